Background: an optimization exercise with open tools, aiming at small area, a short achievable clock period and few clock cycles per item. Do not read the settings as production practice. RTL that was checked went through simulation tests only; none was proved equivalent to the original. The runs stand in the order in which they began. Some may have run side by side, so a run need not build on the results above it, and the first need not be the original design. Some runs may be left out. An edit can pass the tests and still lose a function that they never use. Only the layout flow was run in runs 1, 2, 4, 5, 9 to 11, 13 and 16 to 20; the RTL was not checked for function there.

$ cat design/flow/run.sh
#!/bin/bash
# synth_recipe.tcl (not shown) runs the flow's synth.tcl, then flattens the netlist and writes it again
# the make line also repeats each setting of config.mk as NAME=value (left out here)
make -C /OpenROAD-flow-scripts/flow DESIGN_CONFIG=/design/flow/config.mk WORK_HOME=/design/flow/orfs CLKGATE_MAP_FILE= SYNTH_SCRIPT=/design/flow/synth_recipe.tcl finish
$ cat design/flow/config.mk
export PLATFORM = sky130hd
export DESIGN_NAME = geofence
export DESIGN_NICKNAME = geofence
export VERILOG_FILES = /design/flow/design.v
export SDC_FILE = /design/flow/constraint.sdc
export NUM_CORES = 4
export LEC_CHECK = 0
export CAP_MARGIN = 20
export CORE_MARGIN = 2
export CORE_UTILIZATION = 40
export SLEW_MARGIN = 20
$ cat design/flow/constraint.sdc
create_clock -name core_clock -period 12.0 [get_ports {clk}]
set_input_delay 2.4000 -clock core_clock [delete_from_list [all_inputs] [get_ports {clk}]]
set_output_delay 2.4000 -clock core_clock [all_outputs]
set_load 0.01 [all_outputs]
$ cat design/flow/design.v
module geofence ( clk,reset,X,Y,valid,is_inside);
  input clk;
  input reset;
  input [9:0] X;
  input [9:0] Y;
  output reg valid;
  output reg is_inside;
  parameter RST    = 3'b000,
            GET    = 3'b001,
            SORT   = 3'b010,
            DETECT = 3'b011,
            VALID  = 3'b100;
  reg [9:0] DUT_X;
  reg [9:0] DUT_Y;
  reg [9:0] receiver_x [0:5];
  reg [9:0] receiver_y [0:5];
  reg [2:0] counter;
  reg [2:0] state;
  reg [2:0] n_state;
  reg [2:0] index1;
  reg [2:0] index2;
  wire signed [10:0] x0;
  wire signed [10:0] y0;
  wire signed [10:0] x1;
  wire signed [10:0] y1;
  wire signed [10:0] x2;
  wire signed [10:0] y2;
  wire signed [10:0] Ax;
  wire signed [10:0] Ay;
  wire signed [10:0] Bx;
  wire signed [10:0] By;
  wire signed [20:0] mul_Ax_By;
  wire signed [20:0] mul_Ay_Bx;
  assign x0 = (state==SORT)?{1'b0, receiver_x[0]}:{1'b0, DUT_X};
  assign y0 = (state==SORT)?{1'b0, receiver_y[0]}:{1'b0, DUT_Y};
  assign x1 = {1'b0, receiver_x[index1]};
  assign y1 = {1'b0, receiver_y[index1]};
  assign x2 = {1'b0, receiver_x[index2]};
  assign y2 = {1'b0, receiver_y[index2]};
  assign Ax = x1 - x0;
  assign Ay = y1 - y0;
  assign Bx = x2 - x0;
  assign By = y2 - y0;
  assign mul_Ax_By = Ax * By;
  assign mul_Ay_Bx = Ay * Bx;
  always@(posedge clk or posedge reset)begin
    if(reset)begin
      state <= RST;
    end else begin
      state <= n_state;
    end
  end
  always@(posedge clk)begin
    if(state==RST)begin
      counter <= 3'd0;
    end else if(state!=n_state)begin
      counter <= 3'd0;
    end else begin
      counter <= counter + 3'd1;
    end
  end
  always@(posedge clk)begin
    if(state==RST)begin
      DUT_X <= X;
      DUT_Y <= Y;
    end
  end
  always@(posedge clk)begin
    if(state==GET)begin
      receiver_x[counter] <= X;
      receiver_y[counter] <= Y;
    end else if(state==SORT && mul_Ax_By>mul_Ay_Bx)begin
      receiver_x[index1] <= x2[9:0];
      receiver_y[index1] <= y2[9:0];
      receiver_x[index2] <= x1[9:0];
      receiver_y[index2] <= y1[9:0];
    end
  end
  always@(posedge clk)begin
    if(state==GET)begin
      index1 <= 3'd1;
    end else if(state==SORT && n_state==DETECT)begin
      index1 <= 3'd0;
    end else if(state==DETECT || index2==3'd5)begin
      index1 <= index1 + 3'd1;
    end else begin
      index1 <= index1;
    end
  end
  always@(posedge clk)begin
    if(state==GET)begin
      index2 <= 3'd2;
    end else if(state==SORT && n_state==DETECT)begin
      index2 <= 3'd1;
    end else if(state==DETECT)begin
      index2 <= (index2==3'd5)?3'd0:index2 + 3'd1;
    end else if(index2==3'd5)begin
      index2 <= index1 + 3'd2;
    end else begin
      index2 <= index2 + 3'd1;
    end
  end
  always@(posedge clk)begin
    if(mul_Ax_By<mul_Ay_Bx && index1==3'd5)begin
      is_inside <= 1'b1;
    end else begin
      is_inside <= 1'b0;
    end
  end
  always@(*)begin
    case(state)
      RST:begin
        valid = 1'b0;
        n_state = GET;
      end
      GET:begin
        valid = 1'b0;
        n_state = (counter==3'd5)?SORT:GET;
      end
      SORT:begin
        valid = 1'b0;
        n_state = (index1==3'd4 && index2==3'd5)?DETECT:SORT;
      end
      DETECT:begin
        valid = 1'b0;
        n_state = (mul_Ax_By>mul_Ay_Bx || index1==3'd5)?VALID:DETECT;
      end
      VALID:begin
        valid = 1'b1;
        n_state = RST;
      end
      default:begin
        valid = 1'b0;
        n_state = RST;
      end
    endcase
  end
endmodule
==> results of run 1 <==
[placed cells by master (no fill, tap or decap), types with 4 or more instances in the layout]
master	netlist	final
a21boi_0	4	4
a21o_1	11	11
a21oi_1	118	118
a31oi_1	8	8
and2_1	5	5
and3_1	9	9
buf_12	0	6
buf_4	3	84
clkbuf_16	0	17
clkdlybuf4s50_1	0	23
clkinv_4	0	5
dfxtp_1	10	5
edfxtp_1	140	140
fa_1	230	230
ha_1	157	157
inv_1	359	359
mux2_2	5	5
mux2i_1	143	142
mux4_2	40	40
nand2_1	139	139
nand2b_1	26	26
nand3_1	18	18
nand4_1	7	7
nor2_1	238	238
nor2b_1	18	18
nor3_1	25	24
o211ai_1	5	5
o21a_1	19	19
o21ai_0	43	36
o21ai_1	4	5
o21ai_2	1	7
o21bai_1	5	5
o31ai_1	4	4
or2_2	13	13
or3_1	10	10
xnor2_1	59	59
xor2_1	33	32
[cell type report]
| class | instances | share of cell area |
|---|---|---|
| inverter | 360 | 0.0613 |
| sequential | 153 | 0.204 |
| timing repair buffer | 114 | 0.0450 |
| clock buffer | 18 | 0.0195 |
| clock inverter | 13 | 0.00670 |
| tap | 664 | 0.0377 |
| multi-input combinational | 1454 | 0.626 |
[metal layers]
metal / vias to the layer above / routed length, µm / track usage / share of wire
met5: - / 0 / 0 / 0
met4: 0 / 1890 / 0.0840 / 0.035
met3: 87 / 2970 / 0.0209 / 0.055
met2: 442 / 26500 / 0.377 / 0.49
met1: 7272 / 22500 / 0.283 / 0.42
li1: 6852 / - / - / -
[cells by family (layout without fill, tap and decap cells)]
kind of cell,Yosys count,after routing,synth area share
and+or+nand+nor,526,526,0.118
muxes,190,190,0.122
adders and majority gates,388,388,0.331
AOI/OAI and AO/OA,258,258,0.0801
DFF,153,153,0.226
buffers and inverters,433,505,0.0833
xor gates and xnor gates,92,92,0.0406
[critical path: cells and delay by family, from the launching register on]
kind,cells,cell delay [ns]
multiplexers,1,0.23
AO/OA/AOI/OAI,14,3.00
adder cells (fa/ha/maj),8,3.39
buffers and inverters,8,1.33
AND/OR/NAND/NOR,9,1.38
XOR/XNOR,3,0.79
flip-flops,1,0.86
[sequential cells by signal (all words and copies together), names as in the netlist]
| signal | count |
|---|---|
| DUT_X | 10 |
| state | 3 |
| index2 | 3 |
| receiver_x | 60 |
| index1 | 3 |
| receiver_y | 60 |
| is_inside | 1 |
| counter | 3 |
| DUT_Y | 10 |
[worst paths after layout]
check | startpoint | end | slack [ns]
max in group asynchronous | reset | state[1] | 9.72
worst min register to register | state[2] | state[1] | 0.60
worst max-delay path | index2[0] | receiver_x[4][8] | 0.72
min in group asynchronous | reset | state[2] | 2.14
worst max register to register | index2[0] | receiver_x[4][8] | 0.72
worst min-delay path | state[2] | state[1] | 0.60
[through the flow]
stage / setup slack [ns] / std cells / area, µm²
global route: 0.00279 / 2776 / 22000
finish: 0.725 / 2776 / 22000
global placement: 0.754 / 2745 / 21400
floorplan: -0.235 / 2040 / 19900
detailed placement: 0.438 / 2745 / 21400
CTS: 0.402 / 2776 / 22000
==> summary.txt, run 1 <==
Run status
  • Status: timing/DRC/antenna clean

Drt
  • DR vias: 14653
  • WL per Instance: 19.4 µm
  • Vias per inst: 5.28
  • Residual DRC count: 0
  • Total routed wirelength: 53800 µm
  • Initial DRT Pass Iterations: 5
  • Initial DRC Count: 1063
  • DRT antenna net count: 0

Clock network
  • H-tree depth: 4
  • CTS resizes: 0
  • Setup Buffers After CTS: 0
  • CTS tree: yes
  • Clk buf depth: 2
  • Clock Latency Late Sink: 0.43 ns
  • Clock Sinks: 153
  • Hold_buf cts: 0
  • Root buffer cell: clkbuf_16
  • CTS clock-pin slew for the worst setup and hold paths: 0.06 ns
  • CTS Buf Count: 17

Timing
  • Fin. max-slew vios: 0
  • Final worst-path cycle share: 0.940
  • Max Fclk: 88.7 MHz
  • RSZ-0062 raised after global routing: false
  • # setup viols final: 0
  • Clock Skews: 0.0115 ns
  • Final hold vios: 0
  • Min cycle time layout: 11.28 ns
  • Hold Worst Slack: 0.604 ns
  • Final TNS setup: 0 ns
  • Slew Limit Headroom: 0.314
  • Slew @ Worst Pin: 1.02 ns

Logic synthesis
  • Most area-hungry cell type in the Yosys netlist: fa_1
  • Yosys top cell area share: 0.232
  • Leading post-synthesis cells by cell area: fa_1, edfxtp_1, ha_1
  • Avg Synthesized Cell Area: 9.74 µm²
  • Post-Synthesis Cells: 2040
  • Syn. warnings: 1
  • Number of flops mapped to enable cells by yosys: 140
  • Synth top cells by count: inv_1, nor2_1, fa_1, ha_1, mux2i_1
  • Post-synth ARST share: 0.0196
  • Dominant synthesized flop cell: edfxtp_1
  • Cell area after synthesis: 19900 µm²
  • Count of different cell masters after synthesis: 80
  • Seq/Total Area, Yosys: 0.226
  • Seq cells post-synth: 153
  • Cell with the most instances after synthesis: inv_1

Critical path
  • CP Max Fanout: 25
  • Slowest stage cell, crit path: dfxtp_2
  • CP endpoint kind: flop
  • Max stage delay on crit path: 0.86 ns
  • CP Class: flop to flop
  • Crit path launch type: flop
  • Critical path arrival: 11.41 ns
  • Register-to-Register Path Depth: 43
  • Most frequent CP cell: a21oi_1
  • Worst EP required: 12.13 ns

Floorplanning
  • Die area: 51500 µm²
  • Initial Utilization: 0.406
  • Die height: 227 µm
  • Ports: 24
  • # rows: 81
  • CORE AREA: 49000 µm²
  • Die X: 227 µm

Run
  • Max cap viols: 0

Min path
  • Cell count of the worst hold path: 1
  • Hold crit path type: flop to flop

Global route
  • Pin count of the biggest net entering global routing: 40
  • Total GRT Usage: 0.218
  • Vias in the first global route: 15393
  • Total grt overflow: 0
  • Initial antenna violation count: 0
  • First-pass GRT wire length: 85400 µm

Final layout
  • Area growth, synth to finish: 10.9%
  • FILL cells: 4624
  • N_diodes: 0
  • Footprint of the multi-input gates: 13800 µm²
  • Final Util: 0.450
  • Post-layout net count: 2509
  • Layout cell share with drive strength beyond 1: 0.0999
  • FF+latch area: 4490 µm²

Placement
  • PortBufs: 23
  • Post-DP HPWL: 44300 µm
  • RD Place Congestion: 0.911
Power of run 1 is left out: the tool's default activity adds up to more than one toggle a clock period on the data nets, which glitch-free logic cannot reach.
==> run 2, diff against run 1 <==
==> design/flow/design.v (replaced) <==
module geofence ( clk,reset,X,Y,valid,is_inside);
  input clk;
  input reset;
  input [9:0] X;
  input [9:0] Y;
  output reg valid;
  output reg is_inside;
  reg  [3:0]  cnt;      
  reg  [9:0]  px, py;   
  reg  signed [10:0] v0x, v0y;    
  reg  signed [10:0] vsx, vsy;    
  reg  signed [10:0] vcx, vcy;    
  reg         gc;                 
  reg  signed [10:0] ax, ay, bx, by;    
  reg         has_l, has_r, hit;
  wire signed [10:0] dx = $signed({1'b0, X}) - $signed({1'b0, px});
  wire signed [10:0] dy = $signed({1'b0, Y}) - $signed({1'b0, py});
  wire last = (cnt == 4'd8);
  wire signed [10:0] s_px = last ? bx : vsx;
  wire signed [10:0] s_py = last ? by : vsy;
  wire signed [10:0] s_qx = last ? ax : v0x;
  wire signed [10:0] s_qy = last ? ay : v0y;
  wire signed [21:0] s_d = s_px * s_qy - s_py * s_qx;
  wire s_neg = s_d[21];
  wire use_b = gc ^ last;
  wire signed [10:0] c_px = use_b ? bx : ax;
  wire signed [10:0] c_py = use_b ? by : ay;
  wire signed [21:0] c_d = c_px * vcy - c_py * vcx;
  wire c_neg = c_d[21];
  wire c_pos = ~c_d[21] & (|c_d);
  wire c_act = (cnt >= 4'd4) && (cnt <= 4'd7);
  wire upd_a = c_act & ~gc & (~has_l | c_neg);
  wire upd_b = c_act &  gc & (~has_r | c_pos);
  wire ok_ab = has_l & has_r & ~s_neg;
  wire ok_5  = gc ? (has_l & ~c_pos) : (has_r & ~c_neg);
  wire fin_l = has_l | ~gc;
  wire fin_r = has_r | gc;
  wire res = fin_l & fin_r & (hit | ok_ab | ok_5);
  always @(posedge clk or posedge reset) begin
    if (reset) begin
      cnt <= 4'd0;
    end else begin
      cnt <= (cnt == 4'd9) ? 4'd0 : cnt + 4'd1;
    end
  end
  always @(posedge clk) begin
    valid <= last;
    is_inside <= res;
    vsx <= dx; vsy <= dy;
    vcx <= vsx; vcy <= vsy;
    gc <= s_neg;
    if (cnt == 4'd0) begin px <= X; py <= Y; end
    if (cnt == 4'd1) begin v0x <= dx; v0y <= dy; end
    if (cnt == 4'd1) hit <= 1'b0;
    else if (cnt >= 4'd2 && cnt <= 4'd6 && dx == 0 && dy == 0) hit <= 1'b1;
    if (cnt == 4'd3) begin has_l <= 1'b0; has_r <= 1'b0; end
    else begin
      if (upd_a) begin ax <= vcx; ay <= vcy; has_l <= 1'b1; end
      if (upd_b) begin bx <= vcx; by <= vcy; has_r <= 1'b1; end
    end
  end
endmodule
==> run 2 against run 1 <==
  * Sequential cell count fell by 13
  * Area after synthesis rose by 23%
  * First-iteration DRC count fell by 17%
  * Non-clock buffer count fell by 75
  * Register-to-register slack improved by 1.2 ns
  * Via count rose by 7.8%
  * Clock-buffer cell count rose by 2
  * Cell area rose by 18%
  * Synthesized cell count rose by 18%
  * Still clean
  * Cell count rose by 15%
  * Critical path type unchanged
==> summary.txt, run 2 <==
Placement
  • PortBufs: 23 (unchanged)
  • DP Area: 25500 µm² (+19%)
  • Place WS: 1.79 ns (+1.35 ns)
  • Post-DP HPWL: 49500 µm (+12%)
  • RD Place Congestion: 0.930 (+2.1%)

Final layout
  • Footprint of the multi-input gates: 18200 µm² (+32%)
  • Area growth, synth to finish: 6.81%
  • FILL cells: 5793 (+25%)
  • Layout cell share with drive strength beyond 1: 0.0504 (-0.0496)
  • FF+latch area: 3680 µm² (-18%)
  • Commonest non-fill, non-tap cell in the layout: inv_1
  • Cell area after layout: 26100 µm² (+18%)
  • Post-layout net count: 3123 (+24%)
  • Most frequent cells in the layout: inv_1, fa_1, nand2_1

Drt
  • DR vias: 15799 (+7.8%)
  • Initial DRT Pass Iterations: 6 (+1)
  • Vias per inst: 4.96 (-6.1%)
  • Initial DRC Count: 882 (-17%)
  • DRT antenna net count: 0 (unchanged)
  • WL per Instance: 18.1 µm (-6.7%)
  • Residual DRC count: 0 (unchanged)
  • Total routed wirelength: 57600 µm (+7.1%)

Timing
  • Final worst-path cycle share: 0.842 (-0.0979)
  • Min cycle time layout: 10.10 ns (-1.17 ns)
  • Final TNS setup: 0 ns (unchanged)
  • RSZ-0062 raised after global routing: false
  • Slew @ Worst Pin: 1.02 ns (+0.00226 ns)
  • Slew Limit Headroom: 0.298 (-0.0161)
  • Fin. max-slew vios: 0 (unchanged)
  • Final hold vios: 0 (unchanged)
  • Worst setup margin: 1.90 ns (+1.17 ns)
  • Clock Skews: 0.0105 ns (-0.000977 ns)
  • Max Fclk: 99.0 MHz (+12%)
  • # setup viols final: 0 (unchanged)

Logic synthesis
  • Seq cells post-synth: 140 (-8.5%)
  • Count of different cell masters after synthesis: 65 (-19%)
  • Number of flops mapped to enable cells by yosys: 86 (-39%)
  • Post-Synthesis Cells: 2408 (+18%)
  • Avg Synthesized Cell Area: 10.1 µm² (+4.1%)
  • Cell area after synthesis: 24400 µm² (+23%)
  • Syn. warnings: 1 (unchanged)
  • Synth top cells by count: inv_1, fa_1, nand2_1, ha_1, nor2_1
  • Leading post-synthesis cells by cell area: fa_1, edfxtp_1, ha_1
  • Cell with the most instances after synthesis: inv_1
  • Post-synth ARST share: 0.0286 (+0.00896)
  • Yosys top cell area share: 0.436 (+0.204)
  • Most area-hungry cell type in the Yosys netlist: fa_1
  • Dominant synthesized flop cell: edfxtp_1
  • Seq/Total Area, Yosys: 0.151 (-0.0746)

Critical path
  • R2r endpoint: by[3]
  • Number of cells on the critical path: 27 (-37%)
  • Crit path launch type: flop
  • CP endpoint kind: flop
  • Critical path arrival: 10.14 ns (-1.27 ns)
  • Critical Path Sink: by[3]
  • Crit-path leading delay family: adder cells
  • R2R Setup Slk: 1.90 ns (+1.17 ns)
  • Register-to-Register Path Depth: 27 (-37%)
  • Critical path startpoint: cnt[3]
  • CP Class: flop to flop
  • Most frequent CP cell: fa_1
  • WP buf/inv: 6 (-2)
  • Worst EP required: 12.04 ns (-0.09 ns)
  • R2r startpoint: cnt[3]
  • Max stage delay on crit path: 0.88 ns (+0.02 ns)
  • CP Max Fanout: 29 (+16%)
  • Slowest stage cell, crit path: mux2i_1

Floorplanning
  • Die height: 251 µm (+11%)
  • Die X: 251 µm (+11%)
  • Die area: 63000 µm² (+22%)
  • # rows: 90 (+11%)
  • Ports: 24 (unchanged)
  • Initial Utilization: 0.404 (-0.00131)
  • CORE AREA: 60400 µm² (+23%)

Clock network
  • Root buffer cell: clkbuf_16
  • Hold_buf cts: 0 (unchanged)
  • CTS resizes: 0 (unchanged)
  • CTS Buf Count: 17 (unchanged)
  • Clock Sinks: 140 (-8.5%)
  • Clk buf depth: 2 (unchanged)
  • CTS clock-pin slew for the worst setup and hold paths: 0.06 ns (about the same)
  • Setup Buffers After CTS: 0 (unchanged)
  • Clock Latency Late Sink: 0.42 ns (about the same)
  • CTS tree: yes
  • H-tree depth: 4 (unchanged)

Global route
  • Vias in the first global route: 17814 (+16%)
  • Pin count of the biggest net entering global routing: 47 (+18%)
  • Initial antenna violation count: 0 (unchanged)
  • First-pass GRT wire length: 95400 µm (+12%)
  • Total grt overflow: 0 (unchanged)
  • Total GRT Usage: 0.195 (-0.0236)

Run
  • Max cap viols: 0 (unchanged)

Min path
  • Hold crit path type: flop to flop

Run status
  • Status: timing/DRC/antenna clean
## run 2: changes by cell type in the layout (fill, tap and decap cells not counted), sizes merged, moves of 42 or more
cell | before | now
nor2 | 238 | 169
inv | 361 | 599
mux2i | 143 | 52
nand2 | 139 | 192
fa | 230 | 532
nor2b | 18 | 60
edfxtp | 140 | 86
a21oi | 119 | 22
and2 | 6 | 107
buf | 91 | 16
## run 2: final cells by class
cell class,instances,area share
diodes,1,0.0000960
inverters,596,0.0858
repair buffers,39,0.0137
multi-input cells,1596,0.700
well taps,782,0.0375
clock buffers,20,0.0167
flip-flops and latches,140,0.141
clock inverters,12,0.00528
## run 2: through the flow
stage / cells / hold slack [ns] / util
4_1_cts: 3185 / 0.352 / 0.432
3_5_place_dp: 3153 / 0.339 / 0.422
6_report: 3186 / 0.351 / 0.432
5_1_grt: 3185 / 0.359 / 0.432
2_1_floorplan: 2408 / 0.327 / -
3_3_place_gp: 3152 / 0.341 / 0.422
## run 2: logic make-up (layout without fill, tap and decap cells)
| group | after synthesis | in the layout | share of synthesized area |
|---|---|---|---|
| adders and majority gates | 711 | 711 | 0.528 |
| and+or+nand+nor | 608 | 608 | 0.121 |
| muxes | 99 | 99 | 0.0430 |
| DFF | 140 | 140 | 0.151 |
| other | 0 | 1 | 0 |
| xor gates and xnor gates | 63 | 63 | 0.0232 |
| buffers and inverters | 672 | 667 | 0.104 |
| AOI/OAI and AO/OA | 115 | 115 | 0.0304 |
## run 2: how the worst min path moves through the flow
stage,end,slack [ns],cells past startpoint,startpoint
2_1_floorplan,vcx[2],0.33,0,vsx[2]
3_3_place_gp,vcy[2],0.34,0,vsy[2]
3_5_place_dp,vcy[2],0.34,0,vsy[2]
4_1_cts,vcy[2],0.35,0,vsy[2]
5_1_grt,vcy[3],0.36,0,vsy[3]
6_report,vcy[9],0.35,0,vsy[9]
## run 2: layer usage
metal  GRT usage  part of all wire
met1       0.259              0.43
met2       0.338              0.50
met3      0.0218             0.049
met4      0.0544             0.028
met5           0                 0
## run 2: worst register-to-register path: stages, from the launching register on
cell	delay, ns
dfrtp_1	0.57
nor4b_4	0.26
buf_4	0.44
xnor2_2	0.16
buf_4	0.36
mux2i_1	0.89
nor2b_1	0.17
fa_1	0.55
inv_1	0.05
fa_1	0.47
fa_1	0.52
fa_1	0.51
inv_1	0.05
fa_1	0.50
fa_1	0.49
inv_1	0.05
fa_1	0.47
inv_1	0.04
ha_1	0.35
a2111oi_0	0.40
o21ai_1	0.16
nand4_1	0.17
a31o_1	0.23
o21a_1	0.19
o21ai_0	0.17
xnor2_2	0.39
o41a_1	0.36
o211a_1	0.76
Power of run 2 is left out for the same reason.
==> run 3, diff against run 2 <==
==> design/flow/design.v (replaced) <==
module geofence ( clk,reset,X,Y,valid,is_inside);
  input clk;
  input reset;
  input [9:0] X;
  input [9:0] Y;
  output reg valid;
  output reg is_inside;
  reg  [3:0]  cnt;      
  reg  [9:0]  px, py;   
  reg  signed [10:0] v0x, v0y;    
  reg  signed [10:0] vsx, vsy;    
  reg  signed [10:0] vcx, vcy;    
  reg         gc;                 
  reg  signed [10:0] ax, ay, bx, by;    
  reg         has_l, has_r, hit;
  wire signed [10:0] dx = {1'b0, X} - {1'b0, px};
  wire signed [10:0] dy = {1'b0, Y} - {1'b0, py};
  reg last, c_act, use_b;    
  wire signed [10:0] s_px = last ? bx : vsx;
  wire signed [10:0] s_py = last ? by : vsy;
  wire signed [10:0] s_qx = last ? ax : v0x;
  wire signed [10:0] s_qy = last ? ay : v0y;
  wire s_neg, s_zero;
  xsign u_s (.ax(s_px), .ay(s_py), .bx(s_qx), .by(s_qy), .neg(s_neg), .zero(s_zero));
  wire signed [10:0] c_px = use_b ? bx : ax;
  wire signed [10:0] c_py = use_b ? by : ay;
  wire c_neg, c_zero;
  xsign u_c (.ax(c_px), .ay(c_py), .bx(vcx), .by(vcy), .neg(c_neg), .zero(c_zero));
  wire c_pos = ~c_neg & ~c_zero;
  wire upd_a = c_act & ~gc & (~has_l | c_neg);
  wire upd_b = c_act &  gc & (~has_r | c_pos);
  wire ok_ab = has_l & has_r & ~s_neg;
  wire ok_5  = gc ? (has_l & ~c_pos) : (has_r & ~c_neg);
  wire fin_l = has_l | ~gc;
  wire fin_r = has_r | gc;
  wire res = fin_l & fin_r & (hit | ok_ab | ok_5);
  always @(posedge clk or posedge reset) begin
    if (reset) begin
      cnt <= 4'd0;
    end else begin
      cnt <= (cnt == 4'd9) ? 4'd0 : cnt + 4'd1;
    end
  end
  always @(posedge clk) begin
    valid <= last;
    last <= (cnt == 4'd7);
    c_act <= (cnt >= 4'd3) && (cnt <= 4'd6);
    use_b <= s_neg ^ (cnt == 4'd7);
    is_inside <= res;
    vsx <= dx; vsy <= dy;
    vcx <= vsx; vcy <= vsy;
    gc <= s_neg;
    if (cnt == 4'd0) begin px <= X; py <= Y; end
    if (cnt == 4'd1) begin v0x <= dx; v0y <= dy; end
    if (cnt == 4'd1) hit <= 1'b0;
    else if (cnt >= 4'd2 && cnt <= 4'd6 && dx == 0 && dy == 0) hit <= 1'b1;
    if (cnt == 4'd3) begin has_l <= 1'b0; has_r <= 1'b0; end
    else begin
      if (upd_a) begin ax <= vcx; ay <= vcy; has_l <= 1'b1; end
      if (upd_b) begin bx <= vcx; by <= vcy; has_r <= 1'b1; end
    end
  end
endmodule
module xsign (input [10:0] ax, input [10:0] ay, input [10:0] bx, input [10:0] by, output neg, output zero);
  wire p1 = ax[0] & by[0];
  wire p2 = ax[0] & by[1];
  wire p3 = ax[0] & by[2];
  wire p4 = ax[0] & by[3];
  wire p5 = ax[0] & by[4];
  wire p6 = ax[0] & by[5];
  wire p7 = ax[0] & by[6];
  wire p8 = ax[0] & by[7];
  wire p9 = ax[0] & by[8];
  wire p10 = ax[0] & by[9];
  wire p11 = ~(ax[0] & by[10]);
  wire p12 = ax[1] & by[0];
  wire p13 = ax[1] & by[1];
  wire p14 = ax[1] & by[2];
  wire p15 = ax[1] & by[3];
  wire p16 = ax[1] & by[4];
  wire p17 = ax[1] & by[5];
  wire p18 = ax[1] & by[6];
  wire p19 = ax[1] & by[7];
  wire p20 = ax[1] & by[8];
  wire p21 = ax[1] & by[9];
  wire p22 = ~(ax[1] & by[10]);
  wire p23 = ax[2] & by[0];
  wire p24 = ax[2] & by[1];
  wire p25 = ax[2] & by[2];
  wire p26 = ax[2] & by[3];
  wire p27 = ax[2] & by[4];
  wire p28 = ax[2] & by[5];
  wire p29 = ax[2] & by[6];
  wire p30 = ax[2] & by[7];
  wire p31 = ax[2] & by[8];
  wire p32 = ax[2] & by[9];
  wire p33 = ~(ax[2] & by[10]);
  wire p34 = ax[3] & by[0];
  wire p35 = ax[3] & by[1];
  wire p36 = ax[3] & by[2];
  wire p37 = ax[3] & by[3];
  wire p38 = ax[3] & by[4];
  wire p39 = ax[3] & by[5];
  wire p40 = ax[3] & by[6];
  wire p41 = ax[3] & by[7];
  wire p42 = ax[3] & by[8];
  wire p43 = ax[3] & by[9];
  wire p44 = ~(ax[3] & by[10]);
  wire p45 = ax[4] & by[0];
  wire p46 = ax[4] & by[1];
  wire p47 = ax[4] & by[2];
  wire p48 = ax[4] & by[3];
  wire p49 = ax[4] & by[4];
  wire p50 = ax[4] & by[5];
  wire p51 = ax[4] & by[6];
  wire p52 = ax[4] & by[7];
  wire p53 = ax[4] & by[8];
  wire p54 = ax[4] & by[9];
  wire p55 = ~(ax[4] & by[10]);
  wire p56 = ax[5] & by[0];
  wire p57 = ax[5] & by[1];
  wire p58 = ax[5] & by[2];
  wire p59 = ax[5] & by[3];
  wire p60 = ax[5] & by[4];
  wire p61 = ax[5] & by[5];
  wire p62 = ax[5] & by[6];
  wire p63 = ax[5] & by[7];
  wire p64 = ax[5] & by[8];
  wire p65 = ax[5] & by[9];
  wire p66 = ~(ax[5] & by[10]);
  wire p67 = ax[6] & by[0];
  wire p68 = ax[6] & by[1];
  wire p69 = ax[6] & by[2];
  wire p70 = ax[6] & by[3];
  wire p71 = ax[6] & by[4];
  wire p72 = ax[6] & by[5];
  wire p73 = ax[6] & by[6];
  wire p74 = ax[6] & by[7];
  wire p75 = ax[6] & by[8];
  wire p76 = ax[6] & by[9];
  wire p77 = ~(ax[6] & by[10]);
  wire p78 = ax[7] & by[0];
  wire p79 = ax[7] & by[1];
  wire p80 = ax[7] & by[2];
  wire p81 = ax[7] & by[3];
  wire p82 = ax[7] & by[4];
  wire p83 = ax[7] & by[5];
  wire p84 = ax[7] & by[6];
  wire p85 = ax[7] & by[7];
  wire p86 = ax[7] & by[8];
  wire p87 = ax[7] & by[9];
  wire p88 = ~(ax[7] & by[10]);
  wire p89 = ax[8] & by[0];
  wire p90 = ax[8] & by[1];
  wire p91 = ax[8] & by[2];
  wire p92 = ax[8] & by[3];
  wire p93 = ax[8] & by[4];
  wire p94 = ax[8] & by[5];
  wire p95 = ax[8] & by[6];
  wire p96 = ax[8] & by[7];
  wire p97 = ax[8] & by[8];
  wire p98 = ax[8] & by[9];
  wire p99 = ~(ax[8] & by[10]);
  wire p100 = ax[9] & by[0];
  wire p101 = ax[9] & by[1];
  wire p102 = ax[9] & by[2];
  wire p103 = ax[9] & by[3];
  wire p104 = ax[9] & by[4];
  wire p105 = ax[9] & by[5];
  wire p106 = ax[9] & by[6];
  wire p107 = ax[9] & by[7];
  wire p108 = ax[9] & by[8];
  wire p109 = ax[9] & by[9];
  wire p110 = ~(ax[9] & by[10]);
  wire p111 = ~(ax[10] & by[0]);
  wire p112 = ~(ax[10] & by[1]);
  wire p113 = ~(ax[10] & by[2]);
  wire p114 = ~(ax[10] & by[3]);
  wire p115 = ~(ax[10] & by[4]);
  wire p116 = ~(ax[10] & by[5]);
  wire p117 = ~(ax[10] & by[6]);
  wire p118 = ~(ax[10] & by[7]);
  wire p119 = ~(ax[10] & by[8]);
  wire p120 = ~(ax[10] & by[9]);
  wire p121 = ax[10] & by[10];
  wire [10:0] nbx = ~bx;
  wire p122 = ay[0] & nbx[0];
  wire p123 = ay[0] & nbx[1];
  wire p124 = ay[0] & nbx[2];
  wire p125 = ay[0] & nbx[3];
  wire p126 = ay[0] & nbx[4];
  wire p127 = ay[0] & nbx[5];
  wire p128 = ay[0] & nbx[6];
  wire p129 = ay[0] & nbx[7];
  wire p130 = ay[0] & nbx[8];
  wire p131 = ay[0] & nbx[9];
  wire p132 = ~(ay[0] & nbx[10]);
  wire p133 = ay[1] & nbx[0];
  wire p134 = ay[1] & nbx[1];
  wire p135 = ay[1] & nbx[2];
  wire p136 = ay[1] & nbx[3];
  wire p137 = ay[1] & nbx[4];
  wire p138 = ay[1] & nbx[5];
  wire p139 = ay[1] & nbx[6];
  wire p140 = ay[1] & nbx[7];
  wire p141 = ay[1] & nbx[8];
  wire p142 = ay[1] & nbx[9];
  wire p143 = ~(ay[1] & nbx[10]);
  wire p144 = ay[2] & nbx[0];
  wire p145 = ay[2] & nbx[1];
  wire p146 = ay[2] & nbx[2];
  wire p147 = ay[2] & nbx[3];
  wire p148 = ay[2] & nbx[4];
  wire p149 = ay[2] & nbx[5];
  wire p150 = ay[2] & nbx[6];
  wire p151 = ay[2] & nbx[7];
  wire p152 = ay[2] & nbx[8];
  wire p153 = ay[2] & nbx[9];
  wire p154 = ~(ay[2] & nbx[10]);
  wire p155 = ay[3] & nbx[0];
  wire p156 = ay[3] & nbx[1];
  wire p157 = ay[3] & nbx[2];
  wire p158 = ay[3] & nbx[3];
  wire p159 = ay[3] & nbx[4];
  wire p160 = ay[3] & nbx[5];
  wire p161 = ay[3] & nbx[6];
  wire p162 = ay[3] & nbx[7];
  wire p163 = ay[3] & nbx[8];
  wire p164 = ay[3] & nbx[9];
  wire p165 = ~(ay[3] & nbx[10]);
  wire p166 = ay[4] & nbx[0];
  wire p167 = ay[4] & nbx[1];
  wire p168 = ay[4] & nbx[2];
  wire p169 = ay[4] & nbx[3];
  wire p170 = ay[4] & nbx[4];
  wire p171 = ay[4] & nbx[5];
  wire p172 = ay[4] & nbx[6];
  wire p173 = ay[4] & nbx[7];
  wire p174 = ay[4] & nbx[8];
  wire p175 = ay[4] & nbx[9];
  wire p176 = ~(ay[4] & nbx[10]);
  wire p177 = ay[5] & nbx[0];
  wire p178 = ay[5] & nbx[1];
  wire p179 = ay[5] & nbx[2];
  wire p180 = ay[5] & nbx[3];
  wire p181 = ay[5] & nbx[4];
  wire p182 = ay[5] & nbx[5];
  wire p183 = ay[5] & nbx[6];
  wire p184 = ay[5] & nbx[7];
  wire p185 = ay[5] & nbx[8];
  wire p186 = ay[5] & nbx[9];
  wire p187 = ~(ay[5] & nbx[10]);
  wire p188 = ay[6] & nbx[0];
  wire p189 = ay[6] & nbx[1];
  wire p190 = ay[6] & nbx[2];
  wire p191 = ay[6] & nbx[3];
  wire p192 = ay[6] & nbx[4];
  wire p193 = ay[6] & nbx[5];
  wire p194 = ay[6] & nbx[6];
  wire p195 = ay[6] & nbx[7];
  wire p196 = ay[6] & nbx[8];
  wire p197 = ay[6] & nbx[9];
  wire p198 = ~(ay[6] & nbx[10]);
  wire p199 = ay[7] & nbx[0];
  wire p200 = ay[7] & nbx[1];
  wire p201 = ay[7] & nbx[2];
  wire p202 = ay[7] & nbx[3];
  wire p203 = ay[7] & nbx[4];
  wire p204 = ay[7] & nbx[5];
  wire p205 = ay[7] & nbx[6];
  wire p206 = ay[7] & nbx[7];
  wire p207 = ay[7] & nbx[8];
  wire p208 = ay[7] & nbx[9];
  wire p209 = ~(ay[7] & nbx[10]);
  wire p210 = ay[8] & nbx[0];
  wire p211 = ay[8] & nbx[1];
  wire p212 = ay[8] & nbx[2];
  wire p213 = ay[8] & nbx[3];
  wire p214 = ay[8] & nbx[4];
  wire p215 = ay[8] & nbx[5];
  wire p216 = ay[8] & nbx[6];
  wire p217 = ay[8] & nbx[7];
  wire p218 = ay[8] & nbx[8];
  wire p219 = ay[8] & nbx[9];
  wire p220 = ~(ay[8] & nbx[10]);
  wire p221 = ay[9] & nbx[0];
  wire p222 = ay[9] & nbx[1];
  wire p223 = ay[9] & nbx[2];
  wire p224 = ay[9] & nbx[3];
  wire p225 = ay[9] & nbx[4];
  wire p226 = ay[9] & nbx[5];
  wire p227 = ay[9] & nbx[6];
  wire p228 = ay[9] & nbx[7];
  wire p229 = ay[9] & nbx[8];
  wire p230 = ay[9] & nbx[9];
  wire p231 = ~(ay[9] & nbx[10]);
  wire p232 = ~(ay[10] & nbx[0]);
  wire p233 = ~(ay[10] & nbx[1]);
  wire p234 = ~(ay[10] & nbx[2]);
  wire p235 = ~(ay[10] & nbx[3]);
  wire p236 = ~(ay[10] & nbx[4]);
  wire p237 = ~(ay[10] & nbx[5]);
  wire p238 = ~(ay[10] & nbx[6]);
  wire p239 = ~(ay[10] & nbx[7]);
  wire p240 = ~(ay[10] & nbx[8]);
  wire p241 = ~(ay[10] & nbx[9]);
  wire p242 = ay[10] & nbx[10];
  wire p243 = ~ay[10];
  wire s244 = p10 ^ p20 ^ p30;
  wire c245 = (p10 & p20) | (p10 & p30) | (p20 & p30);
  wire s246 = p11 ^ p21 ^ p31;
  wire c247 = (p11 & p21) | (p11 & p31) | (p21 & p31);
  wire s248 = p41 ^ p51 ^ p61;
  wire c249 = (p41 & p51) | (p41 & p61) | (p51 & p61);
  wire s250 = p71 ^ p81 ^ p91;
  wire c251 = (p71 & p81) | (p71 & p91) | (p81 & p91);
  wire s252 = p22 ^ p32 ^ p42;
  wire c253 = (p22 & p32) | (p22 & p42) | (p32 & p42);
  wire s254 = p52 ^ p62 ^ p72;
  wire c255 = (p52 & p62) | (p52 & p72) | (p62 & p72);
  wire s256 = p82 ^ p92;
  wire c257 = p82 & p92;
  wire s258 = p33 ^ p43 ^ p53;
  wire c259 = (p33 & p43) | (p33 & p53) | (p43 & p53);
  wire s260 = p7 ^ p17 ^ p27;
  wire c261 = (p7 & p17) | (p7 & p27) | (p17 & p27);
  wire s262 = p8 ^ p18 ^ p28;
  wire c263 = (p8 & p18) | (p8 & p28) | (p18 & p28);
  wire s264 = p38 ^ p48 ^ p58;
  wire c265 = (p38 & p48) | (p38 & p58) | (p48 & p58);
  wire s266 = p68 ^ p78;
  wire c267 = p68 & p78;
  wire s268 = p9 ^ p19 ^ p29;
  wire c269 = (p9 & p19) | (p9 & p29) | (p19 & p29);
  wire s270 = p39 ^ p49 ^ p59;
  wire c271 = (p39 & p49) | (p39 & p59) | (p49 & p59);
  wire s272 = p69 ^ p79 ^ p89;
  wire c273 = (p69 & p79) | (p69 & p89) | (p79 & p89);
  wire s274 = p130 ^ p140 ^ p150;
  wire c275 = (p130 & p140) | (p130 & p150) | (p140 & p150);
  wire s276 = p160 ^ p170;
  wire c277 = p160 & p170;
  wire s278 = p40 ^ p50 ^ p60;
  wire c279 = (p40 & p50) | (p40 & p60) | (p50 & p60);
  wire s280 = p70 ^ p80 ^ p90;
  wire c281 = (p70 & p80) | (p70 & p90) | (p80 & p90);
  wire s282 = p100 ^ p131 ^ p141;
  wire c283 = (p100 & p131) | (p100 & p141) | (p131 & p141);
  wire s284 = p151 ^ p161 ^ p171;
  wire c285 = (p151 & p161) | (p151 & p171) | (p161 & p171);
  wire s286 = p181 ^ p191 ^ p201;
  wire c287 = (p181 & p191) | (p181 & p201) | (p191 & p201);
  wire s288 = p211 ^ p221;
  wire c289 = p211 & p221;
  wire s290 = p101 ^ p111 ^ p132;
  wire c291 = (p101 & p111) | (p101 & p132) | (p111 & p132);
  wire s292 = p142 ^ p152 ^ p162;
  wire c293 = (p142 & p152) | (p142 & p162) | (p152 & p162);
  wire s294 = p172 ^ p182 ^ p192;
  wire c295 = (p172 & p182) | (p172 & p192) | (p182 & p192);
  wire s296 = p202 ^ p212 ^ p222;
  wire c297 = (p202 & p212) | (p202 & p222) | (p212 & p222);
  wire s298 = p232 ^ p243 ^ 1'b1;
  wire c299 = (p232 & p243) | (p232 & 1'b1) | (p243 & 1'b1);
  wire s300 = c245 ^ s246 ^ s248;
  wire c301 = (c245 & s246) | (c245 & s248) | (s246 & s248);
  wire s302 = p102 ^ p112 ^ p143;
  wire c303 = (p102 & p112) | (p102 & p143) | (p112 & p143);
  wire s304 = p153 ^ p163 ^ p173;
  wire c305 = (p153 & p163) | (p153 & p173) | (p163 & p173);
  wire s306 = p183 ^ p193 ^ p203;
  wire c307 = (p183 & p193) | (p183 & p203) | (p193 & p203);
  wire s308 = p213 ^ p223 ^ p233;
  wire c309 = (p213 & p223) | (p213 & p233) | (p223 & p233);
  wire s310 = 1'b1 ^ c247 ^ c249;
  wire c311 = (1'b1 & c247) | (1'b1 & c249) | (c247 & c249);
  wire s312 = c251 ^ s252 ^ s254;
  wire c313 = (c251 & s252) | (c251 & s254) | (s252 & s254);
  wire s314 = p63 ^ p73 ^ p83;
  wire c315 = (p63 & p73) | (p63 & p83) | (p73 & p83);
  wire s316 = p93 ^ p103 ^ p113;
  wire c317 = (p93 & p103) | (p93 & p113) | (p103 & p113);
  wire s318 = p154 ^ p164 ^ p174;
  wire c319 = (p154 & p164) | (p154 & p174) | (p164 & p174);
  wire s320 = p184 ^ p194 ^ p204;
  wire c321 = (p184 & p194) | (p184 & p204) | (p194 & p204);
  wire s322 = p214 ^ p224 ^ p234;
  wire c323 = (p214 & p224) | (p214 & p234) | (p224 & p234);
  wire s324 = c253 ^ c255 ^ c257;
  wire c325 = (c253 & c255) | (c253 & c257) | (c255 & c257);
  wire s326 = p44 ^ p54 ^ p64;
  wire c327 = (p44 & p54) | (p44 & p64) | (p54 & p64);
  wire s328 = p74 ^ p84 ^ p94;
  wire c329 = (p74 & p84) | (p74 & p94) | (p84 & p94);
  wire s330 = p104 ^ p114 ^ p165;
  wire c331 = (p104 & p114) | (p104 & p165) | (p114 & p165);
  wire s332 = p175 ^ p185 ^ p195;
  wire c333 = (p175 & p185) | (p175 & p195) | (p185 & p195);
  wire s334 = p205 ^ p215 ^ p225;
  wire c335 = (p205 & p215) | (p205 & p225) | (p215 & p225);
  wire s336 = p55 ^ p65 ^ p75;
  wire c337 = (p55 & p65) | (p55 & p75) | (p65 & p75);
  wire s338 = p85 ^ p95 ^ p105;
  wire c339 = (p85 & p95) | (p85 & p105) | (p95 & p105);
  wire s340 = p115 ^ p176 ^ p186;
  wire c341 = (p115 & p176) | (p115 & p186) | (p176 & p186);
  wire s342 = p66 ^ p76 ^ p86;
  wire c343 = (p66 & p76) | (p66 & p86) | (p76 & p86);
  wire s344 = p5 ^ p15 ^ p25;
  wire c345 = (p5 & p15) | (p5 & p25) | (p15 & p25);
  wire s346 = p6 ^ p16 ^ p26;
  wire c347 = (p6 & p16) | (p6 & p26) | (p16 & p26);
  wire s348 = p36 ^ p46 ^ p56;
  wire c349 = (p36 & p46) | (p36 & p56) | (p46 & p56);
  wire s350 = p127 ^ p137;
  wire c351 = p127 & p137;
  wire s352 = p37 ^ p47 ^ p57;
  wire c353 = (p37 & p47) | (p37 & p57) | (p47 & p57);
  wire s354 = p67 ^ p128 ^ p138;
  wire c355 = (p67 & p128) | (p67 & p138) | (p128 & p138);
  wire s356 = p148 ^ p158 ^ p168;
  wire c357 = (p148 & p158) | (p148 & p168) | (p158 & p168);
  wire s358 = p178 ^ p188;
  wire c359 = p178 & p188;
  wire s360 = p129 ^ p139 ^ p149;
  wire c361 = (p129 & p139) | (p129 & p149) | (p139 & p149);
  wire s362 = p159 ^ p169 ^ p179;
  wire c363 = (p159 & p169) | (p159 & p179) | (p169 & p179);
  wire s364 = p189 ^ p199 ^ ay[7];
  wire c365 = (p189 & p199) | (p189 & ay[7]) | (p199 & ay[7]);
  wire s366 = c261 ^ s262 ^ s264;
  wire c367 = (c261 & s262) | (c261 & s264) | (s262 & s264);
  wire s368 = p180 ^ p190 ^ p200;
  wire c369 = (p180 & p190) | (p180 & p200) | (p190 & p200);
  wire s370 = p210 ^ ay[8] ^ c263;
  wire c371 = (p210 & ay[8]) | (p210 & c263) | (ay[8] & c263);
  wire s372 = c265 ^ c267 ^ s268;
  wire c373 = (c265 & c267) | (c265 & s268) | (c267 & s268);
  wire s374 = s270 ^ s272 ^ s274;
  wire c375 = (s270 & s272) | (s270 & s274) | (s272 & s274);
  wire s376 = ay[9] ^ c269 ^ c271;
  wire c377 = (ay[9] & c269) | (ay[9] & c271) | (c269 & c271);
  wire s378 = c273 ^ c275 ^ c277;
  wire c379 = (c273 & c275) | (c273 & c277) | (c275 & c277);
  wire s380 = s278 ^ s280 ^ s282;
  wire c381 = (s278 & s280) | (s278 & s282) | (s280 & s282);
  wire s382 = s284 ^ s286 ^ s288;
  wire c383 = (s284 & s286) | (s284 & s288) | (s286 & s288);
  wire s384 = c279 ^ c281 ^ c283;
  wire c385 = (c279 & c281) | (c279 & c283) | (c281 & c283);
  wire s386 = c285 ^ c287 ^ c289;
  wire c387 = (c285 & c287) | (c285 & c289) | (c287 & c289);
  wire s388 = s290 ^ s292 ^ s294;
  wire c389 = (s290 & s292) | (s290 & s294) | (s292 & s294);
  wire s390 = s296 ^ s298 ^ s250;
  wire c391 = (s296 & s298) | (s296 & s250) | (s298 & s250);
  wire s392 = c291 ^ c293 ^ c295;
  wire c393 = (c291 & c293) | (c291 & c295) | (c293 & c295);
  wire s394 = c297 ^ c299 ^ s302;
  wire c395 = (c297 & c299) | (c297 & s302) | (c299 & s302);
  wire s396 = s304 ^ s306 ^ s308;
  wire c397 = (s304 & s306) | (s304 & s308) | (s306 & s308);
  wire s398 = s256 ^ c301 ^ s310;
  wire c399 = (s256 & c301) | (s256 & s310) | (c301 & s310);
  wire s400 = c303 ^ c305 ^ c307;
  wire c401 = (c303 & c305) | (c303 & c307) | (c305 & c307);
  wire s402 = c309 ^ s314 ^ s316;
  wire c403 = (c309 & s314) | (c309 & s316) | (s314 & s316);
  wire s404 = s318 ^ s320 ^ s322;
  wire c405 = (s318 & s320) | (s318 & s322) | (s320 & s322);
  wire s406 = s258 ^ c311 ^ c313;
  wire c407 = (s258 & c311) | (s258 & c313) | (c311 & c313);
  wire s408 = p235 ^ c315 ^ c317;
  wire c409 = (p235 & c315) | (p235 & c317) | (c315 & c317);
  wire s410 = c319 ^ c321 ^ c323;
  wire c411 = (c319 & c321) | (c319 & c323) | (c321 & c323);
  wire s412 = s326 ^ s328 ^ s330;
  wire c413 = (s326 & s328) | (s326 & s330) | (s328 & s330);
  wire s414 = s332 ^ s334 ^ c259;
  wire c415 = (s332 & s334) | (s332 & c259) | (s334 & c259);
  wire s416 = p196 ^ p206 ^ p216;
  wire c417 = (p196 & p206) | (p196 & p216) | (p206 & p216);
  wire s418 = p226 ^ p236 ^ c327;
  wire c419 = (p226 & p236) | (p226 & c327) | (p236 & c327);
  wire s420 = c329 ^ c331 ^ c333;
  wire c421 = (c329 & c331) | (c329 & c333) | (c331 & c333);
  wire s422 = c335 ^ s336 ^ s338;
  wire c423 = (c335 & s336) | (c335 & s338) | (s336 & s338);
  wire s424 = p96 ^ p106 ^ p116;
  wire c425 = (p96 & p106) | (p96 & p116) | (p106 & p116);
  wire s426 = p187 ^ p197 ^ p207;
  wire c427 = (p187 & p197) | (p187 & p207) | (p197 & p207);
  wire s428 = p217 ^ p227 ^ p237;
  wire c429 = (p217 & p227) | (p217 & p237) | (p227 & p237);
  wire s430 = c337 ^ c339 ^ c341;
  wire c431 = (c337 & c339) | (c337 & c341) | (c339 & c341);
  wire s432 = p77 ^ p87 ^ p97;
  wire c433 = (p77 & p87) | (p77 & p97) | (p87 & p97);
  wire s434 = p107 ^ p117 ^ p198;
  wire c435 = (p107 & p117) | (p107 & p198) | (p117 & p198);
  wire s436 = p208 ^ p218 ^ p228;
  wire c437 = (p208 & p218) | (p208 & p228) | (p218 & p228);
  wire s438 = p88 ^ p98 ^ p108;
  wire c439 = (p88 & p98) | (p88 & p108) | (p98 & p108);
  wire s440 = p3 ^ p13;
  wire c441 = p3 & p13;
  wire s442 = p4 ^ p14 ^ p24;
  wire c443 = (p4 & p14) | (p4 & p24) | (p14 & p24);
  wire s444 = p34 ^ p125 ^ p135;
  wire c445 = (p34 & p125) | (p34 & p135) | (p125 & p135);
  wire s446 = p35 ^ p45 ^ p126;
  wire c447 = (p35 & p45) | (p35 & p126) | (p45 & p126);
  wire s448 = p136 ^ p146 ^ p156;
  wire c449 = (p136 & p146) | (p136 & p156) | (p146 & p156);
  wire s450 = p166 ^ ay[4];
  wire c451 = p166 & ay[4];
  wire s452 = p147 ^ p157 ^ p167;
  wire c453 = (p147 & p157) | (p147 & p167) | (p157 & p167);
  wire s454 = p177 ^ ay[5] ^ c345;
  wire c455 = (p177 & ay[5]) | (p177 & c345) | (ay[5] & c345);
  wire s456 = s346 ^ s348 ^ s350;
  wire c457 = (s346 & s348) | (s346 & s350) | (s348 & s350);
  wire s458 = ay[6] ^ c347 ^ c349;
  wire c459 = (ay[6] & c347) | (ay[6] & c349) | (c347 & c349);
  wire s460 = c351 ^ s352 ^ s354;
  wire c461 = (c351 & s352) | (c351 & s354) | (s352 & s354);
  wire s462 = s356 ^ s358 ^ s260;
  wire c463 = (s356 & s358) | (s356 & s260) | (s358 & s260);
  wire s464 = c353 ^ c355 ^ c357;
  wire c465 = (c353 & c355) | (c353 & c357) | (c355 & c357);
  wire s466 = c359 ^ s360 ^ s362;
  wire c467 = (c359 & s360) | (c359 & s362) | (s360 & s362);
  wire s468 = s364 ^ s266 ^ s366;
  wire c469 = (s364 & s266) | (s364 & s366) | (s266 & s366);
  wire s470 = c361 ^ c363 ^ c365;
  wire c471 = (c361 & c363) | (c361 & c365) | (c363 & c365);
  wire s472 = s368 ^ s276 ^ c367;
  wire c473 = (s368 & s276) | (s368 & c367) | (s276 & c367);
  wire s474 = s370 ^ s372 ^ s374;
  wire c475 = (s370 & s372) | (s370 & s374) | (s372 & s374);
  wire s476 = c369 ^ s244 ^ c371;
  wire c477 = (c369 & s244) | (c369 & c371) | (s244 & c371);
  wire s478 = c373 ^ c375 ^ s376;
  wire c479 = (c373 & c375) | (c373 & s376) | (c375 & s376);
  wire s480 = s378 ^ s380 ^ s382;
  wire c481 = (s378 & s380) | (s378 & s382) | (s380 & s382);
  wire s482 = c377 ^ c379 ^ c381;
  wire c483 = (c377 & c379) | (c377 & c381) | (c379 & c381);
  wire s484 = c383 ^ s384 ^ s386;
  wire c485 = (c383 & s384) | (c383 & s386) | (s384 & s386);
  wire s486 = s388 ^ s390 ^ s300;
  wire c487 = (s388 & s390) | (s388 & s300) | (s390 & s300);
  wire s488 = c385 ^ c387 ^ c389;
  wire c489 = (c385 & c387) | (c385 & c389) | (c387 & c389);
  wire s490 = c391 ^ s392 ^ s394;
  wire c491 = (c391 & s392) | (c391 & s394) | (s392 & s394);
  wire s492 = s396 ^ s312 ^ s398;
  wire c493 = (s396 & s312) | (s396 & s398) | (s312 & s398);
  wire s494 = c393 ^ c395 ^ c397;
  wire c495 = (c393 & c395) | (c393 & c397) | (c395 & c397);
  wire s496 = s400 ^ s402 ^ s404;
  wire c497 = (s400 & s402) | (s400 & s404) | (s402 & s404);
  wire s498 = s324 ^ c399 ^ s406;
  wire c499 = (s324 & c399) | (s324 & s406) | (c399 & s406);
  wire s500 = c401 ^ c403 ^ c405;
  wire c501 = (c401 & c403) | (c401 & c405) | (c403 & c405);
  wire s502 = s408 ^ s410 ^ s412;
  wire c503 = (s408 & s410) | (s408 & s412) | (s410 & s412);
  wire s504 = s414 ^ c325 ^ c407;
  wire c505 = (s414 & c325) | (s414 & c407) | (c325 & c407);
  wire s506 = s416 ^ s340 ^ c409;
  wire c507 = (s416 & s340) | (s416 & c409) | (s340 & c409);
  wire s508 = c411 ^ c413 ^ c415;
  wire c509 = (c411 & c413) | (c411 & c415) | (c413 & c415);
  wire s510 = s418 ^ s420 ^ s422;
  wire c511 = (s418 & s420) | (s418 & s422) | (s420 & s422);
  wire s512 = c417 ^ s424 ^ s426;
  wire c513 = (c417 & s424) | (c417 & s426) | (s424 & s426);
  wire s514 = s428 ^ s342 ^ c419;
  wire c515 = (s428 & s342) | (s428 & c419) | (s342 & c419);
  wire s516 = c421 ^ c423 ^ s430;
  wire c517 = (c421 & c423) | (c421 & s430) | (c423 & s430);
  wire s518 = p238 ^ c425 ^ c427;
  wire c519 = (p238 & c425) | (p238 & c427) | (c425 & c427);
  wire s520 = c429 ^ s432 ^ s434;
  wire c521 = (c429 & s432) | (c429 & s434) | (s432 & s434);
  wire s522 = s436 ^ c343 ^ c431;
  wire c523 = (s436 & c343) | (s436 & c431) | (c343 & c431);
  wire s524 = p118 ^ p209 ^ p219;
  wire c525 = (p118 & p209) | (p118 & p219) | (p209 & p219);
  wire s526 = p229 ^ p239 ^ c433;
  wire c527 = (p229 & p239) | (p229 & c433) | (p239 & c433);
  wire s528 = c435 ^ c437 ^ s438;
  wire c529 = (c435 & c437) | (c435 & s438) | (c437 & s438);
  wire s530 = p99 ^ p109 ^ p119;
  wire c531 = (p99 & p109) | (p99 & p119) | (p109 & p119);
  wire s532 = p220 ^ p230 ^ p240;
  wire c533 = (p220 & p230) | (p220 & p240) | (p230 & p240);
  wire s534 = p2 ^ p12;
  wire c535 = p2 & p12;
  wire s536 = p23 ^ p124 ^ p134;
  wire c537 = (p23 & p124) | (p23 & p134) | (p124 & p134);
  wire s538 = p144 ^ ay[2];
  wire c539 = p144 & ay[2];
  wire s540 = p145 ^ p155 ^ ay[3];
  wire c541 = (p145 & p155) | (p145 & ay[3]) | (p155 & ay[3]);
  wire s542 = c441 ^ s442 ^ s444;
  wire c543 = (c441 & s442) | (c441 & s444) | (s442 & s444);
  wire s544 = c443 ^ c445 ^ s446;
  wire c545 = (c443 & c445) | (c443 & s446) | (c445 & s446);
  wire s546 = s448 ^ s450 ^ s344;
  wire c547 = (s448 & s450) | (s448 & s344) | (s450 & s344);
  wire s548 = c447 ^ c449 ^ c451;
  wire c549 = (c447 & c449) | (c447 & c451) | (c449 & c451);
  wire s550 = s452 ^ s454 ^ s456;
  wire c551 = (s452 & s454) | (s452 & s456) | (s454 & s456);
  wire s552 = c453 ^ c455 ^ c457;
  wire c553 = (c453 & c455) | (c453 & c457) | (c455 & c457);
  wire s554 = s458 ^ s460 ^ s462;
  wire c555 = (s458 & s460) | (s458 & s462) | (s460 & s462);
  wire s556 = c459 ^ c461 ^ c463;
  wire c557 = (c459 & c461) | (c459 & c463) | (c461 & c463);
  wire s558 = s464 ^ s466 ^ s468;
  wire c559 = (s464 & s466) | (s464 & s468) | (s466 & s468);
  wire s560 = c465 ^ c467 ^ s470;
  wire c561 = (c465 & c467) | (c465 & s470) | (c467 & s470);
  wire s562 = c469 ^ s472 ^ s474;
  wire c563 = (c469 & s472) | (c469 & s474) | (s472 & s474);
  wire s564 = c471 ^ c473 ^ c475;
  wire c565 = (c471 & c473) | (c471 & c475) | (c473 & c475);
  wire s566 = s476 ^ s478 ^ s480;
  wire c567 = (s476 & s478) | (s476 & s480) | (s478 & s480);
  wire s568 = c477 ^ c479 ^ c481;
  wire c569 = (c477 & c479) | (c477 & c481) | (c479 & c481);
  wire s570 = s482 ^ s484 ^ s486;
  wire c571 = (s482 & s484) | (s482 & s486) | (s484 & s486);
  wire s572 = c483 ^ c485 ^ c487;
  wire c573 = (c483 & c485) | (c483 & c487) | (c485 & c487);
  wire s574 = s488 ^ s490 ^ s492;
  wire c575 = (s488 & s490) | (s488 & s492) | (s490 & s492);
  wire s576 = c489 ^ c491 ^ s494;
  wire c577 = (c489 & c491) | (c489 & s494) | (c491 & s494);
  wire s578 = s496 ^ c493 ^ s498;
  wire c579 = (s496 & c493) | (s496 & s498) | (c493 & s498);
  wire s580 = c495 ^ c497 ^ s500;
  wire c581 = (c495 & c497) | (c495 & s500) | (c497 & s500);
  wire s582 = s502 ^ c499 ^ s504;
  wire c583 = (s502 & c499) | (s502 & s504) | (c499 & s504);
  wire s584 = c501 ^ c503 ^ s506;
  wire c585 = (c501 & c503) | (c501 & s506) | (c503 & s506);
  wire s586 = s508 ^ s510 ^ c505;
  wire c587 = (s508 & s510) | (s508 & c505) | (s510 & c505);
  wire s588 = s512 ^ c507 ^ c509;
  wire c589 = (s512 & c507) | (s512 & c509) | (c507 & c509);
  wire s590 = c511 ^ s514 ^ s516;
  wire c591 = (c511 & s514) | (c511 & s516) | (s514 & s516);
  wire s592 = c513 ^ s518 ^ s520;
  wire c593 = (c513 & s518) | (c513 & s520) | (s518 & s520);
  wire s594 = c515 ^ c517 ^ s522;
  wire c595 = (c515 & c517) | (c515 & s522) | (c517 & s522);
  wire s596 = s524 ^ c519 ^ c521;
  wire c597 = (s524 & c519) | (s524 & c521) | (c519 & c521);
  wire s598 = s526 ^ s528 ^ c523;
  wire c599 = (s526 & s528) | (s526 & c523) | (s528 & c523);
  wire s600 = c525 ^ s530 ^ s532;
  wire c601 = (c525 & s530) | (c525 & s532) | (s530 & s532);
  wire s602 = c439 ^ c527 ^ c529;
  wire c603 = (c439 & c527) | (c439 & c529) | (c527 & c529);
  wire s604 = p110 ^ p120 ^ p231;
  wire c605 = (p110 & p120) | (p110 & p231) | (p120 & p231);
  wire s606 = p241 ^ c531 ^ c533;
  wire c607 = (p241 & c531) | (p241 & c533) | (c531 & c533);
  wire s608 = p123 ^ p133;
  wire c609 = p123 & p133;
  wire s610 = c535 ^ s536 ^ s538;
  wire c611 = (c535 & s536) | (c535 & s538) | (s536 & s538);
  wire s612 = c537 ^ c539 ^ s540;
  wire c613 = (c537 & c539) | (c537 & s540) | (c539 & s540);
  wire s614 = c541 ^ c543 ^ s544;
  wire c615 = (c541 & c543) | (c541 & s544) | (c543 & s544);
  wire s616 = c545 ^ c547 ^ s548;
  wire c617 = (c545 & c547) | (c545 & s548) | (c547 & s548);
  wire s618 = c549 ^ c551 ^ s552;
  wire c619 = (c549 & c551) | (c549 & s552) | (c551 & s552);
  wire s620 = c553 ^ c555 ^ s556;
  wire c621 = (c553 & c555) | (c553 & s556) | (c555 & s556);
  wire s622 = c557 ^ s560 ^ c559;
  wire c623 = (c557 & s560) | (c557 & c559) | (s560 & c559);
  wire s624 = c561 ^ c563 ^ s564;
  wire c625 = (c561 & c563) | (c561 & s564) | (c563 & s564);
  wire s626 = c565 ^ c567 ^ s568;
  wire c627 = (c565 & c567) | (c565 & s568) | (c567 & s568);
  wire s628 = c569 ^ c571 ^ s572;
  wire c629 = (c569 & c571) | (c569 & s572) | (c571 & s572);
  wire s630 = c573 ^ s576 ^ c575;
  wire c631 = (c573 & s576) | (c573 & c575) | (s576 & c575);
  wire s632 = c577 ^ s580 ^ c579;
  wire c633 = (c577 & s580) | (c577 & c579) | (s580 & c579);
  wire s634 = c581 ^ s584 ^ c583;
  wire c635 = (c581 & s584) | (c581 & c583) | (s584 & c583);
  wire s636 = c585 ^ s588 ^ s590;
  wire c637 = (c585 & s588) | (c585 & s590) | (s588 & s590);
  wire s638 = s592 ^ c589 ^ c591;
  wire c639 = (s592 & c589) | (s592 & c591) | (c589 & c591);
  wire s640 = c593 ^ s596 ^ c595;
  wire c641 = (c593 & s596) | (c593 & c595) | (s596 & c595);
  wire s642 = s600 ^ c597 ^ s602;
  wire c643 = (s600 & c597) | (s600 & s602) | (c597 & s602);
  wire s644 = s604 ^ c601 ^ s606;
  wire c645 = (s604 & c601) | (s604 & s606) | (c601 & s606);
  wire s646 = p121 ^ p242 ^ c605;
  wire c647 = (p121 & p242) | (p121 & c605) | (p242 & c605);
  wire s648 = p1 ^ p122;
  wire c649 = p1 & p122;
  wire s650 = ay[1] ^ s608 ^ s534;
  wire c651 = (ay[1] & s608) | (ay[1] & s534) | (s608 & s534);
  wire s652 = c609 ^ s440 ^ s610;
  wire c653 = (c609 & s440) | (c609 & s610) | (s440 & s610);
  wire s654 = c611 ^ s612 ^ s542;
  wire c655 = (c611 & s612) | (c611 & s542) | (s612 & s542);
  wire s656 = c613 ^ s546 ^ s614;
  wire c657 = (c613 & s546) | (c613 & s614) | (s546 & s614);
  wire s658 = c615 ^ s616 ^ s550;
  wire c659 = (c615 & s616) | (c615 & s550) | (s616 & s550);
  wire s660 = c617 ^ s554 ^ s618;
  wire c661 = (c617 & s554) | (c617 & s618) | (s554 & s618);
  wire s662 = c619 ^ s620 ^ s558;
  wire c663 = (c619 & s620) | (c619 & s558) | (s620 & s558);
  wire s664 = c621 ^ s562 ^ s622;
  wire c665 = (c621 & s562) | (c621 & s622) | (s562 & s622);
  wire s666 = s566 ^ c623 ^ s624;
  wire c667 = (s566 & c623) | (s566 & s624) | (c623 & s624);
  wire s668 = s570 ^ c625 ^ s626;
  wire c669 = (s570 & c625) | (s570 & s626) | (c625 & s626);
  wire s670 = c627 ^ s628 ^ s574;
  wire c671 = (c627 & s628) | (c627 & s574) | (s628 & s574);
  wire s672 = c629 ^ s578 ^ s630;
  wire c673 = (c629 & s578) | (c629 & s630) | (s578 & s630);
  wire s674 = s582 ^ c631 ^ s632;
  wire c675 = (s582 & c631) | (s582 & s632) | (c631 & s632);
  wire s676 = s586 ^ c633 ^ s634;
  wire c677 = (s586 & c633) | (s586 & s634) | (c633 & s634);
  wire s678 = s636 ^ c587 ^ c635;
  wire c679 = (s636 & c587) | (s636 & c635) | (c587 & c635);
  wire s680 = s594 ^ c637 ^ s638;
  wire c681 = (s594 & c637) | (s594 & s638) | (c637 & s638);
  wire s682 = s598 ^ c639 ^ s640;
  wire c683 = (s598 & c639) | (s598 & s640) | (c639 & s640);
  wire s684 = s642 ^ c599 ^ c641;
  wire c685 = (s642 & c599) | (s642 & c641) | (c599 & c641);
  wire s686 = s644 ^ c603 ^ c643;
  wire c687 = (s644 & c603) | (s644 & c643) | (c603 & c643);
  wire s688 = s646 ^ c607 ^ c645;
  wire c689 = (s646 & c607) | (s646 & c645) | (c607 & c645);
  wire [21:0] r0 = {c689, c687, c685, c683, c681, c679, c677, c675, c673, c671, c669, c667, c665, c663, c661, c659, c657, c655, c653, c651, c649, s648};
  wire [21:0] r1 = {c647, s688, s686, s684, s682, s680, s678, s676, s674, s672, s670, s668, s666, s664, s662, s660, s658, s656, s654, s652, s650, ay[0]};
  wire [21:0] sum = r0 + r1;
  assign neg = sum[21];
  wire [21:0] zc = {r0[20:0] | r1[20:0], 1'b0};
  assign zero = &(~(r0 ^ r1 ^ zc));
endmodule
==> run 3 against run 2 <==
  * First-iteration DRC count increased by 5.9%
  * Sequential share of layout area increased by 3.0 points
  * Worst setup slack improved by 2.2 ns
  * Clock skew increased by 0.0050 ns
  * Critical endpoint is now by[4]
  * Largest cell class unchanged
==> summary.txt, run 3 <==
Drt
  • Total routed wirelength: 53800 µm (-6.6%)
  • Vias per inst: 4.98 (+0.44%)
  • Residual DRC count: 0 (unchanged)
  • DRT antenna net count: 0 (unchanged)
  • Initial DRC Count: 934 (+5.9%)
  • DR vias: 13543 (-14%)
  • Initial DRT Pass Iterations: 6 (unchanged)
  • WL per Instance: 19.8 µm (+9.5%)

Timing
  • Min cycle time layout: 7.88 ns (-2.22 ns)
  • # setup viols final: 0 (unchanged)
  • Fin. max-slew vios: 0 (unchanged)
  • Slew Limit Headroom: 0.264 (-0.0338)
  • RSZ-0062 raised after global routing: false
  • Clock Skews: 0.0155 ns (+0.00496 ns)
  • Final TNS setup: 0 ns (unchanged)
  • Max Fclk: 127 MHz (+28%)
  • Slew @ Worst Pin: 1.07 ns (+0.0492 ns)
  • Final worst-path cycle share: 0.657 (-0.185)
  • Final hold vios: 0 (unchanged)

Final layout
  • FF+latch area: 3750 µm² (+1.7%)
  • Commonest non-fill, non-tap cell in the layout: inv_1
  • FILL cells: 4825 (-17%)
  • Area growth, synth to finish: 8.47%
  • Most frequent cells in the layout: inv_1, fa_1, nor2_1
  • Footprint of the multi-input gates: 14500 µm² (-21%)
  • N_diodes: 0 (-1)
  • Post-layout net count: 2576 (-18%)
  • Layout cell share with drive strength beyond 1: 0.0860 (+0.0356)

Floorplanning
  • CORE AREA: 50000 µm² (-17%)
  • Die X: 229 µm (-8.9%)
  • Die area: 52300 µm² (-17%)
  • Initial Utilization: 0.404 (about the same)
  • Ports: 24 (unchanged)
  • Die height: 229 µm (-8.9%)
  • # rows: 82 (-8.9%)

Clock network
  • CTS clock-pin slew for the worst setup and hold paths: 0.06 ns (about the same)
  • Hold_buf cts: 0 (unchanged)
  • Clk buf depth: 2 (unchanged)
  • CTS Buf Count: 17 (unchanged)
  • Root buffer cell: clkbuf_16
  • H-tree depth: 4 (unchanged)
  • CTS tree: yes
  • Setup Buffers After CTS: 0 (unchanged)
  • CTS resizes: 0 (unchanged)
  • Clock Latency Late Sink: 0.43 ns (about the same)
  • Clock Sinks: 143 (+2.1%)

Critical path
  • Max stage delay on crit path: 0.91 ns (+0.03 ns)
  • Most frequent CP cell: fa_1
  • CP endpoint kind: flop
  • Crit path launch type: flop
  • Critical path startpoint: use_b
  • R2R Setup Slk: 4.12 ns (+2.22 ns)
  • Crit-path cells: buf_4 > mux2i_2 > nor2_1 > fa_1 > inv_1 > fa_1 > inv_1 > fa_1 > inv_1 > fa_1 > fa_1 > inv_1 > fa_1 > ha_1 > a21oi_1 > o21ai_0 > a211oi_1 > o31ai_1 > mux2i_1 > nor2_1 > nor3_2 > buf_4
  • Slowest stage cell, crit path: mux2i_2
  • R2r startpoint: use_b
  • CP Max Fanout: 22 (-24%)
  • CP Class: flop to flop
  • Critical path arrival: 7.96 ns (-2.18 ns)
  • Worst EP required: 12.08 ns (+0.04 ns)

Global route
  • Initial antenna violation count: 0 (unchanged)
  • Total grt overflow: 0 (unchanged)
  • First-pass GRT wire length: 85900 µm (-9.9%)
  • Total GRT Usage: 0.217 (+0.0219)
  • Pin count of the biggest net entering global routing: 60 (+28%)
  • Vias in the first global route: 15139 (-15%)

Logic synthesis
  • Count of different cell masters after synthesis: 58 (-11%)
  • Seq/Total Area, Yosys: 0.185 (+0.0344)
  • Yosys top cell area share: 0.408 (-0.0280)
  • Cell with the most instances after synthesis: inv_1
  • Number of flops mapped to enable cells by yosys: 86 (unchanged)
  • Syn. warnings: 1 (unchanged)
  • Leading post-synthesis cells by cell area: fa_1, edfxtp_1, inv_1
  • Post-synth ARST share: 0.0280 (-0.000599)
  • Most area-hungry cell type in the Yosys netlist: fa_1
  • Avg Synthesized Cell Area: 9.96 µm² (-1.8%)
  • Cell area after synthesis: 20200 µm² (-17%)
  • Seq cells post-synth: 143 (+2.1%)
  • Dominant synthesized flop cell: edfxtp_1
  • Synth top cells by count: inv_1, fa_1, nor2_1, nand2_1, ha_1
  • Post-Synthesis Cells: 2029 (-16%)

Placement
  • Post-DP HPWL: 44700 µm (-9.7%)
  • RD Place Congestion: 0.959 (+3.1%)
  • PortBufs: 23 (unchanged)

Min path
  • Hold crit path type: flop to flop
  • Hold Startpoint: vsy[1]

Run
  • Max cap viols: 0 (unchanged)

Run status
  • Status: timing/DRC/antenna clean
-- run 3: cell types whose count changed in the layout (fill, tap and decap cells not counted), sizes merged, moves of 44 or more --
cell | before | now
fa | 532 | 412
nor2 | 169 | 213
nor2b | 60 | 8
inv | 599 | 481
ha | 179 | 108
-- run 3: stage by stage --
stage               utilization  area [µm²]  worst slack (ns)  hold slack, ns  cells
finish                    0.439       21900              4.12           0.352   2719
global route              0.439       21900              3.85           0.358   2719
CTS                       0.439       21900              4.18           0.351   2719
detailed placement        0.426       21300              4.23           0.339   2687
global placement          0.425       21200              3.87           0.340   2685
floorplan                     -       20200              4.10           0.327   2029
-- run 3: cells by family (layout without fill, tap and decap cells) --
logic type,Yosys count,count (layout),share of synthesized area
XOR/XNOR,48,48,0.0212
adder cells (fa/ha/maj),520,520,0.475
AO/OA/AOI/OAI,92,92,0.0296
AND/OR/NAND/NOR,582,582,0.132
multiplexers,107,107,0.0562
flip-flops,143,143,0.185
buffers and inverters,537,555,0.100
-- run 3: path summary, 6_finish.rpt --
kind                            endpoint  cells after the start
worst max-delay path               by[4]                     22
worst min-delay path              vcy[1]                      0
worst max register to register     by[4]                     22
worst min register to register    vcy[1]                      0
max in group asynchronous         cnt[2]                      2
min in group asynchronous         cnt[0]                      2
-- run 3: final cells by class --
type,instances,share of cell area
Multi-Input combinational cell,1349,0.661
Clock inverter,13,0.00902
Sequential cell,143,0.171
Clock buffer,19,0.0202
Tap cell,672,0.0384
Inverter,475,0.0814
Timing Repair Buffer,48,0.0191
-- run 3: worst max-delay path: cells and delay by family, from the launching register on --
kind            cells  cell delay, ns
fa+ha+maj           7            3.30
mux                 2            1.34
compound gates      4            1.15
buf+inv             6            0.91
simple gates        3            0.44
flops               1            0.37
-- run 3: routing by layer --
metal  track usage  part of all wire  vias to the layer above
met5             0                 0                        -
met4        0.0629             0.028                        0
met3        0.0236             0.051                       77
met2         0.375              0.50                      397
met1         0.287              0.42                     6985
li1              -                 -                     6084
Testbench counts for the RTL of run 3, summed over its fixed seeds: cycles 9,592, items 960.
Power of run 3 is left out for the same reason.
==> run 4, diff against run 3 <==
==> design/flow/design.v (replaced) <==
module geofence ( clk,reset,X,Y,valid,is_inside);
  input clk;
  input reset;
  input [9:0] X;
  input [9:0] Y;
  output reg valid;
  output reg is_inside;
  reg  [3:0]  cnt;
  reg  [9:0]  px, py;                   
  reg  [10:0] spx, spy, sqx, sqy;       
  reg  [10:0] cpx, cpy;                 
  reg  [10:0] vcx, vcy;                 
  reg         gc;                       
  reg  [10:0] ax, ay, bx, by;           
  reg         has_l, has_r, hit;
  reg         last, c_act;              
  wire [10:0] dx = {1'b0, X} - {1'b0, px};
  wire [10:0] dy = {1'b0, Y} - {1'b0, py};
  wire s_neg, s_zero;
  xsign u_s (.ax(spx), .ay(spy), .bx(sqx), .by(sqy), .neg(s_neg), .zero(s_zero));
  wire c_neg, c_zero;
  xsign u_c (.ax(cpx), .ay(cpy), .bx(vcx), .by(vcy), .neg(c_neg), .zero(c_zero));
  wire c_pos = ~c_neg & ~c_zero;
  wire upd_a = c_act & ~gc & (~has_l | c_neg);
  wire upd_b = c_act &  gc & (~has_r | c_pos);
  wire [10:0] ax_n = upd_a ? vcx : ax;
  wire [10:0] ay_n = upd_a ? vcy : ay;
  wire [10:0] bx_n = upd_b ? vcx : bx;
  wire [10:0] by_n = upd_b ? vcy : by;
  wire pre_last = (cnt == 4'd7);
  wire use_b_n = s_neg ^ pre_last;      
  wire ok_ab = has_l & has_r & ~s_neg;
  wire ok_5  = gc ? (has_l & ~c_pos) : (has_r & ~c_neg);
  wire fin_l = has_l | ~gc;
  wire fin_r = has_r | gc;
  wire res = fin_l & fin_r & (hit | ok_ab | ok_5);
  always @(posedge clk or posedge reset) begin
    if (reset) begin
      cnt <= 4'd0;
    end else begin
      cnt <= (cnt == 4'd9) ? 4'd0 : cnt + 4'd1;
    end
  end
  always @(posedge clk) begin
    valid <= last;
    is_inside <= res;
    last <= pre_last;
    c_act <= (cnt >= 4'd3) && (cnt <= 4'd6);
    if (cnt == 4'd0) begin px <= X; py <= Y; end
    if (pre_last) begin spx <= bx_n; spy <= by_n; end
    else begin spx <= dx; spy <= dy; end
    if (cnt == 4'd1) begin sqx <= dx; sqy <= dy; end
    else if (pre_last) begin sqx <= ax_n; sqy <= ay_n; end
    vcx <= spx; vcy <= spy;
    gc <= s_neg;
    if (use_b_n) begin cpx <= bx_n; cpy <= by_n; end
    else begin cpx <= ax_n; cpy <= ay_n; end
    ax <= ax_n; ay <= ay_n; bx <= bx_n; by <= by_n;
    if (cnt == 4'd1) hit <= 1'b0;
    else if (cnt >= 4'd2 && cnt <= 4'd6 && dx == 11'd0 && dy == 11'd0) hit <= 1'b1;
    if (cnt == 4'd3) begin has_l <= 1'b0; has_r <= 1'b0; end
    else begin
      if (upd_a) has_l <= 1'b1;
      if (upd_b) has_r <= 1'b1;
    end
  end
endmodule
module xsign (input [10:0] ax, input [10:0] ay, input [10:0] bx, input [10:0] by, output neg, output zero);
  wire p1 = ax[0] & by[0];
  wire p2 = ax[0] & by[1];
  wire p3 = ax[0] & by[2];
  wire p4 = ax[0] & by[3];
  wire p5 = ax[0] & by[4];
  wire p6 = ax[0] & by[5];
  wire p7 = ax[0] & by[6];
  wire p8 = ax[0] & by[7];
  wire p9 = ax[0] & by[8];
  wire p10 = ax[0] & by[9];
  wire p11 = ~(ax[0] & by[10]);
  wire p12 = ax[1] & by[0];
  wire p13 = ax[1] & by[1];
  wire p14 = ax[1] & by[2];
  wire p15 = ax[1] & by[3];
  wire p16 = ax[1] & by[4];
  wire p17 = ax[1] & by[5];
  wire p18 = ax[1] & by[6];
  wire p19 = ax[1] & by[7];
  wire p20 = ax[1] & by[8];
  wire p21 = ax[1] & by[9];
  wire p22 = ~(ax[1] & by[10]);
  wire p23 = ax[2] & by[0];
  wire p24 = ax[2] & by[1];
  wire p25 = ax[2] & by[2];
  wire p26 = ax[2] & by[3];
  wire p27 = ax[2] & by[4];
  wire p28 = ax[2] & by[5];
  wire p29 = ax[2] & by[6];
  wire p30 = ax[2] & by[7];
  wire p31 = ax[2] & by[8];
  wire p32 = ax[2] & by[9];
  wire p33 = ~(ax[2] & by[10]);
  wire p34 = ax[3] & by[0];
  wire p35 = ax[3] & by[1];
  wire p36 = ax[3] & by[2];
  wire p37 = ax[3] & by[3];
  wire p38 = ax[3] & by[4];
  wire p39 = ax[3] & by[5];
  wire p40 = ax[3] & by[6];
  wire p41 = ax[3] & by[7];
  wire p42 = ax[3] & by[8];
  wire p43 = ax[3] & by[9];
  wire p44 = ~(ax[3] & by[10]);
  wire p45 = ax[4] & by[0];
  wire p46 = ax[4] & by[1];
  wire p47 = ax[4] & by[2];
  wire p48 = ax[4] & by[3];
  wire p49 = ax[4] & by[4];
  wire p50 = ax[4] & by[5];
  wire p51 = ax[4] & by[6];
  wire p52 = ax[4] & by[7];
  wire p53 = ax[4] & by[8];
  wire p54 = ax[4] & by[9];
  wire p55 = ~(ax[4] & by[10]);
  wire p56 = ax[5] & by[0];
  wire p57 = ax[5] & by[1];
  wire p58 = ax[5] & by[2];
  wire p59 = ax[5] & by[3];
  wire p60 = ax[5] & by[4];
  wire p61 = ax[5] & by[5];
  wire p62 = ax[5] & by[6];
  wire p63 = ax[5] & by[7];
  wire p64 = ax[5] & by[8];
  wire p65 = ax[5] & by[9];
  wire p66 = ~(ax[5] & by[10]);
  wire p67 = ax[6] & by[0];
  wire p68 = ax[6] & by[1];
  wire p69 = ax[6] & by[2];
  wire p70 = ax[6] & by[3];
  wire p71 = ax[6] & by[4];
  wire p72 = ax[6] & by[5];
  wire p73 = ax[6] & by[6];
  wire p74 = ax[6] & by[7];
  wire p75 = ax[6] & by[8];
  wire p76 = ax[6] & by[9];
  wire p77 = ~(ax[6] & by[10]);
  wire p78 = ax[7] & by[0];
  wire p79 = ax[7] & by[1];
  wire p80 = ax[7] & by[2];
  wire p81 = ax[7] & by[3];
  wire p82 = ax[7] & by[4];
  wire p83 = ax[7] & by[5];
  wire p84 = ax[7] & by[6];
  wire p85 = ax[7] & by[7];
  wire p86 = ax[7] & by[8];
  wire p87 = ax[7] & by[9];
  wire p88 = ~(ax[7] & by[10]);
  wire p89 = ax[8] & by[0];
  wire p90 = ax[8] & by[1];
  wire p91 = ax[8] & by[2];
  wire p92 = ax[8] & by[3];
  wire p93 = ax[8] & by[4];
  wire p94 = ax[8] & by[5];
  wire p95 = ax[8] & by[6];
  wire p96 = ax[8] & by[7];
  wire p97 = ax[8] & by[8];
  wire p98 = ax[8] & by[9];
  wire p99 = ~(ax[8] & by[10]);
  wire p100 = ax[9] & by[0];
  wire p101 = ax[9] & by[1];
  wire p102 = ax[9] & by[2];
  wire p103 = ax[9] & by[3];
  wire p104 = ax[9] & by[4];
  wire p105 = ax[9] & by[5];
  wire p106 = ax[9] & by[6];
  wire p107 = ax[9] & by[7];
  wire p108 = ax[9] & by[8];
  wire p109 = ax[9] & by[9];
  wire p110 = ~(ax[9] & by[10]);
  wire p111 = ~(ax[10] & by[0]);
  wire p112 = ~(ax[10] & by[1]);
  wire p113 = ~(ax[10] & by[2]);
  wire p114 = ~(ax[10] & by[3]);
  wire p115 = ~(ax[10] & by[4]);
  wire p116 = ~(ax[10] & by[5]);
  wire p117 = ~(ax[10] & by[6]);
  wire p118 = ~(ax[10] & by[7]);
  wire p119 = ~(ax[10] & by[8]);
  wire p120 = ~(ax[10] & by[9]);
  wire p121 = ax[10] & by[10];
  wire [10:0] nbx = ~bx;
  wire p122 = ay[0] & nbx[0];
  wire p123 = ay[0] & nbx[1];
  wire p124 = ay[0] & nbx[2];
  wire p125 = ay[0] & nbx[3];
  wire p126 = ay[0] & nbx[4];
  wire p127 = ay[0] & nbx[5];
  wire p128 = ay[0] & nbx[6];
  wire p129 = ay[0] & nbx[7];
  wire p130 = ay[0] & nbx[8];
  wire p131 = ay[0] & nbx[9];
  wire p132 = ~(ay[0] & nbx[10]);
  wire p133 = ay[1] & nbx[0];
  wire p134 = ay[1] & nbx[1];
  wire p135 = ay[1] & nbx[2];
  wire p136 = ay[1] & nbx[3];
  wire p137 = ay[1] & nbx[4];
  wire p138 = ay[1] & nbx[5];
  wire p139 = ay[1] & nbx[6];
  wire p140 = ay[1] & nbx[7];
  wire p141 = ay[1] & nbx[8];
  wire p142 = ay[1] & nbx[9];
  wire p143 = ~(ay[1] & nbx[10]);
  wire p144 = ay[2] & nbx[0];
  wire p145 = ay[2] & nbx[1];
  wire p146 = ay[2] & nbx[2];
  wire p147 = ay[2] & nbx[3];
  wire p148 = ay[2] & nbx[4];
  wire p149 = ay[2] & nbx[5];
  wire p150 = ay[2] & nbx[6];
  wire p151 = ay[2] & nbx[7];
  wire p152 = ay[2] & nbx[8];
  wire p153 = ay[2] & nbx[9];
  wire p154 = ~(ay[2] & nbx[10]);
  wire p155 = ay[3] & nbx[0];
  wire p156 = ay[3] & nbx[1];
  wire p157 = ay[3] & nbx[2];
  wire p158 = ay[3] & nbx[3];
  wire p159 = ay[3] & nbx[4];
  wire p160 = ay[3] & nbx[5];
  wire p161 = ay[3] & nbx[6];
  wire p162 = ay[3] & nbx[7];
  wire p163 = ay[3] & nbx[8];
  wire p164 = ay[3] & nbx[9];
  wire p165 = ~(ay[3] & nbx[10]);
  wire p166 = ay[4] & nbx[0];
  wire p167 = ay[4] & nbx[1];
  wire p168 = ay[4] & nbx[2];
  wire p169 = ay[4] & nbx[3];
  wire p170 = ay[4] & nbx[4];
  wire p171 = ay[4] & nbx[5];
  wire p172 = ay[4] & nbx[6];
  wire p173 = ay[4] & nbx[7];
  wire p174 = ay[4] & nbx[8];
  wire p175 = ay[4] & nbx[9];
  wire p176 = ~(ay[4] & nbx[10]);
  wire p177 = ay[5] & nbx[0];
  wire p178 = ay[5] & nbx[1];
  wire p179 = ay[5] & nbx[2];
  wire p180 = ay[5] & nbx[3];
  wire p181 = ay[5] & nbx[4];
  wire p182 = ay[5] & nbx[5];
  wire p183 = ay[5] & nbx[6];
  wire p184 = ay[5] & nbx[7];
  wire p185 = ay[5] & nbx[8];
  wire p186 = ay[5] & nbx[9];
  wire p187 = ~(ay[5] & nbx[10]);
  wire p188 = ay[6] & nbx[0];
  wire p189 = ay[6] & nbx[1];
  wire p190 = ay[6] & nbx[2];
  wire p191 = ay[6] & nbx[3];
  wire p192 = ay[6] & nbx[4];
  wire p193 = ay[6] & nbx[5];
  wire p194 = ay[6] & nbx[6];
  wire p195 = ay[6] & nbx[7];
  wire p196 = ay[6] & nbx[8];
  wire p197 = ay[6] & nbx[9];
  wire p198 = ~(ay[6] & nbx[10]);
  wire p199 = ay[7] & nbx[0];
  wire p200 = ay[7] & nbx[1];
  wire p201 = ay[7] & nbx[2];
  wire p202 = ay[7] & nbx[3];
  wire p203 = ay[7] & nbx[4];
  wire p204 = ay[7] & nbx[5];
  wire p205 = ay[7] & nbx[6];
  wire p206 = ay[7] & nbx[7];
  wire p207 = ay[7] & nbx[8];
  wire p208 = ay[7] & nbx[9];
  wire p209 = ~(ay[7] & nbx[10]);
  wire p210 = ay[8] & nbx[0];
  wire p211 = ay[8] & nbx[1];
  wire p212 = ay[8] & nbx[2];
  wire p213 = ay[8] & nbx[3];
  wire p214 = ay[8] & nbx[4];
  wire p215 = ay[8] & nbx[5];
  wire p216 = ay[8] & nbx[6];
  wire p217 = ay[8] & nbx[7];
  wire p218 = ay[8] & nbx[8];
  wire p219 = ay[8] & nbx[9];
  wire p220 = ~(ay[8] & nbx[10]);
  wire p221 = ay[9] & nbx[0];
  wire p222 = ay[9] & nbx[1];
  wire p223 = ay[9] & nbx[2];
  wire p224 = ay[9] & nbx[3];
  wire p225 = ay[9] & nbx[4];
  wire p226 = ay[9] & nbx[5];
  wire p227 = ay[9] & nbx[6];
  wire p228 = ay[9] & nbx[7];
  wire p229 = ay[9] & nbx[8];
  wire p230 = ay[9] & nbx[9];
  wire p231 = ~(ay[9] & nbx[10]);
  wire p232 = ~(ay[10] & nbx[0]);
  wire p233 = ~(ay[10] & nbx[1]);
  wire p234 = ~(ay[10] & nbx[2]);
  wire p235 = ~(ay[10] & nbx[3]);
  wire p236 = ~(ay[10] & nbx[4]);
  wire p237 = ~(ay[10] & nbx[5]);
  wire p238 = ~(ay[10] & nbx[6]);
  wire p239 = ~(ay[10] & nbx[7]);
  wire p240 = ~(ay[10] & nbx[8]);
  wire p241 = ~(ay[10] & nbx[9]);
  wire p242 = ay[10] & nbx[10];
  wire p243 = ~ay[10];
  wire s244, c245;
  assign {c245, s244} = p10 + p20 + p30;
  wire s246, c247;
  assign {c247, s246} = p11 + p21 + p31;
  wire s248, c249;
  assign {c249, s248} = p41 + p51 + p61;
  wire s250, c251;
  assign {c251, s250} = p71 + p81 + p91;
  wire s252, c253;
  assign {c253, s252} = p22 + p32 + p42;
  wire s254, c255;
  assign {c255, s254} = p52 + p62 + p72;
  wire s256 = p82 ^ p92;
  wire c257 = p82 & p92;
  wire s258, c259;
  assign {c259, s258} = p33 + p43 + p53;
  wire s260, c261;
  assign {c261, s260} = p7 + p17 + p27;
  wire s262, c263;
  assign {c263, s262} = p8 + p18 + p28;
  wire s264, c265;
  assign {c265, s264} = p38 + p48 + p58;
  wire s266 = p68 ^ p78;
  wire c267 = p68 & p78;
  wire s268, c269;
  assign {c269, s268} = p9 + p19 + p29;
  wire s270, c271;
  assign {c271, s270} = p39 + p49 + p59;
  wire s272, c273;
  assign {c273, s272} = p69 + p79 + p89;
  wire s274, c275;
  assign {c275, s274} = p130 + p140 + p150;
  wire s276 = p160 ^ p170;
  wire c277 = p160 & p170;
  wire s278, c279;
  assign {c279, s278} = p40 + p50 + p60;
  wire s280, c281;
  assign {c281, s280} = p70 + p80 + p90;
  wire s282, c283;
  assign {c283, s282} = p100 + p131 + p141;
  wire s284, c285;
  assign {c285, s284} = p151 + p161 + p171;
  wire s286, c287;
  assign {c287, s286} = p181 + p191 + p201;
  wire s288 = p211 ^ p221;
  wire c289 = p211 & p221;
  wire s290, c291;
  assign {c291, s290} = p101 + p111 + p132;
  wire s292, c293;
  assign {c293, s292} = p142 + p152 + p162;
  wire s294, c295;
  assign {c295, s294} = p172 + p182 + p192;
  wire s296, c297;
  assign {c297, s296} = p202 + p212 + p222;
  wire s298, c299;
  assign {c299, s298} = p232 + p243 + 1'b1;
  wire s300, c301;
  assign {c301, s300} = c245 + s246 + s248;
  wire s302, c303;
  assign {c303, s302} = p102 + p112 + p143;
  wire s304, c305;
  assign {c305, s304} = p153 + p163 + p173;
  wire s306, c307;
  assign {c307, s306} = p183 + p193 + p203;
  wire s308, c309;
  assign {c309, s308} = p213 + p223 + p233;
  wire s310, c311;
  assign {c311, s310} = 1'b1 + c247 + c249;
  wire s312, c313;
  assign {c313, s312} = c251 + s252 + s254;
  wire s314, c315;
  assign {c315, s314} = p63 + p73 + p83;
  wire s316, c317;
  assign {c317, s316} = p93 + p103 + p113;
  wire s318, c319;
  assign {c319, s318} = p154 + p164 + p174;
  wire s320, c321;
  assign {c321, s320} = p184 + p194 + p204;
  wire s322, c323;
  assign {c323, s322} = p214 + p224 + p234;
  wire s324, c325;
  assign {c325, s324} = c253 + c255 + c257;
  wire s326, c327;
  assign {c327, s326} = p44 + p54 + p64;
  wire s328, c329;
  assign {c329, s328} = p74 + p84 + p94;
  wire s330, c331;
  assign {c331, s330} = p104 + p114 + p165;
  wire s332, c333;
  assign {c333, s332} = p175 + p185 + p195;
  wire s334, c335;
  assign {c335, s334} = p205 + p215 + p225;
  wire s336, c337;
  assign {c337, s336} = p55 + p65 + p75;
  wire s338, c339;
  assign {c339, s338} = p85 + p95 + p105;
  wire s340, c341;
  assign {c341, s340} = p115 + p176 + p186;
  wire s342, c343;
  assign {c343, s342} = p66 + p76 + p86;
  wire s344, c345;
  assign {c345, s344} = p5 + p15 + p25;
  wire s346, c347;
  assign {c347, s346} = p6 + p16 + p26;
  wire s348, c349;
  assign {c349, s348} = p36 + p46 + p56;
  wire s350 = p127 ^ p137;
  wire c351 = p127 & p137;
  wire s352, c353;
  assign {c353, s352} = p37 + p47 + p57;
  wire s354, c355;
  assign {c355, s354} = p67 + p128 + p138;
  wire s356, c357;
  assign {c357, s356} = p148 + p158 + p168;
  wire s358 = p178 ^ p188;
  wire c359 = p178 & p188;
  wire s360, c361;
  assign {c361, s360} = p129 + p139 + p149;
  wire s362, c363;
  assign {c363, s362} = p159 + p169 + p179;
  wire s364, c365;
  assign {c365, s364} = p189 + p199 + ay[7];
  wire s366, c367;
  assign {c367, s366} = c261 + s262 + s264;
  wire s368, c369;
  assign {c369, s368} = p180 + p190 + p200;
  wire s370, c371;
  assign {c371, s370} = p210 + ay[8] + c263;
  wire s372, c373;
  assign {c373, s372} = c265 + c267 + s268;
  wire s374, c375;
  assign {c375, s374} = s270 + s272 + s274;
  wire s376, c377;
  assign {c377, s376} = ay[9] + c269 + c271;
  wire s378, c379;
  assign {c379, s378} = c273 + c275 + c277;
  wire s380, c381;
  assign {c381, s380} = s278 + s280 + s282;
  wire s382, c383;
  assign {c383, s382} = s284 + s286 + s288;
  wire s384, c385;
  assign {c385, s384} = c279 + c281 + c283;
  wire s386, c387;
  assign {c387, s386} = c285 + c287 + c289;
  wire s388, c389;
  assign {c389, s388} = s290 + s292 + s294;
  wire s390, c391;
  assign {c391, s390} = s296 + s298 + s250;
  wire s392, c393;
  assign {c393, s392} = c291 + c293 + c295;
  wire s394, c395;
  assign {c395, s394} = c297 + c299 + s302;
  wire s396, c397;
  assign {c397, s396} = s304 + s306 + s308;
  wire s398, c399;
  assign {c399, s398} = s256 + c301 + s310;
  wire s400, c401;
  assign {c401, s400} = c303 + c305 + c307;
  wire s402, c403;
  assign {c403, s402} = c309 + s314 + s316;
  wire s404, c405;
  assign {c405, s404} = s318 + s320 + s322;
  wire s406, c407;
  assign {c407, s406} = s258 + c311 + c313;
  wire s408, c409;
  assign {c409, s408} = p235 + c315 + c317;
  wire s410, c411;
  assign {c411, s410} = c319 + c321 + c323;
  wire s412, c413;
  assign {c413, s412} = s326 + s328 + s330;
  wire s414, c415;
  assign {c415, s414} = s332 + s334 + c259;
  wire s416, c417;
  assign {c417, s416} = p196 + p206 + p216;
  wire s418, c419;
  assign {c419, s418} = p226 + p236 + c327;
  wire s420, c421;
  assign {c421, s420} = c329 + c331 + c333;
  wire s422, c423;
  assign {c423, s422} = c335 + s336 + s338;
  wire s424, c425;
  assign {c425, s424} = p96 + p106 + p116;
  wire s426, c427;
  assign {c427, s426} = p187 + p197 + p207;
  wire s428, c429;
  assign {c429, s428} = p217 + p227 + p237;
  wire s430, c431;
  assign {c431, s430} = c337 + c339 + c341;
  wire s432, c433;
  assign {c433, s432} = p77 + p87 + p97;
  wire s434, c435;
  assign {c435, s434} = p107 + p117 + p198;
  wire s436, c437;
  assign {c437, s436} = p208 + p218 + p228;
  wire s438, c439;
  assign {c439, s438} = p88 + p98 + p108;
  wire s440 = p3 ^ p13;
  wire c441 = p3 & p13;
  wire s442, c443;
  assign {c443, s442} = p4 + p14 + p24;
  wire s444, c445;
  assign {c445, s444} = p34 + p125 + p135;
  wire s446, c447;
  assign {c447, s446} = p35 + p45 + p126;
  wire s448, c449;
  assign {c449, s448} = p136 + p146 + p156;
  wire s450 = p166 ^ ay[4];
  wire c451 = p166 & ay[4];
  wire s452, c453;
  assign {c453, s452} = p147 + p157 + p167;
  wire s454, c455;
  assign {c455, s454} = p177 + ay[5] + c345;
  wire s456, c457;
  assign {c457, s456} = s346 + s348 + s350;
  wire s458, c459;
  assign {c459, s458} = ay[6] + c347 + c349;
  wire s460, c461;
  assign {c461, s460} = c351 + s352 + s354;
  wire s462, c463;
  assign {c463, s462} = s356 + s358 + s260;
  wire s464, c465;
  assign {c465, s464} = c353 + c355 + c357;
  wire s466, c467;
  assign {c467, s466} = c359 + s360 + s362;
  wire s468, c469;
  assign {c469, s468} = s364 + s266 + s366;
  wire s470, c471;
  assign {c471, s470} = c361 + c363 + c365;
  wire s472, c473;
  assign {c473, s472} = s368 + s276 + c367;
  wire s474, c475;
  assign {c475, s474} = s370 + s372 + s374;
  wire s476, c477;
  assign {c477, s476} = c369 + s244 + c371;
  wire s478, c479;
  assign {c479, s478} = c373 + c375 + s376;
  wire s480, c481;
  assign {c481, s480} = s378 + s380 + s382;
  wire s482, c483;
  assign {c483, s482} = c377 + c379 + c381;
  wire s484, c485;
  assign {c485, s484} = c383 + s384 + s386;
  wire s486, c487;
  assign {c487, s486} = s388 + s390 + s300;
  wire s488, c489;
  assign {c489, s488} = c385 + c387 + c389;
  wire s490, c491;
  assign {c491, s490} = c391 + s392 + s394;
  wire s492, c493;
  assign {c493, s492} = s396 + s312 + s398;
  wire s494, c495;
  assign {c495, s494} = c393 + c395 + c397;
  wire s496, c497;
  assign {c497, s496} = s400 + s402 + s404;
  wire s498, c499;
  assign {c499, s498} = s324 + c399 + s406;
  wire s500, c501;
  assign {c501, s500} = c401 + c403 + c405;
  wire s502, c503;
  assign {c503, s502} = s408 + s410 + s412;
  wire s504, c505;
  assign {c505, s504} = s414 + c325 + c407;
  wire s506, c507;
  assign {c507, s506} = s416 + s340 + c409;
  wire s508, c509;
  assign {c509, s508} = c411 + c413 + c415;
  wire s510, c511;
  assign {c511, s510} = s418 + s420 + s422;
  wire s512, c513;
  assign {c513, s512} = c417 + s424 + s426;
  wire s514, c515;
  assign {c515, s514} = s428 + s342 + c419;
  wire s516, c517;
  assign {c517, s516} = c421 + c423 + s430;
  wire s518, c519;
  assign {c519, s518} = p238 + c425 + c427;
  wire s520, c521;
  assign {c521, s520} = c429 + s432 + s434;
  wire s522, c523;
  assign {c523, s522} = s436 + c343 + c431;
  wire s524, c525;
  assign {c525, s524} = p118 + p209 + p219;
  wire s526, c527;
  assign {c527, s526} = p229 + p239 + c433;
  wire s528, c529;
  assign {c529, s528} = c435 + c437 + s438;
  wire s530, c531;
  assign {c531, s530} = p99 + p109 + p119;
  wire s532, c533;
  assign {c533, s532} = p220 + p230 + p240;
  wire s534 = p2 ^ p12;
  wire c535 = p2 & p12;
  wire s536, c537;
  assign {c537, s536} = p23 + p124 + p134;
  wire s538 = p144 ^ ay[2];
  wire c539 = p144 & ay[2];
  wire s540, c541;
  assign {c541, s540} = p145 + p155 + ay[3];
  wire s542, c543;
  assign {c543, s542} = c441 + s442 + s444;
  wire s544, c545;
  assign {c545, s544} = c443 + c445 + s446;
  wire s546, c547;
  assign {c547, s546} = s448 + s450 + s344;
  wire s548, c549;
  assign {c549, s548} = c447 + c449 + c451;
  wire s550, c551;
  assign {c551, s550} = s452 + s454 + s456;
  wire s552, c553;
  assign {c553, s552} = c453 + c455 + c457;
  wire s554, c555;
  assign {c555, s554} = s458 + s460 + s462;
  wire s556, c557;
  assign {c557, s556} = c459 + c461 + c463;
  wire s558, c559;
  assign {c559, s558} = s464 + s466 + s468;
  wire s560, c561;
  assign {c561, s560} = c465 + c467 + s470;
  wire s562, c563;
  assign {c563, s562} = c469 + s472 + s474;
  wire s564, c565;
  assign {c565, s564} = c471 + c473 + c475;
  wire s566, c567;
  assign {c567, s566} = s476 + s478 + s480;
  wire s568, c569;
  assign {c569, s568} = c477 + c479 + c481;
  wire s570, c571;
  assign {c571, s570} = s482 + s484 + s486;
  wire s572, c573;
  assign {c573, s572} = c483 + c485 + c487;
  wire s574, c575;
  assign {c575, s574} = s488 + s490 + s492;
  wire s576, c577;
  assign {c577, s576} = c489 + c491 + s494;
  wire s578, c579;
  assign {c579, s578} = s496 + c493 + s498;
  wire s580, c581;
  assign {c581, s580} = c495 + c497 + s500;
  wire s582, c583;
  assign {c583, s582} = s502 + c499 + s504;
  wire s584, c585;
  assign {c585, s584} = c501 + c503 + s506;
  wire s586, c587;
  assign {c587, s586} = s508 + s510 + c505;
  wire s588, c589;
  assign {c589, s588} = s512 + c507 + c509;
  wire s590, c591;
  assign {c591, s590} = c511 + s514 + s516;
  wire s592, c593;
  assign {c593, s592} = c513 + s518 + s520;
  wire s594, c595;
  assign {c595, s594} = c515 + c517 + s522;
  wire s596, c597;
  assign {c597, s596} = s524 + c519 + c521;
  wire s598, c599;
  assign {c599, s598} = s526 + s528 + c523;
  wire s600, c601;
  assign {c601, s600} = c525 + s530 + s532;
  wire s602, c603;
  assign {c603, s602} = c439 + c527 + c529;
  wire s604, c605;
  assign {c605, s604} = p110 + p120 + p231;
  wire s606, c607;
  assign {c607, s606} = p241 + c531 + c533;
  wire s608 = p123 ^ p133;
  wire c609 = p123 & p133;
  wire s610, c611;
  assign {c611, s610} = c535 + s536 + s538;
  wire s612, c613;
  assign {c613, s612} = c537 + c539 + s540;
  wire s614, c615;
  assign {c615, s614} = c541 + c543 + s544;
  wire s616, c617;
  assign {c617, s616} = c545 + c547 + s548;
  wire s618, c619;
  assign {c619, s618} = c549 + c551 + s552;
  wire s620, c621;
  assign {c621, s620} = c553 + c555 + s556;
  wire s622, c623;
  assign {c623, s622} = c557 + s560 + c559;
  wire s624, c625;
  assign {c625, s624} = c561 + c563 + s564;
  wire s626, c627;
  assign {c627, s626} = c565 + c567 + s568;
  wire s628, c629;
  assign {c629, s628} = c569 + c571 + s572;
  wire s630, c631;
  assign {c631, s630} = c573 + s576 + c575;
  wire s632, c633;
  assign {c633, s632} = c577 + s580 + c579;
  wire s634, c635;
  assign {c635, s634} = c581 + s584 + c583;
  wire s636, c637;
  assign {c637, s636} = c585 + s588 + s590;
  wire s638, c639;
  assign {c639, s638} = s592 + c589 + c591;
  wire s640, c641;
  assign {c641, s640} = c593 + s596 + c595;
  wire s642, c643;
  assign {c643, s642} = s600 + c597 + s602;
  wire s644, c645;
  assign {c645, s644} = s604 + c601 + s606;
  wire s646, c647;
  assign {c647, s646} = p121 + p242 + c605;
  wire s648 = p1 ^ p122;
  wire c649 = p1 & p122;
  wire s650, c651;
  assign {c651, s650} = ay[1] + s608 + s534;
  wire s652, c653;
  assign {c653, s652} = c609 + s440 + s610;
  wire s654, c655;
  assign {c655, s654} = c611 + s612 + s542;
  wire s656, c657;
  assign {c657, s656} = c613 + s546 + s614;
  wire s658, c659;
  assign {c659, s658} = c615 + s616 + s550;
  wire s660, c661;
  assign {c661, s660} = c617 + s554 + s618;
  wire s662, c663;
  assign {c663, s662} = c619 + s620 + s558;
  wire s664, c665;
  assign {c665, s664} = c621 + s562 + s622;
  wire s666, c667;
  assign {c667, s666} = s566 + c623 + s624;
  wire s668, c669;
  assign {c669, s668} = s570 + c625 + s626;
  wire s670, c671;
  assign {c671, s670} = c627 + s628 + s574;
  wire s672, c673;
  assign {c673, s672} = c629 + s578 + s630;
  wire s674, c675;
  assign {c675, s674} = s582 + c631 + s632;
  wire s676, c677;
  assign {c677, s676} = s586 + c633 + s634;
  wire s678, c679;
  assign {c679, s678} = s636 + c587 + c635;
  wire s680, c681;
  assign {c681, s680} = s594 + c637 + s638;
  wire s682, c683;
  assign {c683, s682} = s598 + c639 + s640;
  wire s684, c685;
  assign {c685, s684} = s642 + c599 + c641;
  wire s686, c687;
  assign {c687, s686} = s644 + c603 + c643;
  wire s688, c689;
  assign {c689, s688} = s646 + c607 + c645;
  wire [21:0] r0 = {c689, c687, c685, c683, c681, c679, c677, c675, c673, c671, c669, c667, c665, c663, c661, c659, c657, c655, c653, c651, c649, s648};
  wire [21:0] r1 = {c647, s688, s686, s684, s682, s680, s678, s676, s674, s672, s670, s668, s666, s664, s662, s660, s658, s656, s654, s652, s650, ay[0]};
  wire [21:0] sum = r0 + r1;
  assign neg = sum[21];
  wire [21:0] zc = {r0[20:0] | r1[20:0], 1'b0};
  assign zero = &(~(r0 ^ r1 ^ zc));
endmodule
--- a/design/flow/config.mk
+++ b/design/flow/config.mk
@@ -5,7 +5,9 @@
 export SDC_FILE = /design/flow/constraint.sdc
 export NUM_CORES = 4
 export LEC_CHECK = 0
+export ABC_CLOCK_PERIOD_IN_PS = 5000
 export CAP_MARGIN = 20
 export CORE_MARGIN = 2
 export CORE_UTILIZATION = 40
+export SETUP_SLACK_MARGIN = 5
 export SLEW_MARGIN = 20
==> run 4 against run 3 <==
  * Still clean on timing, DRC and antenna
  * First-iteration DRC count down 29%
  * Global-route usage shrank 0.89 points
  * Die area rose by 1.1%
  * Utilization is 0.87 points higher
  * Area after synthesis is 1.1% higher
  * Sequential share of layout area is 0.15 points lower
  * Maximum frequency is 16% higher
  * Sequential cell count rose by 21
  * Wire length fell by 1.9%
  * Worst setup slack improved by 1.1 ns
  * Critical path type unchanged
  * Highest routed layer is now met5
==> summary.txt, run 4 <==
Logic synthesis
  • Yosys top cell area share: 0.412 (+0.00336)
  • Avg Synthesized Cell Area: 10.2 µm² (+2.6%)
  • Most area-hungry cell type in the Yosys netlist: fa_1
  • Seq cells post-synth: 164 (+15%)
  • Cell area after synthesis: 20400 µm² (+1.1%)
  • Synth top cells by count: fa_1, inv_1, nor2b_1, and2_1, nand2_1
  • Post-synth ARST share: 0.0244 (-0.00358)
  • Syn. warnings: 1 (unchanged)
  • Post-Synthesis Cells: 2000 (-1.4%)
  • Cell with the most instances after synthesis: fa_1
  • Seq/Total Area, Yosys: 0.182 (-0.00301)
  • Count of different cell masters after synthesis: 60 (+3.4%)
  • Dominant synthesized flop cell: dfxtp_1
  • Leading post-synthesis cells by cell area: fa_1, dfxtp_1, inv_1
  • Number of flops mapped to enable cells by yosys: 42 (-51%)

Placement
  • RD Place Congestion: 0.856 (-11%)
  • DP Area: 21200 µm² (-0.34%)
  • PortBufs: 23 (unchanged)
  • Post-DP HPWL: 41200 µm (-7.9%)

Drt
  • Top layer in use: met5
  • DRT antenna net count: 0 (unchanged)
  • DR vias: 13389 (-1.1%)
  • Vias per inst: 5.00 (+0.34%)
  • Residual DRC count: 0 (unchanged)
  • M1 WL: 21900 µm (-4.2%)
  • Met3 routed WL: 2650 µm (-3.4%)
  • Initial DRC Count: 667 (-29%)
  • WL per Instance: 19.7 µm (-0.45%)
  • Total routed wirelength: 52800 µm (-1.9%)
  • Initial DRT Pass Iterations: 5 (-1)
  • WL met2: 26800 µm (+0.29%)

Clock network
  • Clock Sinks: 164 (+15%)
  • Root buffer cell: clkbuf_16
  • CTS tree: yes
  • Clk buf depth: 2 (unchanged)
  • CTS Buf Count: 17 (unchanged)
  • H-tree depth: 4 (unchanged)
  • CTS clock-pin slew for the worst setup and hold paths: 0.07 ns (about the same)
  • Hold_buf cts: 0 (unchanged)
  • Clock Latency Late Sink: 0.43 ns (about the same)

Timing
  • Slew @ Worst Pin: 0.865 ns (-0.208 ns)
  • # setup viols final: 0 (unchanged)
  • Clock Skews: 0.0129 ns (-0.00254 ns)
  • Final worst-path cycle share: 0.568 (-0.0887)
  • Final hold vios: 0 (unchanged)
  • Fin. max-slew vios: 0 (unchanged)
  • RSZ-0062 raised after global routing: false
  • Slew Limit Headroom: 0.419 (+0.155)
  • Final TNS setup: 0 ns (unchanged)
  • Min cycle time layout: 6.81 ns (-1.06 ns)
  • Max Fclk: 147 MHz (+16%)

Run
  • Max cap viols: 0 (unchanged)

Final layout
  • Post-layout net count: 2540 (-1.4%)
  • Most frequent cells in the layout: fa_1, inv_1, nor2b_1
  • Layout cell share with drive strength beyond 1: 0.0872 (+0.00122)
  • Area growth, synth to finish: 10.1%
  • FILL cells: 4769 (-1.2%)
  • N_diodes: 0 (unchanged)
  • Cell area after layout: 22500 µm² (+2.6%)
  • Commonest non-fill, non-tap cell in the layout: fa_1

Floorplanning
  • CORE AREA: 50300 µm² (+0.62%)
  • Initial Utilization: 0.406 (+0.00198)
  • Die area: 52900 µm² (+1.1%)
  • Die X: 230 µm (+0.54%)
  • # rows: 82 (unchanged)
  • Die height: 230 µm (+0.54%)
  • Ports: 24 (unchanged)

Critical path
  • CP Class: flop to flop
  • Crit path launch type: flop
  • R2r endpoint: sqy[5]
  • Worst EP required: 12.14 ns (+0.06 ns)
  • R2r startpoint: vcy[1]
  • Critical path arrival: 6.96 ns (-1.00 ns)
  • R2R Setup Slk: 5.19 ns (+1.06 ns)
  • Register-to-Register Path Depth: 20 (-9.1%)
  • CP Max Fanout: 13 (-41%)
  • CP endpoint kind: flop

Global route
  • First-pass GRT wire length: 83700 µm (-2.6%)
  • Vias in the first global route: 14803 (-2.2%)
  • Initial antenna violation count: 1 (+1)
  • Total grt overflow: 0 (unchanged)
  • Total GRT Usage: 0.208 (-0.00888)
  • Pin count of the biggest net entering global routing: 40 (-33%)

Run status
  • Status: timing/DRC/antenna clean

Min path
  • Hold Startpoint: last
  • Cell count of the worst hold path: 0 (unchanged)
  • WHS Endpoint: valid
  • Hold crit path type: flop to flop
[run 4: cell types whose count changed after synthesis, moves of 23 or more]
cell and delta:
nand2_1 -52, inv_1 -109, edfxtp_1 -44, nand2b_1 +51, or2_2 -50, clkbuf_1 +41, mux2i_1 +23, nor2_1 -141
nor2b_1 +146, and2_1 +80, dfxtp_1 +65, mux2_2 -47
[run 4: area by class of cell]
class	count	area [µm²]	area share
Inverter	369	1400	0.0620
Clock buffer	19	464	0.0206
Tap cell	672	841	0.0374
Clock inverter	13	111	0.00495
Timing Repair Buffer	76	716	0.0318
Multi-Input combinational cell	1366	15100	0.674
Sequential cell	164	3810	0.169
[run 4: per-layer routing]
layer / track usage / vias to the layer above
met1: 0.267 / 6970
met5: 0 / -
met3: 0.0306 / 86
met4: 0.0556 / 2
met2: 0.365 / 347
li1: - / 5984
[run 4: cells by family after synthesis]
family,synth area share
AND/OR/NAND/NOR,0.163
adder cells (fa/ha/maj),0.475
buffers and inverters,0.0880
flip-flops,0.182
AO/OA/AOI/OAI,0.0329
multiplexers,0.0415
XOR/XNOR,0.0174
[run 4: worst max-delay path, stage by stage, from the launching register on]
cell,delay [ns]
dfxtp_1,0.71
nand2_1,0.14
fa_1,0.54
fa_1,0.45
fa_1,0.47
fa_1,0.51
fa_1,0.53
fa_1,0.61
inv_1,0.06
ha_1,0.31
nand4_1,0.24
nor3_4,0.29
o211ai_1,0.15
buf_4,0.19
and4_2,0.27
o31ai_4,0.22
buf_12,0.15
buf_12,0.15
mux2_2,0.37
nand2_1,0.07
o21ai_1,0.09
[run 4: per-stage QoR]
stage	setup slack, ns	hold slack, ns	std cells	util
after detailed placement	4.39	0.321	2607	0.422
after global placement	4.43	0.313	2607	0.422
after global routing	4.98	0.356	2679	0.447
after floorplan	5.42	0.310	2000	-
after CTS	4.98	0.337	2644	0.437
final	5.19	0.336	2679	0.447
[run 4: worst max-delay path by stage]
stage,from,endpoint,slack [ns],cells after the start
after floorplan,vcy[5],sqx[0],5.42,21
after global placement,vcy[5],sqy[5],4.43,20
after detailed placement,vcy[5],sqy[5],4.39,20
after CTS,vcy[8],sqx[0],4.98,22
after global routing,sqy[7],cpx[1],4.98,19
final,vcy[1],sqy[5],5.19,20
[run 4: what timing repair did]
| action | 4_1_cts | 5_1_grt |
|---|---|---|
| hold endpoints to repair | 0 | 0 |
| resized for setup | 51 | 61 |
| setup buffers | 4 | 34 |
| pin swaps | 6 | 11 |
| cloned | 1 | 1 |
| endpoints found under the setup margin | 110 | 107 |
Power of run 4 is left out for the same reason.
==> run 5, diff against run 4 <==
==> design/flow/config.mk (replaced) <==
export PLATFORM = sky130hd
export DESIGN_NAME = geofence
export DESIGN_NICKNAME = geofence
export VERILOG_FILES = /design/flow/design.v
export SDC_FILE = /design/flow/constraint.sdc
export NUM_CORES = 4
export LEC_CHECK = 0
export CAP_MARGIN = 20
export CORE_MARGIN = 2
export CORE_UTILIZATION = 40
export SLEW_MARGIN = 20
==> run 5 against run 4 <==
  * Still clean on timing, DRC and antenna
  * Non-clock buffer count down 40
  * Hold slack is essentially flat
  * Sequential cell count unchanged
  * Clock skew barely moved
  * Maximum frequency is 11% lower
  * Sequential share of layout area grew 0.15 points
  * Clock-buffer cell count unchanged
  * Critical endpoint unchanged
  * Highest routed layer unchanged
==> summary.txt, run 5 <==
Placement
  • PortBufs: 23 (unchanged)
  • Post-DP HPWL: 41200 µm (unchanged)
  • Placed instance count: 2607 (unchanged)
  • RD Place Congestion: 0.856 (unchanged)
  • DP Area: 21200 µm² (unchanged)

Timing
  • Slew Limit Headroom: 0.421 (+0.00165)
  • Final worst-path cycle share: 0.638 (+0.0705)
  • Min cycle time layout: 7.66 ns (+0.847 ns)
  • Fin. max-slew vios: 0 (unchanged)
  • # setup viols final: 0 (unchanged)
  • Final hold vios: 0 (unchanged)
  • Clock Skews: 0.0129 ns (-0.0000512 ns)
  • Slew @ Worst Pin: 0.868 ns (+0.00255 ns)
  • Max Fclk: 131 MHz (-11%)
  • Final TNS setup: 0 ns (unchanged)
  • RSZ-0062 raised after global routing: false

Drt
  • Initial DRC Count: 838 (+26%)
  • Vias per inst: 5.00 (about the same)
  • WL per Instance: 19.6 µm (-0.45%)
  • Initial DRT Pass Iterations: 5 (unchanged)
  • Residual DRC count: 0 (unchanged)
  • DRT antenna net count: 0 (unchanged)
  • DR vias: 13199 (-1.4%)
  • Total routed wirelength: 51800 µm (-1.9%)

Critical path
  • Crit-path leading delay family: adder cells
  • CP endpoint kind: flop
  • Critical path arrival: 7.79 ns (+0.83 ns)
  • Crit-path cells: nand2_1 > fa_1 > fa_1 > fa_1 > fa_1 > fa_1 > fa_1 > inv_1 > fa_1 > inv_1 > ha_1 > nand4_1 > nor3_2 > o211ai_1 > and4_1 > o31ai_4 > buf_4 > mux2_2 > nand2_1 > o21ai_0
  • CP Max Fanout: 22 (+9)
  • CP Class: flop to flop
  • WP buf/inv: 3 (-1)
  • Most frequent CP cell: fa_1
  • Max stage delay on crit path: 0.69 ns (-0.02 ns)
  • Crit path launch type: flop
  • Slowest stage cell, crit path: dfxtp_1
  • Worst EP required: 12.13 ns (about the same)

Global route
  • Met3 Use GR: 0.0306 (unchanged)
  • GRT busiest layer: met2
  • GR Util met2: 0.363 (-0.00169)
  • Total grt overflow: 0 (unchanged)
  • First-pass GRT wire length: 83100 µm (-0.78%)
  • Total GRT Usage: 0.206 (-0.00191)
  • Initial antenna violation count: 1 (unchanged)
  • Pin count of the biggest net entering global routing: 40 (unchanged)
  • Vias in the first global route: 14737 (-0.45%)
  • GR Util met1: 0.264 (-0.00316)

Final layout
  • FILL cells: 4832 (+1.3%)
  • Final cell count without fillers: 2640 (-1.5%)
  • Most frequent cells in the layout: fa_1, inv_1, nor2b_1
  • Layout cell share with drive strength beyond 1: 0.0300 (-0.0572)
  • Final Util: 0.433 (-0.0141)
  • Post-layout net count: 2500 (-1.6%)
  • Commonest non-fill, non-tap cell in the layout: fa_1
  • Cell area after layout: 21800 µm² (-3.1%)
  • Area growth, synth to finish: 6.62%

Clock network
  • CTS resizes: 0 (-100%)
  • Hold_buf cts: 0 (unchanged)
  • Clock Latency Late Sink: 0.43 ns (about the same)
  • H-tree depth: 4 (unchanged)
  • CTS Buf Count: 17 (unchanged)
  • CTS tree: yes
  • Setup Buffers After CTS: 0 (-4)
  • Clock Sinks: 164 (unchanged)
  • CTS clock-pin slew for the worst setup and hold paths: 0.07 ns (about the same)
  • Root buffer cell: clkbuf_16
  • Clk buf depth: 2 (unchanged)

Logic synthesis
  • Seq cells post-synth: 164 (unchanged)
  • Share of synthesized area spent on multiplexers: 0.0415 (unchanged)
  • Seq/Total Area, Yosys: 0.182 (unchanged)
  • Syn. warnings: 1 (unchanged)
  • Yosys top cell area share: 0.412 (unchanged)
  • Synth Area in Adders: 0.475 (unchanged)
  • Post-Synthesis Cells: 2000 (unchanged)
  • Largest family of logic cells by synthesized area: adder cells
  • Simple-gate share of the synthesized area: 0.163 (unchanged)
  • Dominant synthesized flop cell: dfxtp_1
  • Leading post-synthesis cells by cell area: fa_1, dfxtp_1, inv_1
  • Cell with the most instances after synthesis: fa_1
  • Avg Synthesized Cell Area: 10.2 µm² (unchanged)
  • Count of different cell masters after synthesis: 60 (unchanged)
  • Area share of xor/xnor cells in the synthesized design: 0.0174 (unchanged)
  • Complex-gate fraction of the synthesized area: 0.0329 (unchanged)
  • Post-synth ARST share: 0.0244 (unchanged)
  • Number of flops mapped to enable cells by yosys: 42 (unchanged)
  • Most area-hungry cell type in the Yosys netlist: fa_1
  • Cell area after synthesis: 20400 µm² (unchanged)
  • Synth top cells by count: fa_1, inv_1, nor2b_1, and2_1, nand2_1

Run
  • Max cap viols: 0 (unchanged)

Floorplanning
  • Ports: 24 (unchanged)
  • Die area: 52900 µm² (unchanged)
  • Die X: 230 µm (unchanged)
  • Initial Utilization: 0.406 (unchanged)
  • # rows: 82 (unchanged)
  • Die height: 230 µm (unchanged)
  • CORE AREA: 50300 µm² (unchanged)

Min path
  • Hold crit path type: flop to flop

Run status
  • Status: timing/DRC/antenna clean
[run 5: cell count changes in the layout (fill, tap and decap cells not counted), moves of 7 or more]
cell     previous run  this run
dfxtp_2            28         0
dfxtp_1            76       118
mux2i_4             7         0
dfxtp_4            14         0
mux2i_1            65        79
buf_4              45        13
mux2i_2             7         0
[run 5: kinds of logic (layout without fill, tap and decap cells)]
group / count (synthesis) / count (layout)
and+or+nand+nor: 614 / 614
adders and majority gates: 524 / 524
buffers and inverters: 470 / 437
DFF: 164 / 164
AOI/OAI and AO/OA: 105 / 105
muxes: 84 / 84
xor gates and xnor gates: 39 / 39
other: 0 / 1
[run 5: worst register-to-register path, cell delays in order (launching register included)]
cell	delay (ns)
dfxtp_1	0.69
nand2_1	0.16
fa_1	0.53
fa_1	0.48
fa_1	0.52
fa_1	0.54
fa_1	0.46
fa_1	0.54
inv_1	0.05
fa_1	0.56
inv_1	0.05
ha_1	0.30
nand4_1	0.17
nor3_2	0.34
o211ai_1	0.35
and4_1	0.38
o31ai_4	0.17
buf_4	0.42
mux2_2	0.45
nand2_1	0.07
o21ai_0	0.13
[run 5: routing by layer]
| layer | vias up | routed length (µm) |
|---|---|---|
| li1 | 5901 | - |
| met2 | 349 | 26600 |
| met5 | - | 10 |
| met4 | 2 | 1230 |
| met1 | 6871 | 21400 |
| met3 | 76 | 2500 |
[run 5: worst paths after layout]
check | slack (ns) | from | to | cells past startpoint
max | 4.34 | vcy[5] | sqy[5] | 20
min | 0.34 | last | valid | 0
max reg2reg | 4.34 | vcy[5] | sqy[5] | 20
min reg2reg | 0.34 | last | valid | 0
max in group asynchronous | 9.72 | reset | cnt[1] | 2
min in group asynchronous | 2.14 | reset | cnt[2] | 2
[run 5: layout make-up]
cell class | count | area, µm² | area share
diodes | 1 | 2.50 | 0.000115
flip-flops and latches | 164 | 3720 | 0.171
clock inverters | 13 | 111 | 0.00511
multi-input cells | 1366 | 14900 | 0.685
inverters | 369 | 1390 | 0.0636
well taps | 672 | 841 | 0.0386
clock buffers | 19 | 464 | 0.0213
repair buffers | 36 | 328 | 0.0151
[run 5: stage by stage]
| stage | hold WS (ns) | setup WS (ns) |
|---|---|---|
| floorplan | 0.310 | 5.42 |
| global placement | 0.313 | 4.43 |
| detailed placement | 0.321 | 4.39 |
| CTS | 0.337 | 4.37 |
| global route | 0.356 | 4.05 |
| finish | 0.336 | 4.34 |
Power of run 5 is left out for the same reason.
==> run 6, diff against run 5 <==
==> design/flow/design.v (replaced) <==
module geofence ( clk,reset,X,Y,valid,is_inside);
  input clk;
  input reset;
  input [9:0] X;
  input [9:0] Y;
  output reg valid;
  output reg is_inside;
  reg  [3:0]  cnt;
  reg  [9:0]  px, py;                   
  reg  [10:0] spx, spy, sqx, sqy;       
  reg  [10:0] cpx, cpy;                 
  reg  [10:0] vcx, vcy;                 
  reg         gc;                       
  reg  [10:0] ax, ay, bx, by;           
  reg         has_l, has_r, hit;
  reg         last, c_act;              
  wire [10:0] dx1 = {1'b0, X} - {1'b0, px};
  wire [10:0] dy1 = {1'b0, Y} - {1'b0, py};
  wire [9:0]  dx2 = px - X;
  wire [9:0]  dy2 = py - Y;
  wire [10:0] dx = {dx1[10], dx1[10] ? dx2 : dx1[9:0]};
  wire [10:0] dy = {dy1[10], dy1[10] ? dy2 : dy1[9:0]};
  wire s_neg, s_zero;
  xsm u_s (.ax(spx), .ay(spy), .bx(sqx), .by(sqy), .neg(s_neg), .zero(s_zero));
  wire c_neg, c_zero;
  xsm u_c (.ax(cpx), .ay(cpy), .bx(vcx), .by(vcy), .neg(c_neg), .zero(c_zero));
  wire c_pos = ~c_neg & ~c_zero;
  wire upd_a = c_act & ~gc & (~has_l | c_neg);
  wire upd_b = c_act &  gc & (~has_r | c_pos);
  wire [10:0] ax_n = upd_a ? vcx : ax;
  wire [10:0] ay_n = upd_a ? vcy : ay;
  wire [10:0] bx_n = upd_b ? vcx : bx;
  wire [10:0] by_n = upd_b ? vcy : by;
  wire pre_last = (cnt == 4'd7);
  wire use_b_n = s_neg ^ pre_last;      
  wire ok_ab = has_l & has_r & ~s_neg;
  wire ok_5  = gc ? (has_l & ~c_pos) : (has_r & ~c_neg);
  wire fin_l = has_l | ~gc;
  wire fin_r = has_r | gc;
  wire res = fin_l & fin_r & (hit | ok_ab | ok_5);
  always @(posedge clk or posedge reset) begin
    if (reset) begin
      cnt <= 4'd0;
    end else begin
      cnt <= (cnt == 4'd9) ? 4'd0 : cnt + 4'd1;
    end
  end
  always @(posedge clk) begin
    valid <= last;
    is_inside <= res;
    last <= pre_last;
    c_act <= (cnt >= 4'd3) && (cnt <= 4'd6);
    if (cnt == 4'd0) begin px <= X; py <= Y; end
    if (pre_last) begin spx <= bx_n; spy <= by_n; end
    else begin spx <= dx; spy <= dy; end
    if (cnt == 4'd1) begin sqx <= dx; sqy <= dy; end
    else if (pre_last) begin sqx <= ax_n; sqy <= ay_n; end
    vcx <= spx; vcy <= spy;
    gc <= s_neg;
    if (use_b_n) begin cpx <= bx_n; cpy <= by_n; end
    else begin cpx <= ax_n; cpy <= ay_n; end
    ax <= ax_n; ay <= ay_n; bx <= bx_n; by <= by_n;
    if (cnt == 4'd1) hit <= 1'b0;
    else if (cnt >= 4'd2 && cnt <= 4'd6 && X == px && Y == py) hit <= 1'b1;
    if (cnt == 4'd3) begin has_l <= 1'b0; has_r <= 1'b0; end
    else begin
      if (upd_a) has_l <= 1'b1;
      if (upd_b) has_r <= 1'b1;
    end
  end
endmodule
module xsm (input [10:0] ax, input [10:0] ay, input [10:0] bx, input [10:0] by, output neg, output zero);
  wire p1 = ax[0] & by[0];
  wire p2 = ax[0] & by[1];
  wire p3 = ax[0] & by[2];
  wire p4 = ax[0] & by[3];
  wire p5 = ax[0] & by[4];
  wire p6 = ax[0] & by[5];
  wire p7 = ax[0] & by[6];
  wire p8 = ax[0] & by[7];
  wire p9 = ax[0] & by[8];
  wire p10 = ax[0] & by[9];
  wire p11 = ax[1] & by[0];
  wire p12 = ax[1] & by[1];
  wire p13 = ax[1] & by[2];
  wire p14 = ax[1] & by[3];
  wire p15 = ax[1] & by[4];
  wire p16 = ax[1] & by[5];
  wire p17 = ax[1] & by[6];
  wire p18 = ax[1] & by[7];
  wire p19 = ax[1] & by[8];
  wire p20 = ax[1] & by[9];
  wire p21 = ax[2] & by[0];
  wire p22 = ax[2] & by[1];
  wire p23 = ax[2] & by[2];
  wire p24 = ax[2] & by[3];
  wire p25 = ax[2] & by[4];
  wire p26 = ax[2] & by[5];
  wire p27 = ax[2] & by[6];
  wire p28 = ax[2] & by[7];
  wire p29 = ax[2] & by[8];
  wire p30 = ax[2] & by[9];
  wire p31 = ax[3] & by[0];
  wire p32 = ax[3] & by[1];
  wire p33 = ax[3] & by[2];
  wire p34 = ax[3] & by[3];
  wire p35 = ax[3] & by[4];
  wire p36 = ax[3] & by[5];
  wire p37 = ax[3] & by[6];
  wire p38 = ax[3] & by[7];
  wire p39 = ax[3] & by[8];
  wire p40 = ax[3] & by[9];
  wire p41 = ax[4] & by[0];
  wire p42 = ax[4] & by[1];
  wire p43 = ax[4] & by[2];
  wire p44 = ax[4] & by[3];
  wire p45 = ax[4] & by[4];
  wire p46 = ax[4] & by[5];
  wire p47 = ax[4] & by[6];
  wire p48 = ax[4] & by[7];
  wire p49 = ax[4] & by[8];
  wire p50 = ax[4] & by[9];
  wire p51 = ax[5] & by[0];
  wire p52 = ax[5] & by[1];
  wire p53 = ax[5] & by[2];
  wire p54 = ax[5] & by[3];
  wire p55 = ax[5] & by[4];
  wire p56 = ax[5] & by[5];
  wire p57 = ax[5] & by[6];
  wire p58 = ax[5] & by[7];
  wire p59 = ax[5] & by[8];
  wire p60 = ax[5] & by[9];
  wire p61 = ax[6] & by[0];
  wire p62 = ax[6] & by[1];
  wire p63 = ax[6] & by[2];
  wire p64 = ax[6] & by[3];
  wire p65 = ax[6] & by[4];
  wire p66 = ax[6] & by[5];
  wire p67 = ax[6] & by[6];
  wire p68 = ax[6] & by[7];
  wire p69 = ax[6] & by[8];
  wire p70 = ax[6] & by[9];
  wire p71 = ax[7] & by[0];
  wire p72 = ax[7] & by[1];
  wire p73 = ax[7] & by[2];
  wire p74 = ax[7] & by[3];
  wire p75 = ax[7] & by[4];
  wire p76 = ax[7] & by[5];
  wire p77 = ax[7] & by[6];
  wire p78 = ax[7] & by[7];
  wire p79 = ax[7] & by[8];
  wire p80 = ax[7] & by[9];
  wire p81 = ax[8] & by[0];
  wire p82 = ax[8] & by[1];
  wire p83 = ax[8] & by[2];
  wire p84 = ax[8] & by[3];
  wire p85 = ax[8] & by[4];
  wire p86 = ax[8] & by[5];
  wire p87 = ax[8] & by[6];
  wire p88 = ax[8] & by[7];
  wire p89 = ax[8] & by[8];
  wire p90 = ax[8] & by[9];
  wire p91 = ax[9] & by[0];
  wire p92 = ax[9] & by[1];
  wire p93 = ax[9] & by[2];
  wire p94 = ax[9] & by[3];
  wire p95 = ax[9] & by[4];
  wire p96 = ax[9] & by[5];
  wire p97 = ax[9] & by[6];
  wire p98 = ax[9] & by[7];
  wire p99 = ax[9] & by[8];
  wire p100 = ax[9] & by[9];
  wire p101 = ~(ay[0] & bx[0]);
  wire p102 = ~(ay[0] & bx[1]);
  wire p103 = ~(ay[0] & bx[2]);
  wire p104 = ~(ay[0] & bx[3]);
  wire p105 = ~(ay[0] & bx[4]);
  wire p106 = ~(ay[0] & bx[5]);
  wire p107 = ~(ay[0] & bx[6]);
  wire p108 = ~(ay[0] & bx[7]);
  wire p109 = ~(ay[0] & bx[8]);
  wire p110 = ~(ay[0] & bx[9]);
  wire p111 = ~(ay[1] & bx[0]);
  wire p112 = ~(ay[1] & bx[1]);
  wire p113 = ~(ay[1] & bx[2]);
  wire p114 = ~(ay[1] & bx[3]);
  wire p115 = ~(ay[1] & bx[4]);
  wire p116 = ~(ay[1] & bx[5]);
  wire p117 = ~(ay[1] & bx[6]);
  wire p118 = ~(ay[1] & bx[7]);
  wire p119 = ~(ay[1] & bx[8]);
  wire p120 = ~(ay[1] & bx[9]);
  wire p121 = ~(ay[2] & bx[0]);
  wire p122 = ~(ay[2] & bx[1]);
  wire p123 = ~(ay[2] & bx[2]);
  wire p124 = ~(ay[2] & bx[3]);
  wire p125 = ~(ay[2] & bx[4]);
  wire p126 = ~(ay[2] & bx[5]);
  wire p127 = ~(ay[2] & bx[6]);
  wire p128 = ~(ay[2] & bx[7]);
  wire p129 = ~(ay[2] & bx[8]);
  wire p130 = ~(ay[2] & bx[9]);
  wire p131 = ~(ay[3] & bx[0]);
  wire p132 = ~(ay[3] & bx[1]);
  wire p133 = ~(ay[3] & bx[2]);
  wire p134 = ~(ay[3] & bx[3]);
  wire p135 = ~(ay[3] & bx[4]);
  wire p136 = ~(ay[3] & bx[5]);
  wire p137 = ~(ay[3] & bx[6]);
  wire p138 = ~(ay[3] & bx[7]);
  wire p139 = ~(ay[3] & bx[8]);
  wire p140 = ~(ay[3] & bx[9]);
  wire p141 = ~(ay[4] & bx[0]);
  wire p142 = ~(ay[4] & bx[1]);
  wire p143 = ~(ay[4] & bx[2]);
  wire p144 = ~(ay[4] & bx[3]);
  wire p145 = ~(ay[4] & bx[4]);
  wire p146 = ~(ay[4] & bx[5]);
  wire p147 = ~(ay[4] & bx[6]);
  wire p148 = ~(ay[4] & bx[7]);
  wire p149 = ~(ay[4] & bx[8]);
  wire p150 = ~(ay[4] & bx[9]);
  wire p151 = ~(ay[5] & bx[0]);
  wire p152 = ~(ay[5] & bx[1]);
  wire p153 = ~(ay[5] & bx[2]);
  wire p154 = ~(ay[5] & bx[3]);
  wire p155 = ~(ay[5] & bx[4]);
  wire p156 = ~(ay[5] & bx[5]);
  wire p157 = ~(ay[5] & bx[6]);
  wire p158 = ~(ay[5] & bx[7]);
  wire p159 = ~(ay[5] & bx[8]);
  wire p160 = ~(ay[5] & bx[9]);
  wire p161 = ~(ay[6] & bx[0]);
  wire p162 = ~(ay[6] & bx[1]);
  wire p163 = ~(ay[6] & bx[2]);
  wire p164 = ~(ay[6] & bx[3]);
  wire p165 = ~(ay[6] & bx[4]);
  wire p166 = ~(ay[6] & bx[5]);
  wire p167 = ~(ay[6] & bx[6]);
  wire p168 = ~(ay[6] & bx[7]);
  wire p169 = ~(ay[6] & bx[8]);
  wire p170 = ~(ay[6] & bx[9]);
  wire p171 = ~(ay[7] & bx[0]);
  wire p172 = ~(ay[7] & bx[1]);
  wire p173 = ~(ay[7] & bx[2]);
  wire p174 = ~(ay[7] & bx[3]);
  wire p175 = ~(ay[7] & bx[4]);
  wire p176 = ~(ay[7] & bx[5]);
  wire p177 = ~(ay[7] & bx[6]);
  wire p178 = ~(ay[7] & bx[7]);
  wire p179 = ~(ay[7] & bx[8]);
  wire p180 = ~(ay[7] & bx[9]);
  wire p181 = ~(ay[8] & bx[0]);
  wire p182 = ~(ay[8] & bx[1]);
  wire p183 = ~(ay[8] & bx[2]);
  wire p184 = ~(ay[8] & bx[3]);
  wire p185 = ~(ay[8] & bx[4]);
  wire p186 = ~(ay[8] & bx[5]);
  wire p187 = ~(ay[8] & bx[6]);
  wire p188 = ~(ay[8] & bx[7]);
  wire p189 = ~(ay[8] & bx[8]);
  wire p190 = ~(ay[8] & bx[9]);
  wire p191 = ~(ay[9] & bx[0]);
  wire p192 = ~(ay[9] & bx[1]);
  wire p193 = ~(ay[9] & bx[2]);
  wire p194 = ~(ay[9] & bx[3]);
  wire p195 = ~(ay[9] & bx[4]);
  wire p196 = ~(ay[9] & bx[5]);
  wire p197 = ~(ay[9] & bx[6]);
  wire p198 = ~(ay[9] & bx[7]);
  wire p199 = ~(ay[9] & bx[8]);
  wire p200 = ~(ay[9] & bx[9]);
  wire s201, c202;
  assign {c202, s201} = p10 + p19 + p28;
  wire s203 = p20 ^ p29;
  wire c204 = p20 & p29;
  wire s205, c206;
  assign {c206, s205} = p7 + p16 + p25;
  wire s207, c208;
  assign {c208, s207} = p8 + p17 + p26;
  wire s209, c210;
  assign {c210, s209} = p35 + p44 + p53;
  wire s211 = p62 ^ p71;
  wire c212 = p62 & p71;
  wire s213, c214;
  assign {c214, s213} = p9 + p18 + p27;
  wire s215, c216;
  assign {c216, s215} = p36 + p45 + p54;
  wire s217, c218;
  assign {c218, s217} = p63 + p72 + p81;
  wire s219, c220;
  assign {c220, s219} = p109 + p118 + p127;
  wire s221 = p136 ^ p145;
  wire c222 = p136 & p145;
  wire s223, c224;
  assign {c224, s223} = p37 + p46 + p55;
  wire s225, c226;
  assign {c226, s225} = p64 + p73 + p82;
  wire s227, c228;
  assign {c228, s227} = p91 + p110 + p119;
  wire s229, c230;
  assign {c230, s229} = p128 + p137 + p146;
  wire s231, c232;
  assign {c232, s231} = p155 + p164 + p173;
  wire s233 = p182 ^ p191;
  wire c234 = p182 & p191;
  wire s235, c236;
  assign {c236, s235} = p38 + p47 + p56;
  wire s237, c238;
  assign {c238, s237} = p65 + p74 + p83;
  wire s239, c240;
  assign {c240, s239} = p92 + p120 + p129;
  wire s241, c242;
  assign {c242, s241} = p138 + p147 + p156;
  wire s243, c244;
  assign {c244, s243} = p165 + p174 + p183;
  wire s245, c246;
  assign {c246, s245} = p192 + 1'b1 + c202;
  wire s247, c248;
  assign {c248, s247} = p30 + p39 + p48;
  wire s249, c250;
  assign {c250, s249} = p57 + p66 + p75;
  wire s251, c252;
  assign {c252, s251} = p84 + p93 + p130;
  wire s253, c254;
  assign {c254, s253} = p139 + p148 + p157;
  wire s255, c256;
  assign {c256, s255} = p166 + p175 + p184;
  wire s257, c258;
  assign {c258, s257} = p40 + p49 + p58;
  wire s259, c260;
  assign {c260, s259} = p67 + p76 + p85;
  wire s261, c262;
  assign {c262, s261} = p94 + p140 + p149;
  wire s263, c264;
  assign {c264, s263} = p50 + p59 + p68;
  wire s265, c266;
  assign {c266, s265} = p5 + p14 + p23;
  wire s267, c268;
  assign {c268, s267} = p6 + p15 + p24;
  wire s269, c270;
  assign {c270, s269} = p33 + p42 + p51;
  wire s271 = p106 ^ p115;
  wire c272 = p106 & p115;
  wire s273, c274;
  assign {c274, s273} = p34 + p43 + p52;
  wire s275, c276;
  assign {c276, s275} = p61 + p107 + p116;
  wire s277, c278;
  assign {c278, s277} = p125 + p134 + p143;
  wire s279 = p152 ^ p161;
  wire c280 = p152 & p161;
  wire s281, c282;
  assign {c282, s281} = p108 + p117 + p126;
  wire s283, c284;
  assign {c284, s283} = p135 + p144 + p153;
  wire s285, c286;
  assign {c286, s285} = p162 + p171 + 1'b1;
  wire s287, c288;
  assign {c288, s287} = c206 + s207 + s209;
  wire s289, c290;
  assign {c290, s289} = p154 + p163 + p172;
  wire s291, c292;
  assign {c292, s291} = p181 + 1'b1 + c208;
  wire s293, c294;
  assign {c294, s293} = c210 + c212 + s213;
  wire s295, c296;
  assign {c296, s295} = s215 + s217 + s219;
  wire s297, c298;
  assign {c298, s297} = 1'b1 + c214 + c216;
  wire s299, c300;
  assign {c300, s299} = c218 + c220 + c222;
  wire s301, c302;
  assign {c302, s301} = s223 + s225 + s227;
  wire s303, c304;
  assign {c304, s303} = s229 + s231 + s233;
  wire s305, c306;
  assign {c306, s305} = c224 + c226 + c228;
  wire s307, c308;
  assign {c308, s307} = c230 + c232 + c234;
  wire s309, c310;
  assign {c310, s309} = s235 + s237 + s239;
  wire s311, c312;
  assign {c312, s311} = s241 + s243 + s203;
  wire s313, c314;
  assign {c314, s313} = p193 + c236 + c238;
  wire s315, c316;
  assign {c316, s315} = c240 + c242 + c244;
  wire s317, c318;
  assign {c318, s317} = s247 + s249 + s251;
  wire s319, c320;
  assign {c320, s319} = s253 + s255 + c204;
  wire s321, c322;
  assign {c322, s321} = p158 + p167 + p176;
  wire s323, c324;
  assign {c324, s323} = p185 + p194 + c248;
  wire s325, c326;
  assign {c326, s325} = c250 + c252 + c254;
  wire s327, c328;
  assign {c328, s327} = c256 + s257 + s259;
  wire s329, c330;
  assign {c330, s329} = p77 + p86 + p95;
  wire s331, c332;
  assign {c332, s331} = p150 + p159 + p168;
  wire s333, c334;
  assign {c334, s333} = p177 + p186 + p195;
  wire s335, c336;
  assign {c336, s335} = c258 + c260 + c262;
  wire s337, c338;
  assign {c338, s337} = p60 + p69 + p78;
  wire s339, c340;
  assign {c340, s339} = p87 + p96 + p160;
  wire s341, c342;
  assign {c342, s341} = p169 + p178 + p187;
  wire s343, c344;
  assign {c344, s343} = p70 + p79 + p88;
  wire s345 = p3 ^ p12;
  wire c346 = p3 & p12;
  wire s347, c348;
  assign {c348, s347} = p4 + p13 + p22;
  wire s349, c350;
  assign {c350, s349} = p31 + p104 + p113;
  wire s351, c352;
  assign {c352, s351} = p32 + p41 + p105;
  wire s353, c354;
  assign {c354, s353} = p114 + p123 + p132;
  wire s355 = p141 ^ 1'b1;
  wire c356 = p141 & 1'b1;
  wire s357, c358;
  assign {c358, s357} = p124 + p133 + p142;
  wire s359, c360;
  assign {c360, s359} = p151 + 1'b1 + c266;
  wire s361, c362;
  assign {c362, s361} = s267 + s269 + s271;
  wire s363, c364;
  assign {c364, s363} = 1'b1 + c268 + c270;
  wire s365, c366;
  assign {c366, s365} = c272 + s273 + s275;
  wire s367, c368;
  assign {c368, s367} = s277 + s279 + s205;
  wire s369, c370;
  assign {c370, s369} = c274 + c276 + c278;
  wire s371, c372;
  assign {c372, s371} = c280 + s281 + s283;
  wire s373, c374;
  assign {c374, s373} = s285 + s211 + s287;
  wire s375, c376;
  assign {c376, s375} = c282 + c284 + c286;
  wire s377, c378;
  assign {c378, s377} = s289 + s221 + c288;
  wire s379, c380;
  assign {c380, s379} = s291 + s293 + s295;
  wire s381, c382;
  assign {c382, s381} = c290 + s201 + c292;
  wire s383, c384;
  assign {c384, s383} = c294 + c296 + s297;
  wire s385, c386;
  assign {c386, s385} = s299 + s301 + s303;
  wire s387, c388;
  assign {c388, s387} = c298 + c300 + c302;
  wire s389, c390;
  assign {c390, s389} = c304 + s305 + s307;
  wire s391, c392;
  assign {c392, s391} = s309 + s311 + s245;
  wire s393, c394;
  assign {c394, s393} = c306 + c308 + c310;
  wire s395, c396;
  assign {c396, s395} = c312 + s313 + s315;
  wire s397, c398;
  assign {c398, s397} = s317 + s319 + c246;
  wire s399, c400;
  assign {c400, s399} = s321 + s261 + c314;
  wire s401, c402;
  assign {c402, s401} = c316 + c318 + c320;
  wire s403, c404;
  assign {c404, s403} = s323 + s325 + s327;
  wire s405, c406;
  assign {c406, s405} = c322 + s329 + s331;
  wire s407, c408;
  assign {c408, s407} = s333 + s263 + c324;
  wire s409, c410;
  assign {c410, s409} = c326 + c328 + s335;
  wire s411, c412;
  assign {c412, s411} = p196 + c330 + c332;
  wire s413, c414;
  assign {c414, s413} = c334 + s337 + s339;
  wire s415, c416;
  assign {c416, s415} = s341 + c264 + c336;
  wire s417, c418;
  assign {c418, s417} = p97 + p170 + p179;
  wire s419, c420;
  assign {c420, s419} = p188 + p197 + c338;
  wire s421, c422;
  assign {c422, s421} = c340 + c342 + s343;
  wire s423, c424;
  assign {c424, s423} = p80 + p89 + p98;
  wire s425, c426;
  assign {c426, s425} = p180 + p189 + p198;
  wire s427 = p2 ^ p11;
  wire c428 = p2 & p11;
  wire s429, c430;
  assign {c430, s429} = p21 + p103 + p112;
  wire s431 = p121 ^ 1'b1;
  wire c432 = p121 & 1'b1;
  wire s433, c434;
  assign {c434, s433} = p122 + p131 + 1'b1;
  wire s435, c436;
  assign {c436, s435} = c346 + s347 + s349;
  wire s437, c438;
  assign {c438, s437} = c348 + c350 + s351;
  wire s439, c440;
  assign {c440, s439} = s353 + s355 + s265;
  wire s441, c442;
  assign {c442, s441} = c352 + c354 + c356;
  wire s443, c444;
  assign {c444, s443} = s357 + s359 + s361;
  wire s445, c446;
  assign {c446, s445} = c358 + c360 + c362;
  wire s447, c448;
  assign {c448, s447} = s363 + s365 + s367;
  wire s449, c450;
  assign {c450, s449} = c364 + c366 + c368;
  wire s451, c452;
  assign {c452, s451} = s369 + s371 + s373;
  wire s453, c454;
  assign {c454, s453} = c370 + c372 + s375;
  wire s455, c456;
  assign {c456, s455} = c374 + s377 + s379;
  wire s457, c458;
  assign {c458, s457} = c376 + c378 + c380;
  wire s459, c460;
  assign {c460, s459} = s381 + s383 + s385;
  wire s461, c462;
  assign {c462, s461} = c382 + c384 + c386;
  wire s463, c464;
  assign {c464, s463} = s387 + s389 + s391;
  wire s465, c466;
  assign {c466, s465} = c388 + c390 + c392;
  wire s467, c468;
  assign {c468, s467} = s393 + s395 + s397;
  wire s469, c470;
  assign {c470, s469} = c394 + c396 + c398;
  wire s471, c472;
  assign {c472, s471} = s399 + s401 + s403;
  wire s473, c474;
  assign {c474, s473} = s405 + c400 + c402;
  wire s475, c476;
  assign {c476, s475} = c404 + s407 + s409;
  wire s477, c478;
  assign {c478, s477} = c406 + s411 + s413;
  wire s479, c480;
  assign {c480, s479} = c408 + c410 + s415;
  wire s481, c482;
  assign {c482, s481} = s417 + c412 + c414;
  wire s483, c484;
  assign {c484, s483} = s419 + s421 + c416;
  wire s485, c486;
  assign {c486, s485} = c418 + s423 + s425;
  wire s487, c488;
  assign {c488, s487} = c344 + c420 + c422;
  wire s489, c490;
  assign {c490, s489} = p90 + p99 + p190;
  wire s491, c492;
  assign {c492, s491} = p199 + c424 + c426;
  wire s493 = p102 ^ p111;
  wire c494 = p102 & p111;
  wire s495, c496;
  assign {c496, s495} = c428 + s429 + s431;
  wire s497, c498;
  assign {c498, s497} = c430 + c432 + s433;
  wire s499, c500;
  assign {c500, s499} = c434 + c436 + s437;
  wire s501, c502;
  assign {c502, s501} = c438 + c440 + s441;
  wire s503, c504;
  assign {c504, s503} = c442 + c444 + s445;
  wire s505, c506;
  assign {c506, s505} = c446 + c448 + s449;
  wire s507, c508;
  assign {c508, s507} = c450 + s453 + c452;
  wire s509, c510;
  assign {c510, s509} = c454 + c456 + s457;
  wire s511, c512;
  assign {c512, s511} = c458 + c460 + s461;
  wire s513, c514;
  assign {c514, s513} = c462 + c464 + s465;
  wire s515, c516;
  assign {c516, s515} = c466 + c468 + s469;
  wire s517, c518;
  assign {c518, s517} = c470 + c472 + s473;
  wire s519, c520;
  assign {c520, s519} = s477 + c474 + c476;
  wire s521, c522;
  assign {c522, s521} = c478 + s481 + c480;
  wire s523, c524;
  assign {c524, s523} = s485 + c482 + s487;
  wire s525, c526;
  assign {c526, s525} = s489 + c486 + s491;
  wire s527, c528;
  assign {c528, s527} = p100 + p200 + c490;
  wire s529 = p1 ^ p101;
  wire c530 = p1 & p101;
  wire s531, c532;
  assign {c532, s531} = 1'b1 + s493 + s427;
  wire s533, c534;
  assign {c534, s533} = c494 + s345 + s495;
  wire s535, c536;
  assign {c536, s535} = c496 + s497 + s435;
  wire s537, c538;
  assign {c538, s537} = c498 + s439 + s499;
  wire s539, c540;
  assign {c540, s539} = c500 + s501 + s443;
  wire s541, c542;
  assign {c542, s541} = c502 + s447 + s503;
  wire s543, c544;
  assign {c544, s543} = c504 + s505 + s451;
  wire s545, c546;
  assign {c546, s545} = c506 + s455 + s507;
  wire s547, c548;
  assign {c548, s547} = s459 + c508 + s509;
  wire s549, c550;
  assign {c550, s549} = s463 + c510 + s511;
  wire s551, c552;
  assign {c552, s551} = s467 + c512 + s513;
  wire s553, c554;
  assign {c554, s553} = s471 + c514 + s515;
  wire s555, c556;
  assign {c556, s555} = s475 + c516 + s517;
  wire s557, c558;
  assign {c558, s557} = s479 + c518 + s519;
  wire s559, c560;
  assign {c560, s559} = s483 + c520 + s521;
  wire s561, c562;
  assign {c562, s561} = s523 + c484 + c522;
  wire s563, c564;
  assign {c564, s563} = s525 + c488 + c524;
  wire s565, c566;
  assign {c566, s565} = s527 + c492 + c526;
  wire [20:0] r0 = {1'b1, c566, c564, c562, c560, c558, c556, c554, c552, c550, c548, c546, c544, c542, c540, c538, c536, c534, c532, c530, s529};
  wire [20:0] r1 = {1'b0, c528, s565, s563, s561, s559, s557, s555, s553, s551, s549, s547, s545, s543, s541, s539, s537, s535, s533, s531, 1'b1};
  wire [20:0] e = r0 + r1;
  wire e_neg = e[20];
  wire [20:0] zc = {r0[19:0] | r1[19:0], 1'b0};
  wire e_zero = &(~(r0 ^ r1 ^ zc));
  wire s1 = ax[10] ^ by[10];
  wire s2 = ~(ay[10] ^ bx[10]);
  wire z1 = ~(|ax[9:0]) | ~(|by[9:0]);
  wire z2 = ~(|ay[9:0]) | ~(|bx[9:0]);
  assign zero = (s1 == s2) ? (z1 & z2) : e_zero;
  assign neg = (s1 == s2) ? (s1 & ~(z1 & z2)) : (s1 ? (~e_neg & ~e_zero) : e_neg);
endmodule
--- a/design/flow/config.mk
+++ b/design/flow/config.mk
@@ -5,7 +5,9 @@
 export SDC_FILE = /design/flow/constraint.sdc
 export NUM_CORES = 4
 export LEC_CHECK = 0
+export ABC_CLOCK_PERIOD_IN_PS = 5000
 export CAP_MARGIN = 20
 export CORE_MARGIN = 2
 export CORE_UTILIZATION = 40
+export SETUP_SLACK_MARGIN = 5
 export SLEW_MARGIN = 20
==> run 6 against run 5 <==
  * Critical path type unchanged
  * Clock-buffer cell count up 2
  * Area after synthesis is 3.6% lower
  * Cell area fell by 2.4%
  * Sequential share of layout area is 0.72 points higher
  * Still clean
  * Critical endpoint is now cpx[3]
  * Non-clock buffer count up 3
==> summary.txt, run 6 <==
Clock network
  • Clock Latency Late Sink: 0.44 ns (about the same)
  • Clk buf depth: 2 (unchanged)
  • Clock Sinks: 164 (unchanged)
  • Root buffer cell: clkbuf_16
  • CTS Buf Count: 17 (unchanged)
  • CTS tree: yes
  • H-tree depth: 4 (unchanged)
  • CTS clock-pin slew for the worst setup and hold paths: 0.07 ns (about the same)

Logic synthesis
  • Cell with the most instances after synthesis: inv_1
  • Dominant synthesized flop cell: dfxtp_1
  • Count of different cell masters after synthesis: 66 (+10%)
  • Post-Synthesis Cells: 1991 (-0.45%)
  • Synth top cells by count: inv_1, fa_1, and2_1, nand2_1, ha_1
  • Seq/Total Area, Yosys: 0.189 (+0.00681)
  • Avg Synthesized Cell Area: 9.89 µm² (-3.2%)
  • Leading post-synthesis cells by cell area: fa_1, dfxtp_1, ha_1
  • Post-synth ARST share: 0.0244 (unchanged)
  • Yosys top cell area share: 0.336 (-0.0761)
  • Number of flops mapped to enable cells by yosys: 42 (unchanged)
  • Cell area after synthesis: 19700 µm² (-3.6%)
  • Most area-hungry cell type in the Yosys netlist: fa_1
  • Syn. warnings: 1 (unchanged)
  • Seq cells post-synth: 164 (unchanged)

Floorplanning
  • Die area: 51000 µm² (-3.5%)
  • CORE AREA: 48700 µm² (-3.0%)
  • Initial Utilization: 0.404 (-0.00238)
  • Ports: 24 (unchanged)
  • # rows: 81 (-1.2%)
  • Die height: 226 µm (-1.8%)
  • Die X: 226 µm (-1.8%)

Critical path
  • R2r startpoint: sqx[2]
  • Worst EP required: 12.28 ns (+0.15 ns)
  • Critical path startpoint: sqx[2]
  • CP Max Fanout: 11 (-50%)
  • Crit-path cells: and2_1 > fa_1 > fa_1 > fa_1 > fa_1 > fa_1 > fa_1 > inv_1 > ha_1 > and4_1 > o311a_1 > a221oi_2 > o21a_1 > o211ai_1 > buf_4 > xnor2_2 > buf_4 > mux2i_4 > a222oi_1
  • Most frequent CP cell: fa_1
  • Crit path launch type: flop
  • CP Class: flop to flop
  • CP endpoint kind: flop
  • Slowest stage cell, crit path: edfxtp_1
  • R2r endpoint: cpx[3]
  • Register-to-Register Path Depth: 19 (-5.0%)
  • Max stage delay on crit path: 0.63 ns (-0.06 ns)
  • R2R Setup Slk: 5.24 ns (+0.90 ns)
  • Critical path arrival: 7.04 ns (-0.75 ns)
  • Critical Path Sink: cpx[3]

Drt
  • DRT antenna net count: 0 (unchanged)
  • Initial DRT Pass Iterations: 8 (+3)
  • Residual DRC count: 0 (unchanged)
  • Total routed wirelength: 52600 µm (+1.6%)
  • Initial DRC Count: 881 (+5.1%)
  • DR vias: 13718 (+3.9%)
  • Vias per inst: 5.22 (+4.4%)
  • WL per Instance: 20.0 µm (+2.1%)

Global route
  • Initial antenna violation count: 0 (-1)
  • Pin count of the biggest net entering global routing: 32 (-20%)
  • First-pass GRT wire length: 84400 µm (+1.5%)
  • Total GRT Usage: 0.217 (+0.0114)
  • Vias in the first global route: 14985 (+1.7%)
  • Total grt overflow: 0 (unchanged)

Timing
  • # setup viols final: 0 (unchanged)
  • Slew Limit Headroom: 0.306 (-0.114)
  • Min cycle time layout: 6.76 ns (-0.902 ns)
  • Fin. max-slew vios: 0 (unchanged)
  • RSZ-0062 raised after global routing: true
  • Final TNS setup: 0 ns (unchanged)
  • Final hold vios: 0 (unchanged)
  • Final worst-path cycle share: 0.563 (-0.0751)
  • Clock Skews: 0.0138 ns (+0.000929 ns)
  • Slew @ Worst Pin: 1.04 ns (+0.173 ns)
  • Max Fclk: 148 MHz (+13%)

Placement
  • PortBufs: 23 (unchanged)
  • Post-DP HPWL: 40200 µm (-2.4%)
  • RD Place Congestion: 0.831 (-2.9%)

Final layout
  • Most frequent cells in the layout: inv_1, fa_1, and2_1
  • Area growth, synth to finish: 7.93%
  • FILL cells: 4671 (-3.3%)
  • N_diodes: 0 (-1)
  • Post-layout net count: 2452 (-1.9%)
  • Layout cell share with drive strength beyond 1: 0.0632 (+0.0332)
  • Commonest non-fill, non-tap cell in the layout: inv_1
  • FF+latch area: 3790 µm² (+1.7%)
  • Footprint of the multi-input gates: 14300 µm² (-4.4%)

Run status
  • Status: timing/DRC/antenna clean

Run
  • Max cap viols: 0 (unchanged)

Min path
  • Hold crit path type: flop to flop
==> run 6: cell types whose count changed after synthesis, moves of 13 or more <==
cell,delta
nand2b_1,-57
nor4_1,+14
xor2_1,+33
fa_1,-90
mux2_2,+14
nand2_1,+33
ha_1,+46
o21ai_0,+15
o21ai_1,-17
nor2b_1,-143
a222oi_1,+22
and2_1,+140
o21a_1,+13
nor2_1,-49
==> run 6: how the worst min path moves through the flow <==
| stage | cells past startpoint | slack [ns] | endpoint | from |
|---|---|---|---|---|
| floorplan | 0 | 0.31 | valid | last |
| global placement | 0 | 0.32 | valid | last |
| detailed placement | 0 | 0.32 | valid | last |
| CTS | 0 | 0.34 | valid | last |
| global route | 0 | 0.34 | valid | last |
| finish | 0 | 0.33 | valid | last |
==> run 6: final cells by class <==
class / count / area share
multi-input combinational: 1357 / 0.672
sequential: 164 / 0.178
inverter: 371 / 0.0655
tap: 664 / 0.0391
clock buffer: 21 / 0.0232
timing repair buffer: 39 / 0.0178
clock inverter: 11 / 0.00459
==> run 6: routing by layer <==
metal / wire [µm] / global-route usage
met1: 21400 / 0.274
met4: 1610 / 0.0681
met5: 0 / 0
met2: 26800 / 0.389
met3: 2740 / 0.0235
==> run 6: metrics by stage <==
stage                      util  instance area (µm²)  setup WS, ns  hold WS, ns  std cells
after floorplan               -                19700          5.83        0.310       1991
after global placement    0.418                20400          3.90        0.320       2583
after detailed placement  0.418                20400          3.83        0.319       2583
after CTS                 0.434                21100          5.00        0.340       2621
after global routing      0.436                21300          4.91        0.343       2627
final                     0.436                21300          5.24        0.332       2627
==> run 6: logic make-up (layout without fill, tap and decap cells) <==
kind of cell    Yosys count  in the layout  synth area share
compound gates          155            155            0.0580
xor+xnor                 59             59            0.0262
fa+ha+maj               480            480             0.431
buf+inv                 473            442            0.0926
flops                   164            164             0.189
mux                      87             89            0.0456
simple gates            573            574             0.158
==> run 6: timing repair <==
action                                  4_1_cts  5_1_grt
pin swaps                                     2        2
setup buffers                                 5        4
hold buffers                                  0        0
gates resized for setup                      49       20
endpoints found under the setup margin      111       62
gates cloned                                  1        2
==> run 6: critical path: cells and delay by family (launching register included) <==
family / cells / cell delay [ns]
compound gates: 5 / 0.94
xor+xnor: 1 / 0.15
fa+ha+maj: 7 / 3.40
buf+inv: 3 / 0.47
flops: 1 / 0.63
mux: 1 / 0.49
simple gates: 2 / 0.52
Testbench counts for the RTL of run 6, summed over its fixed seeds: cycles 9,592, items 960.
Power of run 6 is left out for the same reason.
==> run 7, diff against run 6 <==
--- a/design/flow/config.mk
+++ b/design/flow/config.mk
@@ -5,7 +5,6 @@
 export SDC_FILE = /design/flow/constraint.sdc
 export NUM_CORES = 4
 export LEC_CHECK = 0
-export ABC_CLOCK_PERIOD_IN_PS = 5000
 export CAP_MARGIN = 20
 export CORE_MARGIN = 2
 export CORE_UTILIZATION = 40
==> run 7 against run 6 <==
  * Clock-buffer cell count unchanged
  * Hold slack stayed put
  * Non-clock buffer count unchanged
  * Area after synthesis is the same
  * First-iteration DRC count stayed put
  * Sequential cell count unchanged
  * Die area unchanged
  * Wire length did not move
  * Global-route usage is the same
  * Cell count is the same
  * Synthesized cell count stayed put
  * Critical endpoint unchanged
  * Register-to-register slack barely moved
==> summary.txt, run 7 <==
Drt
  • Total routed wirelength: 52600 µm (unchanged)
  • Initial DRC Count: 881 (unchanged)
  • WL per Instance: 20.0 µm (unchanged)
  • Vias per inst: 5.22 (unchanged)
  • Residual DRC count: 0 (unchanged)
  • DRT antenna net count: 0 (unchanged)
  • Initial DRT Pass Iterations: 8 (unchanged)
  • DR vias: 13718 (unchanged)

Timing
  • Clock Skews: 0.0138 ns (unchanged)
  • Slew Limit Headroom: 0.306 (unchanged)
  • Final hold vios: 0 (unchanged)
  • RSZ-0062 raised after global routing: true
  • Fin. max-slew vios: 0 (unchanged)
  • Max Fclk: 148 MHz (unchanged)
  • Final worst-path cycle share: 0.563 (unchanged)
  • Final TNS setup: 0 ns (unchanged)
  • # setup viols final: 0 (unchanged)
  • Min cycle time layout: 6.76 ns (unchanged)
  • Slew @ Worst Pin: 1.04 ns (unchanged)

Logic synthesis
  • Seq/Total Area, Yosys: 0.189 (unchanged)
  • Count of different cell masters after synthesis: 66 (unchanged)
  • Dominant synthesized flop cell: dfxtp_1
  • Number of flops mapped to enable cells by yosys: 42 (unchanged)
  • Most area-hungry cell type in the Yosys netlist: fa_1
  • Syn. warnings: 1 (unchanged)
  • Leading post-synthesis cells by cell area: fa_1, dfxtp_1, ha_1
  • Cell area after synthesis: 19700 µm² (unchanged)
  • Synth top cells by count: inv_1, fa_1, and2_1, nand2_1, ha_1
  • Post-Synthesis Cells: 1991 (unchanged)
  • Avg Synthesized Cell Area: 9.89 µm² (unchanged)
  • Post-synth ARST share: 0.0244 (unchanged)
  • Yosys top cell area share: 0.336 (unchanged)
  • Cell with the most instances after synthesis: inv_1
  • Seq cells post-synth: 164 (unchanged)

Final layout
  • Layout cell share with drive strength beyond 1: 0.0632 (unchanged)
  • N_diodes: 0 (unchanged)
  • Post-layout net count: 2452 (unchanged)
  • Most frequent cells in the layout: inv_1, fa_1, and2_1
  • Final cell count without fillers: 2627 (unchanged)
  • Area growth, synth to finish: 7.93% (unchanged)
  • Commonest non-fill, non-tap cell in the layout: inv_1

Critical path
  • CP endpoint kind: flop
  • Crit path launch type: flop
  • Critical path arrival: 7.04 ns (about the same)
  • CP Class: flop to flop
  • Register-to-Register Path Depth: 19 (unchanged)
  • CP Max Fanout: 11 (unchanged)
  • Worst EP required: 12.28 ns (about the same)

Global route
  • Total grt overflow: 0 (unchanged)
  • Total GRT Usage: 0.217 (unchanged)
  • Pin count of the biggest net entering global routing: 32 (unchanged)
  • Vias in the first global route: 14985 (unchanged)
  • First-pass GRT wire length: 84400 µm (unchanged)
  • Initial antenna violation count: 0 (unchanged)

Floorplanning
  • Initial Utilization: 0.404 (unchanged)
  • Die area: 51000 µm² (unchanged)
  • # rows: 81 (unchanged)
  • CORE AREA: 48700 µm² (unchanged)
  • Ports: 24 (unchanged)
  • Die height: 226 µm (unchanged)
  • Die X: 226 µm (unchanged)

Placement
  • Post-DP HPWL: 40200 µm (unchanged)
  • PortBufs: 23 (unchanged)
  • Placed instance count: 2583 (unchanged)
  • RD Place Congestion: 0.831 (unchanged)

Clock network
  • Clk buf depth: 2 (unchanged)
  • CTS clock-pin slew for the worst setup and hold paths: 0.07 ns (about the same)
  • Clock Sinks: 164 (unchanged)
  • Clock Latency Late Sink: 0.44 ns (about the same)
  • Root buffer cell: clkbuf_16
  • H-tree depth: 4 (unchanged)
  • CTS Buf Count: 17 (unchanged)
  • CTS tree: yes

Run
  • Max cap viols: 0 (unchanged)

Run status
  • Status: timing/DRC/antenna clean

Min path
  • Hold crit path type: flop to flop
  • Cell count of the worst hold path: 0 (unchanged)
run 7: routing by layer:
layer	global-route usage	wire length [µm]	vias to the layer above
li1	-	-	6109
met1	0.274	21400	7049
met2	0.389	26800	458
met3	0.0235	2740	102
met4	0.0681	1610	0
met5	0	0	-
run 7: logic make-up after synthesis:
family | share of synthesized area
AND/OR/NAND/NOR | 0.158
adder cells (fa/ha/maj) | 0.431
buffers and inverters | 0.0926
multiplexers | 0.0456
flip-flops | 0.189
AO/OA/AOI/OAI | 0.0580
XOR/XNOR | 0.0262
run 7: layout make-up:
class,count,area (µm²)
clock inverter,11,97.6
multi-input combinational,1357,14300
fill,4671,27500
clock buffer,21,493
tap,664,831
inverter,371,1390
timing repair buffer,39,379
sequential,164,3790
run 7: repair_timing:
item | 4_1_cts | 5_1_grt
hold buffers | 0 | 0
endpoints found under the setup margin | 111 | 62
cloned | 1 | 2
pin swaps | 2 | 2
gates resized for setup | 49 | 20
setup buffers | 5 | 4
run 7: critical path, cell delays in order (launching register included):
cell and delay (ns):
edfxtp_1 0.63, and2_1 0.29, fa_1 0.56, fa_1 0.44, fa_1 0.46, fa_1 0.51
fa_1 0.52, fa_1 0.57, inv_1 0.06, ha_1 0.34, and4_1 0.23, o311a_1 0.15
a221oi_2 0.39, o21a_1 0.18, o211ai_1 0.09, buf_4 0.18, xnor2_2 0.15, buf_4 0.23
mux2i_4 0.49, a222oi_1 0.13
run 7: worst paths after layout:
path,start,end,slack [ns]
worst max-delay path,sqx[2],cpx[3],5.24
worst min-delay path,last,valid,0.33
worst max register to register,sqx[2],cpx[3],5.24
worst min register to register,last,valid,0.33
max in group asynchronous,reset,cnt[3],9.70
min in group asynchronous,reset,cnt[1],2.15
run 7: through the flow:
step                hold slack [ns]  utilization  worst slack, ns  cell area (µm²)
floorplan                     0.310            -             5.83            19700
global placement              0.320        0.418             3.90            20400
detailed placement            0.319        0.418             3.83            20400
CTS                           0.340        0.434             5.00            21100
global route                  0.343        0.436             4.91            21300
finish                        0.332        0.436             5.24            21300
Power of run 7 is left out for the same reason.
==> run 8, diff against run 7 <==
--- a/design/flow/design.v
+++ b/design/flow/design.v
@@ -271,371 +271,371 @@
   wire p199 = ~(ay[9] & bx[8]);
   wire p200 = ~(ay[9] & bx[9]);
   wire s201, c202;
-  assign {c202, s201} = p10 + p19 + p28;
+  fa1 us201 (.a(p10), .b(p19), .ci(p28), .s(s201), .co(c202));
   wire s203 = p20 ^ p29;
   wire c204 = p20 & p29;
   wire s205, c206;
-  assign {c206, s205} = p7 + p16 + p25;
+  fa1 us205 (.a(p7), .b(p16), .ci(p25), .s(s205), .co(c206));
   wire s207, c208;
-  assign {c208, s207} = p8 + p17 + p26;
+  fa1 us207 (.a(p8), .b(p17), .ci(p26), .s(s207), .co(c208));
   wire s209, c210;
-  assign {c210, s209} = p35 + p44 + p53;
+  fa1 us209 (.a(p35), .b(p44), .ci(p53), .s(s209), .co(c210));
   wire s211 = p62 ^ p71;
   wire c212 = p62 & p71;
   wire s213, c214;
-  assign {c214, s213} = p9 + p18 + p27;
+  fa1 us213 (.a(p9), .b(p18), .ci(p27), .s(s213), .co(c214));
   wire s215, c216;
-  assign {c216, s215} = p36 + p45 + p54;
+  fa1 us215 (.a(p36), .b(p45), .ci(p54), .s(s215), .co(c216));
   wire s217, c218;
-  assign {c218, s217} = p63 + p72 + p81;
+  fa1 us217 (.a(p63), .b(p72), .ci(p81), .s(s217), .co(c218));
   wire s219, c220;
-  assign {c220, s219} = p109 + p118 + p127;
+  fa1 us219 (.a(p109), .b(p118), .ci(p127), .s(s219), .co(c220));
   wire s221 = p136 ^ p145;
   wire c222 = p136 & p145;
   wire s223, c224;
-  assign {c224, s223} = p37 + p46 + p55;
+  fa1 us223 (.a(p37), .b(p46), .ci(p55), .s(s223), .co(c224));
   wire s225, c226;
-  assign {c226, s225} = p64 + p73 + p82;
+  fa1 us225 (.a(p64), .b(p73), .ci(p82), .s(s225), .co(c226));
   wire s227, c228;
-  assign {c228, s227} = p91 + p110 + p119;
+  fa1 us227 (.a(p91), .b(p110), .ci(p119), .s(s227), .co(c228));
   wire s229, c230;
-  assign {c230, s229} = p128 + p137 + p146;
+  fa1 us229 (.a(p128), .b(p137), .ci(p146), .s(s229), .co(c230));
   wire s231, c232;
-  assign {c232, s231} = p155 + p164 + p173;
+  fa1 us231 (.a(p155), .b(p164), .ci(p173), .s(s231), .co(c232));
   wire s233 = p182 ^ p191;
   wire c234 = p182 & p191;
   wire s235, c236;
-  assign {c236, s235} = p38 + p47 + p56;
+  fa1 us235 (.a(p38), .b(p47), .ci(p56), .s(s235), .co(c236));
   wire s237, c238;
-  assign {c238, s237} = p65 + p74 + p83;
+  fa1 us237 (.a(p65), .b(p74), .ci(p83), .s(s237), .co(c238));
   wire s239, c240;
-  assign {c240, s239} = p92 + p120 + p129;
+  fa1 us239 (.a(p92), .b(p120), .ci(p129), .s(s239), .co(c240));
   wire s241, c242;
-  assign {c242, s241} = p138 + p147 + p156;
+  fa1 us241 (.a(p138), .b(p147), .ci(p156), .s(s241), .co(c242));
   wire s243, c244;
-  assign {c244, s243} = p165 + p174 + p183;
+  fa1 us243 (.a(p165), .b(p174), .ci(p183), .s(s243), .co(c244));
   wire s245, c246;
-  assign {c246, s245} = p192 + 1'b1 + c202;
+  fa1 us245 (.a(p192), .b(1'b1), .ci(c202), .s(s245), .co(c246));
   wire s247, c248;
-  assign {c248, s247} = p30 + p39 + p48;
+  fa1 us247 (.a(p30), .b(p39), .ci(p48), .s(s247), .co(c248));
   wire s249, c250;
-  assign {c250, s249} = p57 + p66 + p75;
+  fa1 us249 (.a(p57), .b(p66), .ci(p75), .s(s249), .co(c250));
   wire s251, c252;
-  assign {c252, s251} = p84 + p93 + p130;
+  fa1 us251 (.a(p84), .b(p93), .ci(p130), .s(s251), .co(c252));
   wire s253, c254;
-  assign {c254, s253} = p139 + p148 + p157;
+  fa1 us253 (.a(p139), .b(p148), .ci(p157), .s(s253), .co(c254));
   wire s255, c256;
-  assign {c256, s255} = p166 + p175 + p184;
+  fa1 us255 (.a(p166), .b(p175), .ci(p184), .s(s255), .co(c256));
   wire s257, c258;
-  assign {c258, s257} = p40 + p49 + p58;
+  fa1 us257 (.a(p40), .b(p49), .ci(p58), .s(s257), .co(c258));
   wire s259, c260;
-  assign {c260, s259} = p67 + p76 + p85;
+  fa1 us259 (.a(p67), .b(p76), .ci(p85), .s(s259), .co(c260));
   wire s261, c262;
-  assign {c262, s261} = p94 + p140 + p149;
+  fa1 us261 (.a(p94), .b(p140), .ci(p149), .s(s261), .co(c262));
   wire s263, c264;
-  assign {c264, s263} = p50 + p59 + p68;
+  fa1 us263 (.a(p50), .b(p59), .ci(p68), .s(s263), .co(c264));
   wire s265, c266;
-  assign {c266, s265} = p5 + p14 + p23;
+  fa1 us265 (.a(p5), .b(p14), .ci(p23), .s(s265), .co(c266));
   wire s267, c268;
-  assign {c268, s267} = p6 + p15 + p24;
+  fa1 us267 (.a(p6), .b(p15), .ci(p24), .s(s267), .co(c268));
   wire s269, c270;
-  assign {c270, s269} = p33 + p42 + p51;
+  fa1 us269 (.a(p33), .b(p42), .ci(p51), .s(s269), .co(c270));
   wire s271 = p106 ^ p115;
   wire c272 = p106 & p115;
   wire s273, c274;
-  assign {c274, s273} = p34 + p43 + p52;
+  fa1 us273 (.a(p34), .b(p43), .ci(p52), .s(s273), .co(c274));
   wire s275, c276;
-  assign {c276, s275} = p61 + p107 + p116;
+  fa1 us275 (.a(p61), .b(p107), .ci(p116), .s(s275), .co(c276));
   wire s277, c278;
-  assign {c278, s277} = p125 + p134 + p143;
+  fa1 us277 (.a(p125), .b(p134), .ci(p143), .s(s277), .co(c278));
   wire s279 = p152 ^ p161;
   wire c280 = p152 & p161;
   wire s281, c282;
-  assign {c282, s281} = p108 + p117 + p126;
+  fa1 us281 (.a(p108), .b(p117), .ci(p126), .s(s281), .co(c282));
   wire s283, c284;
-  assign {c284, s283} = p135 + p144 + p153;
+  fa1 us283 (.a(p135), .b(p144), .ci(p153), .s(s283), .co(c284));
   wire s285, c286;
-  assign {c286, s285} = p162 + p171 + 1'b1;
+  fa1 us285 (.a(p162), .b(p171), .ci(1'b1), .s(s285), .co(c286));
   wire s287, c288;
-  assign {c288, s287} = c206 + s207 + s209;
+  fa1 us287 (.a(c206), .b(s207), .ci(s209), .s(s287), .co(c288));
   wire s289, c290;
-  assign {c290, s289} = p154 + p163 + p172;
+  fa1 us289 (.a(p154), .b(p163), .ci(p172), .s(s289), .co(c290));
   wire s291, c292;
-  assign {c292, s291} = p181 + 1'b1 + c208;
+  fa1 us291 (.a(p181), .b(1'b1), .ci(c208), .s(s291), .co(c292));
   wire s293, c294;
-  assign {c294, s293} = c210 + c212 + s213;
+  fa1 us293 (.a(c210), .b(c212), .ci(s213), .s(s293), .co(c294));
   wire s295, c296;
-  assign {c296, s295} = s215 + s217 + s219;
+  fa1 us295 (.a(s215), .b(s217), .ci(s219), .s(s295), .co(c296));
   wire s297, c298;
-  assign {c298, s297} = 1'b1 + c214 + c216;
+  fa1 us297 (.a(1'b1), .b(c214), .ci(c216), .s(s297), .co(c298));
   wire s299, c300;
-  assign {c300, s299} = c218 + c220 + c222;
+  fa1 us299 (.a(c218), .b(c220), .ci(c222), .s(s299), .co(c300));
   wire s301, c302;
-  assign {c302, s301} = s223 + s225 + s227;
+  fa1 us301 (.a(s223), .b(s225), .ci(s227), .s(s301), .co(c302));
   wire s303, c304;
-  assign {c304, s303} = s229 + s231 + s233;
+  fa1 us303 (.a(s229), .b(s231), .ci(s233), .s(s303), .co(c304));
   wire s305, c306;
-  assign {c306, s305} = c224 + c226 + c228;
+  fa1 us305 (.a(c224), .b(c226), .ci(c228), .s(s305), .co(c306));
   wire s307, c308;
-  assign {c308, s307} = c230 + c232 + c234;
+  fa1 us307 (.a(c230), .b(c232), .ci(c234), .s(s307), .co(c308));
   wire s309, c310;
-  assign {c310, s309} = s235 + s237 + s239;
+  fa1 us309 (.a(s235), .b(s237), .ci(s239), .s(s309), .co(c310));
   wire s311, c312;
-  assign {c312, s311} = s241 + s243 + s203;
+  fa1 us311 (.a(s241), .b(s243), .ci(s203), .s(s311), .co(c312));
   wire s313, c314;
-  assign {c314, s313} = p193 + c236 + c238;
+  fa1 us313 (.a(p193), .b(c236), .ci(c238), .s(s313), .co(c314));
   wire s315, c316;
-  assign {c316, s315} = c240 + c242 + c244;
+  fa1 us315 (.a(c240), .b(c242), .ci(c244), .s(s315), .co(c316));
   wire s317, c318;
-  assign {c318, s317} = s247 + s249 + s251;
+  fa1 us317 (.a(s247), .b(s249), .ci(s251), .s(s317), .co(c318));
   wire s319, c320;
-  assign {c320, s319} = s253 + s255 + c204;
+  fa1 us319 (.a(s253), .b(s255), .ci(c204), .s(s319), .co(c320));
   wire s321, c322;
-  assign {c322, s321} = p158 + p167 + p176;
+  fa1 us321 (.a(p158), .b(p167), .ci(p176), .s(s321), .co(c322));
   wire s323, c324;
-  assign {c324, s323} = p185 + p194 + c248;
+  fa1 us323 (.a(p185), .b(p194), .ci(c248), .s(s323), .co(c324));
   wire s325, c326;
-  assign {c326, s325} = c250 + c252 + c254;
+  fa1 us325 (.a(c250), .b(c252), .ci(c254), .s(s325), .co(c326));
   wire s327, c328;
-  assign {c328, s327} = c256 + s257 + s259;
+  fa1 us327 (.a(c256), .b(s257), .ci(s259), .s(s327), .co(c328));
   wire s329, c330;
-  assign {c330, s329} = p77 + p86 + p95;
+  fa1 us329 (.a(p77), .b(p86), .ci(p95), .s(s329), .co(c330));
   wire s331, c332;
-  assign {c332, s331} = p150 + p159 + p168;
+  fa1 us331 (.a(p150), .b(p159), .ci(p168), .s(s331), .co(c332));
   wire s333, c334;
-  assign {c334, s333} = p177 + p186 + p195;
+  fa1 us333 (.a(p177), .b(p186), .ci(p195), .s(s333), .co(c334));
   wire s335, c336;
-  assign {c336, s335} = c258 + c260 + c262;
+  fa1 us335 (.a(c258), .b(c260), .ci(c262), .s(s335), .co(c336));
   wire s337, c338;
-  assign {c338, s337} = p60 + p69 + p78;
+  fa1 us337 (.a(p60), .b(p69), .ci(p78), .s(s337), .co(c338));
   wire s339, c340;
-  assign {c340, s339} = p87 + p96 + p160;
+  fa1 us339 (.a(p87), .b(p96), .ci(p160), .s(s339), .co(c340));
   wire s341, c342;
-  assign {c342, s341} = p169 + p178 + p187;
+  fa1 us341 (.a(p169), .b(p178), .ci(p187), .s(s341), .co(c342));
   wire s343, c344;
-  assign {c344, s343} = p70 + p79 + p88;
+  fa1 us343 (.a(p70), .b(p79), .ci(p88), .s(s343), .co(c344));
   wire s345 = p3 ^ p12;
   wire c346 = p3 & p12;
   wire s347, c348;
-  assign {c348, s347} = p4 + p13 + p22;
+  fa1 us347 (.a(p4), .b(p13), .ci(p22), .s(s347), .co(c348));
   wire s349, c350;
-  assign {c350, s349} = p31 + p104 + p113;
+  fa1 us349 (.a(p31), .b(p104), .ci(p113), .s(s349), .co(c350));
   wire s351, c352;
-  assign {c352, s351} = p32 + p41 + p105;
+  fa1 us351 (.a(p32), .b(p41), .ci(p105), .s(s351), .co(c352));
   wire s353, c354;
-  assign {c354, s353} = p114 + p123 + p132;
+  fa1 us353 (.a(p114), .b(p123), .ci(p132), .s(s353), .co(c354));
   wire s355 = p141 ^ 1'b1;
   wire c356 = p141 & 1'b1;
   wire s357, c358;
-  assign {c358, s357} = p124 + p133 + p142;
+  fa1 us357 (.a(p124), .b(p133), .ci(p142), .s(s357), .co(c358));
   wire s359, c360;
-  assign {c360, s359} = p151 + 1'b1 + c266;
+  fa1 us359 (.a(p151), .b(1'b1), .ci(c266), .s(s359), .co(c360));
   wire s361, c362;
-  assign {c362, s361} = s267 + s269 + s271;
+  fa1 us361 (.a(s267), .b(s269), .ci(s271), .s(s361), .co(c362));
   wire s363, c364;
-  assign {c364, s363} = 1'b1 + c268 + c270;
+  fa1 us363 (.a(1'b1), .b(c268), .ci(c270), .s(s363), .co(c364));
   wire s365, c366;
-  assign {c366, s365} = c272 + s273 + s275;
+  fa1 us365 (.a(c272), .b(s273), .ci(s275), .s(s365), .co(c366));
   wire s367, c368;
-  assign {c368, s367} = s277 + s279 + s205;
+  fa1 us367 (.a(s277), .b(s279), .ci(s205), .s(s367), .co(c368));
   wire s369, c370;
-  assign {c370, s369} = c274 + c276 + c278;
+  fa1 us369 (.a(c274), .b(c276), .ci(c278), .s(s369), .co(c370));
   wire s371, c372;
-  assign {c372, s371} = c280 + s281 + s283;
+  fa1 us371 (.a(c280), .b(s281), .ci(s283), .s(s371), .co(c372));
   wire s373, c374;
-  assign {c374, s373} = s285 + s211 + s287;
+  fa1 us373 (.a(s285), .b(s211), .ci(s287), .s(s373), .co(c374));
   wire s375, c376;
-  assign {c376, s375} = c282 + c284 + c286;
+  fa1 us375 (.a(c282), .b(c284), .ci(c286), .s(s375), .co(c376));
   wire s377, c378;
-  assign {c378, s377} = s289 + s221 + c288;
+  fa1 us377 (.a(s289), .b(s221), .ci(c288), .s(s377), .co(c378));
   wire s379, c380;
-  assign {c380, s379} = s291 + s293 + s295;
+  fa1 us379 (.a(s291), .b(s293), .ci(s295), .s(s379), .co(c380));
   wire s381, c382;
-  assign {c382, s381} = c290 + s201 + c292;
+  fa1 us381 (.a(c290), .b(s201), .ci(c292), .s(s381), .co(c382));
   wire s383, c384;
-  assign {c384, s383} = c294 + c296 + s297;
+  fa1 us383 (.a(c294), .b(c296), .ci(s297), .s(s383), .co(c384));
   wire s385, c386;
-  assign {c386, s385} = s299 + s301 + s303;
+  fa1 us385 (.a(s299), .b(s301), .ci(s303), .s(s385), .co(c386));
   wire s387, c388;
-  assign {c388, s387} = c298 + c300 + c302;
+  fa1 us387 (.a(c298), .b(c300), .ci(c302), .s(s387), .co(c388));
   wire s389, c390;
-  assign {c390, s389} = c304 + s305 + s307;
+  fa1 us389 (.a(c304), .b(s305), .ci(s307), .s(s389), .co(c390));
   wire s391, c392;
-  assign {c392, s391} = s309 + s311 + s245;
+  fa1 us391 (.a(s309), .b(s311), .ci(s245), .s(s391), .co(c392));
   wire s393, c394;
-  assign {c394, s393} = c306 + c308 + c310;
+  fa1 us393 (.a(c306), .b(c308), .ci(c310), .s(s393), .co(c394));
   wire s395, c396;
-  assign {c396, s395} = c312 + s313 + s315;
+  fa1 us395 (.a(c312), .b(s313), .ci(s315), .s(s395), .co(c396));
   wire s397, c398;
-  assign {c398, s397} = s317 + s319 + c246;
+  fa1 us397 (.a(s317), .b(s319), .ci(c246), .s(s397), .co(c398));
   wire s399, c400;
-  assign {c400, s399} = s321 + s261 + c314;
+  fa1 us399 (.a(s321), .b(s261), .ci(c314), .s(s399), .co(c400));
   wire s401, c402;
-  assign {c402, s401} = c316 + c318 + c320;
+  fa1 us401 (.a(c316), .b(c318), .ci(c320), .s(s401), .co(c402));
   wire s403, c404;
-  assign {c404, s403} = s323 + s325 + s327;
+  fa1 us403 (.a(s323), .b(s325), .ci(s327), .s(s403), .co(c404));
   wire s405, c406;
-  assign {c406, s405} = c322 + s329 + s331;
+  fa1 us405 (.a(c322), .b(s329), .ci(s331), .s(s405), .co(c406));
   wire s407, c408;
-  assign {c408, s407} = s333 + s263 + c324;
+  fa1 us407 (.a(s333), .b(s263), .ci(c324), .s(s407), .co(c408));
   wire s409, c410;
-  assign {c410, s409} = c326 + c328 + s335;
+  fa1 us409 (.a(c326), .b(c328), .ci(s335), .s(s409), .co(c410));
   wire s411, c412;
-  assign {c412, s411} = p196 + c330 + c332;
+  fa1 us411 (.a(p196), .b(c330), .ci(c332), .s(s411), .co(c412));
   wire s413, c414;
-  assign {c414, s413} = c334 + s337 + s339;
+  fa1 us413 (.a(c334), .b(s337), .ci(s339), .s(s413), .co(c414));
   wire s415, c416;
-  assign {c416, s415} = s341 + c264 + c336;
+  fa1 us415 (.a(s341), .b(c264), .ci(c336), .s(s415), .co(c416));
   wire s417, c418;
-  assign {c418, s417} = p97 + p170 + p179;
+  fa1 us417 (.a(p97), .b(p170), .ci(p179), .s(s417), .co(c418));
   wire s419, c420;
-  assign {c420, s419} = p188 + p197 + c338;
+  fa1 us419 (.a(p188), .b(p197), .ci(c338), .s(s419), .co(c420));
   wire s421, c422;
-  assign {c422, s421} = c340 + c342 + s343;
+  fa1 us421 (.a(c340), .b(c342), .ci(s343), .s(s421), .co(c422));
   wire s423, c424;
-  assign {c424, s423} = p80 + p89 + p98;
+  fa1 us423 (.a(p80), .b(p89), .ci(p98), .s(s423), .co(c424));
   wire s425, c426;
-  assign {c426, s425} = p180 + p189 + p198;
+  fa1 us425 (.a(p180), .b(p189), .ci(p198), .s(s425), .co(c426));
   wire s427 = p2 ^ p11;
   wire c428 = p2 & p11;
   wire s429, c430;
-  assign {c430, s429} = p21 + p103 + p112;
+  fa1 us429 (.a(p21), .b(p103), .ci(p112), .s(s429), .co(c430));
   wire s431 = p121 ^ 1'b1;
   wire c432 = p121 & 1'b1;
   wire s433, c434;
-  assign {c434, s433} = p122 + p131 + 1'b1;
+  fa1 us433 (.a(p122), .b(p131), .ci(1'b1), .s(s433), .co(c434));
   wire s435, c436;
-  assign {c436, s435} = c346 + s347 + s349;
+  fa1 us435 (.a(c346), .b(s347), .ci(s349), .s(s435), .co(c436));
   wire s437, c438;
-  assign {c438, s437} = c348 + c350 + s351;
+  fa1 us437 (.a(c348), .b(c350), .ci(s351), .s(s437), .co(c438));
   wire s439, c440;
-  assign {c440, s439} = s353 + s355 + s265;
+  fa1 us439 (.a(s353), .b(s355), .ci(s265), .s(s439), .co(c440));
   wire s441, c442;
-  assign {c442, s441} = c352 + c354 + c356;
+  fa1 us441 (.a(c352), .b(c354), .ci(c356), .s(s441), .co(c442));
   wire s443, c444;
-  assign {c444, s443} = s357 + s359 + s361;
+  fa1 us443 (.a(s357), .b(s359), .ci(s361), .s(s443), .co(c444));
   wire s445, c446;
-  assign {c446, s445} = c358 + c360 + c362;
+  fa1 us445 (.a(c358), .b(c360), .ci(c362), .s(s445), .co(c446));
   wire s447, c448;
-  assign {c448, s447} = s363 + s365 + s367;
+  fa1 us447 (.a(s363), .b(s365), .ci(s367), .s(s447), .co(c448));
   wire s449, c450;
-  assign {c450, s449} = c364 + c366 + c368;
+  fa1 us449 (.a(c364), .b(c366), .ci(c368), .s(s449), .co(c450));
   wire s451, c452;
-  assign {c452, s451} = s369 + s371 + s373;
+  fa1 us451 (.a(s369), .b(s371), .ci(s373), .s(s451), .co(c452));
   wire s453, c454;
-  assign {c454, s453} = c370 + c372 + s375;
+  fa1 us453 (.a(c370), .b(c372), .ci(s375), .s(s453), .co(c454));
   wire s455, c456;
-  assign {c456, s455} = c374 + s377 + s379;
+  fa1 us455 (.a(c374), .b(s377), .ci(s379), .s(s455), .co(c456));
   wire s457, c458;
-  assign {c458, s457} = c376 + c378 + c380;
+  fa1 us457 (.a(c376), .b(c378), .ci(c380), .s(s457), .co(c458));
   wire s459, c460;
-  assign {c460, s459} = s381 + s383 + s385;
+  fa1 us459 (.a(s381), .b(s383), .ci(s385), .s(s459), .co(c460));
   wire s461, c462;
-  assign {c462, s461} = c382 + c384 + c386;
+  fa1 us461 (.a(c382), .b(c384), .ci(c386), .s(s461), .co(c462));
   wire s463, c464;
-  assign {c464, s463} = s387 + s389 + s391;
+  fa1 us463 (.a(s387), .b(s389), .ci(s391), .s(s463), .co(c464));
   wire s465, c466;
-  assign {c466, s465} = c388 + c390 + c392;
+  fa1 us465 (.a(c388), .b(c390), .ci(c392), .s(s465), .co(c466));
   wire s467, c468;
-  assign {c468, s467} = s393 + s395 + s397;
+  fa1 us467 (.a(s393), .b(s395), .ci(s397), .s(s467), .co(c468));
   wire s469, c470;
-  assign {c470, s469} = c394 + c396 + c398;
+  fa1 us469 (.a(c394), .b(c396), .ci(c398), .s(s469), .co(c470));
   wire s471, c472;
-  assign {c472, s471} = s399 + s401 + s403;
+  fa1 us471 (.a(s399), .b(s401), .ci(s403), .s(s471), .co(c472));
   wire s473, c474;
-  assign {c474, s473} = s405 + c400 + c402;
+  fa1 us473 (.a(s405), .b(c400), .ci(c402), .s(s473), .co(c474));
   wire s475, c476;
-  assign {c476, s475} = c404 + s407 + s409;
+  fa1 us475 (.a(c404), .b(s407), .ci(s409), .s(s475), .co(c476));
   wire s477, c478;
-  assign {c478, s477} = c406 + s411 + s413;
+  fa1 us477 (.a(c406), .b(s411), .ci(s413), .s(s477), .co(c478));
   wire s479, c480;
-  assign {c480, s479} = c408 + c410 + s415;
+  fa1 us479 (.a(c408), .b(c410), .ci(s415), .s(s479), .co(c480));
   wire s481, c482;
-  assign {c482, s481} = s417 + c412 + c414;
+  fa1 us481 (.a(s417), .b(c412), .ci(c414), .s(s481), .co(c482));
   wire s483, c484;
-  assign {c484, s483} = s419 + s421 + c416;
+  fa1 us483 (.a(s419), .b(s421), .ci(c416), .s(s483), .co(c484));
   wire s485, c486;
-  assign {c486, s485} = c418 + s423 + s425;
+  fa1 us485 (.a(c418), .b(s423), .ci(s425), .s(s485), .co(c486));
   wire s487, c488;
-  assign {c488, s487} = c344 + c420 + c422;
+  fa1 us487 (.a(c344), .b(c420), .ci(c422), .s(s487), .co(c488));
   wire s489, c490;
-  assign {c490, s489} = p90 + p99 + p190;
+  fa1 us489 (.a(p90), .b(p99), .ci(p190), .s(s489), .co(c490));
   wire s491, c492;
-  assign {c492, s491} = p199 + c424 + c426;
+  fa1 us491 (.a(p199), .b(c424), .ci(c426), .s(s491), .co(c492));
   wire s493 = p102 ^ p111;
   wire c494 = p102 & p111;
   wire s495, c496;
-  assign {c496, s495} = c428 + s429 + s431;
+  fa1 us495 (.a(c428), .b(s429), .ci(s431), .s(s495), .co(c496));
   wire s497, c498;
-  assign {c498, s497} = c430 + c432 + s433;
+  fa1 us497 (.a(c430), .b(c432), .ci(s433), .s(s497), .co(c498));
   wire s499, c500;
-  assign {c500, s499} = c434 + c436 + s437;
+  fa1 us499 (.a(c434), .b(c436), .ci(s437), .s(s499), .co(c500));
   wire s501, c502;
-  assign {c502, s501} = c438 + c440 + s441;
+  fa1 us501 (.a(c438), .b(c440), .ci(s441), .s(s501), .co(c502));
   wire s503, c504;
-  assign {c504, s503} = c442 + c444 + s445;
+  fa1 us503 (.a(c442), .b(c444), .ci(s445), .s(s503), .co(c504));
   wire s505, c506;
-  assign {c506, s505} = c446 + c448 + s449;
+  fa1 us505 (.a(c446), .b(c448), .ci(s449), .s(s505), .co(c506));
   wire s507, c508;
-  assign {c508, s507} = c450 + s453 + c452;
+  fa1 us507 (.a(c450), .b(s453), .ci(c452), .s(s507), .co(c508));
   wire s509, c510;
-  assign {c510, s509} = c454 + c456 + s457;
+  fa1 us509 (.a(c454), .b(c456), .ci(s457), .s(s509), .co(c510));
   wire s511, c512;
-  assign {c512, s511} = c458 + c460 + s461;
+  fa1 us511 (.a(c458), .b(c460), .ci(s461), .s(s511), .co(c512));
   wire s513, c514;
-  assign {c514, s513} = c462 + c464 + s465;
+  fa1 us513 (.a(c462), .b(c464), .ci(s465), .s(s513), .co(c514));
   wire s515, c516;
-  assign {c516, s515} = c466 + c468 + s469;
+  fa1 us515 (.a(c466), .b(c468), .ci(s469), .s(s515), .co(c516));
   wire s517, c518;
-  assign {c518, s517} = c470 + c472 + s473;
+  fa1 us517 (.a(c470), .b(c472), .ci(s473), .s(s517), .co(c518));
   wire s519, c520;
-  assign {c520, s519} = s477 + c474 + c476;
+  fa1 us519 (.a(s477), .b(c474), .ci(c476), .s(s519), .co(c520));
   wire s521, c522;
-  assign {c522, s521} = c478 + s481 + c480;
+  fa1 us521 (.a(c478), .b(s481), .ci(c480), .s(s521), .co(c522));
   wire s523, c524;
-  assign {c524, s523} = s485 + c482 + s487;
+  fa1 us523 (.a(s485), .b(c482), .ci(s487), .s(s523), .co(c524));
   wire s525, c526;
-  assign {c526, s525} = s489 + c486 + s491;
+  fa1 us525 (.a(s489), .b(c486), .ci(s491), .s(s525), .co(c526));
   wire s527, c528;
-  assign {c528, s527} = p100 + p200 + c490;
+  fa1 us527 (.a(p100), .b(p200), .ci(c490), .s(s527), .co(c528));
   wire s529 = p1 ^ p101;
   wire c530 = p1 & p101;
   wire s531, c532;
-  assign {c532, s531} = 1'b1 + s493 + s427;
+  fa1 us531 (.a(1'b1), .b(s493), .ci(s427), .s(s531), .co(c532));
   wire s533, c534;
-  assign {c534, s533} = c494 + s345 + s495;
+  fa1 us533 (.a(c494), .b(s345), .ci(s495), .s(s533), .co(c534));
   wire s535, c536;
-  assign {c536, s535} = c496 + s497 + s435;
+  fa1 us535 (.a(c496), .b(s497), .ci(s435), .s(s535), .co(c536));
   wire s537, c538;
-  assign {c538, s537} = c498 + s439 + s499;
+  fa1 us537 (.a(c498), .b(s439), .ci(s499), .s(s537), .co(c538));
   wire s539, c540;
-  assign {c540, s539} = c500 + s501 + s443;
+  fa1 us539 (.a(c500), .b(s501), .ci(s443), .s(s539), .co(c540));
   wire s541, c542;
-  assign {c542, s541} = c502 + s447 + s503;
+  fa1 us541 (.a(c502), .b(s447), .ci(s503), .s(s541), .co(c542));
   wire s543, c544;
-  assign {c544, s543} = c504 + s505 + s451;
+  fa1 us543 (.a(c504), .b(s505), .ci(s451), .s(s543), .co(c544));
   wire s545, c546;
-  assign {c546, s545} = c506 + s455 + s507;
+  fa1 us545 (.a(c506), .b(s455), .ci(s507), .s(s545), .co(c546));
   wire s547, c548;
-  assign {c548, s547} = s459 + c508 + s509;
+  fa1 us547 (.a(s459), .b(c508), .ci(s509), .s(s547), .co(c548));
   wire s549, c550;
-  assign {c550, s549} = s463 + c510 + s511;
+  fa1 us549 (.a(s463), .b(c510), .ci(s511), .s(s549), .co(c550));
   wire s551, c552;
-  assign {c552, s551} = s467 + c512 + s513;
+  fa1 us551 (.a(s467), .b(c512), .ci(s513), .s(s551), .co(c552));
   wire s553, c554;
-  assign {c554, s553} = s471 + c514 + s515;
+  fa1 us553 (.a(s471), .b(c514), .ci(s515), .s(s553), .co(c554));
   wire s555, c556;
-  assign {c556, s555} = s475 + c516 + s517;
+  fa1 us555 (.a(s475), .b(c516), .ci(s517), .s(s555), .co(c556));
   wire s557, c558;
-  assign {c558, s557} = s479 + c518 + s519;
+  fa1 us557 (.a(s479), .b(c518), .ci(s519), .s(s557), .co(c558));
   wire s559, c560;
-  assign {c560, s559} = s483 + c520 + s521;
+  fa1 us559 (.a(s483), .b(c520), .ci(s521), .s(s559), .co(c560));
   wire s561, c562;
-  assign {c562, s561} = s523 + c484 + c522;
+  fa1 us561 (.a(s523), .b(c484), .ci(c522), .s(s561), .co(c562));
   wire s563, c564;
-  assign {c564, s563} = s525 + c488 + c524;
+  fa1 us563 (.a(s525), .b(c488), .ci(c524), .s(s563), .co(c564));
   wire s565, c566;
-  assign {c566, s565} = s527 + c492 + c526;
+  fa1 us565 (.a(s527), .b(c492), .ci(c526), .s(s565), .co(c566));
   wire [20:0] r0 = {1'b1, c566, c564, c562, c560, c558, c556, c554, c552, c550, c548, c546, c544, c542, c540, c538, c536, c534, c532, c530, s529};
   wire [20:0] r1 = {1'b0, c528, s565, s563, s561, s559, s557, s555, s553, s551, s549, s547, s545, s543, s541, s539, s537, s535, s533, s531, 1'b1};
   wire [20:0] e = r0 + r1;
@@ -649,3 +649,6 @@
   assign zero = (s1 == s2) ? (z1 & z2) : e_zero;
   assign neg = (s1 == s2) ? (s1 & ~(z1 & z2)) : (s1 ? (~e_neg & ~e_zero) : e_neg);
 endmodule
+module fa1 (input a, input b, input ci, output s, output co);
+  assign {co, s} = a + b + ci;
+endmodule
--- a/design/flow/config.mk
+++ b/design/flow/config.mk
@@ -10,3 +10,5 @@
 export CORE_UTILIZATION = 40
 export SETUP_SLACK_MARGIN = 5
 export SLEW_MARGIN = 20
+export SYNTH_HIERARCHICAL = 1
+export SYNTH_MINIMUM_KEEP_SIZE = 0
==> run 8 against run 7 <==
  * Still clean on timing, DRC and antenna
  * Synthesized cell count fell by 11%
  * Cell count fell by 11%
  * Non-clock buffer count fell by 8
  * Sequential cell count did not move
  * Cell area fell by 5.9%
  * Register-to-register slack barely moved
  * Largest cell class unchanged
  * Highest routed layer unchanged
==> summary.txt, run 8 <==
Run status
  • Status: timing/DRC/antenna clean

Critical path
  • CP Class: flop to flop
  • CP endpoint kind: flop
  • Critical path arrival: 7.09 ns (+0.05 ns)
  • CP Max Fanout: 22 (+11)
  • Worst EP required: 12.32 ns (+0.04 ns)
  • R2R Setup Slk: 5.24 ns (about the same)
  • Crit path launch type: flop
  • Register-to-Register Path Depth: 19 (unchanged)
  • R2r startpoint: sqy[9]
  • R2r endpoint: cpx[1]

Final layout
  • FF+latch area: 3780 µm² (about the same)
  • Layout cell share with drive strength beyond 1: 0.0564 (-0.00675)
  • Area growth, synth to finish: 7.39%
  • FILL cells: 4385 (-6.1%)
  • Commonest non-fill, non-tap cell in the layout: fa_1
  • Footprint of the multi-input gates: 13900 µm² (-2.8%)
  • Most frequent cells in the layout: fa_1, nand2_1, and2_1
  • N_diodes: 0 (unchanged)
  • Final Util: 0.432 (-0.00359)
  • Post-layout net count: 2226 (-9.2%)

Min path
  • Hold crit path type: flop to flop
  • Hold Startpoint: last
  • WHS Endpoint: valid
  • Cell count of the worst hold path: 0 (unchanged)

Floorplanning
  • Die height: 220 µm (-2.7%)
  • Die area: 48300 µm² (-5.3%)
  • # rows: 79 (-2.5%)
  • Die X: 220 µm (-2.7%)
  • Initial Utilization: 0.403 (-0.00131)
  • Ports: 24 (unchanged)
  • CORE AREA: 46300 µm² (-5.1%)

Global route
  • Initial antenna violation count: 0 (unchanged)
  • Total grt overflow: 0 (unchanged)
  • Total GRT Usage: 0.208 (-0.00945)
  • Vias in the first global route: 13436 (-10%)
  • Pin count of the biggest net entering global routing: 30 (-6.3%)
  • First-pass GRT wire length: 75900 µm (-10%)

Drt
  • Total routed wirelength: 47200 µm (-10%)
  • Top layer in use: met4
  • Vias per inst: 5.19 (-0.52%)
  • DR vias: 12176 (-11%)
  • DRT antenna net count: 0 (unchanged)
  • Initial DRT Pass Iterations: 5 (-3)
  • M1 WL: 19900 µm (-7.0%)
  • Met3 routed WL: 2350 µm (-14%)
  • WL per Instance: 20.1 µm (+0.54%)
  • Initial DRC Count: 721 (-18%)
  • Residual DRC count: 0 (unchanged)
  • WL met2: 23600 µm (-12%)

Timing
  • Clock Skews: 0.0135 ns (-0.000260 ns)
  • Fin. max-slew vios: 0 (unchanged)
  • Hold Worst Slack: 0.328 ns (-0.00432 ns)
  • Final hold vios: 0 (unchanged)
  • Final TNS setup: 0 ns (unchanged)
  • RSZ-0062 raised after global routing: true
  • Final worst-path cycle share: 0.564 (about the same)
  • Max Fclk: 148 MHz (about the same)
  • Slew @ Worst Pin: 0.799 ns (-0.241 ns)
  • Min cycle time layout: 6.76 ns (+0.00401 ns)
  • Slew Limit Headroom: 0.466 (+0.159)
  • # setup viols final: 0 (unchanged)

Clock network
  • CTS Buf Count: 17 (unchanged)
  • Root buffer cell: clkbuf_16
  • Clk buf depth: 2 (unchanged)
  • CTS tree: yes
  • H-tree depth: 4 (unchanged)
  • CTS clock-pin slew for the worst setup and hold paths: 0.07 ns (about the same)
  • Hold_buf cts: 0 (unchanged)
  • Clock Latency Late Sink: 0.43 ns (about the same)
  • Clock Sinks: 164 (unchanged)

Placement
  • PortBufs: 23 (unchanged)
  • RD Place Congestion: 0.906 (+9.1%)
  • Post-DP HPWL: 36700 µm (-8.5%)

Logic synthesis
  • Post-Synthesis Cells: 1766 (-11%)
  • Cell area after synthesis: 18600 µm² (-5.4%)
  • Avg Synthesized Cell Area: 10.5 µm² (+6.6%)
  • Syn. warnings: 7 (+6)

Run
  • Max cap viols: 0 (unchanged)
[run 8: per-layer routing]
metal  GRT usage  vias to the layer above
met3      0.0304                       84
met2       0.359                      335
li1            -                     5478
met1       0.269                     6279
met4      0.0633                        0
met5           0                        -
[run 8: worst max-delay path: stages, from the launching register on]
cell,delay (ns)
edfxtp_1,0.59
and2_1,0.28
fa_1,0.51
fa_1,0.59
fa_1,0.53
fa_1,0.41
fa_1,0.43
fa_1,0.54
inv_1,0.05
ha_1,0.32
a21oi_1,0.18
o21ai_0,0.15
a221oi_1,0.48
o31ai_1,0.28
nand3_1,0.15
o211ai_1,0.10
buf_4,0.18
xor2_2,0.14
buf_4,0.40
mux2i_1,0.32
[run 8: what timing repair did]
item / in CTS / in global routing
endpoints found under the setup margin: 23 / 76
resized for setup: 14 / 36
pin swaps: 0 / 2
setup buffers: 0 / 2
[run 8: layout make-up]
type                       count  area share
clock buffer                  17      0.0213
clock inverter                15     0.00907
inverter                     181      0.0340
multi-input combinational   1329       0.693
sequential                   164       0.189
tap                          607      0.0380
timing repair buffer          31      0.0151
[run 8: worst max-delay path by stage]
stage               startpoint      to  slack [ns]  depth (start not counted)
global placement        vcx[7]  sqx[9]        4.83                         20
finish                  sqy[9]  cpx[1]        5.24                         19
detailed placement      vcx[7]  sqx[9]        4.81                         20
floorplan               vcx[8]  sqx[2]        5.89                         21
global route            vcy[6]  sqx[6]        4.98                         21
CTS                     vcy[8]  sqx[9]        5.00                         19
[run 8: per-stage QoR]
stage	instance area [µm²]	setup slack, ns	cells
floorplan	18700	5.89	1780
detailed placement	19300	4.81	2310
global placement	19300	4.83	2309
global route	20000	4.98	2344
finish	20000	5.24	2344
CTS	19900	5.00	2342
Testbench counts for the RTL of run 8, summed over its fixed seeds: cycles 9,592, items 960.
Power of run 8 is left out for the same reason.
==> run 9, diff against run 8 <==
--- a/design/flow/design.v
+++ b/design/flow/design.v
@@ -8,11 +8,10 @@
   reg  [3:0]  cnt;
   reg  [9:0]  px, py;                   
   reg  [10:0] spx, spy, sqx, sqy;       
-  reg  [10:0] cpx, cpy;                 
   reg  [10:0] vcx, vcy;                 
   reg         gc;                       
-  reg  [10:0] ax, ay, bx, by;           
-  reg         has_l, has_r, hit;
+  reg  [10:0] curx, cury, othx, othy;   
+  reg         has_cur, has_oth, hit;
   reg         last, c_act;              
   wire [10:0] dx1 = {1'b0, X} - {1'b0, px};
   wire [10:0] dy1 = {1'b0, Y} - {1'b0, py};
@@ -23,21 +22,24 @@
   wire s_neg, s_zero;
   xsm u_s (.ax(spx), .ay(spy), .bx(sqx), .by(sqy), .neg(s_neg), .zero(s_zero));
   wire c_neg, c_zero;
-  xsm u_c (.ax(cpx), .ay(cpy), .bx(vcx), .by(vcy), .neg(c_neg), .zero(c_zero));
+  xsm u_c (.ax(curx), .ay(cury), .bx(vcx), .by(vcy), .neg(c_neg), .zero(c_zero));
   wire c_pos = ~c_neg & ~c_zero;
-  wire upd_a = c_act & ~gc & (~has_l | c_neg);
-  wire upd_b = c_act &  gc & (~has_r | c_pos);
-  wire [10:0] ax_n = upd_a ? vcx : ax;
-  wire [10:0] ay_n = upd_a ? vcy : ay;
-  wire [10:0] bx_n = upd_b ? vcx : bx;
-  wire [10:0] by_n = upd_b ? vcy : by;
+  wire upd = c_act & (~has_cur | (gc ? c_pos : c_neg));
+  wire [10:0] nx = upd ? vcx : curx;    
+  wire [10:0] ny = upd ? vcy : cury;
+  wire n_has = has_cur | c_act;
   wire pre_last = (cnt == 4'd7);
-  wire use_b_n = s_neg ^ pre_last;      
-  wire ok_ab = has_l & has_r & ~s_neg;
-  wire ok_5  = gc ? (has_l & ~c_pos) : (has_r & ~c_neg);
-  wire fin_l = has_l | ~gc;
-  wire fin_r = has_r | gc;
-  wire res = fin_l & fin_r & (hit | ok_ab | ok_5);
+  wire g_next = s_neg ^ pre_last;
+  wire keep = (g_next == gc);
+  wire [10:0] curx_n = keep ? nx : othx;
+  wire [10:0] cury_n = keep ? ny : othy;
+  wire [10:0] othx_n = keep ? othx : nx;
+  wire [10:0] othy_n = keep ? othy : ny;
+  wire has_cur_n = keep ? n_has : has_oth;
+  wire has_oth_n = keep ? has_oth : n_has;
+  wire ok_ab = has_cur & has_oth & ~s_neg;
+  wire ok_5  = gc ? ~c_pos : ~c_neg;
+  wire res = has_cur & (hit | ok_ab | ok_5);
   always @(posedge clk or posedge reset) begin
     if (reset) begin
       cnt <= 4'd0;
@@ -51,22 +53,20 @@
     last <= pre_last;
     c_act <= (cnt >= 4'd3) && (cnt <= 4'd6);
     if (cnt == 4'd0) begin px <= X; py <= Y; end
-    if (pre_last) begin spx <= bx_n; spy <= by_n; end
-    else begin spx <= dx; spy <= dy; end
-    if (cnt == 4'd1) begin sqx <= dx; sqy <= dy; end
-    else if (pre_last) begin sqx <= ax_n; sqy <= ay_n; end
+    if (pre_last) begin
+      spx <= s_neg ? othx_n : curx_n; spy <= s_neg ? othy_n : cury_n;
+      sqx <= s_neg ? curx_n : othx_n; sqy <= s_neg ? cury_n : othy_n;
+    end else begin
+      spx <= dx; spy <= dy;
+      if (cnt == 4'd1) begin sqx <= dx; sqy <= dy; end
+    end
     vcx <= spx; vcy <= spy;
     gc <= s_neg;
-    if (use_b_n) begin cpx <= bx_n; cpy <= by_n; end
-    else begin cpx <= ax_n; cpy <= ay_n; end
-    ax <= ax_n; ay <= ay_n; bx <= bx_n; by <= by_n;
+    curx <= curx_n; cury <= cury_n; othx <= othx_n; othy <= othy_n;
+    if (cnt == 4'd3) begin has_cur <= 1'b0; has_oth <= 1'b0; end
+    else begin has_cur <= has_cur_n; has_oth <= has_oth_n; end
     if (cnt == 4'd1) hit <= 1'b0;
     else if (cnt >= 4'd2 && cnt <= 4'd6 && X == px && Y == py) hit <= 1'b1;
-    if (cnt == 4'd3) begin has_l <= 1'b0; has_r <= 1'b0; end
-    else begin
-      if (upd_a) has_l <= 1'b1;
-      if (upd_b) has_r <= 1'b1;
-    end
   end
 endmodule
 module xsm (input [10:0] ax, input [10:0] ay, input [10:0] bx, input [10:0] by, output neg, output zero);
==> run 9 against run 8 <==
  * Still clean
  * Sequential share of layout area down 2.0 points
  * Wire length increased by 4.0%
  * Hold slack better by 0.0094 ns
  * Via count increased by 7.4%
  * Non-clock buffer count up 30
  * Area after synthesis is 1.3% lower
  * Die area fell by 1.3%
  * Clock skew about the same
  * Cell count is 4.6% higher
  * Synthesized cell count rose by 5.3%
  * Maximum frequency decreased by 0.47%
  * Largest cell class unchanged
==> summary.txt, run 9 <==
Run status
  • Status: timing/DRC/antenna clean

Critical path
  • CP Max Fanout: 12 (-45%)
  • Slowest stage cell, crit path: fa_2
  • Crit path launch type: flop
  • CP endpoint kind: flop
  • Max stage delay on crit path: 0.62 ns (+0.03 ns)
  • Worst EP required: 12.17 ns (-0.15 ns)
  • R2r startpoint: vcy[1]
  • R2r endpoint: sqy[5]
  • Crit-path cells: and2_1 > fa_1 > fa_2 > fa_1 > fa_1 > fa_1 > fa_1 > inv_1 > ha_1 > a21oi_2 > o21ai_2 > a221oi_4 > o31ai_4 > o211ai_1 > nor2_1 > mux2_4 > o21ai_4 > clkbuf_16 > mux2i_4 > nand2_1 > o211a_1 > o21bai_2
  • R2R Setup Slk: 5.21 ns (-0.03 ns)
  • Most frequent CP cell: fa_1
  • Critical path arrival: 6.96 ns (-0.13 ns)
  • Register-to-Register Path Depth: 22 (+3)
  • CP Class: flop to flop

Drt
  • DR vias: 13075 (+7.4%)
  • Initial DRT Pass Iterations: 5 (unchanged)
  • Initial DRC Count: 975 (+35%)
  • Total routed wirelength: 49100 µm (+4.0%)
  • DRT antenna net count: 0 (unchanged)
  • Residual DRC count: 0 (unchanged)
  • WL per Instance: 20.0 µm (-0.50%)
  • Vias per inst: 5.33 (+2.7%)

Timing
  • Fin. max-slew vios: 0 (unchanged)
  • Final worst-path cycle share: 0.566 (+0.00268)
  • Max Fclk: 147 MHz (-0.47%)
  • Min cycle time layout: 6.79 ns (+0.0322 ns)
  • Slew Limit Headroom: 0.280 (-0.186)
  • RSZ-0062 raised after global routing: false
  • # setup viols final: 0 (unchanged)
  • Final TNS setup: 0 ns (unchanged)
  • Clock Skews: 0.0133 ns (-0.000207 ns)
  • Final hold vios: 0 (unchanged)
  • Slew @ Worst Pin: 1.08 ns (+0.280 ns)

Clock network
  • Clock Latency Late Sink: 0.43 ns (about the same)
  • Clock Sinks: 142 (-13%)
  • CTS clock-pin slew for the worst setup and hold paths: 0.06 ns (about the same)
  • Clk buf depth: 2 (unchanged)
  • CTS Buf Count: 17 (unchanged)
  • Root buffer cell: clkbuf_16
  • Hold_buf cts: 0 (unchanged)
  • H-tree depth: 4 (unchanged)
  • CTS tree: yes

Floorplanning
  • CORE AREA: 45400 µm² (-1.9%)
  • Die area: 47700 µm² (-1.3%)
  • Initial Utilization: 0.405 (+0.00242)
  • Die height: 218 µm (-0.65%)
  • Ports: 24 (unchanged)
  • Die X: 218 µm (-0.65%)
  • # rows: 78 (-1.3%)

Min path
  • Cell count of the worst hold path: 0 (unchanged)
  • WHS Endpoint: valid
  • Hold Startpoint: last
  • Hold crit path type: flop to flop

Placement
  • Post-DP HPWL: 37100 µm (+0.92%)
  • RD Place Congestion: 0.844 (-6.9%)
  • PortBufs: 23 (unchanged)

Logic synthesis
  • Cell area after synthesis: 18400 µm² (-1.3%)
  • Avg Synthesized Cell Area: 9.89 µm² (-6.2%)
  • Post-Synthesis Cells: 1859 (+5.3%)
  • Syn. warnings: 7 (unchanged)

Final layout
  • Layout cell share with drive strength beyond 1: 0.0800 (+0.0235)
  • FILL cells: 4310 (-1.7%)
  • Final Util: 0.445 (+0.0130)
  • Footprint of the multi-input gates: 14400 µm² (+3.6%)
  • N_diodes: 0 (unchanged)
  • Post-layout net count: 2340 (+5.1%)
  • Area growth, synth to finish: 9.97%
  • Commonest non-fill, non-tap cell in the layout: fa_1
  • FF+latch area: 3420 µm² (-9.8%)
  • Most frequent cells in the layout: fa_1, nand2_1, and2_1

Run
  • Max cap viols: 0 (unchanged)

Global route
  • Initial antenna violation count: 0 (unchanged)
  • First-pass GRT wire length: 78400 µm (+3.2%)
  • Total grt overflow: 0 (unchanged)
  • Total GRT Usage: 0.215 (+0.00718)
  • Pin count of the biggest net entering global routing: 93 (+210%)
  • Vias in the first global route: 14286 (+6.3%)
-- run 9: worst max-delay path: cells and delay by family (launching register included) --
family,cells,cell delay [ns]
simple gates,3,0.35
flops,1,0.42
compound gates,8,1.64
fa+ha+maj,7,3.26
buf+inv,2,0.27
mux,2,0.57
-- run 9: layout make-up --
cell class / count / area share
Multi-Input combinational cell: 1480 / 0.711
Tap cell: 600 / 0.0371
Sequential cell: 142 / 0.169
Clock inverter: 12 / 0.00545
Clock buffer: 20 / 0.0237
Timing Repair Buffer: 61 / 0.0286
Inverter: 136 / 0.0253
-- run 9: layer usage --
metal / vias to the layer above / routed length, µm / global-route usage
met3: 91 / 2920 / 0.0347
met4: 0 / 1560 / 0.0755
met1: 6636 / 19600 / 0.272
li1: 5904 / - / -
met5: - / 0 / 0
met2: 444 / 25000 / 0.372
-- run 9: metrics by stage --
stage / setup slack, ns / std cells / hold WS [ns] / instance area (µm²)
final: 5.21 / 2451 / 0.337 / 20200
after global routing: 4.97 / 2451 / 0.348 / 20200
after CTS: 5.00 / 2426 / 0.342 / 19800
after detailed placement: 3.97 / 2389 / 0.327 / 19000
after global placement: 3.86 / 2388 / 0.333 / 19000
after floorplan: 5.72 / 1873 / 0.310 / 18400
-- run 9: how the worst max path moves through the flow --
stage | start | end | slack (ns)
after floorplan | vcx[8] | sqx[5] | 5.72
final | vcy[1] | sqy[5] | 5.21
after CTS | vcx[8] | sqx[2] | 5.00
after detailed placement | vcx[7] | sqx[8] | 3.97
after global routing | curx[5] | sqy[5] | 4.97
after global placement | vcy[8] | sqx[8] | 3.86
-- run 9: repair_timing --
action,4_1_cts,5_1_grt
pin swaps,3,5
gates cloned,1,1
buffers inserted,4,24
setup endpoints to repair,90,90
gates resized for setup,49,63
Power of run 9 is left out for the same reason.
==> run 10, diff against run 9 <==
--- a/design/flow/design.v
+++ b/design/flow/design.v
@@ -5,71 +5,148 @@
   input [9:0] Y;
   output reg valid;
   output reg is_inside;
-  reg  [3:0]  cnt;
+  reg  [4:0]  cnt;
   reg  [9:0]  px, py;                   
-  reg  [10:0] spx, spy, sqx, sqy;       
+  reg  [9:0]  rx, ry;                   
+  reg  [10:0] v0x, v0y;                 
+  reg  [10:0] max_, may, mbx, mby, mcx, mcy;   
+  reg  [10:0] uax, uay, ubx, uby;       
   reg  [10:0] vcx, vcy;                 
-  reg         gc;                       
-  reg  [10:0] curx, cury, othx, othy;   
-  reg         has_cur, has_oth, hit;
-  reg         last, c_act;              
-  wire [10:0] dx1 = {1'b0, X} - {1'b0, px};
-  wire [10:0] dy1 = {1'b0, Y} - {1'b0, py};
-  wire [9:0]  dx2 = px - X;
-  wire [9:0]  dy2 = py - Y;
-  wire [10:0] dx = {dx1[10], dx1[10] ? dx2 : dx1[9:0]};
-  wire [10:0] dy = {dy1[10], dy1[10] ? dy2 : dy1[9:0]};
-  wire s_neg, s_zero;
-  xsm u_s (.ax(spx), .ay(spy), .bx(sqx), .by(sqy), .neg(s_neg), .zero(s_zero));
-  wire c_neg, c_zero;
-  xsm u_c (.ax(curx), .ay(cury), .bx(vcx), .by(vcy), .neg(c_neg), .zero(c_zero));
-  wire c_pos = ~c_neg & ~c_zero;
-  wire upd = c_act & (~has_cur | (gc ? c_pos : c_neg));
-  wire [10:0] nx = upd ? vcx : curx;    
-  wire [10:0] ny = upd ? vcy : cury;
-  wire n_has = has_cur | c_act;
-  wire pre_last = (cnt == 4'd7);
-  wire g_next = s_neg ^ pre_last;
-  wire keep = (g_next == gc);
-  wire [10:0] curx_n = keep ? nx : othx;
-  wire [10:0] cury_n = keep ? ny : othy;
-  wire [10:0] othx_n = keep ? othx : nx;
-  wire [10:0] othy_n = keep ? othy : ny;
-  wire has_cur_n = keep ? n_has : has_oth;
-  wire has_oth_n = keep ? has_oth : n_has;
-  wire ok_ab = has_cur & has_oth & ~s_neg;
-  wire ok_5  = gc ? ~c_pos : ~c_neg;
-  wire res = has_cur & (hit | ok_ab | ok_5);
+  reg  [10:0] ax, ay, bx, by;           
+  reg         has_a, has_b, hit;
+  reg         g3, g4, g5, gop;          
+  reg         ok_ab;
+  wire [10:0] dx1 = {1'b0, rx} - {1'b0, px};
+  wire [10:0] dy1 = {1'b0, ry} - {1'b0, py};
+  wire [9:0]  dx2 = px - rx;
+  wire [9:0]  dy2 = py - ry;
+  wire [10:0] vx = {dx1[10], dx1[10] ? dx2 : dx1[9:0]};
+  wire [10:0] vy = {dy1[10], dy1[10] ? dy2 : dy1[9:0]};
+  wire neg, zero;
+  xsm u (.clk(clk), .ax(uax), .ay(uay), .bx(ubx), .by(uby), .neg(neg), .zero(zero));
+  wire pos = ~neg & ~zero;
+  wire r_init = (cnt == 5'd5);          
+  wire r_grp  = (cnt == 5'd6) | (cnt == 5'd7) | (cnt == 5'd9) | (cnt == 5'd11);
+  wire r_cmp  = (cnt == 5'd8) | (cnt == 5'd10) | (cnt == 5'd12);
+  wire upd = r_cmp & (gop ? (~has_b | pos) : (~has_a | neg));
+  wire set_a = (r_init & ~pos) | (upd & ~gop);
+  wire set_b = (r_init & pos) | (upd & gop);
+  wire [10:0] ax_n = set_a ? vcx : ax;
+  wire [10:0] ay_n = set_a ? vcy : ay;
+  wire [10:0] bx_n = set_b ? vcx : bx;
+  wire [10:0] by_n = set_b ? vcy : by;
+  reg  [10:0] uax_n, uay_n, ubx_n, uby_n;
+  reg         gop_n;
+  always @(*) begin
+    uax_n = v0x; uay_n = v0y; ubx_n = vx; uby_n = vy; gop_n = gop;
+    case (cnt)
+      5'd6:  begin gop_n = pos;                                    
+                   uax_n = pos ? bx_n : ax_n; uay_n = pos ? by_n : ay_n;
+                   ubx_n = max_; uby_n = may; end
+      5'd7:  begin ubx_n = mcx; uby_n = mcy; end                   
+      5'd8:  begin gop_n = g3;                                     
+                   uax_n = g3 ? bx_n : ax_n; uay_n = g3 ? by_n : ay_n;
+                   ubx_n = mbx; uby_n = mby; end
+      5'd9:  begin ubx_n = max_; uby_n = may; end                  
+      5'd10: begin gop_n = g4;                                     
+                   uax_n = g4 ? bx_n : ax_n; uay_n = g4 ? by_n : ay_n;
+                   ubx_n = mcx; uby_n = mcy; end
+      5'd12: begin uax_n = bx_n; uay_n = by_n; ubx_n = ax_n; uby_n = ay_n; end    
+      5'd13: begin uax_n = g5 ? ax : bx; uay_n = g5 ? ay : by;     
+                   ubx_n = max_; uby_n = may; end
+      default: ;
+    endcase
+  end
+  wire ok_5 = g5 ? (neg | zero) : ~neg;
+  wire has_o = g5 ? has_a : has_b;
+  wire res = has_o & (hit | ok_ab | ok_5);
   always @(posedge clk or posedge reset) begin
     if (reset) begin
-      cnt <= 4'd0;
+      cnt <= 5'd0;
     end else begin
-      cnt <= (cnt == 4'd9) ? 4'd0 : cnt + 4'd1;
+      cnt <= (cnt == 5'd16) ? 5'd0 : cnt + 5'd1;
     end
   end
   always @(posedge clk) begin
-    valid <= last;
+    valid <= (cnt == 5'd15);
     is_inside <= res;
-    last <= pre_last;
-    c_act <= (cnt >= 4'd3) && (cnt <= 4'd6);
-    if (cnt == 4'd0) begin px <= X; py <= Y; end
-    if (pre_last) begin
-      spx <= s_neg ? othx_n : curx_n; spy <= s_neg ? othy_n : cury_n;
-      sqx <= s_neg ? curx_n : othx_n; sqy <= s_neg ? cury_n : othy_n;
-    end else begin
-      spx <= dx; spy <= dy;
-      if (cnt == 4'd1) begin sqx <= dx; sqy <= dy; end
-    end
-    vcx <= spx; vcy <= spy;
-    gc <= s_neg;
-    curx <= curx_n; cury <= cury_n; othx <= othx_n; othy <= othy_n;
-    if (cnt == 4'd3) begin has_cur <= 1'b0; has_oth <= 1'b0; end
-    else begin has_cur <= has_cur_n; has_oth <= has_oth_n; end
-    if (cnt == 4'd1) hit <= 1'b0;
-    else if (cnt >= 4'd2 && cnt <= 4'd6 && X == px && Y == py) hit <= 1'b1;
+    rx <= X; ry <= Y;
+    if (cnt == 5'd0) begin px <= X; py <= Y; end
+    if (cnt == 5'd2) begin v0x <= vx; v0y <= vy; end
+    if (cnt == 5'd4 || cnt == 5'd7) begin max_ <= vx; may <= vy; end    
+    if (cnt == 5'd5) begin mbx <= vx; mby <= vy; end                    
+    if (cnt == 5'd6) begin mcx <= vx; mcy <= vy; end                    
+    uax <= uax_n; uay <= uay_n; ubx <= ubx_n; uby <= uby_n;
+    gop <= gop_n;
+    vcx <= ubx; vcy <= uby;
+    ax <= ax_n; ay <= ay_n; bx <= bx_n; by <= by_n;
+    if (r_init) begin has_a <= ~pos; has_b <= pos; end
+    else if (upd) begin if (gop) has_b <= 1'b1; else has_a <= 1'b1; end
+    if (cnt == 5'd7) g3 <= pos;
+    if (cnt == 5'd9) g4 <= pos;
+    if (cnt == 5'd11) g5 <= pos;
+    if (cnt == 5'd14) ok_ab <= has_a & has_b & ~neg;
+    if (cnt == 5'd2) hit <= 1'b0;
+    else if (cnt >= 5'd3 && cnt <= 5'd7 && rx == px && ry == py) hit <= 1'b1;
   end
 endmodule
-module xsm (input [10:0] ax, input [10:0] ay, input [10:0] bx, input [10:0] by, output neg, output zero);
+module xsm (input clk, input [10:0] ax, input [10:0] ay, input [10:0] bx, input [10:0] by, output neg, output zero);
+  reg q584;
+  reg q583;
+  reg q582;
+  reg q581;
+  reg q580;
+  reg q579;
+  reg q578;
+  reg q577;
+  reg q576;
+  reg q575;
+  reg q574;
+  reg q573;
+  reg q572;
+  reg q571;
+  reg q570;
+  reg q569;
+  reg q568;
+  reg q567;
+  reg q566;
+  reg q565;
+  reg q564;
+  reg q563;
+  reg q562;
+  reg q561;
+  reg q560;
+  reg q559;
+  reg q558;
+  reg q557;
+  reg q556;
+  reg q555;
+  reg q554;
+  reg q553;
+  reg q552;
+  reg q551;
+  reg q550;
+  reg q549;
+  reg q548;
+  reg q547;
+  reg q546;
+  reg q545;
+  reg q544;
+  reg q543;
+  reg q542;
+  reg q541;
+  reg q540;
+  reg q539;
+  reg q538;
+  reg q537;
+  reg q536;
+  reg q535;
+  reg q534;
+  reg q533;
+  reg q532;
+  reg q531;
+  reg q530;
+  reg q529;
   wire p1 = ax[0] & by[0];
   wire p2 = ax[0] & by[1];
   wire p3 = ax[0] & by[2];
@@ -598,54 +675,112 @@
   fa1 us525 (.a(s489), .b(c486), .ci(s491), .s(s525), .co(c526));
   wire s527, c528;
   fa1 us527 (.a(p100), .b(p200), .ci(c490), .s(s527), .co(c528));
-  wire s529 = p1 ^ p101;
-  wire c530 = p1 & p101;
-  wire s531, c532;
-  fa1 us531 (.a(1'b1), .b(s493), .ci(s427), .s(s531), .co(c532));
-  wire s533, c534;
-  fa1 us533 (.a(c494), .b(s345), .ci(s495), .s(s533), .co(c534));
-  wire s535, c536;
-  fa1 us535 (.a(c496), .b(s497), .ci(s435), .s(s535), .co(c536));
-  wire s537, c538;
-  fa1 us537 (.a(c498), .b(s439), .ci(s499), .s(s537), .co(c538));
-  wire s539, c540;
-  fa1 us539 (.a(c500), .b(s501), .ci(s443), .s(s539), .co(c540));
-  wire s541, c542;
-  fa1 us541 (.a(c502), .b(s447), .ci(s503), .s(s541), .co(c542));
-  wire s543, c544;
-  fa1 us543 (.a(c504), .b(s505), .ci(s451), .s(s543), .co(c544));
-  wire s545, c546;
-  fa1 us545 (.a(c506), .b(s455), .ci(s507), .s(s545), .co(c546));
-  wire s547, c548;
-  fa1 us547 (.a(s459), .b(c508), .ci(s509), .s(s547), .co(c548));
-  wire s549, c550;
-  fa1 us549 (.a(s463), .b(c510), .ci(s511), .s(s549), .co(c550));
-  wire s551, c552;
-  fa1 us551 (.a(s467), .b(c512), .ci(s513), .s(s551), .co(c552));
-  wire s553, c554;
-  fa1 us553 (.a(s471), .b(c514), .ci(s515), .s(s553), .co(c554));
-  wire s555, c556;
-  fa1 us555 (.a(s475), .b(c516), .ci(s517), .s(s555), .co(c556));
-  wire s557, c558;
-  fa1 us557 (.a(s479), .b(c518), .ci(s519), .s(s557), .co(c558));
-  wire s559, c560;
-  fa1 us559 (.a(s483), .b(c520), .ci(s521), .s(s559), .co(c560));
-  wire s561, c562;
-  fa1 us561 (.a(s523), .b(c484), .ci(c522), .s(s561), .co(c562));
-  wire s563, c564;
-  fa1 us563 (.a(s525), .b(c488), .ci(c524), .s(s563), .co(c564));
-  wire s565, c566;
-  fa1 us565 (.a(s527), .b(c492), .ci(c526), .s(s565), .co(c566));
-  wire [20:0] r0 = {1'b1, c566, c564, c562, c560, c558, c556, c554, c552, c550, c548, c546, c544, c542, c540, c538, c536, c534, c532, c530, s529};
-  wire [20:0] r1 = {1'b0, c528, s565, s563, s561, s559, s557, s555, s553, s551, s549, s547, s545, s543, s541, s539, s537, s535, s533, s531, 1'b1};
+  wire s585 = q529 ^ q530;
+  wire c586 = q529 & q530;
+  wire s587, c588;
+  fa1 us587 (.a(q531), .b(1'b1), .ci(q532), .s(s587), .co(c588));
+  wire s589, c590;
+  fa1 us589 (.a(q533), .b(q534), .ci(q535), .s(s589), .co(c590));
+  wire s591, c592;
+  fa1 us591 (.a(q536), .b(q537), .ci(q538), .s(s591), .co(c592));
+  wire s593, c594;
+  fa1 us593 (.a(q539), .b(q540), .ci(q541), .s(s593), .co(c594));
+  wire s595, c596;
+  fa1 us595 (.a(q542), .b(q543), .ci(q544), .s(s595), .co(c596));
+  wire s597, c598;
+  fa1 us597 (.a(q545), .b(q546), .ci(q547), .s(s597), .co(c598));
+  wire s599, c600;
+  fa1 us599 (.a(q548), .b(q549), .ci(q550), .s(s599), .co(c600));
+  wire s601, c602;
+  fa1 us601 (.a(q551), .b(q552), .ci(q553), .s(s601), .co(c602));
+  wire s603, c604;
+  fa1 us603 (.a(q554), .b(q555), .ci(q556), .s(s603), .co(c604));
+  wire s605, c606;
+  fa1 us605 (.a(q557), .b(q558), .ci(q559), .s(s605), .co(c606));
+  wire s607, c608;
+  fa1 us607 (.a(q560), .b(q561), .ci(q562), .s(s607), .co(c608));
+  wire s609, c610;
+  fa1 us609 (.a(q563), .b(q564), .ci(q565), .s(s609), .co(c610));
+  wire s611, c612;
+  fa1 us611 (.a(q566), .b(q567), .ci(q568), .s(s611), .co(c612));
+  wire s613, c614;
+  fa1 us613 (.a(q569), .b(q570), .ci(q571), .s(s613), .co(c614));
+  wire s615, c616;
+  fa1 us615 (.a(q572), .b(q573), .ci(q574), .s(s615), .co(c616));
+  wire s617, c618;
+  fa1 us617 (.a(q575), .b(q576), .ci(q577), .s(s617), .co(c618));
+  wire s619, c620;
+  fa1 us619 (.a(q578), .b(q579), .ci(q580), .s(s619), .co(c620));
+  wire s621, c622;
+  fa1 us621 (.a(q581), .b(q582), .ci(q583), .s(s621), .co(c622));
+  reg s1r, s2r, z1r, z2r;
+  always @(posedge clk) begin
+    q529 <= p1;
+    q530 <= p101;
+    q531 <= s493;
+    q532 <= s427;
+    q533 <= c494;
+    q534 <= s495;
+    q535 <= s345;
+    q536 <= c496;
+    q537 <= s497;
+    q538 <= s435;
+    q539 <= c498;
+    q540 <= s499;
+    q541 <= s439;
+    q542 <= c500;
+    q543 <= s501;
+    q544 <= s443;
+    q545 <= c502;
+    q546 <= s503;
+    q547 <= s447;
+    q548 <= c504;
+    q549 <= s505;
+    q550 <= s451;
+    q551 <= c506;
+    q552 <= s507;
+    q553 <= s455;
+    q554 <= c508;
+    q555 <= s509;
+    q556 <= s459;
+    q557 <= c510;
+    q558 <= s511;
+    q559 <= s463;
+    q560 <= c512;
+    q561 <= s513;
+    q562 <= s467;
+    q563 <= c514;
+    q564 <= s515;
+    q565 <= s471;
+    q566 <= c516;
+    q567 <= s517;
+    q568 <= s475;
+    q569 <= c518;
+    q570 <= s519;
+    q571 <= s479;
+    q572 <= c520;
+    q573 <= s521;
+    q574 <= s483;
+    q575 <= c522;
+    q576 <= s523;
+    q577 <= c484;
+    q578 <= c524;
+    q579 <= s525;
+    q580 <= c488;
+    q581 <= c526;
+    q582 <= s527;
+    q583 <= c492;
+    q584 <= c528;
+    s1r <= ax[10] ^ by[10]; s2r <= ~(ay[10] ^ bx[10]);
+    z1r <= ~(|ax[9:0]) | ~(|by[9:0]); z2r <= ~(|ay[9:0]) | ~(|bx[9:0]);
+  end
+  wire [20:0] r0 = {1'b1, c622, c620, c618, c616, c614, c612, c610, c608, c606, c604, c602, c600, c598, c596, c594, c592, c590, c588, c586, s585};
+  wire [20:0] r1 = {1'b0, q584, s621, s619, s617, s615, s613, s611, s609, s607, s605, s603, s601, s599, s597, s595, s593, s591, s589, s587, 1'b1};
   wire [20:0] e = r0 + r1;
   wire e_neg = e[20];
   wire [20:0] zc = {r0[19:0] | r1[19:0], 1'b0};
   wire e_zero = &(~(r0 ^ r1 ^ zc));
-  wire s1 = ax[10] ^ by[10];
-  wire s2 = ~(ay[10] ^ bx[10]);
-  wire z1 = ~(|ax[9:0]) | ~(|by[9:0]);
-  wire z2 = ~(|ay[9:0]) | ~(|bx[9:0]);
+  wire s1 = s1r, s2 = s2r, z1 = z1r, z2 = z2r;
   assign zero = (s1 == s2) ? (z1 & z2) : e_zero;
   assign neg = (s1 == s2) ? (s1 & ~(z1 & z2)) : (s1 ? (~e_neg & ~e_zero) : e_neg);
 endmodule
--- a/design/flow/config.mk
+++ b/design/flow/config.mk
@@ -7,7 +7,7 @@
 export LEC_CHECK = 0
 export CAP_MARGIN = 20
 export CORE_MARGIN = 2
-export CORE_UTILIZATION = 40
+export CORE_UTILIZATION = 70
 export SETUP_SLACK_MARGIN = 5
 export SLEW_MARGIN = 20
 export SYNTH_HIERARCHICAL = 1
==> run 10 against run 9 <==
  * Worst setup slack improved by 2.3 ns
  * Clock-buffer cell count increased by 26
  * Cell count decreased by 26%
  * Hold slack improved by 0.038 ns
  * First-iteration DRC count decreased by 12%
  * Die area decreased by 45%
  * Critical path depth decreased by 9
  * Sequential cell count increased by 171
  * Still clean on timing, DRC and antenna
  * Global-route usage increased by 9.4 points
==> summary.txt, run 10 <==
Critical path
  • WP buf/inv: 1 (-1)
  • CP Max Fanout: 22 (+10)
  • CP endpoint kind: flop
  • Crit-path leading delay family: compound AO/OA/AOI/OAI gates
  • Crit path launch type: flop
  • Worst EP required: 12.42 ns (+0.25 ns)
  • CP Class: flop to flop
  • Max stage delay on crit path: 0.77 ns (+0.15 ns)
  • Slowest stage cell, crit path: a21oi_4
  • Critical path arrival: 4.91 ns (-2.05 ns)
  • Crit-path cells: fa_1 > inv_1 > ha_1 > nand4_2 > nor4_2 > a221oi_1 > a31oi_1 > a21bo_1 > or2_1 > a21oi_4 > mux2_2 > a222oi_1 > o21ai_1

Logic synthesis
  • Post-Synthesis Cells: 1469 (-21%)
  • Number of flops mapped to enable cells by yosys: 115
  • Seq cells post-synth: 313
  • Seq/Total Area, Yosys: 0.427
  • Leading post-synthesis cells by cell area: dfxtp_1, fa_1, edfxtp_1
  • Count of different cell masters after synthesis: 71
  • Cell with the most instances after synthesis: dfxtp_1
  • Most area-hungry cell type in the Yosys netlist: dfxtp_1
  • Avg Synthesized Cell Area: 11.9 µm² (+20%)
  • Synth top cells by count: dfxtp_1, fa_1, nand2_1, inv_1, edfxtp_1
  • Dominant synthesized flop cell: dfxtp_1
  • Yosys top cell area share: 0.222
  • Cell area after synthesis: 17400 µm² (-5.1%)
  • Syn. warnings: 8 (+1)
  • Post-synth ARST share: 0.0160

Drt
  • WL per Instance: 21.4 µm (+6.7%)
  • Residual DRC count: 0 (unchanged)
  • DR vias: 11181 (-14%)
  • Vias per inst: 6.13 (+15%)
  • Total routed wirelength: 39000 µm (-21%)
  • DRT antenna net count: 0 (unchanged)
  • Initial DRT Pass Iterations: 6 (+1)
  • Initial DRC Count: 862 (-12%)

Timing
  • Slew @ Worst Pin: 1.05 ns (-0.0265 ns)
  • Clock Skews: 0.00888 ns (-0.00446 ns)
  • Slew Limit Headroom: 0.296 (+0.0168)
  • RSZ-0062 raised after global routing: false
  • # setup viols final: 0 (unchanged)
  • Final hold vios: 0 (unchanged)
  • Final TNS setup: 0 ns (unchanged)
  • Final worst-path cycle share: 0.374 (-0.193)
  • Min cycle time layout: 4.48 ns (-2.31 ns)
  • Max Fclk: 223 MHz (+52%)
  • Fin. max-slew vios: 0 (unchanged)

Placement
  • PortBufs: 23 (unchanged)
  • Post-DP HPWL: 27900 µm (-25%)
  • RD Place Congestion: 0.835 (-1.1%)

Global route
  • Initial antenna violation count: 0 (unchanged)
  • Pin count of the biggest net entering global routing: 36 (-61%)
  • Total grt overflow: 0 (unchanged)
  • Total GRT Usage: 0.309 (+0.0942)
  • Vias in the first global route: 11885 (-17%)
  • First-pass GRT wire length: 62100 µm (-21%)

Final layout
  • Area growth, synth to finish: 8.52%
  • Layout cell share with drive strength beyond 1: 0.0821 (+0.00210)
  • Final Util: 0.776 (+0.331)
  • Post-layout net count: 1762 (-25%)
  • Most frequent cells in the layout: dfxtp_1, fa_1, nand2_1
  • Commonest non-fill, non-tap cell in the layout: dfxtp_1

Clock network
  • Root buffer cell: clkbuf_16
  • H-tree depth: 1 (-3)
  • Clock Sinks: 313 (+120%)
  • CTS clock-pin slew for the worst setup and hold paths: 0.07 ns (about the same)
  • Hold_buf cts: 0 (unchanged)
  • Clk buf depth: 3 (+1)
  • CTS Buf Count: 31 (+14)
  • Clock Latency Late Sink: 0.58 ns (+0.15 ns)
  • CTS tree: yes
  • CTS resizes: 0 (-100%)
  • Setup Buffers After CTS: 0 (-4)

Run status
  • Status: timing/DRC/antenna clean

Floorplanning
  • Initial Utilization: 0.715 (+0.310)
  • Die height: 162 µm (-26%)
  • CORE AREA: 24400 µm² (-46%)
  • Ports: 24 (unchanged)
  • Die area: 26200 µm² (-45%)
  • # rows: 57 (-27%)
  • Die X: 162 µm (-26%)

Min path
  • Hold crit path type: flop to flop

Run
  • Max cap viols: 0 (unchanged)
run 10: cell types whose count changed in the layout (fill, tap and decap cells not counted), moves of 31 or more:
cell | before | now
o21ai_0 | 87 | 22
and2_1 | 210 | 106
nand2_1 | 302 | 161
mux2_2 | 0 | 41
dfxtp_1 | 52 | 193
a222oi_1 | 0 | 31
dfxtp_4 | 31 | 0
edfxtp_1 | 42 | 115
nor2_1 | 58 | 25
fa_1 | 345 | 175
ha_1 | 134 | 91
run 10: layout make-up:
type                    count  area (µm²)
diodes                      1        2.50
clock buffers              46         908
clock inverters            12         109
fillers                  1554        5460
inverters                 121         454
multi-input cells         967        9250
flip-flops and latches    313        7440
well taps                 324         405
repair buffers             40         358
run 10: logic make-up after synthesis:
group	synth area share
flip-flops	0.427
buffers and inverters	0.0458
AND/OR/NAND/NOR	0.109
XOR/XNOR	0.0191
multiplexers	0.0509
AO/OA/AOI/OAI	0.0826
other	0.000215
adder cells (fa/ha/maj)	0.266
run 10: per-layer routing:
metal  vias to the layer above  wire, µm  GRT usage
li1                       4995         -          -
met1                      5555     15000      0.391
met2                       473     19100      0.516
met3                       158      2550     0.0536
met4                         0      2300      0.161
met5                         -         0          0
run 10: worst paths after layout:
kind                            depth (start not counted)  slack (ns)  endpoint     from
min in group asynchronous                               2        2.01    cnt[2]    reset
max in group asynchronous                               2        9.82    cnt[3]    reset
worst min-delay path                                    0        0.38   vcx[10]  ubx[10]
worst max-delay path                                   13        7.52    uax[6]   u.q581
worst min register to register                          0        0.38   vcx[10]  ubx[10]
worst max register to register                         13        7.52    uax[6]   u.q581
run 10: stage by stage:
stage | area, µm² | setup WS [ns] | std cells | hold slack (ns)
after detailed placement | 17900 | 7.56 | 1765 | 0.364
after CTS | 18900 | 7.55 | 1823 | 0.373
after floorplan | 17500 | 8.24 | 1476 | 0.341
after global placement | 17900 | 7.63 | 1765 | 0.356
final | 18900 | 7.52 | 1824 | 0.375
after global routing | 18900 | 7.25 | 1823 | 0.379
run 10: per-module statistics from Yosys (local to each module, per instance):
module    cells  flops+latches  times used
geofence    828            253           1
xsm         470             60           1
fa1           1              0         171
Power of run 10 is not shown: the default activity estimate is doubtful for this run.
==> run 11, diff against run 10 <==
--- a/design/flow/design.v
+++ b/design/flow/design.v
@@ -26,37 +26,37 @@
   xsm u (.clk(clk), .ax(uax), .ay(uay), .bx(ubx), .by(uby), .neg(neg), .zero(zero));
   wire pos = ~neg & ~zero;
   wire r_init = (cnt == 5'd5);          
-  wire r_grp  = (cnt == 5'd6) | (cnt == 5'd7) | (cnt == 5'd9) | (cnt == 5'd11);
   wire r_cmp  = (cnt == 5'd8) | (cnt == 5'd10) | (cnt == 5'd12);
-  wire upd = r_cmp & (gop ? (~has_b | pos) : (~has_a | neg));
-  wire set_a = (r_init & ~pos) | (upd & ~gop);
-  wire set_b = (r_init & pos) | (upd & gop);
-  wire [10:0] ax_n = set_a ? vcx : ax;
-  wire [10:0] ay_n = set_a ? vcy : ay;
-  wire [10:0] bx_n = set_b ? vcx : bx;
-  wire [10:0] by_n = set_b ? vcy : by;
-  reg  [10:0] uax_n, uay_n, ubx_n, uby_n;
-  reg         gop_n;
+  wire repl = r_cmp & (gop ? (~has_b | pos) : (~has_a | neg));
+  wire set_a = (r_init & ~pos) | (repl & ~gop);
+  wire set_b = (r_init & pos) | (repl & gop);
+  reg  [10:0] ua_ex, ua_ey, ub_ex, ub_ey;
+  reg         same_a, same_b;           
   always @(*) begin
-    uax_n = v0x; uay_n = v0y; ubx_n = vx; uby_n = vy; gop_n = gop;
+    ua_ex = v0x; ua_ey = v0y; ub_ex = vx; ub_ey = vy; same_a = 1'b0; same_b = 1'b0;
     case (cnt)
-      5'd6:  begin gop_n = pos;                                    
-                   uax_n = pos ? bx_n : ax_n; uay_n = pos ? by_n : ay_n;
-                   ubx_n = max_; uby_n = may; end
-      5'd7:  begin ubx_n = mcx; uby_n = mcy; end                   
-      5'd8:  begin gop_n = g3;                                     
-                   uax_n = g3 ? bx_n : ax_n; uay_n = g3 ? by_n : ay_n;
-                   ubx_n = mbx; uby_n = mby; end
-      5'd9:  begin ubx_n = max_; uby_n = may; end                  
-      5'd10: begin gop_n = g4;                                     
-                   uax_n = g4 ? bx_n : ax_n; uay_n = g4 ? by_n : ay_n;
-                   ubx_n = mcx; uby_n = mcy; end
-      5'd12: begin uax_n = bx_n; uay_n = by_n; ubx_n = ax_n; uby_n = ay_n; end    
-      5'd13: begin uax_n = g5 ? ax : bx; uay_n = g5 ? ay : by;     
-                   ubx_n = max_; uby_n = may; end
+      5'd6:  begin ua_ex = ax; ua_ey = ay; ub_ex = max_; ub_ey = may; end   
+      5'd7:  begin ub_ex = mcx; ub_ey = mcy; end                           
+      5'd8:  begin ua_ex = g3 ? bx : ax; ua_ey = g3 ? by : ay;             
+                   same_a = (g3 == gop); ub_ex = mbx; ub_ey = mby; end
+      5'd9:  begin ub_ex = max_; ub_ey = may; end                          
+      5'd10: begin ua_ex = g4 ? bx : ax; ua_ey = g4 ? by : ay;             
+                   same_a = (g4 == gop); ub_ex = mcx; ub_ey = mcy; end
+      5'd12: begin ua_ex = bx; ua_ey = by; ub_ex = ax; ub_ey = ay;         
+                   same_a = gop; same_b = ~gop; end
+      5'd13: begin ua_ex = g5 ? ax : bx; ua_ey = g5 ? ay : by;             
+                   ub_ex = max_; ub_ey = may; end
       default: ;
     endcase
   end
+  wire take_a = repl & same_a;
+  wire take_b = repl & same_b;
+  wire pick_b = (cnt == 5'd6) & pos;    
+  wire [10:0] uax_n = take_a ? vcx : (pick_b ? bx : ua_ex);
+  wire [10:0] uay_n = take_a ? vcy : (pick_b ? by : ua_ey);
+  wire [10:0] ubx_n = take_b ? vcx : ub_ex;
+  wire [10:0] uby_n = take_b ? vcy : ub_ey;
+  wire gop_n = (cnt == 5'd6) ? pos : (cnt == 5'd8) ? g3 : (cnt == 5'd10) ? g4 : gop;
   wire ok_5 = g5 ? (neg | zero) : ~neg;
   wire has_o = g5 ? has_a : has_b;
   wire res = has_o & (hit | ok_ab | ok_5);
@@ -79,9 +79,10 @@
     uax <= uax_n; uay <= uay_n; ubx <= ubx_n; uby <= uby_n;
     gop <= gop_n;
     vcx <= ubx; vcy <= uby;
-    ax <= ax_n; ay <= ay_n; bx <= bx_n; by <= by_n;
+    if (set_a) begin ax <= vcx; ay <= vcy; end
+    if (set_b) begin bx <= vcx; by <= vcy; end
     if (r_init) begin has_a <= ~pos; has_b <= pos; end
-    else if (upd) begin if (gop) has_b <= 1'b1; else has_a <= 1'b1; end
+    else if (repl) begin if (gop) has_b <= 1'b1; else has_a <= 1'b1; end
     if (cnt == 5'd7) g3 <= pos;
     if (cnt == 5'd9) g4 <= pos;
     if (cnt == 5'd11) g5 <= pos;
==> run 11 against run 10 <==
  * Wire length increased by 4.4%
  * Non-clock buffer count fell by 6
  * Critical path depth unchanged
  * Register-to-register slack lost 0.79 ns
  * Largest cell class unchanged
  * Highest routed layer unchanged
==> summary.txt, run 11 <==
Logic synthesis
  • Number of flops mapped to enable cells by yosys: 159 (+38%)
  • Synth top cells by count: nand2_1, fa_1, edfxtp_1, dfxtp_1, and2_1
  • Dominant synthesized flop cell: edfxtp_1
  • Yosys top cell area share: 0.268 (+0.0464)
  • Seq cells post-synth: 313 (unchanged)
  • Cell with the most instances after synthesis: nand2_1
  • Post-Synthesis Cells: 1530 (+4.2%)
  • Seq/Total Area, Yosys: 0.442 (+0.0156)
  • Cell area after synthesis: 17800 µm² (+2.2%)
  • Avg Synthesized Cell Area: 11.6 µm² (-1.9%)
  • Leading post-synthesis cells by cell area: edfxtp_1, fa_1, dfxtp_1
  • Most area-hungry cell type in the Yosys netlist: edfxtp_1
  • Post-synth ARST share: 0.0160 (unchanged)
  • Count of different cell masters after synthesis: 81 (+14%)
  • Syn. warnings: 8 (unchanged)

Drt
  • WL per Instance: 21.7 µm (+1.6%)
  • DRT antenna net count: 0 (unchanged)
  • Total routed wirelength: 40700 µm (+4.4%)
  • Residual DRC count: 0 (unchanged)
  • DR vias: 11577 (+3.5%)
  • Initial DRT Pass Iterations: 6 (unchanged)
  • Vias per inst: 6.18 (+0.78%)
  • Initial DRC Count: 791 (-8.2%)

Timing
  • Fin. max-slew vios: 0 (unchanged)
  • Max Fclk: 190 MHz (-15%)
  • Final hold vios: 0 (unchanged)
  • Min cycle time layout: 5.28 ns (+0.793 ns)
  • RSZ-0062 raised after global routing: false
  • # setup viols final: 0 (unchanged)
  • Slew @ Worst Pin: 1.06 ns (+0.00889 ns)
  • Slew Limit Headroom: 0.290 (-0.00594)
  • Clock Skews: 0.0173 ns (+0.00845 ns)
  • Worst setup margin: 6.72 ns (-0.793 ns)
  • Final TNS setup: 0 ns (unchanged)
  • Final worst-path cycle share: 0.440 (+0.0661)

Global route
  • First-pass GRT wire length: 64600 µm (+4.0%)
  • Vias in the first global route: 12265 (+3.2%)
  • Total GRT Usage: 0.318 (+0.00863)
  • Total grt overflow: 0 (unchanged)
  • Initial antenna violation count: 0 (unchanged)
  • Pin count of the biggest net entering global routing: 45 (+25%)

Critical path
  • R2r endpoint: uax[4]
  • Register-to-Register Path Depth: 13 (unchanged)
  • Crit path launch type: flop
  • R2R Setup Slk: 6.72 ns (-0.79 ns)
  • CP Max Fanout: 24 (+9.1%)
  • CP Class: flop to flop
  • Critical path arrival: 5.69 ns (+0.78 ns)
  • R2r startpoint: u.q557
  • CP endpoint kind: flop
  • Worst EP required: 12.41 ns (about the same)

Final layout
  • Most frequent cells in the layout: nand2_1, fa_1, edfxtp_1
  • Area growth, synth to finish: 8.70%
  • Layout cell share with drive strength beyond 1: 0.0602 (-0.0218)
  • N_diodes: 0 (-1)
  • Commonest non-fill, non-tap cell in the layout: nand2_1
  • Post-layout net count: 1806 (+2.5%)

Clock network
  • Clock Latency Late Sink: 0.52 ns (-0.06 ns)
  • Hold_buf cts: 0 (unchanged)
  • Root buffer cell: clkbuf_16
  • H-tree depth: 2 (+1)
  • Clk buf depth: 3 (unchanged)
  • CTS clock-pin slew for the worst setup and hold paths: 0.06 ns (about the same)
  • Clock Sinks: 313 (unchanged)
  • CTS resizes: 0 (unchanged)
  • CTS tree: yes
  • CTS Buf Count: 34 (+9.7%)
  • Setup Buffers After CTS: 0 (unchanged)

Min path
  • Hold Startpoint: ubx[10]
  • WHS Endpoint: vcx[10]
  • Cell count of the worst hold path: 0 (unchanged)
  • Hold crit path type: flop to flop

Placement
  • RD Place Congestion: 0.867 (+3.7%)
  • Place WS: 6.94 ns (-0.619 ns)
  • PortBufs: 23 (unchanged)
  • Post-DP HPWL: 28500 µm (+1.8%)

Floorplanning
  • Die area: 26800 µm² (+2.1%)
  • Ports: 24 (unchanged)
  • # rows: 58 (+1.8%)
  • Initial Utilization: 0.710 (-0.00526)
  • CORE AREA: 25100 µm² (+2.9%)
  • Die height: 164 µm (+1.1%)
  • Die X: 164 µm (+1.1%)

Run status
  • Status: timing/DRC/antenna clean

Run
  • Max cap viols: 0 (unchanged)
[run 11: changes by cell type after synthesis, sizes merged, moves of 27 or more]
| cell | before | now |
|---|---|---|
| mux2 | 42 | 7 |
| edfxtp | 115 | 159 |
| dfxtp | 193 | 149 |
| o21ai | 43 | 71 |
| inv | 121 | 92 |
| a222oi | 31 | 4 |
[run 11: area by class of cell]
type / count / area [µm²]
sequential: 313 / 7880
clock inverter: 10 / 123
multi-input combinational: 1042 / 9270
inverter: 93 / 354
clock buffer: 52 / 1020
fill: 1647 / 5730
timing repair buffer: 34 / 313
tap: 330 / 413
[run 11: cells by family (layout without fill, tap and decap cells)]
kind of cell / after synthesis / after routing / synth area share
xor gates and xnor gates: 37 / 37 / 0.0182
AOI/OAI and AO/OA: 277 / 277 / 0.103
adders and majority gates: 266 / 266 / 0.260
DFF: 313 / 313 / 0.442
muxes: 31 / 31 / 0.0183
and+or+nand+nor: 423 / 423 / 0.117
other: 1 / 8 / 0.000210
buffers and inverters: 182 / 189 / 0.0409
[run 11: worst max-delay path, cell delays in order, from the launching register on]
cell     delay, ns
dfxtp_1       0.31
fa_1          0.56
inv_1         0.05
ha_1          0.33
xor2_1        0.34
nand4_1       0.23
nor4_1        0.36
a31oi_1       0.16
a21bo_1       0.29
nor2_1        0.39
nand2_1       0.67
nand2_1       0.95
a22oi_1       0.25
o21ai_0       0.27
[run 11: how the worst max path moves through the flow]
stage               startpoint      to  slack [ns]  depth (start not counted)
CTS                     u.q557  uax[4]        6.80                         13
floorplan               cnt[2]   px[0]        8.41                          4
detailed placement      u.q557  uay[4]        6.94                         13
global route            u.q557  uax[4]        6.52                         13
global placement        u.q557  uay[7]        7.24                         13
finish                  u.q557  uax[4]        6.72                         13
[run 11: modules after synthesis (local to each module, per instance)]
module    flip-flops and latches  cells  cell area (µm²)
geofence                     253    889            10700
xsm                           60    470             3680
fa1                            0      1             20.0
[run 11: stage by stage]
step           hold slack, ns  cells   util  cell area [µm²]
2_1_floorplan           0.341   1537      -            17800
3_3_place_gp            0.363   1812  0.726            18200
3_5_place_dp            0.362   1812  0.726            18200
4_1_cts                 0.377   1874  0.772            19400
5_1_grt                 0.380   1874  0.772            19400
6_report                0.382   1874  0.772            19400
[run 11: layer usage]
| layer | global-route usage | wire length (µm) |
|---|---|---|
| met1 | 0.401 | 16000 |
| met2 | 0.545 | 20200 |
| met3 | 0.0500 | 2820 |
| met4 | 0.144 | 1700 |
| met5 | 0 | 0 |
Power of run 11 is not shown: the default activity estimate is doubtful for this run.
==> run 12, diff against run 11 <==
==> design/flow/design.v: back to that of run 8 <==
==> run 12 against run 11 <==
  * Still clean
  * Clock-buffer cell count shrank 35
  * Register-to-register slack lost 1.3 ns
  * Cell area grew 1.0%
  * Sequential cell count shrank 149
  * Wire length grew 13%
==> summary.txt, run 12 <==
Run status
  • Status: timing/DRC/antenna clean

Floorplanning
  • Die area: 27900 µm² (+4.4%)
  • Ports: 24 (unchanged)
  • # rows: 59 (+1.7%)
  • Die height: 167 µm (+2.2%)
  • Initial Utilization: 0.715 (+0.00486)
  • Die X: 167 µm (+2.2%)
  • CORE AREA: 26100 µm² (+3.8%)

Timing
  • Final hold vios: 0 (unchanged)
  • RSZ-0062 raised after global routing: false
  • Worst setup margin: 5.38 ns (-1.34 ns)
  • Clock Skews: 0.0173 ns (-0.0000108 ns)
  • Slew @ Worst Pin: 0.990 ns (-0.0718 ns)
  • # setup viols final: 0 (unchanged)
  • Fin. max-slew vios: 0 (unchanged)
  • Slew Limit Headroom: 0.338 (+0.0477)
  • Max Fclk: 151 MHz (-20%)
  • Final TNS setup: 0 ns (unchanged)
  • Min cycle time layout: 6.62 ns (+1.34 ns)
  • Final worst-path cycle share: 0.552 (+0.112)

Critical path
  • Register-to-Register Path Depth: 22 (+9)
  • Crit path launch type: flop
  • Most frequent CP cell: fa_1
  • Slowest stage cell, crit path: dfxtp_2
  • Crit-path leading delay family: adder cells
  • CP Class: flop to flop
  • CP Max Fanout: 22 (-8.3%)
  • Critical path arrival: 6.79 ns (+1.10 ns)
  • Crit-path cells: and2_1 > fa_1 > fa_1 > fa_1 > fa_1 > fa_1 > fa_1 > inv_1 > ha_1 > nand2_1 > o21ai_1 > a211oi_1 > o31ai_2 > nand3_1 > o211ai_1 > nand2b_1 > and3_1 > buf_6 > mux2i_1 > inv_1 > nand2_1 > o21ai_0
  • R2R Setup Slk: 5.38 ns (-1.34 ns)
  • R2r startpoint: vcy[6]
  • WP buf/inv: 3 (+2)
  • CP endpoint kind: flop
  • Max stage delay on crit path: 0.54 ns (-0.41 ns)
  • R2r endpoint: sqx[6]
  • Worst EP required: 12.17 ns (-0.24 ns)

Clock network
  • CTS tree: yes
  • Root buffer cell: clkbuf_16
  • Clk buf depth: 2 (-1)
  • Clock Latency Late Sink: 0.44 ns (-0.08 ns)
  • H-tree depth: 4 (+2)
  • CTS Buf Count: 17 (-50%)
  • CTS clock-pin slew for the worst setup and hold paths: 0.08 ns (+0.02 ns)
  • Setup Buffers After CTS: 0 (unchanged)
  • Hold_buf cts: 0 (unchanged)
  • Clock Sinks: 164 (-48%)

Global route
  • Vias in the first global route: 14073 (+15%)
  • Initial antenna violation count: 0 (unchanged)
  • Total grt overflow: 0 (unchanged)
  • Total GRT Usage: 0.354 (+0.0359)
  • Pin count of the biggest net entering global routing: 30 (-33%)
  • First-pass GRT wire length: 75700 µm (+17%)

Placement
  • Post-DP HPWL: 34600 µm (+22%)
  • PortBufs: 23 (unchanged)
  • Place WS: 5.00 ns (-1.94 ns)
  • RD Place Congestion: 0.895 (+3.3%)

Drt
  • DRT antenna net count: 0 (unchanged)
  • DR vias: 12719 (+9.9%)
  • Met3 routed WL: 3790 µm (+35%)
  • Residual DRC count: 0 (unchanged)
  • Vias per inst: 6.15 (-0.49%)
  • Top layer in use: met4
  • Initial DRT Pass Iterations: 7 (+1)
  • WL met2: 22900 µm (+13%)
  • Initial DRC Count: 1152 (+46%)
  • M1 WL: 18200 µm (+14%)
  • WL per Instance: 22.3 µm (+2.6%)
  • Total routed wirelength: 46100 µm (+13%)

Final layout
  • Layout cell share with drive strength beyond 1: 0.0507 (-0.00948)
  • Final Util: 0.751 (-0.0204)
  • N_diodes: 0 (unchanged)
  • Area growth, synth to finish: 5.11%
  • Commonest non-fill, non-tap cell in the layout: fa_1
  • Post-layout net count: 2223 (+23%)
  • FILL cells: 1853 (+13%)
  • Most frequent cells in the layout: fa_1, nand2_1, and2_1

Logic synthesis
  • Syn. warnings: 7 (-1)
  • Cell area after synthesis: 18600 µm² (+4.5%)
  • Avg Synthesized Cell Area: 10.5 µm² (-9.5%)
  • Post-Synthesis Cells: 1766 (+15%)

Min path
  • Cell count of the worst hold path: 0 (unchanged)
  • Hold crit path type: flop to flop
  • Hold Startpoint: last
  • WHS Endpoint: valid

Run
  • Max cap viols: 0 (unchanged)
[run 12: worst register-to-register path, cell delays in order, from the launching register on]
cell	delay, ns
dfxtp_2	0.54
and2_1	0.24
fa_1	0.46
fa_1	0.54
fa_1	0.52
fa_1	0.40
fa_1	0.49
fa_1	0.52
inv_1	0.05
ha_1	0.35
nand2_1	0.08
o21ai_1	0.19
a211oi_1	0.11
o31ai_2	0.41
nand3_1	0.13
o211ai_1	0.18
nand2b_1	0.14
and3_1	0.17
buf_6	0.29
mux2i_1	0.32
inv_1	0.09
nand2_1	0.06
o21ai_0	0.07
[run 12: area by class of cell]
type                    instances  area (µm²)  area share
flip-flops and latches        164        3770       0.192
repair buffers                 28         275      0.0141
inverters                     181         679      0.0347
clock buffers                  17         425      0.0217
multi-input cells            1329       13800       0.707
well taps                     335         419      0.0214
clock inverters                15         160     0.00818
[run 12: metal layers]
| metal | up-vias | track usage |
|---|---|---|
| li1 | 5479 | - |
| met1 | 6511 | 0.471 |
| met2 | 611 | 0.598 |
| met3 | 118 | 0.0659 |
| met4 | 0 | 0.104 |
| met5 | - | 0 |
[run 12: how the worst max path moves through the flow]
| stage | startpoint | depth (start not counted) | to |
|---|---|---|---|
| after CTS | vcx[5] | 21 | sqy[6] |
| final | vcy[6] | 22 | sqx[6] |
| after global placement | vcy[6] | 21 | sqx[6] |
| after detailed placement | vcy[6] | 22 | sqx[6] |
| after floorplan | vcx[8] | 21 | sqx[2] |
| after global routing | vcx[8] | 21 | sqx[6] |
[run 12: timing repair]
| action | CTS | global route |
|---|---|---|
| setup endpoints to repair | 4 | 110 |
| resized for setup | 4 | 34 |
| hold endpoints to repair | 0 | 0 |
[run 12: per-stage QoR]
stage	hold slack, ns	instance area [µm²]	instances
3_3_place_gp	0.310	18900	2037
6_report	0.331	19600	2069
3_5_place_dp	0.314	18900	2037
5_1_grt	0.349	19600	2069
2_1_floorplan	0.310	18700	1780
4_1_cts	0.334	19500	2069
Testbench counts for the RTL of run 12, summed over its fixed seeds: cycles 9,592, items 960.
Power of run 12 is left out: the tool's default activity adds up to more than one toggle a clock period on the data nets, which glitch-free logic cannot reach.
==> run 13, diff against run 12 <==
--- a/design/flow/design.v
+++ b/design/flow/design.v
@@ -5,71 +5,156 @@
   input [9:0] Y;
   output reg valid;
   output reg is_inside;
-  reg  [3:0]  cnt;
+  reg  [4:0]  cnt;
   reg  [9:0]  px, py;                   
-  reg  [10:0] spx, spy, sqx, sqy;       
-  reg  [10:0] cpx, cpy;                 
-  reg  [10:0] vcx, vcy;                 
-  reg         gc;                       
+  reg  [9:0]  rx, ry;                   
+  reg  [10:0] v0x, v0y;                 
+  reg  [10:0] max_, may, mbx, mby, mcx, mcy;   
+  reg  [10:0] uax, uay, ubx, uby;       
+  reg  [10:0] vqx, vqy;                 
   reg  [10:0] ax, ay, bx, by;           
-  reg         has_l, has_r, hit;
-  reg         last, c_act;              
-  wire [10:0] dx1 = {1'b0, X} - {1'b0, px};
-  wire [10:0] dy1 = {1'b0, Y} - {1'b0, py};
-  wire [9:0]  dx2 = px - X;
-  wire [9:0]  dy2 = py - Y;
-  wire [10:0] dx = {dx1[10], dx1[10] ? dx2 : dx1[9:0]};
-  wire [10:0] dy = {dy1[10], dy1[10] ? dy2 : dy1[9:0]};
-  wire s_neg, s_zero;
-  xsm u_s (.ax(spx), .ay(spy), .bx(sqx), .by(sqy), .neg(s_neg), .zero(s_zero));
-  wire c_neg, c_zero;
-  xsm u_c (.ax(cpx), .ay(cpy), .bx(vcx), .by(vcy), .neg(c_neg), .zero(c_zero));
-  wire c_pos = ~c_neg & ~c_zero;
-  wire upd_a = c_act & ~gc & (~has_l | c_neg);
-  wire upd_b = c_act &  gc & (~has_r | c_pos);
-  wire [10:0] ax_n = upd_a ? vcx : ax;
-  wire [10:0] ay_n = upd_a ? vcy : ay;
-  wire [10:0] bx_n = upd_b ? vcx : bx;
-  wire [10:0] by_n = upd_b ? vcy : by;
-  wire pre_last = (cnt == 4'd7);
-  wire use_b_n = s_neg ^ pre_last;      
-  wire ok_ab = has_l & has_r & ~s_neg;
-  wire ok_5  = gc ? (has_l & ~c_pos) : (has_r & ~c_neg);
-  wire fin_l = has_l | ~gc;
-  wire fin_r = has_r | gc;
-  wire res = fin_l & fin_r & (hit | ok_ab | ok_5);
+  reg         has_a, has_b, hit;
+  reg         g3, g4, g5, gop;          
+  reg         ok_ab;
+  wire [10:0] dx1 = {1'b0, rx} - {1'b0, px};
+  wire [10:0] dy1 = {1'b0, ry} - {1'b0, py};
+  wire [9:0]  dx2 = px - rx;
+  wire [9:0]  dy2 = py - ry;
+  wire [10:0] vx = {dx1[10], dx1[10] ? dx2 : dx1[9:0]};
+  wire [10:0] vy = {dy1[10], dy1[10] ? dy2 : dy1[9:0]};
+  wire neg;
+  xsm u (.clk(clk), .ax(uax), .ay(uay), .bx(ubx), .by(uby), .neg(neg));
+  wire r_init = (cnt == 5'd5);          
+  wire r_cmp  = (cnt == 5'd8) | (cnt == 5'd10) | (cnt == 5'd12);
+  wire repl = r_cmp & (neg | (gop ? ~has_b : ~has_a));    
+  wire set_a = (r_init & ~neg) | (repl & ~gop);
+  wire set_b = (r_init & neg) | (repl & gop);
+  reg  [10:0] ua_ex, ua_ey, ub_ex, ub_ey, vq_ex, vq_ey;
+  reg         ta, tb;                   
+  always @(*) begin
+    ua_ex = vx; ua_ey = vy; ub_ex = v0x; ub_ey = v0y; vq_ex = vqx; vq_ey = vqy;
+    ta = 1'b0; tb = 1'b0;
+    case (cnt)
+      5'd3:  begin vq_ex = vx; vq_ey = vy; end                           
+      5'd6:  begin ua_ex = ax; ua_ey = ay; ub_ex = max_; ub_ey = may;    
+                   vq_ex = max_; vq_ey = may; end
+      5'd7:  begin ua_ex = mcx; ua_ey = mcy; end                         
+      5'd8:  begin vq_ex = mbx; vq_ey = mby;                             
+                   if (g3) begin ua_ex = mbx; ua_ey = mby; ub_ex = bx; ub_ey = by; tb = gop; end
+                   else    begin ua_ex = ax; ua_ey = ay; ub_ex = mbx; ub_ey = mby; ta = ~gop; end
+             end
+      5'd9:  begin ua_ex = max_; ua_ey = may; end                        
+      5'd10: begin vq_ex = mcx; vq_ey = mcy;                             
+                   if (g4) begin ua_ex = mcx; ua_ey = mcy; ub_ex = bx; ub_ey = by; tb = gop; end
+                   else    begin ua_ex = ax; ua_ey = ay; ub_ex = mcx; ub_ey = mcy; ta = ~gop; end
+             end
+      5'd12: begin ua_ex = bx; ua_ey = by; ub_ex = ax; ub_ey = ay;       
+                   ta = gop; tb = ~gop; end
+      5'd13: begin if (g5) begin ua_ex = max_; ua_ey = may; ub_ex = ax; ub_ey = ay; end
+                   else    begin ua_ex = bx; ua_ey = by; ub_ex = max_; ub_ey = may; end
+             end
+      default: ;
+    endcase
+  end
+  wire r6 = (cnt == 5'd6) & neg;        
+  wire take_a = repl & ta;
+  wire take_b = repl & tb;
+  wire [10:0] uax_n = take_a ? vqx : (r6 ? max_ : ua_ex);
+  wire [10:0] uay_n = take_a ? vqy : (r6 ? may : ua_ey);
+  wire [10:0] ubx_n = take_b ? vqx : (r6 ? bx : ub_ex);
+  wire [10:0] uby_n = take_b ? vqy : (r6 ? by : ub_ey);
+  wire gop_n = (cnt == 5'd6) ? neg : (cnt == 5'd8) ? g3 : (cnt == 5'd10) ? g4 : gop;
+  wire has_o = g5 ? has_a : has_b;
+  wire res = has_o & (hit | ok_ab | ~neg);
   always @(posedge clk or posedge reset) begin
     if (reset) begin
-      cnt <= 4'd0;
+      cnt <= 5'd0;
     end else begin
-      cnt <= (cnt == 4'd9) ? 4'd0 : cnt + 4'd1;
+      cnt <= (cnt == 5'd16) ? 5'd0 : cnt + 5'd1;
     end
   end
   always @(posedge clk) begin
-    valid <= last;
+    valid <= (cnt == 5'd15);
     is_inside <= res;
-    last <= pre_last;
-    c_act <= (cnt >= 4'd3) && (cnt <= 4'd6);
-    if (cnt == 4'd0) begin px <= X; py <= Y; end
-    if (pre_last) begin spx <= bx_n; spy <= by_n; end
-    else begin spx <= dx; spy <= dy; end
-    if (cnt == 4'd1) begin sqx <= dx; sqy <= dy; end
-    else if (pre_last) begin sqx <= ax_n; sqy <= ay_n; end
-    vcx <= spx; vcy <= spy;
-    gc <= s_neg;
-    if (use_b_n) begin cpx <= bx_n; cpy <= by_n; end
-    else begin cpx <= ax_n; cpy <= ay_n; end
-    ax <= ax_n; ay <= ay_n; bx <= bx_n; by <= by_n;
-    if (cnt == 4'd1) hit <= 1'b0;
-    else if (cnt >= 4'd2 && cnt <= 4'd6 && X == px && Y == py) hit <= 1'b1;
-    if (cnt == 4'd3) begin has_l <= 1'b0; has_r <= 1'b0; end
-    else begin
-      if (upd_a) has_l <= 1'b1;
-      if (upd_b) has_r <= 1'b1;
-    end
+    rx <= X; ry <= Y;
+    if (cnt == 5'd0) begin px <= X; py <= Y; end
+    if (cnt == 5'd2) begin v0x <= vx; v0y <= vy; end
+    if (cnt == 5'd4 || cnt == 5'd7) begin max_ <= vx; may <= vy; end    
+    if (cnt == 5'd5) begin mbx <= vx; mby <= vy; end                    
+    if (cnt == 5'd6) begin mcx <= vx; mcy <= vy; end                    
+    uax <= uax_n; uay <= uay_n; ubx <= ubx_n; uby <= uby_n;
+    vqx <= vq_ex; vqy <= vq_ey;
+    gop <= gop_n;
+    if (set_a) begin ax <= vqx; ay <= vqy; end
+    if (set_b) begin bx <= vqx; by <= vqy; end
+    if (r_init) begin has_a <= ~neg; has_b <= neg; end
+    else if (repl) begin if (gop) has_b <= 1'b1; else has_a <= 1'b1; end
+    if (cnt == 5'd7) g3 <= neg;
+    if (cnt == 5'd9) g4 <= neg;
+    if (cnt == 5'd11) g5 <= neg;
+    if (cnt == 5'd14) ok_ab <= has_a & has_b & ~neg;
+    if (cnt == 5'd2) hit <= 1'b0;
+    else if (cnt >= 5'd3 && cnt <= 5'd7 && rx == px && ry == py) hit <= 1'b1;
   end
 endmodule
-module xsm (input [10:0] ax, input [10:0] ay, input [10:0] bx, input [10:0] by, output neg, output zero);
+module xsm (input clk, input [10:0] ax, input [10:0] ay, input [10:0] bx, input [10:0] by, output neg);
+  reg q585;
+  reg q584;
+  reg q583;
+  reg q582;
+  reg q581;
+  reg q580;
+  reg q579;
+  reg q578;
+  reg q577;
+  reg q576;
+  reg q575;
+  reg q574;
+  reg q573;
+  reg q572;
+  reg q571;
+  reg q570;
+  reg q569;
+  reg q568;
+  reg q567;
+  reg q566;
+  reg q565;
+  reg q564;
+  reg q563;
+  reg q562;
+  reg q561;
+  reg q560;
+  reg q559;
+  reg q558;
+  reg q557;
+  reg q556;
+  reg q555;
+  reg q554;
+  reg q553;
+  reg q552;
+  reg q551;
+  reg q550;
+  reg q549;
+  reg q548;
+  reg q547;
+  reg q546;
+  reg q545;
+  reg q544;
+  reg q543;
+  reg q542;
+  reg q541;
+  reg q540;
+  reg q539;
+  reg q538;
+  reg q537;
+  reg q536;
+  reg q535;
+  reg q534;
+  reg q533;
+  reg q532;
+  reg q531;
+  reg q530;
+  reg q529;
   wire p1 = ax[0] & by[0];
   wire p2 = ax[0] & by[1];
   wire p3 = ax[0] & by[2];
@@ -270,6 +355,7 @@
   wire p198 = ~(ay[9] & bx[7]);
   wire p199 = ~(ay[9] & bx[8]);
   wire p200 = ~(ay[9] & bx[9]);
+  wire ks0 = ~(ax[10] ^ by[10]);
   wire s201, c202;
   fa1 us201 (.a(p10), .b(p19), .ci(p28), .s(s201), .co(c202));
   wire s203 = p20 ^ p29;
@@ -598,56 +684,112 @@
   fa1 us525 (.a(s489), .b(c486), .ci(s491), .s(s525), .co(c526));
   wire s527, c528;
   fa1 us527 (.a(p100), .b(p200), .ci(c490), .s(s527), .co(c528));
-  wire s529 = p1 ^ p101;
-  wire c530 = p1 & p101;
-  wire s531, c532;
-  fa1 us531 (.a(1'b1), .b(s493), .ci(s427), .s(s531), .co(c532));
-  wire s533, c534;
-  fa1 us533 (.a(c494), .b(s345), .ci(s495), .s(s533), .co(c534));
-  wire s535, c536;
-  fa1 us535 (.a(c496), .b(s497), .ci(s435), .s(s535), .co(c536));
-  wire s537, c538;
-  fa1 us537 (.a(c498), .b(s439), .ci(s499), .s(s537), .co(c538));
-  wire s539, c540;
-  fa1 us539 (.a(c500), .b(s501), .ci(s443), .s(s539), .co(c540));
-  wire s541, c542;
-  fa1 us541 (.a(c502), .b(s447), .ci(s503), .s(s541), .co(c542));
-  wire s543, c544;
-  fa1 us543 (.a(c504), .b(s505), .ci(s451), .s(s543), .co(c544));
-  wire s545, c546;
-  fa1 us545 (.a(c506), .b(s455), .ci(s507), .s(s545), .co(c546));
-  wire s547, c548;
-  fa1 us547 (.a(s459), .b(c508), .ci(s509), .s(s547), .co(c548));
-  wire s549, c550;
-  fa1 us549 (.a(s463), .b(c510), .ci(s511), .s(s549), .co(c550));
-  wire s551, c552;
-  fa1 us551 (.a(s467), .b(c512), .ci(s513), .s(s551), .co(c552));
-  wire s553, c554;
-  fa1 us553 (.a(s471), .b(c514), .ci(s515), .s(s553), .co(c554));
-  wire s555, c556;
-  fa1 us555 (.a(s475), .b(c516), .ci(s517), .s(s555), .co(c556));
-  wire s557, c558;
-  fa1 us557 (.a(s479), .b(c518), .ci(s519), .s(s557), .co(c558));
-  wire s559, c560;
-  fa1 us559 (.a(s483), .b(c520), .ci(s521), .s(s559), .co(c560));
-  wire s561, c562;
-  fa1 us561 (.a(s523), .b(c484), .ci(c522), .s(s561), .co(c562));
-  wire s563, c564;
-  fa1 us563 (.a(s525), .b(c488), .ci(c524), .s(s563), .co(c564));
-  wire s565, c566;
-  fa1 us565 (.a(s527), .b(c492), .ci(c526), .s(s565), .co(c566));
-  wire [20:0] r0 = {1'b1, c566, c564, c562, c560, c558, c556, c554, c552, c550, c548, c546, c544, c542, c540, c538, c536, c534, c532, c530, s529};
-  wire [20:0] r1 = {1'b0, c528, s565, s563, s561, s559, s557, s555, s553, s551, s549, s547, s545, s543, s541, s539, s537, s535, s533, s531, 1'b1};
+  wire s586 = q529 ^ q530;
+  wire c587 = q529 & q530;
+  wire s588, c589;
+  fa1 us588 (.a(q532), .b(1'b1), .ci(q533), .s(s588), .co(c589));
+  wire s590, c591;
+  fa1 us590 (.a(q534), .b(q535), .ci(q536), .s(s590), .co(c591));
+  wire s592, c593;
+  fa1 us592 (.a(q537), .b(q538), .ci(q539), .s(s592), .co(c593));
+  wire s594, c595;
+  fa1 us594 (.a(q540), .b(q541), .ci(q542), .s(s594), .co(c595));
+  wire s596, c597;
+  fa1 us596 (.a(q543), .b(q544), .ci(q545), .s(s596), .co(c597));
+  wire s598, c599;
+  fa1 us598 (.a(q546), .b(q547), .ci(q548), .s(s598), .co(c599));
+  wire s600, c601;
+  fa1 us600 (.a(q549), .b(q550), .ci(q551), .s(s600), .co(c601));
+  wire s602, c603;
+  fa1 us602 (.a(q552), .b(q553), .ci(q554), .s(s602), .co(c603));
+  wire s604, c605;
+  fa1 us604 (.a(q555), .b(q556), .ci(q557), .s(s604), .co(c605));
+  wire s606, c607;
+  fa1 us606 (.a(q558), .b(q559), .ci(q560), .s(s606), .co(c607));
+  wire s608, c609;
+  fa1 us608 (.a(q561), .b(q562), .ci(q563), .s(s608), .co(c609));
+  wire s610, c611;
+  fa1 us610 (.a(q564), .b(q565), .ci(q566), .s(s610), .co(c611));
+  wire s612, c613;
+  fa1 us612 (.a(q567), .b(q568), .ci(q569), .s(s612), .co(c613));
+  wire s614, c615;
+  fa1 us614 (.a(q570), .b(q571), .ci(q572), .s(s614), .co(c615));
+  wire s616, c617;
+  fa1 us616 (.a(q573), .b(q574), .ci(q575), .s(s616), .co(c617));
+  wire s618, c619;
+  fa1 us618 (.a(q576), .b(q577), .ci(q578), .s(s618), .co(c619));
+  wire s620, c621;
+  fa1 us620 (.a(q579), .b(q580), .ci(q581), .s(s620), .co(c621));
+  wire s622, c623;
+  fa1 us622 (.a(q582), .b(q583), .ci(q584), .s(s622), .co(c623));
+  reg s1r, s2r, z1r, z2r;
+  always @(posedge clk) begin
+    q529 <= p1;
+    q530 <= p101;
+    q531 <= ks0;
+    q532 <= s493;
+    q533 <= s427;
+    q534 <= c494;
+    q535 <= s495;
+    q536 <= s345;
+    q537 <= c496;
+    q538 <= s497;
+    q539 <= s435;
+    q540 <= c498;
+    q541 <= s499;
+    q542 <= s439;
+    q543 <= c500;
+    q544 <= s501;
+    q545 <= s443;
+    q546 <= c502;
+    q547 <= s503;
+    q548 <= s447;
+    q549 <= c504;
+    q550 <= s505;
+    q551 <= s451;
+    q552 <= c506;
+    q553 <= s507;
+    q554 <= s455;
+    q555 <= c508;
+    q556 <= s509;
+    q557 <= s459;
+    q558 <= c510;
+    q559 <= s511;
+    q560 <= s463;
+    q561 <= c512;
+    q562 <= s513;
+    q563 <= s467;
+    q564 <= c514;
+    q565 <= s515;
+    q566 <= s471;
+    q567 <= c516;
+    q568 <= s517;
+    q569 <= s475;
+    q570 <= c518;
+    q571 <= s519;
+    q572 <= s479;
+    q573 <= c520;
+    q574 <= s521;
+    q575 <= s483;
+    q576 <= c522;
+    q577 <= s523;
+    q578 <= c484;
+    q579 <= c524;
+    q580 <= s525;
+    q581 <= c488;
+    q582 <= c526;
+    q583 <= s527;
+    q584 <= c492;
+    q585 <= c528;
+    s1r <= ax[10] ^ by[10]; s2r <= ~(ay[10] ^ bx[10]);
+    z1r <= ~(|ax[9:0]) | ~(|by[9:0]); z2r <= ~(|ay[9:0]) | ~(|bx[9:0]);
+  end
+  wire [20:0] r0 = {1'b1, c623, c621, c619, c617, c615, c613, c611, c609, c607, c605, c603, c601, c599, c597, c595, c593, c591, c589, c587, s586};
+  wire [20:0] r1 = {1'b0, q585, s622, s620, s618, s616, s614, s612, s610, s608, s606, s604, s602, s600, s598, s596, s594, s592, s590, s588, q531};
   wire [20:0] e = r0 + r1;
   wire e_neg = e[20];
-  wire [20:0] zc = {r0[19:0] | r1[19:0], 1'b0};
-  wire e_zero = &(~(r0 ^ r1 ^ zc));
-  wire s1 = ax[10] ^ by[10];
-  wire s2 = ~(ay[10] ^ bx[10]);
-  wire z1 = ~(|ax[9:0]) | ~(|by[9:0]);
-  wire z2 = ~(|ay[9:0]) | ~(|bx[9:0]);
-  assign zero = (s1 == s2) ? (z1 & z2) : e_zero;
-  assign neg = (s1 == s2) ? (s1 & ~(z1 & z2)) : (s1 ? (~e_neg & ~e_zero) : e_neg);
+  wire s1 = s1r, s2 = s2r, z1 = z1r, z2 = z2r;
+  assign neg = (s1 == s2) ? (s1 & ~(z1 & z2)) : (s1 ^ e_neg);
 endmodule
 module fa1 (input a, input b, input ci, output s, output co);
   assign {co, s} = a + b + ci;
==> design/flow/flow/run.sh (new file) <==
#!/bin/bash
set -euo pipefail
bash standard.sh SETUP_SLACK_MARGIN=8.5 finish > standard.log 2>&1
==> design/flow/standard.sh (new file) <==
#!/bin/bash
# synth_recipe.tcl (not shown) runs the flow's synth.tcl, then flattens the netlist and writes it again
# the make line also repeats each setting of config.mk as NAME=value (left out here)
make -C /OpenROAD-flow-scripts/flow DESIGN_CONFIG=/design/flow/config.mk WORK_HOME=/design/flow/orfs CLKGATE_MAP_FILE= SYNTH_SCRIPT=/design/flow/synth_recipe.tcl "${@:-finish}"
--- a/design/flow/config.mk
+++ b/design/flow/config.mk
@@ -8,7 +8,6 @@
 export CAP_MARGIN = 20
 export CORE_MARGIN = 2
 export CORE_UTILIZATION = 70
-export SETUP_SLACK_MARGIN = 5
 export SLEW_MARGIN = 20
 export SYNTH_HIERARCHICAL = 1
 export SYNTH_MINIMUM_KEEP_SIZE = 0
removed: design/flow/run.sh
==> run 13 against run 12 <==
  * Wire length increased by 11%
  * Highest routed layer is now met5
  * Sequential cell count up 150
  * Cell count down 3.9%
  * Clock skew is 0.0092 ns higher
  * Still clean on timing, DRC and antenna
  * Via count grew 9.8%
  * Global-route usage is 0.41 points higher
  * Cell area grew 7.2%
  * Critical path depth down 7
  * Synthesized cell count shrank 8.0%
==> summary.txt, run 13 <==
Drt
  • Initial DRC Count: 2432 (+110%)
  • DR vias: 13961 (+9.8%)
  • WL per Instance: 25.8 µm (+16%)
  • Total routed wirelength: 51300 µm (+11%)
  • Initial DRT Pass Iterations: 14 (+7)
  • Vias per inst: 7.02 (+14%)
  • Residual DRC count: 0 (unchanged)
  • DRT antenna net count: 0 (unchanged)

Logic synthesis
  • Syn. warnings: 8 (+1)
  • Post-synth ARST share: 0.0159
  • Seq cells post-synth: 314
  • Number of flops mapped to enable cells by yosys: 181
  • Seq/Total Area, Yosys: 0.437
  • Avg Synthesized Cell Area: 11.4 µm² (+8.4%)
  • Yosys top cell area share: 0.293
  • Cell with the most instances after synthesis: nand2_1
  • Leading post-synthesis cells by cell area: edfxtp_1, fa_1, dfxtp_1
  • Dominant synthesized flop cell: edfxtp_1
  • Most area-hungry cell type in the Yosys netlist: edfxtp_1
  • Synth top cells by count: nand2_1, edfxtp_1, fa_1, dfxtp_1, and2_1
  • Post-Synthesis Cells: 1625 (-8.0%)
  • Count of different cell masters after synthesis: 83
  • Cell area after synthesis: 18600 µm² (-0.24%)

Timing
  • Clock Skews: 0.0266 ns (+0.00925 ns)
  • # setup viols final: 0 (unchanged)
  • Final worst-path cycle share: 0.297 (-0.255)
  • Min cycle time layout: 3.56 ns (-3.06 ns)
  • Final hold vios: 0 (unchanged)
  • RSZ-0062 raised after global routing: true
  • Max Fclk: 281 MHz (+86%)
  • Final TNS setup: 0 ns (unchanged)
  • Slew @ Worst Pin: 1.10 ns (+0.106 ns)
  • Slew Limit Headroom: 0.267 (-0.0709)
  • Fin. max-slew vios: 0 (unchanged)

Min path
  • WHS Endpoint: u.s2r
  • Hold Startpoint: ubx[10]
  • Cell count of the worst hold path: 1 (+1)
  • Hold crit path type: flop to flop

Critical path
  • R2R Setup Slk: 8.44 ns (+3.06 ns)
  • Worst EP required: 12.45 ns (+0.28 ns)
  • CP Class: flop to flop
  • R2r startpoint: u.q563
  • R2r endpoint: uby[3]
  • CP endpoint kind: flop
  • Register-to-Register Path Depth: 15 (-32%)
  • Critical path arrival: 4.00 ns (-2.79 ns)
  • Crit path launch type: flop
  • Max stage delay on crit path: 0.59 ns (+0.05 ns)
  • CP Max Fanout: 6 (-73%)
  • Slowest stage cell, crit path: fa_1
  • Crit-path cells: fa_1 > ha_4 > a21oi_2 > o21ai_2 > a221oi_2 > buf_4 > a31o_1 > o211a_4 > o21ai_4 > or3_4 > o32ai_4 > buf_6 > clkbuf_16 > nand2_1 > o21ai_1

Floorplanning
  • # rows: 59 (unchanged)
  • CORE AREA: 26100 µm² (unchanged)
  • Ports: 24 (unchanged)
  • Die area: 27900 µm² (-0.23%)
  • Die height: 167 µm (-0.12%)
  • Die X: 167 µm (-0.12%)
  • Initial Utilization: 0.713 (-0.00168)

Global route
  • First-pass GRT wire length: 77100 µm (+1.8%)
  • Initial antenna violation count: 1 (+1)
  • Vias in the first global route: 14016 (-0.41%)
  • Total GRT Usage: 0.358 (+0.00413)
  • Total grt overflow: 0 (unchanged)
  • Pin count of the biggest net entering global routing: 53 (+77%)

Clock network
  • CTS Buf Count: 35 (+18)
  • Hold_buf cts: 0 (unchanged)
  • Clock Sinks: 314 (+91%)
  • CTS tree: yes
  • Clk buf depth: 3 (+1)
  • CTS clock-pin slew for the worst setup and hold paths: 0.06 ns (-0.02 ns)
  • Clock Latency Late Sink: 0.53 ns (+0.09 ns)
  • H-tree depth: 2 (-2)
  • Root buffer cell: clkbuf_16

Final layout
  • Post-layout net count: 1897 (-15%)
  • Commonest non-fill, non-tap cell in the layout: nand2_1
  • N_diodes: 0 (unchanged)
  • Most frequent cells in the layout: nand2_1, edfxtp_1, fa_1
  • Area growth, synth to finish: 12.9%
  • FILL cells: 1516 (-18%)
  • Layout cell share with drive strength beyond 1: 0.125 (+0.0744)

Placement
  • RD Place Congestion: 0.907 (+1.3%)
  • PortBufs: 23 (unchanged)
  • Post-DP HPWL: 32200 µm (-6.9%)

Run
  • Max cap viols: 0 (unchanged)

Run status
  • Status: timing/DRC/antenna clean
## run 13: cell count changes in the layout (fill, tap and decap cells not counted), sizes merged, moves of 35 or more
| cell | delta |
|---|---|
| edfxtp | +139 |
| mux2i | -105 |
| a21oi | +47 |
| buf | +38 |
| inv | -110 |
| and2 | -97 |
| fa | -171 |
| nand2 | -35 |
| clkbuf | +35 |
| o21ai | +79 |
| a222oi | +48 |
| ha | -62 |
## run 13: stage by stage
stage | area, µm² | worst slack [ns] | hold slack [ns] | cells | utilization
after floorplan | 18600 | 8.57 | 0.404 | 1632 | -
after global placement | 19000 | 7.65 | 0.467 | 1900 | 0.729
after detailed placement | 19000 | 7.45 | 0.477 | 1900 | 0.729
after CTS | 20600 | 8.40 | 0.498 | 1980 | 0.789
after global routing | 21000 | 8.36 | 0.501 | 1989 | 0.805
final | 21000 | 8.44 | 0.509 | 1989 | 0.805
## run 13: routing by layer
metal | vias to the layer above | global-route usage | wire length (µm)
met4 | 2 | 0.153 | 2450
met1 | 6754 | 0.460 | 17900
met3 | 269 | 0.0720 | 6200
met5 | - | 0 | 14
met2 | 1119 | 0.597 | 24800
li1 | 5817 | - | -
## run 13: cell type report
class,instances,area (µm²),share of cell area
Multi-Input combinational cell,1130,10200,0.486
Inverter,78,303,0.0144
Tap cell,335,419,0.0200
Clock buffer,47,1000,0.0477
Clock inverter,16,208,0.00990
Timing Repair Buffer,69,718,0.0342
Sequential cell,314,8140,0.388
## run 13: modules after synthesis (local to each module, per instance)
module | area [µm²] | flip-flops and latches | times used
geofence | 12100 | 253 | 1
fa1 | 20.0 | 0 | 171
xsm | 3070 | 61 | 1
## run 13: timing repair
item,4_1_cts,5_1_grt
gates cloned,3,4
resized for setup,44,87
setup buffers,14,5
pin swaps,12,30
setup endpoints to repair,92,80
## run 13: cells by family (layout without fill, tap and decap cells)
family,Yosys count,count (layout),share of synthesized area
multiplexers,12,12,0.00700
other,1,8,0.000202
AO/OA/AOI/OAI,392,393,0.146
flip-flops,314,314,0.437
AND/OR/NAND/NOR,451,451,0.121
buffers and inverters,189,210,0.0424
adder cells (fa/ha/maj),247,247,0.237
XOR/XNOR,19,19,0.00896
## run 13: worst max-delay path by stage
stage | startpoint | endpoint | slack, ns | cells past startpoint
CTS | u.q551 | uax[4] | 8.40 | 13
global placement | u.q561 | by[6] | 7.65 | 10
floorplan | u.q561 | bx[0] | 8.57 | 10
finish | u.q563 | uby[3] | 8.44 | 15
global route | u.q563 | ubx[6] | 8.36 | 15
detailed placement | u.q561 | ubx[4] | 7.45 | 12
## run 13: critical path, delay by kind of cell, from the launching register on
| family | cells | cell delay [ns] |
|---|---|---|
| adder cells (fa/ha/maj) | 2 | 0.81 |
| AO/OA/AOI/OAI | 8 | 1.34 |
| flip-flops | 1 | 0.32 |
| AND/OR/NAND/NOR | 2 | 0.50 |
| buffers and inverters | 3 | 0.51 |
Power of run 13 is not shown: the default activity estimate is doubtful for this run.
==> run 14, diff against run 13 <==
--- a/design/flow/design.v
+++ b/design/flow/design.v
@@ -15,7 +15,7 @@
   reg  [10:0] ax, ay, bx, by;           
   reg         has_a, has_b, hit;
   reg         g3, g4, g5, gop;          
-  reg         ok_ab;
+  reg         ok_ab, ok_5, fast;       
   wire [10:0] dx1 = {1'b0, rx} - {1'b0, px};
   wire [10:0] dy1 = {1'b0, ry} - {1'b0, py};
   wire [9:0]  dx2 = px - rx;
@@ -48,6 +48,7 @@
                    if (g4) begin ua_ex = mcx; ua_ey = mcy; ub_ex = bx; ub_ey = by; tb = gop; end
                    else    begin ua_ex = ax; ua_ey = ay; ub_ex = mcx; ub_ey = mcy; ta = ~gop; end
              end
+      5'd11: begin ua_ex = bx; ua_ey = by; ub_ex = max_; ub_ey = may; end   
       5'd12: begin ua_ex = bx; ua_ey = by; ub_ex = ax; ub_ey = ay;       
                    ta = gop; tb = ~gop; end
       5'd13: begin if (g5) begin ua_ex = max_; ua_ey = may; ub_ex = ax; ub_ey = ay; end
@@ -57,24 +58,26 @@
     endcase
   end
   wire r6 = (cnt == 5'd6) & neg;        
+  wire r11 = (cnt == 5'd11) & neg;      
   wire take_a = repl & ta;
   wire take_b = repl & tb;
-  wire [10:0] uax_n = take_a ? vqx : (r6 ? max_ : ua_ex);
-  wire [10:0] uay_n = take_a ? vqy : (r6 ? may : ua_ey);
-  wire [10:0] ubx_n = take_b ? vqx : (r6 ? bx : ub_ex);
-  wire [10:0] uby_n = take_b ? vqy : (r6 ? by : ub_ey);
+  wire [10:0] uax_n = take_a ? vqx : ((r6 | r11) ? max_ : ua_ex);
+  wire [10:0] uay_n = take_a ? vqy : ((r6 | r11) ? may : ua_ey);
+  wire [10:0] ubx_n = take_b ? vqx : (r6 ? bx : r11 ? ax : ub_ex);
+  wire [10:0] uby_n = take_b ? vqy : (r6 ? by : r11 ? ay : ub_ey);
   wire gop_n = (cnt == 5'd6) ? neg : (cnt == 5'd8) ? g3 : (cnt == 5'd10) ? g4 : gop;
   wire has_o = g5 ? has_a : has_b;
-  wire res = has_o & (hit | ok_ab | ~neg);
+  wire res = has_o & (hit | (fast ? (ok_5 | (has_a & has_b & ~neg)) : (ok_ab | ~neg)));
+  wire fin = fast ? (cnt == 5'd14) : (cnt == 5'd15);
   always @(posedge clk or posedge reset) begin
     if (reset) begin
       cnt <= 5'd0;
     end else begin
-      cnt <= (cnt == 5'd16) ? 5'd0 : cnt + 5'd1;
+      cnt <= (cnt == 5'd16 || (fast && cnt == 5'd15)) ? 5'd0 : cnt + 5'd1;
     end
   end
   always @(posedge clk) begin
-    valid <= (cnt == 5'd15);
+    valid <= fin;
     is_inside <= res;
     rx <= X; ry <= Y;
     if (cnt == 5'd0) begin px <= X; py <= Y; end
@@ -91,7 +94,8 @@
     else if (repl) begin if (gop) has_b <= 1'b1; else has_a <= 1'b1; end
     if (cnt == 5'd7) g3 <= neg;
     if (cnt == 5'd9) g4 <= neg;
-    if (cnt == 5'd11) g5 <= neg;
+    if (cnt == 5'd11) begin g5 <= neg; fast <= (neg == g4); end
+    if (cnt == 5'd13) ok_5 <= ~neg;
     if (cnt == 5'd14) ok_ab <= has_a & has_b & ~neg;
     if (cnt == 5'd2) hit <= 1'b0;
     else if (cnt >= 5'd3 && cnt <= 5'd7 && rx == px && ry == py) hit <= 1'b1;
--- a/design/flow/config.mk
+++ b/design/flow/config.mk
@@ -7,7 +7,7 @@
 export LEC_CHECK = 0
 export CAP_MARGIN = 20
 export CORE_MARGIN = 2
-export CORE_UTILIZATION = 70
+export CORE_UTILIZATION = 55
 export SLEW_MARGIN = 20
 export SYNTH_HIERARCHICAL = 1
 export SYNTH_MINIMUM_KEEP_SIZE = 0
==> run 14 against run 13 <==
  * Wire length increased by 9.3%
  * Worst setup slack got worse by 0.16 ns
  * Maximum frequency decreased by 4.4%
  * Cell count increased by 6.9%
  * Die area increased by 26%
  * Non-clock buffer count increased by 37
  * Sequential share of layout area decreased by 0.88 points
  * Global-route usage decreased by 4.5 points
  * Register-to-register slack got worse by 0.16 ns
  * Utilization decreased by 16 points
==> summary.txt, run 14 <==
Final layout
  • Post-layout net count: 1919 (+1.2%)
  • Final Util: 0.648 (-0.157)
  • Area growth, synth to finish: 16.7%
  • Final cell count without fillers: 2126 (+6.9%)
  • Commonest non-fill, non-tap cell in the layout: nand2_1
  • Layout cell share with drive strength beyond 1: 0.151 (+0.0256)
  • N_diodes: 0 (unchanged)
  • Most frequent cells in the layout: nand2_1, edfxtp_1, fa_1

Placement
  • PortBufs: 23 (unchanged)
  • Place WS: 6.84 ns (-0.611 ns)
  • Post-DP HPWL: 34900 µm (+8.4%)
  • RD Place Congestion: 0.857 (-5.5%)
  • Placed instance count: 1999 (+5.2%)

Logic synthesis
  • Seq cells post-synth: 316 (+0.64%)
  • Dominant synthesized flop cell: edfxtp_1
  • Synth top cells by count: nand2_1, edfxtp_1, fa_1, dfxtp_1, and2_1
  • Yosys top cell area share: 0.297 (+0.00399)
  • Most area-hungry cell type in the Yosys netlist: edfxtp_1
  • Count of different cell masters after synthesis: 76 (-8.4%)
  • Seq/Total Area, Yosys: 0.442 (+0.00436)
  • Post-Synthesis Cells: 1600 (-1.5%)
  • Syn. warnings: 8 (unchanged)
  • Post-synth ARST share: 0.0158 (-0.000101)
  • Number of flops mapped to enable cells by yosys: 183 (+1.1%)
  • Cell with the most instances after synthesis: nand2_1
  • Leading post-synthesis cells by cell area: edfxtp_1, fa_1, dfxtp_1
  • Cell area after synthesis: 18500 µm² (-0.26%)
  • Avg Synthesized Cell Area: 11.6 µm² (+1.3%)

Critical path
  • Worst EP required: 12.43 ns (-0.02 ns)
  • Critical path arrival: 4.15 ns (+0.15 ns)
  • CP Max Fanout: 5 (-1)
  • Crit path launch type: flop
  • CP Class: flop to flop
  • CP endpoint kind: flop

Global route
  • Pin count of the biggest net entering global routing: 47 (-11%)
  • Vias in the first global route: 13835 (-1.3%)
  • Total GRT Usage: 0.313 (-0.0448)
  • Initial antenna violation count: 0 (-1)
  • Total grt overflow: 0 (unchanged)
  • First-pass GRT wire length: 82300 µm (+6.7%)

Floorplanning
  • Die height: 188 µm (+12%)
  • Die X: 188 µm (+12%)
  • Die area: 35200 µm² (+26%)
  • Initial Utilization: 0.555 (-0.158)
  • Ports: 24 (unchanged)
  • CORE AREA: 33400 µm² (+28%)
  • # rows: 67 (+14%)

Timing
  • Max Fclk: 269 MHz (-4.4%)
  • Final TNS setup: 0 ns (unchanged)
  • Clock Skews: 0.0172 ns (-0.00942 ns)
  • Worst setup margin: 8.28 ns (-0.162 ns)
  • Final worst-path cycle share: 0.310 (+0.0135)
  • Final hold vios: 0 (unchanged)
  • Fin. max-slew vios: 0 (unchanged)
  • RSZ-0062 raised after global routing: true
  • Slew @ Worst Pin: 1.09 ns (-0.00366 ns)
  • Slew Limit Headroom: 0.265 (-0.00196)
  • Min cycle time layout: 3.72 ns (+0.162 ns)
  • # setup viols final: 0 (unchanged)

Drt
  • Total routed wirelength: 56000 µm (+9.3%)
  • DRT antenna net count: 0 (unchanged)
  • Vias per inst: 6.42 (-8.5%)
  • DR vias: 13655 (-2.2%)
  • Initial DRT Pass Iterations: 14 (unchanged)
  • Initial DRC Count: 1949 (-20%)
  • WL per Instance: 26.4 µm (+2.2%)
  • Residual DRC count: 0 (unchanged)

Clock network
  • CTS clock-pin slew for the worst setup and hold paths: 0.06 ns (about the same)
  • Clock Sinks: 316 (+0.64%)
  • H-tree depth: 2 (unchanged)
  • Clk buf depth: 3 (unchanged)
  • CTS Buf Count: 36 (+2.9%)
  • Root buffer cell: clkbuf_16
  • Clock Latency Late Sink: 0.56 ns (+0.03 ns)
  • CTS tree: yes

Min path
  • Hold crit path type: flop to flop

Run
  • Max cap viols: 0 (unchanged)

Run status
  • Status: timing/DRC/antenna clean
[run 14: cell count changes in the layout (fill, tap and decap cells not counted), moves of 12 or more]
cell and change:
a21oi_1 -27, buf_4 +13, a222oi_1 +26, nor2_1 +46, nand2_1 +19, o21ai_0 -41, nand3_1 -12, a221o_1 +15
[run 14: logic make-up after synthesis]
group | count (synthesis) | synth area share
other cells | 1 | 0.000202
mux | 21 | 0.0116
xor+xnor | 20 | 0.00945
compound gates | 320 | 0.133
simple gates | 500 | 0.128
buf+inv | 175 | 0.0383
fa+ha+maj | 247 | 0.238
flops | 316 | 0.442
[run 14: per-module statistics from Yosys, one instance, submodules excluded]
| module | copies in the design | flip-flops and latches | area [µm²] |
|---|---|---|---|
| fa1 | 171 | 0 | 20.0 |
| geofence | 1 | 255 | 12000 |
| xsm | 1 | 61 | 3070 |
[run 14: path summary, 6_finish.rpt]
kind                       startpoint  endpoint  slack, ns  cells past startpoint
max                            u.q579    ubx[5]       8.28                     17
min                               hit       hit       0.48                      2
max reg2reg                    u.q579    ubx[5]       8.28                     17
min reg2reg                       hit       hit       0.48                      2
max in group asynchronous       reset    cnt[2]       9.79                      2
min in group asynchronous       reset    cnt[0]       2.04                      2
[run 14: critical path: stages, from the launching register on]
cell,delay [ns]
dfxtp_2,0.32
fa_1,0.47
ha_1,0.31
nand4_1,0.18
nor3_4,0.05
buf_6,0.13
buf_6,0.11
a221oi_4,0.26
a31o_1,0.21
o211a_4,0.24
buf_6,0.13
buf_6,0.09
buf_6,0.10
nand3_4,0.17
buf_12,0.20
buf_16,0.13
a222oi_1,0.34
a21oi_1,0.14
[run 14: layout make-up]
cell class,instances,area [µm²]
clock buffers,44,973
well taps,448,561
inverters,71,272
flip-flops and latches,316,8200
clock inverters,22,199
multi-input cells,1119,10200
repair buffers,106,1220
fillers,2653,11700
[run 14: repair_timing]
| item | 4_1_cts | 5_1_grt |
|---|---|---|
| gates cloned | 8 | 7 |
| gates resized for setup | 68 | 85 |
| hold buffers | 0 | 0 |
| setup buffers | 28 | 18 |
| pin swaps | 29 | 54 |
| endpoints found under the setup margin | 135 | 139 |
[run 14: through the flow]
step | instance area, µm² | hold WS, ns
3_5_place_dp | 19200 | 0.473
4_1_cts | 21100 | 0.487
5_1_grt | 21600 | 0.527
3_3_place_gp | 19200 | 0.462
6_report | 21600 | 0.483
2_1_floorplan | 18600 | 0.404
[run 14: layer usage]
layer / global-route usage / share of wire / up-vias
met5: 0 / 0 / -
met4: 0.177 / 0.056 / 0
met3: 0.0625 / 0.099 / 203
met2: 0.498 / 0.46 / 847
met1: 0.404 / 0.38 / 6736
li1: - / - / 5869
Testbench counts for the RTL of run 14, summed over its fixed seeds: cycles 15,753, items 960.
Power of run 14 is not shown: default switching activity piles up to over one toggle a cycle in this logic, so the estimate is an artifact.
==> run 15, diff against run 14 <==
--- a/design/flow/config.mk
+++ b/design/flow/config.mk
@@ -7,7 +7,7 @@
 export LEC_CHECK = 0
 export CAP_MARGIN = 20
 export CORE_MARGIN = 2
-export CORE_UTILIZATION = 55
+export CORE_UTILIZATION = 70
 export SLEW_MARGIN = 20
 export SYNTH_HIERARCHICAL = 1
 export SYNTH_MINIMUM_KEEP_SIZE = 0
==> run 15 against run 14 <==
  * Still clean on timing, DRC and antenna
  * First-iteration DRC count rose by 13%
  * Cell count fell by 6.3%
  * Hold slack improved by 0.021 ns
==> summary.txt, run 15 <==
Run status
  • Status: timing/DRC/antenna clean

Min path
  • Hold crit path type: flop to flop
  • Hold Startpoint: uay[10]

Logic synthesis
  • Seq/Total Area, Yosys: 0.442 (unchanged)
  • Avg Synthesized Cell Area: 11.6 µm² (unchanged)
  • Most area-hungry cell type in the Yosys netlist: edfxtp_1
  • Number of flops mapped to enable cells by yosys: 183 (unchanged)
  • Post-Synthesis Cells: 1600 (unchanged)
  • Cell area after synthesis: 18500 µm² (unchanged)
  • Leading post-synthesis cells by cell area: edfxtp_1, fa_1, dfxtp_1
  • Count of different cell masters after synthesis: 76 (unchanged)
  • Syn. warnings: 8 (unchanged)
  • Dominant synthesized flop cell: edfxtp_1
  • Cell with the most instances after synthesis: nand2_1
  • Yosys top cell area share: 0.297 (unchanged)
  • Synth top cells by count: nand2_1, edfxtp_1, fa_1, dfxtp_1, and2_1
  • Seq cells post-synth: 316 (unchanged)
  • Post-synth ARST share: 0.0158 (unchanged)

Critical path
  • Worst EP required: 12.41 ns (-0.02 ns)
  • Crit-path leading delay family: compound AO/OA/AOI/OAI gates
  • CP endpoint kind: flop
  • Crit-path cells: fa_1 > ha_4 > nand4_1 > nor3_4 > buf_4 > a221oi_2 > buf_4 > a31o_1 > o211a_4 > inv_6 > buf_4 > nor3_2 > buf_6 > a222oi_1 > a21oi_1
  • Crit path launch type: flop
  • Critical path startpoint: u.q583
  • CP Class: flop to flop
  • Critical path arrival: 4.00 ns (-0.15 ns)
  • CP Max Fanout: 22 (+17)
  • Max stage delay on crit path: 0.57 ns (+0.10 ns)
  • Slowest stage cell, crit path: fa_1
  • R2r startpoint: u.q583
  • WP buf/inv: 5 (-2)
  • Most frequent CP cell: buf_4

Placement
  • PortBufs: 23 (unchanged)
  • Placed instance count: 1886 (-5.7%)
  • Place WS: 7.05 ns (+0.210 ns)
  • Post-DP HPWL: 31900 µm (-8.7%)
  • RD Place Congestion: 0.923 (+7.7%)
  • DP Area: 19000 µm² (-0.94%)

Drt
  • Total routed wirelength: 50200 µm (-10%)
  • DRT antenna net count: 0 (unchanged)
  • Initial DRT Pass Iterations: 11 (-3)
  • Vias per inst: 6.86 (+6.8%)
  • DR vias: 13654 (-0.0073%)
  • Residual DRC count: 0 (unchanged)
  • Initial DRC Count: 2211 (+13%)
  • WL per Instance: 25.2 µm (-4.3%)

Global route
  • First-pass GRT wire length: 77700 µm (-5.5%)
  • Total grt overflow: 0 (unchanged)
  • Vias in the first global route: 14220 (+2.8%)
  • Pin count of the biggest net entering global routing: 48 (+2.1%)
  • Initial antenna violation count: 1 (+1)
  • Total GRT Usage: 0.362 (+0.0487)

Clock network
  • H-tree depth: 2 (unchanged)
  • Clk buf depth: 3 (unchanged)
  • CTS Buf Count: 35 (-2.8%)
  • Root buffer cell: clkbuf_16
  • CTS tree: yes
  • Clock Latency Late Sink: 0.53 ns (-0.03 ns)
  • Clock Sinks: 316 (unchanged)
  • CTS clock-pin slew for the worst setup and hold paths: 0.06 ns (about the same)

Final layout
  • Commonest non-fill, non-tap cell in the layout: nand2_1
  • Area growth, synth to finish: 12.9%
  • Layout cell share with drive strength beyond 1: 0.123 (-0.0275)
  • Most frequent cells in the layout: nand2_1, edfxtp_1, fa_1
  • Final cell count without fillers: 1991 (-6.3%)
  • Post-layout net count: 1898 (-1.1%)
  • Cell area after layout: 20900 µm² (-3.3%)

Timing
  • Max Fclk: 278 MHz (+3.6%)
  • Min cycle time layout: 3.59 ns (-0.128 ns)
  • Fin. max-slew vios: 0 (unchanged)
  • RSZ-0062 raised after global routing: true
  • Final TNS setup: 0 ns (unchanged)
  • Clock Skews: 0.0168 ns (-0.000303 ns)
  • Slew Limit Headroom: 0.312 (+0.0469)
  • # setup viols final: 0 (unchanged)
  • Final hold vios: 0 (unchanged)
  • Worst setup margin: 8.41 ns (+0.128 ns)
  • Slew @ Worst Pin: 1.03 ns (-0.0603 ns)
  • Final worst-path cycle share: 0.299 (-0.0107)

Floorplanning
  • CORE AREA: 26100 µm² (-22%)
  • # rows: 59 (-12%)
  • Die height: 167 µm (-11%)
  • Ports: 24 (unchanged)
  • Initial Utilization: 0.711 (+0.156)
  • Die area: 27800 µm² (-21%)
  • Die X: 167 µm (-11%)

Run
  • Max cap viols: 0 (unchanged)
-- run 15: final timing paths --
check                           slack, ns  endpoint  cells past startpoint
worst max-delay path                 8.41    ubx[6]                     15
worst min-delay path                 0.50     u.s2r                      1
worst max register to register       8.41    ubx[6]                     15
worst min register to register       0.50     u.s2r                      1
max in group asynchronous            9.76    cnt[4]                      2
min in group asynchronous            2.07    cnt[2]                      2
-- run 15: metrics by stage --
step | hold WS, ns | util
2_1_floorplan | 0.404 | -
3_3_place_gp | 0.485 | 0.731
3_5_place_dp | 0.482 | 0.731
4_1_cts | 0.489 | 0.792
5_1_grt | 0.509 | 0.803
6_report | 0.503 | 0.803
-- run 15: modules after synthesis (local to each module, per instance) --
module / copies in the design / cell area (µm²) / flip-flops and latches
geofence: 1 / 12000 / 255
fa1: 171 / 20.0 / 0
xsm: 1 / 3070 / 61
-- run 15: area by class of cell --
type | instances | area (µm²)
Timing Repair Buffer | 86 | 841
Tap cell | 335 | 419
Clock buffer | 42 | 945
Multi-Input combinational cell | 1119 | 10000
Sequential cell | 316 | 8190
Antenna cell | 1 | 2.50
Inverter | 71 | 273
Fill cell | 1600 | 5130
Clock inverter | 21 | 214
-- run 15: layer usage --
metal  share of wire  up-vias  global-route usage
met5         0.00022        -                   0
met3            0.11      254              0.0711
met1            0.35     6543               0.444
met4           0.060        2               0.202
li1                -     5814                   -
met2            0.48     1041               0.606
-- run 15: cell families after synthesis --
kind of cell	share of synthesized area
and+or+nand+nor	0.128
AOI/OAI and AO/OA	0.133
DFF	0.442
adders and majority gates	0.238
buffers and inverters	0.0383
muxes	0.0116
xor gates and xnor gates	0.00945
other	0.000202
-- run 15: worst reg2reg max path, cell delays in order (launching register included) --
cell,delay (ns)
dfxtp_2,0.32
fa_1,0.57
ha_4,0.21
nand4_1,0.17
nor3_4,0.06
buf_4,0.13
a221oi_2,0.22
buf_4,0.18
a31o_1,0.17
o211a_4,0.27
inv_6,0.07
buf_4,0.14
nor3_2,0.18
buf_6,0.30
a222oi_1,0.17
a21oi_1,0.30
-- run 15: repair_timing --
item                                    CTS  global route
endpoints found under the setup margin  107            92
pin swaps                                13            19
setup buffers                            20            15
hold endpoints to repair                  0             0
cloned                                    5             1
gates resized for setup                  49            42
hold buffers                              0             0
Power of run 15 is left out for the same reason.
==> run 16, diff against run 15 <==
--- a/design/flow/design.v
+++ b/design/flow/design.v
@@ -15,7 +15,9 @@
   reg  [10:0] ax, ay, bx, by;           
   reg         has_a, has_b, hit;
   reg         g3, g4, g5, gop;          
-  reg         ok_ab, ok_5, fast;       
+  reg         ok_ab, ok_5, fast, mode_b;
+  wire [4:0] lcnt = (mode_b && cnt >= 5'd7) ? cnt + 5'd1 : cnt;
+  wire [4:0] rcnt = (mode_b && cnt >= 5'd8) ? cnt + 5'd1 : cnt;
   wire [10:0] dx1 = {1'b0, rx} - {1'b0, px};
   wire [10:0] dy1 = {1'b0, ry} - {1'b0, py};
   wire [9:0]  dx2 = px - rx;
@@ -24,56 +26,66 @@
   wire [10:0] vy = {dy1[10], dy1[10] ? dy2 : dy1[9:0]};
   wire neg;
   xsm u (.clk(clk), .ax(uax), .ay(uay), .bx(ubx), .by(uby), .neg(neg));
-  wire r_init = (cnt == 5'd5);          
-  wire r_cmp  = (cnt == 5'd8) | (cnt == 5'd10) | (cnt == 5'd12);
+  wire r_init = (rcnt == 5'd5);         
+  wire r_two  = (rcnt == 5'd6);         
+  wire skip2  = r_two & (neg != has_b);    
+  wire r_cmp  = (rcnt == 5'd8) | (rcnt == 5'd10) | (rcnt == 5'd12);
   wire repl = r_cmp & (neg | (gop ? ~has_b : ~has_a));    
-  wire set_a = (r_init & ~neg) | (repl & ~gop);
-  wire set_b = (r_init & neg) | (repl & gop);
-  reg  [10:0] ua_ex, ua_ey, ub_ex, ub_ey, vq_ex, vq_ey;
-  reg         ta, tb;                   
+  wire set_a = (r_init & ~neg) | (repl & ~gop) | (skip2 & ~neg);
+  wire set_b = (r_init & neg) | (repl & gop) | (skip2 & neg);
+  wire [10:0] nvx = r_two ? max_ : vqx;    
+  wire [10:0] nvy = r_two ? may : vqy;
+  reg  [10:0] ua1x, ua1y, ua0x, ua0y, ub1x, ub1y, ub0x, ub0y, vq_ex, vq_ey;
+  reg         ta, tb, late, esel, gop_e;
   always @(*) begin
-    ua_ex = vx; ua_ey = vy; ub_ex = v0x; ub_ey = v0y; vq_ex = vqx; vq_ey = vqy;
-    ta = 1'b0; tb = 1'b0;
-    case (cnt)
+    ua1x = vx; ua1y = vy; ub1x = v0x; ub1y = v0y;
+    ua0x = vx; ua0y = vy; ub0x = v0x; ub0y = v0y;
+    vq_ex = vqx; vq_ey = vqy; ta = 1'b0; tb = 1'b0; late = 1'b0; esel = 1'b0; gop_e = gop;
+    case (lcnt)
       5'd3:  begin vq_ex = vx; vq_ey = vy; end                           
-      5'd6:  begin ua_ex = ax; ua_ey = ay; ub_ex = max_; ub_ey = may;    
-                   vq_ex = max_; vq_ey = may; end
-      5'd7:  begin ua_ex = mcx; ua_ey = mcy; end                         
-      5'd8:  begin vq_ex = mbx; vq_ey = mby;                             
-                   if (g3) begin ua_ex = mbx; ua_ey = mby; ub_ex = bx; ub_ey = by; tb = gop; end
-                   else    begin ua_ex = ax; ua_ey = ay; ub_ex = mbx; ub_ey = mby; ta = ~gop; end
-             end
-      5'd9:  begin ua_ex = max_; ua_ey = may; end                        
-      5'd10: begin vq_ex = mcx; vq_ey = mcy;                             
-                   if (g4) begin ua_ex = mcx; ua_ey = mcy; ub_ex = bx; ub_ey = by; tb = gop; end
-                   else    begin ua_ex = ax; ua_ey = ay; ub_ex = mcx; ub_ey = mcy; ta = ~gop; end
-             end
-      5'd11: begin ua_ex = bx; ua_ey = by; ub_ex = max_; ub_ey = may; end   
-      5'd12: begin ua_ex = bx; ua_ey = by; ub_ex = ax; ub_ey = ay;       
+      5'd6:  begin late = 1'b1;                                          
+                   if (has_b) begin ua1x = max_; ua1y = may; ub1x = bx; ub1y = by; end    
+                   else begin ua0x = ax; ua0y = ay; ub0x = max_; ub0y = may; end          
+                   vq_ex = max_; vq_ey = may; end                        
+      5'd7:  begin ua0x = mcx; ua0y = mcy; end                           
+      5'd8:  begin late = mode_b; esel = g3;                             
+                   ua1x = mbx; ua1y = mby; ub1x = bx; ub1y = by;
+                   ua0x = ax; ua0y = ay; ub0x = mbx; ub0y = mby;
+                   ta = ~g3 & ~gop; tb = g3 & gop;
+                   vq_ex = mbx; vq_ey = mby; end
+      5'd9:  begin ua0x = max_; ua0y = may; end                          
+      5'd10: begin esel = g4;                                            
+                   ua1x = mcx; ua1y = mcy; ub1x = bx; ub1y = by;
+                   ua0x = ax; ua0y = ay; ub0x = mcx; ub0y = mcy;
+                   ta = ~g4 & ~gop; tb = g4 & gop;
+                   vq_ex = mcx; vq_ey = mcy; gop_e = g4; end
+      5'd11: begin late = 1'b1;                                          
+                   ua1x = max_; ua1y = may; ub1x = ax; ub1y = ay;        
+                   ua0x = bx; ua0y = by; ub0x = max_; ub0y = may; end    
+      5'd12: begin ua0x = bx; ua0y = by; ub0x = ax; ub0y = ay;           
                    ta = gop; tb = ~gop; end
-      5'd13: begin if (g5) begin ua_ex = max_; ua_ey = may; ub_ex = ax; ub_ey = ay; end
-                   else    begin ua_ex = bx; ua_ey = by; ub_ex = max_; ub_ey = may; end
-             end
+      5'd13: begin esel = g5;                                            
+                   ua1x = max_; ua1y = may; ub1x = ax; ub1y = ay;
+                   ua0x = bx; ua0y = by; ub0x = max_; ub0y = may; end
       default: ;
     endcase
   end
-  wire r6 = (cnt == 5'd6) & neg;        
-  wire r11 = (cnt == 5'd11) & neg;      
+  wire sel = late ? neg : esel;
   wire take_a = repl & ta;
   wire take_b = repl & tb;
-  wire [10:0] uax_n = take_a ? vqx : ((r6 | r11) ? max_ : ua_ex);
-  wire [10:0] uay_n = take_a ? vqy : ((r6 | r11) ? may : ua_ey);
-  wire [10:0] ubx_n = take_b ? vqx : (r6 ? bx : r11 ? ax : ub_ex);
-  wire [10:0] uby_n = take_b ? vqy : (r6 ? by : r11 ? ay : ub_ey);
-  wire gop_n = (cnt == 5'd6) ? neg : (cnt == 5'd8) ? g3 : (cnt == 5'd10) ? g4 : gop;
+  wire [10:0] uax_n = take_a ? vqx : (sel ? ua1x : ua0x);
+  wire [10:0] uay_n = take_a ? vqy : (sel ? ua1y : ua0y);
+  wire [10:0] ubx_n = take_b ? vqx : (sel ? ub1x : ub0x);
+  wire [10:0] uby_n = take_b ? vqy : (sel ? ub1y : ub0y);
+  wire gop_n = (lcnt == 5'd6) ? neg : (lcnt == 5'd8) ? sel : gop_e;
   wire has_o = g5 ? has_a : has_b;
   wire res = has_o & (hit | (fast ? (ok_5 | (has_a & has_b & ~neg)) : (ok_ab | ~neg)));
-  wire fin = fast ? (cnt == 5'd14) : (cnt == 5'd15);
+  wire fin = fast ? (rcnt == 5'd14) : (rcnt == 5'd15);
   always @(posedge clk or posedge reset) begin
     if (reset) begin
       cnt <= 5'd0;
     end else begin
-      cnt <= (cnt == 5'd16 || (fast && cnt == 5'd15)) ? 5'd0 : cnt + 5'd1;
+      cnt <= valid ? 5'd0 : cnt + 5'd1;
     end
   end
   always @(posedge clk) begin
@@ -88,15 +100,17 @@
     uax <= uax_n; uay <= uay_n; ubx <= ubx_n; uby <= uby_n;
     vqx <= vq_ex; vqy <= vq_ey;
     gop <= gop_n;
-    if (set_a) begin ax <= vqx; ay <= vqy; end
-    if (set_b) begin bx <= vqx; by <= vqy; end
+    if (set_a) begin ax <= nvx; ay <= nvy; end
+    if (set_b) begin bx <= nvx; by <= nvy; end
     if (r_init) begin has_a <= ~neg; has_b <= neg; end
+    else if (skip2) begin has_a <= 1'b1; has_b <= 1'b1; end
     else if (repl) begin if (gop) has_b <= 1'b1; else has_a <= 1'b1; end
-    if (cnt == 5'd7) g3 <= neg;
-    if (cnt == 5'd9) g4 <= neg;
-    if (cnt == 5'd11) begin g5 <= neg; fast <= (neg == g4); end
-    if (cnt == 5'd13) ok_5 <= ~neg;
-    if (cnt == 5'd14) ok_ab <= has_a & has_b & ~neg;
+    if (r_two) mode_b <= (neg != has_b);
+    if (rcnt == 5'd7) g3 <= neg;
+    if (rcnt == 5'd9) g4 <= neg;
+    if (rcnt == 5'd11) begin g5 <= neg; fast <= (neg == g4); end
+    if (rcnt == 5'd13) ok_5 <= ~neg;
+    if (rcnt == 5'd14) ok_ab <= has_a & has_b & ~neg;
     if (cnt == 5'd2) hit <= 1'b0;
     else if (cnt >= 5'd3 && cnt <= 5'd7 && rx == px && ry == py) hit <= 1'b1;
   end
==> run 16 against run 15 <==
  * Sequential cell count increased by 1
  * First-iteration DRC count increased by 25%
  * Wire length increased by 19%
  * Synthesized cell count increased by 6.3%
  * Die area increased by 5.3%
  * Maximum frequency decreased by 6.6%
  * Worst setup slack got worse by 0.25 ns
  * Clock skew increased by 0.012 ns
  * Utilization increased by 3.0 points
  * Critical path depth increased by 2
==> summary.txt, run 16 <==
Logic synthesis
  • Leading post-synthesis cells by cell area: edfxtp_1, fa_1, dfxtp_1
  • Number of flops mapped to enable cells by yosys: 184 (+0.55%)
  • Seq/Total Area, Yosys: 0.420 (-0.0214)
  • Seq cells post-synth: 317 (+0.32%)
  • Count of different cell masters after synthesis: 85 (+12%)
  • Synth top cells by count: nand2_1, edfxtp_1, fa_1, dfxtp_1, and2_1
  • Cell area after synthesis: 19500 µm² (+5.5%)
  • Dominant synthesized flop cell: edfxtp_1
  • Syn. warnings: 8 (unchanged)
  • Post-Synthesis Cells: 1701 (+6.3%)
  • Most area-hungry cell type in the Yosys netlist: edfxtp_1
  • Avg Synthesized Cell Area: 11.5 µm² (-0.79%)
  • Yosys top cell area share: 0.283 (-0.0138)
  • Post-synth ARST share: 0.0158 (-0.0000499)
  • Cell with the most instances after synthesis: nand2_1

Critical path
  • Crit path launch type: flop
  • Critical path arrival: 4.31 ns (+0.31 ns)
  • CP Max Fanout: 16 (-27%)
  • CP endpoint kind: flop
  • Register-to-Register Path Depth: 17 (+2)
  • Worst EP required: 12.47 ns (+0.06 ns)
  • CP Class: flop to flop
  • R2r endpoint: uax[8]
  • R2R Setup Slk: 8.15 ns (-0.25 ns)
  • R2r startpoint: u.q584

Final layout
  • FF+latch area: 8230 µm² (+0.57%)
  • Final Util: 0.833 (+0.0301)
  • Most frequent cells in the layout: nand2_1, edfxtp_1, fa_1
  • FILL cells: 1478 (-7.6%)
  • Post-layout net count: 2013 (+6.1%)
  • Commonest non-fill, non-tap cell in the layout: nand2_1
  • Layout cell share with drive strength beyond 1: 0.181 (+0.0574)
  • Footprint of the multi-input gates: 11400 µm² (+13%)
  • Area growth, synth to finish: 17.8%

Global route
  • First-pass GRT wire length: 86700 µm (+12%)
  • Initial antenna violation count: 0 (-1)
  • Total GRT Usage: 0.397 (+0.0352)
  • Pin count of the biggest net entering global routing: 46 (-4.2%)
  • Vias in the first global route: 15368 (+8.1%)
  • Total grt overflow: 0 (unchanged)

Min path
  • Hold crit path type: flop to flop
  • WHS Endpoint: uax[6]
  • Cell count of the worst hold path: 2 (+1)
  • Hold Startpoint: vqx[6]

Clock network
  • CTS Buf Count: 35 (unchanged)
  • CTS tree: yes
  • Clk buf depth: 3 (unchanged)
  • Root buffer cell: clkbuf_16
  • Clock Sinks: 317 (+0.32%)
  • H-tree depth: 2 (unchanged)
  • CTS clock-pin slew for the worst setup and hold paths: 0.06 ns (about the same)
  • Hold_buf cts: 0 (unchanged)
  • Clock Latency Late Sink: 0.55 ns (+0.02 ns)

Drt
  • DRT antenna net count: 0 (unchanged)
  • Initial DRC Count: 2772 (+25%)
  • Total routed wirelength: 59800 µm (+19%)
  • Residual DRC count: 0 (unchanged)
  • Initial DRT Pass Iterations: 12 (+1)
  • WL per Instance: 27.8 µm (+10%)
  • Vias per inst: 7.18 (+4.7%)
  • DR vias: 15441 (+13%)

Floorplanning
  • Initial Utilization: 0.707 (-0.00374)
  • Die X: 171 µm (+2.6%)
  • # rows: 61 (+3.4%)
  • CORE AREA: 27600 µm² (+6.0%)
  • Ports: 24 (unchanged)
  • Die height: 171 µm (+2.6%)
  • Die area: 29300 µm² (+5.3%)

Timing
  • Slew @ Worst Pin: 1.12 ns (+0.0856 ns)
  • Final worst-path cycle share: 0.320 (+0.0210)
  • Min cycle time layout: 3.85 ns (+0.252 ns)
  • Hold Worst Slack: 0.523 ns (+0.0196 ns)
  • Fin. max-slew vios: 0 (unchanged)
  • Final TNS setup: 0 ns (unchanged)
  • Clock Skews: 0.0288 ns (+0.0119 ns)
  • Final hold vios: 0 (unchanged)
  • Slew Limit Headroom: 0.252 (-0.0599)
  • Max Fclk: 260 MHz (-6.6%)
  • RSZ-0062 raised after global routing: true
  • # setup viols final: 0 (unchanged)

Run status
  • Status: timing/DRC/antenna clean

Placement
  • Post-DP HPWL: 34400 µm (+7.8%)
  • RD Place Congestion: 0.913 (-1.1%)
  • PortBufs: 23 (unchanged)

Run
  • Max cap viols: 0 (unchanged)
## run 16: how the worst max path moves through the flow
stage / start / end / slack [ns] / depth (start not counted)
2_1_floorplan: u.q561 / ubx[9] / 8.50 / 15
3_3_place_gp: cnt[0] / uax[1] / 7.00 / 12
3_5_place_dp: cnt[0] / uay[1] / 6.78 / 12
4_1_cts: u.q581 / uby[3] / 8.37 / 16
5_1_grt: u.q581 / uax[8] / 8.03 / 17
6_report: u.q584 / uax[8] / 8.15 / 17
## run 16: layout make-up
| cell class | count | share of cell area |
|---|---|---|
| Clock buffer | 46 | 0.0421 |
| Multi-Input combinational cell | 1208 | 0.495 |
| Antenna cell | 1 | 0.000109 |
| Timing Repair Buffer | 115 | 0.0625 |
| Sequential cell | 317 | 0.358 |
| Clock inverter | 17 | 0.0111 |
| Inverter | 68 | 0.0113 |
| Tap cell | 378 | 0.0205 |
## run 16: per-module statistics from Yosys, one instance, submodules excluded
module | flops+latches | copies in the design | cells | area [µm²]
fa1 | 0 | 171 | 1 | 20.0
geofence | 256 | 1 | 1147 | 13100
xsm | 61 | 1 | 383 | 3070
## run 16: worst max-delay path: stages (launching register included)
cell and delay (ns):
dfxtp_2 0.32, fa_1 0.58, ha_4 0.22, nand4_1 0.16
nor3_4 0.08, a221oi_2 0.28, buf_4 0.17, a31o_1 0.18
o211a_4 0.23, o22ai_4 0.08, a2111oi_4 0.23, buf_4 0.21
buf_12 0.11, buf_12 0.09, o21a_4 0.19, bufbuf_16 0.32
nand2_1 0.17, o21ai_1 0.14
## run 16: metrics by stage
step           worst slack (ns)  area (µm²)  std cells
6_report                   8.15       23000       2150
5_1_grt                    8.03       23000       2149
4_1_cts                    8.37       22600       2129
3_5_place_dp               6.78       20000       2011
3_3_place_gp               7.00       20000       2011
2_1_floorplan              8.50       19600       1708
## run 16: routing by layer
metal / global-route usage / part of all wire / vias up
met3: 0.0999 / 0.13 / 445
met2: 0.639 / 0.46 / 1315
met4: 0.256 / 0.083 / 0
met5: 0 / 0 / -
met1: 0.478 / 0.33 / 7439
li1: - / - / 6242
## run 16: kinds of logic after synthesis
| kind of cell | synth area share |
|---|---|
| and+or+nand+nor | 0.119 |
| AOI/OAI and AO/OA | 0.157 |
| DFF | 0.420 |
| adders and majority gates | 0.225 |
| buffers and inverters | 0.0392 |
| muxes | 0.0280 |
| xor gates and xnor gates | 0.0117 |
| other | 0.000192 |
## run 16: what timing repair did
item | 4_1_cts | 5_1_grt
setup buffers | 42 | 17
setup endpoints to repair | 194 | 108
gates resized for setup | 137 | 53
hold endpoints to repair | 0 | 0
cloned | 13 | 3
pin swaps | 34 | 20
Power of run 16 is left out for the same reason.
==> run 17, diff against run 16 <==
--- a/design/flow/design.v
+++ b/design/flow/design.v
@@ -15,9 +15,7 @@
   reg  [10:0] ax, ay, bx, by;           
   reg         has_a, has_b, hit;
   reg         g3, g4, g5, gop;          
-  reg         ok_ab, ok_5, fast, mode_b;
-  wire [4:0] lcnt = (mode_b && cnt >= 5'd7) ? cnt + 5'd1 : cnt;
-  wire [4:0] rcnt = (mode_b && cnt >= 5'd8) ? cnt + 5'd1 : cnt;
+  reg         ok_ab, ok_5, fast;       
   wire [10:0] dx1 = {1'b0, rx} - {1'b0, px};
   wire [10:0] dy1 = {1'b0, ry} - {1'b0, py};
   wire [9:0]  dx2 = px - rx;
@@ -26,66 +24,68 @@
   wire [10:0] vy = {dy1[10], dy1[10] ? dy2 : dy1[9:0]};
   wire neg;
   xsm u (.clk(clk), .ax(uax), .ay(uay), .bx(ubx), .by(uby), .neg(neg));
-  wire r_init = (rcnt == 5'd5);         
-  wire r_two  = (rcnt == 5'd6);         
-  wire skip2  = r_two & (neg != has_b);    
-  wire r_cmp  = (rcnt == 5'd8) | (rcnt == 5'd10) | (rcnt == 5'd12);
+  wire r_init = (cnt == 5'd5);          
+  wire r_cmp  = (cnt == 5'd8) | (cnt == 5'd10) | (cnt == 5'd12);
   wire repl = r_cmp & (neg | (gop ? ~has_b : ~has_a));    
-  wire set_a = (r_init & ~neg) | (repl & ~gop) | (skip2 & ~neg);
-  wire set_b = (r_init & neg) | (repl & gop) | (skip2 & neg);
-  wire [10:0] nvx = r_two ? max_ : vqx;    
-  wire [10:0] nvy = r_two ? may : vqy;
-  reg  [10:0] ua1x, ua1y, ua0x, ua0y, ub1x, ub1y, ub0x, ub0y, vq_ex, vq_ey;
-  reg         ta, tb, late, esel, gop_e;
+  wire sa1 = r_cmp & ~gop, sa0 = r_init | (r_cmp & ~gop & ~has_a);
+  wire sb1 = r_init | (r_cmp & gop), sb0 = r_cmp & gop & ~has_b;
+  wire set_a = neg ? sa1 : sa0;
+  wire set_b = neg ? sb1 : sb0;
+  reg  [10:0] ua_ex, ua_ey, ub_ex, ub_ey, vq_ex, vq_ey;
+  reg         ta, tb;                   
   always @(*) begin
-    ua1x = vx; ua1y = vy; ub1x = v0x; ub1y = v0y;
-    ua0x = vx; ua0y = vy; ub0x = v0x; ub0y = v0y;
-    vq_ex = vqx; vq_ey = vqy; ta = 1'b0; tb = 1'b0; late = 1'b0; esel = 1'b0; gop_e = gop;
-    case (lcnt)
+    ua_ex = vx; ua_ey = vy; ub_ex = v0x; ub_ey = v0y; vq_ex = vqx; vq_ey = vqy;
+    ta = 1'b0; tb = 1'b0;
+    case (cnt)
       5'd3:  begin vq_ex = vx; vq_ey = vy; end                           
-      5'd6:  begin late = 1'b1;                                          
-                   if (has_b) begin ua1x = max_; ua1y = may; ub1x = bx; ub1y = by; end    
-                   else begin ua0x = ax; ua0y = ay; ub0x = max_; ub0y = may; end          
-                   vq_ex = max_; vq_ey = may; end                        
-      5'd7:  begin ua0x = mcx; ua0y = mcy; end                           
-      5'd8:  begin late = mode_b; esel = g3;                             
-                   ua1x = mbx; ua1y = mby; ub1x = bx; ub1y = by;
-                   ua0x = ax; ua0y = ay; ub0x = mbx; ub0y = mby;
-                   ta = ~g3 & ~gop; tb = g3 & gop;
-                   vq_ex = mbx; vq_ey = mby; end
-      5'd9:  begin ua0x = max_; ua0y = may; end                          
-      5'd10: begin esel = g4;                                            
-                   ua1x = mcx; ua1y = mcy; ub1x = bx; ub1y = by;
-                   ua0x = ax; ua0y = ay; ub0x = mcx; ub0y = mcy;
-                   ta = ~g4 & ~gop; tb = g4 & gop;
-                   vq_ex = mcx; vq_ey = mcy; gop_e = g4; end
-      5'd11: begin late = 1'b1;                                          
-                   ua1x = max_; ua1y = may; ub1x = ax; ub1y = ay;        
-                   ua0x = bx; ua0y = by; ub0x = max_; ub0y = may; end    
-      5'd12: begin ua0x = bx; ua0y = by; ub0x = ax; ub0y = ay;           
+      5'd6:  begin ua_ex = ax; ua_ey = ay; ub_ex = max_; ub_ey = may;    
+                   vq_ex = max_; vq_ey = may; end
+      5'd7:  begin ua_ex = mcx; ua_ey = mcy; end                         
+      5'd8:  begin vq_ex = mbx; vq_ey = mby;                             
+                   if (g3) begin ua_ex = mbx; ua_ey = mby; ub_ex = bx; ub_ey = by; tb = gop; end
+                   else    begin ua_ex = ax; ua_ey = ay; ub_ex = mbx; ub_ey = mby; ta = ~gop; end
+             end
+      5'd9:  begin ua_ex = max_; ua_ey = may; end                        
+      5'd10: begin vq_ex = mcx; vq_ey = mcy;                             
+                   if (g4) begin ua_ex = mcx; ua_ey = mcy; ub_ex = bx; ub_ey = by; tb = gop; end
+                   else    begin ua_ex = ax; ua_ey = ay; ub_ex = mcx; ub_ey = mcy; ta = ~gop; end
+             end
+      5'd11: begin ua_ex = bx; ua_ey = by; ub_ex = max_; ub_ey = may; end   
+      5'd12: begin ua_ex = bx; ua_ey = by; ub_ex = ax; ub_ey = ay;       
                    ta = gop; tb = ~gop; end
-      5'd13: begin esel = g5;                                            
-                   ua1x = max_; ua1y = may; ub1x = ax; ub1y = ay;
-                   ua0x = bx; ua0y = by; ub0x = max_; ub0y = may; end
+      5'd13: begin if (g5) begin ua_ex = max_; ua_ey = may; ub_ex = ax; ub_ey = ay; end
+                   else    begin ua_ex = bx; ua_ey = by; ub_ex = max_; ub_ey = may; end
+             end
       default: ;
     endcase
   end
-  wire sel = late ? neg : esel;
-  wire take_a = repl & ta;
-  wire take_b = repl & tb;
-  wire [10:0] uax_n = take_a ? vqx : (sel ? ua1x : ua0x);
-  wire [10:0] uay_n = take_a ? vqy : (sel ? ua1y : ua0y);
-  wire [10:0] ubx_n = take_b ? vqx : (sel ? ub1x : ub0x);
-  wire [10:0] uby_n = take_b ? vqy : (sel ? ub1y : ub0y);
-  wire gop_n = (lcnt == 5'd6) ? neg : (lcnt == 5'd8) ? sel : gop_e;
+  wire c6 = (cnt == 5'd6);              
+  wire c11 = (cnt == 5'd11);            
+  wire nh = gop ? ~has_b : ~has_a;      
+  wire ta1 = r_cmp & ta, ta0 = r_cmp & ta & nh;
+  wire tb1 = r_cmp & tb, tb0 = r_cmp & tb & nh;
+  wire [10:0] ua1x = ta1 ? vqx : ((c6 | c11) ? max_ : ua_ex);
+  wire [10:0] ua1y = ta1 ? vqy : ((c6 | c11) ? may : ua_ey);
+  wire [10:0] ua0x = ta0 ? vqx : ua_ex;
+  wire [10:0] ua0y = ta0 ? vqy : ua_ey;
+  wire [10:0] ub1x = tb1 ? vqx : (c6 ? bx : c11 ? ax : ub_ex);
+  wire [10:0] ub1y = tb1 ? vqy : (c6 ? by : c11 ? ay : ub_ey);
+  wire [10:0] ub0x = tb0 ? vqx : ub_ex;
+  wire [10:0] ub0y = tb0 ? vqy : ub_ey;
+  wire [10:0] uax_n, uay_n, ubx_n, uby_n;
+  mux11 u_max (.s(neg), .a(ua1x), .b(ua0x), .y(uax_n));
+  mux11 u_may (.s(neg), .a(ua1y), .b(ua0y), .y(uay_n));
+  mux11 u_mbx (.s(neg), .a(ub1x), .b(ub0x), .y(ubx_n));
+  mux11 u_mby (.s(neg), .a(ub1y), .b(ub0y), .y(uby_n));
+  wire gop_n = (cnt == 5'd6) ? neg : (cnt == 5'd8) ? g3 : (cnt == 5'd10) ? g4 : gop;
   wire has_o = g5 ? has_a : has_b;
   wire res = has_o & (hit | (fast ? (ok_5 | (has_a & has_b & ~neg)) : (ok_ab | ~neg)));
-  wire fin = fast ? (rcnt == 5'd14) : (rcnt == 5'd15);
+  wire fin = fast ? (cnt == 5'd14) : (cnt == 5'd15);
   always @(posedge clk or posedge reset) begin
     if (reset) begin
       cnt <= 5'd0;
     end else begin
-      cnt <= valid ? 5'd0 : cnt + 5'd1;
+      cnt <= (cnt == 5'd16 || (fast && cnt == 5'd15)) ? 5'd0 : cnt + 5'd1;
     end
   end
   always @(posedge clk) begin
@@ -100,21 +100,22 @@
     uax <= uax_n; uay <= uay_n; ubx <= ubx_n; uby <= uby_n;
     vqx <= vq_ex; vqy <= vq_ey;
     gop <= gop_n;
-    if (set_a) begin ax <= nvx; ay <= nvy; end
-    if (set_b) begin bx <= nvx; by <= nvy; end
+    if (set_a) begin ax <= vqx; ay <= vqy; end
+    if (set_b) begin bx <= vqx; by <= vqy; end
     if (r_init) begin has_a <= ~neg; has_b <= neg; end
-    else if (skip2) begin has_a <= 1'b1; has_b <= 1'b1; end
     else if (repl) begin if (gop) has_b <= 1'b1; else has_a <= 1'b1; end
-    if (r_two) mode_b <= (neg != has_b);
-    if (rcnt == 5'd7) g3 <= neg;
-    if (rcnt == 5'd9) g4 <= neg;
-    if (rcnt == 5'd11) begin g5 <= neg; fast <= (neg == g4); end
-    if (rcnt == 5'd13) ok_5 <= ~neg;
-    if (rcnt == 5'd14) ok_ab <= has_a & has_b & ~neg;
+    if (cnt == 5'd7) g3 <= neg;
+    if (cnt == 5'd9) g4 <= neg;
+    if (cnt == 5'd11) begin g5 <= neg; fast <= (neg == g4); end
+    if (cnt == 5'd13) ok_5 <= ~neg;
+    if (cnt == 5'd14) ok_ab <= has_a & has_b & ~neg;
     if (cnt == 5'd2) hit <= 1'b0;
     else if (cnt >= 5'd3 && cnt <= 5'd7 && rx == px && ry == py) hit <= 1'b1;
   end
 endmodule
+module mux11 (input s, input [10:0] a, input [10:0] b, output [10:0] y);
+  assign y = s ? a : b;
+endmodule
 module xsm (input clk, input [10:0] ax, input [10:0] ay, input [10:0] bx, input [10:0] by, output neg);
   reg q585;
   reg q584;
==> run 17 against run 16 <==
  * Sequential share of layout area grew 1.4 points
  * Via count shrank 1.9%
  * First-iteration DRC count shrank 9.8%
  * Non-clock buffer count shrank 64
  * Clock skew shrank 0.0026 ns
  * Cell area shrank 4.2%
  * Critical path depth shrank 5
  * Critical path type unchanged
  * Die area grew 3.0%
  * Register-to-register slack gained 0.29 ns
==> summary.txt, run 17 <==
Run status
  • Status: timing/DRC/antenna clean

Logic synthesis
  • Leading post-synthesis cells by cell area: edfxtp_1, fa_1, dfxtp_1
  • Seq cells post-synth: 316 (-0.32%)
  • Cell with the most instances after synthesis: nand2_1
  • Most area-hungry cell type in the Yosys netlist: edfxtp_1
  • Dominant synthesized flop cell: edfxtp_1
  • Avg Synthesized Cell Area: 10.9 µm² (-4.8%)
  • Number of flops mapped to enable cells by yosys: 183 (-0.54%)
  • Yosys top cell area share: 0.273 (-0.0100)
  • Cell area after synthesis: 20200 µm² (+3.1%)
  • Synth top cells by count: nand2_1, edfxtp_1, fa_1, dfxtp_1, nor2_1
  • Count of different cell masters after synthesis: 81 (-4.7%)
  • Syn. warnings: 8 (unchanged)
  • Seq/Total Area, Yosys: 0.406 (-0.0141)
  • Post-synth ARST share: 0.0158 (+0.0000499)
  • Post-Synthesis Cells: 1842 (+8.3%)

Timing
  • # setup viols final: 0 (unchanged)
  • Final TNS setup: 0 ns (unchanged)
  • RSZ-0062 raised after global routing: true
  • Max Fclk: 281 MHz (+8.0%)
  • Fin. max-slew vios: 0 (unchanged)
  • Hold Worst Slack: 0.472 ns (-0.0511 ns)
  • Slew Limit Headroom: 0.173 (-0.0793)
  • Slew @ Worst Pin: 1.24 ns (+0.119 ns)
  • Final hold vios: 0 (unchanged)
  • Min cycle time layout: 3.56 ns (-0.285 ns)
  • Final worst-path cycle share: 0.297 (-0.0238)
  • Clock Skews: 0.0261 ns (-0.00265 ns)

Final layout
  • Area growth, synth to finish: 9.43%
  • Commonest non-fill, non-tap cell in the layout: nand2_1
  • Most frequent cells in the layout: nand2_1, edfxtp_1, fa_1
  • Post-layout net count: 2079 (+3.3%)
  • Layout cell share with drive strength beyond 1: 0.123 (-0.0576)
  • N_diodes: 0 (-1)

Clock network
  • CTS tree: yes
  • CTS clock-pin slew for the worst setup and hold paths: 0.06 ns (about the same)
  • Root buffer cell: clkbuf_16
  • Clock Sinks: 316 (-0.32%)
  • Hold_buf cts: 0 (unchanged)
  • CTS Buf Count: 35 (unchanged)
  • Clock Latency Late Sink: 0.53 ns (-0.02 ns)
  • H-tree depth: 2 (unchanged)
  • Clk buf depth: 3 (unchanged)

Critical path
  • Critical path arrival: 4.02 ns (-0.29 ns)
  • Crit path launch type: flop
  • CP Class: flop to flop
  • Worst EP required: 12.46 ns (about the same)
  • CP Max Fanout: 25 (+9)
  • CP endpoint kind: flop

Drt
  • Initial DRT Pass Iterations: 11 (-1)
  • Total routed wirelength: 55900 µm (-6.5%)
  • Initial DRC Count: 2499 (-9.8%)
  • DRT antenna net count: 0 (unchanged)
  • Vias per inst: 6.82 (-5.0%)
  • WL per Instance: 25.2 µm (-9.5%)
  • DR vias: 15146 (-1.9%)
  • Residual DRC count: 0 (unchanged)

Placement
  • PortBufs: 23 (unchanged)
  • Post-DP HPWL: 35200 µm (+2.5%)
  • RD Place Congestion: 0.885 (-3.0%)

Min path
  • Hold crit path type: flop to flop

Global route
  • Initial antenna violation count: 0 (unchanged)
  • First-pass GRT wire length: 86900 µm (+0.14%)
  • Total GRT Usage: 0.376 (-0.0205)
  • Vias in the first global route: 15737 (+2.4%)
  • Pin count of the biggest net entering global routing: 47 (+2.2%)
  • Total grt overflow: 0 (unchanged)

Floorplanning
  • Initial Utilization: 0.706 (-0.00150)
  • Ports: 24 (unchanged)
  • Die area: 30200 µm² (+3.0%)
  • Die height: 174 µm (+1.5%)
  • Die X: 174 µm (+1.5%)
  • CORE AREA: 28500 µm² (+3.3%)
  • # rows: 62 (+1.6%)

Run
  • Max cap viols: 0 (unchanged)
[run 17: cell types whose count changed in the layout (fill, tap and decap cells not counted), moves of 19 or more]
cell / change
a41oi_1: +26
o21ai_0: +19
o31ai_1: +24
nor2_1: +65
a221oi_1: -21
mux2_4: +38
a22o_1: -37
buf_4: -23
a221o_1: -22
a21o_1: -25
nand2_1: +109
a222oi_1: +41
[run 17: modules after synthesis, one instance, submodules excluded]
module / area [µm²] / flops+latches / cells inside / copies in the design
mux11: 173 / 0 / 12 / 4
xsm: 3070 / 61 / 383 / 1
fa1: 20.0 / 0 / 1 / 171
geofence: 13000 / 255 / 1240 / 1
[run 17: layout make-up]
type / instances / area (µm²)
multi-input cells: 1330 / 11300
flip-flops and latches: 316 / 8200
fillers: 1876 / 6490
clock buffers: 45 / 1010
repair buffers: 51 / 537
well taps: 384 / 480
inverters: 76 / 290
clock inverters: 18 / 194
[run 17: worst max-delay path: stages (launching register included)]
cell	delay (ns)
dfrtp_1	0.43
inv_1	0.11
ha_1	0.40
and4bb_4	0.34
nor2b_1	0.14
buf_4	0.38
or2_2	0.60
a222oi_1	0.22
and3_1	0.21
a21oi_1	0.17
mux2i_1	0.11
o21ai_0	0.21
mux2_2	0.17
[run 17: worst paths after layout]
kind,startpoint,end,slack [ns],depth (start not counted)
worst max register to register,cnt[0],uay[8],8.44,12
worst max-delay path,cnt[0],uay[8],8.44,12
worst min register to register,uay[10],u.s2r,0.47,1
worst min-delay path,uay[10],u.s2r,0.47,1
min in group asynchronous,reset,cnt[4],2.07,2
max in group asynchronous,reset,cnt[3],9.75,2
[run 17: timing repair]
item	CTS	global route
setup buffers	4	2
cloned	4	0
setup endpoints to repair	102	69
resized for setup	24	33
pin swaps	3	3
[run 17: cells by family (layout without fill, tap and decap cells)]
logic type      Yosys count  count (layout)  synth area share
compound gates          339             339             0.123
xor+xnor                 21              21           0.00913
fa+ha+maj               247             247             0.219
buf+inv                 205             190            0.0451
flops                   316             316             0.406
mux                      86              86            0.0547
other cells               1               8          0.000186
simple gates            627             629             0.143
[run 17: per-layer routing]
metal | part of all wire | track usage | vias to the layer above
met5 | 0 | 0 | -
met4 | 0.056 | 0.174 | 0
met1 | 0.35 | 0.466 | 7239
li1 | - | - | 6461
met2 | 0.47 | 0.628 | 1149
met3 | 0.12 | 0.0925 | 297
[run 17: per-stage QoR]
step	setup slack, ns	util	instance area (µm²)	instances
finish	8.44	0.773	22100	2220
detailed placement	7.24	0.719	20500	2147
global route	8.43	0.773	22100	2220
global placement	7.28	0.719	20500	2147
floorplan	8.51	-	20200	1849
CTS	8.51	0.768	21900	2218
Power of run 17 is not shown: the default activity estimate is doubtful for this run.
==> run 18, diff against run 17 <==
--- a/design/flow/design.v
+++ b/design/flow/design.v
@@ -7,7 +7,6 @@
   output reg is_inside;
   reg  [4:0]  cnt;
   reg  [9:0]  px, py;                   
-  reg  [9:0]  rx, ry;                   
   reg  [10:0] v0x, v0y;                 
   reg  [10:0] max_, may, mbx, mby, mcx, mcy;   
   reg  [10:0] uax, uay, ubx, uby;       
@@ -16,28 +15,23 @@
   reg         has_a, has_b, hit;
   reg         g3, g4, g5, gop;          
   reg         ok_ab, ok_5, fast;       
-  wire [10:0] dx1 = {1'b0, rx} - {1'b0, px};
-  wire [10:0] dy1 = {1'b0, ry} - {1'b0, py};
-  wire [9:0]  dx2 = px - rx;
-  wire [9:0]  dy2 = py - ry;
-  wire [10:0] vx = {dx1[10], dx1[10] ? dx2 : dx1[9:0]};
-  wire [10:0] vy = {dy1[10], dy1[10] ? dy2 : dy1[9:0]};
+  wire [4:0] c = cnt + 5'd1;
+  wire [10:0] vx, vy;
+  smdiff u_dx (.a(X), .b(px), .v(vx));
+  smdiff u_dy (.a(Y), .b(py), .v(vy));
   wire neg;
   xsm u (.clk(clk), .ax(uax), .ay(uay), .bx(ubx), .by(uby), .neg(neg));
-  wire r_init = (cnt == 5'd5);          
-  wire r_cmp  = (cnt == 5'd8) | (cnt == 5'd10) | (cnt == 5'd12);
+  wire r_init = (c == 5'd5);          
+  wire r_cmp  = (c == 5'd8) | (c == 5'd10) | (c == 5'd12);
   wire repl = r_cmp & (neg | (gop ? ~has_b : ~has_a));    
-  wire sa1 = r_cmp & ~gop, sa0 = r_init | (r_cmp & ~gop & ~has_a);
-  wire sb1 = r_init | (r_cmp & gop), sb0 = r_cmp & gop & ~has_b;
-  wire set_a = neg ? sa1 : sa0;
-  wire set_b = neg ? sb1 : sb0;
+  wire set_a = (r_init & ~neg) | (repl & ~gop);
+  wire set_b = (r_init & neg) | (repl & gop);
   reg  [10:0] ua_ex, ua_ey, ub_ex, ub_ey, vq_ex, vq_ey;
   reg         ta, tb;                   
   always @(*) begin
-    ua_ex = vx; ua_ey = vy; ub_ex = v0x; ub_ey = v0y; vq_ex = vqx; vq_ey = vqy;
+    ua_ex = max_; ua_ey = may; ub_ex = v0x; ub_ey = v0y; vq_ex = vqx; vq_ey = vqy;
     ta = 1'b0; tb = 1'b0;
-    case (cnt)
-      5'd3:  begin vq_ex = vx; vq_ey = vy; end                           
+    case (c)
       5'd6:  begin ua_ex = ax; ua_ey = ay; ub_ex = max_; ub_ey = may;    
                    vq_ex = max_; vq_ey = may; end
       5'd7:  begin ua_ex = mcx; ua_ey = mcy; end                         
@@ -59,60 +53,60 @@
       default: ;
     endcase
   end
-  wire c6 = (cnt == 5'd6);              
-  wire c11 = (cnt == 5'd11);            
-  wire nh = gop ? ~has_b : ~has_a;      
-  wire ta1 = r_cmp & ta, ta0 = r_cmp & ta & nh;
-  wire tb1 = r_cmp & tb, tb0 = r_cmp & tb & nh;
-  wire [10:0] ua1x = ta1 ? vqx : ((c6 | c11) ? max_ : ua_ex);
-  wire [10:0] ua1y = ta1 ? vqy : ((c6 | c11) ? may : ua_ey);
-  wire [10:0] ua0x = ta0 ? vqx : ua_ex;
-  wire [10:0] ua0y = ta0 ? vqy : ua_ey;
-  wire [10:0] ub1x = tb1 ? vqx : (c6 ? bx : c11 ? ax : ub_ex);
-  wire [10:0] ub1y = tb1 ? vqy : (c6 ? by : c11 ? ay : ub_ey);
-  wire [10:0] ub0x = tb0 ? vqx : ub_ex;
-  wire [10:0] ub0y = tb0 ? vqy : ub_ey;
-  wire [10:0] uax_n, uay_n, ubx_n, uby_n;
-  mux11 u_max (.s(neg), .a(ua1x), .b(ua0x), .y(uax_n));
-  mux11 u_may (.s(neg), .a(ua1y), .b(ua0y), .y(uay_n));
-  mux11 u_mbx (.s(neg), .a(ub1x), .b(ub0x), .y(ubx_n));
-  mux11 u_mby (.s(neg), .a(ub1y), .b(ub0y), .y(uby_n));
-  wire gop_n = (cnt == 5'd6) ? neg : (cnt == 5'd8) ? g3 : (cnt == 5'd10) ? g4 : gop;
+  wire r6 = (c == 5'd6) & neg;          
+  wire r11 = (c == 5'd11) & neg;        
+  wire take_a = repl & ta;
+  wire take_b = repl & tb;
+  wire [10:0] uax_r = take_a ? vqx : ((r6 | r11) ? max_ : ua_ex);
+  wire [10:0] uay_r = take_a ? vqy : ((r6 | r11) ? may : ua_ey);
+  wire use_v = (c == 5'd3) | (c == 5'd4) | (c == 5'd5);
+  wire [10:0] uax_n, uay_n, vqx_n, vqy_n;
+  mux11 u_mux_ax (.s(use_v), .a(vx), .b(uax_r), .y(uax_n));
+  mux11 u_mux_ay (.s(use_v), .a(vy), .b(uay_r), .y(uay_n));
+  mux11 u_mux_qx (.s(c == 5'd3), .a(vx), .b(vq_ex), .y(vqx_n));    
+  mux11 u_mux_qy (.s(c == 5'd3), .a(vy), .b(vq_ey), .y(vqy_n));
+  wire [10:0] ubx_n = take_b ? vqx : (r6 ? bx : r11 ? ax : ub_ex);
+  wire [10:0] uby_n = take_b ? vqy : (r6 ? by : r11 ? ay : ub_ey);
+  wire gop_n = (c == 5'd6) ? neg : (c == 5'd8) ? g3 : (c == 5'd10) ? g4 : gop;
   wire has_o = g5 ? has_a : has_b;
   wire res = has_o & (hit | (fast ? (ok_5 | (has_a & has_b & ~neg)) : (ok_ab | ~neg)));
-  wire fin = fast ? (cnt == 5'd14) : (cnt == 5'd15);
+  wire fin = fast ? (c == 5'd14) : (c == 5'd15);
   always @(posedge clk or posedge reset) begin
     if (reset) begin
       cnt <= 5'd0;
     end else begin
-      cnt <= (cnt == 5'd16 || (fast && cnt == 5'd15)) ? 5'd0 : cnt + 5'd1;
+      cnt <= valid ? 5'd0 : cnt + 5'd1;
     end
   end
   always @(posedge clk) begin
     valid <= fin;
     is_inside <= res;
-    rx <= X; ry <= Y;
     if (cnt == 5'd0) begin px <= X; py <= Y; end
-    if (cnt == 5'd2) begin v0x <= vx; v0y <= vy; end
-    if (cnt == 5'd4 || cnt == 5'd7) begin max_ <= vx; may <= vy; end    
-    if (cnt == 5'd5) begin mbx <= vx; mby <= vy; end                    
-    if (cnt == 5'd6) begin mcx <= vx; mcy <= vy; end                    
+    if (c == 5'd2) begin v0x <= vx; v0y <= vy; end
+    if (c == 5'd4 || c == 5'd7) begin max_ <= vx; may <= vy; end        
+    if (c == 5'd5) begin mbx <= vx; mby <= vy; end                      
+    if (c == 5'd6) begin mcx <= vx; mcy <= vy; end                      
     uax <= uax_n; uay <= uay_n; ubx <= ubx_n; uby <= uby_n;
-    vqx <= vq_ex; vqy <= vq_ey;
+    vqx <= vqx_n; vqy <= vqy_n;
     gop <= gop_n;
     if (set_a) begin ax <= vqx; ay <= vqy; end
     if (set_b) begin bx <= vqx; by <= vqy; end
     if (r_init) begin has_a <= ~neg; has_b <= neg; end
     else if (repl) begin if (gop) has_b <= 1'b1; else has_a <= 1'b1; end
-    if (cnt == 5'd7) g3 <= neg;
-    if (cnt == 5'd9) g4 <= neg;
-    if (cnt == 5'd11) begin g5 <= neg; fast <= (neg == g4); end
-    if (cnt == 5'd13) ok_5 <= ~neg;
-    if (cnt == 5'd14) ok_ab <= has_a & has_b & ~neg;
-    if (cnt == 5'd2) hit <= 1'b0;
-    else if (cnt >= 5'd3 && cnt <= 5'd7 && rx == px && ry == py) hit <= 1'b1;
+    if (c == 5'd7) g3 <= neg;
+    if (c == 5'd9) g4 <= neg;
+    if (c == 5'd11) begin g5 <= neg; fast <= (neg == g4); end
+    if (c == 5'd13) ok_5 <= ~neg;
+    if (c == 5'd14) ok_ab <= has_a & has_b & ~neg;
+    if (c == 5'd2) hit <= 1'b0;
+    else if (c >= 5'd3 && c <= 5'd7 && X == px && Y == py) hit <= 1'b1;
   end
 endmodule
+module smdiff (input [9:0] a, input [9:0] b, output [10:0] v);
+  wire [10:0] d1 = {1'b0, a} - {1'b0, b};
+  wire [9:0]  d2 = b - a;
+  assign v = {d1[10], d1[10] ? d2 : d1[9:0]};
+endmodule
 module mux11 (input s, input [10:0] a, input [10:0] b, output [10:0] y);
   assign y = s ? a : b;
 endmodule
==> run 18 against run 17 <==
  * Largest cell class unchanged
  * Global-route usage up 5.5 points
  * Sequential share of layout area shrank 5.1 points
  * First-iteration DRC count grew 33%
  * Sequential cell count down 20
==> summary.txt, run 18 <==
Logic synthesis
  • Post-Synthesis Cells: 1645 (-11%)
  • Most area-hungry cell type in the Yosys netlist: edfxtp_1
  • Yosys top cell area share: 0.252 (-0.0206)
  • Synth top cells by count: fa_1, nand2_1, edfxtp_1, dfxtp_1, and2_1
  • Cell area after synthesis: 19200 µm² (-4.8%)
  • Post-synth ARST share: 0.0169 (+0.00107)
  • Count of different cell masters after synthesis: 76 (-6.2%)
  • Syn. warnings: 8 (unchanged)
  • Leading post-synthesis cells by cell area: edfxtp_1, fa_1, dfxtp_1
  • Cell with the most instances after synthesis: fa_1
  • Dominant synthesized flop cell: edfxtp_1
  • Seq cells post-synth: 296 (-6.3%)
  • Seq/Total Area, Yosys: 0.394 (-0.0117)
  • Avg Synthesized Cell Area: 11.7 µm² (+6.6%)
  • Number of flops mapped to enable cells by yosys: 161 (-12%)

Clock network
  • Clock Latency Late Sink: 0.61 ns (+0.08 ns)
  • Root buffer cell: clkbuf_16
  • CTS clock-pin slew for the worst setup and hold paths: 0.06 ns (about the same)
  • CTS Buf Count: 31 (-11%)
  • Clk buf depth: 3 (unchanged)
  • Clock Sinks: 296 (-6.3%)
  • CTS tree: yes
  • H-tree depth: 1 (-1)
  • Hold_buf cts: 0 (unchanged)

Global route
  • Total GRT Usage: 0.432 (+0.0553)
  • Vias in the first global route: 15969 (+1.5%)
  • GR Util met1: 0.521 (+0.0543)
  • GRT busiest layer: met2
  • Initial antenna violation count: 1 (+1)
  • Total grt overflow: 0 (unchanged)
  • GR Util met2: 0.696 (+0.0682)
  • Pin count of the biggest net entering global routing: 52 (+11%)
  • First-pass GRT wire length: 92700 µm (+6.7%)
  • Met3 Use GR: 0.114 (+0.0213)

Timing
  • # setup viols final: 0 (unchanged)
  • Final TNS setup: 0 ns (unchanged)
  • Min cycle time layout: 4.19 ns (+0.628 ns)
  • Max Fclk: 239 MHz (-15%)
  • Clock Skews: 0.0356 ns (+0.00951 ns)
  • Slew Limit Headroom: 0.0839 (-0.0890)
  • RSZ-0062 raised after global routing: true
  • Fin. max-slew vios: 0 (unchanged)
  • Final hold vios: 0 (unchanged)
  • Final worst-path cycle share: 0.349 (+0.0523)
  • Slew @ Worst Pin: 1.37 ns (+0.134 ns)

Drt
  • Residual DRC count: 0 (unchanged)
  • Vias per inst: 7.55 (+11%)
  • Initial DRC Count: 3318 (+33%)
  • Total routed wirelength: 67100 µm (+20%)
  • DRT antenna net count: 0 (unchanged)
  • Initial DRT Pass Iterations: 14 (+3)
  • WL per Instance: 32.1 µm (+27%)
  • DR vias: 15790 (+4.3%)

Critical path
  • CP Class: flop to flop
  • Slowest stage cell, crit path: fa_1
  • Worst EP required: 12.53 ns (+0.07 ns)
  • Crit-path leading delay family: compound AO/OA/AOI/OAI gates
  • WP buf/inv: 4 (+2)
  • Critical path arrival: 4.72 ns (+0.70 ns)
  • CP endpoint kind: flop
  • Most frequent CP cell: buf_6
  • Max stage delay on crit path: 0.58 ns (-0.02 ns)
  • CP Max Fanout: 7 (-72%)
  • Crit path launch type: flop
  • Crit-path cells: fa_1 > ha_4 > nand4_1 > nor3_4 > buf_6 > a221oi_4 > a31o_1 > o211a_4 > o21ai_4 > or2_4 > nor2_4 > a21oi_4 > buf_6 > buf_6 > o211ai_4 > buf_12 > mux2i_1 > mux2_4

Placement
  • RD Place Congestion: 0.934 (+5.5%)
  • PortBufs: 23 (unchanged)
  • Post-DP HPWL: 34700 µm (-1.6%)

Final layout
  • Footprint of the multi-input gates: 12600 µm² (+11%)
  • Most frequent cells in the layout: fa_1, edfxtp_1, nand2_1
  • N_diodes: 0 (unchanged)
  • Commonest non-fill, non-tap cell in the layout: fa_1
  • Post-layout net count: 1994 (-4.1%)
  • FILL cells: 1152 (-39%)
  • Layout cell share with drive strength beyond 1: 0.281 (+0.158)
  • Area growth, synth to finish: 23.2%
  • FF+latch area: 7580 µm² (-7.5%)

Floorplanning
  • # rows: 60 (-3.2%)
  • Die X: 170 µm (-2.4%)
  • Ports: 24 (unchanged)
  • CORE AREA: 27000 µm² (-5.6%)
  • Die area: 28700 µm² (-4.7%)
  • Die height: 170 µm (-2.4%)
  • Initial Utilization: 0.712 (+0.00565)

Run
  • Max cap viols: 0 (unchanged)

Run status
  • Status: timing/DRC/antenna clean

Min path
  • Hold crit path type: flop to flop
-- run 18: cell types whose count changed after synthesis, moves of 13 or more --
cell      previous run  this run
a21oi_1             71        53
o31ai_1             27         0
a41oi_1             26         0
nand2_1            318       168
o21ai_0             38        24
a222oi_1            63        50
a221oi_1             3        40
xnor2_1             14        32
nor2_1             107        74
mux2i_1             13        64
a221o_1              3        31
mux2_2              33         9
and3_1               7        24
edfxtp_1           183       161
-- run 18: repair_timing --
action,CTS,global route
gates cloned,18,0
setup buffers,64,27
pin swaps,77,54
endpoints found under the setup margin,197,197
gates resized for setup,321,108
-- run 18: cells by family (layout without fill, tap and decap cells) --
group,Yosys count,after routing,synth area share
AO/OA/AOI/OAI,313,316,0.128
XOR/XNOR,44,44,0.0201
adder cells (fa/ha/maj),247,247,0.230
buffers and inverters,184,275,0.0416
flip-flops,296,296,0.394
multiplexers,114,114,0.0707
other,1,8,0.000196
AND/OR/NAND/NOR,446,450,0.116
-- run 18: layout make-up --
class | instances | share of cell area
Inverter | 68 | 0.0124
Multi-Input combinational cell | 1179 | 0.535
Timing Repair Buffer | 149 | 0.0687
Tap cell | 341 | 0.0181
Clock inverter | 26 | 0.0120
Clock buffer | 32 | 0.0330
Sequential cell | 296 | 0.321
-- run 18: worst paths after layout --
kind / startpoint / endpoint / slack (ns) / cells after the start
min: uay[10] / u.s2r / 0.44 / 1
max reg2reg: u.q583 / uay[7] / 7.81 / 18
max: u.q583 / uay[7] / 7.81 / 18
min in group asynchronous: reset / cnt[2] / 1.99 / 2
min reg2reg: uay[10] / u.s2r / 0.44 / 1
max in group asynchronous: reset / cnt[0] / 9.83 / 2
-- run 18: layer usage --
metal  vias up  wire length [µm]
li1       6143                 -
met2      1550             30000
met4         0              6380
met1      7547             21000
met3       550              9740
met5         -                 0
-- run 18: modules after synthesis, one instance, submodules excluded --
module    area (µm²)  flops+latches  cells  times used
mux11            173              0     12           4
smdiff           841              0    113           2
fa1             20.0              0      1         171
xsm             3070             61    383           1
geofence       10300            235    817           1
-- run 18: per-stage QoR --
stage | hold slack (ns) | instances | utilization | area [µm²] | setup WS [ns]
finish | 0.436 | 2091 | 0.877 | 23600 | 7.81
global route | 0.462 | 2091 | 0.877 | 23600 | 7.73
CTS | 0.433 | 2064 | 0.851 | 22900 | 7.99
detailed placement | 0.431 | 1924 | 0.734 | 19800 | 6.41
global placement | 0.432 | 1924 | 0.734 | 19800 | 6.57
floorplan | 0.404 | 1652 | - | 19500 | 7.77
Power of run 18 is left out: the tool's default activity adds up to more than one toggle a clock period on the data nets, which glitch-free logic cannot reach.
==> run 19, diff against run 18 <==
--- a/design/flow/design.v
+++ b/design/flow/design.v
@@ -5,7 +5,7 @@
   input [9:0] Y;
   output reg valid;
   output reg is_inside;
-  reg  [4:0]  cnt;
+  reg  [16:1] st;                       
   reg  [9:0]  px, py;                   
   reg  [10:0] v0x, v0y;                 
   reg  [10:0] max_, may, mbx, mby, mcx, mcy;   
@@ -15,14 +15,13 @@
   reg         has_a, has_b, hit;
   reg         g3, g4, g5, gop;          
   reg         ok_ab, ok_5, fast;       
-  wire [4:0] c = cnt + 5'd1;
   wire [10:0] vx, vy;
   smdiff u_dx (.a(X), .b(px), .v(vx));
   smdiff u_dy (.a(Y), .b(py), .v(vy));
   wire neg;
   xsm u (.clk(clk), .ax(uax), .ay(uay), .bx(ubx), .by(uby), .neg(neg));
-  wire r_init = (c == 5'd5);          
-  wire r_cmp  = (c == 5'd8) | (c == 5'd10) | (c == 5'd12);
+  wire r_init = st[5];          
+  wire r_cmp  = st[8] | st[10] | st[12];
   wire repl = r_cmp & (neg | (gop ? ~has_b : ~has_a));    
   wire set_a = (r_init & ~neg) | (repl & ~gop);
   wire set_b = (r_init & neg) | (repl & gop);
@@ -31,61 +30,61 @@
   always @(*) begin
     ua_ex = max_; ua_ey = may; ub_ex = v0x; ub_ey = v0y; vq_ex = vqx; vq_ey = vqy;
     ta = 1'b0; tb = 1'b0;
-    case (c)
-      5'd6:  begin ua_ex = ax; ua_ey = ay; ub_ex = max_; ub_ey = may;    
+    case (1'b1)
+      st[6]: begin ua_ex = ax; ua_ey = ay; ub_ex = max_; ub_ey = may;    
                    vq_ex = max_; vq_ey = may; end
-      5'd7:  begin ua_ex = mcx; ua_ey = mcy; end                         
-      5'd8:  begin vq_ex = mbx; vq_ey = mby;                             
+      st[7]: begin ua_ex = mcx; ua_ey = mcy; end                         
+      st[8]: begin vq_ex = mbx; vq_ey = mby;                             
                    if (g3) begin ua_ex = mbx; ua_ey = mby; ub_ex = bx; ub_ey = by; tb = gop; end
                    else    begin ua_ex = ax; ua_ey = ay; ub_ex = mbx; ub_ey = mby; ta = ~gop; end
              end
-      5'd9:  begin ua_ex = max_; ua_ey = may; end                        
-      5'd10: begin vq_ex = mcx; vq_ey = mcy;                             
+      st[9]: begin ua_ex = max_; ua_ey = may; end                        
+      st[10]: begin vq_ex = mcx; vq_ey = mcy;                             
                    if (g4) begin ua_ex = mcx; ua_ey = mcy; ub_ex = bx; ub_ey = by; tb = gop; end
                    else    begin ua_ex = ax; ua_ey = ay; ub_ex = mcx; ub_ey = mcy; ta = ~gop; end
              end
-      5'd11: begin ua_ex = bx; ua_ey = by; ub_ex = max_; ub_ey = may; end   
-      5'd12: begin ua_ex = bx; ua_ey = by; ub_ex = ax; ub_ey = ay;       
+      st[11]: begin ua_ex = bx; ua_ey = by; ub_ex = max_; ub_ey = may; end   
+      st[12]: begin ua_ex = bx; ua_ey = by; ub_ex = ax; ub_ey = ay;       
                    ta = gop; tb = ~gop; end
-      5'd13: begin if (g5) begin ua_ex = max_; ua_ey = may; ub_ex = ax; ub_ey = ay; end
+      st[13]: begin if (g5) begin ua_ex = max_; ua_ey = may; ub_ex = ax; ub_ey = ay; end
                    else    begin ua_ex = bx; ua_ey = by; ub_ex = max_; ub_ey = may; end
              end
       default: ;
     endcase
   end
-  wire r6 = (c == 5'd6) & neg;          
-  wire r11 = (c == 5'd11) & neg;        
+  wire r6 = st[6] & neg;          
+  wire r11 = st[11] & neg;        
   wire take_a = repl & ta;
   wire take_b = repl & tb;
   wire [10:0] uax_r = take_a ? vqx : ((r6 | r11) ? max_ : ua_ex);
   wire [10:0] uay_r = take_a ? vqy : ((r6 | r11) ? may : ua_ey);
-  wire use_v = (c == 5'd3) | (c == 5'd4) | (c == 5'd5);
+  wire use_v = st[3] | st[4] | st[5];
   wire [10:0] uax_n, uay_n, vqx_n, vqy_n;
   mux11 u_mux_ax (.s(use_v), .a(vx), .b(uax_r), .y(uax_n));
   mux11 u_mux_ay (.s(use_v), .a(vy), .b(uay_r), .y(uay_n));
-  mux11 u_mux_qx (.s(c == 5'd3), .a(vx), .b(vq_ex), .y(vqx_n));    
-  mux11 u_mux_qy (.s(c == 5'd3), .a(vy), .b(vq_ey), .y(vqy_n));
+  mux11 u_mux_qx (.s(st[3]), .a(vx), .b(vq_ex), .y(vqx_n));    
+  mux11 u_mux_qy (.s(st[3]), .a(vy), .b(vq_ey), .y(vqy_n));
   wire [10:0] ubx_n = take_b ? vqx : (r6 ? bx : r11 ? ax : ub_ex);
   wire [10:0] uby_n = take_b ? vqy : (r6 ? by : r11 ? ay : ub_ey);
-  wire gop_n = (c == 5'd6) ? neg : (c == 5'd8) ? g3 : (c == 5'd10) ? g4 : gop;
+  wire gop_n = st[6] ? neg : st[8] ? g3 : st[10] ? g4 : gop;
   wire has_o = g5 ? has_a : has_b;
   wire res = has_o & (hit | (fast ? (ok_5 | (has_a & has_b & ~neg)) : (ok_ab | ~neg)));
-  wire fin = fast ? (c == 5'd14) : (c == 5'd15);
+  wire fin = fast ? st[14] : st[15];
   always @(posedge clk or posedge reset) begin
     if (reset) begin
-      cnt <= 5'd0;
+      st <= 16'd1;
     end else begin
-      cnt <= valid ? 5'd0 : cnt + 5'd1;
+      st <= valid ? 16'd1 : {st[15:1], 1'b0};
     end
   end
   always @(posedge clk) begin
     valid <= fin;
     is_inside <= res;
-    if (cnt == 5'd0) begin px <= X; py <= Y; end
-    if (c == 5'd2) begin v0x <= vx; v0y <= vy; end
-    if (c == 5'd4 || c == 5'd7) begin max_ <= vx; may <= vy; end        
-    if (c == 5'd5) begin mbx <= vx; mby <= vy; end                      
-    if (c == 5'd6) begin mcx <= vx; mcy <= vy; end                      
+    if (st[1]) begin px <= X; py <= Y; end
+    if (st[2]) begin v0x <= vx; v0y <= vy; end
+    if (st[4] | st[7]) begin max_ <= vx; may <= vy; end        
+    if (st[5]) begin mbx <= vx; mby <= vy; end                      
+    if (st[6]) begin mcx <= vx; mcy <= vy; end                      
     uax <= uax_n; uay <= uay_n; ubx <= ubx_n; uby <= uby_n;
     vqx <= vqx_n; vqy <= vqy_n;
     gop <= gop_n;
@@ -93,13 +92,13 @@
     if (set_b) begin bx <= vqx; by <= vqy; end
     if (r_init) begin has_a <= ~neg; has_b <= neg; end
     else if (repl) begin if (gop) has_b <= 1'b1; else has_a <= 1'b1; end
-    if (c == 5'd7) g3 <= neg;
-    if (c == 5'd9) g4 <= neg;
-    if (c == 5'd11) begin g5 <= neg; fast <= (neg == g4); end
-    if (c == 5'd13) ok_5 <= ~neg;
-    if (c == 5'd14) ok_ab <= has_a & has_b & ~neg;
-    if (c == 5'd2) hit <= 1'b0;
-    else if (c >= 5'd3 && c <= 5'd7 && X == px && Y == py) hit <= 1'b1;
+    if (st[7]) g3 <= neg;
+    if (st[9]) g4 <= neg;
+    if (st[11]) begin g5 <= neg; fast <= (neg == g4); end
+    if (st[13]) ok_5 <= ~neg;
+    if (st[14]) ok_ab <= has_a & has_b & ~neg;
+    if (st[2]) hit <= 1'b0;
+    else if ((st[3] | st[4] | st[5] | st[6] | st[7]) && X == px && Y == py) hit <= 1'b1;
   end
 endmodule
 module smdiff (input [9:0] a, input [9:0] b, output [10:0] v);
==> run 19 against run 18 <==
  * First-iteration DRC count up 14%
  * Maximum frequency grew 1.9%
  * Synthesized cell count up 25%
  * Clock-buffer cell count rose by 18
  * Cell area grew 11%
  * Critical path type unchanged
  * Non-clock buffer count rose by 24
  * Area after synthesis up 13%
==> summary.txt, run 19 <==
Logic synthesis
  • Post-Synthesis Cells: 2052 (+25%)
  • Yosys top cell area share: 0.223 (-0.0290)
  • Synth top cells by count: nand2_1, fa_1, edfxtp_1, dfxtp_1
  • Cell area after synthesis: 21700 µm² (+13%)
  • Syn. warnings: 8 (unchanged)
  • Most area-hungry cell type in the Yosys netlist: edfxtp_1
  • Leading post-synthesis cells by cell area: edfxtp_1, fa_1, dfxtp_1
  • Dominant synthesized flop cell: edfxtp_1
  • Seq/Total Area, Yosys: 0.361 (-0.0337)
  • Cell with the most instances after synthesis: nand2_1
  • Number of flops mapped to enable cells by yosys: 161 (unchanged)
  • Avg Synthesized Cell Area: 10.6 µm² (-9.4%)
  • Seq cells post-synth: 306 (+3.4%)
  • Count of different cell masters after synthesis: 79 (+3.9%)
  • Post-synth ARST share: 0.0490 (+0.0321)

Run
  • Max cap viols: 0 (unchanged)

Timing
  • Fin. max-slew vios: 0 (unchanged)
  • Final worst-path cycle share: 0.343 (-0.00651)
  • Clock Skews: 0.0356 ns (-0.0000157 ns)
  • Max Fclk: 243 MHz (+1.9%)
  • # setup viols final: 0 (unchanged)
  • Slew Limit Headroom: 0.185 (+0.102)
  • Min cycle time layout: 4.11 ns (-0.0781 ns)
  • RSZ-0062 raised after global routing: true
  • Final TNS setup: 0 ns (unchanged)
  • Slew @ Worst Pin: 1.22 ns (-0.149 ns)
  • Final hold vios: 0 (unchanged)

Drt
  • WL per Instance: 31.3 µm (-2.6%)
  • Total routed wirelength: 79500 µm (+18%)
  • DRT antenna net count: 0 (unchanged)
  • Initial DRC Count: 3771 (+14%)
  • Residual DRC count: 0 (unchanged)
  • Vias per inst: 7.61 (+0.82%)
  • DR vias: 19360 (+23%)
  • Initial DRT Pass Iterations: 10 (-4)

Final layout
  • Reg with most FFs: st
  • FILL cells: 1447 (+26%)
  • Most frequent cells in the layout: nand2_1, fa_1, edfxtp_1
  • Max reg flops: 15
  • Commonest non-fill, non-tap cell in the layout: nand2_1
  • Final Util: 0.863 (-0.0135)
  • Final cell count without fillers: 2543 (+22%)
  • Post-layout net count: 2381 (+19%)
  • Area growth, synth to finish: 21.5%
  • Layout cell share with drive strength beyond 1: 0.262 (-0.0193)

Min path
  • Hold crit path type: flop to flop

Placement
  • RD Place Congestion: 0.938 (+0.42%)
  • PortBufs: 23 (unchanged)
  • Post-DP HPWL: 42700 µm (+23%)
  • Placed instance count: 2347 (+22%)

Clock network
  • Root buffer cell: clkbuf_16
  • Hold_buf cts: 0 (unchanged)
  • Clock Latency Late Sink: 0.55 ns (-0.06 ns)
  • Clk buf depth: 3 (unchanged)
  • H-tree depth: 2 (+1)
  • CTS clock-pin slew for the worst setup and hold paths: 0.06 ns (about the same)
  • Clock Sinks: 306 (+3.4%)
  • CTS tree: yes
  • CTS Buf Count: 37 (+19%)

Critical path
  • Critical path arrival: 4.60 ns (-0.12 ns)
  • CP endpoint kind: flop
  • Worst EP required: 12.49 ns (-0.04 ns)
  • Max stage delay on crit path: 0.52 ns (-0.06 ns)
  • Crit-path cells: fa_1 > ha_4 > nand4_1 > nor3_4 > buf_12 > buf_12 > o311ai_4 > a31o_1 > o211a_4 > buf_12 > a21oi_4 > buf_12 > o21ai_0 > a211oi_1 > o221ai_1 > a31oi_1 > mux2_4
  • Slowest stage cell, crit path: fa_1
  • CP Max Fanout: 7 (unchanged)
  • WP buf/inv: 4 (unchanged)
  • Crit path launch type: flop
  • Crit-path leading delay family: compound AO/OA/AOI/OAI gates
  • Most frequent CP cell: buf_12
  • CP Class: flop to flop

Run status
  • Status: timing/DRC/antenna clean

Floorplanning
  • Initial Utilization: 0.710 (-0.00135)
  • # rows: 64 (+6.7%)
  • Die height: 180 µm (+6.1%)
  • CORE AREA: 30500 µm² (+13%)
  • Die area: 32400 µm² (+13%)
  • Ports: 24 (unchanged)
  • Die X: 180 µm (+6.1%)

Global route
  • First-pass GRT wire length: 114000 µm (+23%)
  • Initial antenna violation count: 6 (+5)
  • Total GRT Usage: 0.461 (+0.0295)
  • Total grt overflow: 0 (unchanged)
  • Pin count of the biggest net entering global routing: 67 (+29%)
  • Vias in the first global route: 18940 (+19%)
## run 19: cell types whose count changed in the layout (fill, tap and decap cells not counted), moves of 25 or more
cell	delta
o21ai_0	+57
a21oi_1	+55
mux2_2	+42
nor2_1	+42
a222oi_1	-40
a31oi_1	+36
nor2b_1	+25
## run 19: routing by layer
metal	vias to the layer above	share of wire	global-route usage
met5	-	0.00039	0
met2	1890	0.44	0.706
met3	698	0.15	0.143
li1	7560	-	-
met1	9208	0.32	0.564
met4	4	0.090	0.311
## run 19: cell families after synthesis
logic type / synth area share
XOR/XNOR: 0.0158
adder cells (fa/ha/maj): 0.200
multiplexers: 0.0885
AND/OR/NAND/NOR: 0.121
other: 0.000173
buffers and inverters: 0.0494
flip-flops: 0.361
AO/OA/AOI/OAI: 0.164
## run 19: Yosys stat by module (local to each module, per instance)
module,copies in the design,cells,cell area (µm²),flops+latches
smdiff,2,113,841,0
fa1,171,1,20.0,0
mux11,4,12,173,0
xsm,1,383,3070,61
geofence,1,1224,12800,245
## run 19: final timing paths
check,startpoint,slack [ns],cells past startpoint,endpoint
max reg2reg,u.q579,7.89,17,uay[7]
max in group asynchronous,reset,9.39,2,st[5]
max,u.q579,7.89,17,uay[7]
min,st[14],0.49,1,valid
min in group asynchronous,reset,2.21,2,st[12]
min reg2reg,st[14],0.49,1,valid
## run 19: area by class of cell
| class | instances | area (µm²) | area share |
|---|---|---|---|
| well taps | 396 | 495 | 0.0188 |
| clock buffers | 50 | 1100 | 0.0418 |
| clock inverters | 18 | 128 | 0.00485 |
| diodes | 1 | 2.50 | 0.0000950 |
| repair buffers | 173 | 1900 | 0.0720 |
| flip-flops and latches | 306 | 7840 | 0.298 |
| multi-input cells | 1520 | 14500 | 0.552 |
| inverters | 79 | 347 | 0.0132 |
## run 19: repair_timing
item | in CTS | in global routing
cloned | 13 | 2
setup buffers | 72 | 40
endpoints found under the setup margin | 201 | 200
pin swaps | 88 | 80
resized for setup | 330 | 125
## run 19: through the flow
stage	hold WS (ns)	setup slack, ns	area (µm²)
final	0.487	7.89	26300
after global routing	0.508	7.83	26300
after CTS	0.489	8.07	25300
after detailed placement	0.471	6.39	22100
after global placement	0.464	6.50	22100
after floorplan	0.390	7.77	21900
Power of run 19 is not shown: the default activity estimate is doubtful for this run.
==> run 20, diff against run 19 <==
--- a/design/flow/design.v
+++ b/design/flow/design.v
@@ -5,8 +5,9 @@
   input [9:0] Y;
   output reg valid;
   output reg is_inside;
-  reg  [16:1] st;                       
+  reg  [16:0] st;                       
   reg  [9:0]  px, py;                   
+  reg  [9:0]  rx, ry;                   
   reg  [10:0] v0x, v0y;                 
   reg  [10:0] max_, may, mbx, mby, mcx, mcy;   
   reg  [10:0] uax, uay, ubx, uby;       
@@ -15,22 +16,26 @@
   reg         has_a, has_b, hit;
   reg         g3, g4, g5, gop;          
   reg         ok_ab, ok_5, fast;       
-  wire [10:0] vx, vy;
-  smdiff u_dx (.a(X), .b(px), .v(vx));
-  smdiff u_dy (.a(Y), .b(py), .v(vy));
+  wire [10:0] dx1 = {1'b0, rx} - {1'b0, px};
+  wire [10:0] dy1 = {1'b0, ry} - {1'b0, py};
+  wire [9:0]  dx2 = px - rx;
+  wire [9:0]  dy2 = py - ry;
+  wire [10:0] vx = {dx1[10], dx1[10] ? dx2 : dx1[9:0]};
+  wire [10:0] vy = {dy1[10], dy1[10] ? dy2 : dy1[9:0]};
   wire neg;
   xsm u (.clk(clk), .ax(uax), .ay(uay), .bx(ubx), .by(uby), .neg(neg));
-  wire r_init = st[5];          
-  wire r_cmp  = st[8] | st[10] | st[12];
+  wire r_init = (st[5]);          
+  wire r_cmp  = (st[8]) | (st[10]) | (st[12]);
   wire repl = r_cmp & (neg | (gop ? ~has_b : ~has_a));    
   wire set_a = (r_init & ~neg) | (repl & ~gop);
   wire set_b = (r_init & neg) | (repl & gop);
   reg  [10:0] ua_ex, ua_ey, ub_ex, ub_ey, vq_ex, vq_ey;
   reg         ta, tb;                   
   always @(*) begin
-    ua_ex = max_; ua_ey = may; ub_ex = v0x; ub_ey = v0y; vq_ex = vqx; vq_ey = vqy;
+    ua_ex = vx; ua_ey = vy; ub_ex = v0x; ub_ey = v0y; vq_ex = vqx; vq_ey = vqy;
     ta = 1'b0; tb = 1'b0;
     case (1'b1)
+      st[3]: begin vq_ex = vx; vq_ey = vy; end                           
       st[6]: begin ua_ex = ax; ua_ey = ay; ub_ex = max_; ub_ey = may;    
                    vq_ex = max_; vq_ey = may; end
       st[7]: begin ua_ex = mcx; ua_ey = mcy; end                         
@@ -52,41 +57,36 @@
       default: ;
     endcase
   end
-  wire r6 = st[6] & neg;          
-  wire r11 = st[11] & neg;        
+  wire r6 = (st[6]) & neg;        
+  wire r11 = (st[11]) & neg;      
   wire take_a = repl & ta;
   wire take_b = repl & tb;
-  wire [10:0] uax_r = take_a ? vqx : ((r6 | r11) ? max_ : ua_ex);
-  wire [10:0] uay_r = take_a ? vqy : ((r6 | r11) ? may : ua_ey);
-  wire use_v = st[3] | st[4] | st[5];
-  wire [10:0] uax_n, uay_n, vqx_n, vqy_n;
-  mux11 u_mux_ax (.s(use_v), .a(vx), .b(uax_r), .y(uax_n));
-  mux11 u_mux_ay (.s(use_v), .a(vy), .b(uay_r), .y(uay_n));
-  mux11 u_mux_qx (.s(st[3]), .a(vx), .b(vq_ex), .y(vqx_n));    
-  mux11 u_mux_qy (.s(st[3]), .a(vy), .b(vq_ey), .y(vqy_n));
+  wire [10:0] uax_n = take_a ? vqx : ((r6 | r11) ? max_ : ua_ex);
+  wire [10:0] uay_n = take_a ? vqy : ((r6 | r11) ? may : ua_ey);
   wire [10:0] ubx_n = take_b ? vqx : (r6 ? bx : r11 ? ax : ub_ex);
   wire [10:0] uby_n = take_b ? vqy : (r6 ? by : r11 ? ay : ub_ey);
-  wire gop_n = st[6] ? neg : st[8] ? g3 : st[10] ? g4 : gop;
+  wire gop_n = (st[6]) ? neg : (st[8]) ? g3 : (st[10]) ? g4 : gop;
   wire has_o = g5 ? has_a : has_b;
   wire res = has_o & (hit | (fast ? (ok_5 | (has_a & has_b & ~neg)) : (ok_ab | ~neg)));
-  wire fin = fast ? st[14] : st[15];
+  wire fin = fast ? (st[14]) : (st[15]);
   always @(posedge clk or posedge reset) begin
     if (reset) begin
-      st <= 16'd1;
+      st <= 17'd1;
     end else begin
-      st <= valid ? 16'd1 : {st[15:1], 1'b0};
+      st <= (st[16] || (fast && st[15])) ? 17'd1 : {st[15:0], 1'b0};
     end
   end
   always @(posedge clk) begin
     valid <= fin;
     is_inside <= res;
-    if (st[1]) begin px <= X; py <= Y; end
+    rx <= X; ry <= Y;
+    if (st[0]) begin px <= X; py <= Y; end
     if (st[2]) begin v0x <= vx; v0y <= vy; end
-    if (st[4] | st[7]) begin max_ <= vx; may <= vy; end        
-    if (st[5]) begin mbx <= vx; mby <= vy; end                      
-    if (st[6]) begin mcx <= vx; mcy <= vy; end                      
+    if (st[4] | st[7]) begin max_ <= vx; may <= vy; end    
+    if (st[5]) begin mbx <= vx; mby <= vy; end                    
+    if (st[6]) begin mcx <= vx; mcy <= vy; end                    
     uax <= uax_n; uay <= uay_n; ubx <= ubx_n; uby <= uby_n;
-    vqx <= vqx_n; vqy <= vqy_n;
+    vqx <= vq_ex; vqy <= vq_ey;
     gop <= gop_n;
     if (set_a) begin ax <= vqx; ay <= vqy; end
     if (set_b) begin bx <= vqx; by <= vqy; end
@@ -98,17 +98,9 @@
     if (st[13]) ok_5 <= ~neg;
     if (st[14]) ok_ab <= has_a & has_b & ~neg;
     if (st[2]) hit <= 1'b0;
-    else if ((st[3] | st[4] | st[5] | st[6] | st[7]) && X == px && Y == py) hit <= 1'b1;
+    else if ((st[3] | st[4] | st[5] | st[6] | st[7]) && rx == px && ry == py) hit <= 1'b1;
   end
 endmodule
-module smdiff (input [9:0] a, input [9:0] b, output [10:0] v);
-  wire [10:0] d1 = {1'b0, a} - {1'b0, b};
-  wire [9:0]  d2 = b - a;
-  assign v = {d1[10], d1[10] ? d2 : d1[9:0]};
-endmodule
-module mux11 (input s, input [10:0] a, input [10:0] b, output [10:0] y);
-  assign y = s ? a : b;
-endmodule
 module xsm (input clk, input [10:0] ax, input [10:0] ay, input [10:0] bx, input [10:0] by, output neg);
   reg q585;
   reg q584;
==> run 20 against run 19 <==
  * Utilization shrank 6.0 points
  * Critical path type unchanged
  * Clock-buffer cell count rose by 2
  * Area after synthesis rose by 1.7%
==> summary.txt, run 20 <==
Run status
  • Status: timing/DRC/antenna clean

Placement
  • Place WS: 7.05 ns (+0.658 ns)
  • RD Place Congestion: 0.958 (+2.2%)
  • PortBufs: 23 (unchanged)
  • Post-DP HPWL: 44100 µm (+3.3%)

Timing
  • RSZ-0062 raised after global routing: true
  • Worst setup margin: 8.29 ns (+0.401 ns)
  • Final hold vios: 0 (unchanged)
  • Final worst-path cycle share: 0.309 (-0.0334)
  • Slew @ Worst Pin: 1.23 ns (+0.00544 ns)
  • Clock Skews: 0.0379 ns (+0.00228 ns)
  • Final TNS setup: 0 ns (unchanged)
  • Fin. max-slew vios: 0 (unchanged)
  • # setup viols final: 0 (unchanged)
  • Max Fclk: 270 MHz (+11%)
  • Min cycle time layout: 3.71 ns (-0.401 ns)
  • Slew Limit Headroom: 0.180 (-0.00575)

Clock network
  • Clock Sinks: 328 (+7.2%)
  • H-tree depth: 2 (unchanged)
  • CTS clock-pin slew for the worst setup and hold paths: 0.06 ns (about the same)
  • CTS Buf Count: 36 (-2.7%)
  • Root buffer cell: clkbuf_16
  • Clk buf depth: 3 (unchanged)
  • CTS tree: yes
  • Hold_buf cts: 0 (unchanged)
  • Clock Latency Late Sink: 0.55 ns (about the same)

Global route
  • Total grt overflow: 0 (unchanged)
  • First-pass GRT wire length: 109000 µm (-4.3%)
  • Vias in the first global route: 18960 (+0.11%)
  • Initial antenna violation count: 2 (-4)
  • Pin count of the biggest net entering global routing: 67 (unchanged)
  • Total GRT Usage: 0.435 (-0.0262)

Drt
  • DR vias: 18807 (-2.9%)
  • Vias per inst: 7.50 (-1.5%)
  • Initial DRC Count: 3632 (-3.7%)
  • Initial DRT Pass Iterations: 16 (+6)
  • DRT antenna net count: 0 (unchanged)
  • Total routed wirelength: 73000 µm (-8.2%)
  • WL per Instance: 29.1 µm (-6.9%)
  • Residual DRC count: 0 (unchanged)

Final layout
  • Most frequent cells in the layout: nand2_1, edfxtp_1, fa_1
  • Reg with most FFs: st
  • Max reg flops: 17 (+2)
  • Area growth, synth to finish: 12.4%
  • Post-layout net count: 2344 (-1.6%)
  • Layout cell share with drive strength beyond 1: 0.134 (-0.128)

Critical path
  • CP Max Fanout: 60 (+53)
  • Crit-path cells: buf_4 > nor2_2 > buf_4 > nand2_1 > a211oi_4 > buf_12 > nor2_1 > a21oi_2 > nor2_1 > and3_2 > or3_1
  • Critical path arrival: 4.12 ns (-0.48 ns)
  • Worst EP required: 12.41 ns (-0.08 ns)
  • Max stage delay on crit path: 0.63 ns (+0.11 ns)
  • Slowest stage cell, crit path: dfrtp_2
  • CP Class: flop to flop
  • Crit path launch type: flop
  • CP endpoint kind: flop

Logic synthesis
  • Post-synth ARST share: 0.0518 (+0.00281)
  • Cell with the most instances after synthesis: nand2_1
  • Seq/Total Area, Yosys: 0.385 (+0.0245)
  • Leading post-synthesis cells by cell area: edfxtp_1, fa_1, dfxtp_1
  • Seq cells post-synth: 328 (+7.2%)
  • Post-Synthesis Cells: 2102 (+2.4%)
  • Most area-hungry cell type in the Yosys netlist: edfxtp_1
  • Dominant synthesized flop cell: edfxtp_1
  • Avg Synthesized Cell Area: 10.5 µm² (-0.76%)
  • Count of different cell masters after synthesis: 87 (+10%)
  • Number of flops mapped to enable cells by yosys: 183 (+14%)
  • Cell area after synthesis: 22000 µm² (+1.7%)
  • Syn. warnings: 8 (unchanged)
  • Synth top cells by count: nand2_1, edfxtp_1, fa_1, clkbuf_1, dfxtp_1
  • Yosys top cell area share: 0.249 (+0.0263)

Floorplanning
  • Die height: 181 µm (+0.81%)
  • Die X: 181 µm (+0.81%)
  • CORE AREA: 30800 µm² (+1.0%)
  • Ports: 24 (unchanged)
  • # rows: 64 (unchanged)
  • Initial Utilization: 0.715 (+0.00431)
  • Die area: 32900 µm² (+1.6%)

Run
  • Max cap viols: 0 (unchanged)

Min path
  • Hold crit path type: flop to flop
==> run 20: changes by cell type after synthesis, moves of 22 or more <==
| cell | before | now |
|---|---|---|
| a31oi_1 | 61 | 12 |
| clkbuf_1 | 84 | 131 |
| o211ai_1 | 6 | 48 |
| mux2i_1 | 73 | 113 |
| a211oi_1 | 5 | 44 |
| mux2_4 | 40 | 2 |
| buf_2 | 43 | 11 |
| mux2_2 | 52 | 20 |
| a21o_1 | 34 | 9 |
| a22oi_1 | 24 | 48 |
| edfxtp_1 | 161 | 183 |
==> run 20: area by class of cell <==
type | count | area, µm²
multi-input cells | 1535 | 13100
clock inverters | 14 | 163
inverters | 73 | 283
repair buffers | 106 | 1140
flip-flops and latches | 328 | 8510
clock buffers | 52 | 1070
fillers | 1855 | 6070
diodes | 3 | 7.51
well taps | 396 | 495
==> run 20: what timing repair did <==
item / in CTS / in global routing
cloned: 5 / 4
gates resized for setup: 103 / 50
endpoints found under the setup margin: 94 / 108
pin swaps: 34 / 20
buffers inserted: 26 / 7
==> run 20: path summary, 6_finish.rpt <==
path	slack, ns	start	cells after the start	endpoint
max in group asynchronous	9.32	reset	2	st[8]
max	8.29	st[6]	11	uax[7]
min in group asynchronous	2.24	reset	2	st[2]
min	0.46	st[16]	1	st[16]
min reg2reg	0.46	st[16]	1	st[16]
max reg2reg	8.29	st[6]	11	uax[7]
==> run 20: per-layer routing <==
metal / part of all wire / vias to the layer above / GRT usage
li1: - / 7606 / -
met1: 0.34 / 8935 / 0.546
met2: 0.44 / 1691 / 0.667
met3: 0.15 / 575 / 0.132
met4: 0.079 / 0 / 0.266
met5: 0 / - / 0
==> run 20: stage by stage <==
step                hold slack [ns]   util  instance area (µm²)  instances
floorplan                     0.403      -                22100       2109
global placement              0.414  0.728                22500       2395
detailed placement            0.433  0.728                22500       2395
CTS                           0.468  0.792                24400       2492
global route                  0.481  0.803                24800       2505
finish                        0.464  0.803                24800       2507
==> run 20: cells by family after synthesis <==
logic type,count (synthesis),synth area share
other,1,0.000170
muxes,135,0.0629
xor gates and xnor gates,18,0.00716
and+or+nand+nor,543,0.119
DFF,328,0.385
AOI/OAI and AO/OA,588,0.183
adders and majority gates,242,0.197
buffers and inverters,247,0.0448
==> run 20: critical path, delay by kind of cell, from the launching register on <==
family,cells,cell delay (ns)
simple gates,6,1.29
buf+inv,3,1.07
flops,1,0.63
compound gates,2,0.54
==> run 20: modules after synthesis, one instance, submodules excluded <==
module	times used	flops+latches	area (µm²)
xsm	1	61	3070
geofence	1	267	15500
fa1	171	0	20.0
Power of run 20 is not shown: the default activity estimate is doubtful for this run.
==> run 21, diff against run 20 <==
==> design/flow/design.v: back to that of run 14 <==
--- a/design/flow/config.mk
+++ b/design/flow/config.mk
@@ -7,7 +7,7 @@
 export LEC_CHECK = 0
 export CAP_MARGIN = 20
 export CORE_MARGIN = 2
-export CORE_UTILIZATION = 70
+export CORE_UTILIZATION = 75
 export SLEW_MARGIN = 20
 export SYNTH_HIERARCHICAL = 1
 export SYNTH_MINIMUM_KEEP_SIZE = 0
==> run 21 against run 20 <==
  * Cell area shrank 16%
  * Sequential share of layout area rose by 4.8 points
  * Via count down 24%
  * Register-to-register slack is essentially flat
  * Synthesized cell count fell by 24%
  * Clock-buffer cell count shrank 5
  * First-iteration DRC count down 26%
  * Clock skew is 0.0093 ns lower
  * Worst setup slack worse by 0.0098 ns
  * Maximum frequency shrank 0.26%
  * Cell count down 21%
==> summary.txt, run 21 <==
Final layout
  • Post-layout net count: 1891 (-19%)
  • Most frequent cells in the layout: nand2_1, edfxtp_1, fa_1
  • Area growth, synth to finish: 12.9%
  • N_diodes: 0 (-3)
  • FILL cells: 1192 (-36%)
  • Commonest non-fill, non-tap cell in the layout: nand2_1
  • Layout cell share with drive strength beyond 1: 0.124 (-0.00986)

Timing
  • Min cycle time layout: 3.72 ns (+0.00980 ns)
  • Final worst-path cycle share: 0.310 (+0.000817)
  • Slew @ Worst Pin: 1.06 ns (-0.165 ns)
  • Hold Worst Slack: 0.500 ns (+0.0361 ns)
  • Final TNS setup: 0 ns (unchanged)
  • Fin. max-slew vios: 0 (unchanged)
  • Clock Skews: 0.0286 ns (-0.00927 ns)
  • Max Fclk: 269 MHz (-0.26%)
  • # setup viols final: 0 (unchanged)
  • Slew Limit Headroom: 0.292 (+0.113)
  • Final hold vios: 0 (unchanged)
  • RSZ-0062 raised after global routing: true

Logic synthesis
  • Dominant synthesized flop cell: edfxtp_1
  • Cell area after synthesis: 18500 µm² (-16%)
  • Cell with the most instances after synthesis: nand2_1
  • Post-synth ARST share: 0.0158 (-0.0360)
  • Post-Synthesis Cells: 1600 (-24%)
  • Most area-hungry cell type in the Yosys netlist: edfxtp_1
  • Seq/Total Area, Yosys: 0.442 (+0.0564)
  • Syn. warnings: 8 (unchanged)
  • Count of different cell masters after synthesis: 76 (-13%)
  • Number of flops mapped to enable cells by yosys: 183 (unchanged)
  • Leading post-synthesis cells by cell area: edfxtp_1, fa_1, dfxtp_1
  • Yosys top cell area share: 0.297 (+0.0471)
  • Seq cells post-synth: 316 (-3.7%)
  • Synth top cells by count: nand2_1, edfxtp_1, fa_1, dfxtp_1, and2_1
  • Avg Synthesized Cell Area: 11.6 µm² (+11%)

Drt
  • DR vias: 14241 (-24%)
  • Vias per inst: 7.22 (-3.7%)
  • Total routed wirelength: 54300 µm (-26%)
  • Initial DRT Pass Iterations: 12 (-4)
  • Initial DRC Count: 2677 (-26%)
  • DRT antenna net count: 0 (unchanged)
  • Residual DRC count: 0 (unchanged)
  • WL per Instance: 27.5 µm (-5.4%)

Clock network
  • Clock Latency Late Sink: 0.53 ns (-0.02 ns)
  • Clock Sinks: 316 (-3.7%)
  • CTS tree: yes
  • Root buffer cell: clkbuf_16
  • Hold_buf cts: 0 (unchanged)
  • CTS clock-pin slew for the worst setup and hold paths: 0.06 ns (about the same)
  • H-tree depth: 2 (unchanged)
  • Clk buf depth: 3 (unchanged)
  • CTS Buf Count: 35 (-2.8%)

Min path
  • WHS Endpoint: bx[9]
  • Hold crit path type: flop to flop
  • Hold Startpoint: vqx[9]
  • Cell count of the worst hold path: 0 (-1)

Global route
  • First-pass GRT wire length: 80400 µm (-26%)
  • Vias in the first global route: 14876 (-22%)
  • Total GRT Usage: 0.408 (-0.0272)
  • Total grt overflow: 0 (unchanged)
  • Pin count of the biggest net entering global routing: 48 (-28%)
  • Initial antenna violation count: 0 (-2)

Critical path
  • Crit-path leading delay family: compound AO/OA/AOI/OAI gates
  • Slowest stage cell, crit path: fa_1
  • R2R Setup Slk: 8.28 ns (about the same)
  • Critical path startpoint: u.q543
  • Register-to-Register Path Depth: 12 (+1)
  • Crit path launch type: flop
  • CP endpoint kind: flop
  • R2r endpoint: ubx[8]
  • R2r startpoint: u.q543
  • Critical path arrival: 4.08 ns (-0.04 ns)
  • Worst EP required: 12.36 ns (-0.05 ns)
  • CP Max Fanout: 10 (-83%)
  • Max stage delay on crit path: 0.49 ns (-0.14 ns)
  • CP Class: flop to flop
  • Crit-path cells: fa_1 > ha_1 > a21oi_1 > o21ai_1 > o311ai_2 > a31o_1 > o211a_4 > buf_4 > nand3_4 > clkbuf_16 > a222oi_1 > a21oi_1
  • WP buf/inv: 2 (-1)
  • Most frequent CP cell: a21oi_1

Run status
  • Status: timing/DRC/antenna clean

Run
  • Max cap viols: 0 (unchanged)

Placement
  • Post-DP HPWL: 32000 µm (-27%)
  • RD Place Congestion: 0.906 (-5.5%)
  • PortBufs: 23 (unchanged)

Floorplanning
  • # rows: 57 (-11%)
  • Die X: 161 µm (-11%)
  • CORE AREA: 24300 µm² (-21%)
  • Die height: 161 µm (-11%)
  • Initial Utilization: 0.762 (+0.0475)
  • Ports: 24 (unchanged)
  • Die area: 26000 µm² (-21%)
==> run 21: cell count changes after synthesis, moves of 48 or more <==
cell	change
o21ai_0	-67
mux2i_1	-96
nor2_1	-48
a21oi_1	-54
clkbuf_1	-53
a222oi_1	+73
==> run 21: metal layers <==
metal  track usage  share of wire  up-vias
met5             0              0        -
li1              -              -     5786
met2         0.683           0.47     1327
met3        0.0945           0.13      411
met1         0.479           0.31     6717
met4         0.257          0.083        0
==> run 21: cell families after synthesis <==
| kind of cell | synth area share |
|---|---|
| muxes | 0.0116 |
| xor gates and xnor gates | 0.00945 |
| other | 0.000202 |
| AOI/OAI and AO/OA | 0.133 |
| and+or+nand+nor | 0.128 |
| adders and majority gates | 0.238 |
| buffers and inverters | 0.0383 |
| DFF | 0.442 |
==> run 21: metrics by stage <==
stage | setup slack, ns | cells | util | area (µm²)
floorplan | 8.52 | 1607 | - | 18600
global placement | 7.23 | 1874 | 0.782 | 19000
detailed placement | 6.97 | 1874 | 0.782 | 19000
CTS | 8.45 | 1960 | 0.845 | 20500
global route | 8.20 | 1972 | 0.860 | 20900
finish | 8.28 | 1972 | 0.860 | 20900
==> run 21: worst max path at each step <==
stage              to  slack (ns)  cells past startpoint
2_1_floorplan  ubx[9]        8.52                     14
3_3_place_gp   uax[5]        7.23                     14
3_5_place_dp   uax[3]        6.97                     14
4_1_cts        uax[3]        8.45                     18
5_1_grt        ubx[8]        8.20                     14
6_report       ubx[8]        8.28                     12
==> run 21: Yosys stat by module (local to each module, per instance) <==
| module | cells inside | times used |
|---|---|---|
| xsm | 383 | 1 |
| geofence | 1046 | 1 |
| fa1 | 1 | 171 |
==> run 21: final cells by class <==
class / count / area [µm²] / area share
multi-input combinational: 1117 / 10100 / 0.482
inverter: 71 / 272 / 0.0130
sequential: 316 / 8190 / 0.392
timing repair buffer: 81 / 865 / 0.0413
clock inverter: 16 / 118 / 0.00562
tap: 324 / 405 / 0.0194
clock buffer: 47 / 972 / 0.0465
==> run 21: repair_timing <==
item,in CTS,in global routing
resized for setup,51,64
gates cloned,2,5
pin swaps,15,36
setup endpoints to repair,95,103
setup buffers,21,7
Testbench counts for the RTL of run 21, summed over its fixed seeds: cycles 15,753, items 960.
Power of run 21 is left out: the tool's default activity adds up to more than one toggle a clock period on the data nets, which glitch-free logic cannot reach.

-- separate check: timing with driven ports --
The flow's constraints put no driver on any port. The routed layouts listed below were extracted and timed again, unchanged, in two steps. Step 1 sets driving cells, clkbuf_16 on the clock port and buf_2 on the other inputs (assumed; they add their load-dependent delay and slew). Step 2, shift: input delay + t, output delay - t, t = (earliest + latest rising clock arrival at the registers) / 2. This alone moves slack from input paths to output paths. Three values: ideal ports, drivers, drivers and shift; two values: the first two.
run	t, ns	setup slack, ns	slew at the worst register clock pin (ns)
run 1	0.468	0.725 / 0.725 / 0.725	0.07 / 0.07
run 2	0.464	1.899 / 1.899 / 1.899	0.07 / 0.07
run 3	0.463	4.121 / 4.121 / 4.121	0.07 / 0.07
run 4	0.464	5.186 / 5.186 / 5.186	0.07 / 0.07
run 5	0.463	4.340 / 4.340 / 4.340	0.07 / 0.07
run 6	0.476	5.241 / 5.241 / 5.241	0.07 / 0.07
run 7	0.476	5.241 / 5.241 / 5.241	0.07 / 0.07
run 8	0.469	5.237 / 5.237 / 5.237	0.08 / 0.08
run 9	0.474	5.205 / 5.205 / 5.205	0.07 / 0.07
run 10	0.623	7.516 / 7.516 / 7.516	0.07 / 0.07
run 11	0.560	6.723 / 6.723 / 6.723	0.06 / 0.06
run 12	0.483	5.379 / 5.379 / 5.379	0.08 / 0.08
run 13	0.565	8.441 / 8.441 / 8.441	0.07 / 0.07
run 14	0.609	8.279 / 8.279 / 8.279	0.07 / 0.07
run 15	0.570	8.407 / 8.407 / 8.407	0.06 / 0.06
run 16	0.585	8.155 / 8.155 / 8.155	0.07 / 0.07
run 17	0.570	8.440 / 8.440 / 8.440	0.06 / 0.06
run 18	0.643	7.812 / 7.812 / 7.335	0.07 / 0.07
run 19	0.593	7.890 / 7.890 / 7.324	0.06 / 0.06
run 20	0.581	8.290 / 8.290 / 8.290	0.07 / 0.07
run 21	0.568	8.281 / 8.281 / 8.281	0.06 / 0.06
After both steps every run listed still meets setup and hold. For run 19, which loses most, drivers alone change the setup slack by 0.000 ns; drivers and shift together by -0.566 ns.
